Source: an optimization exercise on an open RTL-to-GDS flow (aim: small area, a short achievable clock period and few clock cycles per item). Production flows keep margins and buffers that such runs may drop.
At most, simulation tests tie the RTL to the original design; equivalence was not proved.
The runs stand in the order in which they began. Some may have run side by side, so a run need not build on the results above it, and the first need not be the original design.
Not every run is shown, and edits may drop behaviour that the tests do not exercise.
Function not checked in runs 2 to 8, 14 to 16, 19 to 23, 26, 27, 31, 37, 40, 41, 45, 56, 59 to 65, 67, 70, 71, 73, 77 and 78: the RTL went through the layout flow alone.
Power figures rest on the tool's default switching activity, not on a simulated workload.

### flow/program.mem
69081
490B2
3B1B3
2B1B4
6B965
0A8A6
28187
39190
70000
70000
70000
70000
70000
70000
70000
70000
### flow/run.sh
#!/bin/bash
# synth_recipe.tcl (not shown) runs the flow's synth.tcl, then flattens the netlist and writes it again
# the make line also repeats each setting of config.mk as NAME=value (left out here)
make -C /OpenROAD-flow-scripts/flow DESIGN_CONFIG=/design/flow/config.mk WORK_HOME=/design/flow/orfs CLKGATE_MAP_FILE= SYNTH_SCRIPT=/design/flow/synth_recipe.tcl finish
### flow/config.mk
export PLATFORM = sky130hd
export DESIGN_NAME = simple_cpu_top
export DESIGN_NICKNAME = simple_cpu_top
export VERILOG_FILES = /design/flow/design.v
export SDC_FILE = /design/flow/constraint.sdc
export NUM_CORES = 4
export LEC_CHECK = 0
export CAP_MARGIN = 20
export CORE_MARGIN = 2
export CORE_UTILIZATION = 40
export SLEW_MARGIN = 20
### flow/constraint.sdc
create_clock -name core_clock -period 5.0 [get_ports {clk}]
set_input_delay 1.0000 -clock core_clock [delete_from_list [all_inputs] [get_ports {clk}]]
set_output_delay 1.0000 -clock core_clock [all_outputs]
set_load 0.01 [all_outputs]
### flow/design.v
module simple_datapath #(
    parameter BIT_WIDTH = 16,
    parameter NUM_REGS = 16
)(
    input wire clk,
    input wire rst_n,
    input wire [2:0] opcode,
    input wire [3:0] reg_a_sel,
    input wire [3:0] reg_b_sel,
    input wire [3:0] dest_reg,
    input wire reg_write,
    input wire load_operands,
    input wire [BIT_WIDTH-1:0] operand_a_in,
    input wire [BIT_WIDTH-1:0] operand_b_in,
    output wire [BIT_WIDTH-1:0] reg_a_val,
    output wire [BIT_WIDTH-1:0] reg_b_val,
    output wire [BIT_WIDTH-1:0] result_out,
    output wire zero_flag,
    output wire equal_flag,
    output wire greater_flag,
    output wire [BIT_WIDTH-1:0] product_reg
);
    localparam OP_ADD = 3'd0;
    localparam OP_SUB = 3'd1;
    localparam OP_SHL = 3'd2;
    localparam OP_SHR = 3'd3;
    localparam OP_MOV = 3'd4;
    localparam OP_BGT = 3'd5;
    localparam OP_BEQ = 3'd6;
    localparam OP_HALT = 3'd7;
    reg [BIT_WIDTH-1:0] registers [0:NUM_REGS-1];
    localparam NUM_CONST_REGS = 8;
    assign reg_a_val = registers[reg_a_sel];
    assign reg_b_val = registers[reg_b_sel];
    reg [BIT_WIDTH-1:0] alu_result;
    assign zero_flag = (reg_b_val == 0);
    assign equal_flag = (reg_a_val == reg_b_val);
    assign greater_flag = (reg_a_val > reg_b_val);
    always @(*) begin
        case (opcode)
            OP_ADD: alu_result = reg_a_val + reg_b_val;
            OP_SUB: alu_result = reg_a_val - reg_b_val;
            OP_SHL: alu_result = reg_a_val << (reg_b_val[3:0]);
            OP_SHR: alu_result = reg_a_val >> (reg_b_val[3:0]);
            OP_MOV: alu_result = reg_a_val;
            default: alu_result = 0;
        endcase
    end
    assign result_out = alu_result;
    assign product_reg = registers[10];
    integer i;
    always @(posedge clk or negedge rst_n) begin
        if (!rst_n) begin
            registers[0] <= 0;    
            registers[1] <= 1;    
            registers[2] <= 2;    
            registers[3] <= 4;    
            registers[4] <= 8;    
            registers[5] <= 16;   
            registers[6] <= 32;   
            registers[7] <= 64;   
            for (i = NUM_CONST_REGS; i < NUM_REGS; i = i + 1) begin
                registers[i] <= 0;
            end
        end else begin
            if (load_operands) begin
                registers[8] <= operand_a_in;    
                registers[9] <= operand_b_in;    
                registers[10] <= 0;              
            end
            else if (reg_write && dest_reg >= NUM_CONST_REGS) begin
                registers[dest_reg] <= alu_result;
            end
        end
    end
endmodule
module simple_control #(
    parameter PROGRAM_SIZE = 16,
    parameter PROGRAM_FILE = "program.mem"
)(
    input wire clk,
    input wire rst_n,
    input wire start,
    input wire zero_flag,
    input wire equal_flag,
    input wire greater_flag,
    output reg [2:0] opcode,
    output reg [3:0] reg_a_sel,
    output reg [3:0] reg_b_sel,
    output reg [3:0] dest_reg,
    output reg reg_write,
    output reg load_operands,
    output reg [3:0] pc,
    output reg done
);
    localparam OP_ADD = 3'd0;
    localparam OP_SUB = 3'd1;
    localparam OP_SHL = 3'd2;
    localparam OP_SHR = 3'd3;
    localparam OP_MOV = 3'd4;
    localparam OP_BGT = 3'd5;
    localparam OP_BEQ = 3'd6;
    localparam OP_HALT = 3'd7;
    reg [18:0] program_rom [0:PROGRAM_SIZE-1];
    wire [18:0] instruction;
    wire [2:0] instr_opcode;
    wire [3:0] instr_reg_a;
    wire [3:0] instr_reg_b;
    wire [3:0] instr_dest1;
    wire [3:0] instr_dest2;
    assign instruction = program_rom[pc];
    assign instr_opcode = instruction[18:16];
    assign instr_reg_a = instruction[15:12];
    assign instr_reg_b = instruction[11:8];
    assign instr_dest1 = instruction[7:4];
    assign instr_dest2 = instruction[3:0];
    reg [2:0] saved_opcode;
    reg [3:0] saved_dest1;
    reg [3:0] saved_dest2;
    localparam S_IDLE   = 3'd0;
    localparam S_LOAD   = 3'd1;
    localparam S_FETCH  = 3'd2;   
    localparam S_EXEC   = 3'd3;   
    localparam S_DONE   = 3'd4;
    reg [2:0] state;
    initial begin
        $readmemh("program.mem", program_rom);
    end
    always @(posedge clk or negedge rst_n) begin
        if (!rst_n) begin
            state <= S_IDLE;
            pc <= 0;
            done <= 0;
            opcode <= 0;
            reg_a_sel <= 0;
            reg_b_sel <= 0;
            dest_reg <= 0;
            reg_write <= 0;
            load_operands <= 0;
            saved_opcode <= 0;
            saved_dest1 <= 0;
            saved_dest2 <= 0;
        end else begin
            case (state)
                S_IDLE: begin
                    done <= 0;
                    load_operands <= 0;
                    reg_write <= 0;
                    if (start) begin
                        state <= S_LOAD;
                        load_operands <= 1;
                    end
                end
                S_LOAD: begin
                    load_operands <= 0;
                    pc <= 0;
                    state <= S_FETCH;
                end
                S_FETCH: begin
                    reg_a_sel <= instr_reg_a;
                    reg_b_sel <= instr_reg_b;
                    dest_reg <= instr_dest1;
                    opcode <= instr_opcode;
                    saved_opcode <= instr_opcode;
                    saved_dest1 <= instr_dest1;
                    saved_dest2 <= instr_dest2;
                    reg_write <= 0;   
                    state <= S_EXEC;
                end
                S_EXEC: begin
                    case (saved_opcode)
                        OP_ADD, OP_SUB, OP_SHL, OP_SHR, OP_MOV: begin
                            reg_write <= 1;
                            pc <= saved_dest2;
                            state <= S_FETCH;
                        end
                        OP_BGT: begin
                            reg_write <= 0;
                            if (greater_flag)
                                pc <= saved_dest1;
                            else
                                pc <= saved_dest2;
                            state <= S_FETCH;
                        end
                        OP_BEQ: begin
                            reg_write <= 0;
                            if (equal_flag)
                                pc <= saved_dest1;
                            else
                                pc <= saved_dest2;
                            state <= S_FETCH;
                        end
                        OP_HALT: begin
                            reg_write <= 0;
                            state <= S_DONE;
                        end
                        default: begin
                            reg_write <= 0;
                            state <= S_DONE;
                        end
                    endcase
                end
                S_DONE: begin
                    done <= 1;
                    reg_write <= 0;
                    if (start) begin
                        state <= S_LOAD;
                        load_operands <= 1;
                        done <= 0;
                    end
                end
            endcase
        end
    end
endmodule
module simple_cpu_top #(
    parameter BIT_WIDTH = 16,
    parameter PROGRAM_FILE = "program.mem"
)(
    input wire clk,
    input wire rst_n,
    input wire start,
    input wire [BIT_WIDTH-1:0] operand_a,
    input wire [BIT_WIDTH-1:0] operand_b,
    output wire [BIT_WIDTH-1:0] result,
    output wire done
);
    wire [2:0] opcode;
    wire [3:0] reg_a_sel;
    wire [3:0] reg_b_sel;
    wire [3:0] dest_reg;
    wire reg_write;
    wire load_operands;
    wire [BIT_WIDTH-1:0] reg_a_val;
    wire [BIT_WIDTH-1:0] reg_b_val;
    wire [BIT_WIDTH-1:0] alu_result;
    wire zero_flag;
    wire equal_flag;
    wire greater_flag;
    wire [3:0] pc;
    wire [BIT_WIDTH-1:0] product_reg;
    simple_control #(
        .PROGRAM_FILE(PROGRAM_FILE)
    ) control (
        .clk(clk),
        .rst_n(rst_n),
        .start(start),
        .zero_flag(zero_flag),
        .equal_flag(equal_flag),
        .greater_flag(greater_flag),
        .opcode(opcode),
        .reg_a_sel(reg_a_sel),
        .reg_b_sel(reg_b_sel),
        .dest_reg(dest_reg),
        .reg_write(reg_write),
        .load_operands(load_operands),
        .pc(pc),
        .done(done)
    );
    simple_datapath #(
        .BIT_WIDTH(BIT_WIDTH)
    ) datapath (
        .clk(clk),
        .rst_n(rst_n),
        .opcode(opcode),
        .reg_a_sel(reg_a_sel),
        .reg_b_sel(reg_b_sel),
        .dest_reg(dest_reg),
        .reg_write(reg_write),
        .load_operands(load_operands),
        .operand_a_in(operand_a),
        .operand_b_in(operand_b),
        .reg_a_val(reg_a_val),
        .reg_b_val(reg_b_val),
        .result_out(alu_result),
        .zero_flag(zero_flag),
        .equal_flag(equal_flag),
        .greater_flag(greater_flag),
        .product_reg(product_reg)
    );
    assign result = product_reg;
endmodule
==> impl_results.md, run 1 <==
- Status: finished clean
- Total Negative Setup Slacks: 0 ns
- Share of cells above drive strength 1: 15.40%
- Pin count of the biggest net entering global routing: 105
- Internal: 0.004941 W
- Cells after Synth: 1235
- Asr flop ratio synth: 100.0%
- Antenna diodes: 0
- Final worst path period share: 91.24%
- YS warnings: 3
- Min-delay worst type: reg -> reg
- Final Instance Count excl. Fillers: 1592
- Setup Buffers After CTS: 0
- DRC errors left: 0
- Combinational share of power: 65.9%
- Clock Power Share: 13.2%
- Fin crit period: 4.562 ns
- Core area: 27710 µm²
- Max H-tree Level: 4
- Starting DRT DRC Count: 1037
- Die area: 29480 µm²
- Sink Count: 153
- EDFF count, synth: 0
- Crit path max fanout: 25
- Clk latency of the worst-skew pair: 0.44 ns
- WP data arrival: 4.90 ns
- Mapped Area: 11250 µm²
- Vias in the first global route: 9306
- Tightest hold margin: 0.3715 ns
- Measured slew at the worst slew-check pin: 1.004 ns
- Unique masters post-synth: 104
- Drt pass-1 iters: 6
- Fmax achieved: 219.2 MHz
- CTS resizes: 0
- Number of nets in the layout: 1277
- Final Hold Fails: 0
- Switching portion of total power: 51.60%
- Max rail drop VDD: 305.4 µV
- R2r setup slk: 0.44 ns
- FF+latch count, synth: 153
- GRT Util Overall: 25.48%
- Port Buf Inserts: 51
- Wire per inst: 22.98 µm
- # rows: 61
- Max Slew Vio Count: 0
- Starting Density: 40.61%
- P_sw: 0.005268 W
- I/O Pins: 52
- Hold_buf cts: 0
- Vias per inst: 6.086
- Reg clk slew, reported paths: 0.07 ns
- Die Wd: 171.7 µm
- Clock buffer depth: 2
- Height of the die: 171.7 µm
- Setup CP Type: reg -> reg
- Initial antenna violation count: 0
- Post-DP HPWL: 27.57 mm
- Final WS setup: 0.4382 ns
- First-pass GRT wire length: 56.64 mm
- Area delta synth->final: 10.55%
- CTS Root Cell: clkbuf_16
- Cell count after placement: 1561
- Slew margin rel.: 32.52%
- Register area share after synthesis: 34.06%
- Pwr dens: 820.8 nW/µm²
- Worst slack at placement: 0.3872 ns
- Fillers: 2682
- Syn Area/Cell: 9.110 µm²
- Max cap viols: 0
- Grt total ovfl: 0
- Seq pwr share: 20.9%
- Leak: 5.204 nW
- Crit start category: register
- Antenna viol nets, final: 0
- Critical Path Sink Type: register
- DR vias: 9689
- Commonest register cell after synthesis: dfrtp_1
- Final Skew: 0.02875 ns
- TritonCTS Buffers: 17
- Critical Path RT: 5.34 ns
- CTS tree: yes
- Unrepaired setup endpoints after global routing: false
- Final wirelength: 36.59 mm
- Max reg flops: 128
- Final Setup Violations: 0
- Gpl congestion: 1.044
final timing paths:
check                                         start                          to  cells after the start
max in group asynchronous                     rst_n    datapath.registers[3][2]                      2
min                        datapath.registers[2][1]    datapath.registers[2][1]                      0
max                            control.reg_a_sel[0]  datapath.registers[10][14]                     16
min in group asynchronous                     rst_n         control.dest_reg[0]                      1
min reg2reg                datapath.registers[2][1]    datapath.registers[2][1]                      0
max reg2reg                    control.reg_a_sel[0]  datapath.registers[10][14]                     16
cell usage after synthesis (7+ instances only):
library cell	number	area share [%]
dfrtp_1	150	33
nor2_1	109	3.6
clkbuf_1	101	3.4
nand2_1	97	3.2
a21oi_1	77	3.4
mux2i_1	58	5.2
inv_1	48	1.6
ha_1	38	4.2
o21ai_0	36	1.6
nor3_1	34	1.5
a211oi_1	32	2.1
mux4_2	28	5.6
o21ai_1	26	1.2
nand3_1	23	1.0
mux2_2	19	1.9
nand2b_1	18	1.0
o211ai_1	18	1.2
a21o_1	17	1.1
nor3b_1	16	1.1
o31ai_1	13	0.87
buf_2	11	0.49
nor2b_1	11	0.61
clkbuf_8	10	1.2
a22oi_1	9	0.60
a31oi_1	9	0.50
buf_4	9	0.60
buf_6	9	0.90
inv_2	9	0.30
o22ai_1	8	0.44
and3b_1	7	0.54
buf_1	7	0.23
o31a_1	7	0.54
or2_2	7	0.39
area by class of cell:
type	count	area, µm²	share of cell area (%)
repair buffers	95	842.1	6.770
well taps	378	473.0	3.802
clock buffers	17	425.4	3.420
clock inverters	14	181.4	1.459
flip-flops and latches	153	3840	30.87
multi-input cells	877	6454	51.89
inverters	58	222.7	1.791
worst max-delay path: stages (launching register included):
cell and delay, ns:
dfrtp_2 0.58, and3b_1 0.33, a22oi_1 0.24, a31oi_1 0.21
inv_1 0.15, ha_1 0.20, inv_1 0.08, fa_1 0.48
a211o_1 0.29, a31oi_1 0.36, a2111oi_0 0.21, o211ai_1 0.25
a21oi_1 0.09, o21ai_0 0.29, mux2i_1 0.39, nor2_1 0.10
a211oi_1 0.23
per-stage QoR:
step	power, W	area, µm²	utilization (%)
global placement	0.008689	11820	42.67
detailed placement	0.008708	11820	42.67
global route	0.01085	12440	44.89
CTS	0.01010	12430	44.86
floorplan	0.006607	11250	-
finish	0.01021	12440	44.89
power by group through the flow:
stage	sequential (W)	clock (W)	combinational [W]
2_1_floorplan	0.00183	0	0.00477
3_3_place_gp	0.00214	0	0.00655
3_5_place_dp	0.00214	0	0.00657
4_1_cts	0.00212	0.00138	0.00660
5_1_grt	0.00219	0.00143	0.00723
6_report	0.00213	0.00135	0.00673
cells in the final DEF, fill, tap and decap left out, types with 6 or more instances in the layout:
cell type        netlist  routed
nor2_1               109     108
or2_2                  7       7
dfrtp_1              150     146
o22ai_1                8       8
mux2_2                19      19
a211oi_1              32      32
o21ai_1               26      26
inv_2                  9       9
and3b_1                7       7
mux4_2                28      28
nand2b_1              18      18
mux2i_1               58      58
a22oi_1                9       9
a31oi_1                9       9
buf_4                  9      44
clkbuf_16              0      17
a21o_1                17      17
xnor2_1                6       6
clkdlybuf4s50_1        0      50
a21oi_1               77      77
o31ai_1               13      13
o211ai_1              18      18
nand3_1               23      22
nor3_1                34      34
ha_1                  38      38
o31a_1                 7       7
nand2_1               97      97
nor2b_1               11      11
o21ai_0               36      36
a22o_1                 6       6
inv_1                 48      48
nand3b_1               6       6
nor3b_1               16      15
kinds of logic after synthesis:
group                      after synthesis  share of synthesized area, %
adders and majority gates               40                         4.582
and+or+nand+nor                        367                         15.98
DFF                                    153                         34.06
buffers and inverters                  205                         8.797
AOI/OAI and AO/OA                      346                         21.83
muxes                                  114                         13.97
xor gates and xnor gates                10                        0.7784
routing by layer:
layer	part of all wire, %	vias to the layer above	routed length, µm	track usage [%]
met5	0	-	0	0
met4	3.2	0	1184	8.659
met3	6.7	70	2459	4.579
met2	46	424	16670	39.86
met1	44	4790	16280	35.57
li1	-	4405	-	-
Testbench counts, summed over its fixed seeds: cycles 44,068, items 384.
==> run 2: changes to the inputs <==
==> flow/design.v (replaced) <==
module simple_datapath #(
    parameter BIT_WIDTH = 16
)(
    input wire [BIT_WIDTH-1:0] a,
    input wire [BIT_WIDTH-1:0] b,
    output wire [BIT_WIDTH-1:0] p
);
    assign p = a * b;
endmodule
module simple_control (
    input wire clk,
    input wire rst_n,
    input wire start,
    output reg done
);
    always @(posedge clk or negedge rst_n) begin
        if (!rst_n)
            done <= 1'b0;
        else if (start)
            done <= 1'b1;
    end
endmodule
module simple_cpu_top #(
    parameter BIT_WIDTH = 16,
    parameter PROGRAM_FILE = "program.mem"
)(
    input wire clk,
    input wire rst_n,
    input wire start,
    input wire [BIT_WIDTH-1:0] operand_a,
    input wire [BIT_WIDTH-1:0] operand_b,
    output wire [BIT_WIDTH-1:0] result,
    output wire done
);
    wire [BIT_WIDTH-1:0] product;
    simple_datapath #(.BIT_WIDTH(BIT_WIDTH)) datapath (
        .a(operand_a), .b(operand_b), .p(product)
    );
    simple_control control (
        .clk(clk), .rst_n(rst_n), .start(start), .done(done)
    );
    reg [BIT_WIDTH-1:0] result_r;
    always @(posedge clk)
        if (start) result_r <= product;
    assign result = result_r;
endmodule
removed: flow/program.mem
==> impl_results.md, run 2 <==
- Status: finished with violations
- Layout Check Fails: setup timing
- Final wirelength: 11.21 mm (-69%)
- Top cell type's share of synthesized area: 35.88% (+2.5 points)
- Unique masters post-synth: 31 (-70%)
- Fillers: 968 (-64%)
- Max cap viols: 0 (unchanged)
- DRC errors left: 0 (unchanged)
- Cell count after placement: 732 (-53%)
- Post-layout power: 0.004129 W (-60%)
- CP peak stage delay: 0.57 ns (about the same)
- Worst R2R Path Depth: 1 (-15)
- Clock buffer depth: 2 (unchanged)
- Final Instance Count excl. Fillers: 767 (-52%)
- Gpl congestion: 0.8781 (-16%)
- Critical Path Sink Type: register
- Slew margin rel.: 47.31% (+15 points)
- Clock Power Share: 2.7% (-11 points)
- Min-delay worst type: reg -> reg
- Final Setup Violations: 6 (+6)
- Hold EP: control.done
- R2r setup slk: 4.23 ns (+3.79 ns)
- Crit Reg-Reg Startpoint: control.done
- Number of nets in the layout: 792 (-38%)
- Instance area after placement: 5683 µm² (-52%)
- Reg-to-Reg End: control.done
- TritonCTS Buffers: 3 (-14)
- Max H-tree Level: 1 (-3)
- Highest metal used: met4
- Leak: 3.080 nW (-41%)
- Top-count cell post-synth: inv_1
- Final WS setup: -0.5932 ns (-1.031 ns)
- Measured slew at the worst slew-check pin: 0.7879 ns (-0.2166 ns)
- Combinational share of power: 89.1% (+23 points)
- Max rail drop VDD: 629.4 µV (+110%)
- Reg clk slew, reported paths: 0.07 ns (about the same)
- Mapped Area: 4463 µm² (-60%)
- Total Negative Setup Slacks: -2.498 ns (-2.498 ns)
- Syn Area/Cell: 9.240 µm² (+1.4%)
- Initial antenna violation count: 0 (unchanged)
- EDFF count, synth: 16 (+16)
- First-pass GRT wire length: 18.34 mm (-68%)
- Met1 usage: 25.24% (-10 points)
- Hold path depth: 1 (+1)
- Core area: 10840 µm² (-61%)
- Sink Count: 17 (-89%)
- Internal: 0.002343 W (-53%)
- Most common cell after layout, fill and taps aside: inv_1
- FF+latch count, synth: 17 (-89%)
[run 2: changes by cell type in the layout (fill, tap and decap cells not counted), moves of 34 or more]
cell     before  now
and2_1        3   42
fa_1          2   72
inv_1        48   99
mux2i_1      58    0
buf_4        44   79
o21ai_0      36    0
nor2_1      108    5
dfrtp_1     146    1
a21oi_1      77    1
nor3_1       34    0
[run 2: worst max-delay path by stage]
stage,endpoint,cells past startpoint
CTS,result_r[15],15
global route,result_r[15],17
global placement,result_r[15],16
finish,result_r[15],16
detailed placement,result_r[15],16
floorplan,result_r[15],19
[run 2: layout make-up]
class                           instances  area, µm²  share of cell area (%)
Clock buffer                            3      41.29                  0.6566
Timing Repair Buffer                  153       1354                   21.53
Inverter                              113      424.2                   6.745
Sequential cell                        17      505.5                   8.038
Clock inverter                          1      5.005                 0.07959
Tap cell                              140      175.2                   2.786
Multi-Input combinational cell        340       3784                   60.17
[run 2: cells by family (layout without fill, tap and decap cells)]
| group | Yosys count | after routing | share of synthesized area [%] |
|---|---|---|---|
| simple gates | 150 | 150 | 16.74 |
| fa+ha+maj | 129 | 129 | 49.62 |
| buf+inv | 126 | 270 | 10.68 |
| xor+xnor | 38 | 38 | 8.102 |
| compound gates | 23 | 23 | 3.532 |
| flops | 17 | 17 | 11.33 |
==> run 3: changes to the inputs <==
==> flow/design.v (replaced) <==
module simple_datapath #(
    parameter BIT_WIDTH = 16,
    parameter K = 2
)(
    input wire clk,
    input wire [BIT_WIDTH-1:0] a,
    input wire [K-1:0] digit,
    input wire first,
    input wire load,
    output reg [BIT_WIDTH-1:0] acc
);
    wire [BIT_WIDTH-1:0] base = first ? {BIT_WIDTH{1'b0}} : (acc << K);
    wire [BIT_WIDTH-1:0] next = base + a * digit;
    always @(posedge clk)
        if (load) acc <= next;
endmodule
module simple_control #(
    parameter BIT_WIDTH = 16,
    parameter K  = 2,
    parameter ND = 8,
    parameter SW = 3
)(
    input wire clk,
    input wire rst_n,
    input wire start,
    input wire [BIT_WIDTH-1:0] operand_b,
    output wire [K-1:0] digit,
    output wire first,
    output reg done
);
    wire [ND*K-1:0] b = {{(ND*K-BIT_WIDTH){1'b0}}, operand_b};
    reg [K-1:0]  top;
    reg [SW-1:0] top_idx;
    integer j;
    always @(*) begin
        top = {K{1'b0}};
        top_idx = {SW{1'b0}};
        for (j = 0; j < ND; j = j + 1)
            if (|b[j*K +: K]) begin
                top = b[j*K +: K];
                top_idx = j;
            end
    end
    reg          busy;
    reg [SW-1:0] idx;    
    assign first = start;
    assign digit = start ? top : b[idx*K +: K];
    always @(posedge clk or negedge rst_n) begin
        if (!rst_n) begin
            done <= 1'b0;
            busy <= 1'b0;
        end else if (start) begin
            done <= (top_idx == 0);
            busy <= (top_idx != 0);
        end else if (busy && idx == 0) begin
            done <= 1'b1;
            busy <= 1'b0;
        end
    end
    always @(posedge clk) begin
        if (start)
            idx <= top_idx - 1'b1;
        else if (busy)
            idx <= idx - 1'b1;
    end
endmodule
module simple_cpu_top #(
    parameter BIT_WIDTH = 16,
    parameter PROGRAM_FILE = "program.mem"
)(
    input wire clk,
    input wire rst_n,
    input wire start,
    input wire [BIT_WIDTH-1:0] operand_a,
    input wire [BIT_WIDTH-1:0] operand_b,
    output wire [BIT_WIDTH-1:0] result,
    output wire done
);
    localparam K  = 2;
    localparam ND = (BIT_WIDTH + K - 1) / K;
    localparam SW = (ND > 1) ? $clog2(ND) : 1;
    wire [K-1:0]  digit;
    wire [SW-1:0] sel;
    wire          first;
    simple_control #(.BIT_WIDTH(BIT_WIDTH), .K(K), .ND(ND), .SW(SW)) control (
        .clk(clk), .rst_n(rst_n), .start(start), .operand_b(operand_b),
        .digit(digit), .first(first), .done(done)
    );
    simple_datapath #(.BIT_WIDTH(BIT_WIDTH), .K(K)) datapath (
        .clk(clk), .a(operand_a), .digit(digit), .first(first),
        .load(start | ~done), .acc(result)
    );
endmodule
==> impl_results.md, run 3 <==
- Status: finished clean
- Final Cell Area: 3147 µm²
- Final wirelength: 5.380 mm (-52%)
- Min-delay worst type: reg -> reg
- Final WS setup: 0.1905 ns (+0.7837 ns)
- First-pass GRT wire length: 9.156 mm (-50%)
- Core area: 5507 µm² (-49%)
- Worst R2R Path Depth: 16 (+15)
- Asr flop ratio synth: 9.524%
- CP peak stage delay: 0.47 ns (-0.10 ns)
- Unique masters post-synth: 38 (+23%)
- Critical path depth: 19 (+3)
- Fillers: 528 (-45%)
- EDFF count, synth: 19 (+3)
- Tightest hold margin: 0.5363 ns
- Mapped Area: 2270 µm² (-49%)
- Reg-to-Reg End: datapath.acc[12]
- Cell count after placement: 401 (-45%)
- CP Buf/Inv Count: 4
- Share of cells above drive strength 1: 14.33%
- Reg clk slew, reported paths: 0.09 ns (+0.02 ns)
- Top cell type's share of synthesized area: 25.14% (-11 points)
- Setup Buffers After CTS: 0
- I/O Pins: 52
- Post-DP HPWL: 4.356 mm
- Gpl congestion: 0.8617 (-1.9%)
- Final core utilization: 57.15%
- Final Skew: 0.01472 ns
- Cells after Synth: 253
- Met2 Usage GRT: 30.76%
- Most common cell after layout, fill and taps aside: clkdlybuf4s50_1
- Die Wd: 79.33 µm
- TritonCTS Buffers: 3 (unchanged)
- Measured slew at the worst slew-check pin: 0.9456 ns (+0.1577 ns)
- # rows: 27
- Max rail drop VDD: 293.3 µV (-53%)
- Total Negative Setup Slacks: 0 ns (+2.498 ns)
- Commonest register cell after synthesis: edfxtp_1
- Final Setup Violations: 0 (-6)
- Max H-tree Level: 1 (unchanged)
- Critical Path Sink Type: register
- Clock buffer depth: 2 (unchanged)
- Post-layout power: 0.001565 W (-62%)
- Syn Area/Cell: 8.971 µm² (-2.9%)
- Instance area after placement: 3077 µm² (-46%)
- Leak: 1.444 nW (-53%)
- Slew margin rel.: 36.96% (-10 points)
- Unrepaired setup endpoints after global routing: false
- Initial antenna violation count: 0 (unchanged)
- Crit Reg-Reg Startpoint: control.idx[0]
- Max cap viols: 0 (unchanged)
- Area delta synth->final: 38.64%
- Met1 usage: 25.83% (+0.60 points)
- Grt total ovfl: 0
- FF+latch count, synth: 21 (+4)
- Crit start category: input pin
- R2r setup slk: 0.98 ns (-3.25 ns)
- Multi-input gate area: 1496 µm² (-60%)
- Vias per inst: 4.924
- Register area: 620.6 µm² (+23%)
- Final Instance Count excl. Fillers: 407 (-47%)
- CP top delay family: compound AO/OA/AOI/OAI gates
- CP endpoint: datapath.acc[12]
- Highest metal used: met4
- Final Hold Fails: 0
- Fmax achieved: 207.9 MHz
- Clk latency of the worst-skew pair: 0.27 ns
- Top-count cell post-synth: inv_1
- Number of nets in the layout: 400 (-49%)
- Sink Count: 21 (+4)
- DRC errors left: 0 (unchanged)
run 3: cell families (layout without fill, tap and decap cells):
logic type / after synthesis / after routing / synth area share, %
flip-flops: 21 / 21 / 27.34
buffers and inverters: 42 / 124 / 7.112
AND/OR/NAND/NOR: 96 / 96 / 20.40
AO/OA/AOI/OAI: 46 / 46 / 14.06
adder cells (fa/ha/maj): 29 / 29 / 20.62
multiplexers: 6 / 6 / 4.851
XOR/XNOR: 13 / 13 / 5.623
run 3: power breakdown:
group	leakage [nW]	switching (W)	internal, W
Clock	0.0255	0.0000627	0.0000557
Combinational	1.19	0.000516	0.000565
Sequential	0.224	0.0000453	0.000320
Total	1.44	0.000624	0.000941
run 3: final cells by class:
type,count,share of cell area [%]
Multi-Input combinational cell,190,47.55
Timing Repair Buffer,84,24.10
Sequential cell,21,19.72
Inverter,36,4.294
Tap cell,72,2.863
Clock buffer,3,1.312
Clock inverter,1,0.1590
run 3: worst min path at each step:
stage | startpoint | to | slack (ns) | cells past startpoint
6_report | control.busy | control.done | 0.54 | 2
5_1_grt | control.busy | control.done | 0.60 | 2
4_1_cts | control.busy | control.done | 0.53 | 2
3_5_place_dp | control.busy | control.done | 0.51 | 2
3_3_place_gp | control.busy | control.done | 0.50 | 2
2_1_floorplan | control.busy | control.done | 0.46 | 2
==> run 4: changes to the inputs <==
==> flow/design.v (replaced) <==
module simple_datapath #(
    parameter BIT_WIDTH = 16
)(
    input wire [BIT_WIDTH-1:0] a,
    input wire [BIT_WIDTH-1:0] b,
    output wire [BIT_WIDTH-1:0] p
);
    assign p = a * b;
endmodule
module simple_control (
    input wire clk,
    input wire rst_n,
    input wire start,
    output reg done
);
    always @(posedge clk or negedge rst_n) begin
        if (!rst_n)
            done <= 1'b0;
        else if (start)
            done <= 1'b1;
    end
endmodule
module simple_cpu_top #(
    parameter BIT_WIDTH = 16,
    parameter PROGRAM_FILE = "program.mem"
)(
    input wire clk,
    input wire rst_n,
    input wire start,
    input wire [BIT_WIDTH-1:0] operand_a,
    input wire [BIT_WIDTH-1:0] operand_b,
    output wire [BIT_WIDTH-1:0] result,
    output wire done
);
    wire [BIT_WIDTH-1:0] product;
    simple_datapath #(.BIT_WIDTH(BIT_WIDTH)) datapath (
        .a(operand_a), .b(operand_b), .p(product)
    );
    simple_control control (
        .clk(clk), .rst_n(rst_n), .start(start), .done(done)
    );
    reg [BIT_WIDTH-1:0] result_r;
    always @(posedge clk)
        if (start) result_r <= product;
    assign result = result_r;
endmodule
--- a/flow/config.mk
+++ b/flow/config.mk
@@ -7,5 +7,6 @@
 export LEC_CHECK = 0
 export CAP_MARGIN = 20
 export CORE_MARGIN = 2
-export CORE_UTILIZATION = 40
+export CORE_UTILIZATION = 65
+export PLACE_DENSITY = 0.75
 export SLEW_MARGIN = 20
==> impl_results.md, run 4 <==
- Asr flop ratio synth: 5.882% (-3.6 points)
- Critical Path Sink Type: register
- Measured slew at the worst slew-check pin: 0.8409 ns (-0.1047 ns)
- Post-layout power: 0.004342 W (+180%)
- Grt total ovfl: 0 (unchanged)
- Unrepaired setup endpoints after global routing: true
- R2r setup slk: 4.16 ns (+3.18 ns)
- Final Setup Violations: 7 (+7)
- Top-count cell post-synth: inv_1
- Crit Reg-Reg Startpoint: control.done
- Vias per inst: 5.818 (+18%)
- Number of nets in the layout: 784 (+96%)
- Share of cells above drive strength 1: 30.37% (+16 points)
- Cell count after placement: 667 (+66%)
- Max rail drop VDD: 631.8 µV (+120%)
- Max cap viols: 0 (unchanged)
- Instance area after placement: 5570 µm² (+81%)
- Layout Check Fails: setup timing
- Commonest register cell after synthesis: edfxtp_1
- # rows: 30 (+11%)
- Internal: 0.002347 W (+150%)
- Core area: 6719 µm² (+22%)
- Met2 Usage GRT: 65.93% (+35 points)
- Clock Power Share: 2.4% (-5.2 points)
- Top cell type's share of synthesized area: 35.88% (+11 points)
- CP Buf/Inv Count: 8 (+4)
- Mapped Area: 4463 µm² (+97%)
- Die Wd: 86.86 µm (+9.5%)
- Clk latency of the worst-skew pair: 0.25 ns (-0.02 ns)
- Gpl congestion: 0.9117 (+5.8%)
- Status: finished with violations
- Multi-input gate area: 3779 µm² (+150%)
- I/O Pins: 52 (unchanged)
- Area delta synth->final: 37.09%
- Final Instance Count excl. Fillers: 699 (+72%)
- Final wirelength: 14.87 mm (+180%)
- First-pass GRT wire length: 20.84 mm (+130%)
- Unique masters post-synth: 31 (-18%)
- Final WS setup: -0.7147 ns (-0.9052 ns)
- Clock buffer depth: 2 (unchanged)
- Initial antenna violation count: 0 (unchanged)
- P_sw: 0.001996 W (+220%)
- Highest metal used: met4
- Final Skew: 0 ns (-0.01472 ns)
- Critical path depth: 20 (+1)
- Syn Area/Cell: 9.240 µm² (+3.0%)
- Leak: 3.041 nW (+110%)
- Final Cell Area: 6118 µm² (+94%)
- CP peak stage delay: 0.55 ns (+0.08 ns)
[run 4: power groups by stage]
| stage | combinational, W | sequential (W) | clock [W] |
|---|---|---|---|
| 2_1_floorplan | 0.00184 | 0.000374 | 0 |
| 3_3_place_gp | 0.00271 | 0.000343 | 0 |
| 3_5_place_dp | 0.00284 | 0.000344 | 0 |
| 4_1_cts | 0.00331 | 0.000341 | 0.000101 |
| 5_1_grt | 0.00414 | 0.000347 | 0.000108 |
| 6_report | 0.00389 | 0.000344 | 0.000106 |
[run 4: cell families (layout without fill, tap and decap cells)]
family                   count (synthesis)  count (layout)  share of synthesized area, %
XOR/XNOR                                38              38                         8.102
buffers and inverters                  126             262                         10.68
AND/OR/NAND/NOR                        150             150                         16.74
adder cells (fa/ha/maj)                129             129                         49.62
AO/OA/AOI/OAI                           23              23                         3.532
flip-flops                              17              17                         11.33
[run 4: cell type report]
class,count,share of cell area (%)
clock buffers,4,0.7362
inverters,113,6.933
multi-input cells,340,61.76
flip-flops and latches,17,8.262
well taps,80,1.636
repair buffers,145,20.67
[run 4: worst max path at each step]
stage | startpoint | endpoint | slack (ns)
global placement | operand_a[6] | result_r[15] | -1.43
floorplan | operand_b[4] | result_r[15] | -0.61
global route | operand_b[4] | result_r[15] | -0.83
CTS | operand_b[9] | result_r[15] | -0.74
detailed placement | operand_a[6] | result_r[15] | -1.48
finish | operand_a[5] | result_r[15] | -0.71
==> run 5: changes to the inputs <==
--- a/flow/config.mk
+++ b/flow/config.mk
@@ -5,8 +5,8 @@
 export SDC_FILE = /design/flow/constraint.sdc
 export NUM_CORES = 4
 export LEC_CHECK = 0
+export ABC_AREA = 1
 export CAP_MARGIN = 20
 export CORE_MARGIN = 2
-export CORE_UTILIZATION = 65
-export PLACE_DENSITY = 0.75
+export CORE_UTILIZATION = 40
 export SLEW_MARGIN = 20
==> impl_results.md, run 5 <==
- Seq power: 0.000337 W (-2%)
- Met2 Usage GRT: 35.89% (-30 points)
- Clock Power Share: 3.7% (+1.3 points)
- Measured slew at the worst slew-check pin: 0.7942 ns (-0.04663 ns)
- Number of nets in the layout: 919 (+17%)
- Fraction of area in multi-input gates: 58.16% (-3.6 points)
- Share of cells above drive strength 1: 26.53% (-3.8 points)
- Commonest register cell after synthesis: edfxtp_1
- Area delta synth->final: 37.76%
- Grt total ovfl: 0 (unchanged)
- Gpl congestion: 0.8734 (-4.2%)
- Comb. pwr: 0.00407 W (+5%)
- Final WS setup: -0.3685 ns (+0.3461 ns)
- WP data arrival: 5.37 ns
- Final non-clock buffer share: 18.80% (-1.9 points)
- N_taps: 143 (+79%)
- Top pwr grp: combinational logic
- Asr flop ratio synth: 5.882% (unchanged)
- Clock group: 0.000169 W (+59%)
- Non-CTS buffers: 138 (-4.8%)
- P_sw: 0.002102 W (+5.3%)
- Clkbuf count: 3 (-1)
- Top-count cell post-synth: nand2_1
- Unique masters post-synth: 30 (-3.2%)
- Mapped Area: 4758 µm² (+6.6%)
- First-pass GRT wire length: 20.23 mm (-2.9%)
- Max cap viols: 0 (unchanged)
- Core area: 11520 µm² (+71%)
- Clk latency of the worst-skew pair: 0.25 ns (about the same)
- Multi-input gate area: 3812 µm² (+0.89%)
- Status: finished with violations
- CP peak stage delay: 0.54 ns (about the same)
- Layout Check Fails: setup timing
- Vias per inst: 4.598 (-21%)
- Critical Path Sink Type: register
- Sequential portion of the cell area: 7.711% (-0.55 points)
- Cell count after placement: 879 (+32%)
- Final Setup Violations: 6 (-1)
- Pwr dens: 697.7 nW/µm²
- Critical path depth: 21 (+5.0%)
- Sequential cell count: 17 (unchanged)
- Internal: 0.002471 W (+5.3%)
- Die Wd: 113.1 µm (+30%)
- Final wirelength: 11.90 mm (-20%)
- Top cell category: multi-input gates
- Clock buffer depth: 2 (unchanged)
- # rows: 39 (+30%)
- Final Skew: 0 ns (unchanged)
- Syn Area/Cell: 7.505 µm² (-19%)
run 5: cell types whose count changed after synthesis, sizes merged, moves of 6 or more:
cell / delta
nand2: +123
o21a: -6
inv: +84
nand3: +15
buf: +8
xnor2: -18
a21oi: +8
and2: -62
run 5: kinds of logic (layout without fill, tap and decap cells):
family	count (synthesis)	after routing	share of synthesized area, %
fa+ha+maj	129	129	46.54
simple gates	228	228	19.09
xor+xnor	18	18	3.313
compound gates	22	22	2.577
flops	17	17	10.62
buf+inv	220	340	17.85
run 5: metrics by stage:
stage	area, µm²	total power [W]
6_report	6555	0.004573
3_5_place_dp	6058	0.003507
3_3_place_gp	6058	0.003433
4_1_cts	6340	0.004092
2_1_floorplan	5017	0.002431
5_1_grt	6555	0.005031
run 5: metal layers:
metal / up-vias / part of all wire (%)
met1: 1980 / 42
met3: 8 / 4.1
met2: 89 / 53
met4: 0 / 0.55
met5: - / 0
li1: 2047 / -
run 5: final timing paths:
path / startpoint / endpoint / slack (ns)
worst max register to register: control.done / control.done / 4.23
max in group asynchronous: rst_n / control.done / 4.02
min in group asynchronous: rst_n / control.done / 0.89
worst min-delay path: control.done / control.done / 0.46
worst min register to register: control.done / control.done / 0.46
worst max-delay path: operand_a[5] / result_r[14] / -0.37
--- run 6: outline of the changes from run 5 ---
flow/design.v: 46 -> 394 lines; modules unchanged: 2
  simple_datapath: edited, 9 -> 357 lines, shown in part
==> module simple_datapath, changes in run 6, first 28 of 355 lines <==
@@ -5,5 +5,353 @@
     input wire [BIT_WIDTH-1:0] b,
     output wire [BIT_WIDTH-1:0] p
 );
-    assign p = a * b;
+    wire w1 = a[0] & b[0];
+    wire w2 = a[1] & b[0];
+    wire w3 = a[2] & b[0];
+    wire w4 = a[3] & b[0];
+    wire w5 = a[4] & b[0];
+    wire w6 = a[5] & b[0];
+    wire w7 = a[6] & b[0];
+    wire w8 = a[7] & b[0];
+    wire w9 = a[8] & b[0];
+    wire w10 = a[9] & b[0];
+    wire w11 = a[10] & b[0];
+    wire w12 = a[11] & b[0];
+    wire w13 = a[12] & b[0];
+    wire w14 = a[13] & b[0];
+    wire w15 = a[14] & b[0];
+    wire w16 = a[15] & b[0];
+    wire w17 = a[0] & b[1];
+    wire w18 = a[1] & b[1];
+    wire w19 = a[2] & b[1];
+    wire w20 = a[3] & b[1];
+    wire w21 = a[4] & b[1];
+    wire w22 = a[5] & b[1];
+    wire w23 = a[6] & b[1];
--- a/flow/config.mk
+++ b/flow/config.mk
@@ -5,7 +5,6 @@
 export SDC_FILE = /design/flow/constraint.sdc
 export NUM_CORES = 4
 export LEC_CHECK = 0
-export ABC_AREA = 1
 export CAP_MARGIN = 20
 export CORE_MARGIN = 2
 export CORE_UTILIZATION = 40
==> impl_results.md, run 6 <==
- Status: finished with violations
- Layout Check Fails: setup timing
- Clock Power Share: 3.2% (-0.5 points)
- Final Skew: 0 ns (unchanged)
- Met2 Usage GRT: 38.99% (+3.1 points)
- Die Wd: 105.6 µm (-6.6%)
- Commonest register cell after synthesis: edfxtp_1
- Largest family of logic cells by synthesized area: adder cells
- Cell count after placement: 667 (-24%)
- First-pass GRT wire length: 17.93 mm (-11%)
- Post-layout power: 0.003163 W (-31%)
- YS warnings: 2
- Max Slew Vio Count: 0
- Pin count of the biggest net entering global routing: 18
- Pwr dens: 578.8 nW/µm² (-17%)
- Vias per inst: 4.720 (+2.7%)
- Final Setup Violations: 1 (-5)
- Syn Area/Cell: 9.457 µm² (+26%)
- CP peak stage delay: 0.55 ns (about the same)
- Mapped Area: 4133 µm² (-13%)
- Compound-Gate Fraction of Synth Area: 5.086% (+2.5 points)
- Area delta synth->final: 32.24%
- Final wirelength: 10.62 mm (-11%)
- Critical Path Sink Type: register
- Clock buffer depth: 2 (unchanged)
- Instance area after placement: 5241 µm² (-13%)
- Max cap viols: 0 (unchanged)
- Met2 wire length: 5.598 mm (-11%)
- Clk latency of the worst-skew pair: 0.25 ns (about the same)
- Adder-cell share of the synthesized area: 46.44% (-0.10 points)
- # rows: 37 (-5.1%)
- Final Cell Area: 5465 µm² (-17%)
- Port Buf Inserts: 51
- Mux share of post-synthesis cell area: 0% (unchanged)
- Grt total ovfl: 0 (unchanged)
- P_sw: 0.001304 W (-38%)
- Post-Synth XOR/XNOR Area: 8.780% (+5.5 points)
- Number of nets in the layout: 685 (-25%)
- Simple-gate share of the synthesized area: 18.89% (-0.20 points)
- Top-count cell post-synth: fa_1
- Final WS setup: -0.02340 ns (+0.3451 ns)
- Measured slew at the worst slew-check pin: 0.7688 ns (-0.02546 ns)
- Post-Route M1 WL: 4.391 mm (-13%)
- Highest metal used: met4
- Gpl congestion: 0.9456 (+8.3%)
- Asr flop ratio synth: 5.882% (unchanged)
- Core area: 10180 µm² (-12%)
- Internal: 0.001859 W (-25%)
- Share of cells above drive strength 1: 28.91% (+2.4 points)
run 6: cell count changes after synthesis, moves of 4 or more:
cell      before  now
nand3_1       16    0
o21a_1         0    4
inv_1        195   75
buf_2          6    1
nand2_1      196   61
and2_1         1   78
nand3b_1       5    0
xnor2_1        9   30
ha_1          49   27
run 6: path summary, 6_finish.rpt:
check | start | endpoint | slack, ns | cells after the start
setup reg to reg | control.done | control.done | 4.23 | 1
hold / removal | control.done | control.done | 0.47 | 1
max in group asynchronous | rst_n | control.done | 4.01 | 1
setup / recovery | operand_b[9] | result_r[15] | -0.02 | 18
min in group asynchronous | rst_n | control.done | 0.89 | 1
hold reg to reg | control.done | control.done | 0.47 | 1
run 6: power by group through the flow:
stage	Clock, W	Sequential (W)	Combinational [W]
finish	0.000102	0.000318	0.00274
global route	0.000110	0.000322	0.00300
CTS	0.000104	0.000319	0.00253
detailed placement	0	0.000322	0.00242
global placement	0	0.000321	0.00238
floorplan	0	0.000352	0.00158
run 6: layout make-up:
cell class	instances	area, µm²	area share, %
multi-input cells	330	3487	63.80
repair buffers	117	975.9	17.86
flip-flops and latches	17	505.5	9.249
inverters	75	281.5	5.151
well taps	136	170.2	3.114
clock buffers	4	45.04	0.8242
run 6: critical path, delay by kind of cell:
family / cells / cell delay (ns)
adders and majority gates: 6 / 2.46
and+or+nand+nor: 1 / 0.15
buffers and inverters: 5 / 0.36
xor gates and xnor gates: 6 / 1.05
==> run 7: too many edits to list; what changed since run 6 <==
flow/design.v: 394 -> 415 lines; modules unchanged: 2
  simple_datapath: edited, 357 -> 357 lines, not shown
  mul_fa: new, 7 lines
  mul_ha: new, 7 lines
  mul_han: new, 7 lines
==> module mul_fa as of run 7 <==
module mul_fa (
    input wire x, y, z,
    output wire s, c
);
    assign s = x ^ y ^ z;
    assign c = (x & y) | (x & z) | (y & z);
endmodule
==> module mul_ha as of run 7 <==
module mul_ha (
    input wire x, y,
    output wire s, c
);
    assign s = x ^ y;
    assign c = x & y;
endmodule
==> module mul_han as of run 7 <==
module mul_han (
    input wire x, y,
    output wire s, c
);
    assign s = ~(x ^ y);
    assign c = x | y;
endmodule
--- a/flow/config.mk
+++ b/flow/config.mk
@@ -9,3 +9,5 @@
 export CORE_MARGIN = 2
 export CORE_UTILIZATION = 40
 export SLEW_MARGIN = 20
+export SYNTH_HIERARCHICAL = 1
+export SYNTH_MINIMUM_KEEP_SIZE = 0
==> impl_results.md, run 7 <==
- Core area: 9774 µm² (-4.0%)
- Layout Check Fails: setup timing
- Register area: 505.5 µm² (unchanged)
- Compound-Gate Fraction of Synth Area: 5.098% (+0.012 points)
- CP peak stage delay: 0.55 ns (about the same)
- Clk latency of the worst-skew pair: 0.26 ns (about the same)
- Mapped Area: 4025 µm² (-2.6%)
- Seq power: 0.000319 W (about the same)
- Instance area after placement: 5301 µm² (+1.1%)
- Post-layout power: 0.003412 W (+7.9%)
- First-pass GRT wire length: 17.73 mm (-1.1%)
- Multi-input gate area: 3542 µm² (+1.6%)
- Mux share of post-synthesis cell area: 0.2487% (+0.25 points)
- Final Skew: 0 ns (unchanged)
- Reg-to-Reg End: control.done
- Crit Reg-Reg Startpoint: control.done
- Cell count after placement: 693 (+3.9%)
- Share of cells above drive strength 1: 38.41% (+9.5 points)
- Clock buffer depth: 2 (unchanged)
- Critical path depth: 20 (+2)
- Critical Path Source: operand_a[5]
- P_sw: 0.001509 W (+16%)
- Area delta synth->final: 43.86%
- CP endpoint: result_r[15]
- Die Wd: 104.3 µm (-1.3%)
- Final Cell Area: 5791 µm² (+6.0%)
- Max Slew Vio Count: 0 (unchanged)
- Pin count of the biggest net entering global routing: 18 (unchanged)
- # rows: 36 (-2.7%)
- Final Setup Violations: 1 (unchanged)
- Top-count cell post-synth: nand2_1
- R2r setup slk: 4.27 ns (+0.04 ns)
- Hold EP: control.done
- Status: finished with violations
- CP top delay family: adder cells
- Simple-gate share of the synthesized area: 16.60% (-2.3 points)
- Clock group: 0.000108 W (+6%)
- Commonest register cell after synthesis: edfxtp_1
- Measured slew at the worst slew-check pin: 0.7778 ns (+0.009051 ns)
- Top pwr grp: combinational logic
- Max cap viols: 0 (unchanged)
- YS warnings: 8 (+6)
- Final wirelength: 10.64 mm (+0.17%)
- Post-Synth XOR/XNOR Area: 8.175% (-0.60 points)
- Internal: 0.001903 W (+2.4%)
- Final WS setup: -0.002052 ns (+0.02134 ns)
- Clock Power Share: 3.2% (about the same)
- Gpl congestion: 0.9161 (-3.1%)
- Vias per inst: 4.783 (+1.3%)
[run 7: changes by cell type after synthesis, sizes merged, moves of 3 or more]
cell | previous run | this run
and2 | 79 | 3
nand2 | 62 | 135
inv | 75 | 84
nand3 | 0 | 4
xnor2 | 31 | 28
[run 7: final cells by class]
cell class                 instances  area share (%)
timing repair buffer             137           20.98
multi-input combinational        336           61.17
tap                              133           2.874
inverter                          84           5.445
sequential                        17           8.729
clock buffer                       3          0.7131
clock inverter                     1         0.08643
[run 7: routing by layer]
layer | global-route usage, % | share of wire [%] | up-vias | wire length, µm
li1 | - | - | 1619 | -
met1 | 22.84 | 38 | 1689 | 4086
met2 | 40.94 | 56 | 69 | 5968
met3 | 1.003 | 2.1 | 24 | 224
met4 | 7.239 | 3.4 | 0 | 357
met5 | 0 | 0 | - | 0
[run 7: repair_timing]
action | 4_1_cts | 5_1_grt
pin swaps | 35 | 51
resized for setup | 160 | 99
setup endpoints to repair | 6 | 6
buffers inserted | 14 | 6
[run 7: per-module statistics from Yosys, one instance, submodules excluded, a selection]
module | area [µm²] | cells inside
mul_fa | 20.02 | 1
simple_control | 31.28 | 2
simple_cpu_top | 480.5 | 16
mul_han | 27.53 | 5
## Run 8: large edit since run 7, in outline
flow/design.v: 415 -> 277 lines; modules unchanged: 5
  simple_datapath: edited, 357 -> 219 lines, shown in part
==> module simple_datapath as of run 8, first 23 of 219 lines <==
module simple_datapath #(
    parameter BIT_WIDTH = 16
)(
    input wire [BIT_WIDTH-1:0] a,
    input wire [BIT_WIDTH-1:0] b,
    output wire [BIT_WIDTH-1:0] p
);
    wire one0 = b[0] ^ 1'b0;
    wire two0 = (b[1] & ~b[0] & ~1'b0) | (~b[1] & b[0] & 1'b0);
    wire neg0 = b[1];
    wire w1 = ((one0 & a[0]) | (two0 & 1'b0)) ^ neg0;
    wire w2 = ((one0 & a[1]) | (two0 & a[0])) ^ neg0;
    wire w3 = ((one0 & a[2]) | (two0 & a[1])) ^ neg0;
    wire w4 = ((one0 & a[3]) | (two0 & a[2])) ^ neg0;
    wire w5 = ((one0 & a[4]) | (two0 & a[3])) ^ neg0;
    wire w6 = ((one0 & a[5]) | (two0 & a[4])) ^ neg0;
    wire w7 = ((one0 & a[6]) | (two0 & a[5])) ^ neg0;
    wire w8 = ((one0 & a[7]) | (two0 & a[6])) ^ neg0;
    wire w9 = ((one0 & a[8]) | (two0 & a[7])) ^ neg0;
    wire w10 = ((one0 & a[9]) | (two0 & a[8])) ^ neg0;
    wire w11 = ((one0 & a[10]) | (two0 & a[9])) ^ neg0;
    wire w12 = ((one0 & a[11]) | (two0 & a[10])) ^ neg0;
    wire w13 = ((one0 & a[12]) | (two0 & a[11])) ^ neg0;
==> impl_results.md, run 8 <==
- Clock buffer depth: 2 (unchanged)
- Measured slew at the worst slew-check pin: 0.6803 ns (-0.09755 ns)
- Final Skew: 0 ns (unchanged)
- Instance area after placement: 6952 µm² (+31%)
- Max cap viols: 0 (unchanged)
- Drt pass-1 iters: 6
- Critical Path RT: 4.99 ns
- Area delta synth->final: 46.83%
- Sink Count: 17
- First-pass GRT wire length: 26.48 mm (+49%)
- Met2 Usage GRT: 38.69% (-2.3 points)
- CTS Root Cell: clkbuf_16
- Hold EP: control.done
- Mapped Area: 5236 µm² (+30%)
- Final wirelength: 17.26 mm (+62%)
- Grt peak-use layer: met2
- Cell count after placement: 1006 (+45%)
- Met1 usage: 31.36% (+8.5 points)
- P_sw: 0.001354 W (-10%)
- Clock Power Share: 4.7% (+1.5 points)
- Max reg flops: 16
- TritonCTS Buffers: 3
- WP data arrival: 4.94 ns
- FF+latch count, synth: 17
- CTS resizes: 66 (-59%)
- Gpl congestion: 0.9143 (-0.20%)
- Vias per inst: 5.524 (+15%)
- Commonest register cell after synthesis: edfxtp_1
- Top pwr grp: combinational logic
- Share of cells above drive strength 1: 33.14% (-5.3 points)
- Reg clk slew, reported paths: 0.05 ns
- # rows: 41 (+14%)
- Final core utilization: 60.43%
- CP endpoint: result_r[15]
- Top-count cell post-synth: nand2_1
- Die Wd: 118.4 µm (+14%)
- Crit path max fanout: 4
- Highest metal used: met4
- Seq power: 0.000333 W (+4%)
- YS warnings: 8 (unchanged)
- Die area: 14020 µm²
- Internal: 0.001957 W (+2.9%)
- Met2 wire length: 8.366 mm (+40%)
- Post-layout power: 0.003311 W (-2.9%)
- Status: finished clean
- Initial antenna violation count: 0
- Critical Path Source: operand_a[4]
- Max H-tree Level: 1
- Most frequent cells in the layout: buf_4 (148), nand2_1 (116), o21ai_0 (65), a21oi_1 (49)
- Synth top cells by count: nand2_1 (116), o21ai_0 (72), a21oi_1 (67)
- Core area: 12720 µm² (+30%)
- Slew margin rel.: 54.51%
- Crit start category: input pin
- Max rail drop VDD: 424.4 µV
- Final WS setup: 0.05122 ns (+0.05328 ns)
- DR WL met3: 761 µm (+240%)
- Clock group: 0.000156 W (+44%)
- Crit Reg-Reg Startpoint: control.done
- Post-Route M1 WL: 7.634 mm (+87%)
- Final Setup Violations: 0 (-1)
- Setup Buffers After CTS: 12 (-2)
- Met3 GRT Util: 1.834% (+0.83 points)
- Max Slew Vio Count: 0 (unchanged)
- Pin count of the biggest net entering global routing: 21 (+3)
- Final Cell Area: 7689 µm² (+33%)
- Reg-to-Reg End: control.done
- Total Negative Setup Slacks: 0 ns
- CTS tree: yes
- R2r setup slk: 4.27 ns (about the same)
- Wire per inst: 16.63 µm
- Clk latency of the worst-skew pair: 0.24 ns (-0.02 ns)
==> run 8: critical path: stages <==
cell and delay, ns:
buf_2 0.13, bufbuf_16 0.27, buf_4 0.14, a21oi_2 0.13, o22ai_2 0.09, a21oi_2 0.15, fa_1 0.45, fa_2 0.57
ha_4 0.14, ha_4 0.13, ha_4 0.20, ha_4 0.24, and2_4 0.15, a221o_1 0.33, a21o_1 0.18, a21oi_2 0.19
o31ai_4 0.12, o31ai_4 0.23, xor2_1 0.09
==> run 8: logic make-up after synthesis <==
logic type                 share of synthesized area (%)
muxes                                             0.4062
AOI/OAI and AO/OA                                  25.57
buffers and inverters                              6.810
DFF                                                9.653
and+or+nand+nor                                    20.33
adders and majority gates                          28.48
xor gates and xnor gates                           8.746
==> run 8: modules after synthesis, one instance, submodules excluded, a selection <==
module          cells inside  area, µm²  flops+latches  copies in the design
mul_ha                     1      12.51              0                    13
simple_cpu_top            16      480.5             16                     1
mul_fa                     1      20.02              0                    36
simple_control             2      31.28              1                     1
==> run 8: area by class of cell <==
| class | count | area, µm² |
|---|---|---|
| clock buffer | 3 | 75.07 |
| clock inverter | 1 | 5.005 |
| fill | 1125 | 5034 |
| inverter | 5 | 18.77 |
| multi-input combinational | 613 | 4737 |
| sequential | 17 | 505.5 |
| tap | 172 | 215.2 |
| timing repair buffer | 227 | 2132 |
==> run 9: too many edits to list; what changed since run 8 <==
flow/design.v: 277 -> 415 lines; modules unchanged: 5
  simple_datapath: edited, 219 -> 357 lines, shown in part
==> module simple_datapath as of run 9, first 38 of 357 lines <==
module simple_datapath #(
    parameter BIT_WIDTH = 16
)(
    input wire [BIT_WIDTH-1:0] a,
    input wire [BIT_WIDTH-1:0] b,
    output wire [BIT_WIDTH-1:0] p
);
    wire w1 = a[0] & b[0];
    wire w2 = a[1] & b[0];
    wire w3 = a[2] & b[0];
    wire w4 = a[3] & b[0];
    wire w5 = a[4] & b[0];
    wire w6 = a[5] & b[0];
    wire w7 = a[6] & b[0];
    wire w8 = a[7] & b[0];
    wire w9 = a[8] & b[0];
    wire w10 = a[9] & b[0];
    wire w11 = a[10] & b[0];
    wire w12 = a[11] & b[0];
    wire w13 = a[12] & b[0];
    wire w14 = a[13] & b[0];
    wire w15 = a[14] & b[0];
    wire w16 = a[15] & b[0];
    wire w17 = a[0] & b[1];
    wire w18 = a[1] & b[1];
    wire w19 = a[2] & b[1];
    wire w20 = a[3] & b[1];
    wire w21 = a[4] & b[1];
    wire w22 = a[5] & b[1];
    wire w23 = a[6] & b[1];
    wire w24 = a[7] & b[1];
    wire w25 = a[8] & b[1];
    wire w26 = a[9] & b[1];
    wire w27 = a[10] & b[1];
    wire w28 = a[11] & b[1];
    wire w29 = a[12] & b[1];
    wire w30 = a[13] & b[1];
    wire w31 = a[14] & b[1];
==> impl_results.md, run 9 <==
- Initial antenna violation count: 0 (unchanged)
- Critical path depth: 16 (-3)
- Max cap viols: 0 (unchanged)
- # rows: 36 (-12%)
- CTS Root Cell: clkbuf_8
- Max Slew Vio Count: 0 (unchanged)
- Pin count of the biggest net entering global routing: 18 (-14%)
- CP top delay family: adder cells
- CP Buf/Inv Count: 3 (unchanged)
- Most common cell after layout, fill and taps aside: and2_1
- First-pass GRT wire length: 16.42 mm (-38%)
- Leak: 2.298 nW
- Share of cells above drive strength 1: 34.82% (+1.7 points)
- Setup Buffers After CTS: 2 (-10)
- Drt pass-1 iters: 4 (-2)
- Hold EP: control.done
- Measured slew at the worst slew-check pin: 0.8334 ns (+0.1531 ns)
- Max reg flops: 16 (unchanged)
- Core area: 9684 µm² (-24%)
- Critical Path Source: operand_a[4]
- Area delta synth->final: 34.76%
- Clock buffer depth: 2 (unchanged)
- Die Wd: 103.4 µm (-13%)
- Max rail drop VDD: 559.5 µV (+32%)
- Critical Path RT: 5.00 ns (about the same)
- Sink Count: 17 (unchanged)
- Crit path max fanout: 6 (+2)
- CTS tree: yes
- Final Cell Area: 5326 µm² (-31%)
- Post-layout power: 0.003251 W (-1.8%)
- Hold path depth: 1
- CP peak stage delay: 0.56 ns (about the same)
- Cell count after placement: 599 (-40%)
- Final wirelength: 10.23 mm (-41%)
- CP max stage cell: fa_2
- Reg-to-Reg End: control.done
- Wire per inst: 16.93 µm (+1.8%)
- Top-count cell post-synth: and2_1
- Instance area after placement: 5131 µm² (-26%)
- CP endpoint: result_r[15]
- CP dominant cell by count: fa_2
- Synth top cells by count: and2_1 (116), fa_1 (79), xnor2_1 (28)
- Crit start category: input pin
- Gpl congestion: 0.9206 (+0.69%)
- Final Setup Violations: 0 (unchanged)
- Status: finished clean
- Clk latency of the worst-skew pair: 0.25 ns (about the same)
- FF+latch count, synth: 17 (unchanged)
- Mapped Area: 3953 µm² (-25%)
## run 9: cell families after synthesis
logic type / after synthesis / share of synthesized area (%)
AND/OR/NAND/NOR: 153 / 22.60
multiplexers: 1 / 0.2533
adder cells (fa/ha/maj): 106 / 48.56
XOR/XNOR: 39 / 9.180
flip-flops: 17 / 12.79
AO/OA/AOI/OAI: 32 / 5.192
buffers and inverters: 14 / 1.424
## run 9: stage by stage
step,utilization [%],setup WS (ns),setup TNS [ns]
floorplan,-,0.01051,0
global placement,52.98,-0.7859,-4.021
detailed placement,52.98,-0.8276,-4.149
CTS,54.64,0.0007065,0
global route,55.00,-0.03398,-0.03398
finish,55.00,0.1113,0
## run 9: per-layer routing
metal	vias up	track usage, %	part of all wire, %
li1	1392	-	-
met1	1516	26.99	43
met2	64	37.62	52
met3	10	0.7392	3.5
met4	0	4.656	1.4
met5	-	0	0
## run 9: layout make-up
class                   instances  area (µm²)  share of cell area (%)
flip-flops and latches         17       505.5                   9.490
well taps                     133       166.4                   3.124
clock buffers                   4       45.04                  0.8457
repair buffers                118       950.9                   17.85
multi-input cells             331        3655                   68.62
inverters                       1       3.754                 0.07047
## run 9: power by group
part           total (W)  internal, W  switching, W
clock network   0.000106    0.0000565     0.0000497
registers       0.000324     0.000308     0.0000164
logic            0.00282      0.00156       0.00126
Testbench counts for the RTL of run 9, summed over its fixed seeds: cycles 384, items 384.
==> run 10: changes to the inputs <==
--- a/flow/config.mk
+++ b/flow/config.mk
@@ -8,6 +8,7 @@
 export CAP_MARGIN = 20
 export CORE_MARGIN = 2
 export CORE_UTILIZATION = 40
+export SETUP_SLACK_MARGIN = 0.4
 export SLEW_MARGIN = 20
 export SYNTH_HIERARCHICAL = 1
 export SYNTH_MINIMUM_KEEP_SIZE = 0
==> impl_results.md, run 10 <==
- CP endpoint: result_r[15]
- Synth top cells by count: and2_1 (116), fa_1 (79), xnor2_1 (28)
- Sequential portion of the cell area: 8.692% (-0.80 points)
- Internal: 0.002254 W (+17%)
- P_sw: 0.001432 W (+8.1%)
- Final Cell Area: 5816 µm² (+9.2%)
- Area delta synth->final: 47.14%
- Clock-cell share of area: 0.7960% (-0.050 points)
- Clock Power Share: 2.9% (-0.4 points)
- Clkbuf count: 3 (-1)
- Leak: 2.489 nW (+8.3%)
- Sequential cell count: 17 (unchanged)
- Combinational share of power: 88.4% (+1.6 points)
- N_taps: 133 (unchanged)
- Final core utilization: 60.05% (+5.1 points)
- Clock buffer depth: 2 (unchanged)
- Switching portion of total power: 38.85% (-1.9 points)
- Gpl congestion: 0.9094 (-1.2%)
- Non-CTS buffers: 140 (+19%)
- Register area: 505.5 µm² (unchanged)
- Initial antenna violation count: 0 (unchanged)
- Die Wd: 103.4 µm (unchanged)
- Critical Path Source: operand_b[2]
- Pin count of the biggest net entering global routing: 18 (unchanged)
- Worst slack at placement: -0.5788 ns (+0.2488 ns)
- Multi-input gate area: 3801 µm² (+4.0%)
- CP max stage cell: fa_1
- Max Slew Vio Count: 0 (unchanged)
- Instance area after placement: 5286 µm² (+3.0%)
- Hold path depth: 1 (unchanged)
- Wire per inst: 17.16 µm (+1.4%)
- Status: finished clean
- CP top delay family: adder cells
- Cell count after placement: 595 (-0.67%)
- Fraction of area in multi-input gates: 65.36% (-3.3 points)
- Post-layout power: 0.003686 W (+13%)
- CP peak stage delay: 0.55 ns (about the same)
- Measured slew at the worst slew-check pin: 0.7494 ns (-0.08394 ns)
- Mapped Area: 3953 µm² (unchanged)
- FF+latch count, synth: 17 (unchanged)
- Final WS setup: 0.05830 ns (-0.05301 ns)
- Critical Path RT: 5.02 ns (+0.02 ns)
- CTS tree: yes
- Crit start category: input pin
- Top cell category: multi-input gates
- Max rail drop VDD: 578.6 µV (+3.4%)
- Share of cells above drive strength 1: 43.81% (+9.0 points)
- Core area: 9684 µm² (unchanged)
- # rows: 36 (unchanged)
[run 10: cell counts after synthesis]
Identical to the previous run, type by type.
[run 10: routing by layer]
metal	track usage (%)	up-vias	part of all wire (%)
li1	-	1435	-
met1	26.45	1524	42
met2	38.26	95	52
met3	1.613	13	4.0
met4	4.757	0	1.4
met5	0	-	0
[run 10: kinds of logic after synthesis]
logic type	synth area share [%]
AND/OR/NAND/NOR	22.60
AO/OA/AOI/OAI	5.192
XOR/XNOR	9.180
multiplexers	0.2533
buffers and inverters	1.424
flip-flops	12.79
adder cells (fa/ha/maj)	48.56
[run 10: power by group through the flow]
| stage | Combinational (W) | Clock (W) | Sequential [W] |
|---|---|---|---|
| 2_1_floorplan | 0.00178 | 0 | 0.000354 |
| 3_3_place_gp | 0.00269 | 0 | 0.000325 |
| 3_5_place_dp | 0.00271 | 0 | 0.000324 |
| 4_1_cts | 0.00311 | 0.000110 | 0.000321 |
| 5_1_grt | 0.00358 | 0.000114 | 0.000327 |
| 6_report | 0.00326 | 0.000106 | 0.000320 |
[run 10: Yosys stat by module, one instance, submodules excluded, excerpt]
module          cells inside  flip-flops and latches
simple_cpu_top            16                      16
simple_control             2                       1
mul_fa                     1                       0
mul_ha                     1                       0
[run 10: timing repair]
item                                    4_1_cts  5_1_grt
gates resized for setup                     138       40
buffers inserted                             20        3
pin swaps                                    39       54
endpoints found under the setup margin        8        7
cloned                                        3        1
==> run 11: changes to the inputs <==
--- a/flow/config.mk
+++ b/flow/config.mk
@@ -8,7 +8,7 @@
 export CAP_MARGIN = 20
 export CORE_MARGIN = 2
 export CORE_UTILIZATION = 40
-export SETUP_SLACK_MARGIN = 0.4
+export GPL_TIMING_DRIVEN = 0
 export SLEW_MARGIN = 20
 export SYNTH_HIERARCHICAL = 1
 export SYNTH_MINIMUM_KEEP_SIZE = 0
==> impl_results.md, run 11 <==
- Final Cell Area: 5116 µm² (-12%)
- Post-Synth XOR/XNOR Area: 9.180% (unchanged)
- Clk latency of the worst-skew pair: 0.24 ns
- # rows: 36 (unchanged)
- Final WS setup: -0.07831 ns (-0.1366 ns)
- Post-layout power: 0.003060 W (-17%)
- Clock buffer depth: 2 (unchanged)
- Area delta synth->final: 29.44%
- Simple-gate share of the synthesized area: 22.60% (unchanged)
- Worst slack at placement: -1.170 ns (-0.5914 ns)
- Mux share of post-synthesis cell area: 0.2532% (unchanged)
- Critical Path RT: 4.99 ns (-0.03 ns)
- Final wirelength: 9.970 mm
- Initial antenna violation count: 0 (unchanged)
- Compound-Gate Fraction of Synth Area: 5.192% (unchanged)
- DRC errors left: 0
- Hold path depth: 1 (unchanged)
- Status: finished with violations
- Pin count of the biggest net entering global routing: 18 (unchanged)
- FF+latch count, synth: 17 (unchanged)
- Height of the die: 103.4 µm
- Final core utilization: 52.83% (-7.2 points)
- Mapped Area: 3953 µm² (unchanged)
- CTS resizes: 137 (-0.72%)
- Share of cells above drive strength 1: 29.70% (-14 points)
- Max rail drop VDD: 385.4 µV (-33%)
- Measured slew at the worst slew-check pin: 0.6816 ns (-0.06786 ns)
- Max reg flops: 16
- CP max stage cell: fa_1
- Wire per inst: 17.68 µm (+3.0%)
- Cell count after placement: 546 (-8.2%)
- Unrepaired setup endpoints after global routing: true
- Adder-cell share of the synthesized area: 48.56% (unchanged)
- Layout Check Fails: setup timing
- Starting Density: 40.81%
- Setup Buffers After CTS: 11 (-45%)
- Die Wd: 103.4 µm (unchanged)
- CP endpoint: result_r[15]
- Instance area after placement: 4693 µm² (-11%)
- Critical Path Source: operand_b[0]
- Max Slew Vio Count: 0 (unchanged)
- Core area: 9684 µm² (unchanged)
- Largest family of logic cells by synthesized area: adder cells
- Unique masters post-synth: 33
- Synth top cells by count: and2_1 (116), fa_1 (79), xnor2_1 (28)
- Leak: 2.130 nW (-14%)
- CP peak stage delay: 0.54 ns (about the same)
- Hold_buf cts: 0
- Final Setup Violations: 1
[run 11: cell count changes in the layout (fill, tap and decap cells not counted), sizes merged]
cell,previous run,this run
dlygate4sd2,2,0
clkdlybuf4s15,8,0
clkbuf,6,21
buf,104,37
[run 11: logic make-up after synthesis]
kind of cell | Yosys count
simple gates | 153
fa+ha+maj | 106
xor+xnor | 39
flops | 17
compound gates | 32
mux | 1
buf+inv | 14
[run 11: metal layers]
layer	global-route usage [%]	vias up	wire length [µm]
li1	-	1309	-
met4	5.567	0	314
met3	0.5376	16	312
met5	0	-	0
met1	26.02	1463	4241
met2	36.38	72	5101
[run 11: cell type report]
cell class / count / area [µm²] / share of cell area (%)
tap: 133 / 166.4 / 3.253
clock buffer: 3 / 41.29 / 0.8070
inverter: 1 / 3.754 / 0.07337
clock inverter: 1 / 5.005 / 0.09782
sequential: 17 / 505.5 / 9.880
multi-input combinational: 331 / 3699 / 72.29
timing repair buffer: 68 / 556.8 / 10.88
buffer: 10 / 138.9 / 2.715
[run 11: power by group]
part,internal [W],switching [W],total [W]
Sequential,0.000307,0.0000104,0.000318
Combinational,0.00141,0.00123,0.00265
Clock,0.0000551,0.0000418,0.0000968
Total,0.00177,0.00129,0.00306
[run 11: worst max-delay path: cells and delay by family]
kind | cells | cell delay [ns]
simple gates | 1 | 0.14
xor+xnor | 6 | 1.10
fa+ha+maj | 6 | 2.47
buf+inv | 3 | 0.37
==> run 12: changes to the inputs <==
--- a/flow/config.mk
+++ b/flow/config.mk
@@ -9,6 +9,7 @@
 export CORE_MARGIN = 2
 export CORE_UTILIZATION = 40
 export GPL_TIMING_DRIVEN = 0
+export SETUP_SLACK_MARGIN = 0.1
 export SLEW_MARGIN = 20
 export SYNTH_HIERARCHICAL = 1
 export SYNTH_MINIMUM_KEEP_SIZE = 0
==> impl_results.md, run 12 <==
- Final core utilization: 54.22% (+1.4 points)
- Leak: 2.210 nW (+3.7%)
- Hold EP: control.done
- Internal: 0.001782 W (+0.51%)
- Commonest register cell after synthesis: edfxtp_1
- Seq pwr share: 10.3% (about the same)
- Final Setup Violations: 1 (unchanged)
- FF+latch count, synth: 17 (unchanged)
- Switching portion of total power: 42.26% (+0.21 points)
- Worst slack at placement: -1.022 ns (+0.1480 ns)
- Asr flop ratio synth: 5.882%
- Comb. pwr: 0.00267 W (about the same)
- Clock group: 0.0000972 W (+0.4%)
- Unrepaired setup endpoints after global routing: true
- Status: finished with violations
- Height of the die: 103.4 µm (unchanged)
- Starting Density: 40.81% (unchanged)
- Combinational share of power: 86.5% (about the same)
- Area delta synth->final: 32.86%
- Top cell type's share of synthesized area: 40.01%
- Synth top cells by count: and2_1 (116), fa_1 (79), xnor2_1 (28)
- Clock Power Share: 3.1% (about the same)
- Clock buffer depth: 2 (unchanged)
- Pin count of the biggest net entering global routing: 18 (unchanged)
- Share of cells above drive strength 1: 32.05% (+2.4 points)
- Max reg flops: 16 (unchanged)
- Layout Check Fails: setup timing
- Critical path depth: 14 (-2)
- Final wirelength: 9.902 mm (-0.68%)
- # rows: 36 (unchanged)
- Die area: 10690 µm²
- CP max stage cell: fa_1
- Initial antenna violation count: 0 (unchanged)
- Hold path depth: 1 (unchanged)
- Hold_buf cts: 0 (unchanged)
- Final WS setup: -0.09022 ns (-0.01191 ns)
- Max Slew Vio Count: 0 (unchanged)
- Cell count after placement: 546 (unchanged)
- Core area: 9684 µm² (unchanged)
- CP endpoint: result_r[15]
- Fin crit period: 5.090 ns
- Unique masters post-synth: 33 (unchanged)
- P_sw: 0.001304 W (+1.4%)
- Clk latency of the worst-skew pair: 0.24 ns (about the same)
- Measured slew at the worst slew-check pin: 0.6664 ns (-0.01520 ns)
- Seq power: 0.000318 W (about the same)
- Max rail drop VDD: 439.1 µV (+14%)
- DRC errors left: 0 (unchanged)
- Top pwr grp: combinational logic
-- run 12: area by class of cell --
class	instances	area (µm²)
multi-input combinational	331	3684
clock inverter	1	5.005
fill	886	4433
sequential	17	505.5
inverter	1	3.754
buffer	13	176.4
timing repair buffer	77	669.4
tap	133	166.4
clock buffer	3	41.29
-- run 12: logic make-up (layout without fill, tap and decap cells) --
logic type / count (synthesis) / in the layout / synth area share, %
AO/OA/AOI/OAI: 32 / 32 / 5.192
XOR/XNOR: 39 / 39 / 9.180
adder cells (fa/ha/maj): 106 / 106 / 48.56
buffers and inverters: 14 / 95 / 1.424
flip-flops: 17 / 17 / 12.79
multiplexers: 1 / 1 / 0.2533
AND/OR/NAND/NOR: 153 / 153 / 22.60
-- run 12: stage by stage --
step / total power (W) / instance area [µm²]
final: 0.003087 / 5251
after global routing: 0.003364 / 5251
after CTS: 0.002984 / 5170
after detailed placement: 0.002537 / 4746
after global placement: 0.002506 / 4746
after floorplan: 0.001980 / 4069
-- run 12: repair_timing --
action                                  in CTS  in global routing
resized for setup                          156                 43
pin swaps                                   36                 35
endpoints found under the setup margin       8                  6
setup buffers                               22                  4
-- run 12: layer usage --
layer | up-vias | global-route usage, % | wire length [µm]
li1 | 1334 | - | -
met1 | 1449 | 26.18 | 4273
met2 | 77 | 34.89 | 5078
met3 | 16 | 0.9409 | 279
met4 | 0 | 6.579 | 271
met5 | - | 0 | 0
==> run 13: changes to the inputs <==
--- a/flow/config.mk
+++ b/flow/config.mk
@@ -9,7 +9,7 @@
 export CORE_MARGIN = 2
 export CORE_UTILIZATION = 40
 export GPL_TIMING_DRIVEN = 0
-export SETUP_SLACK_MARGIN = 0.1
+export SETUP_SLACK_MARGIN = 0.2
 export SLEW_MARGIN = 20
 export SYNTH_HIERARCHICAL = 1
 export SYNTH_MINIMUM_KEEP_SIZE = 0
==> impl_results.md, run 13 <==
- Final WS setup: -0.08192 ns (+0.008304 ns)
- Clock-cell share of area: 0.8673% (-0.014 points)
- Top cell type's share of synthesized area: 40.01% (unchanged)
- Final Setup Violations: 1 (unchanged)
- Area delta synth->final: 35.04%
- Fraction of area in multi-input gates: 70.49% (+0.34 points)
- Instance area after placement: 4815 µm² (+1.5%)
- Unrepaired setup endpoints after global routing: true
- Non-CTS buffers: 88 (-2.2%)
- Seq pwr share: 9.6% (-0.7 points)
- Multi-input gate area: 3762 µm² (+2.1%)
- Sequential portion of the cell area: 9.470% (-0.16 points)
- Layout Check Fails: setup timing
- Final Cell Area: 5338 µm² (+1.6%)
- Hold_buf cts: 0 (unchanged)
- Max reg flops: 16 (unchanged)
- Final non-clock buffer share: 15.99% (-0.12 points)
- Fillers: 856 (-3.4%)
- Internal: 0.001910 W (+7.2%)
- Pin count of the biggest net entering global routing: 18 (unchanged)
- Met3 GRT Util: 1.411% (+0.47 points)
- Final wirelength: 10.02 mm (+1.2%)
- Register area: 505.5 µm² (unchanged)
- Clock buffer depth: 2 (unchanged)
- Starting Density: 40.81% (unchanged)
- DR WL met3: 317 µm (+14%)
- CTS resizes: 169 (+8.3%)
- Clock Power Share: 3.0% (about the same)
- Core area: 9684 µm² (unchanged)
- P_sw: 0.001385 W (+6.2%)
- CP max stage cell: fa_1
- Unique masters post-synth: 33 (unchanged)
- Max rail drop VDD: 576.7 µV (+31%)
- Clkbuf count: 3 (unchanged)
- Combinational share of power: 87.4% (+0.9 points)
- Initial antenna violation count: 0 (unchanged)
- Fin crit period: 5.082 ns (-0.008304 ns)
- Cell count after placement: 546 (unchanged)
- Seq power: 0.000317 W (about the same)
- Top pwr grp: combinational logic
- Met2 Usage GRT: 35.33% (+0.45 points)
- DRC errors left: 0 (unchanged)
- FF+latch count, synth: 17 (unchanged)
- Met1 usage: 25.74% (-0.44 points)
- Status: finished with violations
- Asr flop ratio synth: 5.882% (unchanged)
- Die area: 10690 µm² (unchanged)
- # rows: 36 (unchanged)
- Comb. pwr: 0.00288 W (+7.9%)
## run 13: logic make-up (layout without fill, tap and decap cells)
group | after synthesis | after routing | synth area share, %
simple gates | 153 | 153 | 22.60
fa+ha+maj | 106 | 106 | 48.56
xor+xnor | 39 | 39 | 9.180
compound gates | 32 | 32 | 5.192
flops | 17 | 17 | 12.79
buf+inv | 14 | 93 | 1.424
mux | 1 | 1 | 0.2533
## run 13: worst paths after layout
kind / from / to / cells past startpoint
max in group asynchronous: rst_n / control.done / 1
worst max register to register: control.done / control.done / 1
worst min register to register: control.done / control.done / 1
worst min-delay path: control.done / control.done / 1
min in group asynchronous: rst_n / control.done / 1
worst max-delay path: operand_a[0] / result_r[15] / 16
## run 13: per-stage QoR
stage	util [%]	power (W)	worst slack, ns	setup TNS, ns
2_1_floorplan	-	0.002067	0.1099	0
3_3_place_gp	49.72	0.002595	-0.9734	-4.764
3_5_place_dp	49.72	0.002629	-1.024	-4.943
4_1_cts	54.64	0.003242	-0.2215	-0.2215
5_1_grt	55.12	0.003557	-0.1716	-0.2007
6_report	55.12	0.003295	-0.08192	-0.08192
## run 13: worst max-delay path, delay by kind of cell
kind | cells | cell delay [ns]
buffers and inverters | 3 | 0.36
adder cells (fa/ha/maj) | 6 | 2.49
AND/OR/NAND/NOR | 1 | 0.13
XOR/XNOR | 6 | 1.09
==> run 14: changes to the inputs <==
--- a/flow/design.v
+++ b/flow/design.v
@@ -323,37 +323,65 @@
     mul_fa u90 (.x(w311), .y(w288), .z(w313), .s(w315), .c(w316));
     wire w317, w318;
     mul_ha u91 (.x(w290), .y(w315), .s(w317), .c(w318));
-    wire w319 = w100 ^ w108;
-    wire w320 = w115 ^ w121;
-    wire w321 = w126 ^ w130;
-    wire w322 = w133 ^ w135;
-    wire w323 = w136 ^ w16;
-    wire w324 = w31 ^ w45;
-    wire w325 = w58 ^ w70;
-    wire w326 = w81 ^ w91;
-    wire w327 = w319 ^ w320;
-    wire w328 = w321 ^ w322;
-    wire w329 = w323 ^ w324;
-    wire w330 = w325 ^ w326;
-    wire w331 = w294 ^ w296;
-    wire w332 = w298 ^ w300;
-    wire w333 = w302 ^ w327;
-    wire w334 = w328 ^ w329;
-    wire w335 = w330 ^ w331;
-    wire w336 = w332 ^ w333;
-    wire w337 = w334 ^ w304;
-    wire w338 = w335 ^ w336;
-    wire w339 = w306 ^ w308;
-    wire w340 = w337 ^ w338;
-    wire w341 = w339 ^ w340;
-    wire w342 = w310 ^ w312;
-    wire w343 = w341 ^ w342;
-    wire w344 = w314 ^ w343;
-    wire w345 = w344 ^ w316;
-    wire w346 = w345 ^ w318;
+    wire w319;
+    mul_x2 u92 (.x(w100), .y(w108), .s(w319));
+    wire w320;
+    mul_x2 u93 (.x(w115), .y(w121), .s(w320));
+    wire w321;
+    mul_x2 u94 (.x(w126), .y(w130), .s(w321));
+    wire w322;
+    mul_x2 u95 (.x(w133), .y(w135), .s(w322));
+    wire w323;
+    mul_x2 u96 (.x(w136), .y(w16), .s(w323));
+    wire w324;
+    mul_x2 u97 (.x(w31), .y(w45), .s(w324));
+    wire w325;
+    mul_x2 u98 (.x(w58), .y(w70), .s(w325));
+    wire w326;
+    mul_x2 u99 (.x(w81), .y(w91), .s(w326));
+    wire w327;
+    mul_x2 u100 (.x(w319), .y(w320), .s(w327));
+    wire w328;
+    mul_x2 u101 (.x(w321), .y(w322), .s(w328));
+    wire w329;
+    mul_x2 u102 (.x(w323), .y(w324), .s(w329));
+    wire w330;
+    mul_x2 u103 (.x(w325), .y(w326), .s(w330));
+    wire w331;
+    mul_x2 u104 (.x(w294), .y(w296), .s(w331));
+    wire w332;
+    mul_x2 u105 (.x(w298), .y(w300), .s(w332));
+    wire w333;
+    mul_x2 u106 (.x(w302), .y(w327), .s(w333));
+    wire w334;
+    mul_x2 u107 (.x(w328), .y(w329), .s(w334));
+    wire w335;
+    mul_x2 u108 (.x(w330), .y(w331), .s(w335));
+    wire w336;
+    mul_x2 u109 (.x(w332), .y(w333), .s(w336));
+    wire w337;
+    mul_x2 u110 (.x(w334), .y(w304), .s(w337));
+    wire w338;
+    mul_x2 u111 (.x(w335), .y(w336), .s(w338));
+    wire w339;
+    mul_x2 u112 (.x(w306), .y(w308), .s(w339));
+    wire w340;
+    mul_x2 u113 (.x(w337), .y(w338), .s(w340));
+    wire w341;
+    mul_x2 u114 (.x(w339), .y(w340), .s(w341));
+    wire w342;
+    mul_x2 u115 (.x(w310), .y(w312), .s(w342));
+    wire w343;
+    mul_x2 u116 (.x(w341), .y(w342), .s(w343));
+    wire w344;
+    mul_x2 u117 (.x(w314), .y(w343), .s(w344));
+    wire w345;
+    mul_x2 u118 (.x(w344), .y(w316), .s(w345));
+    wire w346;
+    mul_x2 u119 (.x(w345), .y(w318), .s(w346));
     wire [BIT_WIDTH-1:0] ra = {w346, w292, w268, w246, w226, w208, w205, w189, w175, w163, w153, w145, w139, w32, w2, w1};
     wire [BIT_WIDTH-1:0] rb = {1'b0, w317, w291, w267, w245, w225, w207, w191, w177, w165, w155, w147, w141, w137, w17, 1'b0};
-    assign p = ra + rb;
+    mul_cpa #(.W(BIT_WIDTH)) cpa (.x(ra), .y(rb), .s(p));
 endmodule
 module mul_fa (
     input wire x, y, z,
@@ -369,6 +397,20 @@
     assign s = x ^ y;
     assign c = x & y;
 endmodule
+module mul_x2 (
+    input wire x, y,
+    output wire s
+);
+    assign s = x ^ y;
+endmodule
+module mul_cpa #(
+    parameter W = 16
+)(
+    input wire [W-1:0] x, y,
+    output wire [W-1:0] s
+);
+    assign s = x + y;
+endmodule
 module mul_han (
     input wire x, y,
     output wire s, c
--- a/flow/config.mk
+++ b/flow/config.mk
@@ -8,8 +8,6 @@
 export CAP_MARGIN = 20
 export CORE_MARGIN = 2
 export CORE_UTILIZATION = 40
-export GPL_TIMING_DRIVEN = 0
-export SETUP_SLACK_MARGIN = 0.2
 export SLEW_MARGIN = 20
 export SYNTH_HIERARCHICAL = 1
 export SYNTH_MINIMUM_KEEP_SIZE = 0
==> impl_results.md, run 14 <==
- Status: finished clean
- P_sw: 0.001376 W (-0.69%)
- Internal: 0.002013 W (+5.4%)
- CP max stage cell: fa_1
- Most common cell after layout, fill and taps aside: and2_1
- CP Buf/Inv Count: 3 (unchanged)
- Compound-Gate Fraction of Synth Area: 6.490% (+1.3 points)
- CTS resizes: 94 (-44%)
- Combinational share of power: 87.6% (+0.2 points)
- Worst slack at placement: -0.7628 ns (+0.2612 ns)
- Core area: 10230 µm² (+5.6%)
- Final Cell Area: 5530 µm² (+3.6%)
- Min-delay worst type: reg -> reg
- Hold_buf cts: 0 (unchanged)
- CP endpoint: result_r[15]
- Starting DRT DRC Count: 71
- Clock buffer depth: 2 (unchanged)
- Crit Reg-Reg Startpoint: control.done
- Reg-to-Reg End: control.done
- Hold path depth: 1 (unchanged)
- Hold Path Origin: control.done
- Pin count of the biggest net entering global routing: 18 (unchanged)
- DRC errors left: 0 (unchanged)
- Final core utilization: 54.05% (-1.1 points)
- Final Hold Fails: 0
- Drt pass-1 iters: 4
- EDFF count, synth: 16
- Unique masters post-synth: 38 (+15%)
- Fillers: 934 (+9.1%)
- Top cell type's share of synthesized area: 37.98% (-2.0 points)
- Seq pwr share: 9.5% (about the same)
- Total Negative Setup Slacks: 0 ns (+0.08192 ns)
- Cell count after placement: 613 (+12%)
- Largest family of logic cells by synthesized area: adder cells
- Final wirelength: 10.09 mm (+0.73%)
- Post-Synth XOR/XNOR Area: 9.044% (-0.14 points)
- Final Setup Violations: 0 (-1)
- Asr flop ratio synth: 5.882% (unchanged)
- Instance area after placement: 5236 µm² (+8.8%)
- Max reg flops: 16 (unchanged)
- Grt total ovfl: 0
- Tightest hold margin: 0.4653 ns
- Max Slew Vio Count: 0
- Final Skew: 0 ns
- Starting Density: 40.70% (-0.11 points)
- Adder-cell share of the synthesized area: 46.39% (-2.2 points)
- CP top delay family: adder cells
- Critical path depth: 14 (-2)
- CP peak stage delay: 0.58 ns
- Mux share of post-synthesis cell area: 0.2404% (-0.013 points)
- Worst R2R Path Depth: 1 (unchanged)
- Die area: 11240 µm² (+5.1%)
- Max rail drop VDD: 500.8 µV (-13%)
- Gpl congestion: 0.9093
- Fin crit period: 4.906 ns (-0.1758 ns)
- # rows: 37 (+2.8%)
- R2r setup slk: 4.30 ns
- Initial antenna violation count: 0 (unchanged)
- WP data arrival: 4.89 ns
- Critical Path Source: operand_a[2]
- Sink Count: 17
- FF+latch count, synth: 17 (unchanged)
- Critical Path RT: 4.99 ns
- Unrepaired setup endpoints after global routing: false
- Clock Power Share: 2.9% (about the same)
- Hold EP: control.done
- Antenna diodes: 0
- Area delta synth->final: 32.81%
- Post-layout power: 0.003388 W (+2.8%)
- Simple-gate share of the synthesized area: 23.17% (+0.56 points)
- Final WS setup: 0.09383 ns (+0.1758 ns)
## run 14: changes by cell type after synthesis, moves of 6 or more
cell and change:
clkbuf_1 -11, a21oi_1 +6, clkbuf_2 +6, xor2_1 +24, nand2_1 -13, xnor2_1 -18, and2_1 +20
## run 14: power by group through the flow
stage	Combinational [W]	Sequential, W	Clock [W]
floorplan	0.00172	0.000359	0
global placement	0.00254	0.000327	0
detailed placement	0.00258	0.000327	0
CTS	0.00296	0.000324	0.0000997
global route	0.00330	0.000328	0.000108
finish	0.00297	0.000323	0.0000966
## run 14: final cells by class
cell class | count | area (µm²) | area share, %
clock buffers | 4 | 45.04 | 0.8145
inverters | 4 | 15.01 | 0.2715
multi-input cells | 354 | 3820 | 69.07
flip-flops and latches | 17 | 505.5 | 9.140
well taps | 136 | 170.2 | 3.077
repair buffers | 113 | 974.7 | 17.62
## run 14: metal layers
layer	wire [µm]	global-route usage (%)	share of wire, %
met5	0	0	0
met4	93	2.914	0.92
met3	343	0.7357	3.4
met2	5358	35.12	53
met1	4296	25.02	43
## run 14: cell families (layout without fill, tap and decap cells)
group                    Yosys count  after routing
AND/OR/NAND/NOR                  161            161
adder cells (fa/ha/maj)          107            107
XOR/XNOR                          43             43
AO/OA/AOI/OAI                     40             40
flip-flops                        17             17
buffers and inverters             17            121
other                              1              2
multiplexers                       1              1
## Run 15: large edit since run 14, in outline
flow/design.v: 457 -> 431 lines; modules unchanged: 7
  simple_datapath: edited, 385 -> 359 lines, not shown
==> impl_results.md, run 15 <==
- Pin count of the biggest net entering global routing: 18 (unchanged)
- Status: finished with violations
- CP top delay family: adder cells
- Met3 GRT Util: 1.163% (+0.43 points)
- Combinational share of power: 89.5% (+1.9 points)
- Gpl congestion: 0.9504 (+4.5%)
- Area delta synth->final: 50.86%
- Drt pass-1 iters: 4 (unchanged)
- Worst R2R Path Depth: 1 (unchanged)
- Worst slack at placement: -1.053 ns (-0.2904 ns)
- Max reg flops: 16 (unchanged)
- Cell count after placement: 644 (+5.1%)
- Tightest hold margin: 0.4620 ns (-0.003232 ns)
- Top pwr grp: combinational logic
- Clock buffer depth: 2 (unchanged)
- Final Setup Violations: 1 (+1)
- WP data arrival: 5.07 ns (+0.18 ns)
- Hold_buf cts: 0 (unchanged)
- Final wirelength: 10.45 mm (+3.5%)
- Most common cell after layout, fill and taps aside: nand2_1
- Post-Route M1 WL: 4.370 mm (+1.7%)
- Total Negative Setup Slacks: -0.06842 ns (-0.06842 ns)
- Starting DRT DRC Count: 81 (+14%)
- Antenna diodes: 0 (unchanged)
- EDFF count, synth: 16 (unchanged)
- CP peak stage delay: 0.56 ns (-0.02 ns)
- Unique masters post-synth: 36 (-5.3%)
- Hold path depth: 1 (unchanged)
- DRC errors left: 0 (unchanged)
- Reg-to-Reg End: control.done
- Fin crit period: 5.068 ns (+0.1622 ns)
- FF+latch count, synth: 17 (unchanged)
- Final core utilization: 62.48% (+8.4 points)
- Crit Reg-Reg Startpoint: control.done
- Asr flop ratio synth: 5.882% (unchanged)
- # rows: 35 (-5.4%)
- CP Buf/Inv Count: 1 (-2)
- Instance area after placement: 5295 µm² (+1.1%)
- Layout Check Fails: setup timing
- CP max stage cell: fa_1
- Final WS setup: -0.06842 ns (-0.1622 ns)
- Comb. pwr: 0.00408 W (+37%)
- Max Slew Vio Count: 0 (unchanged)
- Final Cell Area: 5801 µm² (+4.9%)
- Starting Density: 41.42% (+0.72 points)
- Fillers: 775 (-17%)
- Met2 wire length: 5.651 mm (+5.5%)
- DR WL met3: 312 µm (-9.0%)
- Top cell type's share of synthesized area: 47.90% (+9.9 points)
-- run 15: cell type report --
cell class	instances	area, µm²	share of cell area [%]
clock buffers	4	45.04	0.7765
well taps	129	161.4	2.783
inverters	7	26.28	0.4530
repair buffers	150	1376	23.73
flip-flops and latches	17	505.5	8.714
multi-input cells	351	3686	63.55
-- run 15: worst max path at each step --
stage / slack (ns) / depth (start not counted) / end / from
floorplan: 0.002 / 12 / result_r[14] / operand_a[0]
global placement: -0.97 / 14 / result_r[15] / operand_a[1]
detailed placement: -1.05 / 14 / result_r[15] / operand_a[1]
CTS: -0.19 / 15 / result_r[15] / operand_b[0]
global route: -0.21 / 14 / result_r[15] / operand_a[1]
finish: -0.07 / 14 / result_r[15] / operand_a[1]
-- run 15: repair_timing --
| action | CTS | global route |
|---|---|---|
| pin swaps | 40 | 54 |
| resized for setup | 191 | 56 |
| gates cloned | 0 | 0 |
| endpoints found under the setup margin | 8 | 5 |
| buffers inserted | 10 | 2 |
-- run 15: kinds of logic after synthesis --
logic type,share of synthesized area (%)
xor+xnor,9.372
simple gates,16.95
buf+inv,2.636
other cells,0.09753
fa+ha+maj,52.46
flops,13.15
compound gates,5.336
-- run 15: per-module statistics from Yosys (local to each module, per instance), a selection --
module,times used,cell area [µm²],flip-flops and latches,cells inside
simple_cpu_top,1,480.5,16,16
simple_control,1,31.28,1,2
mul_fa,91,20.02,0,1
==> run 16: changes to the inputs <==
--- a/flow/design.v
+++ b/flow/design.v
@@ -142,17 +142,17 @@
     wire w135 = ~(a[1] & b[14]);
     wire w136 = ~(a[0] & b[15]);
     wire w137, w138;
-    mul_fa u1 (.x(w18), .y(w3), .z(1'b1), .s(w137), .c(w138));
+    mul_han u1 (.x(w18), .y(w3), .s(w137), .c(w138));
     wire w139, w140;
     mul_fa u2 (.x(w19), .y(w33), .z(w4), .s(w139), .c(w140));
     wire w141, w142;
-    mul_fa u3 (.x(w46), .y(w138), .z(1'b1), .s(w141), .c(w142));
+    mul_han u3 (.x(w46), .y(w138), .s(w141), .c(w142));
     wire w143, w144;
     mul_fa u4 (.x(w20), .y(w34), .z(w47), .s(w143), .c(w144));
     wire w145, w146;
     mul_fa u5 (.x(w5), .y(w59), .z(w140), .s(w145), .c(w146));
     wire w147, w148;
-    mul_fa u6 (.x(w143), .y(w142), .z(1'b1), .s(w147), .c(w148));
+    mul_han u6 (.x(w142), .y(w143), .s(w147), .c(w148));
     wire w149, w150;
     mul_fa u7 (.x(w21), .y(w35), .z(w48), .s(w149), .c(w150));
     wire w151, w152;
@@ -160,7 +160,7 @@
     wire w153, w154;
     mul_fa u9 (.x(w144), .y(w149), .z(w151), .s(w153), .c(w154));
     wire w155, w156;
-    mul_fa u10 (.x(w146), .y(w153), .z(1'b1), .s(w155), .c(w156));
+    mul_han u10 (.x(w148), .y(w146), .s(w155), .c(w156));
     wire w157, w158;
     mul_fa u11 (.x(w22), .y(w36), .z(w49), .s(w157), .c(w158));
     wire w159, w160;
@@ -170,7 +170,7 @@
     wire w163, w164;
     mul_fa u14 (.x(w157), .y(w159), .z(w154), .s(w163), .c(w164));
     wire w165, w166;
-    mul_fa u15 (.x(w161), .y(w156), .z(1'b1), .s(w165), .c(w166));
+    mul_han u15 (.x(w161), .y(w156), .s(w165), .c(w166));
     wire w167, w168;
     mul_fa u16 (.x(w23), .y(w37), .z(w50), .s(w167), .c(w168));
     wire w169, w170;
@@ -182,7 +182,7 @@
     wire w175, w176;
     mul_fa u20 (.x(w162), .y(w171), .z(w173), .s(w175), .c(w176));
     wire w177, w178;
-    mul_fa u21 (.x(w164), .y(w175), .z(1'b1), .s(w177), .c(w178));
+    mul_han u21 (.x(w164), .y(w166), .s(w177), .c(w178));
     wire w179, w180;
     mul_fa u22 (.x(w101), .y(w24), .z(w38), .s(w179), .c(w180));
     wire w181, w182;
@@ -196,7 +196,7 @@
     wire w189, w190;
     mul_fa u27 (.x(w174), .y(w185), .z(w187), .s(w189), .c(w190));
     wire w191, w192;
-    mul_fa u28 (.x(w176), .y(w189), .z(1'b1), .s(w191), .c(w192));
+    mul_han u28 (.x(w176), .y(w178), .s(w191), .c(w192));
     wire w193, w194;
     mul_fa u29 (.x(w10), .y(w102), .z(w109), .s(w193), .c(w194));
     wire w195, w196;
@@ -212,7 +212,7 @@
     wire w205, w206;
     mul_fa u35 (.x(w201), .y(w188), .z(w203), .s(w205), .c(w206));
     wire w207, w208;
-    mul_fa u36 (.x(w190), .y(w205), .z(1'b1), .s(w207), .c(w208));
+    mul_han u36 (.x(w190), .y(w192), .s(w207), .c(w208));
     wire w209, w210;
     mul_fa u37 (.x(w103), .y(w11), .z(w110), .s(w209), .c(w210));
     wire w211, w212;
@@ -230,7 +230,7 @@
     wire w223, w224;
     mul_fa u44 (.x(w204), .y(w219), .z(w221), .s(w223), .c(w224));
     wire w225, w226;
-    mul_fa u45 (.x(w206), .y(w223), .z(1'b1), .s(w225), .c(w226));
+    mul_han u45 (.x(w206), .y(w223), .s(w225), .c(w226));
     wire w227, w228;
     mul_fa u46 (.x(w104), .y(w111), .z(w117), .s(w227), .c(w228));
     wire w229, w230;
@@ -250,7 +250,7 @@
     wire w243, w244;
     mul_fa u54 (.x(w222), .y(w239), .z(w241), .s(w243), .c(w244));
     wire w245, w246;
-    mul_fa u55 (.x(w224), .y(w243), .z(1'b1), .s(w245), .c(w246));
+    mul_han u55 (.x(w224), .y(w243), .s(w245), .c(w246));
     wire w247, w248;
     mul_fa u56 (.x(w105), .y(w112), .z(w118), .s(w247), .c(w248));
     wire w249, w250;
@@ -272,7 +272,7 @@
     wire w265, w266;
     mul_fa u65 (.x(w261), .y(w242), .z(w263), .s(w265), .c(w266));
     wire w267, w268;
-    mul_fa u66 (.x(w244), .y(w265), .z(1'b1), .s(w267), .c(w268));
+    mul_han u66 (.x(w244), .y(w265), .s(w267), .c(w268));
     wire w269, w270;
     mul_fa u67 (.x(w106), .y(w113), .z(w119), .s(w269), .c(w270));
     wire w271, w272;
@@ -296,7 +296,7 @@
     wire w289, w290;
     mul_fa u77 (.x(w285), .y(w264), .z(w287), .s(w289), .c(w290));
     wire w291, w292;
-    mul_fa u78 (.x(w266), .y(w289), .z(1'b1), .s(w291), .c(w292));
+    mul_han u78 (.x(w266), .y(w289), .s(w291), .c(w292));
     wire w293, w294;
     mul_fa u79 (.x(w107), .y(w114), .z(w120), .s(w293), .c(w294));
     wire w295, w296;
@@ -322,7 +322,7 @@
     wire w315, w316;
     mul_fa u90 (.x(w311), .y(w288), .z(w313), .s(w315), .c(w316));
     wire w317, w318;
-    mul_fa u91 (.x(w290), .y(w315), .z(1'b1), .s(w317), .c(w318));
+    mul_han u91 (.x(w290), .y(w315), .s(w317), .c(w318));
     wire w319 = w100 ^ w108;
     wire w320 = w115 ^ w121;
     wire w321 = w126 ^ w130;
@@ -351,9 +351,9 @@
     wire w344 = w314 ^ w343;
     wire w345 = w344 ^ w316;
     wire w346 = w345 ^ w318;
-    wire [BIT_WIDTH-1:0] ra = {~w346, ~w292, ~w268, ~w246, ~w226, ~w208, ~w192, ~w178, ~w166, ~w163, ~w148, ~w145, ~w139, ~w32, ~w2, ~w1};
+    wire [BIT_WIDTH-1:0] ra = {~w346, ~w292, ~w268, ~w246, ~w226, ~w208, ~w205, ~w189, ~w175, ~w163, ~w153, ~w145, ~w139, ~w32, ~w2, ~w1};
     wire [BIT_WIDTH-1:0] rb = {1'b0, ~w317, ~w291, ~w267, ~w245, ~w225, ~w207, ~w191, ~w177, ~w165, ~w155, ~w147, ~w141, ~w137, ~w17, 1'b0};
-    wire [BIT_WIDTH-1:0] na = {w346, w292, w268, w246, w226, w208, w192, w178, w166, w163, w148, w145, w139, w32, w2, w1};
+    wire [BIT_WIDTH-1:0] na = {w346, w292, w268, w246, w226, w208, w205, w189, w175, w163, w153, w145, w139, w32, w2, w1};
     wire [BIT_WIDTH-1:0] nb = {1'b1, w317, w291, w267, w245, w225, w207, w191, w177, w165, w155, w147, w141, w137, w17, 1'b1};
     assign p = ~(na + nb + 1'b1);
 endmodule
==> impl_results.md, run 16 <==
- Adder-cell share of the synthesized area: 48.73% (-3.7 points)
- Most frequent cells in the layout: nand2_1 (123), buf_4 (83), inv_1 (52), fa_1 (48), fa_2 (31)
- Cell count after placement: 672 (+4.3%)
- CP top delay family: adder cells
- Drt pass-1 iters: 6 (+2)
- CP peak stage delay: 0.61 ns (+0.05 ns)
- Pin count of the biggest net entering global routing: 18 (unchanged)
- Fin crit period: 5.088 ns (+0.01986 ns)
- Max Slew Vio Count: 0 (unchanged)
- Critical path depth: 17 (+3)
- Layout Check Fails: setup timing
- # rows: 36 (+2.9%)
- Hold_buf cts: 0 (unchanged)
- Register area: 505.5 µm² (unchanged)
- Antenna diodes: 0 (unchanged)
- CP endpoint: result_r[15]
- Worst R2R Path Depth: 1 (unchanged)
- FF+latch count, synth: 17 (unchanged)
- Top cell type's share of synthesized area: 40.15% (-7.7 points)
- Critical Path Source: operand_a[7]
- Final core utilization: 59.25% (-3.2 points)
- DRC errors left: 0 (unchanged)
- Largest family of logic cells by synthesized area: adder cells
- Final Setup Violations: 1 (unchanged)
- Tightest hold margin: 0.4751 ns (+0.01302 ns)
- Starting DRT DRC Count: 115 (+42%)
- Area delta synth->final: 45.68%
- YS warnings: 8
- Mux share of post-synthesis cell area: 0% (unchanged)
- Unique masters post-synth: 35 (-2.8%)
- Final Cell Area: 5738 µm² (-1.1%)
- Max reg flops: 16 (unchanged)
- Total Negative Setup Slacks: -0.08827 ns (-0.01986 ns)
- Gpl congestion: 0.8894 (-6.4%)
- Simple-gate share of the synthesized area: 16.55% (-0.40 points)
- Post-Synth XOR/XNOR Area: 9.149% (-0.22 points)
- Crit Reg-Reg Startpoint: control.done
- Final WS setup: -0.08827 ns (-0.01986 ns)
- Fillers: 852 (+9.9%)
- Worst slack at placement: -1.008 ns (+0.04489 ns)
- Status: finished with violations
- Hold path depth: 1 (unchanged)
- Final wirelength: 11.23 mm (+7.5%)
- EDFF count, synth: 16 (unchanged)
- Crit start category: input pin
- Most common cell after layout, fill and taps aside: nand2_1
- Starting Density: 40.67% (-0.74 points)
- Multi-input gate area: 3465 µm² (-6.0%)
- Clock buffer depth: 2 (unchanged)
## run 16: changes by cell type after synthesis
cell / before / now
ha_1: 14 / 27
fa_1: 92 / 79
inv_1: 7 / 59
conb_1: 1 / 0
## run 16: area by class of cell
cell class / instances / share of cell area (%)
inverter: 59 / 3.860
multi-input combinational: 338 / 60.38
timing repair buffer: 152 / 23.24
sequential: 17 / 8.809
clock inverter: 1 / 0.08722
tap: 133 / 2.900
clock buffer: 3 / 0.7196
## run 16: modules after synthesis, one instance, submodules excluded, excerpt
| module | area [µm²] | cells |
|---|---|---|
| simple_cpu_top | 480.5 | 16 |
| mul_fa | 20.02 | 1 |
| mul_han | 27.53 | 5 |
| simple_control | 31.28 | 2 |
## run 16: routing by layer
layer  up-vias  track usage (%)  part of all wire (%)
met5         -                0                     0
met4         0            5.061                   2.9
met3        28            1.747                   4.3
met2       106            41.26                    53
met1      1693            27.43                    40
li1       1601                -                     -
## run 16: where the power goes
group / total (W) / leakage (nW) / switching, W / internal, W
clock: 0.000105 / 0.0255 / 0.0000501 / 0.0000553
sequential: 0.000355 / 0.165 / 0.0000149 / 0.000340
combinational: 0.00413 / 2.29 / 0.00195 / 0.00218
total: 0.00459 / 2.48 / 0.00201 / 0.00258
## run 16: repair_timing
action                                  in CTS  in global routing
pin swaps                                   33                 46
buffers inserted                            15                 13
gates cloned                                 0                  1
resized for setup                           95                 87
endpoints found under the setup margin       6                  6
==> run 17: changes to the inputs <==
==> flow/design.v: back to that of run 9 <==
--- a/flow/config.mk
+++ b/flow/config.mk
@@ -7,7 +7,8 @@
 export LEC_CHECK = 0
 export CAP_MARGIN = 20
 export CORE_MARGIN = 2
-export CORE_UTILIZATION = 40
+export CORE_UTILIZATION = 55
+export PLACE_DENSITY = 0.8
 export SLEW_MARGIN = 20
 export SYNTH_HIERARCHICAL = 1
 export SYNTH_MINIMUM_KEEP_SIZE = 0
==> impl_results.md, run 17 <==
- Fin crit period: 5.054 ns (-0.03466 ns)
- Final Setup Violations: 1 (unchanged)
- Crit start category: input pin
- Highest metal used: met4
- Met1 usage: 31.68% (+4.3 points)
- Fillers: 446 (-48%)
- Status: finished with violations
- Crit Reg-Reg Startpoint: control.done
- Multi-input gate area: 3662 µm² (+5.7%)
- Tightest hold margin: 0.4853 ns (+0.01028 ns)
- Layout Check Fails: setup timing
- Sequential portion of the cell area: 9.558% (+0.75 points)
- Met2 wire length: 5.375 mm (-9.4%)
- Antenna viol nets, final: 0
- DR WL met3: 285 µm (-41%)
- Met2 Usage GRT: 51.90% (+11 points)
- Starting DRT DRC Count: 107 (-7.0%)
- # rows: 30 (-17%)
- FF+latch count, synth: 17 (unchanged)
- Final WS setup: -0.05361 ns (+0.03466 ns)
- Total Negative Setup Slacks: -0.05361 ns (+0.03466 ns)
- CP top delay family: adder cells
- Commonest register cell after synthesis: edfxtp_1
- Most common cell after layout, fill and taps aside: and2_1
- Max reg flops: 16 (unchanged)
- R2r setup slk: 4.28 ns
- CP peak stage delay: 0.56 ns (-0.05 ns)
- YS warnings: 8 (unchanged)
- Clkbuf count: 3 (unchanged)
- Grt peak-use layer: met2
- Final core utilization: 76.99% (+18 points)
- EDFF count, synth: 16 (unchanged)
- CP max stage cell: fa_1
- Clock buffer depth: 2 (unchanged)
- Top cell type's share of synthesized area: 40.01% (-0.14 points)
- DRC errors left: 0 (unchanged)
- Drt pass-1 iters: 4 (-2)
- Logic inverters: 1 (-98%)
- Instance area after placement: 5055 µm²
- Fraction of area in multi-input gates: 69.25% (+8.9 points)
- Register area: 505.5 µm² (unchanged)
- Area delta synth->final: 33.81%
- Gpl congestion: 0.9291 (+4.5%)
- Met3 GRT Util: 1.399% (-0.35 points)
- Starting Density: 57.54% (+17 points)
- Max Slew Vio Count: 0 (unchanged)
- N_taps: 96 (-28%)
- Post-Route M1 WL: 3.978 mm (-11%)
- Critical Path Source: operand_b[2]
- Top cell category: multi-input gates
- Sequential cell count: 17 (unchanged)
- Worst slack at placement: -0.8628 ns (+0.1455 ns)
- Worst R2R Path Depth: 1 (unchanged)
- Hold path depth: 1 (unchanged)
- DR vias: 3049
- Final Instance Count excl. Fillers: 564
- Critical path depth: 14 (-3)
- Multi-In Gates: 331 (-2.1%)
- Final Cell Area: 5289 µm² (-7.8%)
- Unique masters post-synth: 33 (-5.7%)
- Pin count of the biggest net entering global routing: 18 (unchanged)
- Final worst path period share: 101.1%
- Non-CTS buffers: 115 (-24%)
- Cell taking the most area after synthesis: fa_1
- Clock-cell share of area: 0.8753% (+0.069 points)
- Reg-to-Reg End: control.done
- Cell count after placement: 558 (-17%)
- Reg clk slew, reported paths: 0.06 ns
- Register area share after synthesis: 12.79%
- Final wirelength: 9.999 mm (-11%)
- Antenna diodes: 0 (unchanged)
[run 17: changes by cell type in the layout (fill, tap and decap cells not counted), sizes merged, moves of 3 or more]
| cell | change |
|---|---|
| a21o | +3 |
| and2 | +116 |
| buf | -27 |
| o211ai | +3 |
| inv | -58 |
| nand2 | -117 |
| clkbuf | -12 |
| xnor2 | +3 |
| o21ai | -6 |
| a21oi | +3 |
| nand2b | -3 |
[run 17: timing repair]
item | CTS | global route
cloned | 1 | 0
resized for setup | 151 | 24
buffers inserted | 2 | 0
endpoints found under the setup margin | 6 | 5
pin swaps | 30 | 15
[run 17: kinds of logic after synthesis]
logic type | share of synthesized area (%)
AND/OR/NAND/NOR | 22.60
adder cells (fa/ha/maj) | 48.56
XOR/XNOR | 9.180
AO/OA/AOI/OAI | 5.192
flip-flops | 12.79
buffers and inverters | 1.424
multiplexers | 0.2533
[run 17: where the power goes]
group,total [W],leakage (nW),switching [W],internal (W)
registers,0.000322,0.165,0.0000142,0.000308
clock network,0.000101,0.0255,0.0000454,0.0000553
logic,0.00282,2.11,0.00130,0.00153
[run 17: modules after synthesis, one instance, submodules excluded, a selection]
module	flops+latches	cell area, µm²	times used	cells
simple_cpu_top	16	480.5	1	16
simple_control	1	31.28	1	2
mul_fa	0	20.02	78	1
mul_ha	0	12.51	13	1
Testbench counts for the RTL of run 17, summed over its fixed seeds: cycles 384, items 384.
==> run 18: changes to the inputs <==
==> flow/config.mk (replaced) <==
export PLATFORM = sky130hd
export DESIGN_NAME = simple_cpu_top
export DESIGN_NICKNAME = simple_cpu_top
export VERILOG_FILES = /design/flow/design.v
export SDC_FILE = /design/flow/constraint.sdc
export NUM_CORES = 4
export LEC_CHECK = 0
export CAP_MARGIN = 0
export CORE_MARGIN = 2
export CORE_UTILIZATION = 40
export SLEW_MARGIN = 0
export SYNTH_HIERARCHICAL = 1
export SYNTH_MINIMUM_KEEP_SIZE = 0
==> impl_results.md, run 18 <==
- Status: finished clean
- Clock group: 0.000106 W (+5%)
- FF+latch count, synth: 17 (unchanged)
- Sequential cell count: 17 (unchanged)
- Top cell type's share of synthesized area: 40.01% (unchanged)
- EDFF count, synth: 16 (unchanged)
- YS warnings: 8 (unchanged)
- Logic inverters: 1 (unchanged)
- Final Cell Area: 5326 µm² (+0.71%)
- Starting DRT DRC Count: 66 (-38%)
- Cell count after placement: 599 (+7.3%)
- Hold path depth: 1 (unchanged)
- Drt pass-1 iters: 4 (unchanged)
- Final WS setup: 0.1113 ns (+0.1649 ns)
- Setup Buffers After CTS: 2 (unchanged)
- Commonest register cell after synthesis: edfxtp_1
- Tightest hold margin: 0.4647 ns (-0.02067 ns)
- Worst R2R Path Depth: 1 (unchanged)
- Switching portion of total power: 40.75% (-0.99 points)
- Total Negative Setup Slacks: 0 ns (+0.05361 ns)
- Seq pwr share: 10.0% (about the same)
- Pin count of the biggest net entering global routing: 18 (unchanged)
- Gpl congestion: 0.9206 (-0.91%)
- Final worst path period share: 97.77% (-3.3 points)
- Final core utilization: 55.00% (-22 points)
- Max reg flops: 16 (unchanged)
- Reg-to-Reg End: control.done
- Fin crit period: 4.889 ns (-0.1649 ns)
- Final Instance Count excl. Fillers: 604 (+7.1%)
- Top cell category: multi-input gates
- Top pwr grp: combinational logic
- Reg clk slew, reported paths: 0.07 ns (about the same)
- Antenna viol nets, final: 0 (unchanged)
- Comb. pwr: 0.00282 W (about the same)
- Fraction of area in multi-input gates: 68.62% (-0.63 points)
- Clkbuf count: 4 (+1)
- Internal: 0.001926 W (+1.9%)
- P_sw: 0.001325 W (-2.2%)
- Combinational share of power: 86.8% (-0.2 points)
- Clock buffer depth: 2 (unchanged)
- Worst slack at placement: -0.8276 ns (+0.03515 ns)
- Unique masters post-synth: 33 (unchanged)
- # rows: 36 (+20%)
- Crit Reg-Reg Startpoint: control.done
- Register area: 505.5 µm² (unchanged)
- Clock Power Share: 3.3% (+0.2 points)
- Sequential portion of the cell area: 9.490% (-0.067 points)
- DR vias: 2982 (-2.2%)
- Register area share after synthesis: 12.79% (unchanged)
## run 18: how the worst max path moves through the flow
stage            startpoint            to  slack (ns)
2_1_floorplan  operand_b[5]  result_r[15]        0.01
3_3_place_gp   operand_a[5]  result_r[15]       -0.79
3_5_place_dp   operand_b[0]  result_r[15]       -0.83
4_1_cts        operand_a[8]  result_r[15]      0.0007
5_1_grt        operand_a[3]  result_r[15]       -0.03
6_report       operand_a[4]  result_r[15]        0.11
## run 18: critical path, cell delays in order
cell	delay, ns
buf_6	0.11
buf_6	0.11
buf_4	0.14
and2_4	0.14
fa_2	0.45
fa_2	0.41
fa_2	0.56
fa_2	0.45
fa_2	0.39
ha_4	0.17
xnor2_2	0.14
xnor2_2	0.14
xnor2_1	0.15
xnor2_1	0.17
xnor3_1	0.24
xnor2_1	0.13
## run 18: per-layer routing
metal	up-vias	global-route usage (%)	routed length, µm
li1	1392	-	-
met5	-	0	0
met3	10	0.7392	359
met2	64	37.62	5345
met1	1516	26.99	4374
met4	0	4.656	146
## run 18: cell families (layout without fill, tap and decap cells)
logic type | after synthesis | after routing | share of synthesized area, %
AO/OA/AOI/OAI | 32 | 32 | 5.192
XOR/XNOR | 39 | 39 | 9.180
buffers and inverters | 14 | 123 | 1.424
flip-flops | 17 | 17 | 12.79
multiplexers | 1 | 1 | 0.2533
adder cells (fa/ha/maj) | 106 | 106 | 48.56
AND/OR/NAND/NOR | 153 | 153 | 22.60
==> run 19: changes to the inputs <==
--- a/flow/design.v
+++ b/flow/design.v
@@ -150,9 +150,9 @@
     wire w143, w144;
     mul_fa u4 (.x(w20), .y(w34), .z(w47), .s(w143), .c(w144));
     wire w145, w146;
-    mul_fa u5 (.x(w5), .y(w59), .z(w140), .s(w145), .c(w146));
+    mul_fa u5 (.x(w5), .y(w59), .z(w142), .s(w145), .c(w146));
     wire w147, w148;
-    mul_ha u6 (.x(w142), .y(w143), .s(w147), .c(w148));
+    mul_ha u6 (.x(w140), .y(w143), .s(w147), .c(w148));
     wire w149, w150;
     mul_fa u7 (.x(w21), .y(w35), .z(w48), .s(w149), .c(w150));
     wire w151, w152;
@@ -182,7 +182,7 @@
     wire w175, w176;
     mul_fa u20 (.x(w162), .y(w171), .z(w173), .s(w175), .c(w176));
     wire w177, w178;
-    mul_ha u21 (.x(w164), .y(w166), .s(w177), .c(w178));
+    mul_ha u21 (.x(w166), .y(w164), .s(w177), .c(w178));
     wire w179, w180;
     mul_fa u22 (.x(w101), .y(w24), .z(w38), .s(w179), .c(w180));
     wire w181, w182;
@@ -212,7 +212,7 @@
     wire w205, w206;
     mul_fa u35 (.x(w201), .y(w188), .z(w203), .s(w205), .c(w206));
     wire w207, w208;
-    mul_ha u36 (.x(w190), .y(w192), .s(w207), .c(w208));
+    mul_ha u36 (.x(w192), .y(w190), .s(w207), .c(w208));
     wire w209, w210;
     mul_fa u37 (.x(w103), .y(w11), .z(w110), .s(w209), .c(w210));
     wire w211, w212;
@@ -230,7 +230,7 @@
     wire w223, w224;
     mul_fa u44 (.x(w204), .y(w219), .z(w221), .s(w223), .c(w224));
     wire w225, w226;
-    mul_ha u45 (.x(w206), .y(w223), .s(w225), .c(w226));
+    mul_ha u45 (.x(w206), .y(w208), .s(w225), .c(w226));
     wire w227, w228;
     mul_fa u46 (.x(w104), .y(w111), .z(w117), .s(w227), .c(w228));
     wire w229, w230;
@@ -250,7 +250,7 @@
     wire w243, w244;
     mul_fa u54 (.x(w222), .y(w239), .z(w241), .s(w243), .c(w244));
     wire w245, w246;
-    mul_ha u55 (.x(w224), .y(w243), .s(w245), .c(w246));
+    mul_ha u55 (.x(w224), .y(w226), .s(w245), .c(w246));
     wire w247, w248;
     mul_fa u56 (.x(w105), .y(w112), .z(w118), .s(w247), .c(w248));
     wire w249, w250;
@@ -272,7 +272,7 @@
     wire w265, w266;
     mul_fa u65 (.x(w261), .y(w242), .z(w263), .s(w265), .c(w266));
     wire w267, w268;
-    mul_ha u66 (.x(w244), .y(w265), .s(w267), .c(w268));
+    mul_ha u66 (.x(w244), .y(w246), .s(w267), .c(w268));
     wire w269, w270;
     mul_fa u67 (.x(w106), .y(w113), .z(w119), .s(w269), .c(w270));
     wire w271, w272;
@@ -335,24 +335,24 @@
     wire w328 = w321 ^ w322;
     wire w329 = w323 ^ w324;
     wire w330 = w325 ^ w326;
-    wire w331 = w294 ^ w296;
-    wire w332 = w298 ^ w300;
-    wire w333 = w302 ^ w327;
-    wire w334 = w328 ^ w329;
-    wire w335 = w330 ^ w331;
+    wire w331 = w327 ^ w328;
+    wire w332 = w329 ^ w330;
+    wire w333 = w294 ^ w296;
+    wire w334 = w298 ^ w300;
+    wire w335 = w302 ^ w331;
     wire w336 = w332 ^ w333;
-    wire w337 = w334 ^ w304;
-    wire w338 = w335 ^ w336;
-    wire w339 = w306 ^ w308;
-    wire w340 = w337 ^ w338;
+    wire w337 = w334 ^ w335;
+    wire w338 = w336 ^ w337;
+    wire w339 = w304 ^ w306;
+    wire w340 = w308 ^ w338;
     wire w341 = w339 ^ w340;
-    wire w342 = w310 ^ w312;
-    wire w343 = w341 ^ w342;
-    wire w344 = w314 ^ w343;
+    wire w342 = w341 ^ w310;
+    wire w343 = w312 ^ w342;
+    wire w344 = w343 ^ w314;
     wire w345 = w344 ^ w316;
     wire w346 = w345 ^ w318;
-    wire [BIT_WIDTH-1:0] ra = {w346, w292, w268, w246, w226, w208, w205, w189, w175, w163, w153, w145, w139, w32, w2, w1};
-    wire [BIT_WIDTH-1:0] rb = {1'b0, w317, w291, w267, w245, w225, w207, w191, w177, w165, w155, w147, w141, w137, w17, 1'b0};
+    wire [BIT_WIDTH-1:0] ra = {w346, w292, w268, w265, w243, w223, w205, w191, w175, w165, w153, w147, w141, w32, w17, w1};
+    wire [BIT_WIDTH-1:0] rb = {1'b0, w317, w291, w267, w245, w225, w207, w189, w177, w163, w155, w145, w139, w137, w2, 1'b0};
     assign p = ra + rb;
 endmodule
 module mul_fa (
@@ -369,13 +369,6 @@
     assign s = x ^ y;
     assign c = x & y;
 endmodule
-module mul_han (
-    input wire x, y,
-    output wire s, c
-);
-    assign s = ~(x ^ y);
-    assign c = x | y;
-endmodule
 module simple_control (
     input wire clk,
     input wire rst_n,
--- a/flow/config.mk
+++ b/flow/config.mk
@@ -5,9 +5,9 @@
 export SDC_FILE = /design/flow/constraint.sdc
 export NUM_CORES = 4
 export LEC_CHECK = 0
-export CAP_MARGIN = 0
+export CAP_MARGIN = 20
 export CORE_MARGIN = 2
 export CORE_UTILIZATION = 40
-export SLEW_MARGIN = 0
+export SLEW_MARGIN = 20
 export SYNTH_HIERARCHICAL = 1
 export SYNTH_MINIMUM_KEEP_SIZE = 0
==> impl_results.md, run 19 <==
- Status: finished clean
- Starting DRT DRC Count: 83 (+26%)
- Highest metal used: met4
- Final worst path period share: 98.63% (+0.86 points)
- CP peak stage delay: 0.52 ns (-0.04 ns)
- Max reg flops: 16 (unchanged)
- Compound-Gate Fraction of Synth Area: 5.495% (+0.30 points)
- Crit path max fanout: 5
- Max cap viols: 0
- Tightest hold margin: 0.4738 ns (+0.009158 ns)
- Post-Synth XOR/XNOR Area: 7.824% (-1.4 points)
- Register area share after synthesis: 12.54% (-0.25 points)
- YS warnings: 8 (unchanged)
- Adder-cell share of the synthesized area: 47.62% (-0.93 points)
- Largest family of logic cells by synthesized area: adder cells
- Total Negative Setup Slacks: 0 ns (unchanged)
- Fin crit period: 4.932 ns (+0.04299 ns)
- Crit start category: input pin
- DR vias: 3159 (+5.9%)
- Met2 Usage GRT: 36.79% (-0.83 points)
- Top pwr grp: combinational logic
- Post-Route M1 WL: 4.585 mm (+4.8%)
- EDFF count, synth: 16 (unchanged)
- Gpl congestion: 0.8583 (-6.8%)
- Seq pwr share: 9.7% (-0.3 points)
- Final Instance Count excl. Fillers: 625 (+3.5%)
- Met2 wire length: 5.654 mm (+5.8%)
- # rows: 36 (unchanged)
- Switching portion of total power: 42.05% (+1.3 points)
- Unique masters post-synth: 42 (+27%)
- Comb. pwr: 0.00282 W (about the same)
- Met3 GRT Util: 1.253% (+0.51 points)
- Final Cell Area: 5698 µm² (+7.0%)
- P_sw: 0.001359 W (+2.6%)
- Clock group: 0.0000963 W (-9%)
- Commonest register cell after synthesis: edfxtp_1
- Reg clk slew, reported paths: 0.06 ns (about the same)
- Clock buffer depth: 2 (unchanged)
- Cell count after placement: 599 (unchanged)
- Internal: 0.001873 W (-2.8%)
- Mux share of post-synthesis cell area: 0.2794% (+0.026 points)
- Worst slack at placement: -0.7558 ns (+0.07185 ns)
- Met1 usage: 26.50% (-0.49 points)
- Grt peak-use layer: met2
- Antenna viol nets, final: 0 (unchanged)
- CP dominant cell by count: xnor2_1
- Drt pass-1 iters: 4 (unchanged)
- Clock Power Share: 3.0% (-0.3 points)
- Crit-path cells: buf_6 > buf_6 > and2_4 > fa_1 > fa_2 > fa_1 > fa_1 > fa_1 > ha_4 > xnor2_4 > xnor2_2 > xnor2_1 > xnor2_1 > xnor2_1 > xnor2_1 > xnor2_1
run 19: cell count changes after synthesis, moves of 3 or more:
cell / delta
a21oi_1: -6
a311o_1: +3
and2_1: +3
and2_2: -4
clkbuf_1: +3
inv_1: +8
nand3_1: +3
o21ai_0: -3
run 19: what timing repair did:
item / 4_1_cts / 5_1_grt
buffers inserted: 16 / 6
pin swaps: 29 / 50
gates resized for setup: 114 / 97
setup endpoints to repair: 6 / 5
cloned: 3 / 3
run 19: final cells by class:
class,instances,area [µm²]
sequential,17,505.5
inverter,9,33.78
multi-input combinational,337,3770
timing repair buffer,125,1177
clock buffer,4,45.04
tap,133,166.4
fill,849,4076
run 19: critical path: cells and delay by family:
| family | cells | cell delay (ns) |
|---|---|---|
| AND/OR/NAND/NOR | 1 | 0.13 |
| buffers and inverters | 2 | 0.21 |
| adder cells (fa/ha/maj) | 6 | 2.52 |
| XOR/XNOR | 7 | 1.07 |
run 19: worst paths after layout:
kind / end / slack, ns / cells after the start / startpoint
worst min-delay path: control.done / 0.47 / 1 / control.done
worst max register to register: control.done / 4.29 / 1 / control.done
max in group asynchronous: control.done / 4.00 / 1 / rst_n
min in group asynchronous: control.done / 0.90 / 1 / rst_n
worst min register to register: control.done / 0.47 / 1 / control.done
worst max-delay path: result_r[15] / 0.07 / 16 / operand_a[0]
==> run 20: changes to the inputs <==
--- a/flow/design.v
+++ b/flow/design.v
@@ -351,9 +351,39 @@
     wire w344 = w343 ^ w314;
     wire w345 = w344 ^ w316;
     wire w346 = w345 ^ w318;
-    wire [BIT_WIDTH-1:0] ra = {w346, w292, w268, w265, w243, w223, w205, w191, w175, w165, w153, w147, w141, w32, w17, w1};
-    wire [BIT_WIDTH-1:0] rb = {1'b0, w317, w291, w267, w245, w225, w207, w189, w177, w163, w155, w145, w139, w137, w2, 1'b0};
-    assign p = ra + rb;
+    assign p[0] = w1 ^ 1'b0;
+    wire w347 = w1 & 1'b0;
+    wire w348, w349;
+    mul_ha u92 (.x(w17), .y(w2), .s(w348), .c(w349));
+    assign p[1] = w348 ^ w347;
+    wire w350 = w349 | (w348 & w347);
+    wire w351, w352;
+    mul_ha u93 (.x(w32), .y(w137), .s(w351), .c(w352));
+    assign p[2] = w351 ^ w350;
+    wire w353 = w352 | (w351 & w350);
+    wire w354, w355;
+    mul_ha u94 (.x(w141), .y(w139), .s(w354), .c(w355));
+    assign p[3] = w354 ^ w353;
+    wire w356 = w355 | (w354 & w353);
+    wire w357, w358;
+    mul_ha u95 (.x(w147), .y(w145), .s(w357), .c(w358));
+    assign p[4] = w357 ^ w356;
+    wire w359 = w358 | (w357 & w356);
+    wire w360, w361;
+    mul_ha u96 (.x(w153), .y(w155), .s(w360), .c(w361));
+    assign p[5] = w360 ^ w359;
+    wire w362 = w361 | (w360 & w359);
+    wire w363, w364;
+    mul_ha u97 (.x(w165), .y(w163), .s(w363), .c(w364));
+    assign p[6] = w363 ^ w362;
+    wire w365 = w364 | (w363 & w362);
+    wire w366, w367;
+    mul_ha u98 (.x(w175), .y(w177), .s(w366), .c(w367));
+    assign p[7] = w366 ^ w365;
+    wire w368 = w367 | (w366 & w365);
+    wire [7:0] ta = {w346, w292, w268, w265, w243, w223, w205, w191};
+    wire [7:0] tb = {1'b0, w317, w291, w267, w245, w225, w207, w189};
+    assign p[15:8] = ta + tb + w368;
 endmodule
 module mul_fa (
     input wire x, y, z,
==> impl_results.md, run 20 <==
- Final Instance Count excl. Fillers: 559 (-11%)
- Total Negative Setup Slacks: -0.9050 ns (-0.9050 ns)
- Tightest hold margin: 0.4653 ns (-0.008533 ns)
- Gpl congestion: 0.9438 (+10%)
- Crit-path cells: buf_8 > and2_4 > ha_4 > ha_4 > ha_4 > or2_4 > ha_4 > or2_4 > ha_4 > or2_4 > ha_4 > or2_4 > ha_4 > or2_4 > ha_4 > or2_4 > fa_2 > fa_2 > a21o_1 > a21oi_2 > o21bai_1 > a21oi_1 > xnor2_1
- Highest metal used: met4
- Final worst path period share: 106.5% (+7.8 points)
- R2r setup slk: 4.29 ns (about the same)
- Final Setup Violations: 4
- Drt pass-1 iters: 4 (unchanged)
- EDFF count, synth: 16 (unchanged)
- DR vias: 2688 (-15%)
- Clk latency of the worst-skew pair: 0.26 ns
- Antenna viol nets, final: 0 (unchanged)
- Fillers: 823 (-3.1%)
- Clock buffer depth: 2 (unchanged)
- Crit start category: input pin
- Post-Route M1 WL: 4.112 mm (-10%)
- Max cap viols: 0 (unchanged)
- Register area share after synthesis: 13.26% (+0.72 points)
- Status: finished with violations
- Die Wd: 101.6 µm
- Met2 wire length: 5.048 mm (-11%)
- CP Buf/Inv Count: 1 (-1)
- # rows: 35 (-2.8%)
- Unique masters post-synth: 24 (-43%)
- CP dominant cell by count: ha_4
- Max reg flops: 16 (unchanged)
- Worst slack at placement: -1.241 ns (-0.4856 ns)
- Layout Check Fails: setup timing
- Top-count cell post-synth: and2_1
- Reg clk slew, reported paths: 0.08 ns (+0.02 ns)
- Met1 usage: 26.77% (+0.26 points)
- YS warnings: 8 (unchanged)
- Crit path max fanout: 4 (-1)
- Met3 GRT Util: 1.311% (+0.058 points)
- Met2 Usage GRT: 35.12% (-1.7 points)
- Antenna diodes: 0
- Final Cell Area: 5206 µm² (-8.6%)
- CTS Root Cell: clkbuf_8
- Final WS setup: -0.3228 ns
- Grt peak-use layer: met2
- Cell count after placement: 550 (-8.2%)
- Fin crit period: 5.323 ns (+0.3911 ns)
- Critical Path RT: 5.02 ns
- Cells after Synth: 332
- Commonest register cell after synthesis: edfxtp_1
- CP top delay family: adder cells
- CP peak stage delay: 0.36 ns (-0.16 ns)
## run 20: what timing repair did
action | in CTS | in global routing
hold buffers | 0 | 0
pin swaps | 25 | 7
setup endpoints to repair | 7 | 5
gates cloned | 1 | 0
gates resized for setup | 68 | 14
setup buffers | 4 | 0
## run 20: cells by family (layout without fill, tap and decap cells)
family | count (synthesis) | count (layout) | share of synthesized area, %
xor+xnor | 33 | 33 | 8.142
compound gates | 9 | 9 | 1.543
fa+ha+maj | 112 | 112 | 52.53
buf+inv | 15 | 113 | 1.674
flops | 17 | 17 | 13.26
simple gates | 146 | 146 | 22.85
## run 20: area by class of cell
type                            count  area [µm²]  share of cell area, %
Multi-Input combinational cell    300        3495                  67.12
Timing Repair Buffer              108       994.7                  19.11
Sequential cell                    17       505.5                  9.709
Tap cell                          129       161.4                  3.100
Clock buffer                        3       41.29                 0.7931
Clock inverter                      1       5.005                0.09613
Inverter                            1       3.754                0.07210
## run 20: path summary, 6_finish.rpt
check | start | end | depth (start not counted)
setup / recovery | operand_b[0] | result_r[14] | 23
hold / removal | control.done | control.done | 1
setup reg to reg | control.done | control.done | 1
hold reg to reg | control.done | control.done | 1
max in group asynchronous | rst_n | control.done | 1
min in group asynchronous | rst_n | control.done | 1
## run 20: power breakdown
part / internal (W) / switching [W]
sequential: 0.000304 / 0.0000129
clock: 0.0000555 / 0.0000580
combinational: 0.00109 / 0.000820
==> run 21: changes to the inputs <==
--- a/flow/design.v
+++ b/flow/design.v
@@ -381,9 +381,17 @@
     mul_ha u98 (.x(w175), .y(w177), .s(w366), .c(w367));
     assign p[7] = w366 ^ w365;
     wire w368 = w367 | (w366 & w365);
-    wire [7:0] ta = {w346, w292, w268, w265, w243, w223, w205, w191};
-    wire [7:0] tb = {1'b0, w317, w291, w267, w245, w225, w207, w189};
-    assign p[15:8] = ta + tb + w368;
+    wire w369, w370;
+    mul_ha u99 (.x(w191), .y(w189), .s(w369), .c(w370));
+    assign p[8] = w369 ^ w368;
+    wire w371 = w370 | (w369 & w368);
+    wire w372, w373;
+    mul_ha u100 (.x(w205), .y(w207), .s(w372), .c(w373));
+    assign p[9] = w372 ^ w371;
+    wire w374 = w373 | (w372 & w371);
+    wire [5:0] ta = {w346, w292, w268, w265, w243, w223};
+    wire [5:0] tb = {1'b0, w317, w291, w267, w245, w225};
+    assign p[15:10] = ta + tb + w374;
 endmodule
 module mul_fa (
     input wire x, y, z,
==> impl_results.md, run 21 <==
- Starting Density: 41.14%
- Worst slack at placement: -1.907 ns (-0.6658 ns)
- Met2 wire length: 4.742 mm (-6.1%)
- Antenna diodes: 0 (unchanged)
- Clk latency of the worst-skew pair: 0.25 ns (about the same)
- Reg-to-Reg End: control.done
- Combinational share of power: 81.9% (+0.3 points)
- Highest metal used: met4
- Seq pwr share: 13.4% (-0.2 points)
- Final Setup Violations: 6 (+2)
- Slew margin rel.: 43.63%
- Top-count cell post-synth: and2_1
- Hold Path Origin: control.done
- Met2 Usage GRT: 33.67% (-1.4 points)
- Met1 usage: 27.30% (+0.53 points)
- Cell count after placement: 533 (-3.1%)
- Crit Reg-Reg Startpoint: control.done
- Hold path depth: 1 (unchanged)
- Critical path depth: 26 (+13%)
- Hold_buf cts: 0 (unchanged)
- Critical Path Source: operand_b[1]
- Register area share after synthesis: 13.30% (+0.035 points)
- CP Buf/Inv Count: 4 (+3)
- Internal: 0.001505 W (+4.1%)
- EDFF count, synth: 16 (unchanged)
- Crit start category: input pin
- Reg clk slew, reported paths: 0.07 ns (about the same)
- Mapped Area: 3801 µm²
- CP dominant cell by count: ha_4
- Final Hold Fails: 0
- Status: finished with violations
- Hold EP: control.done
- FF+latch count, synth: 17
- Total Negative Setup Slacks: -4.420 ns (-3.515 ns)
- DR vias: 2611 (-2.9%)
- R2r setup slk: 4.28 ns (about the same)
- # rows: 35 (unchanged)
- Crit path max fanout: 4 (unchanged)
- Synth top cells by count: and2_1 (120), fa_1 (80), ha_1 (34)
- Max cap viols: 0 (unchanged)
- Final Instance Count excl. Fillers: 541 (-3.2%)
- Die Wd: 101.5 µm (-0.13%)
- Final Cell Area: 5089 µm² (-2.3%)
- Post-Route M1 WL: 4.063 mm (-1.2%)
- Unique masters post-synth: 18 (-25%)
- Critical Path RT: 5.01 ns (about the same)
- Leak: 2.224 nW
- Gpl congestion: 0.8858 (-6.1%)
- Max reg flops: 16 (unchanged)
- Pwr dens: 462.5 nW/µm²
- CP top delay family: adder cells
- Cells after Synth: 326 (-1.8%)
- Antenna viol nets, final: 0 (unchanged)
- Tightest hold margin: 0.4769 ns (+0.01157 ns)
- Max H-tree Level: 1
- CP peak stage delay: 0.37 ns (about the same)
- YS warnings: 8 (unchanged)
- Final worst path period share: 119.9% (+13 points)
- Grt peak-use layer: met2
- P_sw: 0.0008489 W (-4.7%)
- Vias in the first global route: 2928
- Met3 GRT Util: 1.104% (-0.21 points)
- Final WS setup: -0.9954 ns (-0.6726 ns)
- Clock buffer depth: 2 (unchanged)
- Fin crit period: 5.995 ns (+0.6726 ns)
- Drt pass-1 iters: 4 (unchanged)
- Layout Check Fails: setup timing
- Worst R2R Path Depth: 1 (unchanged)
- CTS Root Cell: clkbuf_8
- Switching portion of total power: 36.07% (-2.1 points)
- Clock Power Share: 4.7% (-0.2 points)
==> run 21: cell types whose count changed in the layout (fill, tap and decap cells not counted), moves of 6 or more <==
cell and delta:
buf_4 -8, clkdlybuf4s50_1 +11, dlymetal6s2s_1 -8, xnor2_1 -7, fa_2 -6, fa_1 +6
==> run 21: power groups by stage <==
stage | combinational, W | clock [W] | sequential (W)
after floorplan | 0.00116 | 0 | 0.000351
after global placement | 0.00176 | 0 | 0.000318
after detailed placement | 0.00181 | 0 | 0.000320
after CTS | 0.00188 | 0.000115 | 0.000317
after global routing | 0.00215 | 0.000120 | 0.000322
final | 0.00193 | 0.000111 | 0.000316
==> run 21: cell type report <==
cell class,count,area [µm²]
clock buffer,4,45.04
multi-input combinational,294,3502
fill,845,4151
inverter,1,3.754
sequential,17,505.5
tap,129,161.4
timing repair buffer,96,870.8
==> run 21: cells by family (layout without fill, tap and decap cells) <==
kind of cell | Yosys count | in the layout | synth area share [%]
adders and majority gates | 114 | 114 | 53.32
AOI/OAI and AO/OA | 5 | 5 | 0.7900
and+or+nand+nor | 147 | 147 | 23.01
DFF | 17 | 17 | 13.30
xor gates and xnor gates | 28 | 28 | 7.900
buffers and inverters | 15 | 101 | 1.678
==> run 21: timing repair <==
action,CTS,global route
resized for setup,56,8
buffers inserted,3,1
setup endpoints to repair,7,6
pin swaps,29,16
==> run 22: changes to the inputs <==
--- a/flow/design.v
+++ b/flow/design.v
@@ -351,47 +351,91 @@
     wire w344 = w343 ^ w314;
     wire w345 = w344 ^ w316;
     wire w346 = w345 ^ w318;
-    assign p[0] = w1 ^ 1'b0;
-    wire w347 = w1 & 1'b0;
-    wire w348, w349;
-    mul_ha u92 (.x(w17), .y(w2), .s(w348), .c(w349));
-    assign p[1] = w348 ^ w347;
-    wire w350 = w349 | (w348 & w347);
+    wire w347, w348;
+    mul_ha u92 (.x(w17), .y(w2), .s(w347), .c(w348));
+    wire w349, w350;
+    mul_ha u93 (.x(w32), .y(w137), .s(w349), .c(w350));
     wire w351, w352;
-    mul_ha u93 (.x(w32), .y(w137), .s(w351), .c(w352));
-    assign p[2] = w351 ^ w350;
-    wire w353 = w352 | (w351 & w350);
-    wire w354, w355;
-    mul_ha u94 (.x(w141), .y(w139), .s(w354), .c(w355));
-    assign p[3] = w354 ^ w353;
-    wire w356 = w355 | (w354 & w353);
+    mul_ha u94 (.x(w141), .y(w139), .s(w351), .c(w352));
+    wire w353, w354;
+    mul_ha u95 (.x(w147), .y(w145), .s(w353), .c(w354));
+    wire w355, w356;
+    mul_ha u96 (.x(w153), .y(w155), .s(w355), .c(w356));
     wire w357, w358;
-    mul_ha u95 (.x(w147), .y(w145), .s(w357), .c(w358));
-    assign p[4] = w357 ^ w356;
-    wire w359 = w358 | (w357 & w356);
-    wire w360, w361;
-    mul_ha u96 (.x(w153), .y(w155), .s(w360), .c(w361));
-    assign p[5] = w360 ^ w359;
-    wire w362 = w361 | (w360 & w359);
+    mul_ha u97 (.x(w165), .y(w163), .s(w357), .c(w358));
+    wire w359, w360;
+    mul_ha u98 (.x(w175), .y(w177), .s(w359), .c(w360));
+    wire w361, w362;
+    mul_ha u99 (.x(w191), .y(w189), .s(w361), .c(w362));
     wire w363, w364;
-    mul_ha u97 (.x(w165), .y(w163), .s(w363), .c(w364));
-    assign p[6] = w363 ^ w362;
-    wire w365 = w364 | (w363 & w362);
-    wire w366, w367;
-    mul_ha u98 (.x(w175), .y(w177), .s(w366), .c(w367));
-    assign p[7] = w366 ^ w365;
-    wire w368 = w367 | (w366 & w365);
+    mul_ha u100 (.x(w205), .y(w207), .s(w363), .c(w364));
+    wire w365, w366;
+    mul_ha u101 (.x(w223), .y(w225), .s(w365), .c(w366));
+    wire w367, w368;
+    mul_ha u102 (.x(w243), .y(w245), .s(w367), .c(w368));
     wire w369, w370;
-    mul_ha u99 (.x(w191), .y(w189), .s(w369), .c(w370));
-    assign p[8] = w369 ^ w368;
-    wire w371 = w370 | (w369 & w368);
-    wire w372, w373;
-    mul_ha u100 (.x(w205), .y(w207), .s(w372), .c(w373));
-    assign p[9] = w372 ^ w371;
-    wire w374 = w373 | (w372 & w371);
-    wire [5:0] ta = {w346, w292, w268, w265, w243, w223};
-    wire [5:0] tb = {1'b0, w317, w291, w267, w245, w225};
-    assign p[15:10] = ta + tb + w374;
+    mul_ha u103 (.x(w265), .y(w267), .s(w369), .c(w370));
+    wire w371, w372;
+    mul_ha u104 (.x(w268), .y(w291), .s(w371), .c(w372));
+    wire w373, w374;
+    mul_ha u105 (.x(w292), .y(w317), .s(w373), .c(w374));
+    wire w375;
+    mul_ao u106 (.g(w350), .p(w349), .ci(w348), .co(w375));
+    wire w376;
+    mul_ao u107 (.g(w352), .p(w351), .ci(w375), .co(w376));
+    wire w377;
+    mul_ao u108 (.g(w354), .p(w353), .ci(w376), .co(w377));
+    wire w378;
+    mul_ao u109 (.g(w356), .p(w355), .ci(w377), .co(w378));
+    wire w379;
+    mul_ao u110 (.g(w358), .p(w357), .ci(w378), .co(w379));
+    wire w380;
+    mul_ao u111 (.g(w360), .p(w359), .ci(w379), .co(w380));
+    wire w381;
+    mul_ao u112 (.g(w362), .p(w361), .ci(w380), .co(w381));
+    wire w382;
+    mul_ao u113 (.g(w364), .p(w363), .ci(w381), .co(w382));
+    wire w383;
+    mul_ao u114 (.g(w368), .p(w367), .ci(w366), .co(w383));
+    wire w384 = w367 & w365;
+    wire w385;
+    mul_ao u115 (.g(w372), .p(w371), .ci(w370), .co(w385));
+    wire w386 = w371 & w369;
+    wire w387;
+    mul_ao u116 (.g(w370), .p(w369), .ci(w383), .co(w387));
+    wire w388 = w369 & w384;
+    wire w389;
+    mul_ao u117 (.g(w385), .p(w386), .ci(w383), .co(w389));
+    wire w390 = w386 & w384;
+    wire w391;
+    mul_ao u118 (.g(w374), .p(w373), .ci(w389), .co(w391));
+    wire w392 = w373 & w390;
+    wire w393;
+    mul_ao u119 (.g(w366), .p(w365), .ci(w382), .co(w393));
+    wire w394;
+    mul_ao u120 (.g(w383), .p(w384), .ci(w382), .co(w394));
+    wire w395;
+    mul_ao u121 (.g(w387), .p(w388), .ci(w382), .co(w395));
+    wire w396;
+    mul_ao u122 (.g(w389), .p(w390), .ci(w382), .co(w396));
+    wire w397;
+    mul_ao u123 (.g(w391), .p(w392), .ci(w382), .co(w397));
+    assign p[0] = w1 ^ 1'b0;
+    assign p[1] = w347 ^ 1'b0;
+    assign p[2] = w349 ^ w348;
+    assign p[3] = w351 ^ w375;
+    assign p[4] = w353 ^ w376;
+    assign p[5] = w355 ^ w377;
+    assign p[6] = w357 ^ w378;
+    assign p[7] = w359 ^ w379;
+    assign p[8] = w361 ^ w380;
+    assign p[9] = w363 ^ w381;
+    assign p[10] = w365 ^ w382;
+    assign p[11] = w367 ^ w393;
+    assign p[12] = w369 ^ w394;
+    assign p[13] = w371 ^ w395;
+    assign p[14] = w373 ^ w396;
+    assign p[15] = w346 ^ w397;
 endmodule
 module mul_fa (
     input wire x, y, z,
@@ -407,6 +451,12 @@
     assign s = x ^ y;
     assign c = x & y;
 endmodule
+module mul_ao (
+    input wire g, p, ci,
+    output wire co
+);
+    assign co = g | (p & ci);
+endmodule
 module simple_control (
     input wire clk,
     input wire rst_n,
==> impl_results.md, run 22 <==
- Sequential cell count: 17 (unchanged)
- Fin crit period: 5.738 ns (-0.2574 ns)
- Met3 GRT Util: 1.173% (+0.069 points)
- Post-Route M1 WL: 4.301 mm (+5.9%)
- Critical Path RT: 5.00 ns (about the same)
- Status: finished with violations
- Reg clk slew, reported paths: 0.07 ns (about the same)
- Clock group: 0.000104 W (-6%)
- Cells after Synth: 337 (+3.4%)
- Register area: 505.5 µm² (unchanged)
- Clkbuf count: 4 (unchanged)
- Max cap viols: 0 (unchanged)
- Slew margin rel.: 47.26% (+3.6 points)
- Met1 usage: 26.72% (-0.58 points)
- Met2 wire length: 5.203 mm (+9.7%)
- Antenna viol nets, final: 0 (unchanged)
- Total Negative Setup Slacks: -1.466 ns (+2.954 ns)
- Final Hold Fails: 0 (unchanged)
- Logic inverters: 0 (-1)
- Unique masters post-synth: 14 (-4)
- Combinational share of power: 86.2% (+4.3 points)
- Crit path max fanout: 4 (unchanged)
- Top pwr grp: combinational logic
- Top-count cell post-synth: and2_1
- Seq pwr share: 10.4% (-3.0 points)
- Seq power: 0.000319 W (about the same)
- CP peak stage delay: 0.56 ns (+0.19 ns)
- Mapped Area: 3821 µm² (+0.53%)
- Final WS setup: -0.7380 ns (+0.2574 ns)
- Switching portion of total power: 36.99% (+0.92 points)
- N_taps: 129 (unchanged)
- Clk latency of the worst-skew pair: 0.25 ns (about the same)
- Leak: 2.538 nW (+14%)
- Layout Check Fails: setup timing
- P_sw: 0.001135 W (+34%)
- Post-Synth XOR/XNOR Area: 9.758% (+1.9 points)
- Compound-Gate Fraction of Synth Area: 3.536% (+2.7 points)
- R2r setup slk: 4.29 ns (about the same)
- Multi-In Gates: 306 (+4.1%)
- Final Setup Violations: 2 (-4)
- Synth top cells by count: and2_1 (123), fa_1 (78), ha_1 (27)
- Final non-clock buffer share: 23.11% (+6.0 points)
- Non-CTS buffers: 146 (+52%)
- # rows: 35 (unchanged)
- Highest metal used: met4
- Grt peak-use layer: met2
- Hold path depth: 1 (unchanged)
- DR vias: 2876 (+10%)
- Critical path depth: 19 (-27%)
run 22: cell types whose count changed after synthesis, sizes merged:
cell,previous run,this run
a21o,1,18
a21oi,3,0
and2,120,123
and3,0,2
fa,80,78
ha,34,27
inv,1,0
nor2,2,0
o21bai,1,0
or2,9,1
xnor2,17,21
xnor3,4,1
xor2,7,19
run 22: modules after synthesis, one instance, submodules excluded, excerpt:
module	cell area (µm²)	cells	flip-flops and latches	copies in the design
simple_cpu_top	480.5	16	16	1
simple_control	31.28	2	1	1
mul_ha	12.51	1	0	27
mul_ao	7.507	1	0	18
mul_fa	20.02	1	0	78
run 22: per-stage QoR:
step	utilization [%]	worst slack, ns	power (W)	std cells
CTS	57.63	-0.8957	0.002671	592
global placement	55.37	-1.388	0.002439	570
detailed placement	55.37	-1.432	0.002470	570
global route	59.16	-0.8747	0.003331	602
floorplan	-	-0.6497	0.001688	337
finish	59.19	-0.7380	0.003068	603
run 22: timing repair:
item                                    4_1_cts  5_1_grt
hold buffers                                  0        0
endpoints found under the hold margin         0        0
gates cloned                                  1        0
endpoints found under the setup margin        4        4
pin swaps                                    29       33
buffers inserted                             17       10
resized for setup                            87       55
run 22: final timing paths:
| path | startpoint | to |
|---|---|---|
| max in group asynchronous | rst_n | control.done |
| max reg2reg | control.done | control.done |
| min | control.done | control.done |
| max | operand_a[0] | result_r[15] |
| min reg2reg | control.done | control.done |
| min in group asynchronous | rst_n | control.done |
==> run 23: changes to the inputs <==
--- a/flow/design.v
+++ b/flow/design.v
@@ -396,30 +396,15 @@
     wire w382;
     mul_ao u113 (.g(w364), .p(w363), .ci(w381), .co(w382));
     wire w383;
-    mul_ao u114 (.g(w368), .p(w367), .ci(w366), .co(w383));
-    wire w384 = w367 & w365;
+    mul_ao u114 (.g(w366), .p(w365), .ci(w382), .co(w383));
+    wire w384;
+    mul_ao u115 (.g(w368), .p(w367), .ci(w383), .co(w384));
     wire w385;
-    mul_ao u115 (.g(w372), .p(w371), .ci(w370), .co(w385));
-    wire w386 = w371 & w369;
+    mul_ao u116 (.g(w370), .p(w369), .ci(w384), .co(w385));
+    wire w386;
+    mul_ao u117 (.g(w372), .p(w371), .ci(w385), .co(w386));
     wire w387;
-    mul_ao u116 (.g(w370), .p(w369), .ci(w383), .co(w387));
-    wire w388 = w369 & w384;
-    wire w389;
-    mul_ao u117 (.g(w385), .p(w386), .ci(w383), .co(w389));
-    wire w390 = w386 & w384;
-    wire w391;
-    mul_ao u118 (.g(w374), .p(w373), .ci(w389), .co(w391));
-    wire w392 = w373 & w390;
-    wire w393;
-    mul_ao u119 (.g(w366), .p(w365), .ci(w382), .co(w393));
-    wire w394;
-    mul_ao u120 (.g(w383), .p(w384), .ci(w382), .co(w394));
-    wire w395;
-    mul_ao u121 (.g(w387), .p(w388), .ci(w382), .co(w395));
-    wire w396;
-    mul_ao u122 (.g(w389), .p(w390), .ci(w382), .co(w396));
-    wire w397;
-    mul_ao u123 (.g(w391), .p(w392), .ci(w382), .co(w397));
+    mul_ao u118 (.g(w374), .p(w373), .ci(w386), .co(w387));
     assign p[0] = w1 ^ 1'b0;
     assign p[1] = w347 ^ 1'b0;
     assign p[2] = w349 ^ w348;
@@ -431,11 +416,11 @@
     assign p[8] = w361 ^ w380;
     assign p[9] = w363 ^ w381;
     assign p[10] = w365 ^ w382;
-    assign p[11] = w367 ^ w393;
-    assign p[12] = w369 ^ w394;
-    assign p[13] = w371 ^ w395;
-    assign p[14] = w373 ^ w396;
-    assign p[15] = w346 ^ w397;
+    assign p[11] = w367 ^ w383;
+    assign p[12] = w369 ^ w384;
+    assign p[13] = w371 ^ w385;
+    assign p[14] = w373 ^ w386;
+    assign p[15] = w346 ^ w387;
 endmodule
 module mul_fa (
     input wire x, y, z,
==> impl_results.md, run 23 <==
- Status: finished with violations
- Critical Path Source: operand_a[5]
- Compound-Gate Fraction of Synth Area: 2.601% (-0.94 points)
- Slew margin rel.: 41.27% (-6.0 points)
- Hold_buf cts: 0 (unchanged)
- CP Buf/Inv Count: 3
- Final Hold Fails: 0 (unchanged)
- Critical path depth: 17 (-2)
- Sequential portion of the cell area: 9.186%
- Synth top cells by count: and2_1 (120), fa_1 (78), ha_1 (27)
- Cell taking the most area after synthesis: fa_1
- CTS resizes: 120 (+38%)
- Leak: 2.473 nW (-2.6%)
- Switching portion of total power: 36.54% (-0.45 points)
- Vias in the first global route: 3094
- CP endpoint: result_r[15]
- Gpl congestion: 0.8639
- Hold Path Origin: control.done
- Met3 GRT Util: 1.318% (+0.14 points)
- Grt total ovfl: 0
- Cells after Synth: 327 (-3.0%)
- Layout Check Fails: setup timing
- Register area: 505.5 µm² (unchanged)
- Post-Synth XOR/XNOR Area: 9.937% (+0.18 points)
- Crit path max fanout: 4 (unchanged)
- Final WS setup: -0.5390 ns (+0.1990 ns)
- Non-CTS buffers: 144 (-1.4%)
- Post-DP HPWL: 7.691 mm
- Crit Reg-Reg Startpoint: control.done
- Final Setup Violations: 1 (-1)
- Setup Buffers After CTS: 20 (+3)
- Critical Path RT: 5.01 ns (about the same)
- Max H-tree Level: 1
- Pwr dens: 478.6 nW/µm²
- YS warnings: 8
- Clkbuf count: 4 (unchanged)
- Setup CP Type: in -> reg
- Multi-In Gates: 296 (-3.3%)
- Clk latency of the worst-skew pair: 0.25 ns (about the same)
- Unique masters post-synth: 13 (-1)
- DRC errors left: 0
- DR vias: 2786 (-3.1%)
- Final non-clock buffer share: 23.10% (about the same)
- Reg clk slew, reported paths: 0.09 ns (+0.02 ns)
- CP peak stage delay: 0.59 ns (+0.03 ns)
- R2r setup slk: 4.29 ns (about the same)
- Register area share after synthesis: 13.47%
- Antenna viol nets, final: 0 (unchanged)
- Die area: 10170 µm²
- Combinational share of power: 83.6% (-2.6 points)
- Reg-to-Reg End: control.done
- Grt peak-use layer: met2
- # rows: 35 (unchanged)
- Max cap viols: 0 (unchanged)
- Top-count cell post-synth: and2_1
- Worst slack at placement: -1.225 ns (+0.2069 ns)
- Mapped Area: 3752 µm² (-1.8%)
- Met1 usage: 27.31% (+0.59 points)
- Seq pwr share: 12.0% (+1.6 points)
- Logic inverters: 0 (unchanged)
- Number of nets in the layout: 602
- Hold EP: control.done
- Hold path depth: 1 (unchanged)
- Adder-cell share of the synthesized area: 50.62%
- Worst R2R Path Depth: 1
- Fin crit period: 5.539 ns (-0.1990 ns)
- N_taps: 111 (-14%)
- P_sw: 0.0009624 W (-15%)
- Min-delay worst type: reg -> reg
- CP max stage cell: fa_1
- Sequential cell count: 17 (unchanged)
run 23: cell count changes in the layout (fill, tap and decap cells not counted), sizes merged:
cell	previous run	this run
clkdlybuf4s50	25	23
buf	107	106
a21o	18	13
dlymetal6s2s	1	2
diode	1	0
and2	123	120
clkdlybuf4s15	2	4
clkbuf	13	5
dlygate4sd2	2	8
and3	2	0
run 23: metal layers:
metal	vias up	wire length [µm]
met5	-	0
li1	1293	-
met1	1421	4168
met3	10	300
met2	62	5111
met4	0	177
run 23: stage by stage:
step	cells	power, W	TNS (ns)	utilization [%]	hold slack, ns
6_report	572	0.002634	-0.5390	60.12	0.4729
4_1_cts	563	0.002499	-0.6762	58.41	0.4728
2_1_floorplan	327	0.001535	-0.5090	-	0.5039
3_5_place_dp	538	0.002235	-1.912	54.57	0.4539
5_1_grt	572	0.002901	-0.7212	60.12	0.4842
3_3_place_gp	538	0.002192	-1.864	54.57	0.4460
run 23: power groups by stage:
| stage | Sequential (W) | Clock (W) | Combinational [W] |
|---|---|---|---|
| after floorplan | 0.000352 | 0 | 0.00118 |
| after detailed placement | 0.000322 | 0 | 0.00191 |
| after global placement | 0.000321 | 0 | 0.00187 |
| after global routing | 0.000322 | 0.000122 | 0.00246 |
| after CTS | 0.000318 | 0.000117 | 0.00206 |
| final | 0.000317 | 0.000114 | 0.00220 |
==> run 24: changes to the inputs <==
==> flow/design.v: back to that of run 9 <==
==> flow/flow/run.sh (new file) <==
#!/bin/bash
# The standard layout, with ORFS's power recovery (downsizing of gates off
# the critical paths after global routing) turned on.
set -euo pipefail
bash standard.sh RECOVER_POWER=100 finish > standard_run.log 2>&1
==> flow/standard.sh (new file) <==
#!/bin/bash
# synth_recipe.tcl (not shown) runs the flow's synth.tcl, then flattens the netlist and writes it again
# the make line also repeats each setting of config.mk as NAME=value (left out here)
make -C /OpenROAD-flow-scripts/flow DESIGN_CONFIG=/design/flow/config.mk WORK_HOME=/design/flow/orfs CLKGATE_MAP_FILE= SYNTH_SCRIPT=/design/flow/synth_recipe.tcl "${@:-finish}"
removed: flow/run.sh
==> impl_results.md, run 24 <==
- Critical Path RT: 5.00 ns (about the same)
- Slew margin rel.: 43.74% (+2.5 points)
- Non-CTS buffers: 118 (-18%)
- Clk latency of the worst-skew pair: 0.25 ns (about the same)
- Post-DP HPWL: 8.821 mm (+15%)
- Logic inverters: 1 (+1)
- Mapped Area: 3953 µm² (+5.3%)
- Hold path depth: 1 (unchanged)
- CP Buf/Inv Count: 3 (unchanged)
- CP dominant cell by count: fa_2
- Number of nets in the layout: 613 (+1.8%)
- Critical path depth: 16 (-1)
- Die area: 10690 µm² (+5.1%)
- Setup CP Type: in -> reg
- Worst R2R Path Depth: 1 (unchanged)
- YS warnings: 8 (unchanged)
- Hold Path Origin: control.done
- DR WL met3: 364 µm (+21%)
- Final Instance Count excl. Fillers: 604 (+5.6%)
- Critical Path Sink Type: register
- Cells after Synth: 362 (+11%)
- DRC errors left: 0 (unchanged)
- Final non-clock buffer share: 17.83% (-5.3 points)
- Reg clk slew, reported paths: 0.07 ns (-0.02 ns)
- Cell count after placement: 599 (+11%)
- Unrepaired setup endpoints after global routing: true
- Final Hold Fails: 0 (unchanged)
- First-pass GRT wire length: 16.42 mm
- Clkbuf count: 4 (unchanged)
- Unique masters post-synth: 33 (+20)
- Sequential cell count: 17 (unchanged)
- Max H-tree Level: 1 (unchanged)
- Met3 GRT Util: 0.7392% (-0.58 points)
- WP data arrival: 4.89 ns
- Status: finished clean
- CP peak stage delay: 0.56 ns (-0.03 ns)
- Met2 wire length: 5.340 mm (+4.5%)
- Highest metal used: met4
- Sequential portion of the cell area: 9.492% (+0.31 points)
- Antenna viol nets, final: 0 (unchanged)
- Gpl congestion: 0.9206 (+6.6%)
- CP max stage cell: fa_2
- Synth top cells by count: and2_1 (116), fa_1 (79), xnor2_1 (28)
- # rows: 36 (+2.9%)
- Vias in the first global route: 3332 (+7.7%)
- Most common cell after layout, fill and taps aside: and2_1
- Min-delay worst type: reg -> reg
- Tightest hold margin: 0.4556 ns (-0.01728 ns)
- Multi-In Gates: 331 (+12%)
- Hold EP: control.done
- Fin crit period: 4.889 ns (-0.6503 ns)
- Crit path max fanout: 6 (+2)
- DR vias: 2981 (+7.0%)
- Critical Path Source: operand_a[4]
- Post-Route M1 WL: 4.366 mm (+4.8%)
- Met1 usage: 26.99% (-0.32 points)
- Crit Reg-Reg Startpoint: control.done
- Register area: 505.5 µm² (unchanged)
- Pwr dens: 606.2 nW/µm² (+27%)
- Share of cells above drive strength 1: 34.61%
- Reg-to-Reg End: control.done
- Leak: 2.295 nW (-7.2%)
- Grt total ovfl: 0 (unchanged)
- Cell taking the most area after synthesis: fa_1
- Final Setup Violations: 0 (-1)
- R2r setup slk: 4.30 ns (about the same)
- Register area share after synthesis: 12.79% (-0.68 points)
- Top-count cell post-synth: and2_1
- Grt peak-use layer: met2
- CP endpoint: result_r[15]
- Fraction of area in multi-input gates: 68.63%
run 24: Yosys stat by module, one instance, submodules excluded, a selection:
module	area (µm²)	flip-flops and latches
simple_cpu_top	480.5	16
simple_control	31.28	1
mul_fa	20.02	0
mul_ha	12.51	0
run 24: cell families after synthesis:
kind of cell    Yosys count  share of synthesized area (%)
compound gates           32                          5.192
xor+xnor                 39                          9.180
fa+ha+maj               106                          48.56
buf+inv                  14                          1.424
flops                    17                          12.79
mux                       1                         0.2533
simple gates            153                          22.60
run 24: per-stage QoR:
step	cell area (µm²)	setup slack [ns]	total power (W)	setup TNS, ns	utilization, %
floorplan	4016	0.01051	0.001890	0	-
global placement	5131	-0.7859	0.002725	-4.021	52.98
detailed placement	5131	-0.8276	0.002760	-4.149	52.98
CTS	5291	0.0007065	0.003082	0	54.64
global route	5325	-0.02764	0.003537	-0.02764	54.99
finish	5325	0.1113	0.003228	0	54.99
run 24: timing repair:
action                     4_1_cts  5_1_grt
setup endpoints to repair        6        3
gates resized for setup        143       30
setup buffers                    2        0
pin swaps                       34       34
hold buffers                     0        0
run 24: report_power, final:
| part | switching [W] | internal [W] |
|---|---|---|
| clock | 0.0000496 | 0.0000565 |
| sequential | 0.0000139 | 0.000307 |
| combinational | 0.00126 | 0.00154 |
| total | 0.00132 | 0.00191 |
Testbench counts for the RTL of run 24, summed over its fixed seeds: cycles 384, items 384.
==> run 25: changes to the inputs <==
--- a/flow/design.v
+++ b/flow/design.v
@@ -150,9 +150,9 @@
     wire w143, w144;
     mul_fa u4 (.x(w20), .y(w34), .z(w47), .s(w143), .c(w144));
     wire w145, w146;
-    mul_fa u5 (.x(w5), .y(w59), .z(w140), .s(w145), .c(w146));
+    mul_fa u5 (.x(w5), .y(w59), .z(w142), .s(w145), .c(w146));
     wire w147, w148;
-    mul_ha u6 (.x(w142), .y(w143), .s(w147), .c(w148));
+    mul_ha u6 (.x(w140), .y(w143), .s(w147), .c(w148));
     wire w149, w150;
     mul_fa u7 (.x(w21), .y(w35), .z(w48), .s(w149), .c(w150));
     wire w151, w152;
@@ -182,7 +182,7 @@
     wire w175, w176;
     mul_fa u20 (.x(w162), .y(w171), .z(w173), .s(w175), .c(w176));
     wire w177, w178;
-    mul_ha u21 (.x(w164), .y(w166), .s(w177), .c(w178));
+    mul_ha u21 (.x(w166), .y(w164), .s(w177), .c(w178));
     wire w179, w180;
     mul_fa u22 (.x(w101), .y(w24), .z(w38), .s(w179), .c(w180));
     wire w181, w182;
@@ -212,7 +212,7 @@
     wire w205, w206;
     mul_fa u35 (.x(w201), .y(w188), .z(w203), .s(w205), .c(w206));
     wire w207, w208;
-    mul_ha u36 (.x(w190), .y(w192), .s(w207), .c(w208));
+    mul_ha u36 (.x(w192), .y(w190), .s(w207), .c(w208));
     wire w209, w210;
     mul_fa u37 (.x(w103), .y(w11), .z(w110), .s(w209), .c(w210));
     wire w211, w212;
@@ -230,7 +230,7 @@
     wire w223, w224;
     mul_fa u44 (.x(w204), .y(w219), .z(w221), .s(w223), .c(w224));
     wire w225, w226;
-    mul_ha u45 (.x(w206), .y(w223), .s(w225), .c(w226));
+    mul_ha u45 (.x(w206), .y(w208), .s(w225), .c(w226));
     wire w227, w228;
     mul_fa u46 (.x(w104), .y(w111), .z(w117), .s(w227), .c(w228));
     wire w229, w230;
@@ -250,7 +250,7 @@
     wire w243, w244;
     mul_fa u54 (.x(w222), .y(w239), .z(w241), .s(w243), .c(w244));
     wire w245, w246;
-    mul_ha u55 (.x(w224), .y(w243), .s(w245), .c(w246));
+    mul_ha u55 (.x(w224), .y(w226), .s(w245), .c(w246));
     wire w247, w248;
     mul_fa u56 (.x(w105), .y(w112), .z(w118), .s(w247), .c(w248));
     wire w249, w250;
@@ -272,7 +272,7 @@
     wire w265, w266;
     mul_fa u65 (.x(w261), .y(w242), .z(w263), .s(w265), .c(w266));
     wire w267, w268;
-    mul_ha u66 (.x(w244), .y(w265), .s(w267), .c(w268));
+    mul_ha u66 (.x(w244), .y(w246), .s(w267), .c(w268));
     wire w269, w270;
     mul_fa u67 (.x(w106), .y(w113), .z(w119), .s(w269), .c(w270));
     wire w271, w272;
@@ -323,37 +323,132 @@
     mul_fa u90 (.x(w311), .y(w288), .z(w313), .s(w315), .c(w316));
     wire w317, w318;
     mul_ha u91 (.x(w290), .y(w315), .s(w317), .c(w318));
-    wire w319 = w100 ^ w108;
-    wire w320 = w115 ^ w121;
-    wire w321 = w126 ^ w130;
-    wire w322 = w133 ^ w135;
-    wire w323 = w136 ^ w16;
-    wire w324 = w31 ^ w45;
-    wire w325 = w58 ^ w70;
-    wire w326 = w81 ^ w91;
-    wire w327 = w319 ^ w320;
-    wire w328 = w321 ^ w322;
-    wire w329 = w323 ^ w324;
-    wire w330 = w325 ^ w326;
-    wire w331 = w294 ^ w296;
-    wire w332 = w298 ^ w300;
-    wire w333 = w302 ^ w327;
-    wire w334 = w328 ^ w329;
-    wire w335 = w330 ^ w331;
-    wire w336 = w332 ^ w333;
-    wire w337 = w334 ^ w304;
-    wire w338 = w335 ^ w336;
-    wire w339 = w306 ^ w308;
-    wire w340 = w337 ^ w338;
-    wire w341 = w339 ^ w340;
-    wire w342 = w310 ^ w312;
-    wire w343 = w341 ^ w342;
-    wire w344 = w314 ^ w343;
-    wire w345 = w344 ^ w316;
-    wire w346 = w345 ^ w318;
-    wire [BIT_WIDTH-1:0] ra = {w346, w292, w268, w246, w226, w208, w205, w189, w175, w163, w153, w145, w139, w32, w2, w1};
-    wire [BIT_WIDTH-1:0] rb = {1'b0, w317, w291, w267, w245, w225, w207, w191, w177, w165, w155, w147, w141, w137, w17, 1'b0};
-    assign p = ra + rb;
+    wire w319;
+    mul_x2 u92 (.x(w100), .y(w108), .s(w319));
+    wire w320;
+    mul_x2 u93 (.x(w115), .y(w121), .s(w320));
+    wire w321;
+    mul_x2 u94 (.x(w126), .y(w130), .s(w321));
+    wire w322;
+    mul_x2 u95 (.x(w133), .y(w135), .s(w322));
+    wire w323;
+    mul_x2 u96 (.x(w136), .y(w16), .s(w323));
+    wire w324;
+    mul_x2 u97 (.x(w31), .y(w45), .s(w324));
+    wire w325;
+    mul_x2 u98 (.x(w58), .y(w70), .s(w325));
+    wire w326;
+    mul_x2 u99 (.x(w81), .y(w91), .s(w326));
+    wire w327;
+    mul_x2 u100 (.x(w319), .y(w320), .s(w327));
+    wire w328;
+    mul_x2 u101 (.x(w321), .y(w322), .s(w328));
+    wire w329;
+    mul_x2 u102 (.x(w323), .y(w324), .s(w329));
+    wire w330;
+    mul_x2 u103 (.x(w325), .y(w326), .s(w330));
+    wire w331;
+    mul_x2 u104 (.x(w327), .y(w328), .s(w331));
+    wire w332;
+    mul_x2 u105 (.x(w329), .y(w330), .s(w332));
+    wire w333;
+    mul_x2 u106 (.x(w294), .y(w296), .s(w333));
+    wire w334;
+    mul_x2 u107 (.x(w298), .y(w300), .s(w334));
+    wire w335;
+    mul_x2 u108 (.x(w302), .y(w331), .s(w335));
+    wire w336;
+    mul_x2 u109 (.x(w332), .y(w333), .s(w336));
+    wire w337;
+    mul_x2 u110 (.x(w334), .y(w335), .s(w337));
+    wire w338;
+    mul_x2 u111 (.x(w336), .y(w337), .s(w338));
+    wire w339;
+    mul_x2 u112 (.x(w304), .y(w306), .s(w339));
+    wire w340;
+    mul_x2 u113 (.x(w308), .y(w338), .s(w340));
+    wire w341;
+    mul_x2 u114 (.x(w339), .y(w340), .s(w341));
+    wire w342;
+    mul_x2 u115 (.x(w341), .y(w310), .s(w342));
+    wire w343;
+    mul_x2 u116 (.x(w312), .y(w342), .s(w343));
+    wire w344;
+    mul_x2 u117 (.x(w343), .y(w314), .s(w344));
+    wire w345;
+    mul_x2 u118 (.x(w344), .y(w316), .s(w345));
+    wire w346;
+    mul_x2 u119 (.x(w345), .y(w318), .s(w346));
+    wire w347, w348;
+    mul_ha u120 (.x(w17), .y(w2), .s(w347), .c(w348));
+    wire w349, w350;
+    mul_ha u121 (.x(w32), .y(w137), .s(w349), .c(w350));
+    wire w351, w352;
+    mul_ha u122 (.x(w141), .y(w139), .s(w351), .c(w352));
+    wire w353, w354;
+    mul_ha u123 (.x(w147), .y(w145), .s(w353), .c(w354));
+    wire w355, w356;
+    mul_ha u124 (.x(w153), .y(w155), .s(w355), .c(w356));
+    wire w357, w358;
+    mul_ha u125 (.x(w165), .y(w163), .s(w357), .c(w358));
+    wire w359, w360;
+    mul_ha u126 (.x(w175), .y(w177), .s(w359), .c(w360));
+    wire w361, w362;
+    mul_ha u127 (.x(w191), .y(w189), .s(w361), .c(w362));
+    wire w363, w364;
+    mul_ha u128 (.x(w205), .y(w207), .s(w363), .c(w364));
+    wire w365, w366;
+    mul_ha u129 (.x(w223), .y(w225), .s(w365), .c(w366));
+    wire w367, w368;
+    mul_ha u130 (.x(w243), .y(w245), .s(w367), .c(w368));
+    wire w369, w370;
+    mul_ha u131 (.x(w265), .y(w267), .s(w369), .c(w370));
+    wire w371, w372;
+    mul_ha u132 (.x(w268), .y(w291), .s(w371), .c(w372));
+    wire w373, w374;
+    mul_ha u133 (.x(w292), .y(w317), .s(w373), .c(w374));
+    wire w375;
+    mul_ao u134 (.g(w350), .p(w349), .ci(w348), .co(w375));
+    wire w376;
+    mul_ao u135 (.g(w352), .p(w351), .ci(w375), .co(w376));
+    wire w377;
+    mul_ao u136 (.g(w354), .p(w353), .ci(w376), .co(w377));
+    wire w378;
+    mul_ao u137 (.g(w356), .p(w355), .ci(w377), .co(w378));
+    wire w379;
+    mul_ao u138 (.g(w358), .p(w357), .ci(w378), .co(w379));
+    wire w380;
+    mul_ao u139 (.g(w360), .p(w359), .ci(w379), .co(w380));
+    wire w381;
+    mul_ao u140 (.g(w362), .p(w361), .ci(w380), .co(w381));
+    wire w382;
+    mul_ao u141 (.g(w364), .p(w363), .ci(w381), .co(w382));
+    wire w383;
+    mul_ao u142 (.g(w366), .p(w365), .ci(w382), .co(w383));
+    wire w384;
+    mul_ao u143 (.g(w368), .p(w367), .ci(w383), .co(w384));
+    wire w385;
+    mul_ao u144 (.g(w370), .p(w369), .ci(w384), .co(w385));
+    wire w386;
+    mul_ao u145 (.g(w372), .p(w371), .ci(w385), .co(w386));
+    wire w387;
+    mul_ao u146 (.g(w374), .p(w373), .ci(w386), .co(w387));
+    assign p[0] = w1 ^ 1'b0;
+    assign p[1] = w347 ^ 1'b0;
+    assign p[2] = w349 ^ w348;
+    assign p[3] = w351 ^ w375;
+    assign p[4] = w353 ^ w376;
+    assign p[5] = w355 ^ w377;
+    assign p[6] = w357 ^ w378;
+    assign p[7] = w359 ^ w379;
+    assign p[8] = w361 ^ w380;
+    assign p[9] = w363 ^ w381;
+    assign p[10] = w365 ^ w382;
+    assign p[11] = w367 ^ w383;
+    assign p[12] = w369 ^ w384;
+    assign p[13] = w371 ^ w385;
+    assign p[14] = w373 ^ w386;
+    assign p[15] = w346 ^ w387;
 endmodule
 module mul_fa (
     input wire x, y, z,
@@ -369,12 +464,17 @@
     assign s = x ^ y;
     assign c = x & y;
 endmodule
-module mul_han (
+module mul_ao (
+    input wire g, p, ci,
+    output wire co
+);
+    assign co = g | (p & ci);
+endmodule
+module mul_x2 (
     input wire x, y,
-    output wire s, c
+    output wire s
 );
-    assign s = ~(x ^ y);
-    assign c = x | y;
+    assign s = x ^ y;
 endmodule
 module simple_control (
     input wire clk,
==> flow/run.sh (new file) <==
#!/bin/bash
# synth_recipe.tcl (not shown) runs the flow's synth.tcl, then flattens the netlist and writes it again
# the make line also repeats each setting of config.mk as NAME=value (left out here)
make -C /OpenROAD-flow-scripts/flow DESIGN_CONFIG=/design/flow/config.mk WORK_HOME=/design/flow/orfs CLKGATE_MAP_FILE= SYNTH_SCRIPT=/design/flow/synth_recipe.tcl finish
removed: flow/flow/run.sh
removed: flow/standard.sh
==> impl_results.md, run 25 <==
- Status: finished clean
- Most common cell after layout, fill and taps aside: and2_1
- Instance area after placement: 4880 µm² (-4.9%)
- Unique masters post-synth: 11 (-67%)
- CTS resizes: 74 (-48%)
- Final core utilization: 57.21% (+2.2 points)
- Fin crit period: 4.901 ns (+0.01259 ns)
- R2r setup slk: 4.30 ns (about the same)
- Die area: 10360 µm² (-3.1%)
- Antenna viol nets, final: 0 (unchanged)
- Worst slack at placement: -0.7628 ns (+0.06485 ns)
- Simple-gate share of the synthesized area: 22.41% (-0.19 points)
- Crit path max fanout: 4 (-2)
- Final Setup Violations: 0 (unchanged)
- Cell count after placement: 556 (-7.2%)
- Cells after Synth: 328 (-9.4%)
- DRC errors left: 0 (unchanged)
- # rows: 35 (-2.8%)
- Post-layout power: 0.002381 W (-26%)
- Gpl congestion: 0.8616 (-6.4%)
- Post-Synth XOR/XNOR Area: 9.617% (+0.44 points)
- Top pwr grp: combinational logic
- Cell taking the most area after synthesis: fa_1
- DR vias: 2751 (-7.7%)
- Clock group: 0.000108 W (about the same)
- First-pass GRT wire length: 15.55 mm (-5.3%)
- Critical Path RT: 5.00 ns (about the same)
- Hold Path Origin: control.done
- Mux share of post-synthesis cell area: 0% (-0.25 points)
- Seq power: 0.000317 W (-1%)
- Total Negative Setup Slacks: 0 ns (unchanged)
- Clock Power Share: 4.6% (+1.3 points)
- Synth top cells by count: and2_1 (136), fa_1 (78), xor2_1 (42)
- Crit Reg-Reg Startpoint: control.done
- Compound-Gate Fraction of Synth Area: 2.552% (-2.6 points)
- Grt total ovfl: 0 (unchanged)
- Critical Path Source: operand_b[12]
- Post-DP HPWL: 7.198 mm (-18%)
- Seq pwr share: 13.3% (+3.3 points)
- Hold EP: control.done
- CP endpoint: result_r[15]
- Unrepaired setup endpoints after global routing: false
- Clk latency of the worst-skew pair: 0.25 ns (about the same)
- Min-delay worst type: reg -> reg
- Number of nets in the layout: 591 (-3.6%)
- Pwr dens: 450.5 nW/µm² (-26%)
- Critical Path Sink Type: register
- P_sw: 0.0008618 W (-35%)
- Max H-tree Level: 1 (unchanged)
==> run 25: cell count changes after synthesis, moves of 5 or more <==
| cell | before | now |
|---|---|---|
| xor2_1 | 9 | 42 |
| clkbuf_1 | 12 | 0 |
| nand2_1 | 21 | 0 |
| buf_4 | 1 | 6 |
| clkbuf_2 | 0 | 6 |
| a21o_1 | 5 | 13 |
| a21oi_1 | 11 | 0 |
| and2_1 | 116 | 136 |
| nor2_1 | 5 | 0 |
| xnor2_1 | 28 | 0 |
==> run 25: final cells by class <==
class                   instances  area [µm²]
repair buffers                132        1100
clock buffers                   4       45.04
well taps                     129       161.4
fillers                       785        3954
multi-input cells             297        3475
flip-flops and latches         17       505.5
==> run 25: logic make-up after synthesis <==
group,count (synthesis)
compound gates,13
flops,17
simple gates,137
buf+inv,14
fa+ha+maj,105
xor+xnor,42
==> run 25: routing by layer <==
metal	track usage [%]	vias to the layer above	share of wire, %
met5	0	-	0
li1	-	1274	-
met1	26.81	1409	43
met4	4.366	0	1.4
met2	35.17	58	53
met3	0.5521	10	3.0
==> run 25: worst max-delay path, cell delays in order <==
cell	delay [ns]
clkdlybuf4s50_1	0.54
and2_1	0.18
fa_1	0.45
fa_2	0.41
fa_1	0.60
fa_1	0.44
fa_1	0.49
ha_4	0.30
ha_4	0.19
a21o_1	0.16
xor2_1	0.15
Testbench counts for the RTL of run 25, summed over its fixed seeds: cycles 384, items 384.
## Run 26: large edit since run 25, in outline
flow/design.v: 515 -> 770 lines; modules unchanged: 6
  simple_datapath: edited, 452 -> 701 lines, shown in part
  mul_maj: new, 6 lines
==> module simple_datapath, changes in run 26, first 23 of 816 lines <==
@@ -144,309 +144,558 @@
     wire w137, w138;
     mul_ha u1 (.x(w18), .y(w3), .s(w137), .c(w138));
     wire w139, w140;
-    mul_fa u2 (.x(w19), .y(w33), .z(w4), .s(w139), .c(w140));
-    wire w141, w142;
-    mul_ha u3 (.x(w46), .y(w138), .s(w141), .c(w142));
-    wire w143, w144;
-    mul_fa u4 (.x(w20), .y(w34), .z(w47), .s(w143), .c(w144));
-    wire w145, w146;
-    mul_fa u5 (.x(w5), .y(w59), .z(w142), .s(w145), .c(w146));
+    wire w141;
+    mul_x2 u2 (.x(w19), .y(w33), .s(w141));
+    mul_x2 u3 (.x(w141), .y(w4), .s(w139));
+    mul_maj u4 (.x(w19), .y(w33), .z(w4), .c(w140));
+    wire w142, w143;
+    mul_ha u5 (.x(w46), .y(w138), .s(w142), .c(w143));
+    wire w144, w145;
+    wire w146;
+    mul_x2 u6 (.x(w20), .y(w34), .s(w146));
+    mul_x2 u7 (.x(w146), .y(w47), .s(w144));
+    mul_maj u8 (.x(w20), .y(w34), .z(w47), .c(w145));
     wire w147, w148;
==> module mul_maj as of run 26 <==
module mul_maj (
    input wire x, y, z,
    output wire c
);
    assign c = (x & y) | (x & z) | (y & z);
endmodule
==> impl_results.md, run 26 <==
- Min-delay worst type: reg -> reg
- Instance area after placement: 6143 µm² (+26%)
- DRC errors left: 0 (unchanged)
- Die area: 12260 µm² (+18%)
- Pin count of the biggest net entering global routing: 18
- Register area: 505.5 µm² (unchanged)
- Grt peak-use layer: met2
- Seq pwr share: 12.1% (-1.2 points)
- CP dominant cell by count: a21o_1
- Clock Power Share: 6.4% (+1.8 points)
- Final Hold Fails: 0
- Status: finished clean
- Cells after Synth: 494 (+51%)
- Clk latency of the worst-skew pair: 0.25 ns (about the same)
- CP peak stage delay: 0.47 ns (-0.13 ns)
- CP Buf/Inv Count: 3 (+2)
- Final Setup Violations: 0 (unchanged)
- Most common cell after layout, fill and taps aside: xor2_1
- P_sw: 0.001083 W (+26%)
- Critical Path Sink Type: register
- CP max stage cell: clkdlybuf4s50_1
- Synth top cells by count: xor2_1 (198), and2_1 (139), maj3_2 (78)
- Crit-path cells: clkdlybuf4s50_1 > buf_4 > buf_4 > and2_1 > maj3_2 > maj3_2 > maj3_2 > xor2_1 > xor2_1 > ha_1 > ha_1 > a21o_1 > a21o_1 > a21o_1 > a21o_1 > xor2_1
- Fillers: 1019 (+30%)
- Worst slack at placement: -0.2385 ns (+0.5243 ns)
- Total Negative Setup Slacks: 0 ns (unchanged)
- Met1 usage: 22.77% (-4.0 points)
- Critical Path RT: 5.00 ns (about the same)
- Post-DP HPWL: 9.649 mm (+34%)
- Unique masters post-synth: 12 (+1)
- Antenna viol nets, final: 0 (unchanged)
- DR vias: 3842 (+40%)
- First-pass GRT wire length: 18.86 mm (+21%)
- Grt total ovfl: 0 (unchanged)
- CP top delay family: adder cells
- Fin crit period: 4.788 ns (-0.1131 ns)
- Internal: 0.001610 W
- Final core utilization: 57.43% (+0.22 points)
- # rows: 38 (+8.6%)
- Met2 Usage GRT: 34.64% (-0.53 points)
- Crit path max fanout: 5 (+1)
- Pwr dens: 426.8 nW/µm² (-5.2%)
- Number of nets in the layout: 730 (+24%)
- Met3 GRT Util: 2.351% (+1.8 points)
- Max H-tree Level: 1 (unchanged)
- Cell count after placement: 801 (+44%)
- Multi-input gate area: 4009 µm² (+15%)
- Gpl congestion: 0.8447 (-2.0%)
- Cell taking the most area after synthesis: xor2_1
-- run 26: area by class of cell --
cell class | count | area share (%)
timing repair buffer | 183 | 24.40
multi-input combinational | 463 | 63.56
clock buffer | 4 | 1.250
tap | 140 | 2.777
sequential | 17 | 8.014
-- run 26: worst paths after layout --
check / startpoint / endpoint / slack [ns] / cells past startpoint
max reg2reg: control.done / control.done / 4.30 / 1
min: control.done / control.done / 0.46 / 1
max in group asynchronous: rst_n / control.done / 4.02 / 1
min in group asynchronous: rst_n / control.done / 0.89 / 1
max: operand_b[6] / result_r[15] / 0.21 / 16
min reg2reg: control.done / control.done / 0.46 / 1
-- run 26: power by group through the flow --
stage	Combinational, W	Clock [W]	Sequential (W)
after global placement	0.00209	0	0.000329
final	0.00220	0.000171	0.000326
after global routing	0.00243	0.000182	0.000332
after CTS	0.00217	0.000176	0.000327
after floorplan	0.00137	0	0.000360
after detailed placement	0.00215	0	0.000329
-- run 26: cell families after synthesis --
kind of cell,share of synthesized area [%]
xor gates and xnor gates,38.06
and+or+nand+nor,19.55
adders and majority gates,26.69
AOI/OAI and AO/OA,2.965
DFF,11.09
buffers and inverters,1.647
-- run 26: repair_timing --
item | in CTS | in global routing
endpoints found under the setup margin | 0 | 2
gates resized for setup | 0 | 20
setup buffers | 0 | 2
-- run 26: layer usage --
layer,vias up,routed length [µm]
li1,1984,-
met1,1790,5022
met2,62,5671
met3,6,293
met4,0,114
met5,-,0
--- run 27: outline of the changes from run 26 ---
flow/design.v: 770 -> 725 lines; modules unchanged: 7
  simple_datapath: edited, 701 -> 656 lines, shown in part
==> module simple_datapath, changes in run 27, first 26 of 973 lines <==
@@ -144,558 +144,513 @@
     wire w137, w138;
     mul_ha u1 (.x(w18), .y(w3), .s(w137), .c(w138));
     wire w139, w140;
-    wire w141;
-    mul_x2 u2 (.x(w19), .y(w33), .s(w141));
-    mul_x2 u3 (.x(w141), .y(w4), .s(w139));
-    mul_maj u4 (.x(w19), .y(w33), .z(w4), .c(w140));
-    wire w142, w143;
-    mul_ha u5 (.x(w46), .y(w138), .s(w142), .c(w143));
-    wire w144, w145;
-    wire w146;
-    mul_x2 u6 (.x(w20), .y(w34), .s(w146));
-    mul_x2 u7 (.x(w146), .y(w47), .s(w144));
-    mul_maj u8 (.x(w20), .y(w34), .z(w47), .c(w145));
+    mul_fa u2 (.x(w19), .y(w33), .z(w4), .s(w139), .c(w140));
+    wire w141, w142;
+    mul_ha u3 (.x(w46), .y(w138), .s(w141), .c(w142));
+    wire w143, w144;
+    mul_fa u4 (.x(w20), .y(w34), .z(w47), .s(w143), .c(w144));
+    wire w145, w146;
+    mul_fa u5 (.x(w5), .y(w59), .z(w142), .s(w145), .c(w146));
     wire w147, w148;
-    wire w149;
-    mul_x2 u9 (.x(w5), .y(w59), .s(w149));
-    mul_x2 u10 (.x(w149), .y(w140), .s(w147));
==> impl_results.md, run 27 <==
- First-pass GRT wire length: 18.18 mm (-3.6%)
- DR WL met3: 232 µm (-21%)
- Seq pwr share: 11.4% (-0.7 points)
- Met3 GRT Util: 1.853% (-0.50 points)
- Comb. pwr: 0.00242 W (+10%)
- Critical Path Sink Type: register
- Highest metal used: met4
- Crit Reg-Reg Startpoint: control.done
- Grt total ovfl: 0 (unchanged)
- Critical Path Source: operand_a[0]
- Fillers: 982 (-3.6%)
- Most common cell after layout, fill and taps aside: xor2_1
- CP max stage cell: fa_1
- Pwr dens: 447.3 nW/µm² (+4.8%)
- CP endpoint: result_r[15]
- Met1 usage: 26.03% (+3.3 points)
- Worst R2R Path Depth: 1 (unchanged)
- Crit path max fanout: 6 (+1)
- Final Hold Fails: 0 (unchanged)
- Hold path depth: 1 (unchanged)
- CP Buf/Inv Count: 3 (unchanged)
- P_sw: 0.001156 W (+6.8%)
- Cell taking the most area after synthesis: xor2_1
- Clock Power Share: 3.8% (-2.6 points)
- Unique masters post-synth: 13 (+1)
- Gpl congestion: 0.8705 (+3.1%)
- Seq power: 0.000325 W (about the same)
- Cells after Synth: 464 (-6.1%)
- Cell count after placement: 793 (-1.0%)
- DRC errors left: 0 (unchanged)
- Post-DP HPWL: 9.649 mm (about the same)
- Status: finished clean
- Pin count of the biggest net entering global routing: 18 (unchanged)
- Min-delay worst type: reg -> reg
- Post-Route M1 WL: 5.110 mm (+1.8%)
- Antenna viol nets, final: 0 (unchanged)
- Met2 wire length: 5.850 mm (+3.2%)
- Critical Path RT: 5.01 ns (about the same)
- Met2 Usage GRT: 35.71% (+1.1 points)
- Number of nets in the layout: 741 (+1.5%)
- Register area: 505.5 µm² (unchanged)
- Grt peak-use layer: met2
- Fin crit period: 4.852 ns (+0.06360 ns)
- Clock group: 0.000108 W (-37%)
- Die area: 11920 µm² (-2.8%)
- Reg-to-Reg End: control.done
- Max H-tree Level: 1 (unchanged)
- Critical path depth: 14 (-2)
- CP peak stage delay: 0.49 ns (+0.02 ns)
run 27: modules after synthesis (local to each module, per instance), excerpt:
module,flops+latches,area (µm²)
mul_ao,0,7.507
mul_ha,0,12.51
simple_control,1,31.28
mul_fa,0,20.02
simple_cpu_top,16,480.5
mul_maj,0,11.26
mul_x2,0,8.758
run 27: layout make-up:
class                   count  share of cell area, %
well taps                 140                  2.747
clock buffers               4                 0.7064
repair buffers            209                  27.35
multi-input cells         433                  61.26
flip-flops and latches     17                  7.928
run 27: what timing repair did:
action | 4_1_cts | 5_1_grt
setup buffers | 2 | 4
gates resized for setup | 1 | 23
pin swaps | 0 | 17
endpoints found under the setup margin | 1 | 5
hold buffers | 0 | 0
run 27: kinds of logic (layout without fill, tap and decap cells):
kind of cell,count (synthesis),count (layout),share of synthesized area [%]
buffers and inverters,14,213,1.696
xor gates and xnor gates,168,168,33.25
DFF,17,17,11.42
adders and majority gates,105,105,30.45
and+or+nand+nor,142,142,20.13
AOI/OAI and AO/OA,18,18,3.053
run 27: metrics by stage:
stage	setup slack [ns]	util (%)	setup TNS, ns	instance area (µm²)	hold slack, ns
floorplan	0.3972	-	0	4425	0.5039
finish	0.1482	58.82	0	6376	0.4711
detailed placement	-0.3087	57.10	-0.8161	6190	0.4580
global route	-0.02292	58.82	-0.03995	6376	0.5011
global placement	-0.2025	57.10	-0.6792	6190	0.4475
CTS	0.02405	57.64	0	6248	0.4759
==> run 28: changes to the inputs <==
==> flow/design.v: back to that of run 9 <==
==> flow/flow/run.sh (new file) <==
#!/bin/bash
# The standard layout, with the port buffers made from buf_2 cells
# (ORFS's default picks a delay buffer, clkdlybuf4s50_1).
set -euo pipefail
bash standard.sh "BUFFER_PORTS_ARGS=-buffer_cell sky130_fd_sc_hd__buf_2" finish > standard_run.log 2>&1
==> flow/standard.sh (new file) <==
#!/bin/bash
# synth_recipe.tcl (not shown) runs the flow's synth.tcl, then flattens the netlist and writes it again
# the make line also repeats each setting of config.mk as NAME=value (left out here)
make -C /OpenROAD-flow-scripts/flow DESIGN_CONFIG=/design/flow/config.mk WORK_HOME=/design/flow/orfs CLKGATE_MAP_FILE= SYNTH_SCRIPT=/design/flow/synth_recipe.tcl "${@:-finish}"
removed: flow/run.sh
==> impl_results.md, run 28 <==
- Cell count after placement: 586 (-26%)
- Worst slack at placement: -0.4343 ns (-0.1256 ns)
- Reg-to-Reg End: control.done
- Sequential portion of the cell area: 10.37% (+2.4 points)
- Setup Buffers After CTS: 0 (-2)
- N_taps: 133 (-5.0%)
- Multi-In Gates: 331 (-24%)
- Crit path max fanout: 6 (unchanged)
- Crit Reg-Reg Startpoint: control.done
- Met2 wire length: 4.955 mm (-15%)
- Instance area after placement: 4778 µm² (-23%)
- CP peak stage delay: 0.50 ns (about the same)
- Hold_buf cts: 0 (unchanged)
- Highest metal used: met4
- Gpl congestion: 0.9275 (+6.5%)
- Min-delay worst type: reg -> reg
- Logic inverters: 1 (+1)
- Non-CTS buffers: 104 (-50%)
- Met3 GRT Util: 0.7392% (-1.1 points)
- Final Setup Violations: 1
- Fraction of area in multi-input gates: 71.70% (+10 points)
- Seq pwr share: 10.9% (-0.5 points)
- Pin count of the biggest net entering global routing: 18 (unchanged)
- CP max stage cell: fa_1
- Most common cell after layout, fill and taps aside: and2_1
- Register area: 505.5 µm² (unchanged)
- Tightest hold margin: 0.4665 ns (-0.004630 ns)
- Cell taking the most area after synthesis: fa_1
- Critical Path Sink Type: register
- Seq power: 0.000318 W (-2%)
- CP endpoint: result_r[15]
- Unique masters post-synth: 33 (+20)
- Worst R2R Path Depth: 1 (unchanged)
- Status: finished with violations
- Final core utilization: 50.31% (-8.5 points)
- Sequential cell count: 17 (unchanged)
- Pwr dens: 598.7 nW/µm² (+34%)
- Clock group: 0.0000986 W (-9%)
- Hold path depth: 1 (unchanged)
- Antenna viol nets, final: 0 (unchanged)
- Fillers: 900 (-8.4%)
- DR WL met3: 262 µm (+13%)
- P_sw: 0.001221 W (+5.6%)
- Clkbuf count: 4 (unchanged)
- Final WS setup: -0.04141 ns (-0.1896 ns)
- Grt peak-use layer: met2
- Final Cell Area: 4872 µm² (-24%)
- Layout Check Fails: setup timing
- Clock Power Share: 3.4% (-0.4 points)
## run 28: cell types whose count changed in the layout (fill, tap and decap cells not counted), sizes merged, moves of 5 or more
cell | before | now
clkdlybuf4s50 | 37 | 0
fa | 15 | 79
nand2 | 0 | 22
dlymetal6s2s | 13 | 0
xnor2 | 0 | 29
a21o | 18 | 5
nor2 | 0 | 5
xor2 | 168 | 9
maj3 | 63 | 0
buf | 158 | 102
and2 | 139 | 120
a21oi | 0 | 11
o21ai | 0 | 5
## run 28: Yosys stat by module, one instance, submodules excluded, a selection
module | cells inside | flops+latches | copies in the design
simple_cpu_top | 16 | 16 | 1
mul_ha | 1 | 0 | 13
simple_control | 2 | 1 | 1
mul_fa | 1 | 0 | 78
## run 28: what timing repair did
action	4_1_cts	5_1_grt
gates resized for setup	2	11
pin swaps	2	2
endpoints found under the setup margin	2	5
## run 28: worst max-delay path, delay by kind of cell
kind                     cells  cell delay, ns
AND/OR/NAND/NOR              1            0.16
XOR/XNOR                     6            1.33
buffers and inverters        2            0.29
adder cells (fa/ha/maj)      5            2.25
## run 28: cells by family after synthesis
family | synth area share [%]
and+or+nand+nor | 22.60
adders and majority gates | 48.56
xor gates and xnor gates | 9.180
AOI/OAI and AO/OA | 5.192
DFF | 12.79
buffers and inverters | 1.424
muxes | 0.2533
Testbench counts for the RTL of run 28, summed over its fixed seeds: cycles 384, items 384.
==> run 29: changes to the inputs <==
--- a/flow/config.mk
+++ b/flow/config.mk
@@ -8,6 +8,7 @@
 export CAP_MARGIN = 20
 export CORE_MARGIN = 2
 export CORE_UTILIZATION = 40
+export SETUP_SLACK_MARGIN = 0.15
 export SLEW_MARGIN = 20
 export SYNTH_HIERARCHICAL = 1
 export SYNTH_MINIMUM_KEEP_SIZE = 0
==> impl_results.md, run 29 <==
- Register area share after synthesis: 12.79%
- Grt peak-use layer: met2
- Hold_buf cts: 0 (unchanged)
- Fin crit period: 5.046 ns
- Instance area after placement: 4868 µm² (+1.9%)
- Wire per inst: 16.62 µm
- P_sw: 0.001434 W (+17%)
- FF+latch count, synth: 17
- CP peak stage delay: 0.59 ns (+0.09 ns)
- CTS tree: yes
- CP max stage cell: fa_1
- Antenna viol nets, final: 0 (unchanged)
- Met3 GRT Util: 1.882% (+1.1 points)
- Final Instance Count excl. Fillers: 587
- Final Setup Violations: 1 (unchanged)
- Pwr dens: 678.3 nW/µm² (+13%)
- Setup Buffers After CTS: 0 (unchanged)
- Critical Path Sink Type: register
- Worst slack at placement: -0.4944 ns (-0.06008 ns)
- Most common cell after layout, fill and taps aside: and2_1
- Final Cell Area: 5126 µm² (+5.2%)
- Sink Count: 17
- Number of nets in the layout: 596
- Commonest register cell after synthesis: edfxtp_1
- Post-layout power: 0.003477 W
- Cell taking the most area after synthesis: fa_1
- Max H-tree Level: 1
- CP top delay family: adder cells
- Starting DRT DRC Count: 42
- Final core utilization: 52.93% (+2.6 points)
- Max reg flops: 16
- Max rail drop VDD: 469.7 µV
- Layout Check Fails: setup timing
- CP Buf/Inv Count: 1 (-1)
- Syn Area/Cell: 10.92 µm²
- Crit path max fanout: 12 (+6)
- Cell count after placement: 583 (-0.51%)
- Top pwr grp: combinational logic
- DRC errors left: 0
- Vias per inst: 4.901
- Tightest hold margin: 0.4764 ns (+0.009884 ns)
- Drt pass-1 iters: 6
- Cells after Synth: 362
- Seq pwr share: 9.1% (-1.8 points)
- Final wirelength: 9.758 mm
- Status: finished with violations
- Port Buf Inserts: 51
- Core area: 9684 µm²
- CTS resizes: 14 (+12)
- Unique masters post-synth: 33 (unchanged)
- Gpl congestion: 0.8854 (-4.5%)
- Combinational share of power: 88.0%
- Grt total ovfl: 0
- Final worst path period share: 100.9%
- Switching portion of total power: 41.23%
- Area delta synth->final: 29.69%
- Highest metal used: met4
- Met2 wire length: 5.101 mm (+2.9%)
- Clock Power Share: 2.9% (-0.5 points)
- Pin count of the biggest net entering global routing: 18 (unchanged)
- Initial antenna violation count: 0
- Max cap viols: 0
- Asr flop ratio synth: 5.882%
- DR WL met3: 350 µm (+34%)
- TritonCTS Buffers: 3
- Clock group: 0.000100 W (about the same)
- Measured slew at the worst slew-check pin: 0.3667 ns
- Setup CP Type: in -> reg
- Seq power: 0.000317 W (about the same)
- Final WS setup: -0.04555 ns (-0.004142 ns)
- Min-delay worst type: reg -> reg
## run 29: changes by cell type in the layout (fill, tap and decap cells not counted), moves of 6 or more
| cell | change |
|---|---|
| buf_2 | -12 |
| and2_4 | +12 |
| fa_2 | +11 |
| ha_1 | -6 |
| and2_1 | -12 |
| ha_4 | +7 |
| fa_1 | -11 |
## run 29: final timing paths
check                                  start      endpoint  slack (ns)  cells after the start
worst max-delay path            operand_b[2]  result_r[15]       -0.05                     14
worst min-delay path            control.done  control.done        0.48                      1
worst max register to register  control.done  control.done        4.29                      1
worst min register to register  control.done  control.done        0.48                      1
max in group asynchronous              rst_n  control.done        4.40                      1
min in group asynchronous              rst_n  control.done        0.51                      1
## run 29: area by class of cell
type                            count  area (µm²)
Clock buffer                        3       41.29
Clock inverter                      1       5.005
Fill cell                         879        4558
Inverter                            1       3.754
Multi-Input combinational cell    331        3702
Sequential cell                    17       505.5
Tap cell                          133       166.4
Timing Repair Buffer              101       701.9
## run 29: cell families (layout without fill, tap and decap cells)
kind of cell / count (synthesis) / in the layout / synth area share [%]
flip-flops: 17 / 17 / 12.79
XOR/XNOR: 39 / 39 / 9.180
adder cells (fa/ha/maj): 106 / 106 / 48.56
multiplexers: 1 / 1 / 0.2533
AND/OR/NAND/NOR: 153 / 153 / 22.60
AO/OA/AOI/OAI: 32 / 32 / 5.192
buffers and inverters: 14 / 106 / 1.424
==> run 30: changes to the inputs <==
==> flow/design.v: back to that of run 25 <==
--- a/flow/config.mk
+++ b/flow/config.mk
@@ -8,7 +8,6 @@
 export CAP_MARGIN = 20
 export CORE_MARGIN = 2
 export CORE_UTILIZATION = 40
-export SETUP_SLACK_MARGIN = 0.15
 export SLEW_MARGIN = 20
 export SYNTH_HIERARCHICAL = 1
 export SYNTH_MINIMUM_KEEP_SIZE = 0
==> impl_results.md, run 30 <==
- Worst slack at placement: -0.2101 ns (+0.2843 ns)
- Tightest hold margin: 0.4619 ns (-0.01447 ns)
- Critical path depth: 16 (+2)
- Cell count after placement: 535 (-8.2%)
- Measured slew at the worst slew-check pin: 0.3986 ns (+0.03184 ns)
- Min-delay worst type: reg -> reg
- Critical Path Source: operand_b[4]
- Crit path max fanout: 12 (unchanged)
- Max rail drop VDD: 310.8 µV (-34%)
- Number of nets in the layout: 551 (-7.6%)
- Worst R2R Path Depth: 1 (unchanged)
- Asr flop ratio synth: 5.882% (unchanged)
- Grt total ovfl: 0 (unchanged)
- Final wirelength: 8.436 mm (-14%)
- Pin count of the biggest net entering global routing: 18 (unchanged)
- Max reg flops: 16 (unchanged)
- Instance area after placement: 4479 µm² (-8.0%)
- TritonCTS Buffers: 3 (unchanged)
- Total Negative Setup Slacks: 0 ns
- CP Buf/Inv Count: 1 (unchanged)
- Status: finished clean
- Initial antenna violation count: 0 (unchanged)
- Commonest register cell after synthesis: edfxtp_1
- Unique masters post-synth: 11 (-67%)
- Final WS setup: 0.1261 ns (+0.1717 ns)
- Register area: 505.5 µm² (unchanged)
- Critical Path Sink Type: register
- Cell taking the most area after synthesis: fa_1
- Grt peak-use layer: met2
- Final Instance Count excl. Fillers: 539 (-8.2%)
- CP peak stage delay: 0.50 ns (-0.09 ns)
- Max H-tree Level: 1 (unchanged)
- Wire per inst: 15.65 µm (-5.8%)
- Port Buf Inserts: 51 (unchanged)
- Antenna viol nets, final: 0 (unchanged)
- Multi-input gate area: 3254 µm² (-12%)
- Sink Count: 17 (unchanged)
- Cells after Synth: 328 (-9.4%)
- Starting DRT DRC Count: 56 (+33%)
- Most common cell after layout, fill and taps aside: and2_1
- Drt pass-1 iters: 4 (-2)
- Fin crit period: 4.874 ns (-0.1717 ns)
- DR vias: 2567
- Gpl congestion: 0.8423 (-4.9%)
- FF+latch count, synth: 17 (unchanged)
- CP top delay family: adder cells
- DRC errors left: 0 (unchanged)
- Syn Area/Cell: 11.66 µm² (+6.8%)
- Hold EP: control.done
- Final Hold Fails: 0
- Pwr dens: 427.3 nW/µm² (-37%)
- Final Cell Area: 4563 µm² (-11%)
- Setup CP Type: in -> reg
- Reg-to-Reg End: control.done
- Crit Reg-Reg Startpoint: control.done
- Vias per inst: 4.763 (-2.8%)
- Hold path depth: 1 (unchanged)
- Core area: 9240 µm² (-4.6%)
- Register area share after synthesis: 13.22% (+0.43 points)
- R2r setup slk: 4.30 ns (about the same)
- Fillers: 845 (-3.9%)
- Area delta synth->final: 19.30%
- Final core utilization: 49.38% (-3.5 points)
- Post-layout power: 0.001950 W (-44%)
- Met3 GRT Util: 0.7591% (-1.1 points)
- Final Setup Violations: 0 (-1)
- Hold Path Origin: control.done
- CP max stage cell: fa_1
- Final worst path period share: 97.48% (-3.4 points)
- CP endpoint: result_r[15]
- CTS tree: yes
run 30: cell families (layout without fill, tap and decap cells):
family / after synthesis / in the layout / synth area share, %
DFF: 17 / 17 / 13.22
adders and majority gates: 105 / 105 / 49.66
and+or+nand+nor: 137 / 137 / 22.41
buffers and inverters: 14 / 96 / 2.551
xor gates and xnor gates: 42 / 42 / 9.617
AOI/OAI and AO/OA: 13 / 13 / 2.551
run 30: routing by layer:
layer / vias up / wire [µm]
li1: 1194 / -
met1: 1321 / 3605
met2: 48 / 4520
met3: 4 / 228
met4: 0 / 82
met5: - / 0
run 30: report_power, final:
part / leakage (nW) / total, W / switching [W] / internal, W
clock network: 0.0255 / 0.000110 / 0.0000546 / 0.0000554
registers: 0.165 / 0.000315 / 0.0000105 / 0.000304
logic: 2.07 / 0.00152 / 0.000681 / 0.000844
total: 2.26 / 0.00195 / 0.000746 / 0.00120
run 30: what timing repair did:
action | 4_1_cts | 5_1_grt
gates resized for setup | 0 | 18
setup endpoints to repair | 0 | 2
hold buffers | 0 | 0
buffers inserted | 0 | 0
run 30: layout make-up:
class,count,share of cell area [%]
Sequential cell,17,11.08
Clock inverter,1,0.1097
Clock buffer,3,0.9049
Timing Repair Buffer,92,13.05
Multi-Input combinational cell,297,71.32
Tap cell,129,3.537
Testbench counts for the RTL of run 30, summed over its fixed seeds: cycles 384, items 384.
## Run 31: large edit since run 30, in outline
flow/design.v: 515 -> 725 lines; modules unchanged: 6
  simple_datapath: edited, 452 -> 656 lines, shown in part
  mul_maj: new, 6 lines
==> module simple_datapath, changes in run 31, first 22 of 704 lines <==
@@ -150,9 +150,9 @@
     wire w143, w144;
     mul_fa u4 (.x(w20), .y(w34), .z(w47), .s(w143), .c(w144));
     wire w145, w146;
-    mul_fa u5 (.x(w5), .y(w59), .z(w142), .s(w145), .c(w146));
+    mul_fa u5 (.x(w5), .y(w59), .z(w140), .s(w145), .c(w146));
     wire w147, w148;
-    mul_ha u6 (.x(w140), .y(w143), .s(w147), .c(w148));
+    mul_ha u6 (.x(w142), .y(w143), .s(w147), .c(w148));
     wire w149, w150;
     mul_fa u7 (.x(w21), .y(w35), .z(w48), .s(w149), .c(w150));
     wire w151, w152;
@@ -184,269 +184,473 @@
     wire w177, w178;
     mul_ha u21 (.x(w166), .y(w164), .s(w177), .c(w178));
     wire w179, w180;
-    mul_fa u22 (.x(w101), .y(w24), .z(w38), .s(w179), .c(w180));
-    wire w181, w182;
-    mul_fa u23 (.x(w51), .y(w63), .z(w74), .s(w181), .c(w182));
-    wire w183, w184;
-    mul_fa u24 (.x(w84), .y(w9), .z(w93), .s(w183), .c(w184));
+    wire w181;
==> module mul_maj as of run 31 <==
module mul_maj (
    input wire x, y, z,
    output wire c
);
    assign c = (x & y) | (x & z) | (y & z);
endmodule
==> impl_results.md, run 31 <==
- Met3 GRT Util: 1.674% (+0.91 points)
- Mux share of post-synthesis cell area: 0% (unchanged)
- N_taps: 140 (+8.5%)
- CP Buf/Inv Count: 1 (unchanged)
- Setup CP Type: in -> reg
- Top pwr grp: combinational logic
- Logic inverters: 0 (unchanged)
- Min-delay worst type: reg -> reg
- Comb. pwr: 0.00204 W (+34%)
- Initial antenna violation count: 0 (unchanged)
- Crit path max fanout: 8 (-4)
- CP top delay family: XOR/XNOR gates
- Clock-cell share of area: 0.8882% (-0.13 points)
- Final worst path period share: 94.56% (-2.9 points)
- Vias per inst: 4.888 (+2.6%)
- Register area: 505.5 µm² (unchanged)
- Area delta synth->final: 14.59%
- CTS tree: yes
- Final core utilization: 46.78% (-2.6 points)
- Final Setup Violations: 0 (unchanged)
- Switching portion of total power: 43.80% (+5.5 points)
- Largest family of logic cells by synthesized area: XOR/XNOR gates
- Asr flop ratio synth: 5.882% (unchanged)
- Number of nets in the layout: 614 (+11%)
- Pin count of the biggest net entering global routing: 18 (unchanged)
- Final non-clock buffer share: 9.623% (-3.4 points)
- Final WS setup: 0.2719 ns (+0.1457 ns)
- Sequential portion of the cell area: 9.968% (-1.1 points)
- Most common cell after layout, fill and taps aside: xor2_1
- Drt pass-1 iters: 4 (unchanged)
- Clock Power Share: 4.4% (-1.2 points)
- Clock group: 0.000110 W (about the same)
- Sink Count: 17 (unchanged)
- Grt peak-use layer: met2
- Simple-gate share of the synthesized area: 20.13% (-2.3 points)
- Core area: 10840 µm² (+17%)
- Pwr dens: 488.4 nW/µm² (+14%)
- Adder-cell share of the synthesized area: 30.45% (-19 points)
- Syn Area/Cell: 9.538 µm² (-18%)
- Tightest hold margin: 0.4613 ns (-0.0006270 ns)
- DR vias: 3304 (+29%)
- Multi-In Gates: 433 (+46%)
- Status: finished clean
- Measured slew at the worst slew-check pin: 0.4173 ns (+0.01871 ns)
- Wire per inst: 14.81 µm (-5.4%)
- Gpl congestion: 0.8591 (+2.0%)
- Clkbuf count: 4 (+1)
- Cells after Synth: 464 (+41%)
- Seq pwr share: 13.1% (-3.1 points)
==> run 31: stage by stage <==
| step | setup TNS, ns | instances | cell area, µm² |
|---|---|---|---|
| final | 0 | 676 | 5071 |
| after CTS | 0 | 671 | 5021 |
| after floorplan | 0 | 464 | 4425 |
| after global routing | -0.005788 | 676 | 5071 |
| after global placement | -0.003187 | 667 | 4976 |
| after detailed placement | -0.06392 | 667 | 4976 |
==> run 31: worst paths after layout <==
path / start / to / slack, ns / cells past startpoint
worst max-delay path: operand_a[3] / result_r[15] / 0.27 / 17
worst min-delay path: control.done / control.done / 0.46 / 1
worst max register to register: control.done / control.done / 4.30 / 1
worst min register to register: control.done / control.done / 0.46 / 1
max in group asynchronous: rst_n / control.done / 4.41 / 1
min in group asynchronous: rst_n / control.done / 0.50 / 1
==> run 31: metal layers <==
metal | wire length, µm | vias to the layer above
met4 | 149 | 0
met2 | 5115 | 41
met3 | 172 | 12
li1 | - | 1659
met5 | 0 | -
met1 | 4572 | 1592
==> run 31: logic make-up after synthesis <==
kind of cell / count (synthesis)
compound gates: 18
buf+inv: 14
simple gates: 142
flops: 17
xor+xnor: 168
fa+ha+maj: 105
==> run 31: what timing repair did <==
| item | 4_1_cts | 5_1_grt |
|---|---|---|
| setup buffers | 0 | 5 |
| hold buffers | 0 | 0 |
| setup endpoints to repair | 0 | 1 |
| resized for setup | 0 | 1 |
| hold endpoints to repair | 0 | 0 |
==> run 32: too many edits to list; what changed since run 31 <==
flow/design.v: 725 -> 544 lines; modules unchanged: 6
  simple_datapath: edited, 656 -> 469 lines, not shown
  mul_xn: new, 6 lines
  mul_or: new, 6 lines
  removed: mul_maj
==> module mul_xn as of run 32 <==
module mul_xn (
    input wire x, y,
    output wire s
);
    assign s = ~(x ^ y);
endmodule
==> module mul_or as of run 32 <==
module mul_or (
    input wire x, y,
    output wire c
);
    assign c = x | y;
endmodule
==> impl_results.md, run 32 <==
- Status: finished clean
- Post-Route M1 WL: 3.239 mm (-29%)
- CP Buf/Inv Count: 2 (+1)
- Number of nets in the layout: 585 (-4.7%)
- Min-delay worst type: reg -> reg
- Wire per inst: 14.70 µm (-0.71%)
- Hold Path Origin: control.done
- Post-layout power: 0.002384 W
- Logic inverters: 0 (unchanged)
- Met1 usage: 22.02%
- Cell count after placement: 559 (-16%)
- Final WS setup: 0.1341 ns (-0.1378 ns)
- Drt pass-1 iters: 4 (unchanged)
- Final Setup Violations: 0 (unchanged)
- Multi-In Gates: 315 (-27%)
- DRC errors left: 0
- Setup CP Type: in -> reg
- Vias per inst: 4.894 (+0.13%)
- Final non-clock buffer share: 18.55% (+8.9 points)
- Register area: 505.5 µm² (unchanged)
- Area delta synth->final: 25.21%
- Syn Area/Cell: 10.21 µm² (+7.0%)
- CTS tree: yes
- Tightest hold margin: 0.4576 ns (-0.003692 ns)
- Mapped Area: 3593 µm²
- Gpl congestion: 0.8911 (+3.7%)
- Cell taking the most area after synthesis: fa_1
- Top-count cell post-synth: nand2_1
- Total Negative Setup Slacks: 0 ns (unchanged)
- Sink Count: 17 (unchanged)
- Clkbuf count: 3 (-1)
- Highest metal used: met4
- Grt total ovfl: 0
- Core area: 8721 µm² (-20%)
- Asr flop ratio synth: 5.882% (unchanged)
- Final worst path period share: 97.32% (+2.8 points)
- N_taps: 108 (-23%)
- Commonest register cell after synthesis: edfxtp_1
- Critical path depth: 13 (-4)
- Instance area after placement: 4389 µm² (-12%)
- Clk latency of the worst-skew pair: 0.24 ns
- Cells after Synth: 352 (-24%)
- DR WL met3: 255 µm (+48%)
- Met2 wire length: 4.637 mm (-9.3%)
- Max H-tree Level: 1
- # rows: 34
- Final Instance Count excl. Fillers: 565 (-16%)
- Reg clk slew, reported paths: 0.07 ns
- Crit path max fanout: 7 (-1)
- Crit Reg-Reg Startpoint: control.done
- Final core utilization: 51.59% (+4.8 points)
- Met2 Usage GRT: 37.27%
- Met3 GRT Util: 1.348% (-0.33 points)
- Final Cell Area: 4499 µm² (-11%)
- Clock-cell share of area: 1.029% (+0.14 points)
- Antenna viol nets, final: 0
- Grt peak-use layer: met2
- Pwr dens: 529.8 nW/µm² (+8.5%)
- CP top delay family: adder cells
- Sequential portion of the cell area: 11.23% (+1.3 points)
- Pin count of the biggest net entering global routing: 18 (unchanged)
- Initial antenna violation count: 0 (unchanged)
- DR vias: 2765 (-16%)
- Hold EP: control.done
- Hold_buf cts: 0 (unchanged)
- R2r setup slk: 4.30 ns (about the same)
- Worst R2R Path Depth: 1 (unchanged)
- Most common cell after layout, fill and taps aside: nand2_1
- Reg-to-Reg End: control.done
- Most frequent cells in the layout: nand2_1 (134), fa_1 (71), buf_4 (69), buf_2 (44), xor2_1 (29)
- Hold path depth: 1 (unchanged)
==> run 32: how the worst max path moves through the flow <==
stage / from / to
after floorplan: operand_b[2] / result_r[15]
after global placement: operand_b[1] / result_r[15]
after detailed placement: operand_b[1] / result_r[15]
after CTS: operand_b[1] / result_r[15]
after global routing: operand_b[2] / result_r[15]
final: operand_b[1] / result_r[15]
==> run 32: Yosys stat by module, one instance, submodules excluded, excerpt <==
module          area, µm²  flip-flops and latches  copies in the design
simple_cpu_top      480.5                      16                     1
mul_ao              7.507                       0                    15
simple_control      31.28                       1                     1
mul_ha              12.51                       0                    14
mul_x2              8.758                       0                    28
mul_fa              20.02                       0                    78
mul_xn              8.758                       0                    13
mul_or              6.256                       0                    13
==> run 32: logic make-up (layout without fill, tap and decap cells) <==
logic type      after synthesis  in the layout  synth area share, %
other cells                   1              1               0.1044
buf+inv                      20            125                3.900
fa+ha+maj                    92             92                48.33
xor+xnor                     56             56                13.65
flops                        17             17                14.07
compound gates               15             15                3.134
simple gates                151            151                16.82
==> run 32: what timing repair did <==
action / CTS / global route
endpoints found under the setup margin: 0 / 2
buffers inserted: 0 / 2
gates resized for setup: 0 / 20
==> run 32: report_power, final <==
group / switching (W) / internal [W]
Clock: 0.0000497 / 0.0000552
Sequential: 0.0000107 / 0.000324
Combinational: 0.000831 / 0.00111
Total: 0.000891 / 0.00149
Testbench counts for the RTL of run 32, summed over its fixed seeds: cycles 384, items 384.
==> run 33: changes to the inputs <==
==> flow/design.v: back to that of run 25 <==
==> flow/flow/run.sh (replaced) <==
#!/bin/bash
# The standard layout, with the port buffers made from buf_1 cells
# (ORFS's default picks a delay buffer, clkdlybuf4s50_1).
set -euo pipefail
bash standard.sh "BUFFER_PORTS_ARGS=-buffer_cell sky130_fd_sc_hd__buf_1" finish > standard_run.log 2>&1
==> impl_results.md, run 33 <==
- Status: finished clean
- Post-Synth XOR/XNOR Area: 9.617% (-4.0 points)
- Seq pwr share: 15.2% (+1.2 points)
- Most frequent cells in the layout: and2_1 (134), fa_1 (61), buf_4 (54), xor2_1 (42), buf_1 (36)
- Core area: 9240 µm² (+6.0%)
- Sink Count: 17 (unchanged)
- Most common cell after layout, fill and taps aside: and2_1
- CP top delay family: adder cells
- Compound-Gate Fraction of Synth Area: 2.552% (-0.58 points)
- Final Setup Violations: 0 (unchanged)
- Vias per inst: 4.706 (-3.8%)
- Hold path depth: 1 (unchanged)
- Reg clk slew, reported paths: 0.07 ns (about the same)
- Pwr dens: 444.8 nW/µm² (-16%)
- Commonest register cell after synthesis: edfxtp_1
- Met1 usage: 22.37% (+0.35 points)
- Final Instance Count excl. Fillers: 551 (-2.5%)
- Post-Route M1 WL: 3.526 mm (+8.9%)
- Critical path depth: 16 (+3)
- Clock group: 0.000111 W (+6%)
- Combinational share of power: 79.4% (-2.1 points)
- DRC errors left: 0 (unchanged)
- Area delta synth->final: 21.79%
- Cells after Synth: 328 (-6.8%)
- Comb. pwr: 0.00165 W (-15%)
- DR vias: 2593 (-6.2%)
- Switching portion of total power: 38.66% (+1.3 points)
- Met2 wire length: 4.395 mm (-5.2%)
- Crit path max fanout: 14 (+7)
- Antenna viol nets, final: 0 (unchanged)
- Gpl congestion: 0.7924 (-11%)
- Met3 GRT Util: 1.380% (+0.033 points)
- Grt peak-use layer: met2
- Post-layout power: 0.002072 W (-13%)
- Clk latency of the worst-skew pair: 0.26 ns (+0.02 ns)
- P_sw: 0.0008010 W (-10%)
- Largest family of logic cells by synthesized area: adder cells
- Final core utilization: 50.41% (-1.2 points)
- Register area: 505.5 µm² (unchanged)
- Grt total ovfl: 0 (unchanged)
- Highest metal used: met4
- Final WS setup: 0.1465 ns (+0.01241 ns)
- Internal: 0.001271 W (-15%)
- Final Cell Area: 4658 µm² (+3.5%)
- Asr flop ratio synth: 5.882% (unchanged)
- Cell taking the most area after synthesis: fa_1
- Number of nets in the layout: 563 (-3.8%)
- DR WL met3: 322 µm (+26%)
- Mux share of post-synthesis cell area: 0% (unchanged)
run 33: cell types whose count changed after synthesis:
cell / previous run / this run
nand2_1: 136 / 0
xor2_1: 29 / 42
or2_1: 14 / 1
conb_1: 1 / 0
and2_1: 1 / 136
ha_1: 14 / 27
a21o_1: 15 / 13
xnor2_1: 27 / 0
buf_6: 4 / 2
clkbuf_2: 0 / 6
buf_2: 10 / 0
run 33: timing repair:
| action | in CTS | in global routing |
|---|---|---|
| endpoints found under the setup margin | 2 | 2 |
| buffers inserted | 0 | 1 |
| resized for setup | 13 | 26 |
| pin swaps | 0 | 12 |
| hold buffers | 0 | 0 |
| hold endpoints to repair | 0 | 0 |
| gates cloned | 0 | 0 |
run 33: final timing paths:
check / startpoint / end / slack [ns]
worst min-delay path: control.done / control.done / 0.46
worst max register to register: control.done / control.done / 4.30
worst max-delay path: operand_b[2] / result_r[15] / 0.15
max in group asynchronous: rst_n / control.done / 4.42
worst min register to register: control.done / control.done / 0.46
min in group asynchronous: rst_n / control.done / 0.48
run 33: layout make-up:
| class | count | share of cell area, % |
|---|---|---|
| Timing Repair Buffer | 104 | 13.64 |
| Clock buffer | 3 | 0.8864 |
| Clock inverter | 1 | 0.1074 |
| Sequential cell | 17 | 10.85 |
| Tap cell | 129 | 3.465 |
| Multi-Input combinational cell | 297 | 71.04 |
Testbench counts for the RTL of run 33, summed over its fixed seeds: cycles 384, items 384.
==> run 34: changes to the inputs <==
==> flow/flow/run.sh (replaced) <==
#!/bin/bash
# The standard layout, with the port buffers made from buf_2 cells
# (ORFS's default picks a delay buffer, clkdlybuf4s50_1).
set -euo pipefail
bash standard.sh "BUFFER_PORTS_ARGS=-buffer_cell sky130_fd_sc_hd__buf_2" finish > standard_run.log 2>&1
--- a/flow/config.mk
+++ b/flow/config.mk
@@ -8,6 +8,7 @@
 export CAP_MARGIN = 20
 export CORE_MARGIN = 2
 export CORE_UTILIZATION = 40
+export GPL_TIMING_DRIVEN = 0
 export SLEW_MARGIN = 20
 export SYNTH_HIERARCHICAL = 1
 export SYNTH_MINIMUM_KEEP_SIZE = 0
==> impl_results.md, run 34 <==
- Combinational share of power: 77.2% (-2.2 points)
- GRT Util Overall: 17.99%
- TritonCTS Buffers: 3
- Hold Path Origin: control.done
- Gpl congestion: 0.8620 (+8.8%)
- Crit path max fanout: 12 (-2)
- Register area share after synthesis: 13.22%
- Clk latency of the worst-skew pair: 0.26 ns (about the same)
- Met1 usage: 24.01% (+1.6 points)
- Highest metal used: met4
- Mapped Area: 3825 µm²
- DR vias: 2449 (-5.6%)
- Grt peak-use layer: met2
- Die area: 10360 µm²
- Status: finished clean
- Final Instance Count excl. Fillers: 511 (-7.3%)
- DRC errors left: 0 (unchanged)
- Reg with most FFs: result_r
- DR WL met3: 209 µm (-35%)
- Vias per inst: 4.793 (+1.8%)
- Final Setup Violations: 0 (unchanged)
- First-pass GRT wire length: 14.20 mm
- Core area: 9240 µm² (unchanged)
- Die Wd: 101.8 µm
- Most frequent cells in the layout: and2_1 (136), fa_1 (62), buf_2 (50), xor2_1 (42)
- Commonest register cell after synthesis: edfxtp_1
- Antenna viol nets, final: 0 (unchanged)
- Leak: 2.097 nW
- Hold EP: control.done
- Drt pass-1 iters: 4
- Post-Route M1 WL: 3.585 mm (+1.7%)
- Final core utilization: 48.56% (-1.9 points)
- Reg-to-Reg End: control.done
- Reg clk slew, reported paths: 0.08 ns (about the same)
- R2r setup slk: 4.30 ns (about the same)
- Final worst path period share: 97.43%
- Met3 GRT Util: 0.8282% (-0.55 points)
- Clock group: 0.000109 W (about the same)
- Pwr dens: 415.4 nW/µm² (-6.6%)
- Final Cell Area: 4487 µm² (-3.7%)
- Comb. pwr: 0.00144 W (-13%)
- Worst R2R Path Depth: 1
- Seq pwr share: 16.9% (+1.7 points)
- Grt total ovfl: 0 (unchanged)
- Clock buffer depth: 2
- Cells after Synth: 328 (unchanged)
- Asr flop ratio synth: 5.882% (unchanged)
- Post-layout power: 0.001864 W (-10%)
- Cell taking the most area after synthesis: fa_1
- Hold path depth: 1 (unchanged)
- Max rail drop VDD: 263.0 µV
- Sink Count: 17 (unchanged)
- Top-count cell post-synth: and2_1
- Met2 wire length: 4.572 mm (+4.0%)
- Crit Reg-Reg Startpoint: control.done
- Pin count of the biggest net entering global routing: 18
- Internal: 0.001102 W (-13%)
- Area delta synth->final: 17.30%
- Register area: 505.5 µm² (unchanged)
- Port Buf Inserts: 51
- Critical Path Source: operand_b[4]
- Final Hold Fails: 0
- P_sw: 0.0007617 W (-4.9%)
- Slew margin rel.: 72.80%
- Hold_buf cts: 0 (unchanged)
- Final WS setup: 0.1284 ns (-0.01811 ns)
- YS warnings: 8
- Number of nets in the layout: 523 (-7.1%)
- CP endpoint: result_r[15]
- Switching portion of total power: 40.87% (+2.2 points)
- Most common cell after layout, fill and taps aside: and2_1
run 34: logic make-up (layout without fill, tap and decap cells):
family                     Yosys count  after routing  share of synthesized area (%)
AOI/OAI and AO/OA                   13             13                          2.551
xor gates and xnor gates            42             42                          9.617
adders and majority gates          105            105                          49.66
buffers and inverters               14             68                          2.551
DFF                                 17             17                          13.22
and+or+nand+nor                    137            137                          22.41
run 34: final cells by class:
type	instances	share of cell area (%)
multi-input combinational	297	75.77
sequential	17	11.27
timing repair buffer	56	6.581
tap	129	3.597
buffer	8	1.757
clock buffer	3	0.9202
clock inverter	1	0.1115
run 34: worst max-delay path, stage by stage:
cell and delay [ns]:
buf_2 0.19, and2_1 0.21, fa_1 0.44, fa_1 0.54, fa_1 0.44, fa_1 0.60
ha_4 0.22, a21o_1 0.20, a21o_1 0.19, a21o_1 0.17, a21o_1 0.17, a21o_1 0.19
a21o_1 0.16, xor2_1 0.15
run 34: Yosys stat by module, one instance, submodules excluded, excerpt:
module          cell area [µm²]  cells inside  flip-flops and latches
mul_fa                    20.02             1                       0
mul_x2                    8.758             1                       0
simple_cpu_top            480.5            16                      16
simple_control            31.28             2                       1
mul_ao                    7.507             1                       0
mul_ha                    12.51             1                       0
run 34: timing repair:
item,CTS,global route
pin swaps,14,24
gates resized for setup,10,16
endpoints found under the setup margin,2,1
setup buffers,1,4
==> run 35: changes to the inputs <==
==> flow/flow/run.sh (replaced) <==
#!/bin/bash
# The standard layout, with the port buffers made from buf_4 cells
# (ORFS's default picks a delay buffer, clkdlybuf4s50_1).
set -euo pipefail
bash standard.sh "BUFFER_PORTS_ARGS=-buffer_cell sky130_fd_sc_hd__buf_4" finish > standard_run.log 2>&1
--- a/flow/config.mk
+++ b/flow/config.mk
@@ -8,7 +8,6 @@
 export CAP_MARGIN = 20
 export CORE_MARGIN = 2
 export CORE_UTILIZATION = 40
-export GPL_TIMING_DRIVEN = 0
 export SLEW_MARGIN = 20
 export SYNTH_HIERARCHICAL = 1
 export SYNTH_MINIMUM_KEEP_SIZE = 0
==> impl_results.md, run 35 <==
- Largest family of logic cells by synthesized area: adder cells
- Register area: 505.5 µm² (unchanged)
- Final worst path period share: 96.96% (-0.47 points)
- Antenna viol nets, final: 0 (unchanged)
- Mux share of post-synthesis cell area: 0% (unchanged)
- Core area: 9240 µm² (unchanged)
- Top-count cell post-synth: and2_1
- Asr flop ratio synth: 5.882% (unchanged)
- Setup Buffers After CTS: 0 (-1)
- First-pass GRT wire length: 14.23 mm (+0.24%)
- Mapped Area: 3825 µm² (unchanged)
- Reg with most FFs: result_r
- Simple-gate share of the synthesized area: 22.41% (unchanged)
- Grt total ovfl: 0 (unchanged)
- Final Setup Violations: 0 (unchanged)
- Crit path max fanout: 11 (-1)
- Compound-Gate Fraction of Synth Area: 2.552% (unchanged)
- Clock buffer depth: 2 (unchanged)
- Post-Synth XOR/XNOR Area: 9.617% (unchanged)
- Status: finished clean
- Final Cell Area: 4649 µm² (+3.6%)
- TritonCTS Buffers: 3 (unchanged)
- Post-layout power: 0.001979 W (+6.2%)
- Commonest register cell after synthesis: edfxtp_1
- Final Instance Count excl. Fillers: 539 (+5.5%)
- CTS resizes: 0 (-10)
- Critical Path Source: operand_a[3]
- CP top delay family: adder cells
- Hold Path Origin: control.done
- Area delta synth->final: 21.56%
- CP peak stage delay: 0.55 ns (-0.05 ns)
- Vias per inst: 4.735 (-1.2%)
- Final WS setup: 0.1520 ns (+0.02364 ns)
- Number of nets in the layout: 551 (+5.4%)
- Crit Reg-Reg Startpoint: control.done
- Cells after Synth: 328 (unchanged)
- CP Buf/Inv Count: 1 (unchanged)
- Final core utilization: 50.32% (+1.8 points)
- GRT Util Overall: 17.98% (about the same)
- Most frequent cells in the layout: and2_1 (136), buf_4 (92), fa_1 (69), xor2_1 (42), ha_1 (26)
- Die Wd: 101.8 µm (unchanged)
- Drt pass-1 iters: 4 (unchanged)
- Clk latency of the worst-skew pair: 0.25 ns (about the same)
- Met1 usage: 25.36% (+1.3 points)
- Gpl congestion: 0.8629 (+0.10%)
- Hold_buf cts: 0 (unchanged)
- Max rail drop VDD: 318.3 µV (+21%)
- Grt peak-use layer: met2
- Register area share after synthesis: 13.22% (unchanged)
[run 35: cell types whose count changed in the layout (fill, tap and decap cells not counted), sizes merged]
cell / previous run / this run
buf: 62 / 92
clkbuf: 5 / 4
clkinv: 1 / 0
[run 35: final cells by class]
type	count	area share, %
Sequential cell	17	10.87
Clock buffer	4	0.9688
Tap cell	129	3.471
Timing Repair Buffer	92	14.85
Multi-Input combinational cell	297	69.83
[run 35: cell families after synthesis]
| group | count (synthesis) |
|---|---|
| AND/OR/NAND/NOR | 137 |
| adder cells (fa/ha/maj) | 105 |
| buffers and inverters | 14 |
| XOR/XNOR | 42 |
| AO/OA/AOI/OAI | 13 |
| flip-flops | 17 |
[run 35: path summary, 6_finish.rpt]
check                                     to  slack (ns)  depth (start not counted)
worst max-delay path            result_r[15]        0.15                         12
worst min-delay path            control.done        0.46                          1
worst max register to register  control.done        4.30                          1
worst min register to register  control.done        0.46                          1
max in group asynchronous       control.done        4.41                          1
min in group asynchronous       control.done        0.51                          1
[run 35: per-layer routing]
layer  part of all wire [%]  routed length (µm)  up-vias
met3                    1.6                 134        6
met1                     46                3844     1319
met4                    1.1                  90        0
met2                     51                4274       34
li1                       -                   -     1193
met5                      0                   0        -
[run 35: where the power goes]
group | leakage [nW] | internal, W | switching [W]
Sequential | 0.165 | 0.000305 | 0.0000127
Combinational | 2.10 | 0.000871 | 0.000683
Clock | 0.0228 | 0.0000566 | 0.0000501
==> run 36: changes to the inputs <==
==> flow/design.v: back to that of run 32 <==
==> flow/flow/run.sh (replaced) <==
#!/bin/bash
# The standard layout, with the port buffers made from buf_2 cells
# (ORFS's default picks a delay buffer, clkdlybuf4s50_1).
set -euo pipefail
bash standard.sh "BUFFER_PORTS_ARGS=-buffer_cell sky130_fd_sc_hd__buf_2" finish > standard_run.log 2>&1
--- a/flow/config.mk
+++ b/flow/config.mk
@@ -8,6 +8,7 @@
 export CAP_MARGIN = 20
 export CORE_MARGIN = 2
 export CORE_UTILIZATION = 40
+export GPL_TIMING_DRIVEN = 0
 export SLEW_MARGIN = 20
 export SYNTH_HIERARCHICAL = 1
 export SYNTH_MINIMUM_KEEP_SIZE = 0
==> impl_results.md, run 36 <==
- Status: finished clean
- Register area share after synthesis: 14.07% (+0.85 points)
- Top-count cell post-synth: nand2_1
- Post-Synth XOR/XNOR Area: 13.65% (+4.0 points)
- Final Setup Violations: 0 (unchanged)
- Simple-gate share of the synthesized area: 16.82% (-5.6 points)
- First-pass GRT wire length: 13.88 mm (-2.5%)
- Max rail drop VDD: 362.7 µV (+14%)
- EDFF count, synth: 16
- CP peak stage delay: 0.48 ns (-0.07 ns)
- Internal: 0.001220 W (-1.1%)
- Vias per inst: 4.994 (+5.5%)
- Setup Buffers After CTS: 10 (+10)
- Post-layout power: 0.002043 W (+3.2%)
- Instance area after placement: 3956 µm²
- Clk latency of the worst-skew pair: 0.26 ns (about the same)
- Antenna viol nets, final: 0 (unchanged)
- Synth area leaders: fa_1 (43%), nand2_1 (14%), edfxtp_1 (13%), xor2_1 (7.1%), xnor2_1 (6.6%)
- Compound-Gate Fraction of Synth Area: 3.134% (+0.58 points)
- Largest family of logic cells by synthesized area: adder cells
- Hold_buf cts: 0 (unchanged)
- Unique masters post-synth: 14
- Critical Path RT: 5.01 ns
- GRT Util Overall: 17.81% (-0.17 points)
- Switching portion of total power: 40.31% (+2.6 points)
- CTS Root Cell: clkbuf_8
- Final worst path period share: 98.30% (+1.3 points)
- Mapped Area: 3593 µm² (-6.1%)
- Commonest register cell after synthesis: edfxtp_1
- Final Cell Area: 4277 µm² (-8.0%)
- I/O Pins: 52
- Number of nets in the layout: 543 (-1.5%)
- Combinational share of power: 78.4% (-0.2 points)
- CP top delay family: adder cells
- Cells after Synth: 352 (+7.3%)
- Seq pwr share: 16.3% (+0.3 points)
- Clock buffer depth: 2 (unchanged)
- Starting Density: 41.21%
- Clock Power Share: 5.3% (about the same)
- Gpl congestion: 0.8624 (about the same)
- Final WS setup: 0.08524 ns (-0.06679 ns)
- Grt total ovfl: 0 (unchanged)
- Asr flop ratio synth: 5.882% (unchanged)
- CTS resizes: 11 (+11)
- Core area: 8721 µm² (-5.6%)
- Final Instance Count excl. Fillers: 523 (-3.0%)
- Cell count after placement: 503
- Crit path max fanout: 6 (-5)
- Unrepaired setup endpoints after global routing: true
==> run 36: power groups by stage <==
stage	Combinational [W]	Sequential, W	Clock, W
finish	0.00160	0.000334	0.000109
CTS	0.00155	0.000335	0.000113
global route	0.00183	0.000339	0.000121
floorplan	0.00119	0.000373	0
detailed placement	0.00154	0.000338	0
global placement	0.00151	0.000338	0
==> run 36: area by class of cell <==
| cell class | count | area (µm²) |
|---|---|---|
| Clock buffer | 3 | 41.29 |
| Clock inverter | 1 | 5.005 |
| Multi-Input combinational cell | 315 | 3003 |
| Fill cell | 793 | 4444 |
| Tap cell | 108 | 135.1 |
| Timing Repair Buffer | 64 | 441.7 |
| Sequential cell | 17 | 505.5 |
| Buffer | 15 | 145.1 |
==> run 36: layer usage <==
metal	share of wire [%]	track usage, %	wire, µm
met4	1.2	3.793	93
met5	0	0	0
met2	53	32.85	4272
met3	3.6	1.135	288
met1	42	23.07	3418
==> run 36: worst paths after layout <==
| check | start | cells after the start | slack (ns) | endpoint |
|---|---|---|---|---|
| max in group asynchronous | rst_n | 1 | 4.42 | control.done |
| min reg2reg | control.done | 1 | 0.46 | control.done |
| max | operand_b[3] | 17 | 0.09 | result_r[15] |
| min | control.done | 1 | 0.46 | control.done |
| min in group asynchronous | rst_n | 1 | 0.50 | control.done |
| max reg2reg | control.done | 1 | 4.30 | control.done |
Testbench counts for the RTL of run 36, summed over its fixed seeds: cycles 384, items 384.
==> run 37: changes to the inputs <==
--- a/flow/design.v
+++ b/flow/design.v
@@ -187,8 +187,8 @@
     wire w175, w176;
     mul_fa u25 (.x(w162), .y(w171), .z(w173), .s(w175), .c(w176));
     wire w177, w178;
-    mul_xn u26 (.x(w166), .y(w164), .s(w177));
-    mul_or u27 (.x(w166), .y(w164), .c(w178));
+    mul_xn u26 (.x(w164), .y(w166), .s(w177));
+    mul_or u27 (.x(w164), .y(w166), .c(w178));
     wire w179, w180;
     mul_fa u28 (.x(w101), .y(w24), .z(w38), .s(w179), .c(w180));
     wire w181, w182;
@@ -238,8 +238,8 @@
     wire w223, w224;
     mul_fa u52 (.x(w204), .y(w219), .z(w221), .s(w223), .c(w224));
     wire w225, w226;
-    mul_xn u53 (.x(w206), .y(w208), .s(w225));
-    mul_or u54 (.x(w206), .y(w208), .c(w226));
+    mul_xn u53 (.x(w206), .y(w223), .s(w225));
+    mul_or u54 (.x(w206), .y(w223), .c(w226));
     wire w227, w228;
     mul_fa u55 (.x(w104), .y(w111), .z(w117), .s(w227), .c(w228));
     wire w229, w230;
@@ -259,8 +259,8 @@
     wire w243, w244;
     mul_fa u63 (.x(w222), .y(w239), .z(w241), .s(w243), .c(w244));
     wire w245, w246;
-    mul_xn u64 (.x(w224), .y(w226), .s(w245));
-    mul_or u65 (.x(w224), .y(w226), .c(w246));
+    mul_xn u64 (.x(w224), .y(w243), .s(w245));
+    mul_or u65 (.x(w224), .y(w243), .c(w246));
     wire w247, w248;
     mul_fa u66 (.x(w105), .y(w112), .z(w118), .s(w247), .c(w248));
     wire w249, w250;
@@ -282,8 +282,8 @@
     wire w265, w266;
     mul_fa u75 (.x(w261), .y(w242), .z(w263), .s(w265), .c(w266));
     wire w267, w268;
-    mul_xn u76 (.x(w244), .y(w246), .s(w267));
-    mul_or u77 (.x(w244), .y(w246), .c(w268));
+    mul_xn u76 (.x(w244), .y(w265), .s(w267));
+    mul_or u77 (.x(w244), .y(w265), .c(w268));
     wire w269, w270;
     mul_fa u78 (.x(w106), .y(w113), .z(w119), .s(w269), .c(w270));
     wire w271, w272;
@@ -401,25 +401,25 @@
     wire w353, w354;
     mul_ha u136 (.x(w147), .y(w145), .s(w353), .c(w354));
     wire w355, w356;
-    mul_ha u137 (.x(w153), .y(w155), .s(w355), .c(w356));
+    mul_ha u137 (.x(w155), .y(w153), .s(w355), .c(w356));
     wire w357, w358;
     mul_ha u138 (.x(w165), .y(w163), .s(w357), .c(w358));
     wire w359, w360;
-    mul_ha u139 (.x(w175), .y(w177), .s(w359), .c(w360));
+    mul_ha u139 (.x(w177), .y(w175), .s(w359), .c(w360));
     wire w361, w362;
     mul_ha u140 (.x(w191), .y(w189), .s(w361), .c(w362));
     wire w363, w364;
     mul_ha u141 (.x(w205), .y(w207), .s(w363), .c(w364));
     wire w365, w366;
-    mul_ha u142 (.x(w223), .y(w225), .s(w365), .c(w366));
+    mul_ha u142 (.x(w208), .y(w225), .s(w365), .c(w366));
     wire w367, w368;
-    mul_ha u143 (.x(w243), .y(w245), .s(w367), .c(w368));
+    mul_ha u143 (.x(w226), .y(w245), .s(w367), .c(w368));
     wire w369, w370;
-    mul_ha u144 (.x(w265), .y(w267), .s(w369), .c(w370));
+    mul_ha u144 (.x(w246), .y(w267), .s(w369), .c(w370));
     wire w371, w372;
     mul_ha u145 (.x(w268), .y(w291), .s(w371), .c(w372));
     wire w373, w374;
-    mul_ha u146 (.x(w292), .y(w317), .s(w373), .c(w374));
+    mul_ha u146 (.x(w317), .y(w292), .s(w373), .c(w374));
     wire w375;
     mul_ao u147 (.g(w1), .p(~w1), .ci(1'b1), .co(w375));
     wire w376;
==> impl_results.md, run 37 <==
- Status: finished clean
- R2r setup slk: 4.30 ns (about the same)
- Instance area after placement: 3951 µm² (-0.13%)
- Top-count cell post-synth: nand2_1
- Hold path depth: 1 (unchanged)
- Vias per inst: 5.218 (+4.5%)
- GRT Util Overall: 17.61% (-0.20 points)
- CP peak stage delay: 0.57 ns (+0.09 ns)
- Switching portion of total power: 40.42% (+0.10 points)
- Non-CTS buffers: 70 (-11%)
- Register area share after synthesis: 14.07% (unchanged)
- Simple-gate share of the synthesized area: 16.82% (unchanged)
- EDFF count, synth: 16 (unchanged)
- Fillers: 806 (+1.6%)
- Clk latency of the worst-skew pair: 0.26 ns (about the same)
- Final Instance Count excl. Fillers: 514 (-1.7%)
- Hold_buf cts: 0 (unchanged)
- Largest family of logic cells by synthesized area: adder cells
- Number of nets in the layout: 534 (-1.7%)
- Final Setup Violations: 0 (unchanged)
- Final worst path period share: 98.12% (-0.18 points)
- Seq pwr share: 15.8% (-0.5 points)
- Top pwr grp: combinational logic
- CTS resizes: 7 (-4)
- Crit path max fanout: 6 (unchanged)
- Cell count after placement: 503 (unchanged)
- Seq power: 0.000349 W (+4%)
- Logic inverters: 0 (unchanged)
- Gpl congestion: 0.8693 (+0.80%)
- Top cell category: multi-input gates
- Setup Buffers After CTS: 5 (-5)
- Starting Density: 41.21% (unchanged)
- Fraction of area in multi-input gates: 72.43% (+2.2 points)
- Max rail drop VDD: 441.8 µV (+22%)
- Asr flop ratio synth: 5.882% (unchanged)
- Multi-input gate area: 3050 µm² (+1.6%)
- N_taps: 108 (unchanged)
- Compound-Gate Fraction of Synth Area: 3.134% (unchanged)
- Mapped Area: 3593 µm² (unchanged)
- Clock buffer depth: 2 (unchanged)
- Core area: 8721 µm² (unchanged)
- Commonest register cell after synthesis: edfxtp_1
- CTS Root Cell: clkbuf_8
- Multi-In Gates: 315 (unchanged)
- Clock-cell share of area: 1.099% (+0.017 points)
- Grt total ovfl: 0 (unchanged)
- Hold EP: control.done
- Unique masters post-synth: 14 (unchanged)
- Sequential portion of the cell area: 12.00% (+0.18 points)
-- run 37: cell counts after synthesis --
Identical to the previous run, type by type.
-- run 37: kinds of logic after synthesis --
family,after synthesis
and+or+nand+nor,151
adders and majority gates,92
xor gates and xnor gates,56
buffers and inverters,20
DFF,17
AOI/OAI and AO/OA,15
other,1
-- run 37: critical path, delay by kind of cell --
kind            cells  cell delay (ns)
compound gates      2             0.37
fa+ha+maj           6             2.75
buf+inv             3             0.41
simple gates        1             0.07
xor+xnor            2             0.31
-- run 37: stage by stage --
| stage | setup TNS, ns | setup WS [ns] |
|---|---|---|
| final | 0 | 0.09416 |
| after global routing | -0.00004174 | -0.00004174 |
| after CTS | 0 | 0.008054 |
| after detailed placement | -0.5674 | -0.3860 |
| after global placement | -0.5437 | -0.3726 |
| after floorplan | 0 | 0.0009059 |
-- run 37: metal layers --
metal	vias to the layer above	part of all wire [%]	global-route usage, %
met1	1364	39	22.13
met5	-	0	0
met3	21	4.8	1.418
met4	0	2.7	7.587
met2	104	54	31.13
li1	1193	-	-
-- run 37: worst max-delay path by stage --
stage | to | slack, ns | depth (start not counted)
2_1_floorplan | result_r[15] | 0.0009 | 14
3_3_place_gp | result_r[15] | -0.37 | 16
3_5_place_dp | result_r[15] | -0.39 | 16
4_1_cts | result_r[15] | 0.008 | 18
5_1_grt | result_r[15] | -0.00004 | 15
6_report | result_r[15] | 0.09 | 14
==> run 38: changes to the inputs <==
--- a/flow/design.v
+++ b/flow/design.v
@@ -447,9 +447,12 @@
     wire w387;
     mul_ao u159 (.g(w370), .p(w369), .ci(w386), .co(w387));
     wire w388;
-    mul_ao u160 (.g(w372), .p(w371), .ci(w387), .co(w388));
-    wire w389;
-    mul_ao u161 (.g(w374), .p(w373), .ci(w388), .co(w389));
+    mul_ao u160 (.g(w374), .p(w373), .ci(w372), .co(w388));
+    wire w389 = w373 & w371;
+    wire w390;
+    mul_ao u161 (.g(w372), .p(w371), .ci(w387), .co(w390));
+    wire w391;
+    mul_ao u162 (.g(w388), .p(w389), .ci(w387), .co(w391));
     assign p[0] = ~(~w1 ^ 1'b1);
     assign p[1] = ~(w347 ^ w375);
     assign p[2] = ~(w349 ^ w376);
@@ -464,8 +467,8 @@
     assign p[11] = ~(w367 ^ w385);
     assign p[12] = ~(w369 ^ w386);
     assign p[13] = ~(w371 ^ w387);
-    assign p[14] = ~(w373 ^ w388);
-    assign p[15] = (w346 ^ w389);
+    assign p[14] = ~(w373 ^ w390);
+    assign p[15] = (w346 ^ w391);
 endmodule
 module mul_fa (
     input wire x, y, z,
==> impl_results.md, run 38 <==
- Port Buf Inserts: 43
- CP Buf/Inv Count: 2 (-1)
- Met2 wire length: 4.194 mm (-5.8%)
- Met3 GRT Util: 1.348% (-0.071 points)
- Gpl congestion: 0.8311 (-4.4%)
- DR WL met3: 490 µm (+22%)
- Met1 usage: 22.54% (+0.42 points)
- CP peak stage delay: 0.53 ns (-0.04 ns)
- Unique masters post-synth: 14 (unchanged)
- Starting DRT DRC Count: 111
- Fmax achieved: 205.5 MHz
- Setup Buffers After CTS: 0 (-5)
- Seq pwr share: 15.8% (about the same)
- Final worst path period share: 97.35% (-0.77 points)
- Status: finished clean
- CTS resizes: 1 (-6)
- Cell count after placement: 505 (+0.40%)
- Top-count cell post-synth: nand2_1
- CP top delay family: adder cells
- EDFF count, synth: 16 (unchanged)
- Crit path max fanout: 10 (+4)
- P_sw: 0.0009124 W
- Switching portion of total power: 41.31% (+0.90 points)
- Top pwr grp: combinational logic
- Starting Density: 41.36% (+0.16 points)
- Number of nets in the layout: 527 (-1.3%)
- FF+latch count, synth: 17
- Final WS setup: 0.1327 ns (+0.03850 ns)
- Clk latency of the worst-skew pair: 0.25 ns (about the same)
- Commonest register cell after synthesis: edfxtp_1
- Crit start category: input pin
- Height of the die: 98.97 µm
- Hold_buf cts: 0 (unchanged)
- Grt peak-use layer: met2
- GRT Util Overall: 17.39% (-0.22 points)
- Worst slack at placement: -0.2942 ns (+0.09182 ns)
- Post-Route M1 WL: 3.201 mm (-0.93%)
- Antenna diodes: 0
- Asr flop ratio synth: 5.882% (unchanged)
- Fillers: 829 (+2.9%)
- Met2 Usage GRT: 31.44% (+0.31 points)
- Grt total ovfl: 0 (unchanged)
- DRC errors left: 0
- Most frequent cells in the layout: nand2_1 (136), fa_1 (68), buf_2 (48), xor2_1 (29), xnor2_1 (27)
- Final Instance Count excl. Fillers: 507 (-1.4%)
- Top cell type's share of synthesized area: 43.29%
- CP max stage cell: fa_1
- Post-layout power: 0.002208 W
- Critical Path RT: 5.00 ns
- Post-DP HPWL: 6.578 mm
- Reg clk slew, reported paths: 0.07 ns
- Highest metal used: met4
- CTS Root Cell: clkbuf_8
- Mapped Area: 3607 µm² (+0.38%)
- Core area: 8721 µm² (unchanged)
- Max rail drop VDD: 452.7 µV (+2.5%)
- Final Cell Area: 4045 µm²
- Initial antenna violation count: 0
- Total Negative Setup Slacks: 0 ns (unchanged)
- Register area share after synthesis: 14.01% (-0.054 points)
- Hold EP: control.done
- Seq power: 0.000350 W (about the same)
- Instance area after placement: 3960 µm² (+0.22%)
- Max cap viols: 0
- CTS tree: yes
- Clock buffer depth: 2 (unchanged)
- Final Setup Violations: 0 (unchanged)
- Tightest hold margin: 0.4662 ns
- Vias per inst: 5.049 (-3.2%)
- R2r setup slk: 4.30 ns (about the same)
- Hold path depth: 1 (unchanged)
run 38: cell count changes after synthesis, sizes merged:
| cell | before | now |
|---|---|---|
| a21o | 15 | 16 |
| and2 | 1 | 2 |
run 38: area by class of cell:
type                            count  area, µm²  share of cell area [%]
Clock buffer                        3      41.29                   1.021
Multi-Input combinational cell    317       2987                   73.83
Buffer                             18      153.9                   3.805
Sequential cell                    17      505.5                   12.50
Timing Repair Buffer               43      217.7                   5.382
Clock inverter                      1      5.005                  0.1237
Tap cell                          108      135.1                   3.341
run 38: kinds of logic after synthesis:
logic type	share of synthesized area, %
AND/OR/NAND/NOR	16.93
adder cells (fa/ha/maj)	48.14
XOR/XNOR	13.60
buffers and inverters	3.885
flip-flops	14.01
AO/OA/AOI/OAI	3.330
other	0.1040
run 38: worst max path at each step:
stage | start | depth (start not counted) | to
after global routing | operand_b[2] | 15 | result_r[15]
after global placement | operand_a[4] | 14 | result_r[15]
after CTS | operand_a[2] | 13 | result_r[15]
after detailed placement | operand_a[4] | 14 | result_r[15]
final | operand_a[3] | 13 | result_r[15]
after floorplan | operand_a[0] | 13 | result_r[15]
run 38: per-module statistics from Yosys, one instance, submodules excluded, excerpt:
module	area, µm²	flops+latches
mul_ha	12.51	0
mul_ao	7.507	0
simple_control	31.28	1
mul_x2	8.758	0
simple_cpu_top	480.5	16
mul_xn	8.758	0
Testbench counts for the RTL of run 38, summed over its fixed seeds: cycles 384, items 384.
==> run 39: changes to the inputs <==
==> flow/flow/run.sh (replaced) <==
#!/bin/bash
# The standard layout with: port buffers made from buf_2 cells (ORFS's
# default picks a delay buffer, clkdlybuf4s50_1), and the buffers that
# synthesis (ABC) inserted removed at floorplan, leaving buffering to the
# resizer, which sees the placement.
set -euo pipefail
bash standard.sh "BUFFER_PORTS_ARGS=-buffer_cell sky130_fd_sc_hd__buf_2" REMOVE_ABC_BUFFERS=1 finish > standard_run.log 2>&1
==> impl_results.md, run 39 <==
- Top cell type's share of synthesized area: 43.29% (unchanged)
- Top cell category: multi-input gates
- R2r setup slk: 4.31 ns (about the same)
- Critical Path RT: 4.99 ns (about the same)
- Grt peak-use layer: met2
- Final worst path period share: 96.84% (-0.51 points)
- Fillers: 853 (+2.9%)
- Height of the die: 98.97 µm (unchanged)
- Final Cell Area: 3950 µm² (-2.4%)
- Multi-In Gates: 317 (unchanged)
- Sequential portion of the cell area: 12.80% (+0.30 points)
- CTS tree: yes
- Clkbuf count: 4 (+1)
- Highest metal used: met4
- Unique masters post-synth: 14 (unchanged)
- Clock-cell share of area: 1.140% (-0.0041 points)
- Commonest register cell after synthesis: edfxtp_1
- Number of nets in the layout: 517 (-1.9%)
- Crit path max fanout: 14 (+4)
- EDFF count, synth: 16 (unchanged)
- Max rail drop VDD: 416.4 µV (-8.0%)
- Clk latency of the worst-skew pair: 0.25 ns (about the same)
- Fraction of area in multi-input gates: 75.10% (+1.3 points)
- Final non-clock buffer share: 7.539% (-1.6 points)
- Logic inverters: 0 (unchanged)
- Max cap viols: 0 (unchanged)
- DRC errors left: 0 (unchanged)
- CTS Root Cell: clkbuf_8
- CP peak stage delay: 0.57 ns (+0.04 ns)
- Non-CTS buffers: 51 (-16%)
- CP top delay family: adder cells
- Port Buf Inserts: 51 (+19%)
- Core area: 8721 µm² (unchanged)
- Crit start category: input pin
- Asr flop ratio synth: 5.882% (unchanged)
- Top-count cell post-synth: nand2_1
- Status: finished clean
- Reg clk slew, reported paths: 0.06 ns (about the same)
- Multi-input gate area: 2967 µm² (-0.67%)
- Met2 wire length: 3.912 mm (-6.7%)
- Met3 GRT Util: 1.560% (+0.21 points)
- Starting DRT DRC Count: 132 (+19%)
- Clock buffer depth: 2 (unchanged)
- Met1 usage: 23.95% (+1.4 points)
- Most frequent cells in the layout: nand2_1 (136), fa_1 (76), buf_2 (37), xor2_1 (29), xnor2_1 (27)
- CP max stage cell: fa_1
- Vias per inst: 4.990 (-1.2%)
- Hold_buf cts: 0 (unchanged)
- N_taps: 108 (unchanged)
==> run 39: repair_timing <==
action                                 CTS  global route
setup endpoints to repair                1             2
gates resized for setup                  1            26
endpoints found under the hold margin    0             0
pin swaps                                0             2
==> run 39: power breakdown <==
part | switching, W | internal (W)
clock | 0.0000472 | 0.0000565
combinational | 0.000843 | 0.000894
sequential | 0.00000999 | 0.000340
total | 0.000900 | 0.00129
==> run 39: worst paths after layout <==
path,cells past startpoint,end,startpoint
max reg2reg,1,control.done,control.done
max,12,result_r[15],operand_a[2]
min,1,control.done,control.done
min reg2reg,1,control.done,control.done
min in group asynchronous,1,control.done,rst_n
max in group asynchronous,1,control.done,rst_n
==> run 39: kinds of logic after synthesis <==
kind of cell | synth area share [%]
compound gates | 3.330
fa+ha+maj | 48.14
buf+inv | 3.885
other cells | 0.1040
flops | 14.01
simple gates | 16.93
xor+xnor | 13.60
==> run 39: metrics by stage <==
stage | util [%] | hold slack (ns) | setup TNS, ns | setup WS (ns)
2_1_floorplan | - | 0.5039 | 0 | 0.2344
3_3_place_gp | 44.23 | 0.4412 | -0.4813 | -0.2620
3_5_place_dp | 44.23 | 0.4519 | -0.5446 | -0.3051
4_1_cts | 44.78 | 0.4674 | 0 | 0.01640
5_1_grt | 45.29 | 0.4729 | 0 | 0.001132
6_report | 45.29 | 0.4556 | 0 | 0.1581
==> run 40: changes to the inputs <==
--- a/flow/design.v
+++ b/flow/design.v
@@ -445,14 +445,17 @@
     wire w386;
     mul_ao u158 (.g(w368), .p(w367), .ci(w385), .co(w386));
     wire w387;
-    mul_ao u159 (.g(w370), .p(w369), .ci(w386), .co(w387));
-    wire w388;
-    mul_ao u160 (.g(w374), .p(w373), .ci(w372), .co(w388));
-    wire w389 = w373 & w371;
-    wire w390;
-    mul_ao u161 (.g(w372), .p(w371), .ci(w387), .co(w390));
+    mul_ao u159 (.g(w372), .p(w371), .ci(w370), .co(w387));
+    wire w388 = w371 & w369;
+    wire w389;
+    mul_ao u160 (.g(w374), .p(w373), .ci(w387), .co(w389));
+    wire w390 = w373 & w388;
     wire w391;
-    mul_ao u162 (.g(w388), .p(w389), .ci(w387), .co(w391));
+    mul_ao u161 (.g(w370), .p(w369), .ci(w386), .co(w391));
+    wire w392;
+    mul_ao u162 (.g(w387), .p(w388), .ci(w386), .co(w392));
+    wire w393;
+    mul_ao u163 (.g(w389), .p(w390), .ci(w386), .co(w393));
     assign p[0] = ~(~w1 ^ 1'b1);
     assign p[1] = ~(w347 ^ w375);
     assign p[2] = ~(w349 ^ w376);
@@ -466,9 +469,9 @@
     assign p[10] = ~(w365 ^ w384);
     assign p[11] = ~(w367 ^ w385);
     assign p[12] = ~(w369 ^ w386);
-    assign p[13] = ~(w371 ^ w387);
-    assign p[14] = ~(w373 ^ w390);
-    assign p[15] = (w346 ^ w391);
+    assign p[13] = ~(w371 ^ w391);
+    assign p[14] = ~(w373 ^ w392);
+    assign p[15] = (w346 ^ w393);
 endmodule
 module mul_fa (
     input wire x, y, z,
==> impl_results.md, run 40 <==
- Height of the die: 99.15 µm (+0.18%)
- Commonest register cell after synthesis: edfxtp_1
- Final WS setup: 0.1278 ns (-0.03032 ns)
- Clk latency of the worst-skew pair: 0.24 ns (about the same)
- Mux share of post-synthesis cell area: 0% (unchanged)
- CTS tree: yes
- Max rail drop VDD: 460.6 µV (+11%)
- Asr flop ratio synth: 5.882% (unchanged)
- Final worst path period share: 97.44% (+0.61 points)
- Reg clk slew, reported paths: 0.06 ns (about the same)
- Compound-Gate Fraction of Synth Area: 3.525% (+0.19 points)
- Critical Path RT: 4.99 ns (about the same)
- Status: finished clean
- Top cell type's share of synthesized area: 43.12% (-0.16 points)
- Most frequent cells in the layout: nand2_1 (136), fa_1 (73), buf_2 (33), xor2_1 (29), xnor2_1 (26)
- DRC errors left: 0 (unchanged)
- Met2 wire length: 3.946 mm (+0.87%)
- Crit start category: input pin
- Final core utilization: 45.73% (+0.44 points)
- Largest family of logic cells by synthesized area: adder cells
- Critical Path Source: operand_b[0]
- CTS Root Cell: clkbuf_8
- Worst slack at placement: -0.3806 ns (-0.07555 ns)
- CP max stage cell: fa_1
- Unique masters post-synth: 15 (+1)
- Vias per inst: 5.036 (+0.92%)
- Switching portion of total power: 41.52% (+0.43 points)
- Crit path max fanout: 17 (+3)
- Total Negative Setup Slacks: 0 ns (unchanged)
- Hold_buf cts: 0 (unchanged)
- Clock Power Share: 4.5% (-0.2 points)
- Core area: 8763 µm² (+0.49%)
- Vias in the first global route: 2748
- Post-Synth XOR/XNOR Area: 13.55% (-0.052 points)
- CP top delay family: adder cells
- CP peak stage delay: 0.55 ns (-0.02 ns)
- P_sw: 0.0009553 W (+6.2%)
- Highest metal used: met4
- Hold Path Origin: control.done
- Combinational share of power: 80.3% (+1.0 points)
- Crit Reg-Reg Startpoint: control.done
- WP data arrival: 4.86 ns
- EDFF count, synth: 16 (unchanged)
- Fillers: 843 (-1.2%)
- Simple-gate share of the synthesized area: 17.04% (+0.11 points)
- Internal: 0.001346 W (+4.3%)
- Clock buffer depth: 2 (unchanged)
- Min-delay worst type: reg -> reg
- Multi-input gate area: 2995 µm² (+0.97%)
[run 40: final cells by class]
type / count / share of cell area (%)
Multi-Input combinational cell: 319 / 74.74
Sequential cell: 17 / 12.61
Timing Repair Buffer: 51 / 8.149
Tap cell: 108 / 3.372
Clock buffer: 4 / 1.124
[run 40: per-stage QoR]
| stage | power (W) | hold slack (ns) |
|---|---|---|
| CTS | 0.002306 | 0.4659 |
| finish | 0.002301 | 0.4590 |
| global route | 0.002585 | 0.4783 |
| detailed placement | 0.002190 | 0.4482 |
| floorplan | 0.001827 | 0.5039 |
| global placement | 0.002169 | 0.4408 |
[run 40: power groups by stage]
stage | logic (W) | registers (W) | clock network (W)
final | 0.00185 | 0.000350 | 0.000103
after global routing | 0.00212 | 0.000355 | 0.000113
after CTS | 0.00185 | 0.000351 | 0.000108
after detailed placement | 0.00184 | 0.000354 | 0
after global placement | 0.00182 | 0.000354 | 0
after floorplan | 0.00144 | 0.000390 | 0
[run 40: metal layers]
layer  vias to the layer above  GRT usage, %
met5                         -             0
met4                         0         4.110
met2                        94         29.57
li1                       1165             -
met1                      1245         23.51
met3                         9         1.265
[run 40: worst paths after layout]
check / end / slack, ns / cells after the start
min in group asynchronous: control.done / 0.51 / 1
min: control.done / 0.46 / 1
max reg2reg: control.done / 4.30 / 1
max in group asynchronous: control.done / 4.40 / 1
max: result_r[15] / 0.13 / 13
min reg2reg: control.done / 0.46 / 1
==> run 41: changes to the inputs <==
--- a/flow/design.v
+++ b/flow/design.v
@@ -394,84 +394,79 @@
     mul_x2 u132 (.x(w345), .y(w318), .s(w346));
     wire w347, w348;
     mul_ha u133 (.x(w17), .y(w2), .s(w347), .c(w348));
-    wire w349, w350;
-    mul_ha u134 (.x(w32), .y(w137), .s(w349), .c(w350));
-    wire w351, w352;
-    mul_ha u135 (.x(w141), .y(w139), .s(w351), .c(w352));
+    wire w349;
+    mul_ao u134 (.g(w348), .p(w347), .ci(1'b1), .co(w349));
+    wire w350, w351;
+    mul_ha u135 (.x(w32), .y(w137), .s(w350), .c(w351));
+    wire w352;
+    mul_ao u136 (.g(w351), .p(w350), .ci(w349), .co(w352));
     wire w353, w354;
-    mul_ha u136 (.x(w147), .y(w145), .s(w353), .c(w354));
-    wire w355, w356;
-    mul_ha u137 (.x(w155), .y(w153), .s(w355), .c(w356));
-    wire w357, w358;
-    mul_ha u138 (.x(w165), .y(w163), .s(w357), .c(w358));
+    mul_ha u137 (.x(w141), .y(w139), .s(w353), .c(w354));
+    wire w355;
+    mul_ao u138 (.g(w354), .p(w353), .ci(w352), .co(w355));
+    wire w356, w357;
+    mul_ha u139 (.x(w147), .y(w145), .s(w356), .c(w357));
+    wire w358;
+    mul_ao u140 (.g(w357), .p(w356), .ci(w355), .co(w358));
     wire w359, w360;
-    mul_ha u139 (.x(w177), .y(w175), .s(w359), .c(w360));
-    wire w361, w362;
-    mul_ha u140 (.x(w191), .y(w189), .s(w361), .c(w362));
-    wire w363, w364;
-    mul_ha u141 (.x(w205), .y(w207), .s(w363), .c(w364));
+    mul_ha u141 (.x(w155), .y(w153), .s(w359), .c(w360));
+    wire w361;
+    mul_ao u142 (.g(w360), .p(w359), .ci(w358), .co(w361));
+    wire w362, w363;
+    mul_ha u143 (.x(w165), .y(w163), .s(w362), .c(w363));
+    wire w364;
+    mul_ao u144 (.g(w363), .p(w362), .ci(w361), .co(w364));
     wire w365, w366;
-    mul_ha u142 (.x(w208), .y(w225), .s(w365), .c(w366));
-    wire w367, w368;
-    mul_ha u143 (.x(w226), .y(w245), .s(w367), .c(w368));
-    wire w369, w370;
-    mul_ha u144 (.x(w246), .y(w267), .s(w369), .c(w370));
+    mul_ha u145 (.x(w177), .y(w175), .s(w365), .c(w366));
+    wire w367;
+    mul_ao u146 (.g(w366), .p(w365), .ci(w364), .co(w367));
+    wire w368, w369;
+    mul_ha u147 (.x(w191), .y(w189), .s(w368), .c(w369));
+    wire w370;
+    mul_ao u148 (.g(w369), .p(w368), .ci(w367), .co(w370));
     wire w371, w372;
-    mul_ha u145 (.x(w268), .y(w291), .s(w371), .c(w372));
-    wire w373, w374;
-    mul_ha u146 (.x(w317), .y(w292), .s(w373), .c(w374));
-    wire w375;
-    mul_ao u147 (.g(w1), .p(~w1), .ci(1'b1), .co(w375));
+    mul_ha u149 (.x(w205), .y(w207), .s(w371), .c(w372));
+    wire w373;
+    mul_ao u150 (.g(w372), .p(w371), .ci(w370), .co(w373));
+    wire w374, w375;
+    mul_ha u151 (.x(w208), .y(w225), .s(w374), .c(w375));
     wire w376;
-    mul_ao u148 (.g(w348), .p(w347), .ci(w375), .co(w376));
-    wire w377;
-    mul_ao u149 (.g(w350), .p(w349), .ci(w376), .co(w377));
-    wire w378;
-    mul_ao u150 (.g(w352), .p(w351), .ci(w377), .co(w378));
+    mul_ao u152 (.g(w375), .p(w374), .ci(w373), .co(w376));
+    wire w377, w378;
+    mul_ha u153 (.x(w226), .y(w245), .s(w377), .c(w378));
     wire w379;
-    mul_ao u151 (.g(w354), .p(w353), .ci(w378), .co(w379));
-    wire w380;
-    mul_ao u152 (.g(w356), .p(w355), .ci(w379), .co(w380));
-    wire w381;
-    mul_ao u153 (.g(w358), .p(w357), .ci(w380), .co(w381));
+    mul_ao u154 (.g(w378), .p(w377), .ci(w376), .co(w379));
+    wire w380, w381;
+    mul_ha u155 (.x(w246), .y(w267), .s(w380), .c(w381));
     wire w382;
-    mul_ao u154 (.g(w360), .p(w359), .ci(w381), .co(w382));
-    wire w383;
-    mul_ao u155 (.g(w362), .p(w361), .ci(w382), .co(w383));
-    wire w384;
-    mul_ao u156 (.g(w364), .p(w363), .ci(w383), .co(w384));
-    wire w385;
-    mul_ao u157 (.g(w366), .p(w365), .ci(w384), .co(w385));
-    wire w386;
-    mul_ao u158 (.g(w368), .p(w367), .ci(w385), .co(w386));
+    mul_ao u156 (.g(w381), .p(w380), .ci(w379), .co(w382));
+    wire w383, w384;
+    mul_ha u157 (.x(w268), .y(w291), .s(w383), .c(w384));
+    wire w385, w386;
+    mul_ha u158 (.x(w317), .y(w292), .s(w385), .c(w386));
     wire w387;
-    mul_ao u159 (.g(w372), .p(w371), .ci(w370), .co(w387));
-    wire w388 = w371 & w369;
+    mul_ao u159 (.g(w386), .p(w385), .ci(w384), .co(w387));
+    wire w388 = w385 & w383;
     wire w389;
-    mul_ao u160 (.g(w374), .p(w373), .ci(w387), .co(w389));
-    wire w390 = w373 & w388;
-    wire w391;
-    mul_ao u161 (.g(w370), .p(w369), .ci(w386), .co(w391));
-    wire w392;
-    mul_ao u162 (.g(w387), .p(w388), .ci(w386), .co(w392));
-    wire w393;
-    mul_ao u163 (.g(w389), .p(w390), .ci(w386), .co(w393));
-    assign p[0] = ~(~w1 ^ 1'b1);
-    assign p[1] = ~(w347 ^ w375);
-    assign p[2] = ~(w349 ^ w376);
-    assign p[3] = ~(w351 ^ w377);
-    assign p[4] = ~(w353 ^ w378);
-    assign p[5] = ~(w355 ^ w379);
-    assign p[6] = ~(w357 ^ w380);
-    assign p[7] = ~(w359 ^ w381);
-    assign p[8] = ~(w361 ^ w382);
-    assign p[9] = ~(w363 ^ w383);
-    assign p[10] = ~(w365 ^ w384);
-    assign p[11] = ~(w367 ^ w385);
-    assign p[12] = ~(w369 ^ w386);
-    assign p[13] = ~(w371 ^ w391);
-    assign p[14] = ~(w373 ^ w392);
-    assign p[15] = (w346 ^ w393);
+    mul_ao u160 (.g(w384), .p(w383), .ci(w382), .co(w389));
+    wire w390;
+    mul_ao u161 (.g(w387), .p(w388), .ci(w382), .co(w390));
+    assign p[0] = ~w1;
+    assign p[1] = ~(w347 ^ 1'b1);
+    assign p[2] = ~(w350 ^ w349);
+    assign p[3] = ~(w353 ^ w352);
+    assign p[4] = ~(w356 ^ w355);
+    assign p[5] = ~(w359 ^ w358);
+    assign p[6] = ~(w362 ^ w361);
+    assign p[7] = ~(w365 ^ w364);
+    assign p[8] = ~(w368 ^ w367);
+    assign p[9] = ~(w371 ^ w370);
+    assign p[10] = ~(w374 ^ w373);
+    assign p[11] = ~(w377 ^ w376);
+    assign p[12] = ~(w380 ^ w379);
+    assign p[13] = ~(w383 ^ w382);
+    assign p[14] = ~(w385 ^ w389);
+    assign p[15] = (w346 ^ w390);
 endmodule
 module mul_fa (
     input wire x, y, z,
==> impl_results.md, run 41 <==
- Fraction of area in multi-input gates: 75.02% (+0.27 points)
- Met1 usage: 22.54% (-0.97 points)
- Non-CTS buffers: 51 (unchanged)
- Compound-Gate Fraction of Synth Area: 3.145% (-0.38 points)
- Crit path max fanout: 15 (-2)
- Hold EP: control.done
- Hold path depth: 1 (unchanged)
- Tightest hold margin: 0.4592 ns (+0.0001490 ns)
- Switching portion of total power: 40.92% (-0.60 points)
- Status: finished clean
- Clock buffer depth: 2 (unchanged)
- Unique masters post-synth: 15 (unchanged)
- EDFF count, synth: 16 (unchanged)
- Logic inverters: 0 (unchanged)
- DRC errors left: 0 (unchanged)
- Sequential portion of the cell area: 12.87% (+0.26 points)
- Asr flop ratio synth: 5.882% (unchanged)
- Commonest register cell after synthesis: edfxtp_1
- Largest family of logic cells by synthesized area: adder cells
- WP data arrival: 4.86 ns (about the same)
- Min-delay worst type: reg -> reg
- Multi-In Gates: 314 (-1.6%)
- Final core utilization: 45.02% (-0.71 points)
- R2r setup slk: 4.30 ns (about the same)
- Met3 GRT Util: 1.844% (+0.58 points)
- Top cell type's share of synthesized area: 43.61% (+0.48 points)
- Internal: 0.001286 W (-4.4%)
- Final non-clock buffer share: 7.521% (-0.63 points)
- Highest metal used: met4
- Fillers: 853 (+1.2%)
- Worst slack at placement: -0.2861 ns (+0.09449 ns)
- Sequential cell count: 17 (unchanged)
- Comb. pwr: 0.00172 W (-7%)
- Met2 wire length: 3.907 mm (-0.99%)
- Height of the die: 98.62 µm (-0.53%)
- Hold_buf cts: 0 (unchanged)
- Final WS setup: 0.1390 ns (+0.01126 ns)
- Critical Path Source: operand_b[1]
- Multi-input gate area: 2945 µm² (-1.7%)
- Vias in the first global route: 2667 (-2.9%)
- Reg clk slew, reported paths: 0.07 ns (about the same)
- Hold Path Origin: control.done
- Clock group: 0.000104 W (about the same)
- Vias per inst: 5.053 (+0.33%)
- Max rail drop VDD: 374.3 µV (-19%)
- Combinational share of power: 79.2% (-1.1 points)
- N_taps: 108 (unchanged)
- Crit Reg-Reg Startpoint: control.done
- Simple-gate share of the synthesized area: 16.98% (-0.054 points)
==> run 41: cell types whose count changed after synthesis <==
cell     previous run  this run
a21o_1             17        15
and2_1              2         1
and2_2              0         1
and3_1              1         0
buf_4               6         5
nand2_1           136       135
xnor2_1            27        26
==> run 41: worst max-delay path, cell delays in order <==
cell and delay (ns):
buf_4 0.20, nand2_1 0.10, fa_1 0.50, fa_1 0.48, fa_1 0.46, fa_1 0.57
fa_1 0.45, or2_1 0.25, ha_1 0.34, a21o_1 0.19, a21o_1 0.16, xor2_1 0.15
==> run 41: Yosys stat by module, one instance, submodules excluded, a selection <==
module	cell area (µm²)	times used
mul_ha	12.51	14
mul_or	6.256	13
mul_fa	20.02	78
simple_cpu_top	480.5	1
mul_ao	7.507	15
mul_x2	8.758	28
simple_control	31.28	1
mul_xn	8.758	13
==> run 41: per-stage QoR <==
step / instances / power [W] / area, µm² / TNS (ns)
2_1_floorplan: 331 / 0.001765 / 3448 / 0
3_3_place_gp: 490 / 0.002079 / 3839 / -0.4634
3_5_place_dp: 490 / 0.002116 / 3839 / -0.5090
4_1_cts: 494 / 0.002237 / 3886 / 0
5_1_grt: 494 / 0.002434 / 3926 / 0
6_report: 494 / 0.002177 / 3926 / 0
==> run 41: what timing repair did <==
| action | in CTS | in global routing |
|---|---|---|
| resized for setup | 1 | 23 |
| setup endpoints to repair | 1 | 2 |
| endpoints found under the hold margin | 0 | 0 |
==> run 42: changes to the inputs <==
--- a/flow/design.v
+++ b/flow/design.v
@@ -392,81 +392,70 @@
     mul_x2 u131 (.x(w344), .y(w316), .s(w345));
     wire w346;
     mul_x2 u132 (.x(w345), .y(w318), .s(w346));
-    wire w347, w348;
-    mul_ha u133 (.x(w17), .y(w2), .s(w347), .c(w348));
-    wire w349;
-    mul_ao u134 (.g(w348), .p(w347), .ci(1'b1), .co(w349));
+    wire w347 = w17 | w2;
+    wire w348, w349;
+    mul_fa u133 (.x(w32), .y(w137), .z(w347), .s(w348), .c(w349));
     wire w350, w351;
-    mul_ha u135 (.x(w32), .y(w137), .s(w350), .c(w351));
-    wire w352;
-    mul_ao u136 (.g(w351), .p(w350), .ci(w349), .co(w352));
-    wire w353, w354;
-    mul_ha u137 (.x(w141), .y(w139), .s(w353), .c(w354));
-    wire w355;
-    mul_ao u138 (.g(w354), .p(w353), .ci(w352), .co(w355));
+    mul_fa u134 (.x(w141), .y(w139), .z(w349), .s(w350), .c(w351));
+    wire w352, w353;
+    mul_fa u135 (.x(w147), .y(w145), .z(w351), .s(w352), .c(w353));
+    wire w354, w355;
+    mul_fa u136 (.x(w155), .y(w153), .z(w353), .s(w354), .c(w355));
     wire w356, w357;
-    mul_ha u139 (.x(w147), .y(w145), .s(w356), .c(w357));
+    mul_ha u137 (.x(w165), .y(w163), .s(w356), .c(w357));
     wire w358;
-    mul_ao u140 (.g(w357), .p(w356), .ci(w355), .co(w358));
+    mul_ao u138 (.g(w357), .p(w356), .ci(w355), .co(w358));
     wire w359, w360;
-    mul_ha u141 (.x(w155), .y(w153), .s(w359), .c(w360));
+    mul_ha u139 (.x(w177), .y(w175), .s(w359), .c(w360));
     wire w361;
-    mul_ao u142 (.g(w360), .p(w359), .ci(w358), .co(w361));
+    mul_ao u140 (.g(w360), .p(w359), .ci(w358), .co(w361));
     wire w362, w363;
-    mul_ha u143 (.x(w165), .y(w163), .s(w362), .c(w363));
+    mul_ha u141 (.x(w191), .y(w189), .s(w362), .c(w363));
     wire w364;
-    mul_ao u144 (.g(w363), .p(w362), .ci(w361), .co(w364));
+    mul_ao u142 (.g(w363), .p(w362), .ci(w361), .co(w364));
     wire w365, w366;
-    mul_ha u145 (.x(w177), .y(w175), .s(w365), .c(w366));
+    mul_ha u143 (.x(w205), .y(w207), .s(w365), .c(w366));
     wire w367;
-    mul_ao u146 (.g(w366), .p(w365), .ci(w364), .co(w367));
+    mul_ao u144 (.g(w366), .p(w365), .ci(w364), .co(w367));
     wire w368, w369;
-    mul_ha u147 (.x(w191), .y(w189), .s(w368), .c(w369));
+    mul_ha u145 (.x(w208), .y(w225), .s(w368), .c(w369));
     wire w370;
-    mul_ao u148 (.g(w369), .p(w368), .ci(w367), .co(w370));
+    mul_ao u146 (.g(w369), .p(w368), .ci(w367), .co(w370));
     wire w371, w372;
-    mul_ha u149 (.x(w205), .y(w207), .s(w371), .c(w372));
+    mul_ha u147 (.x(w226), .y(w245), .s(w371), .c(w372));
     wire w373;
-    mul_ao u150 (.g(w372), .p(w371), .ci(w370), .co(w373));
+    mul_ao u148 (.g(w372), .p(w371), .ci(w370), .co(w373));
     wire w374, w375;
-    mul_ha u151 (.x(w208), .y(w225), .s(w374), .c(w375));
+    mul_ha u149 (.x(w246), .y(w267), .s(w374), .c(w375));
     wire w376;
-    mul_ao u152 (.g(w375), .p(w374), .ci(w373), .co(w376));
+    mul_ao u150 (.g(w375), .p(w374), .ci(w373), .co(w376));
     wire w377, w378;
-    mul_ha u153 (.x(w226), .y(w245), .s(w377), .c(w378));
-    wire w379;
-    mul_ao u154 (.g(w378), .p(w377), .ci(w376), .co(w379));
-    wire w380, w381;
-    mul_ha u155 (.x(w246), .y(w267), .s(w380), .c(w381));
-    wire w382;
-    mul_ao u156 (.g(w381), .p(w380), .ci(w379), .co(w382));
-    wire w383, w384;
-    mul_ha u157 (.x(w268), .y(w291), .s(w383), .c(w384));
-    wire w385, w386;
-    mul_ha u158 (.x(w317), .y(w292), .s(w385), .c(w386));
-    wire w387;
-    mul_ao u159 (.g(w386), .p(w385), .ci(w384), .co(w387));
-    wire w388 = w385 & w383;
-    wire w389;
-    mul_ao u160 (.g(w384), .p(w383), .ci(w382), .co(w389));
-    wire w390;
-    mul_ao u161 (.g(w387), .p(w388), .ci(w382), .co(w390));
+    mul_ha u151 (.x(w268), .y(w291), .s(w377), .c(w378));
+    wire w379, w380;
+    mul_ha u152 (.x(w317), .y(w292), .s(w379), .c(w380));
+    wire w381;
+    mul_ao u153 (.g(w380), .p(w379), .ci(w378), .co(w381));
+    wire w382 = w379 & w377;
+    wire w383;
+    mul_ao u154 (.g(w378), .p(w377), .ci(w376), .co(w383));
+    wire w384;
+    mul_ao u155 (.g(w381), .p(w382), .ci(w376), .co(w384));
     assign p[0] = ~w1;
-    assign p[1] = ~(w347 ^ 1'b1);
-    assign p[2] = ~(w350 ^ w349);
-    assign p[3] = ~(w353 ^ w352);
-    assign p[4] = ~(w356 ^ w355);
-    assign p[5] = ~(w359 ^ w358);
-    assign p[6] = ~(w362 ^ w361);
-    assign p[7] = ~(w365 ^ w364);
-    assign p[8] = ~(w368 ^ w367);
-    assign p[9] = ~(w371 ^ w370);
-    assign p[10] = ~(w374 ^ w373);
-    assign p[11] = ~(w377 ^ w376);
-    assign p[12] = ~(w380 ^ w379);
-    assign p[13] = ~(w383 ^ w382);
-    assign p[14] = ~(w385 ^ w389);
-    assign p[15] = (w346 ^ w390);
+    assign p[1] = w17 ^ w2;
+    assign p[2] = ~w348;
+    assign p[3] = ~w350;
+    assign p[4] = ~w352;
+    assign p[5] = ~w354;
+    assign p[6] = ~(w356 ^ w355);
+    assign p[7] = ~(w359 ^ w358);
+    assign p[8] = ~(w362 ^ w361);
+    assign p[9] = ~(w365 ^ w364);
+    assign p[10] = ~(w368 ^ w367);
+    assign p[11] = ~(w371 ^ w370);
+    assign p[12] = ~(w374 ^ w373);
+    assign p[13] = ~(w377 ^ w376);
+    assign p[14] = ~(w379 ^ w383);
+    assign p[15] = (w346 ^ w384);
 endmodule
 module mul_fa (
     input wire x, y, z,
==> impl_results.md, run 42 <==
- Vias per inst: 5.160 (+2.1%)
- Final Skew: 0 ns
- Fillers: 882 (+3.4%)
- Final core utilization: 45.18% (+0.16 points)
- Clock group: 0.000105 W (about the same)
- Met1 usage: 21.90% (-0.65 points)
- Simple-gate share of the synthesized area: 17.29% (+0.31 points)
- WP data arrival: 4.85 ns (about the same)
- Highest metal used: met4
- Gpl congestion: 0.8580
- Largest family of logic cells by synthesized area: adder cells
- Sequential portion of the cell area: 12.89% (+0.016 points)
- Clock Power Share: 4.8%
- Min-delay worst type: reg -> reg
- Met2 wire length: 4.079 mm (+4.4%)
- Worst slack at placement: -0.3435 ns (-0.05739 ns)
- Leak: 1.484 nW
- Status: finished clean
- Final WS setup: 0.1455 ns (+0.006469 ns)
- Compound-Gate Fraction of Synth Area: 2.113% (-1.0 points)
- Vias in the first global route: 2803 (+5.1%)
- Post-layout power: 0.002178 W (about the same)
- Crit Reg-Reg Startpoint: control.done
- R2r setup slk: 4.30 ns (about the same)
- Final Cell Area: 3921 µm² (-0.13%)
- Final Setup Violations: 0
- Reg clk slew, reported paths: 0.07 ns (about the same)
- Commonest register cell after synthesis: edfxtp_1
- DRC errors left: 0 (unchanged)
- Clock buffer depth: 2 (unchanged)
- Comb. pwr: 0.00173 W (about the same)
- Non-CTS buffers: 51 (unchanged)
- Height of the die: 98.24 µm (-0.39%)
- Final non-clock buffer share: 7.817% (+0.30 points)
- Combinational share of power: 79.3% (about the same)
- Top cell category: multi-input gates
- Clk latency of the worst-skew pair: 0.25 ns
- Logic inverters: 5 (+5)
- CTS resizes: 5 (+4)
- Asr flop ratio synth: 5.882% (unchanged)
- Port Buf Inserts: 51
- TritonCTS Buffers: 3
- EDFF count, synth: 16 (unchanged)
- DR vias: 2523
- Met3 GRT Util: 2.219% (+0.38 points)
- Core area: 8678 µm²
- Multi-input gate area: 2910 µm² (-1.2%)
- Sequential cell count: 17 (unchanged)
- Top cell type's share of synthesized area: 46.21% (+2.6 points)
- Max rail drop VDD: 422.3 µV (+13%)
- Critical Path RT: 5.00 ns
- Instance area after placement: 3817 µm² (-0.55%)
- Cells after Synth: 344
- Critical Path Source: operand_a[3]
- Total Negative Setup Slacks: 0 ns (unchanged)
- Unique masters post-synth: 15 (unchanged)
- Internal: 0.001275 W (-0.86%)
- Hold_buf cts: 0 (unchanged)
- Crit path max fanout: 13 (-2)
- Cell count after placement: 485 (-1.0%)
- Tightest hold margin: 0.4601 ns (+0.0009420 ns)
- Multi-In Gates: 304 (-3.2%)
- Starting Density: 40.93%
- Top-count cell post-synth: nand2_1
- Final Hold Fails: 0
- Fraction of area in multi-input gates: 74.22% (-0.80 points)
- N_taps: 108 (unchanged)
- YS warnings: 8
- Final Instance Count excl. Fillers: 489 (-1.0%)
- Most common cell after layout, fill and taps aside: nand2_1
- Switching portion of total power: 41.45% (+0.52 points)
run 42: worst max-delay path, stage by stage:
cell     delay [ns]
buf_4          0.19
nand2_1        0.10
fa_1           0.51
fa_1           0.48
fa_1           0.44
or2_1          0.26
or2_1          0.28
xnor2_2        0.15
ha_1           0.33
a21o_1         0.21
a21o_1         0.18
a21o_1         0.18
a21o_1         0.20
a21o_1         0.18
xor2_1         0.16
run 42: worst min path at each step:
stage                     cells after the start  slack [ns]    startpoint      endpoint
after floorplan                               1        0.50  control.done  control.done
after global placement                        1        0.44  control.done  control.done
after detailed placement                      1        0.45  control.done  control.done
after CTS                                     1        0.47  control.done  control.done
after global routing                          1        0.48  control.done  control.done
final                                         1        0.46  control.done  control.done
run 42: cell families after synthesis:
| logic type | count (synthesis) |
|---|---|
| xor gates and xnor gates | 51 |
| AOI/OAI and AO/OA | 10 |
| adders and majority gates | 92 |
| and+or+nand+nor | 151 |
| buffers and inverters | 23 |
| DFF | 17 |
run 42: modules after synthesis (local to each module, per instance), excerpt:
module          cell area, µm²  flip-flops and latches  cells
mul_x2                   8.758                       0      1
mul_or                   6.256                       0      1
simple_control           31.28                       1      2
mul_xn                   8.758                       0      1
mul_ao                   7.507                       0      1
mul_ha                   12.51                       0      1
simple_cpu_top           480.5                      16     16
mul_fa                   20.02                       0      1
Testbench counts for the RTL of run 42, summed over its fixed seeds: cycles 384, items 384.
==> run 43: changes to the inputs <==
==> flow/flow/run.sh (replaced) <==
#!/bin/bash
# The standard layout with: port buffers made from buf_2 cells (ORFS's
# default picks a delay buffer, clkdlybuf4s50_1); the buffers that synthesis
# (ABC) inserted removed at floorplan, leaving buffering to the resizer, which
# sees the placement; and ORFS's power recovery after global routing, which
# downsizes gates off the critical paths.
set -euo pipefail
bash standard.sh "BUFFER_PORTS_ARGS=-buffer_cell sky130_fd_sc_hd__buf_2" REMOVE_ABC_BUFFERS=1 RECOVER_POWER=100 finish > standard_run.log 2>&1
==> impl_results.md, run 43 <==
- TritonCTS Buffers: 3 (unchanged)
- Critical Path RT: 5.00 ns (about the same)
- Hold EP: control.done
- WP data arrival: 4.85 ns (about the same)
- Height of the die: 98.24 µm (unchanged)
- Cells after Synth: 344 (unchanged)
- Reg-to-Reg End: control.done
- Vias in the first global route: 2803 (unchanged)
- Critical Path Source: operand_b[2]
- Vias per inst: 5.170 (+0.20%)
- Final wirelength: 7.737 mm
- Final Setup Violations: 0 (unchanged)
- Top-count cell post-synth: nand2_1
- Clock buffer depth: 2 (unchanged)
- Port Buf Inserts: 51 (unchanged)
- DRC errors left: 0 (unchanged)
- Worst slack at placement: -0.3435 ns (unchanged)
- DR vias: 2528 (+0.20%)
- Clk latency of the worst-skew pair: 0.25 ns (about the same)
- Total Negative Setup Slacks: 0 ns (unchanged)
- Number of nets in the layout: 509
- Status: finished clean
- Crit-path cells: buf_4 > nand2_1 > fa_1 > fa_1 > fa_1 > or2_1 > or2_1 > xnor2_2 > ha_1 > a21o_1 > a21o_1 > a21o_1 > a21o_1 > a21o_1 > xor2_1
- Largest family of logic cells by synthesized area: adder cells
- Hold_buf cts: 0 (unchanged)
- Crit path max fanout: 14 (+1)
- Compound-Gate Fraction of Synth Area: 2.113% (unchanged)
- Final WS setup: 0.1447 ns (-0.0008320 ns)
- Commonest register cell after synthesis: edfxtp_1
- Cell count after placement: 485 (unchanged)
- Asr flop ratio synth: 5.882% (unchanged)
- Fmax achieved: 206.0 MHz
- Hold path depth: 1 (unchanged)
- CP peak stage delay: 0.51 ns (about the same)
- CP dominant cell by count: a21o_1
- Crit Reg-Reg Startpoint: control.done
- Unique masters post-synth: 15 (unchanged)
- Tightest hold margin: 0.4649 ns (+0.004743 ns)
- Starting Density: 40.93% (unchanged)
- Min-delay worst type: reg -> reg
- Hold Path Origin: control.done
- Final Skew: 0 ns (unchanged)
- R2r setup slk: 4.30 ns (about the same)
- Top cell type's share of synthesized area: 46.21% (unchanged)
- Gpl congestion: 0.8580 (unchanged)
- Simple-gate share of the synthesized area: 17.29% (unchanged)
- Final Instance Count excl. Fillers: 489 (unchanged)
- Reg clk slew, reported paths: 0.07 ns (about the same)
- CP max stage cell: fa_1
-- run 43: changes by cell type in the layout (fill, tap and decap cells not counted) --
cell	previous run	this run
buf_2	38	20
clkbuf_1	1	19
-- run 43: worst max-delay path: cells and delay by family --
kind                       cells  cell delay [ns]
xor gates and xnor gates       2             0.31
and+or+nand+nor                3             0.64
adders and majority gates      4             1.76
buffers and inverters          1             0.20
AOI/OAI and AO/OA              5             0.95
-- run 43: where the power goes --
| part | leakage (nW) | internal [W] | switching (W) |
|---|---|---|---|
| sequential | 0.165 | 0.000336 | 0.0000122 |
| combinational | 1.25 | 0.000868 | 0.000845 |
| clock | 0.0228 | 0.0000566 | 0.0000488 |
-- run 43: stage by stage --
stage                     cell area, µm²  total power [W]  utilization [%]
final                               3899         0.002167            44.93
after global routing                3899         0.002405            44.93
after CTS                           3875         0.002218            44.65
after detailed placement            3817         0.002093            43.99
after global placement              3817         0.002052            43.99
after floorplan                     3427         0.001740                -
-- run 43: routing by layer --
layer  up-vias  track usage (%)  wire length [µm]
li1       1121                -                 -
met1      1301            21.90              3081
met2        96            29.72              4030
met3        10            2.219               484
met4         0            4.953               140
met5         -                0                 0
-- run 43: cell type report --
type	count	area, µm²
fill	891	4780
multi-input combinational	304	2910
sequential	17	505.5
timing repair buffer	51	284.0
tap	108	135.1
clock buffer	4	45.04
inverter	5	18.77
==> run 44: changes to the inputs <==
--- a/flow/config.mk
+++ b/flow/config.mk
@@ -7,7 +7,7 @@
 export LEC_CHECK = 0
 export CAP_MARGIN = 20
 export CORE_MARGIN = 2
-export CORE_UTILIZATION = 40
+export CORE_UTILIZATION = 50
 export GPL_TIMING_DRIVEN = 0
 export SLEW_MARGIN = 20
 export SYNTH_HIERARCHICAL = 1
==> impl_results.md, run 44 <==
- Status: finished clean
- Cell count after placement: 473 (-2.5%)
- Height of the die: 88.29 µm (-10%)
- Instance area after placement: 3802 µm² (-0.39%)
- Asr flop ratio synth: 5.882% (unchanged)
- Internal: 0.001260 W (about the same)
- Commonest register cell after synthesis: edfxtp_1
- DR WL met3: 224 µm (-54%)
- Final Cell Area: 3901 µm² (about the same)
- Clock Power Share: 4.9% (about the same)
- Final core utilization: 57.11% (+12 points)
- Critical Path RT: 5.00 ns (about the same)
- Top-count cell post-synth: nand2_1
- Combinational share of power: 79.1% (about the same)
- CP max stage cell: fa_1
- Final wirelength: 7.597 mm (-1.8%)
- Worst slack at placement: -0.3620 ns (-0.01845 ns)
- Switching portion of total power: 42.03% (+0.24 points)
- WP data arrival: 4.83 ns (-0.02 ns)
- Final Skew: 0 ns (unchanged)
- Starting Density: 52.00% (+11 points)
- Final Instance Count excl. Fillers: 477 (-2.5%)
- Highest metal used: met4
- CP peak stage delay: 0.55 ns (+0.04 ns)
- Clk latency of the worst-skew pair: 0.25 ns (about the same)
- TritonCTS Buffers: 3 (unchanged)
- Min-delay worst type: reg -> reg
- Met2 wire length: 3.998 mm (-0.79%)
- Unique masters post-synth: 15 (unchanged)
- Number of nets in the layout: 509 (unchanged)
- Crit Reg-Reg Startpoint: control.done
- Hold_buf cts: 0 (unchanged)
- DR vias: 2496 (-1.3%)
- Top cell type's share of synthesized area: 46.21% (unchanged)
- Post-layout power: 0.002174 W (+0.33%)
- Clock buffer depth: 2 (unchanged)
- Fmax achieved: 206.9 MHz (+0.48%)
- Post-Route M1 WL: 3.230 mm (+4.8%)
- Seq pwr share: 16.0% (about the same)
- Vias in the first global route: 2738 (-2.3%)
- Tightest hold margin: 0.4618 ns (-0.003018 ns)
- Multi-input gate area: 2915 µm² (+0.17%)
- CP dominant cell by count: a21o_1
- Cells after Synth: 344 (unchanged)
- Total Negative Setup Slacks: 0 ns (unchanged)
- Hold path depth: 1 (unchanged)
- Critical Path Source: operand_a[4]
- Register area: 505.5 µm² (unchanged)
- Crit-path cells: buf_4 > nand2_1 > fa_1 > fa_1 > fa_1 > fa_1 > ha_1 > a21o_1 > a21o_1 > a21o_1 > a21o_1 > a21o_1 > a21o_1 > xor2_1
-- run 44: kinds of logic after synthesis --
| group | share of synthesized area (%) |
|---|---|
| xor gates and xnor gates | 12.57 |
| AOI/OAI and AO/OA | 2.113 |
| buffers and inverters | 4.051 |
| DFF | 14.23 |
| adders and majority gates | 49.74 |
| and+or+nand+nor | 17.29 |
-- run 44: critical path: cells and delay by family --
family | cells | cell delay (ns)
AND/OR/NAND/NOR | 1 | 0.11
adder cells (fa/ha/maj) | 5 | 2.23
buffers and inverters | 1 | 0.18
AO/OA/AOI/OAI | 6 | 1.13
XOR/XNOR | 1 | 0.17
-- run 44: area by class of cell --
type	count	share of cell area (%)
multi-input cells	304	74.73
flip-flops and latches	17	12.96
repair buffers	51	7.601
well taps	96	3.079
clock buffers	4	1.155
inverters	5	0.4811
-- run 44: power by group through the flow --
stage	logic, W	clock network [W]	registers (W)
after floorplan	0.00136	0	0.000383
after global placement	0.00170	0	0.000348
after detailed placement	0.00175	0	0.000350
after CTS	0.00176	0.000111	0.000347
after global routing	0.00197	0.000116	0.000354
final	0.00172	0.000107	0.000348
-- run 44: repair_timing --
action / CTS / global route
gates resized for setup: 5 / 25
pin swaps: 0 / 2
endpoints found under the setup margin: 2 / 2
-- run 44: routing by layer --
metal	global-route usage (%)	vias to the layer above
li1	-	1120
met4	5.923	0
met5	0	-
met3	2.146	10
met1	30.71	1309
met2	40.67	57
==> run 45: changes to the inputs <==
--- a/flow/design.v
+++ b/flow/design.v
@@ -154,8 +154,8 @@
     wire w145, w146;
     mul_fa u7 (.x(w5), .y(w59), .z(w140), .s(w145), .c(w146));
     wire w147, w148;
-    mul_xn u8 (.x(w142), .y(w143), .s(w147));
-    mul_or u9 (.x(w142), .y(w143), .c(w148));
+    mul_xn u8 (.x(w143), .y(w142), .s(w147));
+    mul_or u9 (.x(w143), .y(w142), .c(w148));
     wire w149, w150;
     mul_fa u10 (.x(w21), .y(w35), .z(w48), .s(w149), .c(w150));
     wire w151, w152;
@@ -259,8 +259,8 @@
     wire w243, w244;
     mul_fa u63 (.x(w222), .y(w239), .z(w241), .s(w243), .c(w244));
     wire w245, w246;
-    mul_xn u64 (.x(w224), .y(w243), .s(w245));
-    mul_or u65 (.x(w224), .y(w243), .c(w246));
+    mul_xn u64 (.x(w224), .y(w226), .s(w245));
+    mul_or u65 (.x(w224), .y(w226), .c(w246));
     wire w247, w248;
     mul_fa u66 (.x(w105), .y(w112), .z(w118), .s(w247), .c(w248));
     wire w249, w250;
@@ -377,9 +377,9 @@
     wire w338;
     mul_x2 u124 (.x(w336), .y(w337), .s(w338));
     wire w339;
-    mul_x2 u125 (.x(w304), .y(w306), .s(w339));
+    mul_x2 u125 (.x(w304), .y(w338), .s(w339));
     wire w340;
-    mul_x2 u126 (.x(w308), .y(w338), .s(w340));
+    mul_x2 u126 (.x(w306), .y(w308), .s(w340));
     wire w341;
     mul_x2 u127 (.x(w339), .y(w340), .s(w341));
     wire w342;
@@ -400,46 +400,49 @@
     wire w352, w353;
     mul_fa u135 (.x(w147), .y(w145), .z(w351), .s(w352), .c(w353));
     wire w354, w355;
-    mul_fa u136 (.x(w155), .y(w153), .z(w353), .s(w354), .c(w355));
+    mul_fa u136 (.x(w153), .y(w155), .z(w353), .s(w354), .c(w355));
     wire w356, w357;
     mul_ha u137 (.x(w165), .y(w163), .s(w356), .c(w357));
     wire w358;
     mul_ao u138 (.g(w357), .p(w356), .ci(w355), .co(w358));
     wire w359, w360;
-    mul_ha u139 (.x(w177), .y(w175), .s(w359), .c(w360));
+    mul_ha u139 (.x(w175), .y(w177), .s(w359), .c(w360));
     wire w361;
-    mul_ao u140 (.g(w360), .p(w359), .ci(w358), .co(w361));
-    wire w362, w363;
-    mul_ha u141 (.x(w191), .y(w189), .s(w362), .c(w363));
-    wire w364;
-    mul_ao u142 (.g(w363), .p(w362), .ci(w361), .co(w364));
-    wire w365, w366;
-    mul_ha u143 (.x(w205), .y(w207), .s(w365), .c(w366));
-    wire w367;
-    mul_ao u144 (.g(w366), .p(w365), .ci(w364), .co(w367));
-    wire w368, w369;
-    mul_ha u145 (.x(w208), .y(w225), .s(w368), .c(w369));
-    wire w370;
-    mul_ao u146 (.g(w369), .p(w368), .ci(w367), .co(w370));
-    wire w371, w372;
-    mul_ha u147 (.x(w226), .y(w245), .s(w371), .c(w372));
-    wire w373;
-    mul_ao u148 (.g(w372), .p(w371), .ci(w370), .co(w373));
-    wire w374, w375;
-    mul_ha u149 (.x(w246), .y(w267), .s(w374), .c(w375));
-    wire w376;
-    mul_ao u150 (.g(w375), .p(w374), .ci(w373), .co(w376));
-    wire w377, w378;
-    mul_ha u151 (.x(w268), .y(w291), .s(w377), .c(w378));
+    mul_ao u140 (.g(w360), .p(w359), .ci(w357), .co(w361));
+    wire w362 = w359 & w356;
+    wire w363;
+    mul_ao u141 (.g(w361), .p(w362), .ci(w355), .co(w363));
+    wire w364, w365;
+    mul_ha u142 (.x(w191), .y(w189), .s(w364), .c(w365));
+    wire w366;
+    mul_ao u143 (.g(w365), .p(w364), .ci(w363), .co(w366));
+    wire w367, w368;
+    mul_ha u144 (.x(w205), .y(w207), .s(w367), .c(w368));
+    wire w369;
+    mul_ao u145 (.g(w368), .p(w367), .ci(w366), .co(w369));
+    wire w370, w371;
+    mul_ha u146 (.x(w225), .y(w208), .s(w370), .c(w371));
+    wire w372;
+    mul_ao u147 (.g(w371), .p(w370), .ci(w369), .co(w372));
+    wire w373, w374;
+    mul_ha u148 (.x(w243), .y(w245), .s(w373), .c(w374));
+    wire w375;
+    mul_ao u149 (.g(w374), .p(w373), .ci(w372), .co(w375));
+    wire w376, w377;
+    mul_ha u150 (.x(w246), .y(w267), .s(w376), .c(w377));
+    wire w378;
+    mul_ao u151 (.g(w377), .p(w376), .ci(w375), .co(w378));
     wire w379, w380;
-    mul_ha u152 (.x(w317), .y(w292), .s(w379), .c(w380));
+    mul_ha u152 (.x(w291), .y(w268), .s(w379), .c(w380));
     wire w381;
     mul_ao u153 (.g(w380), .p(w379), .ci(w378), .co(w381));
-    wire w382 = w379 & w377;
-    wire w383;
-    mul_ao u154 (.g(w378), .p(w377), .ci(w376), .co(w383));
+    wire w382, w383;
+    mul_ha u154 (.x(w317), .y(w292), .s(w382), .c(w383));
     wire w384;
-    mul_ao u155 (.g(w381), .p(w382), .ci(w376), .co(w384));
+    mul_ao u155 (.g(w383), .p(w382), .ci(w380), .co(w384));
+    wire w385 = w382 & w379;
+    wire w386;
+    mul_ao u156 (.g(w384), .p(w385), .ci(w378), .co(w386));
     assign p[0] = ~w1;
     assign p[1] = w17 ^ w2;
     assign p[2] = ~w348;
@@ -448,14 +451,14 @@
     assign p[5] = ~w354;
     assign p[6] = ~(w356 ^ w355);
     assign p[7] = ~(w359 ^ w358);
-    assign p[8] = ~(w362 ^ w361);
-    assign p[9] = ~(w365 ^ w364);
-    assign p[10] = ~(w368 ^ w367);
-    assign p[11] = ~(w371 ^ w370);
-    assign p[12] = ~(w374 ^ w373);
-    assign p[13] = ~(w377 ^ w376);
-    assign p[14] = ~(w379 ^ w383);
-    assign p[15] = (w346 ^ w384);
+    assign p[8] = ~(w364 ^ w363);
+    assign p[9] = ~(w367 ^ w366);
+    assign p[10] = ~(w370 ^ w369);
+    assign p[11] = ~(w373 ^ w372);
+    assign p[12] = ~(w376 ^ w375);
+    assign p[13] = ~(w379 ^ w378);
+    assign p[14] = ~(w382 ^ w381);
+    assign p[15] = (w346 ^ w386);
 endmodule
 module mul_fa (
     input wire x, y, z,
--- a/flow/config.mk
+++ b/flow/config.mk
@@ -7,7 +7,7 @@
 export LEC_CHECK = 0
 export CAP_MARGIN = 20
 export CORE_MARGIN = 2
-export CORE_UTILIZATION = 50
+export CORE_UTILIZATION = 40
 export GPL_TIMING_DRIVEN = 0
 export SLEW_MARGIN = 20
 export SYNTH_HIERARCHICAL = 1
==> impl_results.md, run 45 <==
- Sink Count: 17
- Total Negative Setup Slacks: 0 ns (unchanged)
- Switching portion of total power: 40.81% (-1.2 points)
- Post-layout power: 0.002140 W (-1.6%)
- Register area: 505.5 µm² (unchanged)
- Number of nets in the layout: 511 (+0.39%)
- Final core utilization: 45.34% (-12 points)
- Vias per inst: 5.149
- Antenna diodes: 0
- Top pwr grp: combinational logic
- Adder-cell share of the synthesized area: 49.58% (-0.16 points)
- Vias in the first global route: 2801 (+2.3%)
- Top cell type's share of synthesized area: 46.07% (-0.15 points)
- DR vias: 2528 (+1.3%)
- Clock buffer depth: 2 (unchanged)
- CP dominant cell by count: fa_1
- Min-delay worst type: reg -> reg
- Comb. pwr: 0.00169 W (about the same)
- Final wirelength: 7.582 mm (-0.20%)
- Cells after Synth: 346 (+0.58%)
- Critical Path RT: 5.00 ns (about the same)
- Height of the die: 98.39 µm (+11%)
- Crit-path cells: buf_2 > nand2_1 > fa_1 > fa_1 > fa_1 > fa_1 > fa_1 > or2_1 > ha_1 > and2_1 > a21o_1 > xor2_1
- Largest family of logic cells by synthesized area: adder cells
- Final Cell Area: 3935 µm² (+0.87%)
- Cell taking the most area after synthesis: fa_1
- Clock group: 0.000104 W (about the same)
- CP peak stage delay: 0.59 ns (+0.04 ns)
- CP Buf/Inv Count: 1 (unchanged)
- TritonCTS Buffers: 3 (unchanged)
- CP max stage cell: fa_1
- Max H-tree Level: 1
- Fmax achieved: 206.0 MHz (-0.47%)
- Clock Power Share: 4.9% (about the same)
- Unique masters post-synth: 14 (-1)
- Synth area leaders: fa_1 (46%), nand2_1 (14%), edfxtp_1 (13%), xor2_1 (7.1%), xnor2_1 (5.4%)
- Clk latency of the worst-skew pair: 0.25 ns (about the same)
- Starting Density: 41.06% (-11 points)
- Final Skew: 0 ns (unchanged)
- Seq pwr share: 16.1% (about the same)
- Status: finished clean
- Seq power: 0.000344 W (-1%)
- Asr flop ratio synth: 5.882% (unchanged)
- Tightest hold margin: 0.4554 ns (-0.006453 ns)
- Multi-input gate area: 2922 µm² (+0.21%)
- WP data arrival: 4.85 ns (+0.02 ns)
- CP top delay family: adder cells
- Top-count cell post-synth: nand2_1
- Instance area after placement: 3829 µm² (+0.69%)
-- run 45: cell types whose count changed in the layout (fill, tap and decap cells not counted), sizes merged --
cell / delta
a21o: +1
and2: +1
buf: +19
clkbuf: -19
-- run 45: repair_timing --
action / CTS / global route
resized for setup: 1 / 28
hold buffers: 0 / 0
endpoints found under the setup margin: 1 / 2
-- run 45: per-stage QoR --
step                setup WS, ns  instances
floorplan                 0.2333        328
CTS                     0.003623        491
global placement         -0.2463        487
detailed placement       -0.3038        487
global route            0.001386        491
finish                    0.1452        491
-- run 45: worst paths after layout --
path	from	end	slack (ns)	depth (start not counted)
max	operand_a[10]	result_r[15]	0.15	12
min	control.done	control.done	0.46	1
max reg2reg	control.done	control.done	4.30	1
min reg2reg	control.done	control.done	0.46	1
max in group asynchronous	rst_n	control.done	4.41	1
min in group asynchronous	rst_n	control.done	0.51	1
-- run 45: final cells by class --
class	instances	share of cell area (%)
Timing Repair Buffer	51	7.854
Inverter	5	0.4769
Sequential cell	17	12.85
Tap cell	108	3.434
Multi-Input combinational cell	306	74.24
Clock buffer	4	1.145
-- run 45: layer usage --
layer / GRT usage [%] / up-vias / routed length (µm)
met5: 0 / - / 0
met4: 6.639 / 0 / 216
met3: 1.575 / 17 / 542
met2: 30.93 / 104 / 3922
met1: 22.83 / 1280 / 2900
li1: - / 1127 / -
==> run 46: changes to the inputs <==
--- a/flow/design.v
+++ b/flow/design.v
@@ -434,15 +434,15 @@
     mul_ao u151 (.g(w377), .p(w376), .ci(w375), .co(w378));
     wire w379, w380;
     mul_ha u152 (.x(w291), .y(w268), .s(w379), .c(w380));
-    wire w381;
-    mul_ao u153 (.g(w380), .p(w379), .ci(w378), .co(w381));
-    wire w382, w383;
-    mul_ha u154 (.x(w317), .y(w292), .s(w382), .c(w383));
-    wire w384;
-    mul_ao u155 (.g(w383), .p(w382), .ci(w380), .co(w384));
-    wire w385 = w382 & w379;
+    wire w381, w382;
+    mul_ha u153 (.x(w317), .y(w292), .s(w381), .c(w382));
+    wire w383;
+    mul_ao u154 (.g(w382), .p(w381), .ci(w380), .co(w383));
+    wire w384 = w381 & w379;
+    wire w385;
+    mul_ao u155 (.g(w380), .p(w379), .ci(w378), .co(w385));
     wire w386;
-    mul_ao u156 (.g(w384), .p(w385), .ci(w378), .co(w386));
+    mul_ao u156 (.g(w383), .p(w384), .ci(w378), .co(w386));
     assign p[0] = ~w1;
     assign p[1] = w17 ^ w2;
     assign p[2] = ~w348;
@@ -457,7 +457,7 @@
     assign p[11] = ~(w373 ^ w372);
     assign p[12] = ~(w376 ^ w375);
     assign p[13] = ~(w379 ^ w378);
-    assign p[14] = ~(w382 ^ w381);
+    assign p[14] = ~(w381 ^ w385);
     assign p[15] = (w346 ^ w386);
 endmodule
 module mul_fa (
==> impl_results.md, run 46 <==
- Total Negative Setup Slacks: 0 ns (unchanged)
- Vias per inst: 5.124 (-0.47%)
- Clock buffer depth: 2 (unchanged)
- Number of nets in the layout: 511 (unchanged)
- Fraction of area in multi-input gates: 74.58% (+0.34 points)
- Height of the die: 98.39 µm (unchanged)
- Cell taking the most area after synthesis: fa_1
- Met2 Usage GRT: 31.45% (+0.52 points)
- Antenna diodes: 0 (unchanged)
- Tightest hold margin: 0.4607 ns (+0.005358 ns)
- Starting Density: 41.06% (unchanged)
- Hold_buf cts: 0 (unchanged)
- Clk latency of the worst-skew pair: 0.24 ns (about the same)
- Sequential portion of the cell area: 12.92% (+0.070 points)
- Top cell type's share of synthesized area: 46.07% (unchanged)
- DR vias: 2516 (-0.47%)
- Final WS setup: 0.1795 ns (+0.03433 ns)
- Final Skew: 0 ns (unchanged)
- Worst R2R Path Depth: 1 (unchanged)
- Multi-input gate area: 2919 µm² (about the same)
- Hold path depth: 1 (unchanged)
- Vias in the first global route: 2881 (+2.9%)
- Sequential cell count: 17 (unchanged)
- Asr flop ratio synth: 5.882% (unchanged)
- Clock group: 0.000103 W (about the same)
- Met2 wire length: 3.983 mm (+1.6%)
- Post-Route M1 WL: 3.051 mm (+5.2%)
- Highest metal used: met4
- Status: finished clean
- Seq pwr share: 16.2% (about the same)
- Grt peak-use layer: met2
- Min-delay worst type: reg -> reg
- Final core utilization: 45.10% (-0.25 points)
- Met1 usage: 23.50% (+0.67 points)
- Final Cell Area: 3914 µm² (-0.54%)
- Final Instance Count excl. Fillers: 491 (unchanged)
- Top pwr grp: combinational logic
- Non-CTS buffers: 51 (unchanged)
- Final wirelength: 7.673 mm (+1.2%)
- Critical Path RT: 4.99 ns (about the same)
- Unique masters post-synth: 14 (unchanged)
- Seq power: 0.000345 W (about the same)
- N_taps: 108 (unchanged)
- Instance area after placement: 3829 µm² (unchanged)
- DR WL met3: 561 µm (+3.5%)
- Worst slack at placement: -0.3513 ns (-0.04751 ns)
- Sink Count: 17 (unchanged)
- Clock-cell share of area: 1.151% (+0.0062 points)
- Top cell category: multi-input gates
run 46: cell counts after synthesis:
Identical to the previous run, type by type.
run 46: kinds of logic (layout without fill, tap and decap cells):
group / Yosys count / count (layout) / share of synthesized area [%]
AOI/OAI and AO/OA: 11 / 11 / 2.317
xor gates and xnor gates: 51 / 51 / 12.53
adders and majority gates: 92 / 92 / 49.58
buffers and inverters: 23 / 60 / 4.038
DFF: 17 / 17 / 14.19
and+or+nand+nor: 152 / 152 / 17.35
run 46: worst paths after layout:
path                       slack [ns]         start           end
min in group asynchronous        0.51         rst_n  control.done
max in group asynchronous        4.40         rst_n  control.done
min reg2reg                      0.46  control.done  control.done
max reg2reg                      4.30  control.done  control.done
min                              0.46  control.done  control.done
max                              0.18  operand_b[2]  result_r[15]
run 46: what timing repair did:
item	in CTS	in global routing
hold endpoints to repair	0	0
endpoints found under the setup margin	1	2
gates cloned	0	0
pin swaps	0	2
resized for setup	2	29
run 46: worst max-delay path: stages:
cell and delay [ns]:
buf_4 0.19, nand2_1 0.10, fa_1 0.50, fa_1 0.48, fa_1 0.45, xnor2_1 0.15
ha_1 0.33, and2_0 0.17, a21o_1 0.19, a21o_1 0.18, a21o_1 0.18, a21o_1 0.18
a21o_1 0.18, a21o_1 0.20, a21o_1 0.17, xor2_1 0.16
Testbench counts for the RTL of run 46, summed over its fixed seeds: cycles 384, items 384.
==> run 47: changes to the inputs <==
--- a/flow/config.mk
+++ b/flow/config.mk
@@ -9,6 +9,7 @@
 export CORE_MARGIN = 2
 export CORE_UTILIZATION = 40
 export GPL_TIMING_DRIVEN = 0
+export SETUP_SLACK_MARGIN = 0.3
 export SLEW_MARGIN = 20
 export SYNTH_HIERARCHICAL = 1
 export SYNTH_MINIMUM_KEEP_SIZE = 0
==> impl_results.md, run 47 <==
- CP top delay family: adder cells
- CP max stage cell: fa_1
- Seq power: 0.000345 W (about the same)
- Total Negative Setup Slacks: 0 ns (unchanged)
- Clock buffer depth: 2 (unchanged)
- Vias per inst: 5.176 (+1.0%)
- Post-Route M1 WL: 3.145 mm (+3.1%)
- Number of nets in the layout: 532 (+4.1%)
- Status: finished clean
- Min-delay worst type: reg -> reg
- Critical path depth: 16 (unchanged)
- DR WL met3: 523 µm (-6.8%)
- Grt peak-use layer: met2
- TritonCTS Buffers: 3
- Clk latency of the worst-skew pair: 0.24 ns (about the same)
- Max cap viols: 0
- Unique masters post-synth: 14 (unchanged)
- Antenna diodes: 0 (unchanged)
- Hold_buf cts: 0 (unchanged)
- Met1 usage: 23.05% (-0.44 points)
- Multi-input gate area: 3093 µm² (+6.0%)
- Final core utilization: 50.84% (+5.7 points)
- Highest metal used: met4
- CP dominant cell by count: a21o_1
- Top cell type's share of synthesized area: 46.07% (unchanged)
- Met2 wire length: 4.332 mm (+8.8%)
- R2r setup slk: 4.30 ns (about the same)
- Worst slack at placement: -0.3513 ns (unchanged)
- Starting Density: 41.06% (unchanged)
- CP endpoint: result_r[15]
- Met2 Usage GRT: 32.34% (+0.89 points)
- Clock group: 0.000102 W (about the same)
- Seq pwr share: 14.0% (-2.2 points)
- Tightest hold margin: 0.4609 ns (+0.0001800 ns)
- Die Wd: 98.39 µm
- Final WS setup: 0.2756 ns (+0.09612 ns)
- CP peak stage delay: 0.43 ns (-0.07 ns)
- Height of the die: 98.39 µm (unchanged)
- Crit-path cells: buf_8 > and2_1 > ha_1 > inv_1 > fa_1 > fa_1 > fa_1 > fa_2 > a21o_1 > a21o_1 > a21o_1 > a21o_1 > a21o_1 > a21o_1 > a21o_1 > xor2_1
- Sink Count: 17 (unchanged)
- Final Instance Count excl. Fillers: 512 (+4.3%)
- Asr flop ratio synth: 5.882% (unchanged)
- Final Skew: 0 ns (unchanged)
- Final wirelength: 8.134 mm (+6.0%)
- Cell taking the most area after synthesis: fa_1
- Vias in the first global route: 2938 (+2.0%)
- Top pwr grp: combinational logic
- Reg-to-Reg End: control.done
- Final Cell Area: 4412 µm² (+13%)
run 47: cell counts after synthesis:
Identical to the previous run, type by type.
run 47: worst min-delay path by stage:
stage	start	to	slack (ns)	cells after the start
2_1_floorplan	control.done	control.done	0.50	1
3_3_place_gp	control.done	control.done	0.44	1
3_5_place_dp	control.done	control.done	0.45	1
4_1_cts	control.done	control.done	0.46	1
5_1_grt	rst_n	control.done	0.50	1
6_report	control.done	control.done	0.46	1
run 47: cell type report:
| cell class | instances | area share, % |
|---|---|---|
| Timing Repair Buffer | 72 | 13.93 |
| Multi-Input combinational cell | 306 | 70.11 |
| Clock buffer | 4 | 1.021 |
| Sequential cell | 17 | 11.46 |
| Tap cell | 108 | 3.063 |
| Inverter | 5 | 0.4254 |
run 47: what timing repair did:
action / CTS / global route
resized for setup: 49 / 58
pin swaps: 13 / 41
buffers inserted: 2 / 19
endpoints found under the setup margin: 3 / 2
cloned: 0 / 0
run 47: cell families after synthesis:
logic type / after synthesis / share of synthesized area [%]
XOR/XNOR: 51 / 12.53
adder cells (fa/ha/maj): 92 / 49.58
AO/OA/AOI/OAI: 11 / 2.317
buffers and inverters: 23 / 4.038
AND/OR/NAND/NOR: 152 / 17.35
flip-flops: 17 / 14.19
==> run 48: changes to the inputs <==
--- a/flow/config.mk
+++ b/flow/config.mk
@@ -9,7 +9,7 @@
 export CORE_MARGIN = 2
 export CORE_UTILIZATION = 40
 export GPL_TIMING_DRIVEN = 0
-export SETUP_SLACK_MARGIN = 0.3
+export SETUP_SLACK_MARGIN = 0.6
 export SLEW_MARGIN = 20
 export SYNTH_HIERARCHICAL = 1
 export SYNTH_MINIMUM_KEEP_SIZE = 0
==> impl_results.md, run 48 <==
- Simple-gate share of the synthesized area: 17.35% (unchanged)
- Non-CTS buffers: 83 (+15%)
- CP peak stage delay: 0.44 ns (about the same)
- Vias per inst: 5.143 (-0.63%)
- Setup Buffers After CTS: 22 (+20)
- Sequential portion of the cell area: 11.14% (-0.32 points)
- Final Instance Count excl. Fillers: 523 (+2.1%)
- Synth top cells by count: nand2_1 (133), fa_1 (82), xor2_1 (29)
- Crit-path cells: buf_12 > buf_12 > and2_0 > ha_1 > inv_1 > fa_1 > fa_1 > fa_1 > fa_2 > a21o_1 > a21o_1 > a21o_1 > a21o_1 > a21o_1 > a21o_1 > a21o_1 > xor2_1
- CTS resizes: 97 (+98%)
- Compound-Gate Fraction of Synth Area: 2.317% (unchanged)
- Vias in the first global route: 3036 (+3.3%)
- Max cap viols: 0 (unchanged)
- Antenna diodes: 0 (unchanged)
- CP max stage cell: fa_1
- Sink Count: 17 (unchanged)
- Clock buffer depth: 2 (unchanged)
- Hold path depth: 1 (unchanged)
- Sequential cell count: 17 (unchanged)
- Number of nets in the layout: 543 (+2.1%)
- Total Negative Setup Slacks: 0 ns (unchanged)
- Worst slack at placement: -0.3513 ns (unchanged)
- Asr flop ratio synth: 5.882% (unchanged)
- Largest family of logic cells by synthesized area: adder cells
- Unique masters post-synth: 14 (unchanged)
- Fmax achieved: 214.6 MHz
- Seq pwr share: 13.3% (-0.7 points)
- Final non-clock buffer share: 17.20% (+3.3 points)
- Top cell category: multi-input gates
- FF+latch count, synth: 17
- Clkbuf count: 4 (unchanged)
- TritonCTS Buffers: 3 (unchanged)
- Fraction of area in multi-input gates: 67.28% (-2.8 points)
- Final core utilization: 52.31% (+1.5 points)
- CP dominant cell by count: a21o_1
- Top pwr grp: combinational logic
- R2r setup slk: 4.30 ns (about the same)
- Final Cell Area: 4539 µm² (+2.9%)
- Hold EP: control.done
- Mux share of post-synthesis cell area: 0% (unchanged)
- Post-Synth XOR/XNOR Area: 12.54% (unchanged)
- Cell taking the most area after synthesis: fa_1
- Clock-cell share of area: 0.9923% (-0.029 points)
- Adder-cell share of the synthesized area: 49.58% (unchanged)
- Hold Path Origin: control.done
- Min-delay worst type: reg -> reg
- Die Wd: 98.39 µm (unchanged)
- Status: finished clean
- Multi-input gate area: 3054 µm² (-1.3%)
-- run 48: cell counts after synthesis --
No cell type changed its count.
-- run 48: per-layer routing --
metal  vias to the layer above  track usage [%]  share of wire [%]
li1                       1196                -                  -
met1                      1370            24.37                 39
met2                       100            33.86                 51
met3                        24            2.219                6.5
met4                         0            5.690                3.1
met5                         -                0                  0
-- run 48: how the worst max path moves through the flow --
stage                  startpoint            to  slack, ns  depth (start not counted)
floorplan           operand_b[11]  result_r[15]       0.23                         11
global placement     operand_a[0]  result_r[15]      -0.30                         12
detailed placement   operand_a[0]  result_r[15]      -0.35                         12
CTS                  operand_b[5]  result_r[15]       0.36                         15
global route         operand_a[1]  result_r[15]       0.17                         17
finish               operand_a[1]  result_r[15]       0.34                         17
-- run 48: Yosys stat by module (local to each module, per instance), a selection --
module | times used | cell area (µm²) | flip-flops and latches
mul_ao | 11 | 7.507 | 0
mul_ha | 9 | 12.51 | 0
simple_cpu_top | 1 | 480.5 | 16
mul_x2 | 28 | 8.758 | 0
mul_xn | 13 | 8.758 | 0
mul_fa | 82 | 20.02 | 0
simple_control | 1 | 31.28 | 1
mul_or | 13 | 6.256 | 0
-- run 48: cells by family (layout without fill, tap and decap cells) --
logic type	Yosys count	count (layout)
compound gates	11	11
xor+xnor	51	51
fa+ha+maj	92	92
buf+inv	23	92
flops	17	17
simple gates	152	152
==> run 49: changes to the inputs <==
--- a/flow/config.mk
+++ b/flow/config.mk
@@ -8,8 +8,8 @@
 export CAP_MARGIN = 20
 export CORE_MARGIN = 2
 export CORE_UTILIZATION = 40
+export CTS_BUF_LIST = sky130_fd_sc_hd__clkbuf_4
 export GPL_TIMING_DRIVEN = 0
-export SETUP_SLACK_MARGIN = 0.6
 export SLEW_MARGIN = 20
 export SYNTH_HIERARCHICAL = 1
 export SYNTH_MINIMUM_KEEP_SIZE = 0
==> impl_results.md, run 49 <==
- Crit-path cells: buf_4 > nand2_1 > fa_1 > fa_1 > fa_1 > fa_1 > fa_1 > or2_1 > ha_1 > a21o_1 > a21o_1 > xor2_1
- Max H-tree Level: 1
- Highest metal used: met4
- Met1 usage: 23.54% (-0.82 points)
- DR WL met3: 730 µm (+30%)
- Syn Area/Cell: 10.30 µm²
- Seq pwr share: 16.5% (+3.2 points)
- Synth top cells by count: nand2_1 (133), fa_1 (82), xor2_1 (29)
- Met3 GRT Util: 2.720% (+0.50 points)
- Final Setup Violations: 0
- Post-Synth XOR/XNOR Area: 12.54% (unchanged)
- Comb. pwr: 0.00167 W
- Status: finished clean
- Crit path max fanout: 14
- WP data arrival: 4.87 ns
- Mux share of post-synthesis cell area: 0% (unchanged)
- Number of nets in the layout: 511 (-5.9%)
- Grt peak-use layer: met2
- Asr flop ratio synth: 5.882% (unchanged)
- Post-Route M1 WL: 2.930 mm (-13%)
- Mapped Area: 3563 µm²
- FF+latch count, synth: 17 (unchanged)
- Top pwr grp: combinational logic
- Fin crit period: 4.827 ns
- Sink Count: 17 (unchanged)
- Simple-gate share of the synthesized area: 17.35% (unchanged)
- CP dominant cell by count: fa_1
- TritonCTS Buffers: 3 (unchanged)
- Cell taking the most area after synthesis: fa_1
- Max cap viols: 0 (unchanged)
- Min-delay worst type: in -> async
- Top cell type's share of synthesized area: 46.07%
- CP peak stage delay: 0.59 ns (+0.15 ns)
- CP max stage cell: fa_1
- Largest family of logic cells by synthesized area: adder cells
- Fillers: 867
- Met2 Usage GRT: 31.55% (-2.3 points)
- Wire per inst: 15.44 µm
- Compound-Gate Fraction of Synth Area: 2.317% (unchanged)
- YS warnings: 8
- Cells after Synth: 346
- Unique masters post-synth: 14 (unchanged)
- Die Wd: 98.39 µm (unchanged)
- Vias in the first global route: 2870 (-5.5%)
- Share of cells above drive strength 1: 9.661%
- Clock buffer depth: 2 (unchanged)
- Antenna diodes: 0 (unchanged)
- Vias per inst: 5.141 (about the same)
- Met2 wire length: 3.843 mm (-13%)
-- run 49: cell counts after synthesis --
Identical to the previous run, type by type.
-- run 49: worst paths after layout --
path,start,end,slack [ns],cells past startpoint
max in group asynchronous,rst_n,control.done,4.45,1
min in group core_clock,control.done,control.done,0.47,1
worst max-delay path,operand_a[2],result_r[15],0.17,12
worst min-delay path,rst_n,control.done,0.47,1
worst min register to register,control.done,control.done,0.47,1
worst max register to register,control.done,control.done,4.29,1
-- run 49: cell type report --
type	count	area (µm²)	share of cell area, %
multi-input cells	306	2914	75.15
clock buffers	4	30.03	0.7744
flip-flops and latches	17	505.5	13.04
inverters	5	18.77	0.4840
repair buffers	51	274.0	7.067
well taps	108	135.1	3.485
-- run 49: metrics by stage --
step | setup WS [ns] | area (µm²) | instances | setup TNS, ns | util (%)
2_1_floorplan | 0.2333 | 3438 | 328 | 0 | -
3_3_place_gp | -0.3022 | 3829 | 487 | -0.4598 | 44.12
3_5_place_dp | -0.3513 | 3829 | 487 | -0.5272 | 44.12
4_1_cts | 0.04067 | 3861 | 491 | 0 | 44.49
5_1_grt | 0.01252 | 3877 | 491 | 0 | 44.68
6_report | 0.1729 | 3877 | 491 | 0 | 44.68
-- run 49: timing repair --
action	4_1_cts	5_1_grt
hold buffers	0	0
endpoints found under the hold margin	0	0
resized for setup	1	19
endpoints found under the setup margin	1	2
==> run 50: changes to the inputs <==
==> flow/flow/run.sh (replaced) <==
#!/bin/bash
# The standard layout with: port buffers made from buf_2 cells (ORFS's
# default picks a delay buffer, clkdlybuf4s50_1) and the output-port buffers
# then reduced to buf_1; the buffers that synthesis (ABC) inserted removed at
# floorplan, leaving buffering to the resizer, which sees the placement; and
# ORFS's power recovery after global routing, which downsizes gates off the
# critical paths.
set -euo pipefail
bash standard.sh "BUFFER_PORTS_ARGS=-buffer_cell sky130_fd_sc_hd__buf_2" "POST_GLOBAL_PLACE_TCL=$(pwd)/flow/outbuf.tcl" REMOVE_ABC_BUFFERS=1 RECOVER_POWER=100 finish > standard_run.log 2>&1
==> flow/flow/outbuf.tcl (new file) <==
# After global placement: the output-port buffers drive only the port's fixed
# load and have plenty of slack, so use the smallest buffer for them.
foreach inst [get_cells output*] {
  replace_cell $inst sky130_fd_sc_hd__buf_1
}
--- a/flow/config.mk
+++ b/flow/config.mk
@@ -8,7 +8,6 @@
 export CAP_MARGIN = 20
 export CORE_MARGIN = 2
 export CORE_UTILIZATION = 40
-export CTS_BUF_LIST = sky130_fd_sc_hd__clkbuf_4
 export GPL_TIMING_DRIVEN = 0
 export SLEW_MARGIN = 20
 export SYNTH_HIERARCHICAL = 1
==> impl_results.md, run 50 <==
- Largest family of logic cells by synthesized area: adder cells
- Syn Area/Cell: 10.30 µm² (unchanged)
- Met3 GRT Util: 2.291% (-0.43 points)
- Unique masters post-synth: 14 (unchanged)
- Min-delay worst type: reg -> reg
- Wire per inst: 15.42 µm (about the same)
- Worst R2R Path Depth: 1 (unchanged)
- Final non-clock buffer share: 7.422% (+0.35 points)
- YS warnings: 8 (unchanged)
- Die Wd: 98.39 µm (unchanged)
- Crit-path cells: buf_4 > nand2_1 > fa_1 > fa_1 > fa_1 > xnor2_1 > ha_1 > and2_1 > a21o_1 > a21o_1 > a21o_1 > a21o_1 > a21o_1 > a21o_1 > a21o_1 > xor2_1
- Hold path depth: 1
- Multi-input gate area: 2917 µm² (about the same)
- CP peak stage delay: 0.51 ns (-0.08 ns)
- Fillers: 861 (-0.69%)
- Fin crit period: 4.820 ns (-0.006889 ns)
- Reg-to-Reg End: control.done
- Clock-cell share of area: 1.152% (+0.38 points)
- N_taps: 108 (unchanged)
- Crit path max fanout: 14 (unchanged)
- Synth top cells by count: nand2_1 (133), fa_1 (82), xor2_1 (29)
- Post-Synth XOR/XNOR Area: 12.54% (unchanged)
- Logic inverters: 5 (unchanged)
- Final WS setup: 0.1798 ns (+0.006889 ns)
- Met1 usage: 23.46% (-0.083 points)
- Top cell type's share of synthesized area: 46.07% (unchanged)
- Mux share of post-synthesis cell area: 0% (unchanged)
- Non-CTS buffers: 51 (unchanged)
- Vias in the first global route: 2858 (-0.42%)
- Hold EP: control.done
- Multi-In Gates: 306 (unchanged)
- Mapped Area: 3563 µm² (unchanged)
- Number of nets in the layout: 511 (unchanged)
- CP max stage cell: fa_1
- Simple-gate share of the synthesized area: 17.35% (unchanged)
- Clock buffer depth: 2 (unchanged)
- Seq pwr share: 16.3% (-0.2 points)
- FF+latch count, synth: 17 (unchanged)
- R2r setup slk: 4.30 ns (about the same)
- Asr flop ratio synth: 5.882% (unchanged)
- Critical path depth: 16 (+4)
- Final core utilization: 45.07% (+0.39 points)
- Register area: 505.5 µm² (unchanged)
- Status: finished clean
- Antenna diodes: 0 (unchanged)
- Post-Route M1 WL: 3.032 mm (+3.5%)
- WP data arrival: 4.81 ns (-0.06 ns)
- Clkbuf count: 4 (unchanged)
- Critical Path Source: operand_b[2]
[run 50: changes by cell type in the layout (fill, tap and decap cells not counted), sizes merged]
cell,before,now
buf,27,46
clkbuf,28,9
[run 50: stage by stage]
stage | instance area [µm²] | cells
after floorplan | 3438 | 328
after detailed placement | 3807 | 487
after global routing | 3911 | 491
after CTS | 3857 | 491
final | 3911 | 491
after global placement | 3829 | 487
[run 50: repair_timing]
action | CTS | global route
hold buffers | 0 | 0
endpoints found under the setup margin | 1 | 2
gates resized for setup | 2 | 27
pin swaps | 0 | 3
[run 50: modules after synthesis (local to each module, per instance), a selection]
module / cells inside / times used / flip-flops and latches / cell area, µm²
simple_cpu_top: 16 / 1 / 16 / 480.5
simple_control: 2 / 1 / 1 / 31.28
mul_fa: 1 / 82 / 0 / 20.02
mul_ha: 1 / 9 / 0 / 12.51
mul_x2: 1 / 28 / 0 / 8.758
mul_xn: 1 / 13 / 0 / 8.758
mul_ao: 1 / 11 / 0 / 7.507
mul_or: 1 / 13 / 0 / 6.256
[run 50: power groups by stage]
stage | combinational [W] | sequential [W] | clock, W
floorplan | 0.00134 | 0.000381 | 0
global placement | 0.00168 | 0.000346 | 0
detailed placement | 0.00169 | 0.000349 | 0
CTS | 0.00170 | 0.000346 | 0.000108
global route | 0.00192 | 0.000352 | 0.000114
finish | 0.00167 | 0.000345 | 0.000103
==> run 51: changes to the inputs <==
--- a/flow/config.mk
+++ b/flow/config.mk
@@ -8,6 +8,7 @@
 export CAP_MARGIN = 20
 export CORE_MARGIN = 2
 export CORE_UTILIZATION = 40
+export CTS_BUF_LIST = sky130_fd_sc_hd__clkbuf_4
 export GPL_TIMING_DRIVEN = 0
 export SLEW_MARGIN = 20
 export SYNTH_HIERARCHICAL = 1
==> impl_results.md, run 51 <==
- Top pwr grp: combinational logic
- Clk latency of the worst-skew pair: 0.28 ns
- Syn Area/Cell: 10.30 µm² (unchanged)
- Grt total ovfl: 0
- Antenna diodes: 0 (unchanged)
- Met3 GRT Util: 2.291% (unchanged)
- CP dominant cell by count: fa_1
- Top cell type's share of synthesized area: 46.07% (unchanged)
- Critical Path Source: operand_b[1]
- Fin crit period: 4.830 ns (+0.01024 ns)
- Crit-path cells: buf_4 > nand2_1 > fa_1 > fa_1 > fa_1 > fa_1 > fa_1 > or2_1 > ha_1 > and2_1 > a21o_1 > xor2_1
- CP peak stage delay: 0.59 ns (+0.08 ns)
- Drt pass-1 iters: 5
- Crit path max fanout: 15 (+1)
- Post-layout power: 0.002092 W
- CTS resizes: 1 (-1)
- Mapped Area: 3563 µm² (unchanged)
- Mux share of post-synthesis cell area: 0% (unchanged)
- Die Wd: 98.39 µm (unchanged)
- CP max stage cell: fa_1
- Seq power: 0.000344 W (about the same)
- Largest family of logic cells by synthesized area: adder cells
- Clock group: 0.0000805 W (-22%)
- Post-Synth XOR/XNOR Area: 12.54% (unchanged)
- Reg with most FFs: result_r
- Final WS setup: 0.1695 ns (-0.01025 ns)
- Number of nets in the layout: 511 (unchanged)
- Combinational share of power: 79.7%
- Post-Route M1 WL: 3.003 mm (-0.96%)
- FF+latch count, synth: 17 (unchanged)
- Wire per inst: 15.53 µm (+0.66%)
- Seq pwr share: 16.5% (+0.2 points)
- Met1 usage: 23.41% (-0.047 points)
- Simple-gate share of the synthesized area: 17.35% (unchanged)
- Unique masters post-synth: 14 (unchanged)
- Asr flop ratio synth: 5.882% (unchanged)
- Min-delay worst type: in -> async
- Vias in the first global route: 2844 (-0.49%)
- Clock buffer depth: 2 (unchanged)
- Fillers: 869 (+0.93%)
- WP data arrival: 4.87 ns (+0.06 ns)
- Comb. pwr: 0.00167 W (about the same)
- Status: finished clean
- Switching portion of total power: 41.55%
- YS warnings: 8 (unchanged)
- Max reg flops: 16
- Synth top cells by count: nand2_1 (133), fa_1 (82), xor2_1 (29)
- Most common cell after layout, fill and taps aside: nand2_1
- Internal: 0.001223 W
[run 51: cell counts after synthesis]
No cell type changed its count.
[run 51: Yosys stat by module (local to each module, per instance), a selection]
module	cells inside	flip-flops and latches
mul_xn	1	0
mul_x2	1	0
mul_ha	1	0
mul_or	1	0
mul_fa	1	0
simple_cpu_top	16	16
mul_ao	1	0
simple_control	2	1
[run 51: metrics by stage]
stage	util, %	instances	area [µm²]	TNS, ns	hold slack [ns]
4_1_cts	44.25	491	3840	0	0.4451
2_1_floorplan	-	328	3438	0	0.5039
5_1_grt	44.61	491	3871	0	0.4367
3_5_place_dp	43.87	487	3807	-0.5186	0.4530
6_report	44.61	491	3871	0	0.4673
3_3_place_gp	44.12	487	3829	-0.4598	0.4415
[run 51: final cells by class]
class | instances | area [µm²] | share of cell area [%]
multi-input combinational | 306 | 2914 | 75.27
tap | 108 | 135.1 | 3.491
timing repair buffer | 51 | 267.8 | 6.917
clock buffer | 4 | 30.03 | 0.7757
sequential | 17 | 505.5 | 13.06
inverter | 5 | 18.77 | 0.4848
[run 51: worst paths after layout]
path,endpoint,slack (ns),depth (start not counted)
min in group core_clock,control.done,0.47,1
hold / removal,control.done,0.47,1
max in group asynchronous,control.done,4.45,1
setup / recovery,result_r[15],0.17,12
setup reg to reg,control.done,4.30,1
hold reg to reg,control.done,0.47,1
==> run 52: changes to the inputs <==
--- a/flow/config.mk
+++ b/flow/config.mk
@@ -9,6 +9,8 @@
 export CORE_MARGIN = 2
 export CORE_UTILIZATION = 40
 export CTS_BUF_LIST = sky130_fd_sc_hd__clkbuf_4
+export CTS_CLUSTER_DIAMETER = 200
+export CTS_CLUSTER_SIZE = 30
 export GPL_TIMING_DRIVEN = 0
 export SLEW_MARGIN = 20
 export SYNTH_HIERARCHICAL = 1
==> impl_results.md, run 52 <==
- Fin crit period: 4.830 ns (unchanged)
- Register area: 505.5 µm² (unchanged)
- Final WS setup: 0.1695 ns (unchanged)
- Post-Synth XOR/XNOR Area: 12.54% (unchanged)
- Fillers: 869 (unchanged)
- Syn Area/Cell: 10.30 µm² (unchanged)
- Top cell type's share of synthesized area: 46.07% (unchanged)
- Synth top cells by count: nand2_1 (133), fa_1 (82), xor2_1 (29)
- Antenna diodes: 0 (unchanged)
- CP peak stage delay: 0.59 ns (about the same)
- CP endpoint: result_r[15]
- Worst R2R Path Depth: 1 (unchanged)
- Multi-input gate area: 2914 µm² (unchanged)
- CP top delay family: adder cells
- Sequential portion of the cell area: 13.06% (unchanged)
- WP data arrival: 4.87 ns (about the same)
- Instance area after placement: 3807 µm² (unchanged)
- Simple-gate share of the synthesized area: 17.35% (unchanged)
- Number of nets in the layout: 511 (unchanged)
- Total Negative Setup Slacks: 0 ns (unchanged)
- Clock-cell share of area: 0.7757% (unchanged)
- Grt total ovfl: 0 (unchanged)
- Unique masters post-synth: 14 (unchanged)
- Cell count after placement: 487 (unchanged)
- Critical Path Source: operand_b[1]
- Fraction of area in multi-input gates: 75.27% (unchanged)
- Final non-clock buffer share: 6.917% (unchanged)
- Mapped Area: 3563 µm² (unchanged)
- Largest family of logic cells by synthesized area: adder cells
- FF+latch count, synth: 17 (unchanged)
- Final Cell Area: 3871 µm² (unchanged)
- Vias in the first global route: 2844 (unchanged)
- Clkbuf count: 4 (unchanged)
- Logic inverters: 5 (unchanged)
- Reg with most FFs: result_r
- Clock buffer depth: 2 (unchanged)
- Crit-path cells: buf_4 > nand2_1 > fa_1 > fa_1 > fa_1 > fa_1 > fa_1 > or2_1 > ha_1 > and2_1 > a21o_1 > xor2_1
- Clk latency of the worst-skew pair: 0.28 ns (about the same)
- Max reg flops: 16 (unchanged)
- Most common cell after layout, fill and taps aside: nand2_1
- Wire per inst: 15.53 µm (unchanged)
- CP dominant cell by count: fa_1
- Min-delay worst type: in -> async
- Status: finished clean
- Final Instance Count excl. Fillers: 491 (unchanged)
- R2r setup slk: 4.30 ns (about the same)
- Multi-In Gates: 306 (unchanged)
- Reg-to-Reg End: control.done
- Mux share of post-synthesis cell area: 0% (unchanged)
-- run 52: cell counts after synthesis --
No cell type changed its count.
-- run 52: power breakdown --
group	switching (W)	leakage, nW	internal, W
Combinational	0.000814	1.24	0.000853
Sequential	0.0000107	0.165	0.000334
Clock	0.0000441	0.0184	0.0000364
Total	0.000869	1.43	0.00122
-- run 52: layer usage --
layer  GRT usage [%]  vias to the layer above  wire [µm]
li1                -                     1126          -
met1           23.41                     1303       3003
met2           31.29                      117       3937
met3           2.291                        9        576
met4           4.215                        0        106
met5               0                        -          0
-- run 52: worst min-delay path by stage --
| stage | end | startpoint | cells past startpoint |
|---|---|---|---|
| after floorplan | control.done | control.done | 1 |
| after global routing | control.done | rst_n | 1 |
| after detailed placement | control.done | control.done | 1 |
| after global placement | control.done | control.done | 1 |
| after CTS | control.done | rst_n | 1 |
| final | control.done | rst_n | 1 |
-- run 52: through the flow --
| step | power [W] | hold WS [ns] |
|---|---|---|
| finish | 0.002092 | 0.4673 |
| floorplan | 0.001721 | 0.5039 |
| global placement | 0.002025 | 0.4415 |
| detailed placement | 0.002041 | 0.4530 |
| CTS | 0.002132 | 0.4451 |
| global route | 0.002364 | 0.4367 |
-- run 52: repair_timing --
action,in CTS,in global routing
gates cloned,0,0
setup endpoints to repair,1,2
hold endpoints to repair,0,0
setup buffers,0,0
gates resized for setup,1,17
==> run 53: changes to the inputs <==
==> flow/flow/outbuf.tcl (replaced) <==
# After global placement: the output-port buffers drive only the port's fixed
# load and have plenty of slack, so use the smallest buffer for them; so also
# for input-port buffers with few loads (the resizer upsizes any that need it).
foreach inst [get_cells output*] {
  replace_cell $inst sky130_fd_sc_hd__buf_1
}
foreach inst [get_cells input*] {
  set pin [get_pins -of_objects $inst -filter "direction == output"]
  set net [get_nets -of_objects $pin]
  set nload [llength [get_pins -of_objects $net -filter "direction == input"]]
  if {$nload <= 4} {
    replace_cell $inst sky130_fd_sc_hd__buf_1
  }
}
--- a/flow/config.mk
+++ b/flow/config.mk
@@ -9,8 +9,6 @@
 export CORE_MARGIN = 2
 export CORE_UTILIZATION = 40
 export CTS_BUF_LIST = sky130_fd_sc_hd__clkbuf_4
-export CTS_CLUSTER_DIAMETER = 200
-export CTS_CLUSTER_SIZE = 30
 export GPL_TIMING_DRIVEN = 0
 export SLEW_MARGIN = 20
 export SYNTH_HIERARCHICAL = 1
==> impl_results.md, run 53 <==
- Status: finished clean
- CP peak stage delay: 0.59 ns (about the same)
- Top cell type's share of synthesized area: 46.07% (unchanged)
- Met2 wire length: 3.820 mm (-3.0%)
- Most common cell after layout, fill and taps aside: nand2_1
- Comb. pwr: 0.00166 W (about the same)
- Sequential portion of the cell area: 13.11% (+0.051 points)
- WP data arrival: 4.87 ns (about the same)
- Seq pwr share: 16.5% (about the same)
- Met2 Usage GRT: 31.34% (+0.052 points)
- Synth top cells by count: nand2_1 (133), fa_1 (82), xor2_1 (29)
- Fin crit period: 4.821 ns (-0.009058 ns)
- Vias in the first global route: 2849 (+0.18%)
- Grt total ovfl: 0 (unchanged)
- CP dominant cell by count: fa_1
- Met1 usage: 22.98% (-0.43 points)
- Min-delay worst type: in -> async
- Switching portion of total power: 41.47% (-0.080 points)
- FF+latch count, synth: 17 (unchanged)
- Multi-In Gates: 306 (unchanged)
- Syn Area/Cell: 10.30 µm² (unchanged)
- Combinational share of power: 79.6% (about the same)
- Met3 GRT Util: 2.291% (unchanged)
- Post-Route M1 WL: 2.964 mm (-1.3%)
- Internal: 0.001221 W (-0.17%)
- Multi-input gate area: 2914 µm² (unchanged)
- Critical Path Source: operand_b[0]
- Register area: 505.5 µm² (unchanged)
- Mapped Area: 3563 µm² (unchanged)
- Clock buffer depth: 2 (unchanged)
- CTS resizes: 1 (unchanged)
- Antenna diodes: 0 (unchanged)
- CP endpoint: result_r[15]
- P_sw: 0.0008648 W (-0.50%)
- DR WL met3: 584 µm (+1.4%)
- Fillers: 872 (+0.35%)
- Clock Power Share: 3.9% (about the same)
- Worst R2R Path Depth: 1 (unchanged)
- Clk latency of the worst-skew pair: 0.29 ns (about the same)
- Max reg flops: 16 (unchanged)
- Seq power: 0.000344 W (about the same)
- Tightest hold margin: 0.4498 ns (-0.01748 ns)
- Setup Buffers After CTS: 0 (unchanged)
- Number of nets in the layout: 511 (unchanged)
- Grt peak-use layer: met2
- Unique masters post-synth: 14 (unchanged)
- R2r setup slk: 4.29 ns (about the same)
- Highest metal used: met4
- Clock-cell share of area: 0.7787% (+0.0030 points)
## run 53: changes by cell type in the layout (fill, tap and decap cells not counted)
cell,before,now
clkbuf_4,9,10
buf_2,22,13
or2_1,12,14
and2_0,1,2
buf_6,2,1
or2_0,2,0
and2_1,4,3
buf_1,17,26
## run 53: how the worst min path moves through the flow
stage          cells after the start  slack (ns)           end          from
2_1_floorplan                      1        0.50  control.done  control.done
3_3_place_gp                       1        0.44  control.done  control.done
3_5_place_dp                       1        0.45  control.done  control.done
4_1_cts                            1        0.43  control.done         rst_n
5_1_grt                            1        0.42  control.done         rst_n
6_report                           1        0.45  control.done         rst_n
## run 53: critical path: cells and delay by family
kind	cells	cell delay, ns
buffers and inverters	1	0.22
adder cells (fa/ha/maj)	6	2.80
AO/OA/AOI/OAI	1	0.18
AND/OR/NAND/NOR	3	0.50
XOR/XNOR	1	0.16
## run 53: metrics by stage
step	instances	area, µm²	TNS (ns)
floorplan	328	3438	0
global route	491	3856	0
CTS	491	3829	0
detailed placement	487	3796	-0.5468
global placement	487	3829	-0.4598
finish	491	3856	0
## run 53: logic make-up after synthesis
family	count (synthesis)	synth area share (%)
XOR/XNOR	51	12.53
AND/OR/NAND/NOR	152	17.35
flip-flops	17	14.19
buffers and inverters	23	4.038
AO/OA/AOI/OAI	11	2.317
adder cells (fa/ha/maj)	92	49.58
==> run 54: changes to the inputs <==
==> flow/flow/run.sh (replaced) <==
#!/bin/bash
# The standard layout with: port buffers made from buf_2 cells (ORFS's
# default picks a delay buffer, clkdlybuf4s50_1), then reduced to buf_1 for
# the output ports and the lightly loaded input ports (flow/outbuf.tcl); the
# buffers that synthesis (ABC) inserted removed at
# floorplan, leaving buffering to the resizer, which sees the placement; and
# ORFS's power recovery after global routing, which downsizes gates off the
# critical paths.
set -euo pipefail
bash standard.sh "BUFFER_PORTS_ARGS=-buffer_cell sky130_fd_sc_hd__buf_2" "POST_GLOBAL_PLACE_TCL=$(pwd)/flow/outbuf.tcl" REMOVE_ABC_BUFFERS=1 RECOVER_POWER=100 finish > standard_run.log 2>&1
==> impl_results.md, run 54 <==
- Unique masters post-synth: 14 (unchanged)
- Switching portion of total power: 41.47% (unchanged)
- Grt peak-use layer: met2
- Fraction of area in multi-input gates: 75.57%
- Combinational share of power: 79.6% (about the same)
- Starting DRT DRC Count: 113
- Number of nets in the layout: 511 (unchanged)
- R2r setup slk: 4.29 ns (about the same)
- Final non-clock buffer share: 6.554%
- Top cell type's share of synthesized area: 46.07% (unchanged)
- CTS Root Cell: clkbuf_4
- Sink Count: 17
- DR WL met3: 584 µm (unchanged)
- Clock buffer depth: 2 (unchanged)
- CP dominant cell by count: fa_1
- Final wirelength: 7.497 mm
- Worst R2R Path Depth: 1 (unchanged)
- Antenna diodes: 0 (unchanged)
- Met2 Usage GRT: 31.34% (unchanged)
- Clock-cell share of area: 0.7787% (unchanged)
- Mapped Area: 3563 µm² (unchanged)
- Total Negative Setup Slacks: 0 ns (unchanged)
- Post-Route M1 WL: 2.964 mm (unchanged)
- YS warnings: 8
- Fin crit period: 4.821 ns (unchanged)
- Sequential portion of the cell area: 13.11% (unchanged)
- FF+latch count, synth: 17 (unchanged)
- Most common cell after layout, fill and taps aside: nand2_1
- Final worst path period share: 96.43%
- Area delta synth->final: 8.216%
- Pin count of the biggest net entering global routing: 18
- CP endpoint: result_r[15]
- Critical Path RT: 5.05 ns
- Status: finished clean
- Syn Area/Cell: 10.30 µm² (unchanged)
- Multi-In Gates: 306 (unchanged)
- Max rail drop VDD: 332.3 µV
- Setup Buffers After CTS: 0 (unchanged)
- Min-delay worst type: in -> async
- Height of the die: 98.39 µm
- Core area: 8678 µm²
- WP data arrival: 4.87 ns (about the same)
- Highest metal used: met4
- Clock Power Share: 3.9% (about the same)
- Port Buf Inserts: 51
- Vias in the first global route: 2849 (unchanged)
- Seq power: 0.000344 W (about the same)
- Internal: 0.001221 W (unchanged)
- Fillers: 872 (unchanged)
- Seq pwr share: 16.5% (about the same)
- Comb. pwr: 0.00166 W (about the same)
- Drt pass-1 iters: 4
- Met3 GRT Util: 2.291% (unchanged)
- Crit start category: input pin
- Register area: 505.5 µm² (unchanged)
- Met2 wire length: 3.820 mm (unchanged)
- Met1 usage: 22.98% (unchanged)
- P_sw: 0.0008648 W (unchanged)
- Multi-input gate area: 2914 µm² (unchanged)
- Fmax achieved: 207.4 MHz
- Synth top cells by count: nand2_1 (133), fa_1 (82), xor2_1 (29)
- CTS resizes: 1 (unchanged)
- Reg with most FFs: result_r
- Grt total ovfl: 0 (unchanged)
- CP max stage cell: fa_1
- Max reg flops: 16 (unchanged)
- CP peak stage delay: 0.59 ns (about the same)
- Critical Path Source: operand_b[0]
- Top-count cell post-synth: nand2_1
- Clk latency of the worst-skew pair: 0.29 ns (about the same)
- Die area: 9680 µm²
run 54: logic make-up (layout without fill, tap and decap cells):
group	after synthesis	in the layout	synth area share (%)
AO/OA/AOI/OAI	11	11	2.317
XOR/XNOR	51	51	12.53
adder cells (fa/ha/maj)	92	92	49.58
buffers and inverters	23	60	4.038
flip-flops	17	17	14.19
AND/OR/NAND/NOR	152	152	17.35
run 54: critical path: cells and delay by family:
family          cells  cell delay, ns
fa+ha+maj           6            2.80
simple gates        3            0.50
buf+inv             1            0.22
compound gates      1            0.18
xor+xnor            1            0.16
run 54: per-module statistics from Yosys, one instance, submodules excluded, a selection:
module          flops+latches  cells inside  copies in the design
mul_ha                      0             1                     9
simple_control              1             2                     1
simple_cpu_top             16            16                     1
mul_x2                      0             1                    28
mul_ao                      0             1                    11
mul_or                      0             1                    13
mul_xn                      0             1                    13
mul_fa                      0             1                    82
run 54: metrics by stage:
stage / total power [W] / cell area [µm²] / hold slack [ns] / setup WS (ns) / std cells
after floorplan: 0.001721 / 3438 / 0.5039 / 0.2333 / 328
after global placement: 0.002025 / 3829 / 0.4415 / -0.3022 / 487
after detailed placement: 0.002045 / 3796 / 0.4502 / -0.3422 / 487
after CTS: 0.002135 / 3829 / 0.4327 / 0.05836 / 491
after global routing: 0.002360 / 3856 / 0.4246 / 0.001103 / 491
final: 0.002086 / 3856 / 0.4498 / 0.1786 / 491
==> run 55: changes to the inputs <==
==> flow/design.v: back to that of run 42 <==
==> impl_results.md, run 55 <==
- Instance area after placement: 3785 µm² (-0.30%)
- Grt total ovfl: 0 (unchanged)
- Pin count of the biggest net entering global routing: 18 (unchanged)
- Internal: 0.001236 W (+1.3%)
- Post-layout power: 0.002130 W (+2.1%)
- Register area: 505.5 µm² (unchanged)
- Status: finished clean
- Max rail drop VDD: 421.7 µV (+27%)
- Comb. pwr: 0.00170 W (+2%)
- Final Instance Count excl. Fillers: 489 (-0.41%)
- Cell count after placement: 485 (-0.41%)
- CP max stage cell: fa_1
- Final worst path period share: 96.51% (about the same)
- Area delta synth->final: 8.489%
- Clock buffer depth: 2 (unchanged)
- Sink Count: 17 (unchanged)
- Synth top cells by count: nand2_1 (133), fa_1 (82), xor2_1 (29)
- Vias in the first global route: 2748 (-3.5%)
- Total Negative Setup Slacks: 0 ns (unchanged)
- Final WS setup: 0.1744 ns (-0.004193 ns)
- YS warnings: 8 (unchanged)
- Setup Buffers After CTS: 0 (unchanged)
- Drt pass-1 iters: 4 (unchanged)
- Multi-input gate area: 2903 µm² (-0.39%)
- Height of the die: 98.24 µm (-0.15%)
- Clk latency of the worst-skew pair: 0.28 ns (about the same)
- Syn Area/Cell: 10.33 µm² (+0.26%)
- Crit start category: input pin
- Fillers: 887 (+1.7%)
- Max reg flops: 16 (unchanged)
- Seq power: 0.000347 W (about the same)
- CP Buf/Inv Count: 1 (unchanged)
- Unique masters post-synth: 15 (+1)
- Number of nets in the layout: 509 (-0.39%)
- Sequential portion of the cell area: 13.12% (about the same)
- Most common cell after layout, fill and taps aside: nand2_1
- Die area: 9650 µm² (-0.30%)
- Switching portion of total power: 41.95% (+0.48 points)
- Reg with most FFs: result_r
- Final Cell Area: 3854 µm² (about the same)
- Adder-cell share of the synthesized area: 49.74% (+0.16 points)
- Mux share of post-synthesis cell area: 0% (unchanged)
- CP top delay family: adder cells
- Post-Synth XOR/XNOR Area: 12.57% (+0.040 points)
- Top-count cell post-synth: nand2_1
- Worst slack at placement: -0.3481 ns (-0.005940 ns)
- Mapped Area: 3552 µm² (-0.32%)
- Largest family of logic cells by synthesized area: adder cells
- Starting DRT DRC Count: 116 (+2.7%)
run 55: cell types whose count changed in the layout (fill, tap and decap cells not counted), sizes merged:
cell / delta
a21o: -1
and2: -1
buf: +1
clkbuf: -1
run 55: Yosys stat by module (local to each module, per instance), excerpt:
module	copies in the design	flip-flops and latches	cell area, µm²	cells
mul_or	13	0	6.256	1
mul_xn	13	0	8.758	1
mul_x2	28	0	8.758	1
mul_ao	10	0	7.507	1
mul_ha	9	0	12.51	1
mul_fa	82	0	20.02	1
simple_cpu_top	1	16	480.5	16
simple_control	1	1	31.28	2
run 55: final timing paths:
path,end,cells past startpoint,slack (ns),from
max in group asynchronous,control.done,1,4.45,rst_n
max reg2reg,control.done,1,4.29,control.done
min,control.done,1,0.45,rst_n
min reg2reg,control.done,1,0.47,control.done
max,result_r[15],16,0.17,operand_a[2]
min in group core_clock,control.done,1,0.47,control.done
run 55: per-layer routing:
metal / routed length [µm] / global-route usage (%) / vias to the layer above
met4: 76 / 3.477 / 0
met1: 3101 / 22.15 / 1288
met5: 0 / 0 / -
li1: - / - / 1125
met2: 4224 / 30.40 / 74
met3: 381 / 1.790 / 6
run 55: repair_timing:
action,4_1_cts,5_1_grt
hold buffers,0,0
gates resized for setup,3,13
setup endpoints to repair,1,2
Testbench counts for the RTL of run 55, summed over its fixed seeds: cycles 384, items 384.
==> run 56: changes to the inputs <==
--- a/flow/design.v
+++ b/flow/design.v
@@ -187,8 +187,8 @@
     wire w175, w176;
     mul_fa u25 (.x(w162), .y(w171), .z(w173), .s(w175), .c(w176));
     wire w177, w178;
-    mul_xn u26 (.x(w164), .y(w166), .s(w177));
-    mul_or u27 (.x(w164), .y(w166), .c(w178));
+    mul_xn u26 (.x(w166), .y(w164), .s(w177));
+    mul_or u27 (.x(w166), .y(w164), .c(w178));
     wire w179, w180;
     mul_fa u28 (.x(w101), .y(w24), .z(w38), .s(w179), .c(w180));
     wire w181, w182;
==> impl_results.md, run 56 <==
- Status: finished clean
- Wire per inst: 15.44 µm
- Combinational share of power: 79.7%
- Die area: 9650 µm² (unchanged)
- Vias per inst: 5.198
- CP max stage cell: fa_1
- Synth top cells by count: nand2_1 (133), fa_1 (82), xor2_1 (29)
- Tightest hold margin: 0.4435 ns
- Total Negative Setup Slacks: 0 ns (unchanged)
- Grt total ovfl: 0 (unchanged)
- Setup Buffers After CTS: 0 (unchanged)
- Comb. pwr: 0.00169 W (about the same)
- Syn Area/Cell: 10.33 µm² (unchanged)
- Top pwr grp: combinational logic
- Drt pass-1 iters: 4 (unchanged)
- Unrepaired setup endpoints after global routing: false
- R2r setup slk: 4.29 ns (about the same)
- Min-delay worst type: in -> async
- Clock group: 0.0000837 W
- Synth area leaders: fa_1 (46%), nand2_1 (14%), edfxtp_1 (14%), xor2_1 (7.2%), xnor2_1 (5.4%)
- Hold_buf cts: 0 (unchanged)
- YS warnings: 8 (unchanged)
- Cell count after placement: 485 (unchanged)
- Clk latency of the worst-skew pair: 0.29 ns (about the same)
- Final Hold Fails: 0
- Sink Count: 17 (unchanged)
- Register area share after synthesis: 14.23%
- Top cell type's share of synthesized area: 46.21%
- CP Buf/Inv Count: 1 (unchanged)
- Switching portion of total power: 41.84% (-0.11 points)
- CTS tree: yes
- Final core utilization: 44.35%
- Vias in the first global route: 2725 (-0.84%)
- Fin crit period: 4.881 ns
- Height of the die: 98.24 µm (unchanged)
- Reg-to-Reg End: control.done
- CP top delay family: adder cells
- Final Cell Area: 3849 µm² (-0.13%)
- Pin count of the biggest net entering global routing: 18 (unchanged)
- Most common cell after layout, fill and taps aside: nand2_1
- Final worst path period share: 97.61% (+1.1 points)
- Max H-tree Level: 1
- Crit start category: input pin
- Starting DRT DRC Count: 131 (+13%)
- P_sw: 0.0008873 W
- Max reg flops: 16 (unchanged)
- Share of cells above drive strength 1: 7.874%
- Final WS setup: 0.1194 ns (-0.05500 ns)
- Worst R2R Path Depth: 1 (unchanged)
- Seq power: 0.000346 W (about the same)
- Clock buffer depth: 2 (unchanged)
- Critical Path Sink Type: register
- Critical path depth: 12 (-4)
- Top-count cell post-synth: nand2_1
- Instance area after placement: 3785 µm² (unchanged)
- Reg with most FFs: result_r
- Critical Path Source: operand_b[3]
- CP endpoint: result_r[15]
- Number of nets in the layout: 509 (unchanged)
- Final Instance Count excl. Fillers: 489 (unchanged)
- Crit Reg-Reg Startpoint: control.done
- Worst slack at placement: -0.3759 ns (-0.02776 ns)
- Fillers: 881 (-0.68%)
- Unique masters post-synth: 15 (unchanged)
- Area delta synth->final: 8.348%
- Post-layout power: 0.002121 W (-0.42%)
- Max rail drop VDD: 390.2 µV (-7.5%)
- Mapped Area: 3552 µm² (unchanged)
- Internal: 0.001233 W (-0.24%)
- Starting Density: 40.93%
- Slew margin rel.: 35.30%
run 56: cell counts after synthesis:
No cell type changed its count.
run 56: what timing repair did:
item,CTS,global route
pin swaps,0,0
gates resized for setup,3,11
endpoints found under the setup margin,1,2
run 56: metal layers:
metal	up-vias	GRT usage, %	part of all wire (%)
li1	1124	-	-
met1	1330	22.27	40
met2	80	29.82	53
met3	8	1.575	6.0
met4	0	5.479	1.4
met5	-	0	0
run 56: modules after synthesis, one instance, submodules excluded, a selection:
module          flops+latches  cell area (µm²)  cells inside
simple_cpu_top             16            480.5            16
simple_control              1            31.28             2
mul_fa                      0            20.02             1
mul_ha                      0            12.51             1
mul_x2                      0            8.758             1
mul_xn                      0            8.758             1
mul_ao                      0            7.507             1
mul_or                      0            6.256             1
run 56: layout make-up:
type	count	area (µm²)	area share (%)
Multi-Input combinational cell	304	2903	75.42
Sequential cell	17	505.5	13.13
Timing Repair Buffer	51	256.5	6.665
Tap cell	108	135.1	3.511
Clock buffer	4	30.03	0.7802
Inverter	5	18.77	0.4876
run 56: cell families (layout without fill, tap and decap cells):
logic type	after synthesis	after routing	share of synthesized area [%]
fa+ha+maj	92	92	49.74
simple gates	151	151	17.29
xor+xnor	51	51	12.57
buf+inv	23	60	4.051
compound gates	10	10	2.113
flops	17	17	14.23
==> run 57: changes to the inputs <==
==> flow/design.v: back to that of run 46 <==
--- a/flow/config.mk
+++ b/flow/config.mk
@@ -10,6 +10,7 @@
 export CORE_UTILIZATION = 40
 export CTS_BUF_LIST = sky130_fd_sc_hd__clkbuf_4
 export GPL_TIMING_DRIVEN = 0
+export PLACE_DENSITY = 0.75
 export SLEW_MARGIN = 20
 export SYNTH_HIERARCHICAL = 1
 export SYNTH_MINIMUM_KEEP_SIZE = 0
==> impl_results.md, run 57 <==
- Top cell type's share of synthesized area: 46.07% (-0.15 points)
- Crit start category: input pin
- Post-layout power: 0.002099 W (-1.0%)
- Pin count of the biggest net entering global routing: 18 (unchanged)
- Post-Route M1 WL: 2.881 mm (-3.5%)
- Crit Reg-Reg Startpoint: control.done
- Sequential cell count: 17 (unchanged)
- Final non-clock buffer share: 6.402% (-0.26 points)
- Met3 GRT Util: 1.646% (+0.072 points)
- Simple-gate share of the synthesized area: 17.35% (+0.051 points)
- Slew margin rel.: 35.66% (+0.35 points)
- Critical Path Sink Type: register
- Adder-cell share of the synthesized area: 49.58% (-0.16 points)
- Combinational share of power: 79.6% (about the same)
- Register area: 505.5 µm² (unchanged)
- N_taps: 108 (unchanged)
- Multi-input gate area: 2914 µm² (+0.39%)
- Hold_buf cts: 0 (unchanged)
- Grt total ovfl: 0 (unchanged)
- Syn Area/Cell: 10.30 µm² (-0.26%)
- Unique masters post-synth: 14 (-1)
- CTS resizes: 0 (-3)
- Reg with most FFs: result_r
- Max reg flops: 16 (unchanged)
- Status: finished clean
- Synth top cells by count: nand2_1 (133), fa_1 (82), xor2_1 (29)
- Post-Synth XOR/XNOR Area: 12.54% (-0.040 points)
- Total Negative Setup Slacks: 0 ns (unchanged)
- Mapped Area: 3563 µm² (+0.32%)
- YS warnings: 8 (unchanged)
- Met2 wire length: 4.241 mm (+5.9%)
- P_sw: 0.0008754 W (-1.3%)
- Drt pass-1 iters: 4 (unchanged)
- Most common cell after layout, fill and taps aside: nand2_1
- Die area: 9680 µm² (+0.31%)
- Top-count cell post-synth: nand2_1
- Vias in the first global route: 2939 (+7.9%)
- Register area share after synthesis: 14.19% (-0.045 points)
- Clock-cell share of area: 0.7800% (about the same)
- Internal: 0.001224 W (-0.76%)
- Logic inverters: 5 (unchanged)
- Final Instance Count excl. Fillers: 491 (+0.41%)
- Final Cell Area: 3850 µm² (about the same)
- Sequential portion of the cell area: 13.13% (about the same)
- Fillers: 860 (-2.4%)
- Fin crit period: 4.872 ns (-0.008736 ns)
- Critical Path Source: operand_a[3]
- Instance area after placement: 3796 µm² (+0.30%)
- Starting Density: 41.06% (+0.13 points)
## run 57: Yosys stat by module, one instance, submodules excluded, excerpt
module          cells  copies in the design  area [µm²]
mul_xn              1                    13       8.758
simple_control      2                     1       31.28
simple_cpu_top     16                     1       480.5
mul_fa              1                    82       20.02
mul_or              1                    13       6.256
mul_ha              1                     9       12.51
mul_ao              1                    11       7.507
mul_x2              1                    28       8.758
## run 57: power by group through the flow
stage / clock network (W) / registers, W / logic, W
floorplan: 0 / 0.000381 / 0.00134
global placement: 0 / 0.000347 / 0.00166
detailed placement: 0 / 0.000350 / 0.00169
CTS: 0.0000875 / 0.000346 / 0.00170
global route: 0.0000922 / 0.000351 / 0.00191
finish: 0.0000829 / 0.000345 / 0.00167
## run 57: critical path: stages
cell and delay (ns):
clkbuf_4 0.23, nand2_1 0.11, fa_1 0.51, fa_1 0.50
fa_1 0.46, xnor2_1 0.15, ha_1 0.34, and2_0 0.18
a21o_1 0.20, a21o_1 0.18, a21o_1 0.18, a21o_1 0.18
a21o_1 0.18, a21o_1 0.20, a21o_1 0.17, xor2_1 0.15
## run 57: final timing paths
path / to / cells past startpoint / slack [ns]
worst max-delay path: result_r[15] / 16 / 0.13
worst min-delay path: control.done / 1 / 0.45
worst max register to register: control.done / 1 / 4.29
worst min register to register: control.done / 1 / 0.47
max in group asynchronous: control.done / 1 / 4.46
min in group core_clock: control.done / 1 / 0.47
Testbench counts for the RTL of run 57, summed over its fixed seeds: cycles 384, items 384.
==> run 58: changes to the inputs <==
--- a/flow/config.mk
+++ b/flow/config.mk
@@ -10,7 +10,7 @@
 export CORE_UTILIZATION = 40
 export CTS_BUF_LIST = sky130_fd_sc_hd__clkbuf_4
 export GPL_TIMING_DRIVEN = 0
-export PLACE_DENSITY = 0.75
+export PLACE_DENSITY = 0.5
 export SLEW_MARGIN = 20
 export SYNTH_HIERARCHICAL = 1
 export SYNTH_MINIMUM_KEEP_SIZE = 0
==> impl_results.md, run 58 <==
- Max reg flops: 16 (unchanged)
- Hold_buf cts: 0 (unchanged)
- Worst slack at placement: -0.2856 ns
- Share of cells above drive strength 1: 7.311%
- Die area: 9680 µm² (unchanged)
- Reg with most FFs: result_r
- Fmax achieved: 208.8 MHz
- CP peak stage delay: 0.45 ns (-0.06 ns)
- CTS tree: yes
- Starting Density: 41.06% (unchanged)
- Area delta synth->final: 8.216%
- Max cap viols: 0
- Crit start category: input pin
- Mapped Area: 3563 µm² (unchanged)
- Top cell type's share of synthesized area: 46.07% (unchanged)
- Instance area after placement: 3796 µm² (unchanged)
- Critical Path Sink Type: register
- Min-delay worst type: in -> async
- Drt pass-1 iters: 4 (unchanged)
- Unique masters post-synth: 14 (unchanged)
- Final Instance Count excl. Fillers: 491 (unchanged)
- Register area share after synthesis: 14.19% (unchanged)
- Final Skew: 0 ns
- Final Cell Area: 3856 µm² (+0.16%)
- Vias in the first global route: 2754 (-6.3%)
- CP top delay family: compound AO/OA/AOI/OAI gates
- CP max stage cell: fa_1
- CP Buf/Inv Count: 1 (unchanged)
- Pwr dens: 543.5 nW/µm²
- Status: finished clean
- Synth top cells by count: nand2_1 (133), fa_1 (82), xor2_1 (29)
- Slew margin rel.: 39.82% (+4.2 points)
- Cell count after placement: 487
- Grt total ovfl: 0 (unchanged)
- Total Negative Setup Slacks: 0 ns (unchanged)
- Syn Area/Cell: 10.30 µm² (unchanged)
- Tightest hold margin: 0.4496 ns
- Crit-path cells: buf_4 > nand2_1 > fa_1 > fa_1 > or2_1 > or2_1 > xnor2_1 > ha_1 > and2_1 > a21o_1 > a21o_1 > a21o_1 > a21o_1 > a21o_1 > a21o_1 > a21o_1 > xor2_1
- CP dominant cell by count: a21o_1
- Port Buf Inserts: 51
- Unrepaired setup endpoints after global routing: false
- Wire per inst: 15.79 µm
- YS warnings: 8 (unchanged)
- Top-count cell post-synth: nand2_1
- CTS resizes: 0 (unchanged)
- Post-layout power: 0.002096 W (-0.17%)
- Fin crit period: 4.790 ns (-0.08181 ns)
- Pin count of the biggest net entering global routing: 18 (unchanged)
- Most common cell after layout, fill and taps aside: nand2_1
-- run 58: path summary, 6_finish.rpt --
path                         startpoint           end  slack (ns)  cells after the start
max                        operand_a[1]  result_r[15]        0.21                     17
min                               rst_n  control.done        0.45                      1
max reg2reg                control.done  control.done        4.29                      1
min reg2reg                control.done  control.done        0.47                      1
max in group asynchronous         rst_n  control.done        4.45                      1
min in group core_clock    control.done  control.done        0.47                      1
-- run 58: per-layer routing --
metal	vias up	wire length (µm)	GRT usage, %
li1	1125	-	-
met1	1247	3271	24.04
met2	65	3999	32.29
met3	10	370	1.360
met4	0	111	4.636
met5	-	0	0
-- run 58: power breakdown --
group	switching, W	leakage, nW	internal, W	total [W]
combinational	0.000825	1.22	0.000852	0.00168
clock	0.0000463	0.0177	0.0000297	0.0000760
sequential	0.00000995	0.165	0.000333	0.000343
-- run 58: final cells by class --
cell class | instances | area, µm²
sequential | 17 | 505.5
clock inverter | 1 | 5.005
timing repair buffer | 51 | 255.2
inverter | 5 | 18.77
clock buffer | 3 | 22.52
fill | 908 | 4822
tap | 108 | 135.1
multi-input combinational | 306 | 2914
-- run 58: cell families after synthesis --
group | after synthesis | synth area share, %
and+or+nand+nor | 152 | 17.35
adders and majority gates | 92 | 49.58
xor gates and xnor gates | 51 | 12.53
buffers and inverters | 23 | 4.038
DFF | 17 | 14.19
AOI/OAI and AO/OA | 11 | 2.317
==> run 59: changes to the inputs <==
--- a/flow/design.v
+++ b/flow/design.v
@@ -1,6 +1,8 @@
 module simple_datapath #(
     parameter BIT_WIDTH = 16
 )(
+    input wire clk,
+    input wire en,
     input wire [BIT_WIDTH-1:0] a,
     input wire [BIT_WIDTH-1:0] b,
     output wire [BIT_WIDTH-1:0] p
@@ -420,45 +422,51 @@
     mul_ha u144 (.x(w205), .y(w207), .s(w367), .c(w368));
     wire w369;
     mul_ao u145 (.g(w368), .p(w367), .ci(w366), .co(w369));
+    reg [21:0] q;
+    always @(posedge clk)
+        if (en) q <= {w346, w292, w317, w268, w291, w267, w246, w245, w243, w208, w225, w369, ~(w367 ^ w366), ~(w364 ^ w363), ~(w359 ^ w358), ~(w356 ^ w355), ~w354, ~w352, ~w350, ~w348, w17 ^ w2, ~w1};
+    assign p[0] = q[0];
+    assign p[1] = q[1];
+    assign p[2] = q[2];
+    assign p[3] = q[3];
+    assign p[4] = q[4];
+    assign p[5] = q[5];
+    assign p[6] = q[6];
+    assign p[7] = q[7];
+    assign p[8] = q[8];
+    assign p[9] = q[9];
     wire w370, w371;
-    mul_ha u146 (.x(w225), .y(w208), .s(w370), .c(w371));
+    mul_ha u146 (.x(q[11]), .y(q[12]), .s(w370), .c(w371));
     wire w372;
-    mul_ao u147 (.g(w371), .p(w370), .ci(w369), .co(w372));
+    mul_ao u147 (.g(w371), .p(w370), .ci(q[10]), .co(w372));
     wire w373, w374;
-    mul_ha u148 (.x(w243), .y(w245), .s(w373), .c(w374));
+    mul_ha u148 (.x(q[13]), .y(q[14]), .s(w373), .c(w374));
     wire w375;
     mul_ao u149 (.g(w374), .p(w373), .ci(w372), .co(w375));
     wire w376, w377;
-    mul_ha u150 (.x(w246), .y(w267), .s(w376), .c(w377));
+    mul_ha u150 (.x(q[15]), .y(q[16]), .s(w376), .c(w377));
     wire w378;
-    mul_ao u151 (.g(w377), .p(w376), .ci(w375), .co(w378));
-    wire w379, w380;
-    mul_ha u152 (.x(w291), .y(w268), .s(w379), .c(w380));
+    mul_ao u151 (.g(w377), .p(w376), .ci(w374), .co(w378));
+    wire w379 = w376 & w373;
+    wire w380;
+    mul_ao u152 (.g(w378), .p(w379), .ci(w372), .co(w380));
     wire w381, w382;
-    mul_ha u153 (.x(w317), .y(w292), .s(w381), .c(w382));
-    wire w383;
-    mul_ao u154 (.g(w382), .p(w381), .ci(w380), .co(w383));
-    wire w384 = w381 & w379;
+    mul_ha u153 (.x(q[17]), .y(q[18]), .s(w381), .c(w382));
+    wire w383, w384;
+    mul_ha u154 (.x(q[19]), .y(q[20]), .s(w383), .c(w384));
     wire w385;
-    mul_ao u155 (.g(w380), .p(w379), .ci(w378), .co(w385));
-    wire w386;
-    mul_ao u156 (.g(w383), .p(w384), .ci(w378), .co(w386));
-    assign p[0] = ~w1;
-    assign p[1] = w17 ^ w2;
-    assign p[2] = ~w348;
-    assign p[3] = ~w350;
-    assign p[4] = ~w352;
-    assign p[5] = ~w354;
-    assign p[6] = ~(w356 ^ w355);
-    assign p[7] = ~(w359 ^ w358);
-    assign p[8] = ~(w364 ^ w363);
-    assign p[9] = ~(w367 ^ w366);
-    assign p[10] = ~(w370 ^ w369);
+    mul_ao u155 (.g(w384), .p(w383), .ci(w382), .co(w385));
+    wire w386 = w383 & w381;
+    wire w387;
+    mul_ao u156 (.g(w382), .p(w381), .ci(w380), .co(w387));
+    wire w388;
+    mul_ao u157 (.g(w385), .p(w386), .ci(w380), .co(w388));
+    assign p[10] = ~(w370 ^ q[10]);
     assign p[11] = ~(w373 ^ w372);
     assign p[12] = ~(w376 ^ w375);
-    assign p[13] = ~(w379 ^ w378);
-    assign p[14] = ~(w381 ^ w385);
-    assign p[15] = (w346 ^ w386);
+    assign p[13] = ~(w381 ^ w380);
+    assign p[14] = ~(w383 ^ w387);
+    assign p[15] = (q[21] ^ w388);
 endmodule
 module mul_fa (
     input wire x, y, z,
@@ -523,15 +531,10 @@
     output wire [BIT_WIDTH-1:0] result,
     output wire done
 );
-    wire [BIT_WIDTH-1:0] product;
     simple_datapath #(.BIT_WIDTH(BIT_WIDTH)) datapath (
-        .a(operand_a), .b(operand_b), .p(product)
+        .clk(clk), .en(start), .a(operand_a), .b(operand_b), .p(result)
     );
     simple_control control (
         .clk(clk), .rst_n(rst_n), .start(start), .done(done)
     );
-    reg [BIT_WIDTH-1:0] result_r;
-    always @(posedge clk)
-        if (start) result_r <= product;
-    assign result = result_r;
 endmodule
--- a/flow/config.mk
+++ b/flow/config.mk
@@ -8,9 +8,7 @@
 export CAP_MARGIN = 20
 export CORE_MARGIN = 2
 export CORE_UTILIZATION = 40
-export CTS_BUF_LIST = sky130_fd_sc_hd__clkbuf_4
 export GPL_TIMING_DRIVEN = 0
-export PLACE_DENSITY = 0.5
 export SLEW_MARGIN = 20
 export SYNTH_HIERARCHICAL = 1
 export SYNTH_MINIMUM_KEEP_SIZE = 0
==> impl_results.md, run 59 <==
- Status: finished clean
- Instance area after placement: 4019 µm² (+5.9%)
- Fraction of area in multi-input gates: 72.11% (-3.5 points)
- Logic inverters: 5 (unchanged)
- Final Skew: 0 ns (unchanged)
- Tightest hold margin: 0.4679 ns (+0.01831 ns)
- CP Buf/Inv Count: 1 (unchanged)
- Total Negative Setup Slacks: 0 ns (unchanged)
- Fillers: 915 (+0.77%)
- Non-CTS buffers: 51 (unchanged)
- Seq power: 0.000382 W (+11%)
- Top pwr grp: combinational logic
- Clock Power Share: 6.9% (+3.3 points)
- Register area share after synthesis: 17.88% (+3.7 points)
- Grt total ovfl: 0 (unchanged)
- Crit-path cells: buf_2 > nand2_1 > fa_1 > fa_1 > fa_1 > fa_1 > fa_1 > or2_1 > xor2_1
- Final Cell Area: 4064 µm² (+5.4%)
- Vias in the first global route: 2818 (+2.3%)
- Mapped Area: 3835 µm² (+7.6%)
- Clock group: 0.000120 W (+58%)
- Multi-input gate area: 2930 µm² (+0.56%)
- Switching portion of total power: 41.42% (-0.63 points)
- Synth top cells by count: nand2_1 (133), fa_1 (82), xor2_1 (29)
- Die area: 10390 µm² (+7.3%)
- Critical Path Sink Type: register
- Final non-clock buffer share: 5.449% (-1.2 points)
- Hold_buf cts: 0 (unchanged)
- Syn Area/Cell: 10.54 µm² (+2.3%)
- Pwr dens: 424.9 nW/µm² (-22%)
- CTS tree: yes
- Max cap viols: 0 (unchanged)
- Fmax achieved: 229.9 MHz (+10%)
- Critical Path Source: operand_a[1]
- Fin crit period: 4.349 ns (-0.4408 ns)
- Reg with most FFs: datapath.q
- Clkbuf count: 3 (unchanged)
- P_sw: 0.0007152 W (-19%)
- Comb. pwr: 0.00122 W (-27%)
- Cell count after placement: 516 (+6.0%)
- Pin count of the biggest net entering global routing: 24 (+6)
- Crit Reg-Reg Startpoint: control.done
- Met3 GRT Util: 2.189% (+0.83 points)
- Sequential portion of the cell area: 16.87% (+3.8 points)
- Unique masters post-synth: 15 (+1)
- Met2 Usage GRT: 30.31% (-2.0 points)
- CP peak stage delay: 0.56 ns (+0.11 ns)
- Starting Density: 41.31% (+0.25 points)
- Final Instance Count excl. Fillers: 520 (+5.9%)
- Internal: 0.001012 W (-17%)
==> run 59: cell types whose count changed in the layout (fill, tap and decap cells not counted) <==
cell      previous run  this run
a21o_1              11        12
and2_1               4         3
and2_2               0         2
buf_2               12        24
buf_4                6         0
buf_6                1         0
clkbuf_4             8         0
clkbuf_8             0         3
edfxtp_1            16        22
or2_0                0         1
or2_1               14        13
==> run 59: layer usage <==
metal  vias up  part of all wire [%]  routed length (µm)
li1       1159                     -                   -
met1      1328                    43                3352
met2        81                    50                3901
met3         8                   5.4                 420
met4         0                  0.90                  70
met5         -                     0                   0
==> run 59: cell families (layout without fill, tap and decap cells) <==
group / count (synthesis) / in the layout / synth area share (%)
and+or+nand+nor: 153 / 153 / 16.35
xor gates and xnor gates: 51 / 51 / 11.65
adders and majority gates: 92 / 92 / 46.07
DFF: 23 / 23 / 17.88
buffers and inverters: 33 / 60 / 5.710
AOI/OAI and AO/OA: 12 / 12 / 2.349
==> run 59: path summary, 6_finish.rpt <==
check,slack (ns),cells past startpoint,endpoint
min in group core_clock,0.47,1,control.done
worst min register to register,0.47,1,control.done
max in group asynchronous,4.44,1,control.done
worst min-delay path,0.47,1,control.done
worst max register to register,4.29,1,control.done
worst max-delay path,0.65,9,datapath.q[21]
==> run 60: changes to the inputs <==
--- a/flow/design.v
+++ b/flow/design.v
@@ -392,39 +392,37 @@
     mul_x2 u130 (.x(w343), .y(w314), .s(w344));
     wire w345;
     mul_x2 u131 (.x(w344), .y(w316), .s(w345));
-    wire w346;
-    mul_x2 u132 (.x(w345), .y(w318), .s(w346));
-    wire w347 = w17 | w2;
-    wire w348, w349;
-    mul_fa u133 (.x(w32), .y(w137), .z(w347), .s(w348), .c(w349));
-    wire w350, w351;
-    mul_fa u134 (.x(w141), .y(w139), .z(w349), .s(w350), .c(w351));
-    wire w352, w353;
-    mul_fa u135 (.x(w147), .y(w145), .z(w351), .s(w352), .c(w353));
-    wire w354, w355;
-    mul_fa u136 (.x(w153), .y(w155), .z(w353), .s(w354), .c(w355));
-    wire w356, w357;
-    mul_ha u137 (.x(w165), .y(w163), .s(w356), .c(w357));
-    wire w358;
-    mul_ao u138 (.g(w357), .p(w356), .ci(w355), .co(w358));
-    wire w359, w360;
-    mul_ha u139 (.x(w175), .y(w177), .s(w359), .c(w360));
-    wire w361;
-    mul_ao u140 (.g(w360), .p(w359), .ci(w357), .co(w361));
-    wire w362 = w359 & w356;
-    wire w363;
-    mul_ao u141 (.g(w361), .p(w362), .ci(w355), .co(w363));
-    wire w364, w365;
-    mul_ha u142 (.x(w191), .y(w189), .s(w364), .c(w365));
-    wire w366;
-    mul_ao u143 (.g(w365), .p(w364), .ci(w363), .co(w366));
-    wire w367, w368;
-    mul_ha u144 (.x(w205), .y(w207), .s(w367), .c(w368));
-    wire w369;
-    mul_ao u145 (.g(w368), .p(w367), .ci(w366), .co(w369));
-    reg [21:0] q;
+    wire w346 = w17 | w2;
+    wire w347, w348;
+    mul_fa u132 (.x(w32), .y(w137), .z(w346), .s(w347), .c(w348));
+    wire w349, w350;
+    mul_fa u133 (.x(w141), .y(w139), .z(w348), .s(w349), .c(w350));
+    wire w351, w352;
+    mul_fa u134 (.x(w147), .y(w145), .z(w350), .s(w351), .c(w352));
+    wire w353, w354;
+    mul_fa u135 (.x(w153), .y(w155), .z(w352), .s(w353), .c(w354));
+    wire w355, w356;
+    mul_ha u136 (.x(w165), .y(w163), .s(w355), .c(w356));
+    wire w357;
+    mul_ao u137 (.g(w356), .p(w355), .ci(w354), .co(w357));
+    wire w358, w359;
+    mul_ha u138 (.x(w175), .y(w177), .s(w358), .c(w359));
+    wire w360;
+    mul_ao u139 (.g(w359), .p(w358), .ci(w356), .co(w360));
+    wire w361 = w358 & w355;
+    wire w362;
+    mul_ao u140 (.g(w360), .p(w361), .ci(w354), .co(w362));
+    wire w363, w364;
+    mul_ha u141 (.x(w191), .y(w189), .s(w363), .c(w364));
+    wire w365;
+    mul_ao u142 (.g(w364), .p(w363), .ci(w362), .co(w365));
+    wire w366, w367;
+    mul_ha u143 (.x(w205), .y(w207), .s(w366), .c(w367));
+    wire w368;
+    mul_ao u144 (.g(w367), .p(w366), .ci(w365), .co(w368));
+    reg [22:0] q;
     always @(posedge clk)
-        if (en) q <= {w346, w292, w317, w268, w291, w267, w246, w245, w243, w208, w225, w369, ~(w367 ^ w366), ~(w364 ^ w363), ~(w359 ^ w358), ~(w356 ^ w355), ~w354, ~w352, ~w350, ~w348, w17 ^ w2, ~w1};
+        if (en) q <= {w345, w318, w292, w317, w268, w291, w267, w246, w245, w243, w208, w225, w368, ~(w366 ^ w365), ~(w363 ^ w362), ~(w358 ^ w357), ~(w355 ^ w354), ~w353, ~w351, ~w349, ~w347, w17 ^ w2, ~w1};
     assign p[0] = q[0];
     assign p[1] = q[1];
     assign p[2] = q[2];
@@ -435,38 +433,29 @@
     assign p[7] = q[7];
     assign p[8] = q[8];
     assign p[9] = q[9];
-    wire w370, w371;
-    mul_ha u146 (.x(q[11]), .y(q[12]), .s(w370), .c(w371));
-    wire w372;
-    mul_ao u147 (.g(w371), .p(w370), .ci(q[10]), .co(w372));
+    wire w369, w370;
+    mul_fa u145 (.x(q[11]), .y(q[12]), .z(q[10]), .s(w369), .c(w370));
+    wire w371, w372;
+    mul_fa u146 (.x(q[13]), .y(q[14]), .z(w370), .s(w371), .c(w372));
     wire w373, w374;
-    mul_ha u148 (.x(q[13]), .y(q[14]), .s(w373), .c(w374));
-    wire w375;
-    mul_ao u149 (.g(w374), .p(w373), .ci(w372), .co(w375));
-    wire w376, w377;
-    mul_ha u150 (.x(q[15]), .y(q[16]), .s(w376), .c(w377));
-    wire w378;
-    mul_ao u151 (.g(w377), .p(w376), .ci(w374), .co(w378));
-    wire w379 = w376 & w373;
-    wire w380;
-    mul_ao u152 (.g(w378), .p(w379), .ci(w372), .co(w380));
-    wire w381, w382;
-    mul_ha u153 (.x(q[17]), .y(q[18]), .s(w381), .c(w382));
-    wire w383, w384;
-    mul_ha u154 (.x(q[19]), .y(q[20]), .s(w383), .c(w384));
-    wire w385;
-    mul_ao u155 (.g(w384), .p(w383), .ci(w382), .co(w385));
-    wire w386 = w383 & w381;
-    wire w387;
-    mul_ao u156 (.g(w382), .p(w381), .ci(w380), .co(w387));
-    wire w388;
-    mul_ao u157 (.g(w385), .p(w386), .ci(w380), .co(w388));
-    assign p[10] = ~(w370 ^ q[10]);
-    assign p[11] = ~(w373 ^ w372);
-    assign p[12] = ~(w376 ^ w375);
-    assign p[13] = ~(w381 ^ w380);
-    assign p[14] = ~(w383 ^ w387);
-    assign p[15] = (q[21] ^ w388);
+    mul_fa u147 (.x(q[15]), .y(q[16]), .z(w372), .s(w373), .c(w374));
+    wire w375, w376;
+    mul_ha u148 (.x(q[17]), .y(q[18]), .s(w375), .c(w376));
+    wire w377, w378;
+    mul_ha u149 (.x(q[19]), .y(q[20]), .s(w377), .c(w378));
+    wire w379;
+    mul_ao u150 (.g(w378), .p(w377), .ci(w376), .co(w379));
+    wire w380 = w377 & w375;
+    wire w381;
+    mul_ao u151 (.g(w376), .p(w375), .ci(w374), .co(w381));
+    wire w382;
+    mul_ao u152 (.g(w379), .p(w380), .ci(w374), .co(w382));
+    assign p[10] = ~w369;
+    assign p[11] = ~w371;
+    assign p[12] = ~w373;
+    assign p[13] = ~(w375 ^ w374);
+    assign p[14] = ~(w377 ^ w381);
+    assign p[15] = (q[21] ^ q[22] ^ w382);
 endmodule
 module mul_fa (
     input wire x, y, z,
==> impl_results.md, run 60 <==
- Final wirelength: 7.795 mm
- Critical Path Sink Type: register
- Seq pwr share: 22.9%
- Met3 GRT Util: 2.622% (+0.43 points)
- Top-count cell post-synth: nand2_1
- Vias in the first global route: 2833 (+0.53%)
- I/O Pins: 52
- Tightest hold margin: 0.4683 ns (+0.0003550 ns)
- Clock group: 0.000178 W (+48%)
- Slew margin rel.: 14.06%
- Final WS setup: 0.6339 ns
- Share of cells above drive strength 1: 6.995%
- Hold_buf cts: 0 (unchanged)
- Internal: 0.001052 W (+4.0%)
- Most common cell after layout, fill and taps aside: nand2_1
- Number of nets in the layout: 514
- Reg with most FFs: datapath.q
- Antenna diodes: 0
- First-pass GRT wire length: 14.03 mm
- Final Skew: 0 ns (unchanged)
- Met2 Usage GRT: 29.10% (-1.2 points)
- Starting Density: 41.34% (about the same)
- Fmax achieved: 229.0 MHz (-0.39%)
- DR WL met3: 531 µm (+26%)
- Comb. pwr: 0.00117 W (-4%)
- Leak: 1.482 nW
- Critical Path Source: operand_b[0]
- Max cap viols: 0 (unchanged)
- Post-Route M1 WL: 3.275 mm (-2.3%)
- Register area share after synthesis: 18.74% (+0.86 points)
- Port Buf Inserts: 51
- Status: finished clean
- Crit-path cells: clkbuf_1 > nand2_1 > fa_1 > fa_1 > fa_1 > fa_1 > fa_1 > or2_1
- Die Wd: 101.7 µm
- Fin crit period: 4.366 ns (+0.01687 ns)
- Synth top cells by count: nand2_1 (133), fa_1 (85), xor2_1 (27)
- Grt total ovfl: 0 (unchanged)
- GRT Util Overall: 17.47%
- Unique masters post-synth: 14 (-1)
- Mapped Area: 3820 µm² (-0.39%)
- Max Slew Vio Count: 0
- Clk latency of the worst-skew pair: 0.27 ns
- Crit Reg-Reg Startpoint: control.done
- Final core utilization: 44.29%
- Met2 wire length: 3.844 mm (-1.5%)
- Final Setup Violations: 0
- Wire per inst: 15.14 µm
- Sink Count: 24
- Seq power: 0.000400 W (+5%)
- Syn Area/Cell: 10.64 µm² (+1.0%)
- Initial antenna violation count: 0
- EDFF count, synth: 23
- Max reg flops: 23
- Pwr dens: 427.1 nW/µm² (+0.50%)
- CP dominant cell by count: fa_1
- FF+latch count, synth: 24
- CP peak stage delay: 0.55 ns (about the same)
- P_sw: 0.0006960 W (-2.7%)
- Highest metal used: met4
- Core area: 9240 µm²
- Cells after Synth: 359
- Pin count of the biggest net entering global routing: 25 (+4.2%)
- Top pwr grp: combinational logic
- Switching portion of total power: 39.82% (-1.6 points)
- Total Negative Setup Slacks: 0 ns (unchanged)
- CP top delay family: adder cells
- CP Buf/Inv Count: 1 (unchanged)
- Die area: 10350 µm² (-0.38%)
- Clock Power Share: 10.2% (+3.3 points)
- DR vias: 2518
- CTS tree: yes
run 60: final cells by class:
| type | instances | area [µm²] |
|---|---|---|
| clock buffer | 3 | 41.29 |
| clock inverter | 1 | 30.03 |
| fill | 908 | 5147 |
| inverter | 8 | 30.03 |
| multi-input combinational | 299 | 2894 |
| sequential | 24 | 715.7 |
| tap | 129 | 161.4 |
| timing repair buffer | 51 | 220.2 |
run 60: through the flow:
step / std cells / area [µm²] / power (W)
after floorplan: 331 / 3640 / 0.001310
after global placement: 511 / 4056 / 0.001614
after detailed placement: 511 / 4024 / 0.001613
after CTS: 515 / 4095 / 0.001794
after global routing: 515 / 4093 / 0.001968
final: 515 / 4093 / 0.001748
run 60: kinds of logic after synthesis:
| family | count (synthesis) | share of synthesized area [%] |
|---|---|---|
| compound gates | 8 | 1.572 |
| xor+xnor | 47 | 11.17 |
| fa+ha+maj | 92 | 46.84 |
| buf+inv | 36 | 5.503 |
| flops | 24 | 18.74 |
| simple gates | 152 | 16.18 |
run 60: worst paths after layout:
check                                  to  slack, ns  cells past startpoint
setup / recovery           datapath.q[21]       0.63                      8
hold / removal               control.done       0.47                      1
setup reg to reg             control.done       4.29                      1
hold reg to reg              control.done       0.47                      1
max in group asynchronous    control.done       4.44                      1
min in group core_clock      control.done       0.47                      1
==> run 61: changes to the inputs <==
==> flow/flow/outbuf.tcl (replaced) <==
# After global placement: the output-port buffers drive only the port's fixed
# load, so use the smallest buffer for them (the resizer upsizes any that
# need it).
foreach inst [get_cells output*] {
  replace_cell $inst sky130_fd_sc_hd__buf_1
}
--- a/flow/config.mk
+++ b/flow/config.mk
@@ -9,6 +9,7 @@
 export CORE_MARGIN = 2
 export CORE_UTILIZATION = 40
 export GPL_TIMING_DRIVEN = 0
+export SETUP_SLACK_MARGIN = 0.5
 export SLEW_MARGIN = 20
 export SYNTH_HIERARCHICAL = 1
 export SYNTH_MINIMUM_KEEP_SIZE = 0
==> impl_results.md, run 61 <==
- Reg with most FFs: datapath.q
- Unique masters post-synth: 14 (unchanged)
- Clk latency of the worst-skew pair: 0.27 ns (about the same)
- Mapped Area: 3820 µm² (unchanged)
- CP top delay family: adder cells
- Final WS setup: 0.6338 ns (-0.00007500 ns)
- Met2 Usage GRT: 29.40% (+0.30 points)
- Die Wd: 101.7 µm (unchanged)
- Post-Route M1 WL: 3.251 mm (-0.73%)
- Seq pwr share: 22.9% (about the same)
- Top-count cell post-synth: nand2_1
- Adder-cell share of the synthesized area: 46.84% (unchanged)
- Post-Synth XOR/XNOR Area: 11.17% (unchanged)
- Final Setup Violations: 0 (unchanged)
- CTS tree: yes
- Core area: 9240 µm² (unchanged)
- Tightest hold margin: 0.4674 ns (-0.0008850 ns)
- P_sw: 0.0006933 W (-0.40%)
- EDFF count, synth: 23 (unchanged)
- Number of nets in the layout: 514 (unchanged)
- Instance area after placement: 4035 µm² (+0.28%)
- Fmax achieved: 229.0 MHz (about the same)
- Critical Path Sink Type: register
- Syn Area/Cell: 10.64 µm² (unchanged)
- FF+latch count, synth: 24 (unchanged)
- Total Negative Setup Slacks: 0 ns (unchanged)
- Met3 GRT Util: 2.208% (-0.41 points)
- Cell count after placement: 511 (unchanged)
- Switching portion of total power: 39.71% (-0.11 points)
- DR vias: 2508 (-0.40%)
- DR WL met3: 484 µm (-8.9%)
- Internal: 0.001053 W (about the same)
- I/O Pins: 52 (unchanged)
- Highest metal used: met4
- GRT Util Overall: 17.21% (-0.26 points)
- Max reg flops: 23 (unchanged)
- Final Skew: 0 ns (unchanged)
- Compound-Gate Fraction of Synth Area: 1.572% (unchanged)
- Simple-gate share of the synthesized area: 16.18% (unchanged)
- Clock Power Share: 10.0% (-0.2 points)
- Hold_buf cts: 0 (unchanged)
- Largest family of logic cells by synthesized area: adder cells
- Pin count of the biggest net entering global routing: 25 (unchanged)
- Sink Count: 24 (unchanged)
- Status: finished clean
- Starting Density: 41.34% (unchanged)
- Final Cell Area: 4104 µm² (+0.28%)
- Leak: 1.506 nW (+1.6%)
- Slew margin rel.: 13.84% (-0.23 points)
## run 61: path summary, 6_finish.rpt
check	endpoint	cells past startpoint	slack [ns]	start
worst max-delay path	datapath.q[21]	8	0.63	operand_b[0]
worst min-delay path	control.done	1	0.47	control.done
worst max register to register	control.done	1	4.29	control.done
worst min register to register	control.done	1	0.47	control.done
max in group asynchronous	control.done	1	4.44	rst_n
min in group asynchronous	control.done	1	0.48	rst_n
## run 61: power by group through the flow
stage	clock [W]	combinational [W]	sequential [W]
detailed placement	0	0.00121	0.000406
global placement	0	0.00121	0.000405
global route	0.000188	0.00136	0.000410
floorplan	0	0.000890	0.000419
CTS	0.000182	0.00121	0.000402
finish	0.000174	0.00117	0.000400
## run 61: area by class of cell
| cell class | count | area, µm² | area share [%] |
|---|---|---|---|
| multi-input combinational | 299 | 2894 | 70.52 |
| sequential | 24 | 715.7 | 17.44 |
| timing repair buffer | 51 | 231.5 | 5.640 |
| tap | 129 | 161.4 | 3.933 |
| clock buffer | 3 | 41.29 | 1.006 |
| clock inverter | 1 | 30.03 | 0.7317 |
| inverter | 8 | 30.03 | 0.7317 |
## run 61: Yosys stat by module (local to each module, per instance), a selection
module	area, µm²	cells inside	flops+latches
mul_ha	12.51	1	0
mul_or	6.256	1	0
simple_control	31.28	2	1
mul_xn	8.758	1	0
mul_ao	7.507	1	0
mul_fa	20.02	1	0
mul_x2	8.758	1	0
==> run 62: changes to the inputs <==
==> flow/design.v: back to that of run 59 <==
==> impl_results.md, run 62 <==
- Reg with most FFs: datapath.q
- Final non-clock buffer share: 5.711% (+0.071 points)
- Unique masters post-synth: 15 (+1)
- Clock group: 0.000120 W (-31%)
- Measured slew at the worst slew-check pin: 1.230 ns
- Total Negative Setup Slacks: 0 ns (unchanged)
- Combinational share of power: 70.9%
- Adder-cell share of the synthesized area: 46.07% (-0.77 points)
- Clock Power Share: 6.9% (-3.1 points)
- I/O Pins: 52 (unchanged)
- FF+latch count, synth: 23 (-4.2%)
- Starting DRT DRC Count: 91
- Top-count cell post-synth: nand2_1
- Sequential cell count: 23 (-4.2%)
- Pin count of the biggest net entering global routing: 24 (-4.0%)
- Multi-input gate area: 2930 µm² (+1.3%)
- Fin crit period: 4.337 ns
- Starting Density: 41.31% (about the same)
- Die Wd: 101.9 µm (+0.19%)
- Antenna viol nets, final: 0
- Tightest hold margin: 0.4664 ns (-0.001001 ns)
- Crit start category: input pin
- Seq power: 0.000383 W (-4%)
- DR vias: 2553 (+1.8%)
- Hold_buf cts: 0 (unchanged)
- GRT Util Overall: 16.72% (-0.49 points)
- Final WS setup: 0.6627 ns (+0.02892 ns)
- Final Skew: 0 ns (unchanged)
- Number of nets in the layout: 519 (+0.97%)
- Mapped Area: 3835 µm² (+0.39%)
- Status: finished clean
- Seq pwr share: 22.1% (-0.8 points)
- Final Cell Area: 4075 µm² (-0.70%)
- Top pwr grp: combinational logic
- Clkbuf count: 3 (unchanged)
- Top cell category: multi-input gates
- Clock-cell share of area: 1.136% (-0.60 points)
- Fmax achieved: 230.6 MHz (+0.67%)
- Core area: 9284 µm² (+0.47%)
- Slew margin rel.: 17.97% (+4.1 points)
- Critical Path Sink Type: register
- Top cell type's share of synthesized area: 42.81%
- Switching portion of total power: 41.39% (+1.7 points)
- Instance area after placement: 4030 µm² (-0.12%)
- N_taps: 129 (unchanged)
- Logic inverters: 5 (-3)
- Multi-In Gates: 308 (+3.0%)
- Non-CTS buffers: 51 (unchanged)
- Crit path max fanout: 15
- Comb. pwr: 0.00122 W (+4%)
- Simple-gate share of the synthesized area: 16.35% (+0.17 points)
- Post-Synth XOR/XNOR Area: 11.65% (+0.48 points)
- Register area: 685.7 µm² (-4.2%)
- Leak: 1.508 nW (+0.13%)
- Internal: 0.001012 W (-3.8%)
- Antenna diodes: 0
- Compound-Gate Fraction of Synth Area: 2.349% (+0.78 points)
- Sink Count: 23 (-4.2%)
- Syn Area/Cell: 10.54 µm² (-0.99%)
- Fraction of area in multi-input gates: 71.91% (+1.4 points)
- Port Buf Inserts: 51
- Cell count after placement: 516 (+0.98%)
- Largest family of logic cells by synthesized area: adder cells
- Max reg flops: 22 (-4.3%)
- EDFF count, synth: 22 (-4.3%)
- Clk latency of the worst-skew pair: 0.27 ns (about the same)
- P_sw: 0.0007149 W (+3.1%)
- Final Setup Violations: 0 (unchanged)
- Sequential portion of the cell area: 16.83% (-0.61 points)
- CP top delay family: adder cells
- CTS tree: yes
-- run 62: path summary, 6_finish.rpt --
kind | slack, ns | depth (start not counted) | endpoint | startpoint
max in group asynchronous | 4.44 | 1 | control.done | rst_n
min in group asynchronous | 0.48 | 1 | control.done | rst_n
hold reg to reg | 0.47 | 1 | control.done | control.done
setup reg to reg | 4.29 | 1 | control.done | control.done
hold / removal | 0.47 | 1 | control.done | control.done
setup / recovery | 0.66 | 9 | datapath.q[21] | operand_a[1]
-- run 62: routing by layer --
layer | wire [µm] | vias up | global-route usage, % | part of all wire, %
met5 | 0 | - | 0 | 0
met4 | 104 | 0 | 3.897 | 1.3
met3 | 529 | 10 | 1.915 | 6.8
met2 | 3795 | 91 | 29.81 | 49
met1 | 3301 | 1293 | 21.98 | 43
li1 | - | 1159 | - | -
-- run 62: Yosys stat by module (local to each module, per instance), excerpt --
| module | cells inside | flip-flops and latches | area, µm² |
|---|---|---|---|
| simple_control | 2 | 1 | 31.28 |
| mul_fa | 1 | 0 | 20.02 |
| mul_ha | 1 | 0 | 12.51 |
| mul_x2 | 1 | 0 | 8.758 |
| mul_xn | 1 | 0 | 8.758 |
| mul_ao | 1 | 0 | 7.507 |
| mul_or | 1 | 0 | 6.256 |
==> run 63: changes to the inputs <==
--- a/flow/config.mk
+++ b/flow/config.mk
@@ -9,7 +9,7 @@
 export CORE_MARGIN = 2
 export CORE_UTILIZATION = 40
 export GPL_TIMING_DRIVEN = 0
-export SETUP_SLACK_MARGIN = 0.5
+export SETUP_SLACK_MARGIN = 1.0
 export SLEW_MARGIN = 20
 export SYNTH_HIERARCHICAL = 1
 export SYNTH_MINIMUM_KEEP_SIZE = 0
==> impl_results.md, run 63 <==
- Status: finished clean
- Seq power: 0.000383 W (about the same)
- Switching portion of total power: 40.80% (-0.59 points)
- CP top delay family: adder cells
- Final Setup Violations: 0 (unchanged)
- Final Cell Area: 4258 µm² (+4.5%)
- Seq pwr share: 21.5% (-0.6 points)
- Starting DRT DRC Count: 81 (-11%)
- Clk latency of the worst-skew pair: 0.27 ns (about the same)
- Register area: 685.7 µm² (unchanged)
- Reg with most FFs: datapath.q
- Combinational share of power: 71.7% (+0.8 points)
- Final WS setup: 0.7912 ns (+0.1285 ns)
- Hold_buf cts: 0 (unchanged)
- Grt peak-use layer: met2
- Met2 Usage GRT: 30.52% (+0.71 points)
- Crit start category: input pin
- Multi-input gate area: 2965 µm² (+1.2%)
- Syn Area/Cell: 10.54 µm² (unchanged)
- Pin count of the biggest net entering global routing: 24 (unchanged)
- Max reg flops: 22 (unchanged)
- Port Buf Inserts: 51 (unchanged)
- Comb. pwr: 0.00127 W (+4%)
- Critical Path Sink Type: register
- Crit path max fanout: 9 (-6)
- P_sw: 0.0007244 W (+1.3%)
- Antenna viol nets, final: 0 (unchanged)
- Sink Count: 23 (unchanged)
- FF+latch count, synth: 23 (unchanged)
- Total Negative Setup Slacks: 0 ns (unchanged)
- Core area: 9284 µm² (unchanged)
- Met3 GRT Util: 1.778% (-0.14 points)
- Mapped Area: 3835 µm² (unchanged)
- Top-count cell post-synth: nand2_1
- Starting Density: 41.31% (unchanged)
- Highest metal used: met4
- Clock Power Share: 6.8% (about the same)
- I/O Pins: 52 (unchanged)
- Unique masters post-synth: 15 (unchanged)
- GRT Util Overall: 16.79% (+0.070 points)
- Antenna diodes: 0 (unchanged)
- Measured slew at the worst slew-check pin: 1.230 ns (-0.00002441 ns)
- Clock group: 0.000120 W (about the same)
- EDFF count, synth: 22 (unchanged)
- Met2 wire length: 3.911 mm (+3.1%)
- Fin crit period: 4.209 ns (-0.1285 ns)
- DR vias: 2575 (+0.86%)
- Top cell type's share of synthesized area: 42.81% (unchanged)
- CTS tree: yes
-- run 63: logic make-up after synthesis --
| logic type | Yosys count | share of synthesized area (%) |
|---|---|---|
| AOI/OAI and AO/OA | 12 | 2.349 |
| xor gates and xnor gates | 51 | 11.65 |
| buffers and inverters | 33 | 5.710 |
| and+or+nand+nor | 153 | 16.35 |
| adders and majority gates | 92 | 46.07 |
| DFF | 23 | 17.88 |
-- run 63: worst paths after layout --
kind / from / end / slack [ns] / cells after the start
min: control.done / control.done / 0.47 / 1
min reg2reg: control.done / control.done / 0.47 / 1
max: operand_a[7] / datapath.q[21] / 0.79 / 9
min in group asynchronous: rst_n / control.done / 0.48 / 1
max reg2reg: control.done / control.done / 4.29 / 1
max in group asynchronous: rst_n / control.done / 4.44 / 1
-- run 63: per-module statistics from Yosys (local to each module, per instance), a selection --
module          cells  flops+latches  cell area [µm²]  times used
simple_control      2              1            31.28           1
mul_fa              1              0            20.02          82
mul_x2              1              0            8.758          28
mul_ha              1              0            12.51           9
mul_ao              1              0            7.507          12
mul_or              1              0            6.256          13
mul_xn              1              0            8.758          13
-- run 63: final cells by class --
cell class	count	share of cell area (%)
clock buffers	3	0.9697
repair buffers	52	8.933
clock inverters	1	0.1175
inverters	5	0.4408
well taps	129	3.791
flip-flops and latches	23	16.10
multi-input cells	308	69.64
==> run 64: changes to the inputs <==
==> flow/design.v: back to that of run 60 <==
--- a/flow/config.mk
+++ b/flow/config.mk
@@ -9,7 +9,7 @@
 export CORE_MARGIN = 2
 export CORE_UTILIZATION = 40
 export GPL_TIMING_DRIVEN = 0
-export SETUP_SLACK_MARGIN = 1.0
+export SETUP_SLACK_MARGIN = 0.9
 export SLEW_MARGIN = 20
 export SYNTH_HIERARCHICAL = 1
 export SYNTH_MINIMUM_KEEP_SIZE = 0
==> impl_results.md, run 64 <==
- Status: finished clean
- I/O Pins: 52 (unchanged)
- YS warnings: 8
- Simple-gate share of the synthesized area: 16.18% (-0.17 points)
- Pin count of the biggest net entering global routing: 25 (+4.2%)
- DRC errors left: 0
- Adder-cell share of the synthesized area: 46.84% (+0.77 points)
- Largest family of logic cells by synthesized area: adder cells
- CP dominant cell by count: fa_1
- # rows: 35
- Height of the die: 101.7 µm
- Clk latency of the worst-skew pair: 0.27 ns (about the same)
- Hold Path Origin: control.done
- Crit start category: input pin
- Final wirelength: 7.714 mm
- WP data arrival: 4.30 ns
- Antenna diodes: 0 (unchanged)
- Port Buf Inserts: 51 (unchanged)
- EDFF count, synth: 23 (+4.5%)
- Sink Count: 24 (+4.3%)
- Crit Reg-Reg Startpoint: control.done
- Unique masters post-synth: 14 (-1)
- Final Hold Fails: 0
- Final WS setup: 0.7308 ns (-0.06037 ns)
- Post-Synth XOR/XNOR Area: 11.17% (-0.48 points)
- Post-layout power: 0.001750 W
- Top-count cell post-synth: nand2_1
- GRT Util Overall: 17.17% (+0.38 points)
- CP max stage cell: fa_1
- Max reg flops: 23 (+4.5%)
- Final Cell Area: 4145 µm² (-2.6%)
- Register area: 715.7 µm² (+4.4%)
- Top cell type's share of synthesized area: 44.55% (+1.7 points)
- Final Setup Violations: 0 (unchanged)
- Mux share of post-synthesis cell area: 0% (unchanged)
- Syn Area/Cell: 10.64 µm² (+1.0%)
- Number of nets in the layout: 514
- Total Negative Setup Slacks: 0 ns (unchanged)
- Most frequent cells in the layout: nand2_1 (133), fa_1 (85), xor2_1 (27), edfxtp_1 (23), buf_2 (20)
- Max rail drop VDD: 223.6 µV
- DR vias: 2542 (-1.3%)
- Measured slew at the worst slew-check pin: 1.310 ns (+0.07969 ns)
- Reg-to-Reg End: control.done
- Min-delay worst type: reg -> reg
- Worst R2R Path Depth: 1 (unchanged)
- Multi-input gate area: 2894 µm² (-2.4%)
- Compound-Gate Fraction of Synth Area: 1.572% (-0.78 points)
- Grt total ovfl: 0
- Critical path depth: 8 (-1)
- Critical Path Source: operand_b[4]
- Reg with most FFs: datapath.q
- CTS tree: yes
- Critical Path Sink Type: register
- CP endpoint: datapath.q[20]
- Core area: 9240 µm² (-0.47%)
- R2r setup slk: 4.29 ns (about the same)
- CP peak stage delay: 0.58 ns
- Antenna viol nets, final: 0 (unchanged)
- Mapped Area: 3820 µm² (-0.39%)
- Starting DRT DRC Count: 80 (-1.2%)
- TritonCTS Buffers: 3
- Hold EP: control.done
- Fin crit period: 4.269 ns (+0.06037 ns)
- Cell count after placement: 511
- Starting Density: 41.34% (about the same)
- Crit path max fanout: 12 (+3)
- FF+latch count, synth: 24 (+4.3%)
- CP top delay family: adder cells
- Hold path depth: 1 (unchanged)
- Hold_buf cts: 0 (unchanged)
- Instance area after placement: 4035 µm²
## run 64: report_power, final
part / leakage, nW / internal (W) / switching, W / total [W]
clock: 0.0357 / 0.000107 / 0.0000673 / 0.000174
combinational: 1.25 / 0.000573 / 0.000602 / 0.00117
sequential: 0.235 / 0.000376 / 0.0000246 / 0.000400
## run 64: cell type report
| class | instances | share of cell area [%] |
|---|---|---|
| clock inverter | 1 | 0.7244 |
| sequential | 24 | 17.27 |
| clock buffer | 3 | 0.9961 |
| tap | 129 | 3.894 |
| inverter | 8 | 0.7244 |
| multi-input combinational | 299 | 69.82 |
| timing repair buffer | 51 | 6.580 |
## run 64: layer usage
layer  part of all wire (%)  vias to the layer above  global-route usage, %
li1                       -                     1135                      -
met1                     44                     1307                  23.72
met2                     50                       87                  29.30
met3                    5.1                       13                  2.277
met4                    1.7                        0                  3.326
met5                      0                        -                      0
## run 64: Yosys stat by module (local to each module, per instance), a selection
module          area (µm²)  flip-flops and latches
mul_xn               8.758                       0
mul_or               6.256                       0
simple_control       31.28                       1
mul_ha               12.51                       0
mul_x2               8.758                       0
mul_ao               7.507                       0
mul_fa               20.02                       0
## run 64: repair_timing
item                                   in CTS  in global routing
endpoints found under the hold margin       0                  0
gates resized for setup                     5                 11
setup endpoints to repair                   2                  5
cloned                                      0                  0
==> run 65: too many edits to list; what changed since run 64 <==
flow/design.v: 529 -> 540 lines; modules unchanged: 8
  simple_datapath: edited, 459 -> 470 lines, shown in part
==> module simple_datapath, changes in run 65, first 15 of 258 lines <==
@@ -309,120 +309,115 @@
     wire w289, w290;
     mul_fa u88 (.x(w285), .y(w264), .z(w287), .s(w289), .c(w290));
     wire w291, w292;
-    mul_xn u89 (.x(w266), .y(w289), .s(w291));
-    mul_or u90 (.x(w266), .y(w289), .c(w292));
+    mul_fa u89 (.x(w107), .y(w114), .z(w120), .s(w291), .c(w292));
     wire w293, w294;
-    mul_fa u91 (.x(w107), .y(w114), .z(w120), .s(w293), .c(w294));
+    mul_fa u90 (.x(w125), .y(w129), .z(w132), .s(w293), .c(w294));
     wire w295, w296;
-    mul_fa u92 (.x(w125), .y(w129), .z(w132), .s(w295), .c(w296));
+    mul_fa u91 (.x(w134), .y(w15), .z(w30), .s(w295), .c(w296));
     wire w297, w298;
-    mul_fa u93 (.x(w134), .y(w15), .z(w30), .s(w297), .c(w298));
--- a/flow/config.mk
+++ b/flow/config.mk
@@ -9,7 +9,6 @@
 export CORE_MARGIN = 2
 export CORE_UTILIZATION = 40
 export GPL_TIMING_DRIVEN = 0
-export SETUP_SLACK_MARGIN = 0.9
 export SLEW_MARGIN = 20
 export SYNTH_HIERARCHICAL = 1
 export SYNTH_MINIMUM_KEEP_SIZE = 0
==> impl_results.md, run 65 <==
- Status: finished clean
- Crit Reg-Reg Startpoint: control.done
- Crit start category: input pin
- Top cell type's share of synthesized area: 42.15% (-2.4 points)
- CP endpoint: datapath.q[19]
- Worst R2R Path Depth: 1 (unchanged)
- DR vias: 2534 (-0.31%)
- FF+latch count, synth: 25 (+4.2%)
- Number of nets in the layout: 521 (+1.4%)
- Met2 Usage GRT: 29.91% (+0.61 points)
- Reg with most FFs: datapath.q
- CTS resizes: 0 (-5)
- Post-layout power: 0.001762 W (+0.72%)
- Syn Area/Cell: 10.64 µm² (about the same)
- CP top delay family: adder cells
- CP max stage cell: clkbuf_1
- Max reg flops: 24 (+4.3%)
- Hold Path Origin: control.done
- Grt peak-use layer: met2
- Sink Count: 25 (+4.2%)
- CP peak stage delay: 0.58 ns (about the same)
- Critical Path Source: operand_b[0]
- Largest family of logic cells by synthesized area: adder cells
- CTS tree: yes
- Starting Density: 40.60% (-0.74 points)
- Critical Path Sink Type: register
- Mapped Area: 3895 µm² (+2.0%)
- Most frequent cells in the layout: nand2_1 (133), fa_1 (82), buf_2 (32), xor2_1 (29), edfxtp_1 (24)
- EDFF count, synth: 24 (+4.3%)
- Antenna diodes: 0 (unchanged)
- Final wirelength: 7.867 mm (+2.0%)
- Final Cell Area: 4141 µm² (about the same)
- WP data arrival: 4.42 ns (+0.12 ns)
- I/O Pins: 52 (unchanged)
- Height of the die: 102.7 µm (+0.94%)
- Adder-cell share of the synthesized area: 45.36% (-1.5 points)
- Core area: 9594 µm² (+3.8%)
- Met2 wire length: 3.989 mm (+4.3%)
- Unique masters post-synth: 15 (+1)
- Simple-gate share of the synthesized area: 16.09% (-0.087 points)
- DRC errors left: 0 (unchanged)
- Pin count of the biggest net entering global routing: 26 (+4.0%)
- Critical path depth: 8 (unchanged)
- Final Setup Violations: 0 (unchanged)
- R2r setup slk: 4.29 ns (about the same)
- Total Negative Setup Slacks: 0 ns (unchanged)
- Min-delay worst type: reg -> reg
- Top-count cell post-synth: nand2_1
- GRT Util Overall: 16.70% (-0.46 points)
==> run 65: cell types whose count changed after synthesis, sizes merged <==
cell	change
a21o	+4
inv	-3
fa	-3
xor3	-1
edfxtp	+1
xor2	+2
ha	+3
and2	+1
xnor2	+3
==> run 65: area by class of cell <==
type / instances / area [µm²] / share of cell area, %
inverters: 5 / 18.77 / 0.4532
clock inverters: 1 / 7.507 / 0.1813
flip-flops and latches: 25 / 745.7 / 18.01
well taps: 133 / 166.4 / 4.018
multi-input cells: 308 / 2930 / 70.76
repair buffers: 51 / 231.5 / 5.589
clock buffers: 3 / 41.29 / 0.9970
==> run 65: logic make-up after synthesis <==
| logic type | Yosys count |
|---|---|
| buffers and inverters | 33 |
| AND/OR/NAND/NOR | 153 |
| flip-flops | 25 |
| XOR/XNOR | 51 |
| adder cells (fa/ha/maj) | 92 |
| AO/OA/AOI/OAI | 12 |
==> run 65: per-module statistics from Yosys, one instance, submodules excluded, a selection <==
module / flip-flops and latches / cell area, µm²
mul_ao: 0 / 7.507
mul_ha: 0 / 12.51
mul_fa: 0 / 20.02
mul_x2: 0 / 8.758
mul_xn: 0 / 8.758
mul_or: 0 / 6.256
simple_control: 1 / 31.28
==> run 65: report_power, final <==
| part | internal (W) | switching [W] |
|---|---|---|
| registers | 0.000380 | 0.0000274 |
| logic | 0.000588 | 0.000639 |
| clock network | 0.0000565 | 0.0000712 |
--- run 66: outline of the changes from run 65 ---
flow/design.v: 540 -> 540 lines; modules unchanged: 8
  simple_datapath: edited, 470 -> 470 lines, shown in part
==> module simple_datapath, changes in run 66, first 21 of 359 lines <==
@@ -240,184 +240,170 @@
     wire w223, w224;
     mul_fa u52 (.x(w204), .y(w219), .z(w221), .s(w223), .c(w224));
     wire w225, w226;
-    mul_xn u53 (.x(w206), .y(w223), .s(w225));
-    mul_or u54 (.x(w206), .y(w223), .c(w226));
+    mul_fa u53 (.x(w104), .y(w111), .z(w117), .s(w225), .c(w226));
     wire w227, w228;
-    mul_fa u55 (.x(w104), .y(w111), .z(w117), .s(w227), .c(w228));
+    mul_fa u54 (.x(w12), .y(w122), .z(w27), .s(w227), .c(w228));
     wire w229, w230;
-    mul_fa u56 (.x(w12), .y(w122), .z(w27), .s(w229), .c(w230));
+    mul_fa u55 (.x(w41), .y(w54), .z(w66), .s(w229), .c(w230));
     wire w231, w232;
-    mul_fa u57 (.x(w41), .y(w54), .z(w66), .s(w231), .c(w232));
+    mul_fa u56 (.x(w77), .y(w87), .z(w96), .s(w231), .c(w232));
     wire w233, w234;
-    mul_fa u58 (.x(w77), .y(w87), .z(w96), .s(w233), .c(w234));
+    mul_fa u57 (.x(w210), .y(w212), .z(w214), .s(w233), .c(w234));
     wire w235, w236;
-    mul_fa u59 (.x(w210), .y(w212), .z(w214), .s(w235), .c(w236));
==> impl_results.md, run 66 <==
- Logic inverters: 5 (unchanged)
- Fillers: 969
- Total Negative Setup Slacks: 0 ns (unchanged)
- Multi-input gate area: 2930 µm² (unchanged)
- Crit start category: input pin
- Reg clk slew, reported paths: 0.07 ns
- # rows: 36
- Syn Area/Cell: 10.92 µm² (+2.6%)
- Height of the die: 104.4 µm (+1.7%)
- Multi-In Gates: 308 (unchanged)
- Most frequent cells in the layout: nand2_1 (133), fa_1 (82), buf_2 (31), xor2_1 (29), edfxtp_1 (29)
- Clock-cell share of area: 1.966% (+0.79 points)
- DR vias: 2660 (+5.0%)
- Min-delay worst type: reg -> reg
- Internal: 0.001110 W (+8.3%)
- Layout Check Fails: capacitance limit, slew limit
- Unique masters post-synth: 15 (unchanged)
- EDFF count, synth: 29 (+21%)
- Number of nets in the layout: 528 (+1.3%)
- Die area: 10890 µm²
- Core area: 9774 µm² (+1.9%)
- N_taps: 133 (unchanged)
- Sequential portion of the cell area: 20.71% (+2.7 points)
- I/O Pins: 52 (unchanged)
- Sink Count: 30 (+20%)
- Final Skew: 0 ns
- R2r setup slk: 4.29 ns (about the same)
- Top-count cell post-synth: nand2_1
- Sequential cell count: 30 (+20%)
- GRT Util Overall: 16.93% (+0.22 points)
- Switching portion of total power: 42.34% (+0.50 points)
- Clkbuf count: 5 (+2)
- CP endpoint: datapath.q[7]
- Starting Density: 41.23% (+0.63 points)
- Seq pwr share: 23.3% (+0.2 points)
- Antenna diodes: 0 (unchanged)
- Critical Path Sink Type: register
- Non-CTS buffers: 51 (unchanged)
- Final wirelength: 8.338 mm (+6.0%)
- WP data arrival: 4.15 ns (-0.27 ns)
- Clock group: 0.000192 W (+50%)
- CTS tree: yes
- Critical Path Source: operand_b[0]
- Max H-tree Level: 2
- Top pwr grp: combinational logic
- Seq power: 0.000449 W (+10%)
- Top cell category: multi-input gates
- P_sw: 0.0008151 W (+11%)
- Hold Path Origin: control.done
- Max cap viols: 1
- Worst R2R Path Depth: 1 (unchanged)
- Mapped Area: 4030 µm² (+3.5%)
- Final Setup Violations: 0 (unchanged)
- Crit Reg-Reg Startpoint: control.done
- CTS resizes: 0 (unchanged)
- Cells after Synth: 369
- Comb. pwr: 0.00128 W (+4%)
- Combinational share of power: 66.7% (-2.9 points)
- Max reg flops: 29 (+21%)
- Reg with most FFs: datapath.q
- Final non-clock buffer share: 5.321% (-0.27 points)
- Fraction of area in multi-input gates: 67.73% (-3.0 points)
- Max Slew Vio Count: 31
- Register area: 895.9 µm² (+20%)
- DRC errors left: 0 (unchanged)
- Clock Power Share: 10.0% (+2.8 points)
- FF+latch count, synth: 30 (+20%)
- Top cell type's share of synthesized area: 40.73% (-1.4 points)
- Pin count of the biggest net entering global routing: 31 (+19%)
- Post-layout power: 0.001925 W (+9.2%)
- Status: finished with violations
run 66: critical path, cell delays in order:
cell and delay [ns]:
clkbuf_1 0.60, and2_2 0.26, ha_1 0.13, inv_1 0.05, fa_1 0.43, fa_1 0.45, fa_1 0.43, fa_1 0.48
a21o_1 0.20, xnor2_1 0.11
run 66: layer usage:
layer	GRT usage [%]	wire length (µm)	up-vias
met3	3.070	491	16
met1	21.99	3607	1357
met4	5.985	207	0
li1	-	-	1195
met2	28.43	4031	92
met5	0	0	-
run 66: cell families after synthesis:
logic type	Yosys count	share of synthesized area (%)
xor gates and xnor gates	51	11.08
DFF	30	22.23
AOI/OAI and AO/OA	12	2.235
and+or+nand+nor	153	15.55
buffers and inverters	31	5.061
adders and majority gates	92	43.84
run 66: stage by stage:
step                      hold slack, ns  setup slack (ns)  cell area [µm²]  std cells  util (%)
after global routing              0.4623            0.7923             4327        535     44.27
after floorplan                   0.5039             1.433             3845        343         -
after detailed placement          0.4539            0.9571             4245        527     43.43
after global placement            0.4424            0.9760             4267        527     43.65
final                             0.4664            0.8984             4327        535     44.27
after CTS                         0.4705             1.253             4330        535     44.30
Testbench counts for the RTL of run 66, summed over its fixed seeds: cycles 384, items 384.
==> run 67: changes to the inputs <==
==> flow/design.v: back to that of run 59 <==
--- a/flow/flow/run.sh
+++ b/flow/flow/run.sh
@@ -7,4 +7,4 @@
 # ORFS's power recovery after global routing, which downsizes gates off the
 # critical paths.
 set -euo pipefail
-bash standard.sh "BUFFER_PORTS_ARGS=-buffer_cell sky130_fd_sc_hd__buf_2" "POST_GLOBAL_PLACE_TCL=$(pwd)/flow/outbuf.tcl" REMOVE_ABC_BUFFERS=1 RECOVER_POWER=100 finish > standard_run.log 2>&1
+bash standard.sh "BUFFER_PORTS_ARGS=-buffer_cell sky130_fd_sc_hd__buf_2" "POST_GLOBAL_PLACE_TCL=$(pwd)/flow/outbuf.tcl" REMOVE_ABC_BUFFERS=1 finish > standard_run.log 2>&1
==> impl_results.md, run 67 <==
- GRT Util Overall: 16.72% (-0.21 points)
- Min-delay worst type: reg -> reg
- Internal: 0.001013 W (-8.8%)
- Multi-input gate area: 2930 µm² (unchanged)
- Final Cell Area: 4076 µm² (-5.8%)
- Critical path depth: 9 (-1)
- CP dominant cell by count: fa_1
- Number of nets in the layout: 519 (-1.7%)
- Unique masters post-synth: 15 (unchanged)
- Worst R2R Path Depth: 1 (unchanged)
- Instance area after placement: 4030 µm² (-5.1%)
- Hold Path Origin: control.done
- Clock Power Share: 6.9% (-3.1 points)
- R2r setup slk: 4.30 ns (about the same)
- CP top delay family: adder cells
- CP max stage cell: fa_1
- Max cap viols: 0 (-1)
- CP Buf/Inv Count: 1 (-1)
- Top-count cell post-synth: nand2_1
- Critical Path Sink Type: register
- Max reg flops: 22 (-24%)
- CP endpoint: datapath.q[21]
- Antenna diodes: 0 (unchanged)
- Post-layout power: 0.001727 W (-10%)
- CP peak stage delay: 0.56 ns (-0.04 ns)
- Top cell type's share of synthesized area: 42.81% (+2.1 points)
- CTS tree: yes
- Final core utilization: 43.91% (-0.36 points)
- Status: finished clean
- Die area: 10390 µm² (-4.7%)
- Sink Count: 23 (-23%)
- Final Setup Violations: 0 (unchanged)
- Final wirelength: 7.704 mm (-7.6%)
- Switching portion of total power: 41.37% (-0.97 points)
- Final Skew: 0 ns (unchanged)
- WP data arrival: 4.36 ns (+0.21 ns)
- Critical Path Source: operand_a[1]
- Core area: 9284 µm² (-5.0%)
- Pin count of the biggest net entering global routing: 24 (-23%)
- Final Instance Count excl. Fillers: 520 (-2.8%)
- Max H-tree Level: 1 (-1)
- Syn Area/Cell: 10.54 µm² (-3.5%)
- Reg with most FFs: datapath.q
- Crit-path cells: buf_2 > nand2_1 > fa_1 > fa_1 > fa_1 > fa_1 > fa_1 > or2_1 > xor2_1
- Mapped Area: 3835 µm² (-4.8%)
- I/O Pins: 52 (unchanged)
- DR vias: 2569 (-3.4%)
- Crit start category: input pin
- Starting Density: 41.31% (+0.076 points)
-- run 67: cell count changes after synthesis --
cell and delta:
edfxtp_1 -7, buf_4 +2
-- run 67: through the flow --
step	setup WS (ns)	hold slack [ns]
3_3_place_gp	0.3630	0.4423
3_5_place_dp	0.3455	0.4511
5_1_grt	0.5558	0.4670
2_1_floorplan	0.8778	0.5039
6_report	0.6647	0.4664
4_1_cts	0.6470	0.4707
-- run 67: cell families after synthesis --
kind of cell,after synthesis,synth area share [%]
buffers and inverters,33,5.710
AOI/OAI and AO/OA,12,2.349
xor gates and xnor gates,51,11.65
DFF,23,17.88
and+or+nand+nor,153,16.35
adders and majority gates,92,46.07
-- run 67: area by class of cell --
type | instances | area share, %
clock buffers | 3 | 1.013
flip-flops and latches | 23 | 16.82
multi-input cells | 308 | 71.88
inverters | 5 | 0.4604
repair buffers | 51 | 5.740
clock inverters | 1 | 0.1228
well taps | 129 | 3.959
-- run 67: power groups by stage --
stage               Combinational, W  Clock [W]  Sequential (W)
CTS                          0.00126   0.000125        0.000384
detailed placement           0.00126          0        0.000388
floorplan                   0.000945          0        0.000400
global placement             0.00126          0        0.000387
finish                       0.00123   0.000120        0.000382
global route                 0.00142   0.000131        0.000392
-- run 67: layer usage --
layer | GRT usage [%] | share of wire, %
met1 | 21.98 | 44
met3 | 1.915 | 5.5
met4 | 3.897 | 1.2
met2 | 29.81 | 49
met5 | 0 | 0
==> run 68: changes to the inputs <==
==> flow/design.v: back to that of run 66 <==
==> impl_results.md, run 68 <==
- Final core utilization: 44.30% (+0.40 points)
- Pin count of the biggest net entering global routing: 31 (+29%)
- Starting Density: 41.23% (-0.076 points)
- Final Hold Fails: 0
- Core area: 9774 µm² (+5.3%)
- Critical Path Source: operand_b[0]
- Post-layout power: 0.001926 W (+12%)
- Adder-cell share of the synthesized area: 43.84% (-2.2 points)
- CP max stage cell: fa_1
- CTS tree: yes
- Unique masters post-synth: 15 (unchanged)
- Max reg flops: 29 (+32%)
- Top-count cell post-synth: nand2_1
- Sink Count: 30 (+30%)
- Final Skew: 0 ns (unchanged)
- Clock Power Share: 10.0% (+3.1 points)
- Syn Area/Cell: 10.92 µm² (+3.7%)
- Min-delay worst type: reg -> reg
- Simple-gate share of the synthesized area: 15.55% (-0.79 points)
- Reg with most FFs: datapath.q
- Final wirelength: 8.325 mm (+8.1%)
- Final Instance Count excl. Fillers: 535 (+2.9%)
- DR vias: 2624 (+2.1%)
- Largest family of logic cells by synthesized area: adder cells
- Post-Synth XOR/XNOR Area: 11.08% (-0.56 points)
- CP dominant cell by count: fa_1
- Critical Path Sink Type: register
- Tightest hold margin: 0.4664 ns (+0.000005000 ns)
- Instance area after placement: 4245 µm² (+5.3%)
- I/O Pins: 52 (unchanged)
- Worst slack at placement: 0.9571 ns (+0.6116 ns)
- GRT Util Overall: 16.93% (+0.21 points)
- CP peak stage delay: 0.48 ns (-0.08 ns)
- Compound-Gate Fraction of Synth Area: 2.235% (-0.11 points)
- Die area: 10890 µm² (+4.9%)
- Status: finished clean
- Final WS setup: 1.265 ns (+0.6002 ns)
- Hold Path Origin: control.done
- WP data arrival: 3.78 ns (-0.58 ns)
- Internal: 0.001111 W (+9.7%)
- Mux share of post-synthesis cell area: 0% (unchanged)
- CP Buf/Inv Count: 2 (+1)
- CP top delay family: adder cells
- Max H-tree Level: 2 (+1)
- Clock group: 0.000192 W (+60%)
- Antenna diodes: 0 (unchanged)
- Comb. pwr: 0.00129 W (+5%)
- Crit-path cells: buf_2 > and2_2 > ha_1 > inv_1 > fa_1 > fa_1 > fa_1 > fa_1 > a21o_1 > xnor2_1
- Final Cell Area: 4330 µm² (+6.2%)
==> run 68: cell types whose count changed after synthesis, sizes merged <==
cell	change
edfxtp	+7
buf	-2
==> run 68: worst paths after layout <==
kind / endpoint / cells past startpoint / slack, ns
worst max-delay path: datapath.q[7] / 10 / 1.26
worst min-delay path: control.done / 1 / 0.47
worst max register to register: control.done / 1 / 4.30
worst min register to register: control.done / 1 / 0.47
max in group asynchronous: control.done / 1 / 4.44
min in group asynchronous: control.done / 1 / 0.48
==> run 68: layout make-up <==
| cell class | count | area (µm²) |
|---|---|---|
| Multi-Input combinational cell | 308 | 2930 |
| Fill cell | 971 | 5444 |
| Clock inverter | 3 | 16.27 |
| Clock buffer | 5 | 68.82 |
| Timing Repair Buffer | 51 | 234.0 |
| Tap cell | 133 | 166.4 |
| Inverter | 5 | 18.77 |
| Sequential cell | 30 | 895.9 |
==> run 68: modules after synthesis, one instance, submodules excluded, a selection <==
module,cells,area (µm²)
mul_x2,1,8.758
mul_ao,1,7.507
mul_fa,1,20.02
simple_control,2,31.28
mul_or,1,6.256
mul_xn,1,8.758
mul_ha,1,12.51
==> run 68: per-layer routing <==
layer / routed length [µm] / part of all wire [%] / global-route usage, %
met1: 3572 / 43 / 21.99
met2: 3960 / 48 / 28.43
met3: 596 / 7.2 / 3.070
met4: 197 / 2.4 / 5.985
met5: 0 / 0 / 0
Testbench counts for the RTL of run 68, summed over its fixed seeds: cycles 384, items 384.
==> run 69: changes to the inputs <==
==> flow/flow/run.sh (replaced) <==
#!/bin/bash
# The standard layout with: port buffers made from buf_2 cells (ORFS's
# default picks a delay buffer, clkdlybuf4s50_1), then reduced to buf_1 for
# the output ports (flow/outbuf.tcl); and the buffers that synthesis (ABC)
# inserted removed at floorplan, leaving buffering to the resizer, which sees
# the placement.
set -euo pipefail
bash standard.sh "BUFFER_PORTS_ARGS=-buffer_cell sky130_fd_sc_hd__buf_2" "POST_GLOBAL_PLACE_TCL=$(pwd)/flow/outbuf.tcl" REMOVE_ABC_BUFFERS=1 finish > standard_run.log 2>&1
==> impl_results.md, run 69 <==
- Adder-cell share of the synthesized area: 43.84% (unchanged)
- Antenna diodes: 0 (unchanged)
- CP Buf/Inv Count: 2 (unchanged)
- Unique masters post-synth: 15 (unchanged)
- Sink Count: 30 (unchanged)
- Top-count cell post-synth: nand2_1
- Crit-path cells: buf_2 > and2_2 > ha_1 > inv_1 > fa_1 > fa_1 > fa_1 > fa_1 > a21o_1 > xnor2_1
- CP dominant cell by count: fa_1
- CP peak stage delay: 0.48 ns (about the same)
- Register area: 895.9 µm² (unchanged)
- Die area: 10890 µm² (unchanged)
- DR vias: 2624 (unchanged)
- Final Instance Count excl. Fillers: 535 (unchanged)
- Compound-Gate Fraction of Synth Area: 2.235% (unchanged)
- Internal: 0.001111 W (unchanged)
- WP data arrival: 3.78 ns (about the same)
- Post-Synth XOR/XNOR Area: 11.08% (unchanged)
- Worst R2R Path Depth: 1 (unchanged)
- CTS tree: yes
- TritonCTS Buffers: 5
- Syn Area/Cell: 10.92 µm² (unchanged)
- GRT Util Overall: 16.93% (unchanged)
- CP top delay family: adder cells
- Largest family of logic cells by synthesized area: adder cells
- Tightest hold margin: 0.4664 ns (unchanged)
- Fillers: 971 (unchanged)
- Max H-tree Level: 2 (unchanged)
- Instance area after placement: 4245 µm² (unchanged)
- Reg with most FFs: datapath.q
- Status: finished clean
- Simple-gate share of the synthesized area: 15.55% (unchanged)
- Comb. pwr: 0.00129 W (about the same)
- Core area: 9774 µm² (unchanged)
- Clock Power Share: 10.0% (about the same)
- Final core utilization: 44.30% (unchanged)
- Starting Density: 41.23% (unchanged)
- Hold path depth: 1 (unchanged)
- Max Slew Vio Count: 0
- Reg-to-Reg End: control.done
- Final Hold Fails: 0 (unchanged)
- CP max stage cell: fa_1
- Final Cell Area: 4330 µm² (unchanged)
- Clock group: 0.000192 W (about the same)
- I/O Pins: 52 (unchanged)
- Final WS setup: 1.265 ns (unchanged)
- Max reg flops: 29 (unchanged)
- Min-delay worst type: reg -> reg
- Critical path depth: 10 (unchanged)
- Pin count of the biggest net entering global routing: 31 (unchanged)
[run 69: per-layer routing]
layer	GRT usage, %	part of all wire (%)
met4	5.985	2.4
met5	0	0
met2	28.43	48
met1	21.99	43
met3	3.070	7.2
[run 69: logic make-up (layout without fill, tap and decap cells)]
family | Yosys count | after routing
and+or+nand+nor | 153 | 153
adders and majority gates | 92 | 92
xor gates and xnor gates | 51 | 51
buffers and inverters | 31 | 64
DFF | 30 | 30
AOI/OAI and AO/OA | 12 | 12
[run 69: Yosys stat by module (local to each module, per instance), a selection]
module | times used | flip-flops and latches | cells
simple_control | 1 | 1 | 2
mul_fa | 82 | 0 | 1
mul_ha | 9 | 0 | 1
mul_x2 | 28 | 0 | 1
mul_xn | 13 | 0 | 1
mul_ao | 12 | 0 | 1
mul_or | 13 | 0 | 1
[run 69: how the worst min path moves through the flow]
stage,from,endpoint,slack (ns)
finish,control.done,control.done,0.47
global route,rst_n,control.done,0.46
CTS,rst_n,control.done,0.47
detailed placement,control.done,control.done,0.45
global placement,control.done,control.done,0.44
floorplan,control.done,control.done,0.50
[run 69: cell type report]
type | count | area share [%]
Sequential cell | 30 | 20.69
Inverter | 5 | 0.4334
Timing Repair Buffer | 51 | 5.403
Clock inverter | 3 | 0.3756
Tap cell | 133 | 3.843
Multi-Input combinational cell | 308 | 67.67
Clock buffer | 5 | 1.589
==> run 70: changes to the inputs <==
--- a/flow/design.v
+++ b/flow/design.v
@@ -385,25 +385,28 @@
     wire w337, w338;
     mul_fa u126 (.x(w32), .y(w137), .z(w336), .s(w337), .c(w338));
     wire w339, w340;
-    mul_fa u127 (.x(w141), .y(w139), .z(w338), .s(w339), .c(w340));
-    wire w341, w342;
-    mul_fa u128 (.x(w147), .y(w145), .z(w340), .s(w341), .c(w342));
-    wire w343, w344;
-    mul_fa u129 (.x(w153), .y(w155), .z(w342), .s(w343), .c(w344));
+    mul_ha u127 (.x(w141), .y(w139), .s(w339), .c(w340));
+    wire w341;
+    mul_ao u128 (.g(w340), .p(w339), .ci(w338), .co(w341));
+    wire w342, w343;
+    mul_ha u129 (.x(w147), .y(w145), .s(w342), .c(w343));
+    wire w344;
+    mul_ao u130 (.g(w343), .p(w342), .ci(w341), .co(w344));
     wire w345, w346;
-    mul_ha u130 (.x(w165), .y(w163), .s(w345), .c(w346));
+    mul_ha u131 (.x(w153), .y(w155), .s(w345), .c(w346));
     wire w347;
-    mul_ao u131 (.g(w346), .p(w345), .ci(w344), .co(w347));
+    mul_ao u132 (.g(w346), .p(w345), .ci(w344), .co(w347));
     wire w348, w349;
-    mul_ha u132 (.x(w175), .y(w177), .s(w348), .c(w349));
+    mul_ha u133 (.x(w165), .y(w163), .s(w348), .c(w349));
     wire w350;
-    mul_ao u133 (.g(w349), .p(w348), .ci(w346), .co(w350));
-    wire w351 = w348 & w345;
-    wire w352;
-    mul_ao u134 (.g(w350), .p(w351), .ci(w344), .co(w352));
+    mul_ao u134 (.g(w349), .p(w348), .ci(w347), .co(w350));
+    wire w351, w352;
+    mul_ha u135 (.x(w175), .y(w177), .s(w351), .c(w352));
+    wire w353;
+    mul_ao u136 (.g(w352), .p(w351), .ci(w350), .co(w353));
     reg [28:0] q;
     always @(posedge clk)
-        if (en) q <= {w335, w284, w307, w305, w283, w262, w281, w259, w261, w240, w224, w239, w241, w208, w223, w206, w207, w205, w189, w191, w352, ~(w348 ^ w347), ~(w345 ^ w344), ~w343, ~w341, ~w339, ~w337, w17 ^ w2, ~w1};
+        if (en) q <= {w335, w284, w307, w305, w283, w262, w281, w259, w261, w240, w224, w239, w241, w208, w223, w206, w207, w205, w189, w191, w353, ~(w351 ^ w350), ~(w348 ^ w347), ~(w345 ^ w344), ~(w342 ^ w341), ~(w339 ^ w338), ~w337, w17 ^ w2, ~w1};
     assign p[0] = q[0];
     assign p[1] = q[1];
     assign p[2] = q[2];
@@ -412,61 +415,61 @@
     assign p[5] = q[5];
     assign p[6] = q[6];
     assign p[7] = q[7];
-    wire w353, w354;
-    mul_xn u135 (.x(q[13]), .y(q[14]), .s(w353));
-    mul_or u136 (.x(q[13]), .y(q[14]), .c(w354));
-    wire w355, w356;
-    mul_fa u137 (.x(q[16]), .y(q[17]), .z(q[18]), .s(w355), .c(w356));
-    wire w357, w358;
-    mul_fa u138 (.x(q[19]), .y(q[20]), .z(q[21]), .s(w357), .c(w358));
-    wire w359, w360;
-    mul_fa u139 (.x(q[22]), .y(q[23]), .z(q[24]), .s(w359), .c(w360));
-    wire w361, w362;
-    mul_fa u140 (.x(q[25]), .y(q[26]), .z(q[27]), .s(w361), .c(w362));
-    wire w363;
-    mul_x2 u141 (.x(q[28]), .y(w362), .s(w363));
-    wire w364, w365;
-    mul_ha u142 (.x(q[10]), .y(q[9]), .s(w364), .c(w365));
-    wire w366;
-    mul_ao u143 (.g(w365), .p(w364), .ci(q[8]), .co(w366));
-    wire w367, w368;
-    mul_ha u144 (.x(q[11]), .y(q[12]), .s(w367), .c(w368));
-    wire w369;
-    mul_ao u145 (.g(w368), .p(w367), .ci(w366), .co(w369));
-    wire w370, w371;
-    mul_ha u146 (.x(q[15]), .y(w353), .s(w370), .c(w371));
-    wire w372;
-    mul_ao u147 (.g(w371), .p(w370), .ci(w369), .co(w372));
-    wire w373, w374;
-    mul_ha u148 (.x(w354), .y(w355), .s(w373), .c(w374));
-    wire w375;
-    mul_ao u149 (.g(w374), .p(w373), .ci(w372), .co(w375));
-    wire w376, w377;
-    mul_ha u150 (.x(w356), .y(w357), .s(w376), .c(w377));
-    wire w378;
-    mul_ao u151 (.g(w377), .p(w376), .ci(w374), .co(w378));
-    wire w379 = w376 & w373;
-    wire w380;
-    mul_ao u152 (.g(w378), .p(w379), .ci(w372), .co(w380));
-    wire w381, w382;
-    mul_ha u153 (.x(w358), .y(w359), .s(w381), .c(w382));
-    wire w383, w384;
-    mul_ha u154 (.x(w360), .y(w361), .s(w383), .c(w384));
-    wire w385;
-    mul_ao u155 (.g(w384), .p(w383), .ci(w382), .co(w385));
-    wire w386 = w383 & w381;
-    wire w387;
-    mul_ao u156 (.g(w382), .p(w381), .ci(w380), .co(w387));
+    wire w354, w355;
+    mul_xn u137 (.x(q[13]), .y(q[14]), .s(w354));
+    mul_or u138 (.x(q[13]), .y(q[14]), .c(w355));
+    wire w356, w357;
+    mul_fa u139 (.x(q[16]), .y(q[17]), .z(q[18]), .s(w356), .c(w357));
+    wire w358, w359;
+    mul_fa u140 (.x(q[19]), .y(q[20]), .z(q[21]), .s(w358), .c(w359));
+    wire w360, w361;
+    mul_fa u141 (.x(q[22]), .y(q[23]), .z(q[24]), .s(w360), .c(w361));
+    wire w362, w363;
+    mul_fa u142 (.x(q[25]), .y(q[26]), .z(q[27]), .s(w362), .c(w363));
+    wire w364;
+    mul_x2 u143 (.x(q[28]), .y(w363), .s(w364));
+    wire w365, w366;
+    mul_ha u144 (.x(q[10]), .y(q[9]), .s(w365), .c(w366));
+    wire w367;
+    mul_ao u145 (.g(w366), .p(w365), .ci(q[8]), .co(w367));
+    wire w368, w369;
+    mul_ha u146 (.x(q[11]), .y(q[12]), .s(w368), .c(w369));
+    wire w370;
+    mul_ao u147 (.g(w369), .p(w368), .ci(w367), .co(w370));
+    wire w371, w372;
+    mul_ha u148 (.x(q[15]), .y(w354), .s(w371), .c(w372));
+    wire w373;
+    mul_ao u149 (.g(w372), .p(w371), .ci(w370), .co(w373));
+    wire w374, w375;
+    mul_ha u150 (.x(w355), .y(w356), .s(w374), .c(w375));
+    wire w376;
+    mul_ao u151 (.g(w375), .p(w374), .ci(w373), .co(w376));
+    wire w377, w378;
+    mul_ha u152 (.x(w357), .y(w358), .s(w377), .c(w378));
+    wire w379;
+    mul_ao u153 (.g(w378), .p(w377), .ci(w375), .co(w379));
+    wire w380 = w377 & w374;
+    wire w381;
+    mul_ao u154 (.g(w379), .p(w380), .ci(w373), .co(w381));
+    wire w382, w383;
+    mul_ha u155 (.x(w359), .y(w360), .s(w382), .c(w383));
+    wire w384, w385;
+    mul_ha u156 (.x(w361), .y(w362), .s(w384), .c(w385));
+    wire w386;
+    mul_ao u157 (.g(w385), .p(w384), .ci(w383), .co(w386));
+    wire w387 = w384 & w382;
     wire w388;
-    mul_ao u157 (.g(w385), .p(w386), .ci(w380), .co(w388));
-    assign p[8] = ~(w364 ^ q[8]);
-    assign p[9] = ~(w367 ^ w366);
-    assign p[10] = ~(w370 ^ w369);
-    assign p[11] = ~(w373 ^ w372);
-    assign p[12] = ~(w376 ^ w375);
-    assign p[13] = ~(w381 ^ w380);
-    assign p[14] = ~(w383 ^ w387);
-    assign p[15] = (w363 ^ w388);
+    mul_ao u158 (.g(w383), .p(w382), .ci(w381), .co(w388));
+    wire w389;
+    mul_ao u159 (.g(w386), .p(w387), .ci(w381), .co(w389));
+    assign p[8] = ~(w365 ^ q[8]);
+    assign p[9] = ~(w368 ^ w367);
+    assign p[10] = ~(w371 ^ w370);
+    assign p[11] = ~(w374 ^ w373);
+    assign p[12] = ~(w377 ^ w376);
+    assign p[13] = ~(w382 ^ w381);
+    assign p[14] = ~(w384 ^ w388);
+    assign p[15] = (w364 ^ w389);
 endmodule
 module mul_fa (
     input wire x, y, z,
==> impl_results.md, run 70 <==
- CTS tree: yes
- Min-delay worst type: reg -> reg
- Internal: 0.001167 W (+5.0%)
- Setup CP Type: in -> reg
- YS warnings: 8
- Final Cell Area: 4355 µm² (+0.58%)
- Clock Power Share: 12.4% (+2.4 points)
- Pin count of the biggest net entering global routing: 31 (unchanged)
- Number of nets in the layout: 529
- Slew margin rel.: 53.99%
- Max H-tree Level: 2 (unchanged)
- Final Hold Fails: 0 (unchanged)
- Setup Buffers After CTS: 0
- Mapped Area: 4031 µm²
- CTS Root Cell: clkbuf_8
- Worst R2R Path Depth: 1 (unchanged)
- Final WS setup: 1.277 ns (+0.01179 ns)
- Register area share after synthesis: 22.22%
- Instance area after placement: 4247 µm² (about the same)
- Antenna diodes: 0 (unchanged)
- EDFF count, synth: 29
- Antenna viol nets, final: 0
- Fmax achieved: 268.6 MHz
- Starting Density: 41.24% (about the same)
- Comb. pwr: 0.00129 W (about the same)
- I/O Pins: 52 (unchanged)
- Post-DP HPWL: 6.424 mm
- Clock group: 0.000247 W (+29%)
- Top-count cell post-synth: nand2_1
- Final wirelength: 8.297 mm
- Combinational share of power: 64.8%
- Port Buf Inserts: 51
- Top cell type's share of synthesized area: 39.23%
- Post-Synth XOR/XNOR Area: 11.73% (+0.65 points)
- CTS resizes: 0
- Synth area leaders: fa_1 (39%), edfxtp_1 (22%), nand2_1 (12%), xor2_1 (6.3%), xnor2_1 (5.4%)
- Measured slew at the worst slew-check pin: 0.6902 ns
- Final Instance Count excl. Fillers: 536 (+0.19%)
- Core area: 9774 µm² (unchanged)
- Commonest register cell after synthesis: edfxtp_1
- Final core utilization: 44.56% (+0.26 points)
- Leak: 1.620 nW
- TritonCTS Buffers: 5 (unchanged)
- Max rail drop VDD: 147.5 µV
- Reg with most FFs: datapath.q
- Die Wd: 104.4 µm
- Post-layout power: 0.001985 W
- Cells after Synth: 370
- Syn Area/Cell: 10.90 µm² (-0.24%)
- Max cap viols: 0
- Initial antenna violation count: 0
- Cell taking the most area after synthesis: fa_1
- Max reg flops: 29 (unchanged)
- Die area: 10900 µm² (about the same)
- Max Slew Vio Count: 0 (unchanged)
- Largest family of logic cells by synthesized area: adder cells
- Hold path depth: 1 (unchanged)
- Tightest hold margin: 0.4638 ns (-0.002604 ns)
- Compound-Gate Fraction of Synth Area: 2.607% (+0.37 points)
- Height of the die: 104.4 µm
- DR vias: 2631 (+0.27%)
- Unique masters post-synth: 15 (unchanged)
- Crit path max fanout: 16
- GRT Util Overall: 16.75% (-0.18 points)
- Status: finished clean
- Simple-gate share of the synthesized area: 15.39% (-0.16 points)
- Sink Count: 30 (unchanged)
- Adder-cell share of the synthesized area: 43.27% (-0.57 points)
- Critical Path Sink Type: register
- P_sw: 0.0008189 W
- WP data arrival: 3.75 ns (-0.03 ns)
## run 70: changes by cell type in the layout (fill, tap and decap cells not counted), moves of 2 or more
cell,change
a21o_1,+2
fa_1,-3
ha_1,+3
inv_1,-3
xnor2_1,+3
## run 70: worst paths after layout
check	from	to	slack [ns]
min in group asynchronous	rst_n	control.done	0.48
min	control.done	control.done	0.46
max reg2reg	control.done	control.done	4.30
max	operand_a[0]	datapath.q[28]	1.28
max in group asynchronous	rst_n	control.done	4.44
min reg2reg	control.done	control.done	0.46
## run 70: critical path, cell delays in order
cell,delay (ns)
buf_2,0.29
nand2_1,0.13
fa_1,0.52
fa_1,0.46
fa_1,0.46
fa_1,0.46
or2_1,0.25
xor2_1,0.16
## run 70: cell type report
class | instances | area, µm²
tap | 133 | 166.4
clock buffer | 5 | 68.82
sequential | 30 | 895.9
multi-input combinational | 312 | 2943
fill | 956 | 5419
timing repair buffer | 51 | 234.0
clock inverter | 3 | 40.04
inverter | 2 | 7.507
## run 70: per-layer routing
layer / global-route usage [%] / part of all wire [%] / vias up
met5: 0 / 0 / -
met4: 5.888 / 2.1 / 0
met2: 28.34 / 48 / 107
li1: - / - / 1202
met3: 2.193 / 7.2 / 12
met1: 22.12 / 42 / 1310
==> run 71: changes to the inputs <==
--- a/flow/design.v
+++ b/flow/design.v
@@ -379,34 +379,32 @@
     mul_x2 u123 (.x(w304), .y(w332), .s(w333));
     wire w334;
     mul_x2 u124 (.x(w333), .y(w306), .s(w334));
-    wire w335;
-    mul_x2 u125 (.x(w334), .y(w308), .s(w335));
-    wire w336 = w17 | w2;
-    wire w337, w338;
-    mul_fa u126 (.x(w32), .y(w137), .z(w336), .s(w337), .c(w338));
-    wire w339, w340;
-    mul_ha u127 (.x(w141), .y(w139), .s(w339), .c(w340));
-    wire w341;
-    mul_ao u128 (.g(w340), .p(w339), .ci(w338), .co(w341));
-    wire w342, w343;
-    mul_ha u129 (.x(w147), .y(w145), .s(w342), .c(w343));
-    wire w344;
-    mul_ao u130 (.g(w343), .p(w342), .ci(w341), .co(w344));
-    wire w345, w346;
-    mul_ha u131 (.x(w153), .y(w155), .s(w345), .c(w346));
-    wire w347;
-    mul_ao u132 (.g(w346), .p(w345), .ci(w344), .co(w347));
-    wire w348, w349;
-    mul_ha u133 (.x(w165), .y(w163), .s(w348), .c(w349));
-    wire w350;
-    mul_ao u134 (.g(w349), .p(w348), .ci(w347), .co(w350));
-    wire w351, w352;
-    mul_ha u135 (.x(w175), .y(w177), .s(w351), .c(w352));
-    wire w353;
-    mul_ao u136 (.g(w352), .p(w351), .ci(w350), .co(w353));
-    reg [28:0] q;
+    wire w335 = w17 | w2;
+    wire w336, w337;
+    mul_fa u125 (.x(w32), .y(w137), .z(w335), .s(w336), .c(w337));
+    wire w338, w339;
+    mul_ha u126 (.x(w141), .y(w139), .s(w338), .c(w339));
+    wire w340;
+    mul_ao u127 (.g(w339), .p(w338), .ci(w337), .co(w340));
+    wire w341, w342;
+    mul_ha u128 (.x(w147), .y(w145), .s(w341), .c(w342));
+    wire w343;
+    mul_ao u129 (.g(w342), .p(w341), .ci(w340), .co(w343));
+    wire w344, w345;
+    mul_ha u130 (.x(w153), .y(w155), .s(w344), .c(w345));
+    wire w346;
+    mul_ao u131 (.g(w345), .p(w344), .ci(w343), .co(w346));
+    wire w347, w348;
+    mul_ha u132 (.x(w165), .y(w163), .s(w347), .c(w348));
+    wire w349;
+    mul_ao u133 (.g(w348), .p(w347), .ci(w346), .co(w349));
+    wire w350, w351;
+    mul_ha u134 (.x(w175), .y(w177), .s(w350), .c(w351));
+    wire w352;
+    mul_ao u135 (.g(w351), .p(w350), .ci(w349), .co(w352));
+    reg [29:0] q;
     always @(posedge clk)
-        if (en) q <= {w335, w284, w307, w305, w283, w262, w281, w259, w261, w240, w224, w239, w241, w208, w223, w206, w207, w205, w189, w191, w353, ~(w351 ^ w350), ~(w348 ^ w347), ~(w345 ^ w344), ~(w342 ^ w341), ~(w339 ^ w338), ~w337, w17 ^ w2, ~w1};
+        if (en) q <= {w308, w334, w284, w307, w305, w283, w262, w281, w259, w261, w240, w224, w239, w241, w208, w223, w206, w207, w205, w189, w191, w352, ~(w350 ^ w349), ~(w347 ^ w346), ~(w344 ^ w343), ~(w341 ^ w340), ~(w338 ^ w337), ~w336, w17 ^ w2, ~w1};
     assign p[0] = q[0];
     assign p[1] = q[1];
     assign p[2] = q[2];
@@ -415,19 +413,21 @@
     assign p[5] = q[5];
     assign p[6] = q[6];
     assign p[7] = q[7];
-    wire w354, w355;
-    mul_xn u137 (.x(q[13]), .y(q[14]), .s(w354));
-    mul_or u138 (.x(q[13]), .y(q[14]), .c(w355));
-    wire w356, w357;
-    mul_fa u139 (.x(q[16]), .y(q[17]), .z(q[18]), .s(w356), .c(w357));
-    wire w358, w359;
-    mul_fa u140 (.x(q[19]), .y(q[20]), .z(q[21]), .s(w358), .c(w359));
-    wire w360, w361;
-    mul_fa u141 (.x(q[22]), .y(q[23]), .z(q[24]), .s(w360), .c(w361));
-    wire w362, w363;
-    mul_fa u142 (.x(q[25]), .y(q[26]), .z(q[27]), .s(w362), .c(w363));
+    wire w353, w354;
+    mul_xn u136 (.x(q[13]), .y(q[14]), .s(w353));
+    mul_or u137 (.x(q[13]), .y(q[14]), .c(w354));
+    wire w355, w356;
+    mul_fa u138 (.x(q[16]), .y(q[17]), .z(q[18]), .s(w355), .c(w356));
+    wire w357, w358;
+    mul_fa u139 (.x(q[19]), .y(q[20]), .z(q[21]), .s(w357), .c(w358));
+    wire w359, w360;
+    mul_fa u140 (.x(q[22]), .y(q[23]), .z(q[24]), .s(w359), .c(w360));
+    wire w361, w362;
+    mul_fa u141 (.x(q[25]), .y(q[26]), .z(q[27]), .s(w361), .c(w362));
+    wire w363;
+    mul_x2 u142 (.x(q[28]), .y(q[29]), .s(w363));
     wire w364;
-    mul_x2 u143 (.x(q[28]), .y(w363), .s(w364));
+    mul_x2 u143 (.x(w363), .y(w362), .s(w364));
     wire w365, w366;
     mul_ha u144 (.x(q[10]), .y(q[9]), .s(w365), .c(w366));
     wire w367;
@@ -437,24 +437,24 @@
     wire w370;
     mul_ao u147 (.g(w369), .p(w368), .ci(w367), .co(w370));
     wire w371, w372;
-    mul_ha u148 (.x(q[15]), .y(w354), .s(w371), .c(w372));
+    mul_ha u148 (.x(q[15]), .y(w353), .s(w371), .c(w372));
     wire w373;
     mul_ao u149 (.g(w372), .p(w371), .ci(w370), .co(w373));
     wire w374, w375;
-    mul_ha u150 (.x(w355), .y(w356), .s(w374), .c(w375));
+    mul_ha u150 (.x(w354), .y(w355), .s(w374), .c(w375));
     wire w376;
     mul_ao u151 (.g(w375), .p(w374), .ci(w373), .co(w376));
     wire w377, w378;
-    mul_ha u152 (.x(w357), .y(w358), .s(w377), .c(w378));
+    mul_ha u152 (.x(w356), .y(w357), .s(w377), .c(w378));
     wire w379;
     mul_ao u153 (.g(w378), .p(w377), .ci(w375), .co(w379));
     wire w380 = w377 & w374;
     wire w381;
     mul_ao u154 (.g(w379), .p(w380), .ci(w373), .co(w381));
     wire w382, w383;
-    mul_ha u155 (.x(w359), .y(w360), .s(w382), .c(w383));
+    mul_ha u155 (.x(w358), .y(w359), .s(w382), .c(w383));
     wire w384, w385;
-    mul_ha u156 (.x(w361), .y(w362), .s(w384), .c(w385));
+    mul_ha u156 (.x(w360), .y(w361), .s(w384), .c(w385));
     wire w386;
     mul_ao u157 (.g(w385), .p(w384), .ci(w383), .co(w386));
     wire w387 = w384 & w382;
==> impl_results.md, run 71 <==
- Status: finished clean
- Grt peak-use layer: met2
- DR WL met3: 537 µm (-9.7%)
- Starting Density: 41.36% (+0.12 points)
- Antenna diodes: 0 (unchanged)
- Clock group: 0.000258 W (+4%)
- Pin count of the biggest net entering global routing: 32 (+3.2%)
- Crit Reg-Reg Startpoint: control.done
- GRT Util Overall: 16.68% (-0.072 points)
- Combinational share of power: 63.8% (-1.0 points)
- Mapped Area: 4061 µm² (+0.74%)
- Core area: 9819 µm² (+0.46%)
- Top cell type's share of synthesized area: 38.94% (-0.29 points)
- Post-DP HPWL: 6.503 mm (+1.2%)
- CTS Root Cell: clkbuf_8
- Clock Power Share: 13.0% (+0.6 points)
- CP max stage cell: fa_1
- Highest metal used: met4
- Critical Path Source: operand_a[1]
- Min-delay worst type: reg -> reg
- Reg with most FFs: datapath.q
- Max reg flops: 30 (+3.4%)
- Post-Synth XOR/XNOR Area: 11.65% (-0.087 points)
- Crit-path cells: buf_2 > nand2_1 > fa_1 > fa_1 > or2_1 > or2_1 > or2_1 > or2_1 > or2_1
- CP endpoint: datapath.q[15]
- CP top delay family: simple AND/OR/NAND/NOR gates
- Hold path depth: 1 (unchanged)
- Internal: 0.001191 W (+2.1%)
- Register area share after synthesis: 22.80% (+0.58 points)
- Cells after Synth: 371 (+0.27%)
- P_sw: 0.0008023 W (-2.0%)
- Met2 wire length: 3.849 mm (-4.3%)
- CP peak stage delay: 0.47 ns (-0.05 ns)
- Post-Route M1 WL: 3.816 mm (+8.8%)
- Leak: 1.634 nW (+0.91%)
- Initial antenna violation count: 0 (unchanged)
- WP data arrival: 3.61 ns (-0.14 ns)
- Top-count cell post-synth: nand2_1
- Setup CP Type: in -> reg
- YS warnings: 8 (unchanged)
- Synth area leaders: fa_1 (39%), edfxtp_1 (22%), nand2_1 (12%), xor2_1 (6.3%), xnor2_1 (5.4%)
- I/O Pins: 52 (unchanged)
- Setup Buffers After CTS: 0 (unchanged)
- Fmax achieved: 279.5 MHz (+4.1%)
- Final wirelength: 8.388 mm (+1.1%)
- Final Hold Fails: 0 (unchanged)
- Measured slew at the worst slew-check pin: 0.6937 ns (+0.003511 ns)
- EDFF count, synth: 30 (+3.4%)
- CTS resizes: 0 (unchanged)
## run 71: changes by cell type in the layout (fill, tap and decap cells not counted), sizes merged
cell    previous run  this run
edfxtp            29        30
clkbuf             5         6
clkinv             2         1
## run 71: metrics by stage
stage	hold WS [ns]	setup WS (ns)	util, %	std cells	power (W)
floorplan	0.5039	1.607	-	345	0.001421
global placement	0.4420	1.137	43.77	529	0.001784
detailed placement	0.4558	1.131	43.55	529	0.001765
CTS	0.4687	1.412	44.75	537	0.002034
global route	0.4607	1.321	44.75	537	0.002211
finish	0.4681	1.422	44.75	537	0.001993
## run 71: area by class of cell
type	instances	area, µm²
fill	970	5425
multi-input combinational	312	2943
sequential	31	925.9
timing repair buffer	51	234.0
tap	133	166.4
clock buffer	6	82.58
clock inverter	2	35.03
inverter	2	7.507
## run 71: modules after synthesis, one instance, submodules excluded, a selection
| module | area (µm²) | copies in the design | cells inside |
|---|---|---|---|
| mul_x2 | 8.758 | 28 | 1 |
| simple_control | 31.28 | 1 | 2 |
| mul_fa | 20.02 | 79 | 1 |
| mul_ao | 7.507 | 14 | 1 |
| mul_or | 6.256 | 13 | 1 |
| mul_ha | 12.51 | 12 | 1 |
| mul_xn | 8.758 | 13 | 1 |
## Run 72: large edit since run 71, in outline
flow/design.v: 543 -> 543 lines; modules unchanged: 8
  simple_datapath: edited, 473 -> 473 lines, shown in part
==> module simple_datapath, changes in run 72, first 21 of 341 lines <==
@@ -221,190 +221,188 @@
     wire w205, w206;
     mul_fa u42 (.x(w201), .y(w188), .z(w203), .s(w205), .c(w206));
     wire w207, w208;
-    mul_xn u43 (.x(w190), .y(w192), .s(w207));
-    mul_or u44 (.x(w190), .y(w192), .c(w208));
+    mul_fa u43 (.x(w103), .y(w11), .z(w110), .s(w207), .c(w208));
     wire w209, w210;
-    mul_fa u45 (.x(w103), .y(w11), .z(w110), .s(w209), .c(w210));
+    mul_fa u44 (.x(w116), .y(w26), .z(w40), .s(w209), .c(w210));
     wire w211, w212;
-    mul_fa u46 (.x(w116), .y(w26), .z(w40), .s(w211), .c(w212));
+    mul_fa u45 (.x(w53), .y(w65), .z(w76), .s(w211), .c(w212));
     wire w213, w214;
-    mul_fa u47 (.x(w53), .y(w65), .z(w76), .s(w213), .c(w214));
+    mul_fa u46 (.x(w86), .y(w95), .z(w194), .s(w213), .c(w214));
     wire w215, w216;
-    mul_fa u48 (.x(w86), .y(w95), .z(w194), .s(w215), .c(w216));
+    mul_fa u47 (.x(w196), .y(w198), .z(w207), .s(w215), .c(w216));
     wire w217, w218;
-    mul_fa u49 (.x(w196), .y(w198), .z(w209), .s(w217), .c(w218));
==> impl_results.md, run 72 <==
- Largest family of logic cells by synthesized area: adder cells
- Final WS setup: 1.441 ns (+0.01882 ns)
- Crit path max fanout: 16
- I/O Pins: 52 (unchanged)
- CP top delay family: adder cells
- Clock Power Share: 12.7% (-0.3 points)
- YS warnings: 8 (unchanged)
- Die Wd: 105.1 µm
- Leak: 1.639 nW (+0.28%)
- EDFF count, synth: 31 (+3.3%)
- Reg with most FFs: datapath.q
- Cells after Synth: 372 (+0.27%)
- GRT Util Overall: 16.95% (+0.27 points)
- Register area share after synthesis: 23.36% (+0.57 points)
- CP peak stage delay: 0.54 ns (+0.07 ns)
- WP data arrival: 3.60 ns (about the same)
- Status: finished clean
- Final core utilization: 44.79% (about the same)
- Share of cells above drive strength 1: 10.86%
- Final wirelength: 8.415 mm (+0.32%)
- Post-Synth XOR/XNOR Area: 11.56% (-0.085 points)
- CP max stage cell: fa_1
- Setup Buffers After CTS: 0 (unchanged)
- Antenna diodes: 0 (unchanged)
- Initial antenna violation count: 0 (unchanged)
- Setup CP Type: in -> reg
- Tightest hold margin: 0.4643 ns (-0.003809 ns)
- CP endpoint: datapath.q[30]
- Top cell type's share of synthesized area: 38.65% (-0.29 points)
- Critical Path Source: operand_a[0]
- Measured slew at the worst slew-check pin: 0.7129 ns (+0.01921 ns)
- Mapped Area: 4091 µm² (+0.74%)
- Final Hold Fails: 0 (unchanged)
- Cell count after placement: 530 (+0.19%)
- Combinational share of power: 63.6% (-0.2 points)
- Crit-path cells: buf_2 > nand2_1 > fa_1 > fa_1 > fa_1 > fa_1 > or2_1
- CP dominant cell by count: fa_1
- Max reg flops: 31 (+3.3%)
- Worst slack at placement: 1.121 ns (-0.01051 ns)
- Final Instance Count excl. Fillers: 538 (+0.19%)
- Min-delay worst type: reg -> reg
- Fmax achieved: 281.0 MHz (+0.53%)
- Post-DP HPWL: 6.352 mm (-2.3%)
- Core area: 9864 µm² (+0.46%)
- Hold path depth: 1 (unchanged)
- Pin count of the biggest net entering global routing: 33 (+3.1%)
- CTS resizes: 0 (unchanged)
- Synth area leaders: fa_1 (39%), edfxtp_1 (23%), nand2_1 (12%), xor2_1 (6.2%), xnor2_1 (5.4%)
- Internal: 0.001180 W (-0.92%)
-- run 72: per-layer routing --
metal / track usage (%) / up-vias / routed length, µm
met2: 26.76 / 107 / 3923
met3: 2.558 / 17 / 609
met4: 7.714 / 0 / 216
li1: - / 1211 / -
met5: 0 / - / 0
met1: 23.09 / 1381 / 3665
-- run 72: area by class of cell --
class | count | area [µm²]
tap | 133 | 166.4
clock buffer | 5 | 68.82
timing repair buffer | 51 | 234.0
inverter | 2 | 7.507
fill | 935 | 5446
multi-input combinational | 312 | 2943
clock inverter | 3 | 42.54
sequential | 32 | 955.9
-- run 72: logic make-up (layout without fill, tap and decap cells) --
| group | after synthesis | in the layout |
|---|---|---|
| compound gates | 14 | 14 |
| xor+xnor | 54 | 54 |
| fa+ha+maj | 92 | 92 |
| buf+inv | 28 | 61 |
| flops | 32 | 32 |
| simple gates | 152 | 152 |
-- run 72: Yosys stat by module (local to each module, per instance), excerpt --
| module | cells | times used | flops+latches |
|---|---|---|---|
| mul_x2 | 1 | 28 | 0 |
| simple_control | 2 | 1 | 1 |
| mul_xn | 1 | 13 | 0 |
| mul_ha | 1 | 12 | 0 |
| mul_fa | 1 | 79 | 0 |
| mul_or | 1 | 13 | 0 |
| mul_ao | 1 | 14 | 0 |
Testbench counts for the RTL of run 72, summed over its fixed seeds: cycles 384, items 384.
--- run 73: outline of the changes from run 72 ---
flow/design.v: 543 -> 543 lines; modules unchanged: 8
  simple_datapath: edited, 473 -> 473 lines, shown in part
==> module simple_datapath, changes in run 73, first 13 of 422 lines <==
@@ -204,205 +204,199 @@
     wire w189, w190;
     mul_fa u33 (.x(w174), .y(w185), .z(w187), .s(w189), .c(w190));
     wire w191, w192;
-    mul_xn u34 (.x(w176), .y(w178), .s(w191));
-    mul_or u35 (.x(w176), .y(w178), .c(w192));
+    mul_fa u34 (.x(w10), .y(w102), .z(w109), .s(w191), .c(w192));
     wire w193, w194;
-    mul_fa u36 (.x(w10), .y(w102), .z(w109), .s(w193), .c(w194));
+    mul_fa u35 (.x(w25), .y(w39), .z(w52), .s(w193), .c(w194));
     wire w195, w196;
-    mul_fa u37 (.x(w25), .y(w39), .z(w52), .s(w195), .c(w196));
+    mul_fa u36 (.x(w64), .y(w75), .z(w85), .s(w195), .c(w196));
==> flow/flow/outbuf.tcl (replaced) <==
# After global placement: the output-port buffers drive only the port's fixed
# load, so use the smallest buffer for them (the resizer upsizes any that
# need it); input-port buffers that drive many gates get a stronger buffer.
foreach inst [get_cells output*] {
  replace_cell $inst sky130_fd_sc_hd__buf_1
}
foreach inst [get_cells input*] {
  set pin [get_pins -of_objects $inst -filter "direction == output"]
  set net [get_nets -of_objects $pin]
  set nload [llength [get_pins -of_objects $net -filter "direction == input"]]
  if {$nload > 8} {
    replace_cell $inst sky130_fd_sc_hd__buf_4
  }
}
==> impl_results.md, run 73 <==
- Sequential cell count: 34 (+6.3%)
- Post-Synth XOR/XNOR Area: 11.41% (-0.15 points)
- Multi-In Gates: 312 (unchanged)
- Pin count of the biggest net entering global routing: 35 (+6.1%)
- Fillers: 1000 (+7.0%)
- Top cell category: multi-input gates
- EDFF count, synth: 33 (+6.5%)
- Leak: 1.659 nW (+1.2%)
- Non-CTS buffers: 51 (unchanged)
- Cell count after placement: 535 (+0.94%)
- Top cell type's share of synthesized area: 38.16% (-0.49 points)
- Die Wd: 105.8 µm (+0.62%)
- Critical Path RT: 4.00 ns
- Final non-clock buffer share: 6.165% (+0.87 points)
- Register area: 1016 µm² (+6.3%)
- Most common cell after layout, fill and taps aside: nand2_1
- Clkbuf count: 5 (unchanged)
- CP top delay family: adder cells
- Reg with most FFs: datapath.q
- CTS resizes: 0 (unchanged)
- CP peak stage delay: 0.49 ns (-0.05 ns)
- Setup Buffers After CTS: 0 (unchanged)
- Logic inverters: 2 (unchanged)
- Vias per inst: 4.913
- I/O Pins: 52 (unchanged)
- Critical Path Source: datapath.q[14]
- Worst slack at placement: 1.246 ns (+0.1256 ns)
- WP data arrival: 2.60 ns (-1.00 ns)
- Clock-cell share of area: 1.618% (-0.90 points)
- Final Instance Count excl. Fillers: 541 (+0.56%)
- Min-delay worst type: reg -> reg
- CP max stage cell: fa_1
- Multi-input gate area: 2943 µm² (unchanged)
- Final Hold Fails: 0 (unchanged)
- Final WS setup: 1.399 ns (-0.04211 ns)
- Max reg flops: 33 (+6.5%)
- Final core utilization: 44.04% (-0.75 points)
- Setup CP Type: reg -> out
- Register area share after synthesis: 24.52% (+1.2 points)
- GRT Util Overall: 17.12% (+0.18 points)
- Synth area leaders: fa_1 (38%), edfxtp_1 (24%), nand2_1 (12%), xor2_1 (6.1%), xnor2_1 (5.3%)
- CP dominant cell by count: a21o_1
- Final wirelength: 8.443 mm (+0.33%)
- Status: finished clean
- Largest family of logic cells by synthesized area: adder cells
- Fraction of area in multi-input gates: 65.61% (-1.0 points)
- YS warnings: 8 (unchanged)
- Mux share of post-synthesis cell area: 0%
- Mapped Area: 4144 µm² (+1.3%)
[run 73: stage by stage]
stage	cell area, µm²	hold slack [ns]
final	4486	0.4628
after global routing	4486	0.4598
after CTS	4486	0.4565
after detailed placement	4413	0.4566
after global placement	4392	0.4424
after floorplan	3966	0.5039
[run 73: where the power goes]
group          switching (W)  internal [W]
combinational       0.000669      0.000597
sequential         0.0000377      0.000450
clock              0.0000927     0.0000906
[run 73: per-module statistics from Yosys, one instance, submodules excluded, excerpt]
module / copies in the design / cell area, µm²
mul_ha: 12 / 12.51
mul_x2: 28 / 8.758
simple_control: 1 / 31.28
mul_xn: 13 / 8.758
mul_ao: 14 / 7.507
mul_fa: 79 / 20.02
mul_or: 13 / 6.256
[run 73: how the worst min path moves through the flow]
stage,cells after the start,startpoint,to,slack (ns)
5_1_grt,1,rst_n,control.done,0.46
3_3_place_gp,1,control.done,control.done,0.44
2_1_floorplan,1,control.done,control.done,0.50
3_5_place_dp,1,control.done,control.done,0.46
4_1_cts,1,rst_n,control.done,0.46
6_report,1,control.done,control.done,0.46
[run 73: routing by layer]
metal / vias up / part of all wire [%] / wire length (µm) / GRT usage [%]
met5: - / 0 / 0 / 0
li1: 1216 / - / - / -
met1: 1342 / 43 / 3600 / 22.36
met4: 0 / 1.9 / 158 / 5.545
met3: 12 / 5.7 / 481 / 2.412
met2: 88 / 50 / 4203 / 29.45
==> run 74: changes to the inputs <==
==> flow/design.v: back to that of run 72 <==
==> impl_results.md, run 74 <==
- Instance area after placement: 4349 µm² (-1.4%)
- Post-Synth XOR/XNOR Area: 11.56% (+0.15 points)
- Top cell type's share of synthesized area: 38.65% (+0.49 points)
- Cell count after placement: 530 (-0.93%)
- GRT Util Overall: 16.75% (-0.37 points)
- Tightest hold margin: 0.4645 ns (+0.001691 ns)
- Compound-Gate Fraction of Synth Area: 2.569%
- Max reg flops: 31 (-6.1%)
- Min-delay worst type: reg -> reg
- Setup CP Type: reg -> out
- Final core utilization: 45.22% (+1.2 points)
- Antenna viol nets, final: 0
- Final Cell Area: 4461 µm² (-0.56%)
- Fillers: 934 (-6.6%)
- Commonest register cell after synthesis: edfxtp_1
- Leak: 1.654 nW (-0.33%)
- Crit path max fanout: 3
- Die Wd: 105.1 µm (-0.61%)
- Post-DP HPWL: 6.382 mm
- Reg with most FFs: datapath.q
- I/O Pins: 52 (unchanged)
- CP peak stage delay: 0.48 ns (about the same)
- Pin count of the biggest net entering global routing: 33 (-5.7%)
- Cell taking the most area after synthesis: fa_1
- YS warnings: 8 (unchanged)
- CP top delay family: adder cells
- EDFF count, synth: 31 (-6.1%)
- Mux share of post-synthesis cell area: 0% (unchanged)
- CP max stage cell: fa_1
- Core area: 9864 µm²
- Post-layout power: 0.001993 W
- Status: finished clean
- Crit-path cells: fa_1 > ha_1 > a21o_1 > a21o_1 > a21o_1 > xor2_1 > buf_1
- Setup Buffers After CTS: 0 (unchanged)
- DRC errors left: 0
- Worst slack at placement: 1.263 ns (+0.01690 ns)
- Register area share after synthesis: 23.36% (-1.2 points)
- CP dominant cell by count: a21o_1
- Vias in the first global route: 2916
- Mapped Area: 4091 µm² (-1.3%)
- Final WS setup: 1.576 ns (+0.1767 ns)
- Final Hold Fails: 0 (unchanged)
- Synth area leaders: fa_1 (39%), edfxtp_1 (23%), nand2_1 (12%), xor2_1 (6.2%), xnor2_1 (5.4%)
- Largest family of logic cells by synthesized area: adder cells
- Reg clk slew, reported paths: 0.07 ns
- Final Instance Count excl. Fillers: 538 (-0.55%)
- Vias per inst: 5.069 (+3.2%)
- CTS resizes: 0 (unchanged)
- Critical Path RT: 4.00 ns (about the same)
==> run 74: changes by cell type in the layout (fill, tap and decap cells not counted), sizes merged <==
cell      delta
edfxtp       -2
clkinvlp     +1
bufinv       +1
==> run 74: layer usage <==
layer  global-route usage [%]  vias to the layer above  share of wire (%)  wire [µm]
met4                    7.429                        0                2.1        174
li1                         -                     1211                  -          -
met1                    22.71                     1384                 43       3625
met5                        0                        -                  0          0
met3                    2.246                       14                7.3        613
met2                    26.90                      118                 47       3940
==> run 74: path summary, 6_finish.rpt <==
check                          startpoint  cells past startpoint  slack [ns]            to
hold reg to reg              control.done                      1        0.46  control.done
min in group asynchronous           rst_n                      1        0.47  control.done
hold / removal               control.done                      1        0.46  control.done
max in group asynchronous           rst_n                      1        4.45  control.done
setup / recovery           datapath.q[15]                      7        1.58    result[15]
setup reg to reg             control.done                      1        4.30  control.done
==> run 74: area by class of cell <==
class / count / area (µm²) / share of cell area (%)
repair buffers: 51 / 276.5 / 6.199
well taps: 133 / 166.4 / 3.731
inverters: 2 / 7.507 / 0.1683
multi-input cells: 312 / 2943 / 65.97
clock inverters: 3 / 42.54 / 0.9537
clock buffers: 5 / 68.82 / 1.543
flip-flops and latches: 32 / 955.9 / 21.43
==> run 74: power by group <==
group          switching, W  internal (W)  total, W
sequential        0.0000361      0.000436  0.000472
clock              0.000106      0.000147  0.000253
combinational      0.000668      0.000601   0.00127
total              0.000809       0.00118   0.00199
Testbench counts for the RTL of run 74, summed over its fixed seeds: cycles 384, items 384.
==> run 75: changes to the inputs <==
==> flow/flow/run.sh (replaced) <==
#!/bin/bash
# The standard layout with: port buffers made from buf_2 cells (ORFS's
# default picks a delay buffer, clkdlybuf4s50_1), then changed to buf_1 for
# the output ports and buf_4 for input ports with many loads
# (flow/outbuf.tcl); and the buffers that synthesis (ABC) inserted removed at
# floorplan, leaving buffering to the resizer, which sees the placement.
set -euo pipefail
bash standard.sh "BUFFER_PORTS_ARGS=-buffer_cell sky130_fd_sc_hd__buf_2" "POST_GLOBAL_PLACE_TCL=$(pwd)/flow/outbuf.tcl" REMOVE_ABC_BUFFERS=1 finish > standard_run.log 2>&1
==> impl_results.md, run 75 <==
- Grt peak-use layer: met2
- Final wirelength: 8.354 mm
- Total Negative Setup Slacks: 0 ns
- Seq power: 0.000472 W (about the same)
- DRC errors left: 0 (unchanged)
- Comb. pwr: 0.00127 W (about the same)
- P_sw: 0.0008092 W (unchanged)
- CP dominant cell by count: a21o_1
- Antenna viol nets, final: 0 (unchanged)
- Reg with most FFs: datapath.q
- Synth top cells by count: nand2_1 (133), fa_1 (79), edfxtp_1 (31)
- Final Setup Violations: 0
- Cell count after placement: 530 (unchanged)
- Met1 usage: 22.71% (unchanged)
- Worst R2R Path Depth: 1 (unchanged)
- Met2 wire length: 3.940 mm (unchanged)
- Post-Route M1 WL: 3.625 mm (unchanged)
- Final Instance Count excl. Fillers: 538 (unchanged)
- Hold EP: control.done
- Reg-to-Reg End: control.done
- Met3 GRT Util: 2.246% (unchanged)
- Setup CP Type: reg -> out
- Status: finished clean
- Fillers: 934 (unchanged)
- Reg clk slew, reported paths: 0.07 ns (about the same)
- CP max stage cell: fa_1
- Top pwr grp: combinational logic
- Critical Path RT: 4.00 ns (about the same)
- DR WL met3: 613 µm (unchanged)
- Top cell type's share of synthesized area: 38.65% (unchanged)
- CP peak stage delay: 0.48 ns (about the same)
- YS warnings: 8 (unchanged)
- Cell taking the most area after synthesis: fa_1
- I/O Pins: 52 (unchanged)
- Met2 Usage GRT: 26.90% (unchanged)
- Min-delay worst type: reg -> reg
- Combinational share of power: 63.6% (about the same)
- Vias in the first global route: 2916 (unchanged)
- Register area share after synthesis: 23.36% (unchanged)
- Final Skew: 0 ns
- Post-DP HPWL: 6.382 mm (unchanged)
- Clock Power Share: 12.7% (about the same)
- Multi-input gate area: 2943 µm² (unchanged)
- Commonest register cell after synthesis: edfxtp_1
- Cells after Synth: 372
- CP top delay family: adder cells
- Pin count of the biggest net entering global routing: 33 (unchanged)
- Internal: 0.001184 W (unchanged)
- CTS resizes: 0 (unchanged)
- Final Hold Fails: 0 (unchanged)
- Synth area leaders: fa_1 (39%), edfxtp_1 (23%), nand2_1 (12%), xor2_1 (6.2%), xnor2_1 (5.4%)
- Crit path max fanout: 3 (unchanged)
- Crit-path cells: fa_1 > ha_1 > a21o_1 > a21o_1 > a21o_1 > xor2_1 > buf_1
- Highest metal used: met4
- Register area: 955.9 µm² (unchanged)
- Clock group: 0.000253 W (about the same)
- Core area: 9864 µm² (unchanged)
- Mapped Area: 4091 µm² (unchanged)
- Starting DRT DRC Count: 142
- Worst slack at placement: 1.263 ns (unchanged)
- Tightest hold margin: 0.4645 ns (unchanged)
- Hold Path Origin: control.done
- Hold path depth: 1 (unchanged)
- Drt pass-1 iters: 4
- GRT Util Overall: 16.75% (unchanged)
- Leak: 1.654 nW (unchanged)
- Max reg flops: 31 (unchanged)
- Seq pwr share: 23.7% (about the same)
- Switching portion of total power: 40.60% (unchanged)
- Setup Buffers After CTS: 0 (unchanged)
- Wire per inst: 15.53 µm
## run 75: cell families after synthesis
family	Yosys count	synth area share (%)
DFF	32	23.36
xor gates and xnor gates	54	11.56
buffers and inverters	28	4.710
and+or+nand+nor	152	15.17
adders and majority gates	92	42.63
AOI/OAI and AO/OA	14	2.569
## run 75: area by class of cell
| class | count | share of cell area, % |
|---|---|---|
| Multi-Input combinational cell | 312 | 65.97 |
| Sequential cell | 32 | 21.43 |
| Timing Repair Buffer | 51 | 6.199 |
| Tap cell | 133 | 3.731 |
| Clock buffer | 5 | 1.543 |
| Clock inverter | 3 | 0.9537 |
| Inverter | 2 | 0.1683 |
## run 75: worst max-delay path by stage
stage	from	end	slack, ns	cells after the start
after floorplan	operand_b[11]	datapath.q[30]	1.61	6
after global placement	operand_a[0]	datapath.q[30]	1.15	7
after detailed placement	operand_a[0]	datapath.q[30]	1.26	7
after CTS	datapath.q[15]	result[15]	1.53	7
after global routing	operand_b[8]	datapath.q[29]	1.40	13
final	datapath.q[15]	result[15]	1.58	7
## run 75: through the flow
stage	utilization [%]	area [µm²]	power, W
global placement	43.87	4328	0.001788
detailed placement	44.09	4349	0.001772
floorplan	-	3906	0.001421
finish	45.22	4461	0.001993
global route	45.22	4461	0.002200
CTS	45.22	4461	0.002035
==> run 76: changes to the inputs <==
--- a/flow/config.mk
+++ b/flow/config.mk
@@ -9,6 +9,7 @@
 export CORE_MARGIN = 2
 export CORE_UTILIZATION = 40
 export GPL_TIMING_DRIVEN = 0
+export SETUP_SLACK_MARGIN = 1.75
 export SLEW_MARGIN = 20
 export SYNTH_HIERARCHICAL = 1
 export SYNTH_MINIMUM_KEEP_SIZE = 0
==> impl_results.md, run 76 <==
- Commonest register cell after synthesis: edfxtp_1
- Cell taking the most area after synthesis: fa_1
- CP top delay family: adder cells
- Worst slack at placement: 1.263 ns (unchanged)
- Final wirelength: 8.919 mm (+6.8%)
- Fillers: 878 (-6.0%)
- Worst R2R Path Depth: 1 (unchanged)
- Final non-clock buffer share: 11.30% (+5.1 points)
- Critical Path RT: 4.00 ns (about the same)
- Non-CTS buffers: 63 (+24%)
- Sequential portion of the cell area: 19.58% (-1.8 points)
- DRC errors left: 0 (unchanged)
- Register area share after synthesis: 23.36% (unchanged)
- CP dominant cell by count: a21o_1
- Top pwr grp: combinational logic
- Reg-to-Reg End: control.done
- Sequential cell count: 32 (unchanged)
- Post-layout power: 0.002202 W (+10%)
- Switching portion of total power: 38.91% (-1.7 points)
- GRT Util Overall: 17.37% (+0.61 points)
- Pin count of the biggest net entering global routing: 33 (unchanged)
- Hold path depth: 1 (unchanged)
- Final core utilization: 49.48% (+4.3 points)
- Status: finished clean
- CP max stage cell: fa_1
- Cells after Synth: 372 (unchanged)
- Crit path max fanout: 3 (unchanged)
- Logic inverters: 2 (unchanged)
- Clock group: 0.000253 W (about the same)
- Multi-In Gates: 312 (unchanged)
- Multi-input gate area: 3088 µm² (+4.9%)
- Starting DRT DRC Count: 148 (+4.2%)
- Clock-cell share of area: 2.281% (-0.22 points)
- YS warnings: 8 (unchanged)
- Leak: 1.823 nW (+10%)
- Fraction of area in multi-input gates: 63.27% (-2.7 points)
- Combinational share of power: 67.1% (+3.5 points)
- Wire per inst: 16.22 µm (+4.4%)
- Post-DP HPWL: 6.382 mm (unchanged)
- Comb. pwr: 0.00148 W (+17%)
- Internal: 0.001345 W (+14%)
- CP endpoint: result[15]
- Setup Buffers After CTS: 11 (+11)
- Synth top cells by count: nand2_1 (133), fa_1 (79), edfxtp_1 (31)
- Antenna viol nets, final: 0 (unchanged)
- Final Skew: 0 ns (unchanged)
- Reg with most FFs: datapath.q
- Mapped Area: 4091 µm² (unchanged)
- Hold Path Origin: control.done
run 76: cell types whose count changed in the layout (fill, tap and decap cells not counted), sizes merged:
| cell | before | now |
|---|---|---|
| buf | 51 | 62 |
| bufbuf | 0 | 1 |
run 76: routing by layer:
| layer | track usage [%] | wire [µm] | up-vias |
|---|---|---|---|
| met3 | 2.745 | 592 | 20 |
| li1 | - | - | 1234 |
| met5 | 0 | 0 | - |
| met2 | 28.57 | 4282 | 130 |
| met1 | 22.47 | 3806 | 1420 |
| met4 | 8.190 | 238 | 0 |
run 76: cell families after synthesis:
family | share of synthesized area [%]
simple gates | 15.17
fa+ha+maj | 42.63
xor+xnor | 11.56
flops | 23.36
buf+inv | 4.710
compound gates | 2.569
run 76: modules after synthesis, one instance, submodules excluded, excerpt:
module / cells / cell area, µm² / copies in the design
mul_ao: 1 / 7.507 / 14
simple_control: 2 / 31.28 / 1
mul_xn: 1 / 8.758 / 13
mul_ha: 1 / 12.51 / 12
mul_fa: 1 / 20.02 / 79
mul_or: 1 / 6.256 / 13
mul_x2: 1 / 8.758 / 28
run 76: per-stage QoR:
| step | hold WS [ns] | instances | area [µm²] |
|---|---|---|---|
| after global placement | 0.4422 | 530 | 4328 |
| final | 0.4644 | 550 | 4881 |
| after floorplan | 0.5039 | 346 | 3906 |
| after detailed placement | 0.4566 | 530 | 4349 |
| after global routing | 0.4496 | 550 | 4881 |
| after CTS | 0.4621 | 550 | 4802 |
==> run 77: changes to the inputs <==
--- a/flow/design.v
+++ b/flow/design.v
@@ -396,13 +396,9 @@
     mul_ha u131 (.x(w165), .y(w163), .s(w345), .c(w346));
     wire w347;
     mul_ao u132 (.g(w346), .p(w345), .ci(w344), .co(w347));
-    wire w348, w349;
-    mul_ha u133 (.x(w175), .y(w177), .s(w348), .c(w349));
-    wire w350;
-    mul_ao u134 (.g(w349), .p(w348), .ci(w347), .co(w350));
-    reg [30:0] q;
+    reg [31:0] q;
     always @(posedge clk)
-        if (en) q <= {w306, w332, w282, w305, w303, w281, w260, w279, w257, w259, w238, w237, w222, w239, w206, w221, w219, w205, w192, w190, w189, w191, w350, ~(w348 ^ w347), ~(w345 ^ w344), ~(w342 ^ w341), ~(w339 ^ w338), ~(w336 ^ w335), ~w334, w17 ^ w2, ~w1};
+        if (en) q <= {w306, w332, w282, w305, w303, w281, w260, w279, w257, w259, w238, w237, w222, w239, w206, w221, w219, w205, w192, w190, w189, w191, w177, w175, w347, ~(w345 ^ w344), ~(w342 ^ w341), ~(w339 ^ w338), ~(w336 ^ w335), ~w334, w17 ^ w2, ~w1};
     assign p[0] = q[0];
     assign p[1] = q[1];
     assign p[2] = q[2];
@@ -410,66 +406,73 @@
     assign p[4] = q[4];
     assign p[5] = q[5];
     assign p[6] = q[6];
-    assign p[7] = q[7];
-    wire w351, w352;
-    mul_xn u135 (.x(q[11]), .y(q[12]), .s(w351));
-    mul_or u136 (.x(q[11]), .y(q[12]), .c(w352));
-    wire w353, w354;
-    mul_fa u137 (.x(q[14]), .y(q[15]), .z(q[16]), .s(w353), .c(w354));
-    wire w355, w356;
-    mul_fa u138 (.x(q[17]), .y(q[18]), .z(q[19]), .s(w355), .c(w356));
-    wire w357, w358;
-    mul_fa u139 (.x(q[20]), .y(q[21]), .z(q[22]), .s(w357), .c(w358));
-    wire w359, w360;
-    mul_fa u140 (.x(q[23]), .y(q[24]), .z(q[25]), .s(w359), .c(w360));
-    wire w361, w362;
-    mul_fa u141 (.x(q[26]), .y(q[27]), .z(q[28]), .s(w361), .c(w362));
-    wire w363;
-    mul_x2 u142 (.x(q[29]), .y(q[30]), .s(w363));
+    wire w348, w349;
+    mul_xn u133 (.x(q[12]), .y(q[13]), .s(w348));
+    mul_or u134 (.x(q[12]), .y(q[13]), .c(w349));
+    wire w350, w351;
+    mul_fa u135 (.x(q[15]), .y(q[16]), .z(q[17]), .s(w350), .c(w351));
+    wire w352, w353;
+    mul_fa u136 (.x(q[18]), .y(q[19]), .z(q[20]), .s(w352), .c(w353));
+    wire w354, w355;
+    mul_fa u137 (.x(q[21]), .y(q[22]), .z(q[23]), .s(w354), .c(w355));
+    wire w356, w357;
+    mul_fa u138 (.x(q[24]), .y(q[25]), .z(q[26]), .s(w356), .c(w357));
+    wire w358, w359;
+    mul_fa u139 (.x(q[27]), .y(q[28]), .z(q[29]), .s(w358), .c(w359));
+    wire w360;
+    mul_x2 u140 (.x(q[30]), .y(q[31]), .s(w360));
+    wire w361;
+    mul_x2 u141 (.x(w360), .y(w359), .s(w361));
+    wire w362, w363;
+    mul_ha u142 (.x(q[8]), .y(q[9]), .s(w362), .c(w363));
     wire w364;
-    mul_x2 u143 (.x(w363), .y(w362), .s(w364));
+    mul_ao u143 (.g(w363), .p(w362), .ci(q[7]), .co(w364));
     wire w365, w366;
-    mul_ha u144 (.x(q[10]), .y(q[9]), .s(w365), .c(w366));
+    mul_ha u144 (.x(q[10]), .y(q[11]), .s(w365), .c(w366));
     wire w367;
-    mul_ao u145 (.g(w366), .p(w365), .ci(q[8]), .co(w367));
+    mul_ao u145 (.g(w366), .p(w365), .ci(w364), .co(w367));
     wire w368, w369;
-    mul_ha u146 (.x(q[13]), .y(w351), .s(w368), .c(w369));
+    mul_ha u146 (.x(q[14]), .y(w348), .s(w368), .c(w369));
     wire w370;
     mul_ao u147 (.g(w369), .p(w368), .ci(w367), .co(w370));
     wire w371, w372;
-    mul_ha u148 (.x(w352), .y(w353), .s(w371), .c(w372));
+    mul_ha u148 (.x(w349), .y(w350), .s(w371), .c(w372));
     wire w373;
     mul_ao u149 (.g(w372), .p(w371), .ci(w370), .co(w373));
     wire w374, w375;
-    mul_ha u150 (.x(w354), .y(w355), .s(w374), .c(w375));
+    mul_ha u150 (.x(w351), .y(w352), .s(w374), .c(w375));
     wire w376;
-    mul_ao u151 (.g(w375), .p(w374), .ci(w373), .co(w376));
-    wire w377, w378;
-    mul_ha u152 (.x(w356), .y(w357), .s(w377), .c(w378));
-    wire w379;
-    mul_ao u153 (.g(w378), .p(w377), .ci(w375), .co(w379));
-    wire w380 = w377 & w374;
+    mul_ao u151 (.g(w375), .p(w374), .ci(w372), .co(w376));
+    wire w377 = w374 & w371;
+    wire w378;
+    mul_ao u152 (.g(w376), .p(w377), .ci(w370), .co(w378));
+    wire w379, w380;
+    mul_ha u153 (.x(w353), .y(w354), .s(w379), .c(w380));
     wire w381;
-    mul_ao u154 (.g(w379), .p(w380), .ci(w373), .co(w381));
-    wire w382, w383;
-    mul_ha u155 (.x(w358), .y(w359), .s(w382), .c(w383));
+    mul_ao u154 (.g(w380), .p(w379), .ci(w375), .co(w381));
+    wire w382 = w379 & w374;
+    wire w383;
+    mul_ao u155 (.g(w381), .p(w382), .ci(w373), .co(w383));
     wire w384, w385;
-    mul_ha u156 (.x(w360), .y(w361), .s(w384), .c(w385));
-    wire w386;
-    mul_ao u157 (.g(w385), .p(w384), .ci(w383), .co(w386));
-    wire w387 = w384 & w382;
+    mul_ha u156 (.x(w355), .y(w356), .s(w384), .c(w385));
+    wire w386, w387;
+    mul_ha u157 (.x(w357), .y(w358), .s(w386), .c(w387));
     wire w388;
-    mul_ao u158 (.g(w383), .p(w382), .ci(w381), .co(w388));
-    wire w389;
-    mul_ao u159 (.g(w386), .p(w387), .ci(w381), .co(w389));
-    assign p[8] = ~(w365 ^ q[8]);
+    mul_ao u158 (.g(w387), .p(w386), .ci(w385), .co(w388));
+    wire w389 = w386 & w384;
+    wire w390;
+    mul_ao u159 (.g(w385), .p(w384), .ci(w383), .co(w390));
+    wire w391;
+    mul_ao u160 (.g(w388), .p(w389), .ci(w383), .co(w391));
+    assign p[7] = ~(w362 ^ q[7]);
+    assign p[8] = ~(w365 ^ w364);
     assign p[9] = ~(w368 ^ w367);
     assign p[10] = ~(w371 ^ w370);
     assign p[11] = ~(w374 ^ w373);
-    assign p[12] = ~(w377 ^ w376);
-    assign p[13] = ~(w382 ^ w381);
-    assign p[14] = ~(w384 ^ w388);
-    assign p[15] = (w364 ^ w389);
+    assign p[12] = ~(w379 ^ w378);
+    assign p[13] = ~(w384 ^ w383);
+    assign p[14] = ~(w386 ^ w390);
+    assign p[15] = (w361 ^ w391);
 endmodule
 module mul_fa (
     input wire x, y, z,
--- a/flow/config.mk
+++ b/flow/config.mk
@@ -9,7 +9,6 @@
 export CORE_MARGIN = 2
 export CORE_UTILIZATION = 40
 export GPL_TIMING_DRIVEN = 0
-export SETUP_SLACK_MARGIN = 1.75
 export SLEW_MARGIN = 20
 export SYNTH_HIERARCHICAL = 1
 export SYNTH_MINIMUM_KEEP_SIZE = 0
==> impl_results.md, run 77 <==
- Status: finished clean
- CP dominant cell by count: a21o_1
- Largest family of logic cells by synthesized area: adder cells
- Crit path max fanout: 3 (unchanged)
- CP max stage cell: edfxtp_1
- YS warnings: 8 (unchanged)
- Instance area after placement: 4397 µm² (+1.1%)
- Switching portion of total power: 41.13% (+2.2 points)
- Reg-to-Reg End: control.done
- Non-CTS buffers: 51 (-19%)
- Met3 GRT Util: 2.350% (-0.39 points)
- Setup Buffers After CTS: 0 (-11)
- Sequential portion of the cell area: 21.92% (+2.3 points)
- Cells after Synth: 374 (+0.54%)
- GRT Util Overall: 17.38% (about the same)
- Fraction of area in multi-input gates: 65.73% (+2.5 points)
- Sequential cell count: 33 (+3.1%)
- Combinational share of power: 64.6% (-2.5 points)
- Clock Power Share: 11.5%
- Reg with most FFs: datapath.q
- Cell taking the most area after synthesis: fa_1
- Mapped Area: 4128 µm² (+0.89%)
- Met2 Usage GRT: 31.29% (+2.7 points)
- Adder-cell share of the synthesized area: 42.26% (-0.37 points)
- Hold path depth: 1 (unchanged)
- CP endpoint: result[15]
- Starting DRT DRC Count: 194 (+31%)
- Final Skew: 0 ns (unchanged)
- Register area share after synthesis: 23.89% (+0.52 points)
- Worst R2R Path Depth: 1 (unchanged)
- Leak: 1.676 nW (-8.1%)
- Commonest register cell after synthesis: edfxtp_1
- Multi-In Gates: 314 (+0.64%)
- Fillers: 994 (+13%)
- Core area: 10180 µm²
- Critical Path RT: 4.00 ns (about the same)
- Starting Density: 40.53%
- Multi-input gate area: 2957 µm² (-4.3%)
- Logic inverters: 2 (unchanged)
- Synth top cells by count: nand2_1 (133), fa_1 (79), edfxtp_1 (32)
- Hold Path Origin: control.done
- Grt peak-use layer: met2
- Tightest hold margin: 0.4625 ns (-0.001878 ns)
- Compound-Gate Fraction of Synth Area: 2.728% (+0.16 points)
- Post-DP HPWL: 6.678 mm (+4.6%)
- Simple-gate share of the synthesized area: 15.19% (+0.018 points)
- Final wirelength: 8.696 mm (-2.5%)
- Met1 usage: 21.94% (-0.52 points)
- Internal: 0.001176 W (-13%)
## run 77: power groups by stage
stage / clock network [W] / registers, W / logic [W]
final: 0.000229 / 0.000478 / 0.00129
after global placement: 0 / 0.000482 / 0.00133
after CTS: 0.000236 / 0.000481 / 0.00132
after floorplan: 0 / 0.000488 / 0.000951
after detailed placement: 0 / 0.000488 / 0.00132
after global routing: 0.000247 / 0.000490 / 0.00147
## run 77: metal layers
layer  part of all wire [%]  wire length (µm)
met4                    1.6               141
met3                    6.9               599
met1                     40              3518
met5                      0                 0
met2                     51              4437
## run 77: worst max-delay path, delay by kind of cell (launching register included)
| kind | cells | cell delay (ns) |
|---|---|---|
| adders and majority gates | 1 | 0.33 |
| DFF | 1 | 0.37 |
| xor gates and xnor gates | 1 | 0.15 |
| buffers and inverters | 1 | 0.16 |
| AOI/OAI and AO/OA | 6 | 1.16 |
## run 77: through the flow
| step | utilization [%] | setup slack, ns | power (W) | std cells |
|---|---|---|---|---|
| 3_3_place_gp | 42.96 | 1.130 | 0.001812 | 536 |
| 2_1_floorplan | - | 1.607 | 0.001439 | 349 |
| 6_report | 44.16 | 1.546 | 0.001997 | 544 |
| 5_1_grt | 44.16 | 1.394 | 0.002205 | 544 |
| 3_5_place_dp | 43.17 | 1.220 | 0.001805 | 536 |
| 4_1_cts | 44.16 | 1.480 | 0.002041 | 544 |
==> run 78: changes to the inputs <==
==> flow/design.v: back to that of run 71 <==
==> impl_results.md, run 78 <==
- Unrepaired setup endpoints after global routing: false
- Pin count of the biggest net entering global routing: 32
- Synth area leaders: fa_1 (39%), edfxtp_1 (22%), nand2_1 (12%), xor2_1 (6.3%), xnor2_1 (5.4%)
- Die area: 10980 µm²
- Share of cells above drive strength 1: 10.89%
- Clock buffer depth: 2
- Crit path max fanout: 14 (+11)
- Height of the die: 104.8 µm
- Core area: 9819 µm² (-3.6%)
- Synth top cells by count: nand2_1 (133), fa_1 (79), edfxtp_1 (30)
- CP dominant cell by count: or2_1
- Post-DP HPWL: 6.527 mm (-2.2%)
- Clk latency of the worst-skew pair: 0.28 ns
- Commonest register cell after synthesis: edfxtp_1
- Cell count after placement: 529 (-1.3%)
- Unique masters post-synth: 15
- CP Buf/Inv Count: 1 (unchanged)
- Status: finished clean
- Hold Path Origin: control.done
- Max rail drop VDD: 333.5 µV
- CTS Root Cell: clkbuf_8
- Post-layout power: 0.002008 W (+0.53%)
- Cell taking the most area after synthesis: fa_1
- Mapped Area: 4061 µm² (-1.6%)
- I/O Pins: 52
- Hold path depth: 1 (unchanged)
- Vias per inst: 4.931
- Critical Path RT: 5.04 ns (+1.04 ns)
- Max Slew Vio Count: 0
- CP top delay family: simple AND/OR/NAND/NOR gates
- Instance area after placement: 4319 µm² (-1.8%)
- CP max stage cell: fa_1
- Drt pass-1 iters: 4
- Area delta synth->final: 9.242%
- Cells after Synth: 371 (-0.80%)
- Final core utilization: 45.18% (+1.0 points)
- Fmax achieved: 291.2 MHz
- Number of nets in the layout: 530
- Starting DRT DRC Count: 139 (-28%)
- Setup Buffers After CTS: 0 (unchanged)
- Fin crit period: 3.434 ns
- Final WS setup: 1.566 ns (+0.02003 ns)
- Pwr dens: 452.5 nW/µm²
- Final worst path period share: 68.67%
- Port Buf Inserts: 51
- Leak: 1.649 nW (-1.6%)
- Die Wd: 104.8 µm
- Worst R2R Path Depth: 1 (unchanged)
- YS warnings: 8 (unchanged)
- Reg-to-Reg End: control.done
- # rows: 36
- Final Instance Count excl. Fillers: 537 (-1.3%)
- Crit Reg-Reg Startpoint: control.done
- Final Setup Violations: 0
- Tightest hold margin: 0.4711 ns (+0.008554 ns)
- Final Skew: 0 ns (unchanged)
- Final wirelength: 8.443 mm (-2.9%)
- Critical Path Source: operand_b[2]
- Setup CP Type: in -> reg
- Reg clk slew, reported paths: 0.06 ns
- Critical path depth: 9 (unchanged)
- Starting Density: 41.36% (+0.83 points)
- Hold_buf cts: 0
- CP endpoint: datapath.q[15]
- Max cap viols: 0
- Max reg flops: 30
- GRT Util Overall: 16.82% (-0.56 points)
- Worst slack at placement: 1.243 ns (+0.02299 ns)
- Reg with most FFs: datapath.q
- Antenna viol nets, final: 0
- Register area share after synthesis: 22.80% (-1.1 points)
==> run 78: cell count changes in the layout (fill, tap and decap cells not counted), sizes merged <==
cell / delta
edfxtp: -2
a21o: -1
clkbuf: -1
and2: -1
bufinv: +1
==> run 78: power by group <==
group	internal (W)	leakage [nW]	switching (W)	total [W]
logic	0.000607	1.28	0.000672	0.00128
clock network	0.000161	0.0612	0.000104	0.000265
registers	0.000428	0.304	0.0000358	0.000464
total	0.00120	1.65	0.000812	0.00201
==> run 78: cell families after synthesis <==
group | Yosys count | synth area share, %
adder cells (fa/ha/maj) | 92 | 42.95
flip-flops | 31 | 22.80
AO/OA/AOI/OAI | 14 | 2.588
buffers and inverters | 28 | 4.744
XOR/XNOR | 54 | 11.65
AND/OR/NAND/NOR | 152 | 15.28
==> run 78: layout make-up <==
| type | count | area (µm²) |
|---|---|---|
| Fill cell | 978 | 5383 |
| Multi-Input combinational cell | 312 | 2943 |
| Sequential cell | 31 | 925.9 |
| Timing Repair Buffer | 51 | 276.5 |
| Tap cell | 133 | 166.4 |
| Clock buffer | 6 | 82.58 |
| Clock inverter | 2 | 35.03 |
| Inverter | 2 | 7.507 |
==> run 78: metal layers <==
metal / share of wire, % / global-route usage, %
met2: 47 / 27.74
met4: 1.3 / 4.952
met3: 6.0 / 2.371
met1: 45 / 23.18
met5: 0 / 0
==> run 79: changes to the inputs <==
==> flow/design.v: back to that of run 72 <==
--- a/flow/config.mk
+++ b/flow/config.mk
@@ -9,6 +9,7 @@
 export CORE_MARGIN = 2
 export CORE_UTILIZATION = 40
 export GPL_TIMING_DRIVEN = 0
+export PLACE_DENSITY = 0.5
 export SLEW_MARGIN = 20
 export SYNTH_HIERARCHICAL = 1
 export SYNTH_MINIMUM_KEEP_SIZE = 0
==> impl_results.md, run 79 <==
- Fmax achieved: 290.3 MHz (-0.32%)
- Final wirelength: 8.536 mm (+1.1%)
- Pin count of the biggest net entering global routing: 33 (+3.1%)
- # rows: 36 (unchanged)
- Cell taking the most area after synthesis: fa_1
- Register area share after synthesis: 23.36% (+0.57 points)
- Internal: 0.001181 W (-1.3%)
- P_sw: 0.0007975 W (-1.8%)
- Commonest register cell after synthesis: edfxtp_1
- Antenna viol nets, final: 0 (unchanged)
- Reg clk slew, reported paths: 0.07 ns (about the same)
- Pwr dens: 443.9 nW/µm² (-1.9%)
- Unrepaired setup endpoints after global routing: false
- Clock group: 0.000248 W (-6%)
- Clock Power Share: 12.5% (-0.7 points)
- Unique masters post-synth: 15 (unchanged)
- Crit path max fanout: 16 (+2)
- GRT Util Overall: 16.95% (+0.13 points)
- Status: finished clean
- Final Instance Count excl. Fillers: 538 (+0.19%)
- Final core utilization: 45.18% (about the same)
- Max rail drop VDD: 403.6 µV (+21%)
- Met2 Usage GRT: 27.60% (-0.14 points)
- CP top delay family: adder cells
- Switching portion of total power: 40.31% (-0.12 points)
- Worst R2R Path Depth: 1 (unchanged)
- Max cap viols: 0 (unchanged)
- Vias per inst: 4.851 (-1.6%)
- Setup CP Type: in -> reg
- Hold_buf cts: 0 (unchanged)
- Fin crit period: 3.445 ns (+0.01091 ns)
- Height of the die: 105.1 µm (+0.35%)
- Drt pass-1 iters: 4 (unchanged)
- Core area: 9864 µm² (+0.46%)
- Post-Route M1 WL: 4.090 mm (+7.0%)
- Comb. pwr: 0.00126 W (about the same)
- Tightest hold margin: 0.4694 ns (-0.001710 ns)
- Max reg flops: 31 (+3.3%)
- Cells after Synth: 372 (+0.27%)
- Mapped Area: 4091 µm² (+0.74%)
- Leak: 1.655 nW (+0.34%)
- Die Wd: 105.1 µm (+0.35%)
- Starting Density: 41.48% (+0.12 points)
- Crit Reg-Reg Startpoint: control.done
- Clock buffer depth: 2 (unchanged)
- Reg-to-Reg End: control.done
- CP Buf/Inv Count: 1 (unchanged)
- CP max stage cell: fa_1
- Clk latency of the worst-skew pair: 0.28 ns (about the same)
==> run 79: changes by cell type in the layout (fill, tap and decap cells not counted) <==
cell and change:
edfxtp_1 +1, clkbuf_8 -1, clkbuf_1 +1
==> run 79: metrics by stage <==
stage                     instance area, µm²  worst slack [ns]
after floorplan                         3906             1.607
after global placement                  4328             1.129
after detailed placement                4349             1.228
after CTS                               4457             1.528
after global routing                    4457             1.414
final                                   4457             1.555
==> run 79: area by class of cell <==
type	count	area, µm²
multi-input cells	312	2943
repair buffers	51	276.5
clock inverters	2	35.03
fillers	946	5408
flip-flops and latches	32	955.9
inverters	2	7.507
well taps	133	166.4
clock buffers	6	72.57
==> run 79: cells by family after synthesis <==
| kind of cell | Yosys count | share of synthesized area [%] |
|---|---|---|
| simple gates | 152 | 15.17 |
| fa+ha+maj | 92 | 42.63 |
| xor+xnor | 54 | 11.56 |
| flops | 32 | 23.36 |
| buf+inv | 28 | 4.710 |
| compound gates | 14 | 2.569 |
==> run 79: worst min-delay path by stage <==
stage	from	endpoint	slack, ns	cells after the start
2_1_floorplan	control.done	control.done	0.50	1
3_3_place_gp	control.done	control.done	0.44	1
3_5_place_dp	control.done	control.done	0.45	1
4_1_cts	rst_n	control.done	0.47	1
5_1_grt	rst_n	control.done	0.47	1
6_report	control.done	control.done	0.47	1
Testbench counts for the RTL of run 79, summed over its fixed seeds: cycles 384, items 384.

## what the ideal ports hide
The flow's constraints put no driver on any port. The routed layouts listed below were extracted and timed again, unchanged, in two steps.
Step 1, drivers: a clkbuf_16 drives clk and a buf_2 each remaining input, both assumed.
Step 2 times the ports against the registers' clock, not the clock port: input delays grow and output delays shrink by t, the midpoint of the rising clock arrivals with the driver on.
Slacks: ideal ports / drivers / drivers and shift; pairs: ideal ports / drivers.
run	t, ns	setup slack, ns	latest minus earliest clock arrival (ns)
run 1	0.475	0.438 / 0.438 / 0.438	0.029 / 0.029
run 2	0.284	-0.593 / -0.620 / -0.905	0.007 / 0.007
run 3	0.291	0.190 / 0.194 / -0.097	0.015 / 0.014
run 4	0.277	-0.715 / -0.732 / -1.009	0.004 / 0.004
run 5	0.284	-0.369 / -0.376 / -0.660	0.005 / 0.004
run 6	0.271	-0.023 / -0.038 / -0.308	0.003 / 0.003
run 7	0.280	-0.002 / -0.034 / -0.315	0.005 / 0.005
run 8	0.271	0.051 / 0.051 / -0.220	0.001 / 0.002
run 9	0.275	0.111 / 0.107 / -0.168	0.002 / 0.001
run 10	0.283	0.058 / 0.050 / -0.233	0.008 / 0.008
run 11	0.266	-0.078 / -0.103 / -0.369	0.002 / 0.002
run 12	0.267	-0.090 / -0.091 / -0.358	0.002 / 0.002
run 13	0.268	-0.082 / -0.104 / -0.372	0.003 / 0.003
run 14	0.267	0.094 / 0.086 / -0.181	0.001 / 0.001
run 15	0.271	-0.068 / -0.121 / -0.392	0.005 / 0.006
run 16	0.278	-0.088 / -0.095 / -0.374	0.010 / 0.011
run 17	0.276	-0.054 / -0.063 / -0.339	0.002 / 0.002
run 18	0.275	0.111 / 0.107 / -0.168	0.002 / 0.001
run 19	0.266	0.068 / 0.059 / -0.206	0.001 / 0.001
run 20	0.286	-0.323 / -0.339 / -0.625	0.004 / 0.004
run 21	0.283	-0.995 / -1.005 / -1.288	0.006 / 0.006
run 22	0.278	-0.738 / -0.750 / -1.027	0.007 / 0.007
run 23	0.287	-0.539 / -0.547 / -0.835	0.009 / 0.009
run 24	0.275	0.111 / 0.107 / -0.168	0.002 / 0.001
run 25	0.282	0.099 / 0.100 / -0.183	0.007 / 0.007
run 26	0.287	0.212 / 0.223 / -0.064	0.005 / 0.006
run 27	0.286	0.148 / 0.154 / -0.133	0.004 / 0.005
run 28	0.269	-0.041 / -0.035 / -0.304	0.002 / 0.001
run 29	0.275	-0.046 / -0.043 / -0.318	0.003 / 0.002
run 30	0.285	0.126 / 0.133 / -0.152	0.004 / 0.004
run 31	0.285	0.272 / 0.279 / -0.006	0.008 / 0.008
run 32	0.277	0.134 / 0.138 / -0.138	0.009 / 0.009
run 33	0.291	0.147 / 0.149 / -0.142	0.006 / 0.006
run 34	0.284	0.128 / 0.137 / -0.147	0.005 / 0.006
run 35	0.283	0.152 / 0.158 / -0.125	0.006 / 0.006
run 36	0.287	0.085 / 0.053 / -0.234	0.003 / 0.002
run 37	0.287	0.094 / 0.096 / -0.191	0.002 / 0.002
run 38	0.280	0.133 / 0.136 / -0.144	0.005 / 0.005
run 39	0.278	0.158 / 0.162 / -0.116	0.006 / 0.005
run 40	0.276	0.128 / 0.117 / -0.159	0.008 / 0.007
run 41	0.273	0.139 / 0.138 / -0.135	0.006 / 0.006
run 42	0.278	0.145 / 0.135 / -0.142	0.003 / 0.003
run 43	0.278	0.145 / 0.138 / -0.140	0.004 / 0.003
run 44	0.277	0.168 / 0.150 / -0.127	0.004 / 0.004
run 45	0.283	0.145 / 0.150 / -0.133	0.007 / 0.006
run 46	0.272	0.179 / 0.175 / -0.097	0.006 / 0.006
run 47	0.271	0.276 / 0.251 / -0.019	0.003 / 0.003
run 48	0.272	0.340 / 0.251 / -0.021	0.005 / 0.005
run 49	0.306	0.173 / 0.171 / -0.136	0.005 / 0.005
run 50	0.272	0.180 / 0.172 / -0.100	0.006 / 0.006
run 51	0.306	0.170 / 0.168 / -0.138	0.007 / 0.007
run 52	0.306	0.170 / 0.168 / -0.138	0.007 / 0.007
run 53	0.311	0.179 / 0.170 / -0.142	0.005 / 0.005
run 54	0.311	0.179 / 0.170 / -0.142	0.005 / 0.005
run 55	0.311	0.174 / 0.170 / -0.142	0.010 / 0.009
run 56	0.325	0.119 / 0.122 / -0.203	0.009 / 0.008
run 57	0.320	0.128 / 0.128 / -0.192	0.012 / 0.012
run 58	0.314	0.210 / 0.211 / -0.103	0.003 / 0.003
run 59	0.294	0.651 / 0.653 / 0.359	0.006 / 0.006
run 60	0.298	0.634 / 0.637 / 0.339	0.002 / 0.002
run 61	0.295	0.634 / 0.638 / 0.343	0.004 / 0.004
run 62	0.298	0.663 / 0.653 / 0.355	0.009 / 0.010
run 63	0.298	0.791 / 0.793 / 0.495	0.010 / 0.010
run 64	0.295	0.731 / 0.734 / 0.439	0.003 / 0.004
run 65	0.301	0.613 / 0.620 / 0.319	0.004 / 0.004
run 66	0.315	0.898 / 0.896 / 0.582	0.007 / 0.007
run 67	0.297	0.665 / 0.657 / 0.360	0.010 / 0.010
run 68	0.314	1.265 / 1.268 / 0.955	0.006 / 0.005
run 69	0.314	1.265 / 1.268 / 0.955	0.006 / 0.005
run 70	0.313	1.277 / 1.287 / 0.974	0.012 / 0.012
run 71	0.312	1.422 / 1.432 / 1.120	0.008 / 0.008
run 72	0.322	1.441 / 1.455 / 1.133	0.008 / 0.008
run 73	0.319	1.399 / 1.369 / 1.266	0.006 / 0.007
run 74	0.324	1.576 / 1.540 / 1.267	0.007 / 0.007
run 75	0.324	1.576 / 1.540 / 1.267	0.007 / 0.007
run 76	0.322	1.669 / 1.635 / 1.394	0.007 / 0.008
run 77	0.317	1.546 / 1.516 / 1.244	0.014 / 0.014
run 78	0.316	1.566 / 1.572 / 1.256	0.011 / 0.011
run 79	0.314	1.555 / 1.561 / 1.247	0.006 / 0.006
With both steps, setup timing fails in 40 of these runs, where it was met with ideal ports. The setup slack of run 48, which loses most, moves by -0.089 ns with the drivers and by -0.361 ns with both steps.
